From an optimization exercise on the open Yosys and OpenROAD flow, aimed at small area, a short achievable clock period and few clock cycles; shortcuts taken in it are not production practice.
At most, simulation tests tie the RTL to the original design; equivalence was not proved.
Order is by start time. A run may have started before the one above it ended, and the first run may already hold edits.
Not every run is shown, and edits may drop behaviour that the tests do not exercise.
No functional check of the RTL was part of runs 4, 5, 7 to 18, 22 to 28, 31, 32, 34, 54, 55, 57, 62, 69, 72 and 73.
Power and IR drop assume default switching activity.

[design/flow/run.sh]
#!/bin/bash
# synth_recipe.tcl (not shown) runs the flow's synth.tcl, then flattens the netlist and writes it again
# the make line also repeats each setting of config.mk as NAME=value (left out here)
make -C /OpenROAD-flow-scripts/flow DESIGN_CONFIG=/design/flow/config.mk WORK_HOME=/design/flow/orfs CLKGATE_MAP_FILE= SYNTH_SCRIPT=/design/flow/synth_recipe.tcl finish
[design/flow/config.mk]
export PLATFORM = sky130hd
export DESIGN_NAME = rsm_cpu
export DESIGN_NICKNAME = rsm_cpu
export VERILOG_FILES = /design/flow/design.v
export SDC_FILE = /design/flow/constraint.sdc
export NUM_CORES = 4
export LEC_CHECK = 0
export CAP_MARGIN = 20
export CORE_MARGIN = 2
export CORE_UTILIZATION = 40
export SLEW_MARGIN = 20
[design/flow/constraint.sdc]
create_clock -name core_clock -period 8.0 [get_ports {clk}]
set_input_delay 1.6000 -clock core_clock [delete_from_list [all_inputs] [get_ports {clk}]]
set_output_delay 1.6000 -clock core_clock [all_outputs]
set_load 0.01 [all_outputs]
[design/flow/design.v]
module shifter(in,shift,sout);
  input [15:0] in;
  input [1:0] shift;
  output reg [15:0] sout;
  always @(*) begin
    case (shift)
      2'b00: sout = in;
      2'b01: sout = {in[14:0],1'b0};
      2'b10: sout = {1'b0,in[15:1]};
      2'b11: sout = {in[0],in[15:1]};
    endcase
  end
endmodule
module ALU(Ain,Bin,ALUop,out,stat);
  input [15:0] Ain, Bin;
  input [1:0] ALUop;
  output reg [15:0] out;
  output reg [2:0] stat;
  wire aovf, sovf;
  wire [15:0] added, subbed;
  AddSub #(16) Add(Ain,Bin,1'b0,added,aovf);
  AddSub #(16) Sub(Ain,Bin,1'b1,subbed,sovf) ;
  always @(*) begin
    case (ALUop)
      2'b00: out = added;
      2'b01: out = subbed;
      2'b10: out = Ain & Bin;
      2'b11: out = ~Bin;
      default: out = 0;
    endcase
    casex (out)
      16'b0000000000000000: stat[1:0] = 2'b01;  
      16'b1xxxxxxxxxxxxxxx: stat[1:0] = 2'b10;  
      16'b0xxxxxxxxxxxxxxx: stat[1:0] = 2'b00;  
      default: stat[1:0] = 2'b00;
    endcase
    casex ({aovf,sovf})
      2'b00: stat[2] = 1'b0;
      2'b1x: stat[2] = 1'b1;  
      2'bx1: stat[2] = 1'b1;  
      default: stat[2] = 1'b0;
    endcase
  end
endmodule
module AddSub(a,b,sub,s,ovf) ;
  parameter n = 16 ;
  input [n-1:0] a, b ;
  input sub ;            
  output [n-1:0] s ;
  output ovf ;           
  wire c1, c2 ;          
  wire ovf = c1 ^ c2 ;   
  Adder1 #(n-1) ai(a[n-2:0],b[n-2:0]^{n-1{sub}},sub,c1,s[n-2:0]) ;
  Adder1 #(1)   as(a[n-1],b[n-1]^sub,c1,c2,s[n-1]) ;
endmodule
module Adder1(a,b,cin,cout,s) ;
  parameter n = 16 ;
  input [n-1:0] a, b ;
  input cin ;
  output [n-1:0] s ;
  output cout ;
  wire [n-1:0] s;
  wire cout ;
  assign {cout, s} = a + b + cin ;
endmodule 
module regfile(data_in, writenum, write, readnum, clk, data_out);
  input [15:0] data_in;
  input [2:0] writenum, readnum;
  input write, clk;
  output [15:0] data_out;
  wire [7:0] dec_writenum, load;
  wire [15:0] R0, R1, R2, R3, R4, R5, R6, R7;  
  Dec #(3,8) dwn(writenum, dec_writenum);
  assign load = dec_writenum & {8{write}};
  vDFFE #(16) U0(clk, load[0], data_in, R0);
  vDFFE #(16) U1(clk, load[1], data_in, R1);
  vDFFE #(16) U2(clk, load[2], data_in, R2);
  vDFFE #(16) U3(clk, load[3], data_in, R3);
  vDFFE #(16) U4(clk, load[4], data_in, R4);
  vDFFE #(16) U5(clk, load[5], data_in, R5);
  vDFFE #(16) U6(clk, load[6], data_in, R6);
  vDFFE #(16) U7(clk, load[7], data_in, R7);
  Muxb8 #(16) read(R7, R6, R5, R4, R3, R2, R1, R0, readnum, data_out);
endmodule
module vDFFE(clk, load, in, out);
  parameter n = 16;  
  input clk, load ;
  input  [n-1:0] in ;
  output [n-1:0] out ;
  reg    [n-1:0] out ;
  wire   [n-1:0] next_out ;
  assign next_out = load ? in : out;
  always @(posedge clk)
    out <= next_out;  
endmodule
module Muxb8(a7, a6, a5, a4, a3, a2, a1, a0, sb, b);
  parameter k = 16 ;  
  input [k-1:0] a7, a6, a5, a4, a3, a2, a1, a0;  
  input [2:0] sb;  
  output[k-1:0] b;  
  wire  [7:0] s;  
  Dec #(3,8) d(sb,s) ;  
  Mux8 #(16)  m(a7, a6, a5, a4, a3, a2, a1, a0, s, b) ;  
endmodule
module Dec(a, b) ;
  parameter n=3 ;
  parameter m=8 ;
  input  [n-1:0] a ;
  output [m-1:0] b ;
  wire [m-1:0] b = 1 << a ;
endmodule
module Mux8(a7, a6, a5, a4, a3, a2, a1, a0, s, out) ;
  parameter k = 16;  
  input [k-1:0] a0, a1, a2, a3, a4, a5, a6, a7;  
  input [7:0] s;  
  output[k-1:0] out;
  wire [k-1:0] out = ({k{s[0]}} & a0) | ({k{s[1]}} & a1) | ({k{s[2]}} & a2) | ({k{s[3]}} & a3) |
                   ({k{s[4]}} & a4) | ({k{s[5]}} & a5) | ({k{s[6]}} & a6) | ({k{s[7]}} & a7) ;
endmodule
module datapath (clk, readnum , vsel, loada, loadb, shift, asel, bsel, ALUop, loadc, loads, 
                 writenum, write, mdata, sximm8, PC, sximm5, stat_out, C);
  input clk, loada, loadb, asel, bsel, loadc, loads, write;
  input [1:0] shift, ALUop, vsel;
  input [2:0] readnum, writenum;
  wire [15:0] data_in, data_out, Aout, Bout, sout, Ain, Bin, out;
  input [15:0] mdata, sximm8, sximm5;
  input [8:0] PC;
  output [15:0] C;
  output [2:0] stat_out;
  wire [2:0] stat;
  wire [15:0] exPC = {7'b0,PC};
  Muxb4 #(16) muxv(mdata, sximm8, exPC, C, vsel, data_in);
  regfile REGFILE(data_in, writenum, write, readnum, clk, data_out);
  vDFFE #(16) A(clk, loada, data_out, Aout);
  vDFFE #(16) B(clk, loadb, data_out, Bout);
  shifter shifter(Bout, shift, sout);
  Muxb2 #(16) muxa(16'b0000000000000000, Aout, asel, Ain);
  Muxb2 #(16) muxb(sximm5, sout, bsel, Bin);
  ALU alu(Ain,Bin,ALUop,out,stat);
  vDFFE #(3) status(clk, loads, stat, stat_out);
  vDFFE #(16) regC(clk, loadc, out, C);
endmodule
module Muxb2(a1, a0, sb, b);
  parameter k = 16;  
  input [k-1:0] a0, a1;  
  input sb;  
  output[k-1:0] b;
  wire  [1:0] s;
  Dec #(1,2) d2(sb,s);  
  Mux2 #(k) m2(a1, a0, s, b);  
endmodule
module Mux2(a1, a0, s, out) ;
  parameter k = 16;  
  input [k-1:0] a0, a1;  
  input [1:0] s;  
  output[k-1:0] out;
  wire [k-1:0] out = ({k{s[0]}} & a0) | ({k{s[1]}} & a1);
endmodule
module Muxb4(a3, a2, a1, a0, sb, b);
  parameter k = 16 ;  
  input [k-1:0] a3, a2, a1, a0;  
  input [1:0] sb;  
  output[k-1:0] b;  
  wire  [3:0] s;  
  Dec #(2,4) d(sb,s) ;  
  Mux4 #(16) m(a3, a2, a1, a0, s, b) ;  
endmodule
module Mux4(a3, a2, a1, a0, s, out) ;
  parameter k = 16;  
  input [k-1:0] a0, a1, a2, a3;  
  input [3:0] s;  
  output[k-1:0] out;
  wire [k-1:0] out = ({k{s[0]}} & a0) | ({k{s[1]}} & a1) | ({k{s[2]}} & a2) | ({k{s[3]}} & a3);
endmodule
module cpu(clk,reset,read_data,out,N,V,Z,w,mem_addr,mem_cmd, PC, state);
  input [15:0] read_data;  
  input clk, reset;
  output [15:0] out;
  output N, V, Z, w;
  output [8:0] mem_addr;  
  output [1:0] mem_cmd;  
  output [4:0] state;  
  wire [15:0] irout;
  wire [15:0] sximm5, sximm8;
  wire [2:0] opcode, readnum, writenum;
  wire [1:0] op, ALUop, shift;
  wire [2:0] Bcond;
  wire [2:0] nsel;  
  wire [1:0] vsel;  
  wire loada, loadb, asel, bsel, loadc, loads, write;
  wire load_ir;
  wire [15:0] datapath_out;
  output wire [8:0] PC;  
  wire [2:0] stat_out;  
  wire [8:0] new_pc;
  wire [2:0] pc_select;  
  wire [8:0] pc_addOne = PC + 1'b1;  
  wire [8:0] pc_addI = PC + 1'b1 + sximm8;  
  wire [8:0] pc_addImm;
  wire [8:0] BL_register;
  wire load_BL;
  Mux3 #(9) muxpc({BL_register}, pc_addImm, pc_addOne, pc_select, new_pc);  
  vDFFE #(9) BL_Rd(clk, load_BL, PC, BL_register);
  wire reset_pc, load_pc, addr_sel, load_addr;  
  wire [8:0] data_address;  
  wire [8:0] next_pc = reset_pc ? 9'b0 : new_pc;  
  assign mem_addr = addr_sel ? PC : data_address;  
  vDFFE #(16) IR(clk, load_ir, read_data, irout);  
  vDFFE #(9) PCR(clk, load_pc, next_pc, PC);  
  vDFFE #(9) DAR(clk, load_addr, datapath_out[8:0], data_address);  
  vDFFE #(9) PCI(clk, load_pc, pc_addI, pc_addImm);  
  instruction_decoder ID(irout, nsel, opcode, op, ALUop, sximm5, sximm8, shift, readnum, writenum, Bcond);
  state_machine FSM(clk, reset, opcode, op, vsel, loada, loadb, asel, bsel, loadc, loads, write, nsel, w,
                   load_ir, load_pc, load_addr, addr_sel, reset_pc, mem_cmd, state,
		   pc_select, Bcond, stat_out, load_BL);  
  datapath DP(clk, readnum , vsel, loada, loadb, shift, asel, bsel, ALUop, loadc, loads,
              writenum, write, read_data, sximm8, PC, sximm5, stat_out, datapath_out);  
  assign Z = stat_out[0];  
  assign N = stat_out[1];  
  assign V = stat_out[2];  
  assign out = datapath_out;
endmodule
module instruction_decoder (irout, nsel, opcode, op, ALUop, sximm5, sximm8, shift, readnum, writenum, Bcond);
  input [15:0] irout;
  input [2:0] nsel;
  output [15:0] sximm5, sximm8;
  output [2:0] opcode, readnum, writenum;
  output [1:0] op, ALUop;
  output reg [1:0] shift;
  output [2:0] Bcond;
  wire [7:0] imm8 = irout[7:0];
  wire [4:0] imm5 = irout [4:0];
  wire [2:0] Rn = irout[10:8];
  wire [2:0] Rd = irout[7:5];
  wire [2:0] Rm = irout[2:0];
  Mux3 #(3) muxn(Rn, Rd, Rm, nsel, writenum);
  assign Bcond = Rn;
  assign opcode = irout[15:13];
  assign op = irout[12:11];
  assign ALUop = irout[12:11];
  assign sximm5 = {{11{imm5[4]}}, imm5};
  assign sximm8 = {{8{imm8[7]}},imm8};
  always @(*) begin
    if (({opcode,op} == 5'b01100) | ({opcode,op} == 5'b10000)) shift = 2'b00;
    else shift = irout[4:3];
  end
  assign readnum = writenum;
endmodule
module state_machine(clk, reset, opcode, op, vsel, loada, loadb, asel, bsel, loadc, loads, write, nsel, w,
                     load_ir, load_pc, load_addr, addr_sel, reset_pc, mem_cmd, p,
		     pc_select, Bcond, stat_out, load_BL);  
  input [2:0] opcode;
  input [1:0] op;
  input clk, reset;
  input [2:0] Bcond;
  input [2:0] stat_out;
  output reg [2:0] nsel;  
  output reg [1:0] vsel;  
  output reg loada, loadb, asel, bsel, loadc, loads, write;
  output reg w;
  output [4:0] p;
  output reg [1:0] mem_cmd;
  output reg load_ir, load_pc, load_addr, addr_sel, reset_pc;
  output reg [2:0] pc_select;
  output reg load_BL;
  reg [4:0] p, next_state;
  always @(posedge clk) begin
    if (reset) begin
                  next_state = 5'b00000;
                  reset_pc <= 1'b1;
                  load_pc <= 1'b1;
                  vsel <= 2'b00;
                  loada <= 1'b0;
                  loadb <= 1'b0;
                  asel <= 1'b0;
                  bsel <= 1'b0;
                  loadc <= 1'b0;
                  loads <= 1'b0;
                  write <= 1'b0;
                  nsel <= 3'b000;
                  w <= 1'b1;
                  mem_cmd <= 2'b00;
                  load_ir <= 1'b0;
                  load_addr <= 1'b0;
                  addr_sel <= 1'b0;
                  pc_select <= 3'b001;
                  load_BL <= 1'b0;
                end
    else begin
      case (p)
	5'b00000: begin
		  next_state = 5'b00001;
                  vsel <= 2'b00;
                  loada <= 1'b0;
                  loadb <= 1'b0;
                  asel <= 1'b0;
                  bsel <= 1'b0;
                  loadc <= 1'b0;
                  loads <= 1'b0;
                  write <= 1'b0;
                  nsel <= 3'b000;
                  w <= 1'b1;
		  mem_cmd <= 2'b00;
		  load_ir <= 1'b0;
		  load_addr <= 1'b0;
		  addr_sel <= 1'b0;
		  pc_select <= 3'b001;
		end
        5'b00001: begin
                next_state = 5'b00010;
                reset_pc <= 1'b0;
                load_pc <= 1'b0;
                addr_sel <= 1'b1;
                mem_cmd <= 2'b10;  
                vsel <= 2'b00;
                loada <= 1'b0;
                loadb <= 1'b0;
                asel <= 1'b0;
                bsel <= 1'b0;
                loads <= 1'b0;
                write <= 1'b0;
                nsel <= 3'b000;
                w <= 1'b1;
		pc_select <= 3'b001;
              end
        5'b00010: begin
                next_state = 5'b00011;
                load_ir <= 1'b1;
              end
        5'b00011: begin
                     next_state = 5'b00100;
                     load_ir <= 1'b0;
                     addr_sel <= 1'b0;
                     mem_cmd <= 2'b00;
                     load_pc <= 1'b1;
                   end
        5'b00100: begin
                   load_pc <= 1'b0;
                   w <= 1'b0;
                   if ({opcode,op} == 5'b11010) begin  
                     next_state = 5'b00101;
		     pc_select <= 3'b001;
                   end
                   else if (({opcode,op} == 5'b11000) | ({opcode,op} == 5'b10111)) begin  
                     next_state = 5'b00111;
		     pc_select <= 3'b001;
                   end
                   else if ({opcode,op} == 5'b11100) begin
		     next_state = 5'b10011;
		     pc_select <= 3'b001;
		   end
		   else if({opcode, op, Bcond} == 8'b00100000 |					 
	   		   {opcode, op, Bcond} == 8'b00100001 & stat_out[0] == 1 |		 
	   		   {opcode, op, Bcond} == 8'b00100010 & stat_out[0] == 0 |		 
	  		   {opcode, op, Bcond} == 8'b00100011 & stat_out[1] !== stat_out[2] |	 
	  		   {opcode, op, Bcond} == 8'b00100100 & stat_out[1] !== stat_out[2] |	 
	   		   {opcode, op, Bcond} == 8'b00100100 & stat_out[0] == 1) begin		 
			     pc_select <= 3'b010;
			     next_state = 5'b10100;
		   end
		   else if({opcode, op} == 5'b00100) begin	 
			   pc_select <= 3'b001;
			   next_state = 5'b00001;
		   end
		   else if({opcode, op} == 5'b01011 | {opcode, op} == 5'b01010) begin	 
			   next_state = 5'b10010;
		   end
		   else if({opcode, op} == 5'b01000) begin	 
			   pc_select <= 3'b100;
			   nsel <= 3'b010;
			   next_state = 5'b10100;
		   end
		   else begin  
			   next_state = 5'b00110;
		   end
                 end
	5'b10100: begin
		  next_state = 5'b00001;
		  load_BL <= 1'b0;
		  load_pc <= 1'b1;
		  write <= 1'b0;
	    end
	5'b10110: begin
		write <= 1'b1;
		load_BL <= 1'b1;
		pc_select <= 3'b010;
		if({op, opcode} == 01010) next_state = 5'b10111;
		else next_state = 5'b10100;
	       end
	5'b10111: begin
		write <= 1'b0;
		load_BL <= 1'b0;
		pc_select <= 3'b100;
		nsel <= 3'b010;
		next_state = 5'b10100;
	      end
        5'b10011: next_state = 5'b10011;
        5'b00101: begin
                     nsel <= 3'b100;  
                     vsel <= 2'b10;  
                     write <= 1'b1;
                     next_state = 5'b00001;
                  end
        5'b00110: begin
                 nsel <= 3'b100;  
                 loada <= 1'b1;
                 next_state = 5'b00111;
               end
        5'b00111: begin
                 nsel <= 3'b001;  
                 loada <= 1'b0;
                 loadb <= 1'b1;
                 if ({opcode,op} == 5'b10100) begin  
                   next_state = 5'b01001;
                 end
                 else if ({opcode,op} == 5'b10101) begin  
                   next_state = 5'b01010;
                 end
                 else if ({opcode,op} == 5'b10110) begin  
                   next_state = 5'b01011;
                 end
                 else if ({opcode,op} == 5'b10111) begin  
                   next_state = 5'b01100;
                 end
                 else if ({opcode,op} == 5'b11000) begin  
                   next_state = 5'b01000;
                 end
                 else if ({opcode,op} == 5'b01100) begin
                   next_state = 5'b01001;
                 end
                 else if ({opcode,op} == 5'b10000) begin
                   next_state = 5'b01001;
                 end
               end
        5'b01001: begin
                if ({opcode,op} == 5'b01100) begin  
                  asel <= 1'b0;  
                  bsel <= 1'b1;  
                  loadb <= 1'b0;
                  loadc <= 1'b1;  
                  next_state = 5'b01101;
                end
                else if ({opcode,op} == 5'b10000) begin  
                  asel <= 1'b0;  
                  bsel <= 1'b1;  
                  loadb <= 1'b0;
                  loadc <= 1'b1;
                  next_state = 5'b01101;
                end
                else begin  
                  asel <= 1'b0;  
                  bsel <= 1'b0;  
                  loadb <= 1'b0;
                  loadc <= 1'b1;
                  next_state = 5'b10010;
                end
              end
        5'b01101: begin
                     load_addr <= 1'b1;  
                     addr_sel <= 1'b0;  
                     loadc <= 1'b0;
                     if({opcode, op} == 5'b01100) next_state = 5'b01110;
                     else if({opcode, op} == 5'b10000) next_state = 5'b01111;
                   end
        5'b01010: begin
                asel <= 1'b0;  
                bsel <= 1'b0;  
                loadb <= 1'b0;
                loadc <= 1'b1;
                loads <= 1'b1;  
                next_state = 5'b10010;
              end
        5'b01011: begin
                asel <= 1'b0;  
                bsel <= 1'b0;  
                loadb <= 1'b0;
                loadc <= 1'b1;
                next_state = 5'b10010;
              end
        5'b01100: begin
                asel <= 1'b1;  
                bsel <= 1'b0;  
                loadb <= 1'b0;
                loadc <= 1'b1;
                next_state = 5'b10010;
              end
        5'b01000: begin
                  asel <= 1'b1;  
                  bsel <= 1'b0;  
                  loadb <= 1'b0;
                  loadc <= 1'b1;
                  next_state = 5'b10010;
                end
        5'b01110: begin
                mem_cmd <= 2'b10;
                load_addr <= 1'b0;
                next_state = 5'b10010;
              end
        5'b01111: begin
                load_addr <= 1'b0;
                nsel <= 3'b010;  
                loadb <= 1'b1;
                next_state = 5'b10000;
              end
        5'b10000: begin
                 asel <= 1'b1;
                 bsel <= 1'b0;
                 loadb <= 1'b0;
                 loadc <= 1'b1;
                 next_state = 5'b10001;
               end
        5'b10001: begin
                 mem_cmd <= 2'b01;
                 next_state = 5'b00001;
               end
        5'b10010: begin
                     if ({opcode,op} == 5'b01100) begin
                       nsel <= 3'b010;  
                       vsel <= 2'b11;  
                       write <= 1'b1;
                       next_state = 5'b00001;
                     end
		     else if({opcode, op} == 5'b10101) begin
			write <= 1'b0;
			next_state = 5'b00001;
		     end
		     else if({opcode, op} == 5'b01011 | {opcode, op} == 5'b01010) begin	 
			   write <= 1'b1;
			   vsel <= 2'b01;
			   nsel <= 3'b100;
			   next_state = 5'b10110;
		     end
                     else begin
                       nsel <= 3'b010;  
                       vsel <= 2'b00;  
                       write <= 1'b1;
                       next_state = 5'b00001;
                     end
                   end
         default: begin
                  p <= 5'b00001;
                  next_state = 5'b00001;
                  end
      endcase
    end
    p <= next_state;
  end
endmodule
module Mux3(a2, a1, a0, s, out) ;
  parameter k = 16;  
  input [k-1:0] a0, a1, a2;  
  input [2:0] s;  
  output[k-1:0] out;
  wire [k-1:0] out = ({k{s[0]}} & a0) | ({k{s[1]}} & a1) | ({k{s[2]}} & a2);
endmodule
module rsm_cpu(clk, reset, mem_rdata, mem_cmd, mem_addr, mem_wdata, halted);
  input clk, reset;
  input [15:0] mem_rdata;
  output [1:0] mem_cmd;
  output [8:0] mem_addr;
  output [15:0] mem_wdata;
  output halted;
  wire N, V, Z, w;
  wire [8:0] PC;
  wire [4:0] present_state;
  cpu CPU(clk, reset, mem_rdata, mem_wdata, N, V, Z, w, mem_addr, mem_cmd, PC, present_state);
  assign halted = (present_state == 5'b10011);
endmodule
==> impl_metrics.env, run 1 <==
export IMPL_wl_per_cell_um=23.3
export IMPL_p_leak_nw=5.22
export IMPL_path_buf_inv=0
export IMPL_path_class="register to register"
export IMPL_cp_slowest_stage_delay_ps=560
export IMPL_clockBufferDepth=3
export IMPL_post_cts_buffers=0
export IMPL_totalWireLength_um=39600
export IMPL_cp_arrival_ps=6300
export IMPL_fin_crit_ps=6010
export IMPL_first_global_vias=9649
export IMPL_clk_insertion_delay_late_ps=560
export IMPL_io_pins=46
export IMPL_cap_violations=0
export IMPL_async_flop_share=0
export IMPL_core_area_sq_um=33400
export IMPL_clock_sinks=259
export IMPL_vias_per_cell=5.96
export IMPL_ys_types=75
export IMPL_ir_worst_vdd_mv=0.203
export IMPL_ys_warn_count=7
export IMPL_htreeDepth=1
export IMPL_cellPowerDensity_nw_per_um2=195
export IMPL_rsz0062_at_grt="no"
export IMPL_synth_main_ff_cell="edfxtp_1"
export IMPL_netlist_instances=1213
export IMPL_r2r_start="CPU.IR.out[13]"
export IMPL_reg2reg_depth=18
export IMPL_vias=10112
export IMPL_crit_path_frequent_cell="a21o_1"
export IMPL_first_pass_iters=5
export IMPL_syn_area_per_cell_sq_um=11.1
export IMPL_die_area_sq_um=35100
export IMPL_place_congestion=0.915
export IMPL_cp_data_required_time_ps=8290
export IMPL_hold_path_class="register to register"
export IMPL_drv_slew=0
export IMPL_max_slew_margin=0.237
export IMPL_clk_pin_slew_ps=70
export IMPL_fin_util=0.453
export IMPL_power_w=0.00295
export IMPL_crit_fanout=23
export IMPL_holdPathStages=2
export IMPL_nFillCells=3146
export IMPL_rows=67
export IMPL_io_buffer_count=45
export IMPL_status="no timing/DRC/antenna violations"
export IMPL_drive_gt1_frac=0.0707
export IMPL_grt_start_max_net_pins=72
export IMPL_hold_violations=0
export IMPL_syn_to_final_growth_pct=12.3
export IMPL_final_area_sq_um=15100
export IMPL_ys_ff_latch=259
export IMPL_worst_r2r_setup_slack_ps=1990
export IMPL_min_to="CPU.FSM.mem_cmd[1]"
export IMPL_drc=0
export IMPL_drt_iter0_markers=1218
export IMPL_netlist_area_sq_um=13500
export IMPL_tns_ps=0
export IMPL_drtAntennaViolNets=0
export IMPL_slowest_stage="edfxtp_1"
export IMPL_period_share=0.752
export IMPL_cts_tree="built"
export IMPL_grt_pass1_wl_um=59300
export IMPL_fmax_mhz=166
export IMPL_synth_enable_flop_cells=231
export IMPL_synth_seq_area_share=0.557
export IMPL_root_buffer="clkbuf_16"
export IMPL_tightest_slew_ps=1140
export IMPL_syn_nets=1276
export IMPL_start_util=0.403
export IMPL_path_delay_family="compound AO/OA/AOI/OAI gates"
export IMPL_setup_viol=0
export IMPL_die_w_um=187
export IMPL_dpl_cell_area_sq_um=14300
export IMPL_crit_path_cell_trace="or3b_4 > a21o_1 > and3_1 > a21o_1 > o31ai_1 > ha_1 > nor2_1 > a211o_1 > o211a_1 > o41ai_1 > o31ai_1 > a21o_1 > a21oi_1 > fa_1 > mux2_2 > o221ai_1 > nand4bb_1 > nor4_2"
export IMPL_r2r_end="CPU.DP.status.out[0]"
export IMPL_grt_ovfl_total=0
export IMPL_gr_usage_all_layers=0.220
export IMPL_ctsResizeCount=0
export IMPL_final_nets=1287
export IMPL_numPlacedInstances=1643
export IMPL_critPathCaptureType="register"
export IMPL_skew_ps=14.3
export IMPL_hold_buffers=0
export IMPL_antenna_found_initial=1
export IMPL_min_from="CPU.FSM.mem_cmd[1]"
export IMPL_cts_buffers=27
export IMPL_stdcell_count=1698
export IMPL_die_h_um=187
export IMPL_post_dp_hpwl_um=27100
export IMPL_startpoint_type="register"
-- through the flow --
step | hold slack [ps] | setup WS [ps]
after CTS | 497 | 2050
after global routing | 507 | 1660
after floorplan | 472 | 2870
after detailed placement | 483 | 2070
final | 496 | 1990
after global placement | 469 | 2230
-- power by group --
group | internal [W] | switching [W]
sequential | 0.00150 | 0.0000484
clock | 0.000659 | 0.000542
combinational | 0.0000870 | 0.000113
total | 0.00225 | 0.000704
-- Yosys cell counts (6+ instances only) --
master,n,area (sq um)
buf_1,12,45.0
a22oi_1,44,330
a221oi_1,8,70.1
ha_1,40,500
nand3_1,30,150
xnor2_1,19,166
clkbuf_1,58,218
edfxtp_1,231,6940
nand4_1,14,87.6
inv_1,49,184
a21oi_1,76,380
xor2_1,13,114
a21o_1,11,82.6
or3_1,6,37.5
dfxtp_1,28,561
o21ai_0,74,370
nand2b_1,19,119
nand2_1,106,398
a211oi_1,6,45.0
mux4_2,10,225
a32oi_1,6,52.6
and2_1,12,75.1
nor2_1,93,349
o31ai_1,8,60.1
mux2_2,10,113
mux2i_1,9,90.1
a222oi_1,13,130
nor2b_1,31,194
a31oi_1,22,138
o211ai_1,8,60.1
and3_1,11,68.8
o21bai_1,10,75.1
nor3_1,28,140
-- worst max path at each step --
| stage | startpoint | endpoint | slack, ps | depth (start not counted) |
|---|---|---|---|---|
| after floorplan | CPU.IR.out[12] | CPU.DP.status.out[0] | 2870 | 22 |
| after global placement | CPU.IR.out[13] | CPU.DP.status.out[0] | 2230 | 18 |
| after detailed placement | CPU.IR.out[13] | CPU.DP.status.out[0] | 2070 | 18 |
| after CTS | CPU.IR.out[13] | CPU.DP.status.out[0] | 2050 | 18 |
| after global routing | CPU.IR.out[12] | CPU.DP.status.out[0] | 1660 | 19 |
| final | CPU.IR.out[13] | CPU.DP.status.out[0] | 1990 | 18 |
-- worst min-delay path, stage by stage, from the launching register on --
cell	delay (ps)
dfxtp_1	330
a21oi_1	60
nor2_1	70
-- kinds of logic after synthesis --
family                   Yosys count  share of synthesized area
AO/OA/AOI/OAI                    341                      0.170
XOR/XNOR                          32                     0.0208
adder cells (fa/ha/maj)           45                     0.0446
buffers and inverters            126                     0.0367
flip-flops                       259                      0.557
multiplexers                      29                     0.0318
AND/OR/NAND/NOR                  381                      0.140
-- placed cells by master (no fill, tap or decap), types with 27 or more instances in the layout --
cell             count
a21oi_1             76
a22oi_1             44
clkbuf_16           27
clkdlybuf4s50_1     45
dfxtp_1             28
edfxtp_1           231
ha_1                40
inv_1               49
nand2_1            106
nand3_1             30
nor2_1              93
nor2b_1             31
o21ai_0             73
-- layer usage --
layer | global-route usage | wire length (um) | part of all wire | vias to the layer above
li1 | - | - | - | 4623
met1 | 0.307 | 17100 | 0.43 | 4953
met2 | 0.351 | 18100 | 0.46 | 445
met3 | 0.0328 | 2940 | 0.074 | 89
met4 | 0.0790 | 1470 | 0.037 | 2
met5 | 0 | 11 | 0.00028 | -
-- final cells by class --
| class | instances | area, sq um | share of cell area |
|---|---|---|---|
| flip-flops and latches | 259 | 7500 | 0.496 |
| well taps | 448 | 561 | 0.0371 |
| inverters | 49 | 184 | 0.0122 |
| diodes | 5 | 12.5 | 0.000828 |
| clock buffers | 33 | 698 | 0.0462 |
| repair buffers | 59 | 556 | 0.0367 |
| multi-input cells | 828 | 5480 | 0.362 |
| clock inverters | 17 | 131 | 0.00869 |
Testbench counts, summed over its fixed seeds: cycles 421,003.
==> inputs of run 2 (changes only) <==
==> design/flow/design.v (replaced) <==
module rsm_cpu(clk, reset, mem_rdata, mem_cmd, mem_addr, mem_wdata, halted);
  input clk, reset;
  input [15:0] mem_rdata;
  output [1:0] mem_cmd;
  output [8:0] mem_addr;
  output [15:0] mem_wdata;
  output halted;
  reg [15:0] R [0:7];       
  reg [8:0]  fpc;           
  reg        fv;            
  reg [8:0]  link;          
  reg        fN, fV, fZ;    
  reg        halt_q;
  reg        w_ld;          
  reg [2:0]  ld_rd;
  reg [2:0]  e_ra;          
  reg [2:0]  e_rb;          
  reg [2:0]  e_wd;          
  reg [1:0]  e_sh;
  reg [7:0]  e_imm8;
  reg        e_we;          
  reg        e_ldr, e_str, e_cmp;
  reg        s_imm, s_mov, s_add, s_and, s_mvn, s_link;   
  wire        e_go = !w_ld;                
  wire [15:0] A = R[e_ra];
  wire [15:0] Bq = R[e_rb];
  reg  [15:0] B;
  always @(*)
    case (e_sh)
      2'b00: B = Bq;
      2'b01: B = {Bq[14:0], 1'b0};
      2'b10: B = {1'b0, Bq[15:1]};
      default: B = {Bq[0], Bq[15:1]};
    endcase
  wire [15:0] sum  = A + B;
  wire [15:0] diff = A - B;
  wire [15:0] res  = ({16{s_imm}}  & {{8{e_imm8[7]}}, e_imm8}) |
                     ({16{s_mov}}  & B) |
                     ({16{s_add}}  & sum) |
                     ({16{s_and}}  & (A & B)) |
                     ({16{s_mvn}}  & ~B) |
                     ({16{s_link}} & {7'b0, link});
  wire nN = diff[15];
  wire nZ = (A == B);
  wire nV = (A[15] == B[15]) ? (sum[15] != A[15]) : (diff[15] != A[15]);
  wire [8:0] daddr = A[8:0] + {{4{e_imm8[4]}}, e_imm8[4:0]};
  wire e_mem = e_go & (e_ldr | e_str);
  assign mem_cmd   = halt_q ? 2'b00 : (e_go & e_str) ? 2'b01 : 2'b10;
  assign mem_addr  = e_mem ? daddr : fpc;
  assign mem_wdata = Bq;
  assign halted    = halt_q;
  wire fetch = !halt_q & !e_mem;
  wire [15:0] I = mem_rdata;
  wire [4:0]  opc = I[15:11];
  wire d_b    = (opc == 5'b00100);
  wire d_bl   = (opc == 5'b01011) | (opc == 5'b01010);
  wire d_bx   = (opc == 5'b01000);
  wire d_halt = (opc == 5'b11100);
  wire d_str  = (opc == 5'b10000);
  wire cmp_now = e_go & e_cmp;
  wire cN = cmp_now ? nN : fN;
  wire cV = cmp_now ? nV : fV;
  wire cZ = cmp_now ? nZ : fZ;
  reg cond;
  always @(*)
    case (I[10:8])
      3'b000: cond = 1'b1;
      3'b001: cond = cZ;
      3'b010: cond = ~cZ;
      3'b011: cond = cN ^ cV;
      3'b100: cond = (cN ^ cV) | cZ;
      default: cond = 1'b0;
    endcase
  wire taken = fv & ((d_b & cond) | d_bl | d_bx);
  wire [8:0] target = d_bx ? link : fpc + {I[7], I[7:0]};
  integer i;
  always @(posedge clk) begin
    if (reset) begin
      fpc <= 9'd0;
      fv <= 1'b0;
      halt_q <= 1'b0;
      w_ld <= 1'b0;
      e_we <= 1'b0; e_ldr <= 1'b0; e_str <= 1'b0; e_cmp <= 1'b0;
    end else begin
      if (taken) fpc <= target;
      else if (fetch) fpc <= fpc + 9'd1;
      fv <= fetch & ~taken;
      if (fv & d_bl) link <= fpc;
      if (fv & d_halt) halt_q <= 1'b1;
      w_ld <= e_go & e_ldr;
      if (e_go & e_ldr) ld_rd <= e_wd;
      if (fv) begin
        e_ra   <= I[10:8];
        e_rb   <= d_str ? I[7:5] : I[2:0];
        e_wd   <= ((opc == 5'b11010) | d_bl) ? I[10:8] : I[7:5];
        e_sh   <= I[4:3];
        e_imm8 <= I[7:0];
        e_we   <= (opc == 5'b11010) | (opc == 5'b11000) | (opc == 5'b10100) |
                  (opc == 5'b10110) | (opc == 5'b10111) | d_bl;
        e_ldr  <= (opc == 5'b01100);
        e_str  <= d_str;
        e_cmp  <= (opc == 5'b10101);
        s_imm  <= (opc == 5'b11010);
        s_mov  <= (opc == 5'b11000);
        s_add  <= (opc == 5'b10100);
        s_and  <= (opc == 5'b10110);
        s_mvn  <= (opc == 5'b10111);
        s_link <= d_bl;
      end else if (e_go) begin
        e_we <= 1'b0; e_ldr <= 1'b0; e_str <= 1'b0; e_cmp <= 1'b0;
      end
      if (cmp_now) begin fN <= nN; fV <= nV; fZ <= nZ; end
    end
  end
  always @(posedge clk) begin
    if (w_ld) R[ld_rd] <= mem_rdata;
    else if (e_we) R[e_wd] <= res;
  end
endmodule
==> run 2 against run 1 <==
- final area down 17%
- die area down 17%
- register-to-register slack better by 170 ps
- fmax down 4.7%
- cell count down 25%
- largest cell class unchanged
- critical path type is now register to output pin
- highest routed layer is now met4
- clock power down 29%
- worst setup slack worse by 300 ps
- hold slack worse by 49 ps
==> impl_metrics.env, run 2 <==
export IMPL_syn_to_final_growth_pct=13.3
export IMPL_biggestCellCategory="flip-flops and latches"
export IMPL_synth_xor_xnor_area_share=0.0275
export IMPL_num_nonclk_inverters=43
export IMPL_ys_ff_latch=188
export IMPL_startpoint_type="register"
export IMPL_rsz0062_at_grt="no"
export IMPL_die_w_um=170
export IMPL_cts_buffers=17
export IMPL_antenna_found_initial=0
export IMPL_vias_per_cell=5.82
export IMPL_seq_share=0.433
export IMPL_place_congestion=0.883
export IMPL_cp_data_required_time_ps=6400
export IMPL_rows=60
export IMPL_ys_warn_count=1
export IMPL_multi_input_area_share=0.425
export IMPL_drc=0
export IMPL_final_clk_cell_share=0.0480
export IMPL_layout_common_cells="166 x edfxtp_1, 72 x nor2_1, 64 x mux4_2"
export IMPL_layout_setup_ws_ps=1690
export IMPL_synth_seq_area_share=0.491
export IMPL_die_h_um=170
export IMPL_ys_top_cells_by_area="edfxtp_1 45%, mux4_2 13%, ha_1 5.5%, dfxtp_1 4.0%, mux2_2 3.9%"
export IMPL_yosysMostFrequentCell="edfxtp_1"
export IMPL_stdcell_count=1279
export IMPL_min_from="e_rb[1]"
export IMPL_ys_types=59
export IMPL_dr_wl_met2_um=14400
export IMPL_post_cts_buffers=0
export IMPL_status="no timing/DRC/antenna violations"
export IMPL_synth_top_area_share=0.451
export IMPL_fin_crit_ps=6310
export IMPL_crit_path_frequent_cell="o21ai_0"
export IMPL_gr_usage_all_layers=0.210
export IMPL_synth_area_leader_cell="edfxtp_1"
export IMPL_hold_buffers=0
export IMPL_synth_area_mux_share=0.201
export IMPL_fin_util=0.463
export IMPL_wl_per_cell_um=22.9
export IMPL_final_seq_area_sq_um=5430
export IMPL_grt_ovfl_total=0
export IMPL_cp_arrival_ps=4710
export IMPL_num_tap_cells=341
export IMPL_crit_fanout=17
export IMPL_root_buffer="clkbuf_16"
export IMPL_cellPowerDensity_nw_per_um2=202
export IMPL_drt_iter0_markers=840
export IMPL_clock_sinks=188
export IMPL_syn_nets=955
export IMPL_path_buf_inv=2
export IMPL_io_buffer_count=45
export IMPL_htreeDepth=4
export IMPL_drv_slew=0
export IMPL_grtUsageMet2=0.350
export IMPL_met3_usage=0.0330
export IMPL_yosys_area_share_adder=0.0609
export IMPL_grt_pass1_wl_um=45200
export IMPL_netlist_area_sq_um=11100
export IMPL_die_area_sq_um=29000
export IMPL_core_area_sq_um=27000
export IMPL_skew_ps=13.8
export IMPL_drive_gt1_frac=0.180
export IMPL_period_share=0.789
export IMPL_clk_insertion_delay_late_ps=440
export IMPL_slowest_stage="dfxtp_2"
export IMPL_busiest_layer="met2"
export IMPL_pre_cts_ws_ps=2100
export IMPL_vias=7439
export IMPL_path_delay_family="buffers and inverters"
export IMPL_top_layer_used="met4"
-- run 2: cell types whose count changed after synthesis, moves of 28 or more --
cell,change
a22oi_1,-36
clkbuf_1,-30
mux2_2,+28
nand2_1,-45
o21ai_0,-39
edfxtp_1,-65
mux4_2,+54
-- run 2: where the power goes --
part	switching (W)	total (W)	leakage, nW	internal [W]
clock network	0.000427	0.000847	0.288	0.000421
registers	0.0000368	0.00113	1.68	0.00110
logic	0.000300	0.000547	2.52	0.000247
-- run 2: per-stage QoR --
stage / power [W] / hold WS [ps] / instance area [sq um]
2_1_floorplan: 0.00153 / 415 / 11100
3_3_place_gp: 0.00170 / 426 / 11900
3_5_place_dp: 0.00170 / 429 / 11900
4_1_cts: 0.00254 / 448 / 12500
5_1_grt: 0.00265 / 467 / 12500
6_report: 0.00253 / 447 / 12500
-- run 2: worst paths after layout --
kind	to	slack, ps	cells past startpoint
worst min register to register	register	450	2
worst max register to register	fpc[8]	2160	17
worst min-delay path	register	450	2
worst max-delay path	mem_addr[8]	1690	13
-- run 2: kinds of logic (layout without fill, tap and decap cells) --
logic type                 count (synthesis)  count (layout)
AOI/OAI and AO/OA                        178             178
DFF                                      188             188
muxes                                    136             136
buffers and inverters                     85             138
and+or+nand+nor                          213             213
xor gates and xnor gates                  33              33
adders and majority gates                 52              52
Testbench counts for the RTL of run 2, summed over its fixed seeds: cycles 76,740.
==> inputs of run 3 (changes only) <==
--- a/design/flow/config.mk
+++ b/design/flow/config.mk
@@ -5,7 +5,9 @@
 export SDC_FILE = /design/flow/constraint.sdc
 export NUM_CORES = 4
 export LEC_CHECK = 0
+export ABC_CLOCK_PERIOD_IN_PS = 4000
 export CAP_MARGIN = 20
 export CORE_MARGIN = 2
 export CORE_UTILIZATION = 40
+export SETUP_SLACK_MARGIN = 3.5
 export SLEW_MARGIN = 20
==> run 3 against run 2 <==
- largest cell class is now multi-input gates
- sequential share of layout area fell by 4.6 points
- hold slack better by 14 ps
- synthesized cell count stayed put
- cell count grew 6.3%
- critical path type unchanged
- first-iteration DRC count is 18% lower
- combinational power rose by 42%
- wire length rose by 6.8%
- final area is 12% higher
- area after synthesis unchanged
- via count increased by 7.0%
==> impl_metrics.env, run 3 <==
export IMPL_status="no timing/DRC/antenna violations"
export IMPL_clock_sinks=188
export IMPL_grt_util_met1=0.305
export IMPL_ys_types=59
export IMPL_grt_ovfl_total=0
export IMPL_busiest_layer="met2"
export IMPL_htreeDepth=4
export IMPL_cts_tree="built"
export IMPL_top_layer_used="met4"
export IMPL_rows=60
export IMPL_antenna_cells=0
export IMPL_grt_pass1_wl_um=47300
export IMPL_drc=0
export IMPL_hold_path_class="register to register"
export IMPL_fmax_mhz=198
export IMPL_die_area_sq_um=29000
export IMPL_p_leak_nw=5.11
export IMPL_core_area_sq_um=27000
export IMPL_cp_arrival_ps=3460
export IMPL_first_global_vias=7897
export IMPL_io_pins=46
export IMPL_cp_slowest_stage_delay_ps=490
export IMPL_cts_buffers=17
export IMPL_pre_cts_ws_ps=2140
export IMPL_wl_met3_um=1700
export IMPL_cap_violations=0
export IMPL_path_buf_inv=3
export IMPL_fin_crit_ps=5060
export IMPL_async_flop_share=0
export IMPL_clk_pin_slew_ps=70
export IMPL_drive_gt1_frac=0.350
export IMPL_start_util=0.409
export IMPL_final_nets=1076
export IMPL_synth_area_leader_cell="edfxtp_1"
export IMPL_clockBufferDepth=2
export IMPL_ys_top_cells_by_area="edfxtp_1 45%, mux4_2 13%, ha_1 5.5%, dfxtp_1 4.0%, mux2_2 3.9%"
export IMPL_layout_common_cells="166 x edfxtp_1, 77 x buf_4, 71 x nor2_1"
export IMPL_period_share=0.632
export IMPL_place_congestion=0.871
export IMPL_drv_slew=0
export IMPL_syn_area_per_cell_sq_um=12.5
export IMPL_gr_usage_all_layers=0.222
export IMPL_vias_per_cell=5.85
export IMPL_ys_top_cells_by_count="166 x edfxtp_1, 80 x nor2_1, 64 x mux4_2, 61 x a21oi_1, 61 x nand2_1"
export IMPL_drtAntennaViolNets=0
export IMPL_io_buffer_count=45
export IMPL_synth_seq_area_share=0.491
export IMPL_syn_to_final_growth_pct=27.0
export IMPL_met3_usage=0.0312
-- run 3: cell counts after synthesis --
No cell type changed its count.
-- run 3: cells by family after synthesis --
family,after synthesis,synth area share
AO/OA/AOI/OAI,178,0.102
XOR/XNOR,33,0.0275
adder cells (fa/ha/maj),52,0.0609
buffers and inverters,85,0.0299
flip-flops,188,0.491
multiplexers,136,0.201
AND/OR/NAND/NOR,213,0.0884
-- run 3: power breakdown --
group / total (W) / internal [W] / switching (W)
clock: 0.000890 / 0.000453 / 0.000437
combinational: 0.000779 / 0.000386 / 0.000394
sequential: 0.00113 / 0.00110 / 0.0000292
total: 0.00280 / 0.00194 / 0.000860
-- run 3: layout make-up --
type	instances	area, sq um	area share
clock inverters	15	184	0.0131
repair buffers	143	1370	0.0977
inverters	43	161	0.0115
well taps	341	427	0.0304
multi-input cells	613	6040	0.430
flip-flops and latches	188	5440	0.387
clock buffers	17	425	0.0303
-- run 3: final timing paths --
kind | slack (ps) | endpoint | from | cells past startpoint
max | 2940 | mem_addr[8] | register | 13
min | 460 | register | e_rb[2] | 2
max reg2reg | 3120 | fpc[8] | register | 19
min reg2reg | 460 | register | e_rb[2] | 2
-- run 3: per-stage QoR --
step	utilization	total power (W)	cells	hold slack [ps]	area [sq um]
2_1_floorplan	-	0.00157	885	415	11400
4_1_cts	0.498	0.00271	1326	460	13400
3_5_place_dp	0.449	0.00174	1248	443	12100
5_1_grt	0.520	0.00290	1360	492	14000
3_3_place_gp	0.449	0.00174	1248	426	12100
6_report	0.520	0.00280	1360	461	14000
==> inputs of run 4 (changes only) <==
--- a/design/flow/design.v
+++ b/design/flow/design.v
@@ -20,8 +20,10 @@
   reg [7:0]  e_imm8;
   reg        e_we;          
   reg        e_ldr, e_str, e_cmp;
+  reg        e_fix;         
+  reg [8:0]  ea;            
   reg        s_imm, s_mov, s_add, s_and, s_mvn, s_link;   
-  wire        e_go = !w_ld;                
+  wire        e_go = !w_ld & !e_fix;       
   wire [15:0] A = R[e_ra];
   wire [15:0] Bq = R[e_rb];
   reg  [15:0] B;
@@ -43,13 +45,13 @@
   wire nN = diff[15];
   wire nZ = (A == B);
   wire nV = (A[15] == B[15]) ? (sum[15] != A[15]) : (diff[15] != A[15]);
-  wire [8:0] daddr = A[8:0] + {{4{e_imm8[4]}}, e_imm8[4:0]};
+  wire [8:0] eaddr = A[8:0] + {{4{e_imm8[4]}}, e_imm8[4:0]};
   wire e_mem = e_go & (e_ldr | e_str);
   assign mem_cmd   = halt_q ? 2'b00 : (e_go & e_str) ? 2'b01 : 2'b10;
-  assign mem_addr  = e_mem ? daddr : fpc;
+  assign mem_addr  = e_mem ? ea : fpc;
   assign mem_wdata = Bq;
   assign halted    = halt_q;
-  wire fetch = !halt_q & !e_mem;
+  wire fetch = !halt_q & !e_mem & !(e_fix & w_ld);
   wire [15:0] I = mem_rdata;
   wire [4:0]  opc = I[15:11];
   wire d_b    = (opc == 5'b00100);
@@ -57,6 +59,10 @@
   wire d_bx   = (opc == 5'b01000);
   wire d_halt = (opc == 5'b11100);
   wire d_str  = (opc == 5'b10000);
+  wire d_ldr  = (opc == 5'b01100);
+  wire [15:0] RnD = R[I[10:8]];
+  wire [8:0] daddr = RnD[8:0] + {{4{I[4]}}, I[4:0]};
+  wire haz = fv & (d_ldr | d_str) & e_go & (e_we | e_ldr) & (e_wd == I[10:8]);
   wire cmp_now = e_go & e_cmp;
   wire cN = cmp_now ? nN : fN;
   wire cV = cmp_now ? nV : fV;
@@ -81,10 +87,14 @@
       halt_q <= 1'b0;
       w_ld <= 1'b0;
       e_we <= 1'b0; e_ldr <= 1'b0; e_str <= 1'b0; e_cmp <= 1'b0;
+      e_fix <= 1'b0;
     end else begin
       if (taken) fpc <= target;
-      else if (fetch) fpc <= fpc + 9'd1;
-      fv <= fetch & ~taken;
+      else if (fetch & ~haz) fpc <= fpc + 9'd1;
+      fv <= fetch & ~taken & ~haz;
+      e_fix <= haz | (e_fix & w_ld);
+      if (e_fix & ~w_ld) ea <= eaddr;
+      else if (fv) ea <= daddr;
       if (fv & d_bl) link <= fpc;
       if (fv & d_halt) halt_q <= 1'b1;
       w_ld <= e_go & e_ldr;
@@ -97,7 +107,7 @@
         e_imm8 <= I[7:0];
         e_we   <= (opc == 5'b11010) | (opc == 5'b11000) | (opc == 5'b10100) |
                   (opc == 5'b10110) | (opc == 5'b10111) | d_bl;
-        e_ldr  <= (opc == 5'b01100);
+        e_ldr  <= d_ldr;
         e_str  <= d_str;
         e_cmp  <= (opc == 5'b10101);
         s_imm  <= (opc == 5'b11010);
@@ -114,6 +124,6 @@
   end
   always @(posedge clk) begin
     if (w_ld) R[ld_rd] <= mem_rdata;
-    else if (e_we) R[e_wd] <= res;
+    else if (e_go & e_we) R[e_wd] <= res;
   end
 endmodule
==> design/flow/config.mk (replaced) <==
export PLATFORM = sky130hd
export DESIGN_NAME = rsm_cpu
export DESIGN_NICKNAME = rsm_cpu
export VERILOG_FILES = /design/flow/design.v
export SDC_FILE = /design/flow/constraint.sdc
export NUM_CORES = 4
export LEC_CHECK = 0
export CAP_MARGIN = 20
export CORE_MARGIN = 2
export CORE_UTILIZATION = 40
export SLEW_MARGIN = 20
==> run 4 against run 3 <==
- still clean on timing, DRC and antenna
- clock power hardly changed
- utilization decreased by 6.4 points
- via count rose by 7.4%
- combinational power shrank about 20%
- clock-buffer cell count unchanged
- critical path depth grew 3
- global-route usage down 0.66 points
- final area decreased by 0.53%
- hold slack got worse by 6.2 ps
- worst setup slack worse by 710 ps
- critical path type is now register to register
- critical endpoint is now fpc[3]
==> impl_metrics.env, run 4 <==
export IMPL_crit_path_frequent_cell="o31ai_2"
export IMPL_num_nonclk_inverters=53
export IMPL_rsz0062_at_grt="no"
export IMPL_startpoint_type="register"
export IMPL_ys_types=67
export IMPL_synthSimpleGateAreaFrac=0.0822
export IMPL_cellPowerDensity_nw_per_um2=194
export IMPL_busiest_layer="met2"
export IMPL_cp_slowest_stage_delay_ps=730
export IMPL_grt_ovfl_total=0
export IMPL_tns_ps=0
export IMPL_htreeDepth=4
export IMPL_pre_cts_ws_ps=2240
export IMPL_synth_area_leader_cell="edfxtp_1"
export IMPL_tightest_slew_ps=1080
export IMPL_netlist_area_sq_um=12500
export IMPL_synth_main_ff_cell="edfxtp_1"
export IMPL_numPlacedInstances=1396
export IMPL_stdcell_count=1428
export IMPL_cts_tree="built"
export IMPL_io_pins=46
export IMPL_clk_pin_slew_ps=80
export IMPL_nClkBuffers=17
export IMPL_hold_violations=0
export IMPL_grt_pass1_wl_um=52800
export IMPL_hold_path_class="register to register"
export IMPL_drv_slew=0
export IMPL_num_tap_cells=396
export IMPL_status="no timing/DRC/antenna violations"
export IMPL_synth_area_mux_share=0.227
export IMPL_slowest_stage="dfxtp_2"
export IMPL_cts_buffers=17
export IMPL_layout_setup_ws_ps=2240
export IMPL_vias_per_cell=5.99
export IMPL_die_w_um=181
export IMPL_path_delay_family="compound AO/OA/AOI/OAI gates"
export IMPL_ys_ff_latch=198
export IMPL_path_buf_inv=2
export IMPL_clock_sinks=198
export IMPL_top_layer_used="met4"
export IMPL_crit_fanout=18
export IMPL_drive_gt1_frac=0.215
export IMPL_final_clk_cell_share=0.0436
export IMPL_ys_top_cells_by_count="175 x edfxtp_1, 84 x nor2_1, 82 x mux4_2, 60 x a21oi_1, 57 x ha_1"
export IMPL_power_w=0.00271
export IMPL_met1_length_um=14700
export IMPL_layout_common_cells="175 x edfxtp_1, 82 x mux4_2, 76 x nor2_1"
export IMPL_syn_area_per_cell_sq_um=12.6
export IMPL_setup_viol=0
==> run 4: cell types whose count changed in the layout (fill, tap and decap cells not counted), sizes merged, moves of 7 or more <==
| cell | before | now |
|---|---|---|
| edfxtp | 166 | 175 |
| mux4 | 64 | 82 |
| nand2 | 61 | 53 |
| buf | 104 | 19 |
| xnor2 | 17 | 29 |
| mux2i | 32 | 39 |
| mux2 | 40 | 53 |
| ha | 49 | 57 |
| clkdlybuf4s50 | 37 | 44 |
==> run 4: cell families (layout without fill, tap and decap cells) <==
logic type / after synthesis / count (layout)
multiplexers: 174 / 174
flip-flops: 198 / 198
buffers and inverters: 112 / 148
adder cells (fa/ha/maj): 61 / 61
XOR/XNOR: 45 / 45
AO/OA/AOI/OAI: 191 / 191
AND/OR/NAND/NOR: 215 / 215
==> run 4: path summary, 6_finish.rpt <==
| check | to | slack [ps] | cells after the start | from |
|---|---|---|---|---|
| hold / removal | register | 460 | 2 | e_rb[1] |
| setup reg to reg | fpc[3] | 2240 | 16 | register |
| hold reg to reg | register | 460 | 2 | e_rb[1] |
| setup / recovery | fpc[3] | 2240 | 16 | register |
==> run 4: report_power, final <==
| part | total [W] | internal [W] | switching [W] | leakage [nW] |
|---|---|---|---|---|
| logic | 0.000625 | 0.000281 | 0.000344 | 2.93 |
| clock network | 0.000890 | 0.000449 | 0.000442 | 0.296 |
| registers | 0.00120 | 0.00116 | 0.0000371 | 1.78 |
==> inputs of run 5 (changes only) <==
--- a/design/flow/config.mk
+++ b/design/flow/config.mk
@@ -5,7 +5,9 @@
 export SDC_FILE = /design/flow/constraint.sdc
 export NUM_CORES = 4
 export LEC_CHECK = 0
+export ABC_CLOCK_PERIOD_IN_PS = 4000
 export CAP_MARGIN = 20
 export CORE_MARGIN = 2
 export CORE_UTILIZATION = 40
+export SETUP_SLACK_MARGIN = 4
 export SLEW_MARGIN = 20
==> run 5 against run 4 <==
- register-to-register slack improved by 1400 ps
- area after synthesis unchanged
- die area is the same
- sequential share of layout area shrank 4.7 points
- clock skew up 4.1 ps
- combinational power is 42% higher
- sequential cell count did not move
- fmax increased by 32%
- clock power decreased by 5.6%
- clock-buffer cell count is 2 higher
- critical endpoint is now R[2][13]
==> impl_metrics.env, run 5 <==
export IMPL_grt_pass1_wl_um=55100
export IMPL_critPathCaptureType="register"
export IMPL_fmax_mhz=229
export IMPL_nFillCells=2587
export IMPL_ys_types=67
export IMPL_tns_ps=0
export IMPL_die_h_um=181
export IMPL_path_class="register to register"
export IMPL_post_cts_buffers=64
export IMPL_numPlacedInstances=1400
export IMPL_multi_input_comb_cells=688
export IMPL_synth_seq_area_share=0.457
export IMPL_top_layer_used="met5"
export IMPL_power_w=0.00291
export IMPL_clockBufferDepth=2
export IMPL_synth_area_leader_cell="edfxtp_1"
export IMPL_final_area_sq_um=15800
export IMPL_synth_top_area_share=0.420
export IMPL_clk_insertion_delay_late_ps=450
export IMPL_clock_sinks=198
export IMPL_ys_ff_latch=198
export IMPL_synth_enable_flop_cells=175
export IMPL_met3_usage=0.0439
export IMPL_seq_share=0.363
export IMPL_cp_arrival_ps=4630
export IMPL_ctsResizeCount=128
export IMPL_ir_worst_vdd_mv=0.102
export IMPL_nonClkBufAreaFrac=0.0963
export IMPL_hold_violations=0
export IMPL_busiest_layer="met2"
export IMPL_totalWireLength_um=36800
export IMPL_met1_length_um=15500
export IMPL_crit_fanout=8
export IMPL_cp_data_required_time_ps=8260
export IMPL_stdcell_count=1528
export IMPL_syn_nets=1075
export IMPL_htreeDepth=4
export IMPL_buffers_excl_clock=161
export IMPL_first_pass_iters=5
export IMPL_wl_met3_um=2600
export IMPL_io_buffer_count=45
export IMPL_start_util=0.408
export IMPL_synth_main_ff_cell="edfxtp_1"
export IMPL_cellPowerDensity_nw_per_um2=185
export IMPL_nFlopsAndLatches=198
export IMPL_rows=64
export IMPL_tightest_slew_ps=1100
export IMPL_core_area_sq_um=30700
export IMPL_die_w_um=181
export IMPL_yosysMostFrequentCell="edfxtp_1"
export IMPL_p_leak_nw=5.72
export IMPL_status="no timing/DRC/antenna violations"
export IMPL_drt_iter0_markers=924
export IMPL_startpoint_type="register"
export IMPL_post_dp_hpwl_um=23700
export IMPL_first_global_vias=9094
export IMPL_cts_tree="built"
export IMPL_ys_top_cells_by_area="edfxtp_1 42%, mux4_2 15%, ha_1 5.7%, mux2_2 4.8%, dfxtp_1 3.7%"
export IMPL_drtAntennaViolNets=0
export IMPL_die_area_sq_um=32700
export IMPL_period_share=0.546
export IMPL_layout_common_cells="175 x edfxtp_1, 96 x buf_4, 82 x mux4_2"
export IMPL_layout_setup_ws_ps=3630
export IMPL_grt_ovfl_total=0
export IMPL_rsz0062_at_grt="yes"
export IMPL_syn_to_final_growth_pct=26.1
export IMPL_hold_worst_slack_ps=446
export IMPL_cts_buffers=17
export IMPL_io_pins=46
export IMPL_final_seq_area_sq_um=5720
export IMPL_multi_input_area_sq_um=7270
[run 5: changes by cell type in the layout (fill, tap and decap cells not counted), sizes merged]
cell,previous run,this run
inv,59,60
bufbuf,0,1
dlygate4sd2,0,9
bufinv,1,0
or2,3,4
buf,19,117
clkinv,8,6
clkdlybuf4s15,0,3
dlymetal6s2s,0,2
clkdlybuf4s50,44,27
mux2i,39,40
clkbuf,17,21
[run 5: kinds of logic (layout without fill, tap and decap cells)]
group	count (synthesis)	after routing	share of synthesized area
compound gates	191	191	0.102
fa+ha+maj	61	61	0.0635
xor+xnor	45	45	0.0327
mux	174	175	0.227
flops	198	198	0.457
simple gates	215	216	0.0822
buf+inv	112	246	0.0356
[run 5: worst max-delay path, cell delays in order, from the launching register on]
cell and delay (ps):
dfxtp_4 420, buf_6 120, buf_12 130, mux4_2 510, mux2_4 310, mux2i_1 140
nor2_1 70, a21oi_2 220, inv_2 80, ha_4 180, or4_4 500, o21ai_4 210
buf_4 140, buf_6 90, o21ai_0 100, o21a_1 210, nor2_2 160, xnor2_1 140
nand2_1 110, a31oi_4 310
[run 5: path summary, 6_finish.rpt]
check                               from        to  slack, ps  cells after the start
worst max-delay path            register  R[2][13]       3630                     19
worst min-delay path             e_rb[2]  register        450                      2
worst max register to register  register  R[2][13]       3630                     19
worst min register to register   e_rb[2]  register        450                      2
[run 5: report_power, final]
part | internal, W | switching (W)
sequential | 0.00116 | 0.0000237
clock | 0.000418 | 0.000423
combinational | 0.000430 | 0.000457
==> inputs of run 6 (changes only) <==
==> design/flow/design.v: back to that of run 2 <==
==> design/flow/config.mk (replaced) <==
export PLATFORM = sky130hd
export DESIGN_NAME = rsm_cpu
export DESIGN_NICKNAME = rsm_cpu
export VERILOG_FILES = /design/flow/design.v
export SDC_FILE = /design/flow/constraint.sdc
export NUM_CORES = 4
export LEC_CHECK = 0
export CAP_MARGIN = 20
export CORE_MARGIN = 2
export CORE_UTILIZATION = 40
export SETUP_SLACK_MARGIN = 3.5
export SLEW_MARGIN = 20
==> run 6 against run 5 <==
- still clean
- wire length fell by 15%
- clock-buffer cell count fell by 2
- sequential share of layout area is 2.4 points higher
- synthesized cell count decreased by 11%
- die area fell by 11%
- sequential power fell by 4%
- clock power up 6.0%
- fmax fell by 14%
- area after synthesis is 12% lower
- largest cell class unchanged
- largest power group unchanged
==> impl_metrics.env, run 6 <==
export IMPL_status="no timing/DRC/antenna violations"
export IMPL_first_pass_iters=5
export IMPL_final_nets=1076
export IMPL_synth_top_area_share=0.451
export IMPL_wl_per_cell_um=23.0
export IMPL_synth_seq_area_share=0.491
export IMPL_setup_viol=0
export IMPL_gr_usage_all_layers=0.222
export IMPL_skew_ps=16.7
export IMPL_die_w_um=170
export IMPL_path_class="register to output pin"
export IMPL_wl_met3_um=1700
export IMPL_die_h_um=170
export IMPL_slowest_stage="mux4_2"
export IMPL_comb_power_w=0.000779
export IMPL_hold_worst_slack_ps=461
export IMPL_syn_to_final_growth_pct=27.0
export IMPL_vias=7962
export IMPL_place_congestion=0.871
export IMPL_cp_arrival_ps=3460
export IMPL_ir_worst_vdd_mv=0.107
export IMPL_die_area_sq_um=29000
export IMPL_power_internal_w=0.00194
export IMPL_switching_power_w=0.000860
export IMPL_rsz0062_at_grt="yes"
export IMPL_crit_path_cell_trace="buf_12 > buf_12 > mux4_2 > mux2_2 > ha_1 > a21boi_2 > o21ai_1 > nand2b_1 > a21o_1 > a21oi_2 > xor3_1 > o21ai_2 > buf_2"
export IMPL_fin_crit_ps=5060
export IMPL_ys_warn_count=1
export IMPL_yosysMostFrequentCell="edfxtp_1"
export IMPL_cap_violations=0
export IMPL_async_flop_share=0
export IMPL_fin_util=0.520
export IMPL_grt_util_met1=0.305
export IMPL_root_buffer="clkbuf_16"
export IMPL_met3_usage=0.0312
export IMPL_drc=0
export IMPL_grtUsageMet2=0.368
export IMPL_synth_area_leader_cell="edfxtp_1"
export IMPL_start_util=0.409
export IMPL_ys_ff_latch=188
export IMPL_crit_path_frequent_cell="buf_12"
export IMPL_layout_common_cells="166 x edfxtp_1, 77 x buf_4, 71 x nor2_1"
export IMPL_hold_violations=0
export IMPL_startpoint_type="register"
export IMPL_top_layer_used="met4"
export IMPL_cp_slowest_stage_delay_ps=490
export IMPL_rows=60
export IMPL_tns_ps=0
export IMPL_drtAntennaViolNets=0
## run 6: cell types whose count changed after synthesis, moves of 9 or more
cell / change
edfxtp_1: -9
mux2_2: -15
mux4_2: -18
o31ai_2: -10
xnor2_1: -12
## run 6: timing repair
| action | in CTS | in global routing |
|---|---|---|
| buffers inserted | 43 | 34 |
| pin swaps | 38 | 40 |
| resized for setup | 98 | 65 |
| setup endpoints to repair | 141 | 113 |
| cloned | 3 | 0 |
## run 6: worst paths after layout
check	startpoint	end	depth (start not counted)	slack, ps
max	register	mem_addr[8]	13	2940
min	e_rb[2]	register	2	460
max reg2reg	register	fpc[8]	19	3120
min reg2reg	e_rb[2]	register	2	460
## run 6: logic make-up (layout without fill, tap and decap cells)
kind of cell | Yosys count | count (layout)
compound gates | 178 | 178
xor+xnor | 33 | 33
fa+ha+maj | 52 | 52
buf+inv | 85 | 218
flops | 188 | 188
mux | 136 | 136
simple gates | 213 | 214
## run 6: through the flow
step	worst slack, ps	cells	area [sq um]
floorplan	3230	885	11400
global placement	2170	1248	12100
detailed placement	2140	1248	12100
CTS	2880	1326	13400
global route	2810	1360	14000
finish	2940	1360	14000
## run 6: cell type report
| type | instances | area, sq um |
|---|---|---|
| fill | 2318 | 13000 |
| inverter | 43 | 161 |
| tap | 341 | 427 |
| multi-input combinational | 613 | 6040 |
| clock buffer | 17 | 425 |
| clock inverter | 15 | 184 |
| sequential | 188 | 5440 |
| timing repair buffer | 143 | 1370 |
Testbench counts for the RTL of run 6, summed over its fixed seeds: cycles 76,740.
==> inputs of run 7 (changes only) <==
--- a/design/flow/design.v
+++ b/design/flow/design.v
@@ -13,43 +13,43 @@
   reg        halt_q;
   reg        w_ld;          
   reg [2:0]  ld_rd;
-  reg [2:0]  e_ra;          
-  reg [2:0]  e_rb;          
+  reg [15:0] A_q;           
+  reg [15:0] B_q;           
+  reg [8:0]  ea;            
   reg [2:0]  e_wd;          
   reg [1:0]  e_sh;
   reg [7:0]  e_imm8;
   reg        e_we;          
   reg        e_ldr, e_str, e_cmp;
   reg        s_imm, s_mov, s_add, s_and, s_mvn, s_link;   
+  reg        wA, wB;        
+  function [15:0] shf(input [15:0] x, input [1:0] sh);
+    case (sh)
+      2'b00: shf = x;
+      2'b01: shf = {x[14:0], 1'b0};
+      2'b10: shf = {1'b0, x[15:1]};
+      default: shf = {x[0], x[15:1]};
+    endcase
+  endfunction
   wire        e_go = !w_ld;                
-  wire [15:0] A = R[e_ra];
-  wire [15:0] Bq = R[e_rb];
-  reg  [15:0] B;
-  always @(*)
-    case (e_sh)
-      2'b00: B = Bq;
-      2'b01: B = {Bq[14:0], 1'b0};
-      2'b10: B = {1'b0, Bq[15:1]};
-      default: B = {Bq[0], Bq[15:1]};
-    endcase
-  wire [15:0] sum  = A + B;
-  wire [15:0] diff = A - B;
+  wire [15:0] sum  = A_q + B_q;
+  wire [15:0] diff = A_q - B_q;
   wire [15:0] res  = ({16{s_imm}}  & {{8{e_imm8[7]}}, e_imm8}) |
-                     ({16{s_mov}}  & B) |
+                     ({16{s_mov}}  & B_q) |
                      ({16{s_add}}  & sum) |
-                     ({16{s_and}}  & (A & B)) |
-                     ({16{s_mvn}}  & ~B) |
+                     ({16{s_and}}  & (A_q & B_q)) |
+                     ({16{s_mvn}}  & ~B_q) |
                      ({16{s_link}} & {7'b0, link});
   wire nN = diff[15];
-  wire nZ = (A == B);
-  wire nV = (A[15] == B[15]) ? (sum[15] != A[15]) : (diff[15] != A[15]);
-  wire [8:0] daddr = A[8:0] + {{4{e_imm8[4]}}, e_imm8[4:0]};
+  wire nZ = (A_q == B_q);
+  wire nV = (A_q[15] == B_q[15]) ? (sum[15] != A_q[15]) : (diff[15] != A_q[15]);
   wire e_mem = e_go & (e_ldr | e_str);
   assign mem_cmd   = halt_q ? 2'b00 : (e_go & e_str) ? 2'b01 : 2'b10;
-  assign mem_addr  = e_mem ? daddr : fpc;
-  assign mem_wdata = Bq;
+  assign mem_addr  = e_mem ? ea : fpc;
+  assign mem_wdata = B_q;
   assign halted    = halt_q;
   wire fetch = !halt_q & !e_mem;
+  wire e_wr  = e_go & e_we;                
   wire [15:0] I = mem_rdata;
   wire [4:0]  opc = I[15:11];
   wire d_b    = (opc == 5'b00100);
@@ -57,6 +57,12 @@
   wire d_bx   = (opc == 5'b01000);
   wire d_halt = (opc == 5'b11100);
   wire d_str  = (opc == 5'b10000);
+  wire d_ldr  = (opc == 5'b01100);
+  wire [2:0] rn = I[10:8];
+  wire [2:0] rb = d_str ? I[7:5] : I[2:0];
+  wire [1:0] sh = d_str ? 2'b00 : I[4:3];
+  wire [15:0] Av = (e_wr & (e_wd == rn)) ? res : R[rn];
+  wire [15:0] Bv = (e_wr & (e_wd == rb)) ? res : R[rb];
   wire cmp_now = e_go & e_cmp;
   wire cN = cmp_now ? nN : fN;
   wire cV = cmp_now ? nV : fV;
@@ -73,7 +79,6 @@
     endcase
   wire taken = fv & ((d_b & cond) | d_bl | d_bx);
   wire [8:0] target = d_bx ? link : fpc + {I[7], I[7:0]};
-  integer i;
   always @(posedge clk) begin
     if (reset) begin
       fpc <= 9'd0;
@@ -90,14 +95,12 @@
       w_ld <= e_go & e_ldr;
       if (e_go & e_ldr) ld_rd <= e_wd;
       if (fv) begin
-        e_ra   <= I[10:8];
-        e_rb   <= d_str ? I[7:5] : I[2:0];
         e_wd   <= ((opc == 5'b11010) | d_bl) ? I[10:8] : I[7:5];
-        e_sh   <= I[4:3];
+        e_sh   <= sh;
         e_imm8 <= I[7:0];
         e_we   <= (opc == 5'b11010) | (opc == 5'b11000) | (opc == 5'b10100) |
                   (opc == 5'b10110) | (opc == 5'b10111) | d_bl;
-        e_ldr  <= (opc == 5'b01100);
+        e_ldr  <= d_ldr;
         e_str  <= d_str;
         e_cmp  <= (opc == 5'b10101);
         s_imm  <= (opc == 5'b11010);
@@ -113,7 +116,22 @@
     end
   end
   always @(posedge clk) begin
+    if (fv) begin
+      A_q <= Av;
+      B_q <= shf(Bv, sh);
+      ea  <= Av[8:0] + {{4{I[4]}}, I[4:0]};
+      wA  <= e_go & e_ldr & (e_wd == rn);
+      wB  <= e_go & e_ldr & (e_wd == rb);
+    end else if (w_ld) begin
+      if (wA) begin
+        A_q <= mem_rdata;
+        ea  <= mem_rdata[8:0] + {{4{e_imm8[4]}}, e_imm8[4:0]};
+      end
+      if (wB) B_q <= shf(mem_rdata, e_sh);
+    end
+  end
+  always @(posedge clk) begin
     if (w_ld) R[ld_rd] <= mem_rdata;
-    else if (e_we) R[e_wd] <= res;
+    else if (e_wr) R[e_wd] <= res;
   end
 endmodule
--- a/design/flow/config.mk
+++ b/design/flow/config.mk
@@ -8,5 +8,5 @@
 export CAP_MARGIN = 20
 export CORE_MARGIN = 2
 export CORE_UTILIZATION = 40
-export SETUP_SLACK_MARGIN = 3.5
+export SETUP_SLACK_MARGIN = 4.5
 export SLEW_MARGIN = 20
==> run 7 against run 6 <==
- area after synthesis up 25%
- critical path type is now input pin to register
- largest cell class unchanged
- sequential cell count up 33
- die area up 24%
- sequential power up 21%
- global-route usage up 3.3 points
- worst setup slack better by 990 ps
- hold slack better by 57 ps
- final area up 29%
- combinational power about the same
- non-clock buffer count up 51
- critical path depth up 2
- largest power group is now the clock network
==> impl_metrics.env, run 7 <==
export IMPL_stdcell_count=1893
export IMPL_slowest_stage="mux4_2"
export IMPL_start_util=0.403
export IMPL_holdPathStages=2
export IMPL_status="no timing/DRC/antenna violations"
export IMPL_critPathCaptureType="register"
export IMPL_cts_buffers=27
export IMPL_worst_r2r_setup_slack_ps=4130
export IMPL_synth_seq_area_share=0.469
export IMPL_numPlacedInstances=1717
export IMPL_rsz0062_at_grt="yes"
export IMPL_first_global_vias=11128
export IMPL_syn_nets=1342
export IMPL_grt_start_max_net_pins=54
export IMPL_tns_ps=0
export IMPL_core_area_sq_um=34300
export IMPL_startpoint="mem_rdata[8]"
export IMPL_power_w=0.00358
export IMPL_clk_pin_slew_ps=60
export IMPL_htreeDepth=1
export IMPL_min_from="e_ldr"
export IMPL_pre_cts_ws_ps=2360
export IMPL_drc=0
export IMPL_drive_gt1_frac=0.293
export IMPL_cp_arrival_ps=4360
export IMPL_layout_commonest_cell="edfxtp_1"
export IMPL_syn_area_per_cell_sq_um=10.9
export IMPL_wl_per_cell_um=24.8
export IMPL_startpoint_type="input pin"
export IMPL_crit_path_cell_trace="buf_16 > buf_16 > mux4_2 > mux2i_4 > a21oi_2 > ha_2 > fa_2 > a21o_1 > a21oi_2 > o21bai_1 > a21oi_2 > o21ai_2 > xnor2_1 > xnor2_1 > mux2i_1"
export IMPL_die_h_um=190
export IMPL_cellPowerDensity_nw_per_um2=198
export IMPL_fin_crit_ps=4070
export IMPL_ys_warn_count=1
export IMPL_drt_iter0_markers=993
export IMPL_io_buffer_count=45
export IMPL_ir_worst_vdd_mv=0.178
export IMPL_min_to="e_ldr"
export IMPL_hold_buffers=0
export IMPL_vias_per_cell=6.07
export IMPL_io_pins=46
export IMPL_synth_main_ff_cell="edfxtp_1"
export IMPL_skew_ps=27.4
export IMPL_vias=11497
export IMPL_clock_sinks=221
export IMPL_cp_data_required_time_ps=8280
export IMPL_crit_end="ea[8]"
export IMPL_path_delay_family="multiplexers"
export IMPL_final_area_sq_um=18100
==> run 7: routing by layer <==
layer / part of all wire / GRT usage / up-vias / wire, um
li1: - / - / 5094 / -
met1: 0.40 / 0.345 / 5696 / 18900
met2: 0.47 / 0.411 / 585 / 21900
met3: 0.085 / 0.0365 / 122 / 4000
met4: 0.046 / 0.106 / 0 / 2170
met5: 0 / 0 / - / 0
==> run 7: cell type report <==
class	count	area, sq um
fillers	2861	16200
multi-input cells	924	7840
flip-flops and latches	221	6490
repair buffers	194	1970
clock buffers	34	712
well taps	455	569
clock inverters	16	327
inverters	49	191
==> run 7: power breakdown <==
part / leakage (nW) / internal (W) / switching [W]
sequential: 2.03 / 0.00132 / 0.0000463
clock: 0.495 / 0.000923 / 0.000509
combinational: 4.36 / 0.000345 / 0.000436
==> run 7: cell families (layout without fill, tap and decap cells) <==
| group | after synthesis | in the layout | synth area share |
|---|---|---|---|
| AND/OR/NAND/NOR | 361 | 365 | 0.119 |
| AO/OA/AOI/OAI | 291 | 292 | 0.136 |
| flip-flops | 221 | 221 | 0.469 |
| multiplexers | 162 | 162 | 0.156 |
| buffers and inverters | 124 | 293 | 0.0346 |
| adder cells (fa/ha/maj) | 60 | 60 | 0.0566 |
| XOR/XNOR | 45 | 45 | 0.0286 |
==> run 7: what timing repair did <==
item,in CTS,in global routing
setup endpoints to repair,88,58
buffers inserted,69,45
gates cloned,11,1
resized for setup,188,104
pin swaps,42,63
==> inputs of run 8 (changes only) <==
--- a/design/flow/design.v
+++ b/design/flow/design.v
@@ -1,3 +1,30 @@
+module pfx_add #(parameter N = 16) (a, b, cin, s, c);
+  input  [N-1:0] a, b;
+  input          cin;
+  output [N-1:0] s;
+  output [N:0]   c;
+  localparam L = (N <= 1) ? 1 : $clog2(N);
+  wire [N-1:0] p = a ^ b;
+  wire [(L+1)*N-1:0] G, P;
+  assign G[N-1:0] = {a[N-1:1] & b[N-1:1], (a[0] & b[0]) | (p[0] & cin)};
+  assign P[N-1:0] = p;
+  genvar k, i;
+  generate
+    for (k = 0; k < L; k = k + 1) begin : lvl
+      for (i = 0; i < N; i = i + 1) begin : bt
+        if (i >= (1 << k)) begin : op
+          assign G[(k+1)*N+i] = G[k*N+i] | (P[k*N+i] & G[k*N+i-(1<<k)]);
+          assign P[(k+1)*N+i] = P[k*N+i] & P[k*N+i-(1<<k)];
+        end else begin : pass
+          assign G[(k+1)*N+i] = G[k*N+i];
+          assign P[(k+1)*N+i] = P[k*N+i];
+        end
+      end
+    end
+  endgenerate
+  assign c = {G[L*N +: N], cin};
+  assign s = p ^ c[N-1:0];
+endmodule
 module rsm_cpu(clk, reset, mem_rdata, mem_cmd, mem_addr, mem_wdata, halted);
   input clk, reset;
   input [15:0] mem_rdata;
@@ -31,18 +58,23 @@
       default: shf = {x[0], x[15:1]};
     endcase
   endfunction
-  wire        e_go = !w_ld;                
-  wire [15:0] sum  = A_q + B_q;
-  wire [15:0] diff = A_q - B_q;
+  reg         e_fix;         
+  wire        e_go = !w_ld & !e_fix;       
+  wire [15:0] sum;
+  wire [16:0] ca;                           
+  wire [14:0] dlo;
+  wire [15:0] cs;                           
+  pfx_add #(16) u_add(A_q, B_q, 1'b0, sum, ca);
+  pfx_add #(15) u_sub(A_q[14:0], ~B_q[14:0], 1'b1, dlo, cs);
   wire [15:0] res  = ({16{s_imm}}  & {{8{e_imm8[7]}}, e_imm8}) |
                      ({16{s_mov}}  & B_q) |
                      ({16{s_add}}  & sum) |
                      ({16{s_and}}  & (A_q & B_q)) |
                      ({16{s_mvn}}  & ~B_q) |
                      ({16{s_link}} & {7'b0, link});
-  wire nN = diff[15];
+  wire nN = A_q[15] ^ ~B_q[15] ^ cs[15];
   wire nZ = (A_q == B_q);
-  wire nV = (A_q[15] == B_q[15]) ? (sum[15] != A_q[15]) : (diff[15] != A_q[15]);
+  wire nV = (A_q[15] == B_q[15]) ? (ca[15] != A_q[15]) : (cs[15] != A_q[15]);
   wire e_mem = e_go & (e_ldr | e_str);
   assign mem_cmd   = halt_q ? 2'b00 : (e_go & e_str) ? 2'b01 : 2'b10;
   assign mem_addr  = e_mem ? ea : fpc;
@@ -61,7 +93,15 @@
   wire [2:0] rn = I[10:8];
   wire [2:0] rb = d_str ? I[7:5] : I[2:0];
   wire [1:0] sh = d_str ? 2'b00 : I[4:3];
-  wire [15:0] Av = (e_wr & (e_wd == rn)) ? res : R[rn];
+  wire [15:0] Rn_v = R[rn];
+  wire        fA = e_wr & (e_wd == rn);
+  wire [15:0] Av = fA ? res : Rn_v;
+  wire [8:0]  eaD, eaF, eaW;
+  wire [9:0]  c1_unused, c2_unused, c3_unused;
+  pfx_add #(9) u_eaD(Rn_v[8:0], {{4{I[4]}}, I[4:0]}, 1'b0, eaD, c1_unused);
+  pfx_add #(9) u_eaF(A_q[8:0], {{4{e_imm8[4]}}, e_imm8[4:0]}, 1'b0, eaF, c2_unused);
+  pfx_add #(9) u_eaW(mem_rdata[8:0], {{4{e_imm8[4]}}, e_imm8[4:0]}, 1'b0, eaW, c3_unused);
+  wire haz = fv & (d_ldr | d_str) & fA;
   wire [15:0] Bv = (e_wr & (e_wd == rb)) ? res : R[rb];
   wire cmp_now = e_go & e_cmp;
   wire cN = cmp_now ? nN : fN;
@@ -78,7 +118,10 @@
       default: cond = 1'b0;
     endcase
   wire taken = fv & ((d_b & cond) | d_bl | d_bx);
-  wire [8:0] target = d_bx ? link : fpc + {I[7], I[7:0]};
+  wire [8:0] boff;
+  wire [9:0] bc_unused;
+  pfx_add #(9) u_tgt(fpc, {I[7], I[7:0]}, 1'b0, boff, bc_unused);
+  wire [8:0] target = d_bx ? link : boff;
   always @(posedge clk) begin
     if (reset) begin
       fpc <= 9'd0;
@@ -86,10 +129,12 @@
       halt_q <= 1'b0;
       w_ld <= 1'b0;
       e_we <= 1'b0; e_ldr <= 1'b0; e_str <= 1'b0; e_cmp <= 1'b0;
+      e_fix <= 1'b0;
     end else begin
       if (taken) fpc <= target;
-      else if (fetch) fpc <= fpc + 9'd1;
-      fv <= fetch & ~taken;
+      else if (fetch & ~haz) fpc <= fpc + 9'd1;
+      fv <= fetch & ~taken & ~haz;
+      e_fix <= haz;
       if (fv & d_bl) link <= fpc;
       if (fv & d_halt) halt_q <= 1'b1;
       w_ld <= e_go & e_ldr;
@@ -119,16 +164,17 @@
     if (fv) begin
       A_q <= Av;
       B_q <= shf(Bv, sh);
-      ea  <= Av[8:0] + {{4{I[4]}}, I[4:0]};
+      ea  <= eaD;
       wA  <= e_go & e_ldr & (e_wd == rn);
       wB  <= e_go & e_ldr & (e_wd == rb);
     end else if (w_ld) begin
       if (wA) begin
         A_q <= mem_rdata;
-        ea  <= mem_rdata[8:0] + {{4{e_imm8[4]}}, e_imm8[4:0]};
+        ea  <= eaW;
       end
       if (wB) B_q <= shf(mem_rdata, e_sh);
-    end
+    end else if (e_fix)
+      ea <= eaF;
   end
   always @(posedge clk) begin
     if (w_ld) R[ld_rd] <= mem_rdata;
==> run 8 against run 7 <==
- still clean on timing, DRC and antenna
- combinational power grew 9.0%
- largest power group is now registers
- sequential share of layout area shrank 2.2 points
- die area grew 5.6%
- non-clock buffer count is 33 higher
- synthesized cell count up 11%
- sequential power about the same
==> impl_metrics.env, run 8 <==
export IMPL_rsz0062_at_grt="yes"
export IMPL_rows=69
export IMPL_grt_pass1_wl_um=76600
export IMPL_syn_nets=1491
export IMPL_synth_area_leader_cell="edfxtp_1"
export IMPL_status="no timing/DRC/antenna violations"
export IMPL_worst_r2r_setup_slack_ps=4360
export IMPL_die_w_um=195
export IMPL_grtUsageMet2=0.416
export IMPL_core_area_sq_um=35700
export IMPL_first_global_vias=12026
export IMPL_grt_util_met1=0.367
export IMPL_power_internal_w=0.00240
export IMPL_netlist_area_sq_um=14600
export IMPL_cts_buffers=26
export IMPL_final_nets=1667
export IMPL_htreeDepth=1
export IMPL_slowest_stage="mux4_2"
export IMPL_hold_buffers=0
export IMPL_final_seq_area_sq_um=6500
export IMPL_io_buffer_count=45
export IMPL_ctsResizeCount=273
export IMPL_power_group_top="registers"
export IMPL_path_buf_inv=1
export IMPL_grt_start_max_net_pins=68
export IMPL_async_flop_share=0
export IMPL_seqPwrFrac=0.406
export IMPL_switching_power_w=0.00101
export IMPL_drtAntennaViolNets=0
export IMPL_path_class="input pin to register"
export IMPL_comb_power_w=0.000851
export IMPL_totalWireLength_um=53100
export IMPL_top_layer_used="met4"
export IMPL_nFillCells=3029
export IMPL_root_buffer="clkbuf_16"
export IMPL_crit_fanout=5
export IMPL_netlist_instances=1404
export IMPL_gr_usage_all_layers=0.266
export IMPL_synth_top_area_share=0.422
export IMPL_hold_violations=0
export IMPL_post_cts_buffers=103
export IMPL_synth_seq_area_share=0.445
export IMPL_fin_util=0.540
export IMPL_powerSeq_w=0.00138
export IMPL_ir_worst_vdd_mv=0.195
export IMPL_drt_iter0_markers=1410
export IMPL_wl_met3_um=4450
export IMPL_clkPwrFrac=0.345
export IMPL_drc=0
[run 8: cell types whose count changed after synthesis, sizes merged, moves of 13 or more]
cell / previous run / this run
a211oi: 9 / 54
o31ai: 3 / 16
o21ai: 64 / 88
and3: 7 / 29
mux2i: 81 / 65
a32oi: 16 / 3
nor2: 94 / 115
nand2: 152 / 133
[run 8: through the flow]
stage | instance area, sq um | setup WS [ps] | hold WS (ps)
after floorplan | 15000 | 3740 | 424
after global placement | 15700 | 2170 | 466
after detailed placement | 15700 | 2150 | 487
after CTS | 18500 | 4240 | 503
after global routing | 19300 | 4080 | 520
final | 19300 | 4190 | 501
[run 8: how the worst max path moves through the flow]
stage          endpoint  slack (ps)
3_5_place_dp     B_q[2]        2150
4_1_cts           ea[8]        4240
3_3_place_gp     B_q[1]        2170
5_1_grt           ea[8]        4080
2_1_floorplan     ea[8]        3740
6_report          ea[8]        4190
[run 8: kinds of logic (layout without fill, tap and decap cells)]
kind of cell / after synthesis / after routing / share of synthesized area
fa+ha+maj: 69 / 69 / 0.0617
compound gates: 362 / 362 / 0.161
buf+inv: 145 / 327 / 0.0394
simple gates: 418 / 429 / 0.136
xor+xnor: 50 / 50 / 0.0300
flops: 222 / 222 / 0.445
mux: 138 / 138 / 0.126
[run 8: layout make-up]
cell class                      instances  area share
Inverter                               55      0.0118
Sequential cell                       222       0.336
Timing Repair Buffer                  227       0.131
Multi-Input combinational cell       1048       0.448
Clock inverter                         13     0.00784
Tap cell                              461      0.0299
Clock buffer                           32      0.0348
==> inputs of run 9 (changes only) <==
--- a/design/flow/design.v
+++ b/design/flow/design.v
@@ -42,7 +42,6 @@
   reg [2:0]  ld_rd;
   reg [15:0] A_q;           
   reg [15:0] B_q;           
-  reg [8:0]  ea;            
   reg [2:0]  e_wd;          
   reg [1:0]  e_sh;
   reg [7:0]  e_imm8;
@@ -50,31 +49,33 @@
   reg        e_ldr, e_str, e_cmp;
   reg        s_imm, s_mov, s_add, s_and, s_mvn, s_link;   
   reg        wA, wB;        
-  function [15:0] shf(input [15:0] x, input [1:0] sh);
-    case (sh)
-      2'b00: shf = x;
-      2'b01: shf = {x[14:0], 1'b0};
-      2'b10: shf = {1'b0, x[15:1]};
-      default: shf = {x[0], x[15:1]};
+  wire        e_go = !w_ld;                
+  reg  [15:0] B;                           
+  always @(*)
+    case (e_sh)
+      2'b00: B = B_q;
+      2'b01: B = {B_q[14:0], 1'b0};
+      2'b10: B = {1'b0, B_q[15:1]};
+      default: B = {B_q[0], B_q[15:1]};
     endcase
-  endfunction
-  reg         e_fix;         
-  wire        e_go = !w_ld & !e_fix;       
   wire [15:0] sum;
   wire [16:0] ca;                           
   wire [14:0] dlo;
   wire [15:0] cs;                           
-  pfx_add #(16) u_add(A_q, B_q, 1'b0, sum, ca);
-  pfx_add #(15) u_sub(A_q[14:0], ~B_q[14:0], 1'b1, dlo, cs);
+  pfx_add #(16) u_add(A_q, B, 1'b0, sum, ca);
+  pfx_add #(15) u_sub(A_q[14:0], ~B[14:0], 1'b1, dlo, cs);
   wire [15:0] res  = ({16{s_imm}}  & {{8{e_imm8[7]}}, e_imm8}) |
-                     ({16{s_mov}}  & B_q) |
+                     ({16{s_mov}}  & B) |
                      ({16{s_add}}  & sum) |
-                     ({16{s_and}}  & (A_q & B_q)) |
-                     ({16{s_mvn}}  & ~B_q) |
+                     ({16{s_and}}  & (A_q & B)) |
+                     ({16{s_mvn}}  & ~B) |
                      ({16{s_link}} & {7'b0, link});
-  wire nN = A_q[15] ^ ~B_q[15] ^ cs[15];
-  wire nZ = (A_q == B_q);
-  wire nV = (A_q[15] == B_q[15]) ? (ca[15] != A_q[15]) : (cs[15] != A_q[15]);
+  wire nN = A_q[15] ^ ~B[15] ^ cs[15];
+  wire nZ = (A_q == B);
+  wire nV = (A_q[15] == B[15]) ? (ca[15] != A_q[15]) : (cs[15] != A_q[15]);
+  wire [8:0] ea;
+  wire [9:0] ea_c;
+  pfx_add #(9) u_ea(A_q[8:0], {{4{e_imm8[4]}}, e_imm8[4:0]}, 1'b0, ea, ea_c);
   wire e_mem = e_go & (e_ldr | e_str);
   assign mem_cmd   = halt_q ? 2'b00 : (e_go & e_str) ? 2'b01 : 2'b10;
   assign mem_addr  = e_mem ? ea : fpc;
@@ -92,16 +93,7 @@
   wire d_ldr  = (opc == 5'b01100);
   wire [2:0] rn = I[10:8];
   wire [2:0] rb = d_str ? I[7:5] : I[2:0];
-  wire [1:0] sh = d_str ? 2'b00 : I[4:3];
-  wire [15:0] Rn_v = R[rn];
-  wire        fA = e_wr & (e_wd == rn);
-  wire [15:0] Av = fA ? res : Rn_v;
-  wire [8:0]  eaD, eaF, eaW;
-  wire [9:0]  c1_unused, c2_unused, c3_unused;
-  pfx_add #(9) u_eaD(Rn_v[8:0], {{4{I[4]}}, I[4:0]}, 1'b0, eaD, c1_unused);
-  pfx_add #(9) u_eaF(A_q[8:0], {{4{e_imm8[4]}}, e_imm8[4:0]}, 1'b0, eaF, c2_unused);
-  pfx_add #(9) u_eaW(mem_rdata[8:0], {{4{e_imm8[4]}}, e_imm8[4:0]}, 1'b0, eaW, c3_unused);
-  wire haz = fv & (d_ldr | d_str) & fA;
+  wire [15:0] Av = (e_wr & (e_wd == rn)) ? res : R[rn];
   wire [15:0] Bv = (e_wr & (e_wd == rb)) ? res : R[rb];
   wire cmp_now = e_go & e_cmp;
   wire cN = cmp_now ? nN : fN;
@@ -129,19 +121,17 @@
       halt_q <= 1'b0;
       w_ld <= 1'b0;
       e_we <= 1'b0; e_ldr <= 1'b0; e_str <= 1'b0; e_cmp <= 1'b0;
-      e_fix <= 1'b0;
     end else begin
       if (taken) fpc <= target;
-      else if (fetch & ~haz) fpc <= fpc + 9'd1;
-      fv <= fetch & ~taken & ~haz;
-      e_fix <= haz;
+      else if (fetch) fpc <= fpc + 9'd1;
+      fv <= fetch & ~taken;
       if (fv & d_bl) link <= fpc;
       if (fv & d_halt) halt_q <= 1'b1;
       w_ld <= e_go & e_ldr;
       if (e_go & e_ldr) ld_rd <= e_wd;
       if (fv) begin
         e_wd   <= ((opc == 5'b11010) | d_bl) ? I[10:8] : I[7:5];
-        e_sh   <= sh;
+        e_sh   <= I[4:3];
         e_imm8 <= I[7:0];
         e_we   <= (opc == 5'b11010) | (opc == 5'b11000) | (opc == 5'b10100) |
                   (opc == 5'b10110) | (opc == 5'b10111) | d_bl;
@@ -163,18 +153,13 @@
   always @(posedge clk) begin
     if (fv) begin
       A_q <= Av;
-      B_q <= shf(Bv, sh);
-      ea  <= eaD;
+      B_q <= Bv;
       wA  <= e_go & e_ldr & (e_wd == rn);
       wB  <= e_go & e_ldr & (e_wd == rb);
     end else if (w_ld) begin
-      if (wA) begin
-        A_q <= mem_rdata;
-        ea  <= eaW;
-      end
-      if (wB) B_q <= shf(mem_rdata, e_sh);
-    end else if (e_fix)
-      ea <= eaF;
+      if (wA) A_q <= mem_rdata;
+      if (wB) B_q <= mem_rdata;
+    end
   end
   always @(posedge clk) begin
     if (w_ld) R[ld_rd] <= mem_rdata;
--- a/design/flow/config.mk
+++ b/design/flow/config.mk
@@ -8,5 +8,5 @@
 export CAP_MARGIN = 20
 export CORE_MARGIN = 2
 export CORE_UTILIZATION = 40
-export SETUP_SLACK_MARGIN = 4.5
+export SETUP_SLACK_MARGIN = 3.5
 export SLEW_MARGIN = 20
==> run 9 against run 8 <==
- global-route usage is 5.6 points lower
- still clean
- worst setup slack lost 700 ps
- largest power group unchanged
- fmax fell by 15%
- critical path depth stayed put
==> impl_metrics.env, run 9 <==
export IMPL_clock_sinks=210
export IMPL_dr_wl_met2_um=16100
export IMPL_status="no timing/DRC/antenna violations"
export IMPL_critPathCaptureType="output pin"
export IMPL_ys_types=75
export IMPL_synth_seq_area_share=0.484
export IMPL_place_congestion=0.890
export IMPL_ys_ff_latch=210
export IMPL_cap_violations=0
export IMPL_drv_slew=0
export IMPL_clk_pin_slew_ps=60
export IMPL_p_leak_nw=5.35
export IMPL_first_pass_iters=6
export IMPL_ys_warn_count=1
export IMPL_syn_to_final_growth_pct=14.3
export IMPL_rsz0062_at_grt="yes"
export IMPL_syn_area_per_cell_sq_um=12.2
export IMPL_totalWireLength_um=34400
export IMPL_cp_slowest_stage_delay_ps=420
export IMPL_setup_viol=0
export IMPL_path_class="register to output pin"
export IMPL_tns_ps=0
export IMPL_met1_length_um=15000
export IMPL_grtUsageMet2=0.345
export IMPL_pre_cts_ws_ps=2540
export IMPL_grt_start_max_net_pins=51
export IMPL_tightest_slew_ps=994
export IMPL_hold_violations=0
export IMPL_die_area_sq_um=33200
export IMPL_drive_gt1_frac=0.179
export IMPL_root_buffer="clkbuf_16"
export IMPL_hold_path_class="register to register"
export IMPL_clockBufferDepth=3
export IMPL_rows=65
export IMPL_stdcell_count=1509
export IMPL_vias_per_cell=5.92
export IMPL_grt_util_met1=0.294
export IMPL_period_share=0.564
export IMPL_final_nets=1162
export IMPL_post_dp_hpwl_um=24200
export IMPL_ys_top_cells_by_area="edfxtp_1 46%, mux4_2 11%, mux2i_1 5.4%, ha_1 5.0%, nand2_1 2.9%"
export IMPL_cts_tree="built"
export IMPL_ys_top_cells_by_count="194 x edfxtp_1, 98 x nand2_1, 74 x nor2_1, 72 x a21oi_1, 68 x mux2i_1"
export IMPL_layout_setup_ws_ps=3490
export IMPL_busiest_layer="met2"
export IMPL_core_area_sq_um=31400
export IMPL_netlist_instances=1041
export IMPL_fin_crit_ps=4510
export IMPL_async_flop_share=0
export IMPL_cts_buffers=24
export IMPL_syn_nets=1113
export IMPL_gr_usage_all_layers=0.210
export IMPL_max_slew_margin=0.331
export IMPL_antenna_cells=0
export IMPL_htreeDepth=1
export IMPL_drtAntennaViolNets=0
export IMPL_power_w=0.00287
export IMPL_netlist_area_sq_um=12700
export IMPL_drt_iter0_markers=942
export IMPL_synth_main_ff_cell="edfxtp_1"
export IMPL_antenna_found_initial=0
export IMPL_vias=8938
export IMPL_layout_common_cells="194 x edfxtp_1, 98 x nand2_1, 74 x nor2_1"
export IMPL_crit_fanout=3
export IMPL_yosysMostFrequentCell="edfxtp_1"
export IMPL_die_w_um=182
export IMPL_synth_top_area_share=0.459
export IMPL_io_pins=46
export IMPL_cp_data_required_time_ps=6400
export IMPL_skew_ps=31.8
export IMPL_met3_usage=0.0239
-- run 9: cells by family after synthesis --
family | Yosys count | share of synthesized area
and+or+nand+nor | 265 | 0.0998
muxes | 147 | 0.183
buffers and inverters | 99 | 0.0323
xor gates and xnor gates | 37 | 0.0255
adders and majority gates | 54 | 0.0550
DFF | 210 | 0.484
AOI/OAI and AO/OA | 229 | 0.120
-- run 9: final timing paths --
path	from	end	slack, ps	cells after the start
setup / recovery	A_q[0]	mem_addr[8]	3490	13
hold / removal	e_ldr	e_ldr	470	2
setup reg to reg	e_sh[0]	fpc[6]	3770	16
hold reg to reg	e_ldr	e_ldr	470	2
-- run 9: report_power, final --
group	switching (W)	internal [W]	total (W)
sequential	0.0000495	0.00125	0.00130
clock	0.000435	0.000611	0.00105
combinational	0.000303	0.000224	0.000527
-- run 9: area by class of cell --
| cell class | count | area [sq um] |
|---|---|---|
| multi-input cells | 732 | 6220 |
| well taps | 402 | 503 |
| clock inverters | 12 | 98.8 |
| flip-flops and latches | 210 | 6150 |
| inverters | 43 | 161 |
| fillers | 2806 | 16900 |
| repair buffers | 79 | 709 |
| clock buffers | 31 | 657 |
-- run 9: repair_timing --
item,in CTS,in global routing
resized for setup,8,24
hold buffers,0,0
pin swaps,3,5
buffers inserted,8,3
endpoints found under the setup margin,63,61
-- run 9: metrics by stage --
step	hold slack, ps	util	cell area [sq um]
after floorplan	445	-	12700
after global routing	489	0.462	14500
after CTS	471	0.459	14400
after detailed placement	463	0.432	13600
after global placement	457	0.432	13600
final	473	0.462	14500
==> inputs of run 10 (changes only) <==
--- a/design/flow/config.mk
+++ b/design/flow/config.mk
@@ -8,5 +8,5 @@
 export CAP_MARGIN = 20
 export CORE_MARGIN = 2
 export CORE_UTILIZATION = 40
-export SETUP_SLACK_MARGIN = 3.5
+export SETUP_SLACK_MARGIN = 4.0
 export SLEW_MARGIN = 20
==> run 10 against run 9 <==
- fmax is 6.6% higher
- via count is 0.81% higher
- hold slack hardly changed
- combinational power is 9.9% higher
- clock-buffer cell count is 5 lower
- first-iteration DRC count is 2.3% lower
- clock power hardly changed
- worst setup slack better by 280 ps
- final area is 2.9% higher
- critical endpoint is now mem_addr[7]
- largest power group unchanged
- highest routed layer unchanged
==> impl_metrics.env, run 10 <==
export IMPL_synth_top_family_by_area="multiplexers"
export IMPL_cp_data_required_time_ps=6400
export IMPL_power_w=0.00293
export IMPL_first_pass_iters=5
export IMPL_max_slew_margin=0.285
export IMPL_cts_buffers=24
export IMPL_vias=9010
export IMPL_layout_common_cells="194 x edfxtp_1, 98 x nand2_1, 73 x nor2_1"
export IMPL_ir_worst_vdd_mv=0.137
export IMPL_grt_pass1_wl_um=53300
export IMPL_synth_area_mux_share=0.183
export IMPL_status="no timing/DRC/antenna violations"
export IMPL_ctsResizeCount=67
export IMPL_synth_seq_area_share=0.484
export IMPL_yosys_area_share_adder=0.0550
export IMPL_slowest_stage="edfxtp_1"
export IMPL_holdPathStages=2
export IMPL_io_buffer_count=45
export IMPL_synthSimpleGateAreaFrac=0.0998
export IMPL_antenna_cells=0
export IMPL_root_buffer="clkbuf_16"
export IMPL_post_dp_hpwl_um=24300
export IMPL_min_to="e_ldr"
export IMPL_drive_gt1_frac=0.229
export IMPL_die_w_um=182
export IMPL_ys_top_cells_by_count="194 x edfxtp_1, 98 x nand2_1, 74 x nor2_1, 72 x a21oi_1, 68 x mux2i_1"
export IMPL_htreeDepth=1
export IMPL_ys_ff_latch=210
export IMPL_drtAntennaViolNets=0
export IMPL_numPlacedInstances=1453
export IMPL_fmax_mhz=236
export IMPL_hold_path_class="register to register"
export IMPL_final_area_sq_um=14900
export IMPL_ys_warn_count=1
export IMPL_min_from="e_ldr"
export IMPL_critPathCaptureType="output pin"
export IMPL_period_share=0.529
export IMPL_crit_path_frequent_cell="a21oi_2"
export IMPL_ys_top_cells_by_area="edfxtp_1 46%, mux4_2 11%, mux2i_1 5.4%, ha_1 5.0%, nand2_1 2.9%"
export IMPL_synth_area_leader_cell="edfxtp_1"
export IMPL_r2r_end="fpc[4]"
export IMPL_rsz0062_at_grt="yes"
export IMPL_vias_per_cell=5.89
export IMPL_netlist_instances=1041
export IMPL_cellPowerDensity_nw_per_um2=196
export IMPL_hold_buffers=0
export IMPL_stdcell_count=1529
export IMPL_syn_to_final_growth_pct=17.7
export IMPL_io_pins=46
run 10: final cells by class:
cell class | instances | share of cell area
Multi-Input combinational cell | 733 | 0.430
Sequential cell | 210 | 0.412
Timing Repair Buffer | 97 | 0.0622
Clock buffer | 26 | 0.0422
Tap cell | 402 | 0.0337
Inverter | 43 | 0.0109
Clock inverter | 18 | 0.00872
run 10: per-layer routing:
layer | vias up | routed length (um) | global-route usage | share of wire
met5 | - | 0 | 0 | 0
met4 | 0 | 1270 | 0.0758 | 0.036
met3 | 71 | 2470 | 0.0327 | 0.070
met2 | 289 | 16500 | 0.338 | 0.47
met1 | 4503 | 14800 | 0.293 | 0.42
li1 | 4147 | - | - | -
run 10: how the worst max path moves through the flow:
stage | start | cells past startpoint | end
after global routing | A_q[0] | 13 | mem_addr[8]
after CTS | e_imm8[0] | 13 | mem_addr[8]
final | A_q[1] | 11 | mem_addr[7]
after global placement | mem_rdata[15] | 11 | B_q[10]
after detailed placement | mem_rdata[15] | 11 | B_q[10]
after floorplan | mem_rdata[15] | 10 | B_q[10]
run 10: worst max-delay path, delay by kind of cell (launching register included):
kind | cells | cell delay [ps]
adders and majority gates | 1 | 200
buffers and inverters | 2 | 290
xor gates and xnor gates | 1 | 220
DFF | 1 | 430
AOI/OAI and AO/OA | 7 | 980
run 10: power breakdown:
part / internal (W) / switching (W) / total [W]
sequential: 0.00125 / 0.0000445 / 0.00129
clock: 0.000604 / 0.000453 / 0.00106
combinational: 0.000254 / 0.000325 / 0.000579
==> inputs of run 11 (changes only) <==
--- a/design/flow/config.mk
+++ b/design/flow/config.mk
@@ -8,5 +8,5 @@
 export CAP_MARGIN = 20
 export CORE_MARGIN = 2
 export CORE_UTILIZATION = 40
-export SETUP_SLACK_MARGIN = 4.0
+export SETUP_SLACK_MARGIN = 3.0
 export SLEW_MARGIN = 20
==> run 11 against run 10 <==
- largest power group unchanged
- critical path type unchanged
- via count down 0.59%
- sequential power about the same
- largest cell class unchanged
- final area fell by 3.3%
- utilization down 1.6 points
- clock power hardly changed
- still clean
- area after synthesis unchanged
- global-route usage fell by 0.21 points
- cell count shrank 1.3%
- non-clock buffer count down 19
- critical endpoint is now mem_addr[8]
==> impl_metrics.env, run 11 <==
export IMPL_critPathCaptureType="output pin"
export IMPL_r2r_end="R[4][14]"
export IMPL_setup_viol=0
export IMPL_hold_worst_slack_ps=472
export IMPL_htreeDepth=1
export IMPL_syn_nets=1113
export IMPL_cts_buffers=24
export IMPL_syn_to_final_growth_pct=13.8
export IMPL_post_dp_hpwl_um=24200
export IMPL_crit_path_cell_trace="ha_1 > inv_1 > fa_1 > nor2b_1 > o21ai_0 > a21boi_1 > o21ai_0 > nand2b_1 > a21o_1 > a21oi_1 > xnor2_1 > o21ai_0 > clkdlybuf4s50_1"
export IMPL_die_area_sq_um=33200
export IMPL_hold_violations=0
export IMPL_syn_area_per_cell_sq_um=12.2
export IMPL_grt_pass1_wl_um=53000
export IMPL_fin_util=0.460
export IMPL_io_buffer_count=45
export IMPL_skew_ps=31.6
export IMPL_r2r_start="e_sh[0]"
export IMPL_ir_worst_vdd_mv=0.149
export IMPL_crit_path_frequent_cell="o21ai_0"
export IMPL_die_h_um=182
export IMPL_start_util=0.404
export IMPL_min_to="e_ldr"
export IMPL_synth_main_ff_cell="edfxtp_1"
export IMPL_status="no timing/DRC/antenna violations"
export IMPL_drc=0
export IMPL_totalWireLength_um=34100
export IMPL_final_area_sq_um=14400
export IMPL_synth_top_area_share=0.459
export IMPL_tightest_slew_ps=1010
export IMPL_gr_usage_all_layers=0.209
export IMPL_yosysMostFrequentCell="edfxtp_1"
export IMPL_synth_compound_area_frac=0.120
export IMPL_layout_commonest_cell="edfxtp_1"
export IMPL_slowest_stage="clkdlybuf4s50_1"
export IMPL_final_nets=1161
export IMPL_root_buffer="clkbuf_16"
export IMPL_crit_fanout=3
export IMPL_max_slew_margin=0.320
export IMPL_multi_input_area_sq_um=6150
export IMPL_p_leak_nw=5.33
export IMPL_clockBufferDepth=3
export IMPL_grt_start_max_net_pins=51
export IMPL_pre_cts_ws_ps=2540
export IMPL_fin_crit_ps=4880
export IMPL_ys_top_cells_by_area="edfxtp_1 46%, mux4_2 11%, mux2i_1 5.4%, ha_1 5.0%, nand2_1 2.9%"
export IMPL_cp_data_required_time_ps=6400
export IMPL_first_pass_iters=6
export IMPL_yosys_area_share_adder=0.0550
## run 11: worst max-delay path by stage
stage	depth (start not counted)	slack (ps)	from	to
after floorplan	16	3790	e_sh[0]	R[0][14]
after global placement	8	2640	mem_rdata[14]	B_q[10]
after detailed placement	8	2540	mem_rdata[14]	B_q[10]
after CTS	12	3030	A_q[1]	mem_addr[8]
after global routing	13	2770	A_q[0]	mem_addr[8]
final	13	3120	A_q[0]	mem_addr[8]
## run 11: power breakdown
group          total (W)  leakage (nW)  internal (W)  switching [W]
registers        0.00130          1.92       0.00125      0.0000491
logic           0.000512          3.04      0.000217       0.000295
clock network    0.00105         0.373      0.000611       0.000435
## run 11: critical path, delay by kind of cell, from the launching register on
kind,cells,cell delay [ps]
AO/OA/AOI/OAI,6,1000
XOR/XNOR,1,110
adder cells (fa/ha/maj),2,450
buffers and inverters,2,620
flip-flops,1,420
AND/OR/NAND/NOR,2,160
## run 11: layer usage
layer,wire (um),global-route usage,vias up
met1,15200,0.292,4507
li1,-,-,4095
met5,0,0,-
met3,1840,0.0277,58
met2,16000,0.340,297
met4,1050,0.0671,0
## run 11: final cells by class
cell class                 count  area share
multi-input combinational    732       0.426
sequential                   210       0.426
timing repair buffer          78      0.0497
clock buffer                  31      0.0455
tap                          402      0.0348
inverter                      43      0.0112
clock inverter                12     0.00685
antenna                        1    0.000173
## run 11: what timing repair did
| item | CTS | global route |
|---|---|---|
| setup buffers | 1 | 9 |
| pin swaps | 0 | 2 |
| endpoints found under the setup margin | 1 | 56 |
| gates resized for setup | 0 | 4 |
==> inputs of run 12 (changes only) <==
--- a/design/flow/config.mk
+++ b/design/flow/config.mk
@@ -5,8 +5,9 @@
 export SDC_FILE = /design/flow/constraint.sdc
 export NUM_CORES = 4
 export LEC_CHECK = 0
+export ABC_AREA = 1
 export CAP_MARGIN = 20
 export CORE_MARGIN = 2
 export CORE_UTILIZATION = 40
-export SETUP_SLACK_MARGIN = 3.0
+export SETUP_SLACK_MARGIN = 3.5
 export SLEW_MARGIN = 20
==> run 12 against run 11 <==
- largest cell class is now flip-flops and latches
- die area fell by 0.16%
- utilization rose by 0.12 points
- clock-buffer cell count fell by 3
- critical endpoint unchanged
- largest power group unchanged
- critical path type unchanged
- first-iteration DRC count grew 15%
==> impl_metrics.env, run 12 <==
export IMPL_p_leak_nw=5.68
export IMPL_drc=0
export IMPL_period_share=0.545
export IMPL_ys_ff_latch=210
export IMPL_antenna_found_initial=0
export IMPL_stdcell_count=1913
export IMPL_ys_warn_count=1
export IMPL_power_clock_w=0.00110
export IMPL_critPathCaptureType="output pin"
export IMPL_layout_setup_ws_ps=3640
export IMPL_clkPwrFrac=0.378
export IMPL_seqPwrFrac=0.441
export IMPL_core_area_sq_um=31400
export IMPL_die_h_um=182
export IMPL_startpoint_type="register"
export IMPL_place_congestion=0.889
export IMPL_met1_length_um=16700
export IMPL_drive_gt1_frac=0.0834
export IMPL_wl_met3_um=2780
export IMPL_skew_ps=18.4
export IMPL_first_pass_iters=6
export IMPL_clk_insertion_delay_late_ps=520
export IMPL_fin_crit_ps=4360
export IMPL_ys_top_cells_by_count="276 x nand2_1, 194 x edfxtp_1, 166 x nor2_1, 148 x o21ai_0, 142 x inv_1"
export IMPL_rsz0062_at_grt="yes"
export IMPL_dpl_cell_area_sq_um=13500
export IMPL_drv_slew=0
export IMPL_async_flop_share=0
export IMPL_vias_per_cell=5.67
export IMPL_setup_viol=0
export IMPL_power_internal_w=0.00209
export IMPL_fin_util=0.461
export IMPL_start_util=0.403
export IMPL_r2r_start="e_imm8[4]"
export IMPL_comb_power_w=0.000526
export IMPL_grt_pass1_wl_um=59500
export IMPL_htreeDepth=1
export IMPL_busiest_layer="met2"
export IMPL_reg2reg_depth=22
export IMPL_synth_seq_area_share=0.485
export IMPL_synth_main_ff_cell="edfxtp_1"
export IMPL_swShare=0.282
export IMPL_cap_violations=0
export IMPL_r2r_end="A_q[12]"
export IMPL_cts_tree="built"
export IMPL_synth_enable_flop_cells=194
export IMPL_root_buffer="clkbuf_16"
export IMPL_syn_nets=1533
export IMPL_die_w_um=182
export IMPL_clock_sinks=210
export IMPL_numPlacedInstances=1854
export IMPL_final_area_sq_um=14500
export IMPL_ys_top_cells_by_area="edfxtp_1 46%, nand2_1 8.2%, o21ai_0 5.8%, ha_1 5.0%, nor2_1 4.9%"
export IMPL_wl_per_cell_um=20.3
export IMPL_power_w=0.00291
export IMPL_tns_ps=0
export IMPL_cp_data_required_time_ps=6400
export IMPL_hold_worst_slack_ps=480
export IMPL_power_group_top="registers"
export IMPL_cellPowerDensity_nw_per_um2=201
export IMPL_antenna_cells=0
export IMPL_gr_usage_all_layers=0.233
export IMPL_min_to="e_ldr"
export IMPL_final_nets=1567
export IMPL_nFillCells=2948
export IMPL_cts_buffers=24
export IMPL_grtUsageMet2=0.396
export IMPL_syn_to_final_growth_pct=14.3
export IMPL_worst_r2r_setup_slack_ps=3900
export IMPL_grt_start_max_net_pins=66
export IMPL_status="no timing/DRC/antenna violations"
==> run 12: cell types whose count changed after synthesis, moves of 23 or more <==
cell     delta
o22ai_1    +36
o21ai_0    +97
nor2_1     +92
nand2_1   +178
a21oi_1    -23
mux4_2     -64
mux2i_1    -68
nand3_1    +55
inv_1     +101
a22oi_1    +55
==> run 12: layout make-up <==
cell class	instances	area, sq um	area share
clock buffer	28	637	0.0440
clock inverter	14	150	0.0104
inverter	151	583	0.0403
multi-input combinational	1032	5750	0.397
sequential	210	6150	0.425
tap	402	503	0.0348
timing repair buffer	76	706	0.0488
==> run 12: logic make-up (layout without fill, tap and decap cells) <==
group | after synthesis | after routing | share of synthesized area
compound gates | 389 | 389 | 0.188
xor+xnor | 27 | 27 | 0.0187
fa+ha+maj | 54 | 54 | 0.0551
buf+inv | 219 | 269 | 0.0681
flops | 210 | 210 | 0.485
simple gates | 562 | 562 | 0.184
==> run 12: worst max-delay path, cell delays in order, from the launching register on <==
cell and delay, ps:
edfxtp_1 400, ha_1 210, inv_1 90, fa_2 220, nor2_1 60, a211oi_2 230
nor2_1 70, nor2_1 90, nor2_1 40, nor2_1 110, nor2_1 70, o21ai_1 110
nand2_1 70, xor2_1 150, o21ai_0 150, clkbuf_2 150
==> run 12: repair_timing <==
action / in CTS / in global routing
setup buffers: 6 / 10
pin swaps: 0 / 2
resized for setup: 11 / 22
setup endpoints to repair: 98 / 74
==> inputs of run 13 (changes only) <==
--- a/design/flow/config.mk
+++ b/design/flow/config.mk
@@ -5,9 +5,8 @@
 export SDC_FILE = /design/flow/constraint.sdc
 export NUM_CORES = 4
 export LEC_CHECK = 0
-export ABC_AREA = 1
 export CAP_MARGIN = 20
 export CORE_MARGIN = 2
-export CORE_UTILIZATION = 40
+export CORE_UTILIZATION = 60
 export SETUP_SLACK_MARGIN = 3.5
 export SLEW_MARGIN = 20
==> run 13 against run 12 <==
- non-clock buffer count is 2 lower
- total power is 3.6% lower
- sequential cell count stayed put
- die area is 33% lower
- final area is 1.7% lower
- clock power is 9% lower
- area after synthesis is 0.17% higher
- critical path type unchanged
- highest routed layer unchanged
==> impl_metrics.env, run 13 <==
export IMPL_status="no timing/DRC/antenna violations"
export IMPL_path_delay_family="compound AO/OA/AOI/OAI gates"
export IMPL_drv_slew=0
export IMPL_tightest_slew_ps=1060
export IMPL_path_class="register to output pin"
export IMPL_io_pins=46
export IMPL_power_internal_w=0.00203
export IMPL_biggestCellCategory="multi-input gates"
export IMPL_grt_ovfl_total=0
export IMPL_combPwrFrac=0.183
export IMPL_synth_enable_flop_cells=194
export IMPL_seq_share=0.432
export IMPL_syn_nets=1113
export IMPL_synth_seq_area_share=0.484
export IMPL_grt_pass1_wl_um=50700
export IMPL_antenna_cells=0
export IMPL_nonClkBufAreaFrac=0.0479
export IMPL_cp_slowest_stage_delay_ps=420
export IMPL_cts_buffers=24
export IMPL_htreeDepth=1
export IMPL_ys_top_cells_by_area="edfxtp_1 46%, mux4_2 11%, mux2i_1 5.4%, ha_1 5.0%, nand2_1 2.9%"
export IMPL_fin_crit_ps=4490
export IMPL_skew_ps=35.8
export IMPL_ys_warn_count=1
export IMPL_num_tap_cells=275
export IMPL_gr_usage_all_layers=0.305
export IMPL_cellPowerDensity_nw_per_um2=197
export IMPL_wl_per_cell_um=24.4
export IMPL_path_buf_inv=2
export IMPL_yosys_area_share_adder=0.0550
export IMPL_root_buffer="clkbuf_16"
export IMPL_start_util=0.607
export IMPL_yosysMostFrequentCell="edfxtp_1"
export IMPL_multi_input_area_sq_um=6170
export IMPL_nFlopsAndLatches=210
export IMPL_layout_common_cells="194 x edfxtp_1, 98 x nand2_1, 74 x nor2_1"
export IMPL_cp_data_required_time_ps=6400
export IMPL_ys_types=75
export IMPL_grt_start_max_net_pins=51
export IMPL_synth_top_area_share=0.459
export IMPL_clk_insertion_delay_late_ps=540
export IMPL_io_buffer_count=45
export IMPL_core_area_sq_um=20900
export IMPL_p_leak_nw=5.32
export IMPL_cts_tree="built"
export IMPL_crit_fanout=4
export IMPL_first_pass_iters=5
export IMPL_nClkBuffers=31
export IMPL_die_h_um=149
export IMPL_clk_pin_slew_ps=50
export IMPL_drtAntennaViolNets=0
export IMPL_drive_gt1_frac=0.167
export IMPL_tns_ps=0
export IMPL_startpoint_type="register"
export IMPL_synth_main_ff_cell="edfxtp_1"
export IMPL_fmax_mhz=223
export IMPL_post_dp_hpwl_um=23500
export IMPL_slowest_stage="edfxtp_1"
export IMPL_cap_violations=0
export IMPL_max_slew_margin=0.294
export IMPL_antenna_found_initial=0
export IMPL_synthSimpleGateAreaFrac=0.0998
export IMPL_setup_viol=0
export IMPL_die_area_sq_um=22300
export IMPL_ir_worst_vdd_mv=0.190
export IMPL_multi_input_comb_cells=732
export IMPL_place_congestion=0.856
export IMPL_clockBufferDepth=3
export IMPL_hold_path_class="register to register"
export IMPL_ys_ff_latch=210
export IMPL_vias_per_cell=6.44
-- run 13: layer usage --
layer,GRT usage,vias up,wire length [um]
li1,-,4086,-
met1,0.418,4384,13900
met2,0.501,334,16000
met3,0.0466,67,2210
met4,0.112,0,1420
met5,0,-,0
-- run 13: timing repair --
action	4_1_cts	5_1_grt
gates resized for setup	8	15
hold buffers	0	0
setup buffers	6	2
setup endpoints to repair	83	78
pin swaps	4	2
-- run 13: final timing paths --
path                start     endpoint  slack [ps]  cells past startpoint
setup / recovery   A_q[1]  mem_addr[7]        3510                     11
hold / removal      e_ldr        e_ldr         470                      2
setup reg to reg  e_sh[0]       fpc[4]        3730                     16
hold reg to reg     e_ldr        e_ldr         470                      2
-- run 13: through the flow --
stage               hold WS [ps]  instances   util  total power, W  setup WS [ps]
finish                       468       1378  0.681         0.00281           3510
global route                 497       1378  0.681         0.00292           3310
CTS                          471       1376  0.679         0.00281           3370
detailed placement           466       1326  0.641         0.00182           2630
global placement             460       1326  0.641         0.00181           2660
floorplan                    445       1041      -         0.00166           3790
-- run 13: power groups by stage --
stage | sequential, W | combinational, W | clock [W]
2_1_floorplan | 0.00130 | 0.000364 | 0
3_5_place_dp | 0.00132 | 0.000496 | 0
3_3_place_gp | 0.00132 | 0.000491 | 0
6_report | 0.00130 | 0.000514 | 0.000996
4_1_cts | 0.00130 | 0.000505 | 0.00101
5_1_grt | 0.00130 | 0.000563 | 0.00105
==> inputs of run 14 (changes only) <==
--- a/design/flow/config.mk
+++ b/design/flow/config.mk
@@ -7,6 +7,6 @@
 export LEC_CHECK = 0
 export CAP_MARGIN = 20
 export CORE_MARGIN = 2
-export CORE_UTILIZATION = 60
-export SETUP_SLACK_MARGIN = 3.5
+export CORE_UTILIZATION = 40
+export SETUP_SLACK_MARGIN = 4.5
 export SLEW_MARGIN = 20
==> run 14 against run 13 <==
- combinational power rose by about 40%
- clock skew shrank 22 ps
- non-clock buffer count grew 83
- still clean
- hold slack better by 6.9 ps
- die area grew 49%
- highest routed layer unchanged
- critical endpoint is now mem_addr[8]
- sequential power about the same
- final area is 13% higher
==> impl_metrics.env, run 14 <==
export IMPL_swShare=0.286
export IMPL_synth_main_ff_cell="edfxtp_1"
export IMPL_drive_gt1_frac=0.344
export IMPL_start_util=0.404
export IMPL_hold_path_class="register to register"
export IMPL_syn_area_per_cell_sq_um=12.2
export IMPL_totalWireLength_um=37700
export IMPL_drt_iter0_markers=909
export IMPL_vias_per_cell=5.94
export IMPL_fin_crit_ps=4260
export IMPL_first_pass_iters=6
export IMPL_clk_insertion_delay_late_ps=530
export IMPL_antenna_found_initial=0
export IMPL_root_buffer="clkbuf_16"
export IMPL_clock_sinks=210
export IMPL_ys_warn_count=1
export IMPL_ys_top_cells_by_area="edfxtp_1 46%, mux4_2 11%, mux2i_1 5.4%, ha_1 5.0%, nand2_1 2.9%"
export IMPL_power_internal_w=0.00226
export IMPL_ys_types=75
export IMPL_grt_start_max_net_pins=51
export IMPL_fin_util=0.512
export IMPL_power_w=0.00317
export IMPL_critPathCaptureType="output pin"
export IMPL_power_clock_w=0.00115
export IMPL_power_group_top="registers"
export IMPL_rsz0062_at_grt="yes"
export IMPL_hold_worst_slack_ps=474
export IMPL_path_buf_inv=2
export IMPL_seqPwrFrac=0.410
export IMPL_htreeDepth=1
export IMPL_synth_enable_flop_cells=194
export IMPL_hold_buffers=0
export IMPL_status="no timing/DRC/antenna violations"
export IMPL_die_h_um=182
export IMPL_first_global_vias=9223
export IMPL_switching_power_w=0.000906
export IMPL_io_buffer_count=45
export IMPL_die_area_sq_um=33200
export IMPL_powerSeq_w=0.00130
export IMPL_synth_top_area_share=0.459
export IMPL_place_congestion=0.873
export IMPL_post_dp_hpwl_um=24800
export IMPL_drtAntennaViolNets=0
export IMPL_clk_pin_slew_ps=60
export IMPL_drc=0
export IMPL_pre_cts_ws_ps=2530
export IMPL_slowest_stage="edfxtp_1"
export IMPL_nFillCells=2654
export IMPL_syn_to_final_growth_pct=26.7
-- run 14: worst paths after layout --
path                      end  cells past startpoint  slack [ps]    start
hold reg to reg         e_cmp                      2         470    e_cmp
setup / recovery  mem_addr[8]                     13        3740   A_q[0]
setup reg to reg     R[5][14]                     19        3990  e_sh[0]
hold / removal          e_cmp                      2         470    e_cmp
-- run 14: logic make-up (layout without fill, tap and decap cells) --
group | after synthesis | count (layout) | share of synthesized area
XOR/XNOR | 37 | 37 | 0.0255
multiplexers | 147 | 148 | 0.183
flip-flops | 210 | 210 | 0.484
buffers and inverters | 99 | 246 | 0.0323
adder cells (fa/ha/maj) | 54 | 54 | 0.0550
AND/OR/NAND/NOR | 265 | 267 | 0.0998
AO/OA/AOI/OAI | 229 | 229 | 0.120
-- run 14: per-layer routing --
metal,GRT usage,share of wire,vias to the layer above
li1,-,-,4275
met1,0.294,0.41,4749
met2,0.381,0.49,340
met3,0.0309,0.063,91
met4,0.0690,0.035,0
met5,0,0,-
-- run 14: area by class of cell --
type,count,area [sq um],share of cell area
clock buffers,26,629,0.0391
clock inverters,20,205,0.0128
inverters,43,169,0.0105
multi-input cells,735,7010,0.436
flip-flops and latches,210,6150,0.383
well taps,402,503,0.0313
repair buffers,157,1410,0.0879
-- run 14: through the flow --
step                      cells  instance area (sq um)
after floorplan            1041                  12900
after global placement     1455                  13700
after detailed placement   1455                  13700
after CTS                  1570                  15500
after global routing       1593                  16100
final                      1593                  16100
==> inputs of run 15 (changes only) <==
--- a/design/flow/design.v
+++ b/design/flow/design.v
@@ -1,29 +1,8 @@
-module pfx_add #(parameter N = 16) (a, b, cin, s, c);
-  input  [N-1:0] a, b;
-  input          cin;
-  output [N-1:0] s;
-  output [N:0]   c;
-  localparam L = (N <= 1) ? 1 : $clog2(N);
-  wire [N-1:0] p = a ^ b;
-  wire [(L+1)*N-1:0] G, P;
-  assign G[N-1:0] = {a[N-1:1] & b[N-1:1], (a[0] & b[0]) | (p[0] & cin)};
-  assign P[N-1:0] = p;
-  genvar k, i;
-  generate
-    for (k = 0; k < L; k = k + 1) begin : lvl
-      for (i = 0; i < N; i = i + 1) begin : bt
-        if (i >= (1 << k)) begin : op
-          assign G[(k+1)*N+i] = G[k*N+i] | (P[k*N+i] & G[k*N+i-(1<<k)]);
-          assign P[(k+1)*N+i] = P[k*N+i] & P[k*N+i-(1<<k)];
-        end else begin : pass
-          assign G[(k+1)*N+i] = G[k*N+i];
-          assign P[(k+1)*N+i] = P[k*N+i];
-        end
-      end
-    end
-  endgenerate
-  assign c = {G[L*N +: N], cin};
-  assign s = p ^ c[N-1:0];
+module ea_add(base, imm5, ea);
+  input  [8:0] base;
+  input  [4:0] imm5;
+  output [8:0] ea;
+  assign ea = base + {{4{imm5[4]}}, imm5};
 endmodule
 module rsm_cpu(clk, reset, mem_rdata, mem_cmd, mem_addr, mem_wdata, halted);
   input clk, reset;
@@ -58,24 +37,21 @@
       2'b10: B = {1'b0, B_q[15:1]};
       default: B = {B_q[0], B_q[15:1]};
     endcase
-  wire [15:0] sum;
-  wire [16:0] ca;                           
-  wire [14:0] dlo;
-  wire [15:0] cs;                           
-  pfx_add #(16) u_add(A_q, B, 1'b0, sum, ca);
-  pfx_add #(15) u_sub(A_q[14:0], ~B[14:0], 1'b1, dlo, cs);
+  wire [15:0] sum = A_q + B;
+  wire [15:0] dlo = {1'b0, A_q[14:0]} + {1'b0, ~B[14:0]} + 16'd1;
+  wire ca15 = sum[15] ^ A_q[15] ^ B[15];
+  wire cs15 = dlo[15];
   wire [15:0] res  = ({16{s_imm}}  & {{8{e_imm8[7]}}, e_imm8}) |
                      ({16{s_mov}}  & B) |
                      ({16{s_add}}  & sum) |
                      ({16{s_and}}  & (A_q & B)) |
                      ({16{s_mvn}}  & ~B) |
                      ({16{s_link}} & {7'b0, link});
-  wire nN = A_q[15] ^ ~B[15] ^ cs[15];
+  wire nN = A_q[15] ^ ~B[15] ^ cs15;
   wire nZ = (A_q == B);
-  wire nV = (A_q[15] == B[15]) ? (ca[15] != A_q[15]) : (cs[15] != A_q[15]);
+  wire nV = (A_q[15] == B[15]) ? (ca15 != A_q[15]) : (cs15 != A_q[15]);
   wire [8:0] ea;
-  wire [9:0] ea_c;
-  pfx_add #(9) u_ea(A_q[8:0], {{4{e_imm8[4]}}, e_imm8[4:0]}, 1'b0, ea, ea_c);
+  ea_add u_ea(A_q[8:0], e_imm8[4:0], ea);
   wire e_mem = e_go & (e_ldr | e_str);
   assign mem_cmd   = halt_q ? 2'b00 : (e_go & e_str) ? 2'b01 : 2'b10;
   assign mem_addr  = e_mem ? ea : fpc;
@@ -110,9 +86,7 @@
       default: cond = 1'b0;
     endcase
   wire taken = fv & ((d_b & cond) | d_bl | d_bx);
-  wire [8:0] boff;
-  wire [9:0] bc_unused;
-  pfx_add #(9) u_tgt(fpc, {I[7], I[7:0]}, 1'b0, boff, bc_unused);
+  wire [8:0] boff = fpc + {I[7], I[7:0]};
   wire [8:0] target = d_bx ? link : boff;
   always @(posedge clk) begin
     if (reset) begin
==> design/flow/flow/run.sh (new file) <==
#!/bin/bash
# The standard layout, with the input and output port buffers made from
# plain buffers (sky130_fd_sc_hd__buf_4) instead of the delay cells
# buffer_ports picks by default. Every port is still buffered.
set -euo pipefail
cd "$(dirname "$0")/.."
export BUFFER_PORTS_ARGS="-buffer_cell sky130_fd_sc_hd__buf_4"
bash standard.sh > standard_flow.log 2>&1
==> design/flow/standard.sh (new file) <==
#!/bin/bash
# synth_recipe.tcl (not shown) runs the flow's synth.tcl, then flattens the netlist and writes it again
# the make line also repeats each setting of config.mk as NAME=value (left out here)
make -C /OpenROAD-flow-scripts/flow DESIGN_CONFIG=/design/flow/config.mk WORK_HOME=/design/flow/orfs CLKGATE_MAP_FILE= SYNTH_SCRIPT=/design/flow/synth_recipe.tcl "${@:-finish}"
--- a/design/flow/config.mk
+++ b/design/flow/config.mk
@@ -8,5 +8,5 @@
 export CAP_MARGIN = 20
 export CORE_MARGIN = 2
 export CORE_UTILIZATION = 40
-export SETUP_SLACK_MARGIN = 4.5
+export SETUP_SLACK_MARGIN = 4
 export SLEW_MARGIN = 20
removed: design/flow/run.sh
==> run 15 against run 14 <==
- first-iteration DRC count is 5.4% lower
- wire length decreased by 3.6%
- via count fell by 3.6%
- sequential share of layout area rose by 2.7 points
- largest power group unchanged
- critical path type unchanged
- global-route usage down 0.65 points
- non-clock buffer count shrank 45
- combinational power down 21%
- still clean
==> impl_metrics.env, run 15 <==
export IMPL_status="no timing/DRC/antenna violations"
export IMPL_worst_r2r_setup_slack_ps=4190
export IMPL_met1_length_um=15600
export IMPL_vias=9118
export IMPL_r2r_end="fpc[2]"
export IMPL_min_from="e_cmp"
export IMPL_ys_top_cells_by_count="194 x edfxtp_1, 111 x nand2_1, 71 x a21oi_1, 71 x nor2_1, 64 x mux4_2"
export IMPL_clockBufferDepth=3
export IMPL_die_h_um=181
export IMPL_syn_nets=1128
export IMPL_fin_crit_ps=4510
export IMPL_post_dp_hpwl_um=24400
export IMPL_vias_per_cell=5.90
export IMPL_power_w=0.00297
export IMPL_first_pass_iters=6
export IMPL_dpl_cell_area_sq_um=13300
export IMPL_drc=0
export IMPL_crit_end="mem_addr[4]"
export IMPL_drt_iter0_markers=860
export IMPL_place_congestion=0.912
export IMPL_synth_enable_flop_cells=194
export IMPL_hold_path_class="register to register"
export IMPL_ys_top_cells_by_area="edfxtp_1 46%, mux4_2 11%, ha_1 5.0%, mux2i_1 4.9%, nand2_1 3.3%"
export IMPL_htreeDepth=1
export IMPL_startpoint="A_q[0]"
export IMPL_ys_types=70
export IMPL_tns_ps=0
export IMPL_stdcell_count=1546
export IMPL_wl_met3_um=2110
export IMPL_synth_main_ff_cell="edfxtp_1"
export IMPL_cts_tree="built"
export IMPL_min_to="e_cmp"
export IMPL_drtAntennaViolNets=0
export IMPL_ir_worst_vdd_mv=0.156
export IMPL_critPathCaptureType="output pin"
export IMPL_startpoint_type="register"
export IMPL_grt_start_max_net_pins=48
export IMPL_numPlacedInstances=1456
export IMPL_layout_setup_ws_ps=3490
export IMPL_netlist_instances=1057
export IMPL_clk_insertion_delay_late_ps=540
export IMPL_ys_ff_latch=210
export IMPL_die_area_sq_um=32900
export IMPL_netlist_area_sq_um=12600
export IMPL_gr_usage_all_layers=0.216
export IMPL_drive_gt1_frac=0.277
export IMPL_slowest_stage="edfxtp_1"
export IMPL_cp_slowest_stage_delay_ps=410
export IMPL_syn_area_per_cell_sq_um=11.9
[run 15: changes by cell type after synthesis, moves of 7 or more]
cell / change
a211oi_1: +7
nand2_1: +13
nor3_1: +8
inv_1: +10
clkbuf_1: +7
[run 15: critical path, delay by kind of cell, from the launching register on]
| family | cells | cell delay (ps) |
|---|---|---|
| flops | 1 | 410 |
| compound gates | 2 | 270 |
| fa+ha+maj | 2 | 530 |
| buf+inv | 9 | 950 |
| simple gates | 3 | 210 |
[run 15: cell families (layout without fill, tap and decap cells)]
family / Yosys count / in the layout / synth area share
AND/OR/NAND/NOR: 278 / 278 / 0.102
flip-flops: 210 / 210 / 0.488
multiplexers: 139 / 139 / 0.177
adder cells (fa/ha/maj): 53 / 53 / 0.0544
AO/OA/AOI/OAI: 227 / 227 / 0.116
XOR/XNOR: 37 / 37 / 0.0257
buffers and inverters: 113 / 206 / 0.0365
[run 15: report_power, final]
group,switching [W],internal [W],leakage (nW),total (W)
Clock,0.000448,0.000681,0.399,0.00113
Combinational,0.000318,0.000250,3.27,0.000568
Sequential,0.0000392,0.00124,1.92,0.00128
[run 15: layout make-up]
type | instances | area (sq um) | area share
Timing Repair Buffer | 112 | 997 | 0.0664
Clock inverter | 14 | 191 | 0.0128
Tap cell | 396 | 495 | 0.0330
Clock buffer | 28 | 614 | 0.0409
Multi-Input combinational cell | 734 | 6370 | 0.424
Sequential cell | 210 | 6150 | 0.409
Inverter | 52 | 195 | 0.0130
==> inputs of run 16 (changes only) <==
==> design/flow/run.sh (new file) <==
#!/bin/bash
# synth_recipe.tcl (not shown) runs the flow's synth.tcl, then flattens the netlist and writes it again
# the make line also repeats each setting of config.mk as NAME=value (left out here)
make -C /OpenROAD-flow-scripts/flow DESIGN_CONFIG=/design/flow/config.mk WORK_HOME=/design/flow/orfs CLKGATE_MAP_FILE= SYNTH_SCRIPT=/design/flow/synth_recipe.tcl finish
removed: design/flow/flow/run.sh
removed: design/flow/standard.sh
==> run 16 against run 15 <==
- sequential share of layout area rose by 0.38 points
- critical endpoint is now mem_addr[8]
- clock skew fell by 5.8 ps
- clock-buffer cell count rose by 1
- still clean
- worst setup slack improved by 29 ps
- sequential cell count did not move
- critical path depth fell by 4
- non-clock buffer count fell by 11
- first-iteration DRC count rose by 0.12%
- via count barely moved
- die area did not move
- cell count fell by 0.65%
==> impl_metrics.env, run 16 <==
export IMPL_die_area_sq_um=32900
export IMPL_drive_gt1_frac=0.223
export IMPL_clockBufferDepth=3
export IMPL_synth_main_ff_cell="edfxtp_1"
export IMPL_vias=9113
export IMPL_busiest_layer="met2"
export IMPL_layout_setup_ws_ps=3520
export IMPL_cellPowerDensity_nw_per_um2=197
export IMPL_cts_tree="built"
export IMPL_top_layer_used="met4"
export IMPL_numPlacedInstances=1460
export IMPL_yosysMostFrequentCell="edfxtp_1"
export IMPL_ys_types=70
export IMPL_layout_commonest_cell="edfxtp_1"
export IMPL_max_slew_margin=0.179
export IMPL_rsz0062_at_grt="yes"
export IMPL_die_w_um=181
export IMPL_skew_ps=17.0
export IMPL_cp_arrival_ps=2880
export IMPL_cap_violations=0
export IMPL_tightest_slew_ps=1220
export IMPL_antenna_cells=0
export IMPL_fin_util=0.483
export IMPL_reg2reg_depth=14
export IMPL_r2r_end="R[5][14]"
export IMPL_startpoint_type="register"
export IMPL_dr_wl_met2_um=16900
export IMPL_hold_violations=0
export IMPL_synth_seq_area_share=0.488
export IMPL_rows=64
export IMPL_first_pass_iters=5
export IMPL_netlist_instances=1057
export IMPL_netlist_area_sq_um=12600
export IMPL_vias_per_cell=5.93
export IMPL_power_w=0.00293
export IMPL_pre_cts_ws_ps=2050
export IMPL_wl_met3_um=2250
export IMPL_cp_data_required_time_ps=6400
export IMPL_syn_nets=1128
export IMPL_synth_enable_flop_cells=194
export IMPL_io_pins=46
export IMPL_die_h_um=181
export IMPL_synth_area_leader_cell="edfxtp_1"
export IMPL_core_area_sq_um=30800
export IMPL_status="no timing/DRC/antenna violations"
export IMPL_drc=0
export IMPL_grt_start_max_net_pins=48
export IMPL_final_area_sq_um=14900
export IMPL_antenna_found_initial=0
export IMPL_r2r_start="e_imm8[4]"
export IMPL_final_nets=1194
export IMPL_io_buffer_count=45
export IMPL_syn_area_per_cell_sq_um=11.9
export IMPL_htreeDepth=1
export IMPL_grt_pass1_wl_um=53600
export IMPL_period_share=0.560
export IMPL_clk_insertion_delay_late_ps=540
export IMPL_layout_common_cells="194 x edfxtp_1, 111 x nand2_1, 71 x nor2_1"
export IMPL_crit_fanout=2
export IMPL_met1_length_um=15300
export IMPL_tns_ps=0
export IMPL_fmax_mhz=223
export IMPL_post_dp_hpwl_um=24500
export IMPL_met3_usage=0.0311
export IMPL_path_class="register to output pin"
export IMPL_crit_end="mem_addr[8]"
export IMPL_synth_top_area_share=0.462
export IMPL_hold_buffers=0
export IMPL_ys_ff_latch=210
export IMPL_first_global_vias=8829
export IMPL_p_leak_nw=5.54
run 16: layout make-up:
cell class                 count  area [sq um]
sequential                   210          6150
fill                        2746         16000
clock buffer                  29           619
tap                          396           495
timing repair buffer         101           967
clock inverter                14           170
multi-input combinational    734          6280
inverter                      52           195
run 16: critical path: stages (launching register included):
cell      delay, ps
edfxtp_1        400
ha_2            220
inv_2            40
fa_2            350
nor2b_2         130
o21ai_2          70
a21boi_2        160
o21ai_2          90
a21oi_2         170
o21a_1          160
nor4b_1          50
or3b_4          380
buf_6           130
run 16: report_power, final:
group | leakage (nW) | switching, W | internal, W | total (W)
registers | 1.92 | 0.0000447 | 0.00124 | 0.00128
logic | 3.25 | 0.000300 | 0.000240 | 0.000540
clock network | 0.369 | 0.000457 | 0.000651 | 0.00111
total | 5.54 | 0.000802 | 0.00213 | 0.00293
run 16: cells by family (layout without fill, tap and decap cells):
logic type,Yosys count,count (layout),synth area share
simple gates,278,278,0.102
compound gates,227,227,0.116
flops,210,210,0.488
mux,139,139,0.177
buf+inv,113,196,0.0365
fa+ha+maj,53,53,0.0544
xor+xnor,37,37,0.0257
run 16: worst min path at each step:
stage	from	slack, ps	to
after floorplan	e_cmp	460	e_cmp
after global placement	e_cmp	480	e_cmp
after detailed placement	e_cmp	480	e_cmp
after CTS	e_cmp	500	e_cmp
after global routing	e_we	560	e_we
final	e_cmp	510	e_cmp
run 16: timing repair:
action                     CTS  global route
pin swaps                   15             6
gates resized for setup     74            60
cloned                       2             0
buffers inserted            23             8
setup endpoints to repair  111           113
==> inputs of run 17 (changes only) <==
--- a/design/flow/config.mk
+++ b/design/flow/config.mk
@@ -10,3 +10,4 @@
 export CORE_UTILIZATION = 40
 export SETUP_SLACK_MARGIN = 4
 export SLEW_MARGIN = 20
+export SYNTH_HIERARCHICAL = 1
==> run 17 against run 16 <==
- area after synthesis up 0.85%
- clock skew up 11 ps
- final area up 3.6%
- combinational power up about 10%
- die area up 0.83%
- hold slack worse by 16 ps
- fmax up 5.6%
- wire length up 5.3%
- sequential power about the same
- worst setup slack better by 240 ps
- total power down 0.42%
- critical path type unchanged
- largest cell class unchanged
==> impl_metrics.env, run 17 <==
export IMPL_ys_types=69
export IMPL_die_area_sq_um=33200
export IMPL_crit_path_cell_trace="buf_6 > fa_2 > a21o_4 > a21oi_4 > o21ai_1 > xor2_1 > mux2_2 > clkdlybuf4s15_2"
export IMPL_io_pins=46
export IMPL_drv_slew=0
export IMPL_synth_area_leader_cell="edfxtp_1"
export IMPL_dr_wl_met2_um=17500
export IMPL_clk_insertion_delay_late_ps=550
export IMPL_hold_violations=0
export IMPL_pre_cts_ws_ps=2170
export IMPL_power_internal_w=0.00210
export IMPL_netlist_instances=1042
export IMPL_wl_per_cell_um=24.1
export IMPL_htreeDepth=1
export IMPL_core_area_sq_um=31400
export IMPL_post_dp_hpwl_um=24800
export IMPL_hold_buffers=0
export IMPL_status="no timing/DRC/antenna violations"
export IMPL_totalWireLength_um=37300
export IMPL_clockBufferDepth=3
export IMPL_r2r_start="e_sh[0]"
export IMPL_drtAntennaViolNets=0
export IMPL_yosysMostFrequentCell="edfxtp_1"
export IMPL_synth_top_area_share=0.458
export IMPL_die_h_um=182
export IMPL_power_w=0.00292
export IMPL_power_clock_w=0.00104
export IMPL_min_from="e_we"
export IMPL_cts_buffers=24
export IMPL_cp_slowest_stage_delay_ps=440
export IMPL_reg2reg_depth=15
export IMPL_period_share=0.530
export IMPL_skew_ps=27.6
export IMPL_stdcell_count=1550
export IMPL_io_buffer_count=45
export IMPL_ys_top_cells_by_area="edfxtp_1 46%, mux4_2 11%, ha_1 4.9%, mux2i_1 4.7%, mux2_2 3.2%"
export IMPL_final_nets=1201
export IMPL_comb_power_w=0.000595
export IMPL_layout_setup_ws_ps=3760
export IMPL_clock_sinks=210
export IMPL_synth_main_ff_cell="edfxtp_1"
export IMPL_swShare=0.282
export IMPL_worst_r2r_setup_slack_ps=3800
export IMPL_cp_data_required_time_ps=6400
export IMPL_path_delay_family="compound AO/OA/AOI/OAI gates"
export IMPL_holdPathStages=2
export IMPL_max_slew_margin=0.339
export IMPL_r2r_end="fpc[8]"
export IMPL_top_layer_used="met4"
## run 17: logic make-up (layout without fill, tap and decap cells)
| logic type | after synthesis | count (layout) | synth area share |
|---|---|---|---|
| muxes | 161 | 161 | 0.194 |
| AOI/OAI and AO/OA | 212 | 212 | 0.110 |
| and+or+nand+nor | 274 | 275 | 0.104 |
| DFF | 210 | 210 | 0.484 |
| buffers and inverters | 96 | 201 | 0.0297 |
| xor gates and xnor gates | 36 | 36 | 0.0248 |
| adders and majority gates | 53 | 53 | 0.0540 |
## run 17: worst max-delay path by stage
stage | from | to | slack (ps) | cells after the start
4_1_cts | e_sh[0] | fpc[6] | 3750 | 17
6_report | e_imm8[1] | mem_addr[6] | 3760 | 8
2_1_floorplan | mem_rdata[11] | B_q[10] | 3820 | 10
3_3_place_gp | mem_rdata[15] | B_q[10] | 2220 | 9
3_5_place_dp | mem_rdata[15] | B_q[10] | 2170 | 9
5_1_grt | e_sh[0] | fpc[7] | 3650 | 17
## run 17: cell type report
cell class / instances / area (sq um) / area share
Inverter: 40 / 150 / 0.00974
Clock inverter: 18 / 141 / 0.00917
Sequential cell: 210 / 6150 / 0.399
Multi-Input combinational cell: 737 / 6720 / 0.436
Tap cell: 402 / 503 / 0.0326
Timing Repair Buffer: 117 / 1140 / 0.0743
Clock buffer: 26 / 608 / 0.0395
## run 17: timing repair
item                                    in CTS  in global routing
gates resized for setup                    101                 42
gates cloned                                 4                  1
pin swaps                                   21                  6
endpoints found under the setup margin     104                112
endpoints found under the hold margin        0                  0
setup buffers                               36                  9
==> inputs of run 18 (changes only) <==
--- a/design/flow/config.mk
+++ b/design/flow/config.mk
@@ -5,9 +5,9 @@
 export SDC_FILE = /design/flow/constraint.sdc
 export NUM_CORES = 4
 export LEC_CHECK = 0
+export ABC_AREA = 1
 export CAP_MARGIN = 20
 export CORE_MARGIN = 2
 export CORE_UTILIZATION = 40
 export SETUP_SLACK_MARGIN = 4
 export SLEW_MARGIN = 20
-export SYNTH_HIERARCHICAL = 1
==> run 18 against run 17 <==
- sequential share of layout area down 0.22 points
- fmax down 1.8%
- non-clock buffer count up 3
- utilization up 0.40 points
- highest routed layer unchanged
- sequential power about the same
- combinational power up 7.1%
- die area down 0.59%
- largest cell class unchanged
- clock skew down 10 ps
- total power up 4.5%
- first-iteration DRC count up 28%
- global-route usage up 1.5 points
==> impl_metrics.env, run 18 <==
export IMPL_rsz0062_at_grt="yes"
export IMPL_synth_main_ff_cell="edfxtp_1"
export IMPL_cts_tree="built"
export IMPL_rows=65
export IMPL_grt_pass1_wl_um=59900
export IMPL_io_buffer_count=45
export IMPL_path_delay_family="simple AND/OR/NAND/NOR gates"
export IMPL_pre_cts_ws_ps=2500
export IMPL_synth_enable_flop_cells=194
export IMPL_synth_top_area_share=0.461
export IMPL_clockBufferDepth=3
export IMPL_root_buffer="clkbuf_16"
export IMPL_totalWireLength_um=41900
export IMPL_gr_usage_all_layers=0.237
export IMPL_status="no timing/DRC/antenna violations"
export IMPL_post_dp_hpwl_um=26600
export IMPL_synth_seq_area_share=0.487
export IMPL_start_util=0.403
export IMPL_first_global_vias=10348
export IMPL_cp_slowest_stage_delay_ps=360
export IMPL_yosysMostFrequentCell="nand2_1"
export IMPL_fin_crit_ps=4320
export IMPL_wl_per_cell_um=21.5
export IMPL_slowest_stage="edfxtp_1"
export IMPL_synth_xor_xnor_area_share=0.0166
export IMPL_drc=0
export IMPL_stdcell_count=1946
export IMPL_cp_arrival_ps=2720
export IMPL_synthSimpleGateAreaFrac=0.182
export IMPL_ir_worst_vdd_mv=0.158
export IMPL_cap_violations=0
export IMPL_htreeDepth=1
export IMPL_final_nets=1597
export IMPL_crit_path_cell_trace="ha_2 > inv_2 > fa_2 > nor2_2 > a211oi_2 > nor2_1 > nor2_1 > nor2_1 > nor2_1 > nor2_1 > nor2_1 > nor2_1 > nor3_1 > nand3b_1 > o21ai_1 > buf_2"
export IMPL_clk_insertion_delay_late_ps=520
export IMPL_synth_area_mux_share=0.00347
export IMPL_first_pass_iters=5
export IMPL_drive_gt1_frac=0.169
export IMPL_fmax_mhz=232
export IMPL_vias=11305
export IMPL_cp_data_required_time_ps=6400
export IMPL_synth_compound_area_frac=0.190
export IMPL_netlist_area_sq_um=12600
export IMPL_tightest_slew_ps=1030
export IMPL_tns_ps=0
export IMPL_clock_sinks=210
export IMPL_place_congestion=0.911
export IMPL_drtAntennaViolNets=0
export IMPL_drt_iter0_markers=1277
[run 18: power breakdown]
part           leakage, nW  internal [W]  switching [W]  total (W)
clock                0.392      0.000696       0.000437    0.00113
combinational         3.64      0.000240       0.000396   0.000637
sequential            1.92       0.00124      0.0000391    0.00128
total                 5.95       0.00218       0.000872    0.00305
[run 18: path summary, 6_finish.rpt]
check             startpoint     endpoint  slack [ps]  cells past startpoint
hold / removal        fpc[8]      link[8]         480                      0
setup / recovery      A_q[0]  mem_addr[8]        3680                     16
setup reg to reg     e_sh[0]       fpc[3]        3930                     28
hold reg to reg       fpc[8]      link[8]         480                      0
[run 18: area by class of cell]
| cell class | instances | area [sq um] |
|---|---|---|
| multi-input combinational | 1020 | 6260 |
| sequential | 210 | 6150 |
| timing repair buffer | 120 | 1170 |
| timing repair inverter | 2 | 15.0 |
| inverter | 148 | 579 |
| tap | 402 | 503 |
| clock inverter | 9 | 123 |
| clock buffer | 35 | 693 |
| fill | 2862 | 15800 |
[run 18: timing repair]
action,CTS,global route
setup endpoints to repair,137,124
setup buffers,22,31
cloned,3,6
gates resized for setup,76,119
pin swaps,13,65
[run 18: metal layers]
metal,part of all wire,vias up,GRT usage,wire [um]
met4,0.038,0,0.0888,1590
li1,-,5269,-,-
met3,0.081,110,0.0319,3410
met5,0,-,0,0
met2,0.48,568,0.402,20000
met1,0.40,5358,0.311,16800
==> inputs of run 19 (changes only) <==
--- a/design/flow/design.v
+++ b/design/flow/design.v
@@ -1,8 +1,28 @@
-module ea_add(base, imm5, ea);
-  input  [8:0] base;
-  input  [4:0] imm5;
-  output [8:0] ea;
-  assign ea = base + {{4{imm5[4]}}, imm5};
+module pfx_add #(parameter N = 16, parameter L = 4) (a, b, cin, s, c);
+  input  [N-1:0] a, b;
+  input          cin;
+  output [N-1:0] s;
+  output [N:0]   c;
+  wire [N-1:0] p = a ^ b;
+  wire [(L+1)*N-1:0] G, P;
+  assign G[N-1:0] = {a[N-1:1] & b[N-1:1], (a[0] & b[0]) | (p[0] & cin)};
+  assign P[N-1:0] = p;
+  genvar k, i;
+  generate
+    for (k = 0; k < L; k = k + 1) begin : lvl
+      for (i = 0; i < N; i = i + 1) begin : bt
+        if (i >= (1 << k)) begin : op
+          assign G[(k+1)*N+i] = G[k*N+i] | (P[k*N+i] & G[k*N+i-(1<<k)]);
+          assign P[(k+1)*N+i] = P[k*N+i] & P[k*N+i-(1<<k)];
+        end else begin : pass
+          assign G[(k+1)*N+i] = G[k*N+i];
+          assign P[(k+1)*N+i] = P[k*N+i];
+        end
+      end
+    end
+  endgenerate
+  assign c = {G[L*N +: N], cin};
+  assign s = p ^ c[N-1:0];
 endmodule
 module rsm_cpu(clk, reset, mem_rdata, mem_cmd, mem_addr, mem_wdata, halted);
   input clk, reset;
@@ -37,21 +57,24 @@
       2'b10: B = {1'b0, B_q[15:1]};
       default: B = {B_q[0], B_q[15:1]};
     endcase
-  wire [15:0] sum = A_q + B;
-  wire [15:0] dlo = {1'b0, A_q[14:0]} + {1'b0, ~B[14:0]} + 16'd1;
-  wire ca15 = sum[15] ^ A_q[15] ^ B[15];
-  wire cs15 = dlo[15];
+  wire [15:0] sum;
+  wire [16:0] ca;                           
+  wire [14:0] dlo;
+  wire [15:0] cs;                           
+  pfx_add #(16, 4) u_add(A_q, B, 1'b0, sum, ca);
+  pfx_add #(15, 4) u_sub(A_q[14:0], ~B[14:0], 1'b1, dlo, cs);
   wire [15:0] res  = ({16{s_imm}}  & {{8{e_imm8[7]}}, e_imm8}) |
                      ({16{s_mov}}  & B) |
                      ({16{s_add}}  & sum) |
                      ({16{s_and}}  & (A_q & B)) |
                      ({16{s_mvn}}  & ~B) |
                      ({16{s_link}} & {7'b0, link});
-  wire nN = A_q[15] ^ ~B[15] ^ cs15;
+  wire nN = A_q[15] ^ ~B[15] ^ cs[15];
   wire nZ = (A_q == B);
-  wire nV = (A_q[15] == B[15]) ? (ca15 != A_q[15]) : (cs15 != A_q[15]);
+  wire nV = (A_q[15] == B[15]) ? (ca[15] != A_q[15]) : (cs[15] != A_q[15]);
   wire [8:0] ea;
-  ea_add u_ea(A_q[8:0], e_imm8[4:0], ea);
+  wire [9:0] ea_c;
+  pfx_add #(9, 4) u_ea(A_q[8:0], {{4{e_imm8[4]}}, e_imm8[4:0]}, 1'b0, ea, ea_c);
   wire e_mem = e_go & (e_ldr | e_str);
   assign mem_cmd   = halt_q ? 2'b00 : (e_go & e_str) ? 2'b01 : 2'b10;
   assign mem_addr  = e_mem ? ea : fpc;
@@ -86,7 +109,9 @@
       default: cond = 1'b0;
     endcase
   wire taken = fv & ((d_b & cond) | d_bl | d_bx);
-  wire [8:0] boff = fpc + {I[7], I[7:0]};
+  wire [8:0] boff;
+  wire [9:0] bc_unused;
+  pfx_add #(9, 4) u_tgt(fpc, {I[7], I[7:0]}, 1'b0, boff, bc_unused);
   wire [8:0] target = d_bx ? link : boff;
   always @(posedge clk) begin
     if (reset) begin
--- a/design/flow/config.mk
+++ b/design/flow/config.mk
@@ -5,7 +5,6 @@
 export SDC_FILE = /design/flow/constraint.sdc
 export NUM_CORES = 4
 export LEC_CHECK = 0
-export ABC_AREA = 1
 export CAP_MARGIN = 20
 export CORE_MARGIN = 2
 export CORE_UTILIZATION = 40
==> run 19 against run 18 <==
- sequential cell count unchanged
- global-route usage decreased by 2.6 points
- via count decreased by 20%
- clock power decreased by 6%
- hold slack got worse by 11 ps
- register-to-register slack improved by 240 ps
- synthesized cell count decreased by 28%
- total power decreased by 3.9%
- critical endpoint is now mem_addr[7]
==> impl_metrics.env, run 19 <==
export IMPL_status="no timing/DRC/antenna violations"
export IMPL_startpoint="A_q[1]"
export IMPL_yosysMostFrequentCell="edfxtp_1"
export IMPL_layout_setup_ws_ps=3770
export IMPL_final_seq_area_sq_um=6150
export IMPL_ys_top_cells_by_area="edfxtp_1 46%, mux4_2 11%, mux2i_1 5.4%, ha_1 5.0%, nand2_1 2.9%"
export IMPL_period_share=0.529
export IMPL_p_leak_nw=5.57
export IMPL_netlist_instances=1041
export IMPL_r2r_end="fpc[4]"
export IMPL_drc=0
export IMPL_cts_tree="built"
export IMPL_ys_top_cells_by_count="194 x edfxtp_1, 98 x nand2_1, 74 x nor2_1, 72 x a21oi_1, 68 x mux2i_1"
export IMPL_worst_r2r_setup_slack_ps=4170
export IMPL_min_from="e_ldr"
export IMPL_rsz0062_at_grt="yes"
export IMPL_place_congestion=0.878
export IMPL_path_class="register to output pin"
export IMPL_antenna_cells=0
export IMPL_totalWireLength_um=35100
export IMPL_path_delay_family="compound AO/OA/AOI/OAI gates"
export IMPL_first_pass_iters=5
export IMPL_final_nets=1181
export IMPL_rows=65
export IMPL_die_area_sq_um=33200
export IMPL_syn_area_per_cell_sq_um=12.2
export IMPL_synth_area_leader_cell="edfxtp_1"
export IMPL_synth_enable_flop_cells=194
export IMPL_syn_nets=1113
export IMPL_holdPathStages=2
export IMPL_post_dp_hpwl_um=24300
export IMPL_drtAntennaViolNets=0
export IMPL_power_w=0.00293
export IMPL_syn_to_final_growth_pct=17.7
export IMPL_hold_buffers=0
export IMPL_final_area_sq_um=14900
export IMPL_start_util=0.404
export IMPL_multi_input_area_sq_um=6420
export IMPL_setup_viol=0
export IMPL_synth_main_ff_cell="edfxtp_1"
export IMPL_path_buf_inv=2
export IMPL_drv_slew=0
export IMPL_fmax_mhz=236
export IMPL_async_flop_share=0
export IMPL_root_buffer="clkbuf_16"
export IMPL_cap_violations=0
export IMPL_drt_iter0_markers=920
export IMPL_vias_per_cell=5.89
export IMPL_r2r_start="e_sh[0]"
-- run 19: changes by cell type in the layout (fill, tap and decap cells not counted), moves of 15 or more --
cell     change
nor2_1      -74
a22oi_1     -50
inv_1       -89
mux2i_1     +66
mux4_2      +64
o21ai_1     -19
o22ai_1     -28
xnor2_1     +15
nand2_2     -17
o21ai_0    -104
buf_4       -15
nor2b_1     +16
nand2_1    -138
nand3_1     -43
-- run 19: kinds of logic after synthesis --
kind of cell	count (synthesis)	share of synthesized area
simple gates	265	0.0998
buf+inv	99	0.0323
xor+xnor	37	0.0255
fa+ha+maj	54	0.0550
compound gates	229	0.120
mux	147	0.183
flops	210	0.484
-- run 19: what timing repair did --
item                                   CTS  global route
cloned                                   1             1
resized for setup                       67            44
setup endpoints to repair              134           110
setup buffers                           18            12
endpoints found under the hold margin    0             0
pin swaps                               20            16
-- run 19: layer usage --
metal	global-route usage	share of wire
met5	0	0
met4	0.0758	0.036
met3	0.0327	0.070
met2	0.338	0.47
met1	0.293	0.42
-- run 19: power by group --
part	switching [W]	internal, W	leakage [nW]
sequential	0.0000445	0.00125	1.92
clock	0.000453	0.000604	0.367
combinational	0.000325	0.000254	3.29
-- run 19: final cells by class --
type	instances	area share
Sequential cell	210	0.412
Clock inverter	18	0.00872
Clock buffer	26	0.0422
Timing Repair Buffer	97	0.0622
Multi-Input combinational cell	733	0.430
Inverter	43	0.0109
Tap cell	402	0.0337
-- run 19: tightest hold or removal path: stages (launching register included) --
cell and delay [ps]:
dfxtp_1 320, nand2_1 60, a21oi_1 50
Testbench counts for the RTL of run 19, summed over its fixed seeds: cycles 76,740.
==> inputs of run 20 (changes only) <==
--- a/design/flow/config.mk
+++ b/design/flow/config.mk
@@ -8,5 +8,6 @@
 export CAP_MARGIN = 20
 export CORE_MARGIN = 2
 export CORE_UTILIZATION = 40
+export CTS_BUF_LIST = sky130_fd_sc_hd__clkbuf_8
 export SETUP_SLACK_MARGIN = 4
 export SLEW_MARGIN = 20
==> run 20 against run 19 <==
- total power is 5.9% lower
- utilization is 0.41 points lower
- fmax is 0.60% lower
- cell count is 1.1% higher
- synthesized cell count stayed put
- global-route usage is 0.13 points higher
- non-clock buffer count is 1 lower
- clock skew is 29 ps higher
- worst setup slack worse by 25 ps
- combinational power hardly changed
- critical endpoint unchanged
- largest power group unchanged
==> impl_metrics.env, run 20 <==
export IMPL_power_internal_w=0.00195
export IMPL_cp_arrival_ps=2660
export IMPL_grt_ovfl_total=0
export IMPL_clk_insertion_delay_late_ps=550
export IMPL_vias_per_cell=5.88
export IMPL_clock_sinks=210
export IMPL_ir_worst_vdd_mv=0.121
export IMPL_swShare=0.294
export IMPL_tightest_slew_ps=1030
export IMPL_gr_usage_all_layers=0.212
export IMPL_skew_ps=38.3
export IMPL_totalWireLength_um=35400
export IMPL_seqPwrFrac=0.470
export IMPL_cp_data_required_time_ps=6400
export IMPL_core_area_sq_um=31400
export IMPL_yosysMostFrequentCell="edfxtp_1"
export IMPL_max_slew_margin=0.310
export IMPL_start_util=0.404
export IMPL_fin_crit_ps=4260
export IMPL_power_w=0.00276
export IMPL_clk_pin_slew_ps=60
export IMPL_hold_path_class="register to register"
export IMPL_drive_gt1_frac=0.235
export IMPL_cellPowerDensity_nw_per_um2=186
export IMPL_crit_path_frequent_cell="a21oi_2"
export IMPL_async_flop_share=0
export IMPL_p_leak_nw=5.58
export IMPL_place_congestion=0.878
export IMPL_switching_power_w=0.000811
export IMPL_combPwrFrac=0.211
export IMPL_root_buffer="clkbuf_8"
export IMPL_clkPwrFrac=0.319
export IMPL_drtAntennaViolNets=0
export IMPL_status="no timing/DRC/antenna violations"
export IMPL_first_pass_iters=6
export IMPL_dpl_cell_area_sq_um=13600
export IMPL_netlist_area_sq_um=12700
export IMPL_synthSimpleGateAreaFrac=0.0998
export IMPL_synth_compound_area_frac=0.120
export IMPL_path_delay_family="compound AO/OA/AOI/OAI gates"
export IMPL_cts_tree="built"
export IMPL_synth_main_ff_cell="edfxtp_1"
export IMPL_die_h_um=182
export IMPL_hold_violations=0
export IMPL_path_class="register to output pin"
export IMPL_layout_commonest_cell="edfxtp_1"
export IMPL_vias=9085
export IMPL_cp_slowest_stage_delay_ps=430
export IMPL_yosys_area_share_adder=0.0550
## run 20: cell counts after synthesis
Identical to the previous run, type by type.
## run 20: final cells by class
cell class              count  area, sq um  share of cell area
repair buffers             96          918              0.0621
multi-input cells         732         6430               0.434
clock buffers              38          523              0.0353
well taps                 402          503              0.0340
inverters                  43          163              0.0110
clock inverters            25          115             0.00778
flip-flops and latches    210         6150               0.416
## run 20: kinds of logic after synthesis
logic type      count (synthesis)
compound gates                229
fa+ha+maj                      54
flops                         210
xor+xnor                       37
mux                           147
simple gates                  265
buf+inv                        99
## run 20: timing repair
| action | in CTS | in global routing |
|---|---|---|
| pin swaps | 20 | 15 |
| endpoints found under the setup margin | 134 | 104 |
| setup buffers | 19 | 10 |
| gates cloned | 1 | 0 |
| gates resized for setup | 64 | 56 |
## run 20: worst paths after layout
path                start           to  slack (ps)  cells after the start
hold reg to reg     e_cmp        e_cmp         470                      2
setup / recovery   A_q[1]  mem_addr[7]        3740                     11
hold / removal      e_cmp        e_cmp         470                      2
setup reg to reg  e_sh[0]       fpc[4]        4010                     17
## run 20: metal layers
layer | track usage | share of wire
met1 | 0.294 | 0.43
met5 | 0 | 0
met3 | 0.0303 | 0.059
met4 | 0.0874 | 0.039
met2 | 0.338 | 0.47
## run 20: power groups by stage
stage	registers [W]	logic [W]	clock network [W]
final	0.00129	0.000581	0.000881
after global routing	0.00130	0.000631	0.000943
after CTS	0.00129	0.000546	0.000894
after detailed placement	0.00132	0.000507	0
after global placement	0.00132	0.000503	0
after floorplan	0.00130	0.000365	0
==> inputs of run 21 (changes only) <==
--- a/design/flow/config.mk
+++ b/design/flow/config.mk
@@ -5,9 +5,9 @@
 export SDC_FILE = /design/flow/constraint.sdc
 export NUM_CORES = 4
 export LEC_CHECK = 0
+export ABC_AREA = 1
 export CAP_MARGIN = 20
 export CORE_MARGIN = 2
 export CORE_UTILIZATION = 40
-export CTS_BUF_LIST = sky130_fd_sc_hd__clkbuf_8
 export SETUP_SLACK_MARGIN = 4
 export SLEW_MARGIN = 20
==> run 21 against run 20 <==
- still clean
- register-to-register slack hardly changed
- clock-buffer cell count is 10 lower
- clock skew is 20 ps lower
- utilization is 1.4 points higher
- synthesized cell count is 40% higher
- sequential share of layout area is 1.2 points lower
- total power is 8.7% higher
- sequential cell count stayed put
- area after synthesis is 0.17% lower
- via count is 24% higher
- clock power is 25% higher
- highest routed layer unchanged
==> impl_metrics.env, run 21 <==
export IMPL_path_class="register to output pin"
export IMPL_buffers_excl_clock=104
export IMPL_multi_input_area_share=0.409
export IMPL_syn_area_per_cell_sq_um=8.67
export IMPL_synth_area_leader_cell="edfxtp_1"
export IMPL_layout_commonest_cell="nand2_1"
export IMPL_io_buffer_count=45
export IMPL_tns_ps=0
export IMPL_clock_sinks=210
export IMPL_hold_violations=0
export IMPL_seqPwrFrac=0.431
export IMPL_post_dp_hpwl_um=26400
export IMPL_top_layer_used="met4"
export IMPL_ys_ff_latch=210
export IMPL_clk_insertion_delay_late_ps=520
export IMPL_start_util=0.403
export IMPL_combPwrFrac=0.202
export IMPL_synth_enable_flop_cells=194
export IMPL_clockBufferDepth=3
export IMPL_hold_path_class="register to register"
export IMPL_numPlacedInstances=1854
export IMPL_reg2reg_depth=24
export IMPL_die_w_um=182
export IMPL_power_internal_w=0.00213
export IMPL_syn_nets=1533
export IMPL_vias=11238
export IMPL_num_nonclk_inverters=152
export IMPL_critPathCaptureType="output pin"
export IMPL_totalWireLength_um=41800
export IMPL_min_from="e_ldr"
export IMPL_drive_gt1_frac=0.153
export IMPL_antenna_found_initial=0
export IMPL_grt_ovfl_total=0
export IMPL_status="no timing/DRC/antenna violations"
export IMPL_stdcell_count=1948
export IMPL_comb_power_w=0.000604
export IMPL_synth_seq_area_share=0.485
export IMPL_nFlopsAndLatches=210
export IMPL_drtAntennaViolNets=0
export IMPL_power_clock_w=0.00110
export IMPL_wl_per_cell_um=21.5
export IMPL_r2r_end="A_q[12]"
export IMPL_fmax_mhz=233
export IMPL_startpoint="A_q[0]"
export IMPL_period_share=0.537
export IMPL_antenna_cells=1
export IMPL_seq_share=0.404
export IMPL_crit_end="mem_addr[8]"
export IMPL_num_tap_cells=402
export IMPL_met1_length_um=17500
export IMPL_rows=65
export IMPL_layout_common_cells="268 x nand2_1, 194 x edfxtp_1, 148 x nor2_1"
export IMPL_grt_pass1_wl_um=60700
export IMPL_place_congestion=0.889
export IMPL_powerSeq_w=0.00129
export IMPL_htreeDepth=1
export IMPL_power_group_top="registers"
export IMPL_final_nets=1601
export IMPL_nFillCells=2882
export IMPL_drc=0
export IMPL_first_global_vias=10414
export IMPL_die_h_um=182
export IMPL_die_area_sq_um=33100
export IMPL_met3_usage=0.0341
export IMPL_async_flop_share=0
export IMPL_nClkBuffers=28
export IMPL_final_clk_cell_share=0.0517
export IMPL_setup_viol=0
export IMPL_synth_main_ff_cell="edfxtp_1"
export IMPL_switching_power_w=0.000867
export IMPL_grt_util_met1=0.317
## run 21: cell count changes in the layout (fill, tap and decap cells not counted), sizes merged, moves of 55 or more
cell   before  now
inv        57  148
nand2     100  284
mux2i      71    0
nand3      16   74
o21ai      55  174
nor2       75  171
a22oi       3   58
mux4       64    0
## run 21: per-stage QoR
stage                     instance area, sq um   util  power [W]
final                                    15200  0.485    0.00300
after global routing                     15200  0.485    0.00312
after CTS                                14600  0.465    0.00293
after detailed placement                 13500  0.429    0.00181
after global placement                   13500  0.429    0.00180
after floorplan                          12700      -    0.00164
## run 21: repair_timing
action,CTS,global route
resized for setup,58,107
pin swaps,9,17
endpoints found under the hold margin,0,0
setup buffers,26,17
cloned,2,6
endpoints found under the setup margin,159,114
## run 21: critical path, stage by stage, from the launching register on
cell	delay [ps]
edfxtp_1	410
ha_2	190
inv_2	70
fa_2	240
nor2_2	50
a211oi_2	220
nor2_1	80
nor2_1	90
nor2_1	40
nor2_1	120
nor2_1	80
o21ai_1	110
nand2_1	70
xor2_1	150
o21ai_1	120
buf_2	140
## run 21: logic make-up (layout without fill, tap and decap cells)
kind of cell,count (synthesis),after routing,synth area share
adder cells (fa/ha/maj),54,54,0.0551
buffers and inverters,219,298,0.0681
AND/OR/NAND/NOR,562,566,0.184
other,0,1,0
flip-flops,210,210,0.485
AO/OA/AOI/OAI,389,390,0.188
XOR/XNOR,27,27,0.0187
==> inputs of run 22 (changes only) <==
==> design/flow/design.v (replaced) <==
module ea_add(base, imm5, ea);
  input  [8:0] base;
  input  [4:0] imm5;
  output [8:0] ea;
  assign ea = base + {{4{imm5[4]}}, imm5};
endmodule
module rsm_cpu(clk, reset, mem_rdata, mem_cmd, mem_addr, mem_wdata, halted);
  input clk, reset;
  input [15:0] mem_rdata;
  output [1:0] mem_cmd;
  output [8:0] mem_addr;
  output [15:0] mem_wdata;
  output halted;
  reg [15:0] R [0:7];       
  reg [8:0]  fpc;           
  reg        fv;            
  reg [8:0]  link;          
  reg        fN, fV, fZ;    
  reg        halt_q;
  reg        w_ld;          
  reg [2:0]  ld_rd;
  reg [15:0] A_q;           
  reg [15:0] B_q;           
  reg [2:0]  e_wd;          
  reg [1:0]  e_sh;
  reg [7:0]  e_imm8;
  reg        e_we;          
  reg        e_ldr, e_str, e_cmp;
  reg        s_imm, s_mov, s_add, s_and, s_mvn, s_link;   
  reg        wA, wB;        
  wire        e_go = !w_ld;                
  reg  [15:0] B;                           
  always @(*)
    case (e_sh)
      2'b00: B = B_q;
      2'b01: B = {B_q[14:0], 1'b0};
      2'b10: B = {1'b0, B_q[15:1]};
      default: B = {B_q[0], B_q[15:1]};
    endcase
  wire [15:0] sum = A_q + B;
  wire [15:0] dlo = {1'b0, A_q[14:0]} + {1'b0, ~B[14:0]} + 16'd1;
  wire ca15 = sum[15] ^ A_q[15] ^ B[15];
  wire cs15 = dlo[15];
  wire [15:0] res  = ({16{s_imm}}  & {{8{e_imm8[7]}}, e_imm8}) |
                     ({16{s_mov}}  & B) |
                     ({16{s_add}}  & sum) |
                     ({16{s_and}}  & (A_q & B)) |
                     ({16{s_mvn}}  & ~B) |
                     ({16{s_link}} & {7'b0, link});
  wire nN = A_q[15] ^ ~B[15] ^ cs15;
  wire nZ = (A_q == B);
  wire nV = (A_q[15] == B[15]) ? (ca15 != A_q[15]) : (cs15 != A_q[15]);
  wire [8:0] ea;
  ea_add u_ea(A_q[8:0], e_imm8[4:0], ea);
  wire e_mem = e_go & (e_ldr | e_str);
  assign mem_cmd   = halt_q ? 2'b00 : (e_go & e_str) ? 2'b01 : 2'b10;
  assign mem_addr  = e_mem ? ea : fpc;
  assign mem_wdata = B_q;
  assign halted    = halt_q;
  wire fetch = !halt_q & !e_mem;
  wire e_wr  = e_go & e_we;                
  wire [15:0] I = mem_rdata;
  wire [2:0]  opc = I[15:13];
  wire d_b    = (opc == 3'b001);
  wire d_bl   = (opc == 3'b010) &  I[12];    
  wire d_bx   = (opc == 3'b010) & ~I[12];
  wire d_halt = (opc == 3'b111);
  wire d_str  = (opc == 3'b100);
  wire d_ldr  = (opc == 3'b011);
  wire d_movi = (opc == 3'b110) &  I[12];
  wire d_movr = (opc == 3'b110) & ~I[12];
  wire d_alu  = (opc == 3'b101);            
  wire [2:0] rn = I[10:8];
  wire [2:0] rb = d_str ? I[7:5] : I[2:0];
  function [15:0] rd8(input [2:0] n, input [127:0] r);
    integer k;
    begin
      rd8 = 16'd0;
      for (k = 0; k < 8; k = k + 1)
        rd8 = rd8 | (r[16*k +: 16] & {16{n == k}});
    end
  endfunction
  wire [127:0] Rall = {R[7], R[6], R[5], R[4], R[3], R[2], R[1], R[0]};
  wire [15:0] Av = (e_wr & (e_wd == rn)) ? res : rd8(rn, Rall);
  wire [15:0] Bv = (e_wr & (e_wd == rb)) ? res : rd8(rb, Rall);
  wire cmp_now = e_go & e_cmp;
  wire cN = cmp_now ? nN : fN;
  wire cV = cmp_now ? nV : fV;
  wire cZ = cmp_now ? nZ : fZ;
  reg cond;
  always @(*)
    case (I[10:8])
      3'b000: cond = 1'b1;
      3'b001: cond = cZ;
      3'b010: cond = ~cZ;
      3'b011: cond = cN ^ cV;
      3'b100: cond = (cN ^ cV) | cZ;
      default: cond = 1'b0;
    endcase
  wire taken = fv & ((d_b & cond) | d_bl | d_bx);
  wire [8:0] boff = fpc + {I[7], I[7:0]};
  wire [8:0] target = d_bx ? link : boff;
  always @(posedge clk) begin
    if (reset) begin
      fpc <= 9'd0;
      fv <= 1'b0;
      halt_q <= 1'b0;
      w_ld <= 1'b0;
      e_we <= 1'b0; e_ldr <= 1'b0; e_str <= 1'b0; e_cmp <= 1'b0;
    end else begin
      if (taken) fpc <= target;
      else if (fetch) fpc <= fpc + 9'd1;
      fv <= fetch & ~taken;
      if (fv & d_bl) link <= fpc;
      if (fv & d_halt) halt_q <= 1'b1;
      w_ld <= e_go & e_ldr;
      if (e_go & e_ldr) ld_rd <= e_wd;
      if (fv) begin
        e_wd   <= (d_movi | d_bl) ? I[10:8] : I[7:5];
        e_sh   <= I[4:3];
        e_imm8 <= I[7:0];
        e_we   <= d_movi | d_movr | (d_alu & (I[12:11] != 2'b01)) | d_bl;
        e_ldr  <= d_ldr;
        e_str  <= d_str;
        e_cmp  <= d_alu & (I[12:11] == 2'b01);
        s_imm  <= d_movi;
        s_mov  <= d_movr;
        s_add  <= d_alu & (I[12:11] == 2'b00);
        s_and  <= d_alu & (I[12:11] == 2'b10);
        s_mvn  <= d_alu & (I[12:11] == 2'b11);
        s_link <= d_bl;
      end else if (e_go) begin
        e_we <= 1'b0; e_ldr <= 1'b0; e_str <= 1'b0; e_cmp <= 1'b0;
      end
      if (cmp_now) begin fN <= nN; fV <= nV; fZ <= nZ; end
    end
  end
  always @(posedge clk) begin
    if (fv) begin
      A_q <= Av;
      B_q <= Bv;
      wA  <= e_go & e_ldr & (e_wd == rn);
      wB  <= e_go & e_ldr & (e_wd == rb);
    end else if (w_ld) begin
      if (wA) A_q <= mem_rdata;
      if (wB) B_q <= mem_rdata;
    end
  end
  always @(posedge clk) begin
    if (w_ld) R[ld_rd] <= mem_rdata;
    else if (e_wr) R[e_wd] <= res;
  end
endmodule
--- a/design/flow/config.mk
+++ b/design/flow/config.mk
@@ -5,7 +5,6 @@
 export SDC_FILE = /design/flow/constraint.sdc
 export NUM_CORES = 4
 export LEC_CHECK = 0
-export ABC_AREA = 1
 export CAP_MARGIN = 20
 export CORE_MARGIN = 2
 export CORE_UTILIZATION = 40
==> run 22 against run 21 <==
- register-to-register slack lost 40 ps
- combinational power grew 7.9%
- via count shrank 9.1%
- critical endpoint unchanged
- sequential share of layout area grew 0.70 points
- clock-buffer cell count grew 5
- still clean on timing, DRC and antenna
==> impl_metrics.env, run 22 <==
export IMPL_synth_xor_xnor_area_share=0.0301
export IMPL_layout_setup_ws_ps=3740
export IMPL_crit_fanout=2
export IMPL_grt_pass1_wl_um=58400
export IMPL_syn_to_final_growth_pct=16.8
export IMPL_period_share=0.532
export IMPL_totalWireLength_um=38900
export IMPL_synthSimpleGateAreaFrac=0.161
export IMPL_clockBufferDepth=3
export IMPL_io_buffer_count=45
export IMPL_tns_ps=0
export IMPL_async_flop_share=0
export IMPL_rsz0062_at_grt="yes"
export IMPL_dpl_cell_area_sq_um=13700
export IMPL_final_seq_area_sq_um=6150
export IMPL_die_area_sq_um=33500
export IMPL_pre_cts_ws_ps=2490
export IMPL_antenna_found_initial=0
export IMPL_yosysMostFrequentCell="nand2_1"
export IMPL_reg2reg_depth=16
export IMPL_synth_seq_area_share=0.480
export IMPL_vias_per_cell=5.91
export IMPL_status="no timing/DRC/antenna violations"
export IMPL_path_class="register to output pin"
export IMPL_cts_tree="built"
export IMPL_antenna_cells=0
export IMPL_ir_worst_vdd_mv=0.119
export IMPL_fmax_mhz=235
export IMPL_skew_ps=16.5
export IMPL_power_w=0.00306
export IMPL_cp_slowest_stage_delay_ps=390
export IMPL_cts_buffers=25
export IMPL_drv_slew=0
export IMPL_first_pass_iters=5
export IMPL_path_delay_family="compound AO/OA/AOI/OAI gates"
export IMPL_root_buffer="clkbuf_16"
export IMPL_setup_viol=0
export IMPL_layout_commonest_cell="nand2_1"
export IMPL_drtAntennaViolNets=0
export IMPL_first_global_vias=9612
export IMPL_path_buf_inv=2
export IMPL_cp_data_required_time_ps=6400
export IMPL_hold_violations=0
export IMPL_p_leak_nw=5.67
export IMPL_synth_area_leader_cell="edfxtp_1"
export IMPL_rows=65
export IMPL_synth_enable_flop_cells=194
export IMPL_grt_ovfl_total=0
export IMPL_drc=0
## run 22: what timing repair did
item,CTS,global route
cloned,2,0
buffers inserted,17,12
pin swaps,17,12
endpoints found under the setup margin,88,85
gates resized for setup,61,43
## run 22: final timing paths
path,from,end,slack [ps]
max reg2reg,e_sh[0],R[5][12],3980
min reg2reg,e_ldr,e_ldr,540
max,A_q[0],mem_addr[8],3740
min,e_ldr,e_ldr,540
## run 22: routing by layer
layer | vias up | wire length [um] | GRT usage | part of all wire
met5 | - | 0 | 0 | 0
met4 | 0 | 1090 | 0.0749 | 0.028
met3 | 67 | 2520 | 0.0238 | 0.065
met2 | 402 | 18300 | 0.370 | 0.47
met1 | 5001 | 17000 | 0.316 | 0.44
li1 | 4744 | - | - | -
## run 22: area by class of cell
cell class                      instances  area share
Clock buffer                           33      0.0458
Clock inverter                         12     0.00794
Inverter                               39      0.0100
Multi-Input combinational cell        934       0.435
Sequential cell                       210       0.411
Tap cell                              402      0.0336
Timing Repair Buffer                   98      0.0569
## run 22: power breakdown
part | leakage, nW | switching [W] | internal [W] | total [W]
combinational | 3.35 | 0.000379 | 0.000273 | 0.000652
sequential | 1.92 | 0.0000472 | 0.00125 | 0.00129
clock | 0.399 | 0.000447 | 0.000666 | 0.00111
total | 5.67 | 0.000873 | 0.00219 | 0.00306
## run 22: worst min-delay path, delay by kind of cell, from the launching register on
| kind | cells | cell delay (ps) |
|---|---|---|
| compound gates | 1 | 60 |
| simple gates | 1 | 90 |
| flops | 1 | 340 |
==> inputs of run 23 (changes only) <==
--- a/design/flow/design.v
+++ b/design/flow/design.v
@@ -1,8 +1,28 @@
-module ea_add(base, imm5, ea);
-  input  [8:0] base;
-  input  [4:0] imm5;
-  output [8:0] ea;
-  assign ea = base + {{4{imm5[4]}}, imm5};
+module pfx_add #(parameter N = 16, parameter L = 4) (a, b, cin, s, c);
+  input  [N-1:0] a, b;
+  input          cin;
+  output [N-1:0] s;
+  output [N:0]   c;
+  wire [N-1:0] p = a ^ b;
+  wire [(L+1)*N-1:0] G, P;
+  assign G[N-1:0] = {a[N-1:1] & b[N-1:1], (a[0] & b[0]) | (p[0] & cin)};
+  assign P[N-1:0] = p;
+  genvar k, i;
+  generate
+    for (k = 0; k < L; k = k + 1) begin : lvl
+      for (i = 0; i < N; i = i + 1) begin : bt
+        if (i >= (1 << k)) begin : op
+          assign G[(k+1)*N+i] = G[k*N+i] | (P[k*N+i] & G[k*N+i-(1<<k)]);
+          assign P[(k+1)*N+i] = P[k*N+i] & P[k*N+i-(1<<k)];
+        end else begin : pass
+          assign G[(k+1)*N+i] = G[k*N+i];
+          assign P[(k+1)*N+i] = P[k*N+i];
+        end
+      end
+    end
+  endgenerate
+  assign c = {G[L*N +: N], cin};
+  assign s = p ^ c[N-1:0];
 endmodule
 module rsm_cpu(clk, reset, mem_rdata, mem_cmd, mem_addr, mem_wdata, halted);
   input clk, reset;
@@ -37,21 +57,24 @@
       2'b10: B = {1'b0, B_q[15:1]};
       default: B = {B_q[0], B_q[15:1]};
     endcase
-  wire [15:0] sum = A_q + B;
-  wire [15:0] dlo = {1'b0, A_q[14:0]} + {1'b0, ~B[14:0]} + 16'd1;
-  wire ca15 = sum[15] ^ A_q[15] ^ B[15];
-  wire cs15 = dlo[15];
+  wire [15:0] sum;
+  wire [16:0] ca;                           
+  wire [14:0] dlo;
+  wire [15:0] cs;                           
+  pfx_add #(16, 4) u_add(A_q, B, 1'b0, sum, ca);
+  pfx_add #(15, 4) u_sub(A_q[14:0], ~B[14:0], 1'b1, dlo, cs);
   wire [15:0] res  = ({16{s_imm}}  & {{8{e_imm8[7]}}, e_imm8}) |
                      ({16{s_mov}}  & B) |
                      ({16{s_add}}  & sum) |
                      ({16{s_and}}  & (A_q & B)) |
                      ({16{s_mvn}}  & ~B) |
                      ({16{s_link}} & {7'b0, link});
-  wire nN = A_q[15] ^ ~B[15] ^ cs15;
+  wire nN = A_q[15] ^ ~B[15] ^ cs[15];
   wire nZ = (A_q == B);
-  wire nV = (A_q[15] == B[15]) ? (ca15 != A_q[15]) : (cs15 != A_q[15]);
+  wire nV = (A_q[15] == B[15]) ? (ca[15] != A_q[15]) : (cs[15] != A_q[15]);
   wire [8:0] ea;
-  ea_add u_ea(A_q[8:0], e_imm8[4:0], ea);
+  wire [9:0] ea_c;
+  pfx_add #(9, 4) u_ea(A_q[8:0], {{4{e_imm8[4]}}, e_imm8[4:0]}, 1'b0, ea, ea_c);
   wire e_mem = e_go & (e_ldr | e_str);
   assign mem_cmd   = halt_q ? 2'b00 : (e_go & e_str) ? 2'b01 : 2'b10;
   assign mem_addr  = e_mem ? ea : fpc;
@@ -72,17 +95,12 @@
   wire d_alu  = (opc == 3'b101);            
   wire [2:0] rn = I[10:8];
   wire [2:0] rb = d_str ? I[7:5] : I[2:0];
-  function [15:0] rd8(input [2:0] n, input [127:0] r);
-    integer k;
-    begin
-      rd8 = 16'd0;
-      for (k = 0; k < 8; k = k + 1)
-        rd8 = rd8 | (r[16*k +: 16] & {16{n == k}});
-    end
-  endfunction
-  wire [127:0] Rall = {R[7], R[6], R[5], R[4], R[3], R[2], R[1], R[0]};
-  wire [15:0] Av = (e_wr & (e_wd == rn)) ? res : rd8(rn, Rall);
-  wire [15:0] Bv = (e_wr & (e_wd == rb)) ? res : rd8(rb, Rall);
+  wire fA = e_wr & (e_wd == rn);
+  wire fB = e_wr & (e_wd == rb);
+  wire [15:0] Ain = ({16{w_ld}} & mem_rdata) | ({16{~w_ld & fA}} & res) |
+                    ({16{~w_ld & ~fA}} & R[rn]);
+  wire [15:0] Bin = ({16{w_ld}} & mem_rdata) | ({16{~w_ld & fB}} & res) |
+                    ({16{~w_ld & ~fB}} & R[rb]);
   wire cmp_now = e_go & e_cmp;
   wire cN = cmp_now ? nN : fN;
   wire cV = cmp_now ? nV : fV;
@@ -98,7 +116,9 @@
       default: cond = 1'b0;
     endcase
   wire taken = fv & ((d_b & cond) | d_bl | d_bx);
-  wire [8:0] boff = fpc + {I[7], I[7:0]};
+  wire [8:0] boff;
+  wire [9:0] bc_unused;
+  pfx_add #(9, 4) u_tgt(fpc, {I[7], I[7:0]}, 1'b0, boff, bc_unused);
   wire [8:0] target = d_bx ? link : boff;
   always @(posedge clk) begin
     if (reset) begin
@@ -136,14 +156,11 @@
     end
   end
   always @(posedge clk) begin
+    if (fv | (w_ld & wA)) A_q <= Ain;
+    if (fv | (w_ld & wB)) B_q <= Bin;
     if (fv) begin
-      A_q <= Av;
-      B_q <= Bv;
       wA  <= e_go & e_ldr & (e_wd == rn);
       wB  <= e_go & e_ldr & (e_wd == rb);
-    end else if (w_ld) begin
-      if (wA) A_q <= mem_rdata;
-      if (wB) B_q <= mem_rdata;
     end
   end
   always @(posedge clk) begin
==> run 23 against run 22 <==
- still clean
- utilization is 0.51 points higher
- clock-buffer cell count is 8 lower
- total power shrank 2.7%
- hold slack got worse by 33 ps
- clock power fell by 9%
- clock skew shrank 5.2 ps
- area after synthesis decreased by 0.32%
==> impl_metrics.env, run 23 <==
export IMPL_seqPwrFrac=0.436
export IMPL_antenna_cells=0
export IMPL_post_cts_buffers=19
export IMPL_ys_top_cells_by_count="225 x nand2_1, 194 x edfxtp_1, 62 x nor2_1, 59 x a21oi_1"
export IMPL_post_dp_hpwl_um=25000
export IMPL_dr_wl_met2_um=18000
export IMPL_met3_usage=0.0307
export IMPL_layout_common_cells="222 x nand2_1, 194 x edfxtp_1, 61 x nor2_1"
export IMPL_stdcell_count=1672
export IMPL_root_buffer="clkbuf_16"
export IMPL_dpl_cell_area_sq_um=13600
export IMPL_htreeDepth=1
export IMPL_grt_pass1_wl_um=56900
export IMPL_netlist_area_sq_um=12800
export IMPL_numPlacedInstances=1588
export IMPL_synth_enable_flop_cells=194
export IMPL_power_internal_w=0.00211
export IMPL_io_pins=46
export IMPL_critPathCaptureType="output pin"
export IMPL_grt_ovfl_total=0
export IMPL_cp_arrival_ps=2670
export IMPL_layout_commonest_cell="nand2_1"
export IMPL_pre_cts_ws_ps=2180
export IMPL_combPwrFrac=0.226
export IMPL_ys_types=81
export IMPL_synth_top_area_share=0.456
export IMPL_hold_buffers=0
export IMPL_crit_fanout=2
export IMPL_tightest_slew_ps=972
export IMPL_first_pass_iters=5
export IMPL_reg2reg_depth=15
export IMPL_switching_power_w=0.000863
export IMPL_vias=9928
export IMPL_cts_buffers=23
export IMPL_ys_ff_latch=210
export IMPL_fin_util=0.480
export IMPL_cts_tree="built"
export IMPL_worst_r2r_setup_slack_ps=4120
export IMPL_ys_warn_count=1
export IMPL_synth_main_ff_cell="edfxtp_1"
export IMPL_async_flop_share=0
export IMPL_synth_area_leader_cell="edfxtp_1"
export IMPL_drv_slew=0
export IMPL_final_area_sq_um=15100
export IMPL_core_area_sq_um=31500
export IMPL_grt_util_met1=0.302
export IMPL_io_buffer_count=45
export IMPL_clkPwrFrac=0.338
export IMPL_clockBufferDepth=3
export IMPL_hold_worst_slack_ps=511
export IMPL_drc=0
export IMPL_clk_insertion_delay_late_ps=510
export IMPL_status="no timing/DRC/antenna violations"
export IMPL_ctsResizeCount=84
export IMPL_crit_end="mem_addr[8]"
export IMPL_startpoint="A_q[0]"
export IMPL_die_h_um=183
export IMPL_antenna_found_initial=0
export IMPL_drtAntennaViolNets=0
export IMPL_netlist_instances=1190
export IMPL_rows=65
export IMPL_r2r_end="R[2][14]"
export IMPL_period_share=0.533
export IMPL_wl_met3_um=2410
export IMPL_wl_per_cell_um=22.6
export IMPL_busiest_layer="met2"
export IMPL_layout_setup_ws_ps=3730
export IMPL_gr_usage_all_layers=0.222
export IMPL_final_nets=1329
export IMPL_syn_area_per_cell_sq_um=10.7
export IMPL_max_slew_margin=0.345
run 23: changes by cell type in the layout (fill, tap and decap cells not counted), sizes merged, moves of 12 or more:
cell	delta
a21oi	-28
a31oi	+14
nand3	-29
mux4	+12
o221ai	+23
nor2	-33
mux2	-24
a311oi	+13
run 23: layout make-up:
cell class	count	area [sq um]	share of cell area
Clock buffer	25	583	0.0386
Clock inverter	13	111	0.00738
Inverter	44	165	0.0109
Multi-Input combinational cell	868	6590	0.436
Sequential cell	210	6150	0.407
Tap cell	402	503	0.0333
Timing Repair Buffer	110	996	0.0660
run 23: critical path: stages, from the launching register on:
cell	delay [ps]
edfxtp_1	380
ha_2	210
inv_2	40
fa_2	350
nor2b_1	140
o21ai_2	80
a21boi_2	150
o21ai_1	90
nand2b_1	100
a21o_1	150
a21oi_2	60
xnor2_1	180
o21ai_1	90
buf_2	140
run 23: power by group through the flow:
stage	clock (W)	combinational [W]	sequential (W)
after floorplan	0	0.000411	0.00130
after global placement	0	0.000562	0.00132
after detailed placement	0	0.000570	0.00132
after CTS	0.00102	0.000611	0.00130
after global routing	0.00107	0.000733	0.00130
final	0.00101	0.000672	0.00130
run 23: logic make-up after synthesis:
family,count (synthesis),synth area share
AO/OA/AOI/OAI,256,0.144
XOR/XNOR,38,0.0275
adder cells (fa/ha/maj),54,0.0546
buffers and inverters,113,0.0354
flip-flops,210,0.481
multiplexers,89,0.103
AND/OR/NAND/NOR,430,0.155
==> inputs of run 24 (changes only) <==
==> design/flow/flow/run.sh (new file) <==
#!/bin/bash
# The standard layout, with the input and output port buffers made from
# plain buffers (sky130_fd_sc_hd__buf_4) instead of the delay cells
# buffer_ports picks by default. Every port is still buffered.
set -euo pipefail
cd "$(dirname "$0")/.."
export BUFFER_PORTS_ARGS="-buffer_cell sky130_fd_sc_hd__buf_4"
bash standard.sh > standard_flow.log 2>&1
==> design/flow/standard.sh (new file) <==
#!/bin/bash
# synth_recipe.tcl (not shown) runs the flow's synth.tcl, then flattens the netlist and writes it again
# the make line also repeats each setting of config.mk as NAME=value (left out here)
make -C /OpenROAD-flow-scripts/flow DESIGN_CONFIG=/design/flow/config.mk WORK_HOME=/design/flow/orfs CLKGATE_MAP_FILE= SYNTH_SCRIPT=/design/flow/synth_recipe.tcl "${@:-finish}"
removed: design/flow/run.sh
==> run 24 against run 23 <==
- sequential power about the same
- final area down 0.33%
- non-clock buffer count down 6
- synthesized cell count unchanged
- clock skew up 12 ps
- via count down 0.26%
- fmax down 0.17%
- sequential share of layout area up 0.11 points
- sequential cell count unchanged
- register-to-register slack worse by 70 ps
- wire length down 2.2%
- critical path type unchanged
- largest power group unchanged
==> impl_metrics.env, run 24 <==
export IMPL_status="no timing/DRC/antenna violations"
export IMPL_post_cts_buffers=16
export IMPL_netlist_instances=1190
export IMPL_drive_gt1_frac=0.213
export IMPL_wl_met3_um=2270
export IMPL_dr_wl_met2_um=17600
export IMPL_seq_share=0.408
export IMPL_synth_top_area_share=0.456
export IMPL_numPlacedInstances=1585
export IMPL_cellPowerDensity_nw_per_um2=208
export IMPL_layout_common_cells="222 x nand2_1, 194 x edfxtp_1, 94 x buf_4"
export IMPL_antenna_found_initial=0
export IMPL_slowest_stage="edfxtp_1"
export IMPL_first_global_vias=9435
export IMPL_io_buffer_count=45
export IMPL_clock_sinks=210
export IMPL_vias_per_cell=5.92
export IMPL_wl_per_cell_um=22.1
export IMPL_crit_path_frequent_cell="o21ai_1"
export IMPL_busiest_layer="met2"
export IMPL_max_slew_margin=0.302
export IMPL_syn_nets=1262
export IMPL_cp_arrival_ps=2670
export IMPL_die_w_um=183
export IMPL_final_nets=1325
export IMPL_nFlopsAndLatches=210
export IMPL_drtAntennaViolNets=0
export IMPL_nonClkBufAreaFrac=0.0558
export IMPL_grt_ovfl_total=0
export IMPL_path_class="register to output pin"
export IMPL_die_area_sq_um=33400
export IMPL_met1_length_um=15900
export IMPL_grtUsageMet2=0.359
export IMPL_htreeDepth=1
export IMPL_crit_path_cell_trace="ha_4 > inv_2 > fa_2 > nor2b_1 > o21ai_1 > a21boi_1 > o21ai_1 > nand2b_1 > a21o_1 > a21oi_2 > xnor2_1 > o21ai_1 > buf_4"
export IMPL_hold_path_class="register to register"
export IMPL_core_area_sq_um=31500
export IMPL_holdPathStages=2
export IMPL_multi_input_area_share=0.435
export IMPL_hold_worst_slack_ps=509
export IMPL_hold_buffers=0
export IMPL_ir_worst_vdd_mv=0.133
export IMPL_synth_area_leader_cell="edfxtp_1"
export IMPL_vias=9902
export IMPL_buffers_excl_clock=104
export IMPL_fin_crit_ps=4270
export IMPL_syn_to_final_growth_pct=17.8
export IMPL_top_layer_used="met4"
export IMPL_ys_types=81
==> run 24: cell counts after synthesis <==
Identical to the previous run, type by type.
==> run 24: worst paths after layout <==
check	startpoint	to	slack, ps
hold / removal	e_ldr	e_ldr	510
setup / recovery	A_q[0]	mem_addr[8]	3730
hold reg to reg	e_ldr	e_ldr	510
setup reg to reg	e_sh[0]	fpc[0]	4050
==> run 24: cells by family after synthesis <==
kind of cell | Yosys count | synth area share
adder cells (fa/ha/maj) | 54 | 0.0546
AO/OA/AOI/OAI | 256 | 0.144
buffers and inverters | 113 | 0.0354
XOR/XNOR | 38 | 0.0275
flip-flops | 210 | 0.481
AND/OR/NAND/NOR | 430 | 0.155
multiplexers | 89 | 0.103
==> run 24: power breakdown <==
part           internal (W)  leakage, nW  switching, W  total, W
registers           0.00125         1.91     0.0000508   0.00130
clock network      0.000715        0.416      0.000454   0.00117
logic              0.000272         3.26      0.000384  0.000656
total               0.00224         5.59      0.000888   0.00312
==> run 24: metrics by stage <==
| step | total power, W | utilization | cell area (sq um) |
|---|---|---|---|
| 5_1_grt | 0.00325 | 0.478 | 15000 |
| 4_1_cts | 0.00308 | 0.464 | 14600 |
| 6_report | 0.00312 | 0.478 | 15000 |
| 3_5_place_dp | 0.00188 | 0.428 | 13500 |
| 2_1_floorplan | 0.00171 | - | 12800 |
| 3_3_place_gp | 0.00188 | 0.428 | 13500 |
==> inputs of run 25 (changes only) <==
==> design/flow/run.sh (new file) <==
#!/bin/bash
# synth_recipe.tcl (not shown) runs the flow's synth.tcl, then flattens the netlist and writes it again
# the make line also repeats each setting of config.mk as NAME=value (left out here)
make -C /OpenROAD-flow-scripts/flow DESIGN_CONFIG=/design/flow/config.mk WORK_HOME=/design/flow/orfs CLKGATE_MAP_FILE= SYNTH_SCRIPT=/design/flow/synth_recipe.tcl finish
--- a/design/flow/config.mk
+++ b/design/flow/config.mk
@@ -8,5 +8,6 @@
 export CAP_MARGIN = 20
 export CORE_MARGIN = 2
 export CORE_UTILIZATION = 40
+export CTS_BUF_LIST = sky130_fd_sc_hd__clkbuf_8
 export SETUP_SLACK_MARGIN = 4
 export SLEW_MARGIN = 20
removed: design/flow/flow/run.sh
removed: design/flow/standard.sh
==> run 25 against run 24 <==
- die area unchanged
- cell count grew 1.4%
- first-iteration DRC count increased by 12%
- worst setup slack lost 16 ps
- non-clock buffer count increased by 2
- sequential cell count is the same
- area after synthesis unchanged
- global-route usage is 0.65 points higher
- utilization barely moved
- sequential share of layout area about the same
- total power is 5.9% lower
- critical path type unchanged
- largest cell class unchanged
- highest routed layer unchanged
==> impl_metrics.env, run 25 <==
export IMPL_die_h_um=183
export IMPL_crit_path_frequent_cell="o21ai_1"
export IMPL_syn_to_final_growth_pct=17.8
export IMPL_post_dp_hpwl_um=25000
export IMPL_syn_area_per_cell_sq_um=10.7
export IMPL_ctsResizeCount=92
export IMPL_cts_tree="built"
export IMPL_antenna_cells=0
export IMPL_synth_top_family_by_area="simple AND/OR/NAND/NOR gates"
export IMPL_top_layer_used="met4"
export IMPL_cap_violations=0
export IMPL_drtAntennaViolNets=0
export IMPL_vias=9987
export IMPL_startpoint_type="register"
export IMPL_synth_seq_area_share=0.481
export IMPL_netlist_area_sq_um=12800
export IMPL_ys_top_cells_by_count="225 x nand2_1, 194 x edfxtp_1, 62 x nor2_1, 59 x a21oi_1"
export IMPL_drc=0
export IMPL_max_slew_margin=0.327
export IMPL_place_congestion=0.864
export IMPL_fin_crit_ps=4290
export IMPL_rsz0062_at_grt="yes"
export IMPL_synth_enable_flop_cells=194
export IMPL_reg2reg_depth=17
export IMPL_numPlacedInstances=1588
export IMPL_netlist_instances=1190
export IMPL_crit_fanout=2
export IMPL_wl_met3_um=2490
export IMPL_rows=65
export IMPL_layout_common_cells="222 x nand2_1, 194 x edfxtp_1, 61 x nor2_1"
export IMPL_clk_insertion_delay_late_ps=550
export IMPL_cellPowerDensity_nw_per_um2=195
export IMPL_skew_ps=34.3
export IMPL_switching_power_w=0.000897
export IMPL_cp_slowest_stage_delay_ps=380
export IMPL_grt_pass1_wl_um=57700
export IMPL_hold_violations=0
export IMPL_ys_top_cells_by_area="edfxtp_1 46%, nand2_1 6.6%, mux4_2 5.6%, ha_1 5.0%, mux2i_1 4.0%"
export IMPL_core_area_sq_um=31500
export IMPL_yosysMostFrequentCell="nand2_1"
export IMPL_clk_pin_slew_ps=60
export IMPL_hold_worst_slack_ps=512
export IMPL_die_w_um=183
export IMPL_stdcell_count=1698
export IMPL_status="no timing/DRC/antenna violations"
export IMPL_wl_per_cell_um=22.3
export IMPL_io_pins=46
export IMPL_cp_data_required_time_ps=6400
export IMPL_drv_slew=0
run 25: cell counts after synthesis:
No cell type changed its count.
run 25: cell type report:
type	count	area [sq um]	area share
well taps	402	503	0.0334
repair buffers	106	956	0.0635
clock buffers	39	537	0.0357
flip-flops and latches	210	6150	0.409
multi-input cells	868	6560	0.436
clock inverters	29	181	0.0121
inverters	44	165	0.0110
run 25: power groups by stage:
stage          combinational, W  sequential (W)  clock, W
2_1_floorplan          0.000411         0.00130         0
3_3_place_gp           0.000562         0.00132         0
3_5_place_dp           0.000570         0.00132         0
4_1_cts                0.000616         0.00130   0.00100
5_1_grt                0.000720         0.00130   0.00105
6_report               0.000660         0.00130  0.000980
run 25: layer usage:
layer,track usage,up-vias
met5,0,-
met4,0.0858,0
met3,0.0367,82
met2,0.367,375
met1,0.305,4894
li1,-,4636
run 25: worst paths after layout:
kind	slack (ps)	start	endpoint
setup / recovery	3710	A_q[0]	mem_addr[8]
hold / removal	510	e_ldr	e_ldr
setup reg to reg	4090	e_sh[0]	fpc[6]
hold reg to reg	510	e_ldr	e_ldr
run 25: worst reg2reg max path: stages (launching register included):
cell	delay, ps
edfxtp_1	460
buf_6	190
buf_4	140
mux2i_1	130
nor2_1	50
a21oi_1	260
inv_1	80
ha_1	390
nor4_4	240
nand2_2	150
a311oi_4	370
nor3_2	100
nor3b_2	290
o211ai_4	180
buf_12	180
or3_1	360
a21oi_1	160
a2111oi_2	70
==> inputs of run 26 (changes only) <==
--- a/design/flow/config.mk
+++ b/design/flow/config.mk
@@ -8,6 +8,6 @@
 export CAP_MARGIN = 20
 export CORE_MARGIN = 2
 export CORE_UTILIZATION = 40
-export CTS_BUF_LIST = sky130_fd_sc_hd__clkbuf_8
 export SETUP_SLACK_MARGIN = 4
 export SLEW_MARGIN = 20
+export TNS_END_PERCENT = 5
==> run 26 against run 25 <==
- worst setup slack better by 32 ps
- clock-buffer cell count shrank 14
- via count is 2.5% lower
- utilization shrank 1.3 points
- first-iteration DRC count decreased by 15%
- wire length decreased by 2.9%
- non-clock buffer count is 21 lower
- sequential cell count unchanged
- die area is the same
- fmax up 0.75%
- clock power hardly changed
- critical path type unchanged
- largest power group unchanged
==> impl_metrics.env, run 26 <==
export IMPL_drc=0
export IMPL_path_class="register to output pin"
export IMPL_fmax_mhz=235
export IMPL_grt_start_max_net_pins=66
export IMPL_p_leak_nw=5.37
export IMPL_async_flop_share=0
export IMPL_ys_top_cells_by_area="edfxtp_1 46%, nand2_1 6.6%, mux4_2 5.6%, ha_1 5.0%, mux2i_1 4.0%"
export IMPL_wl_per_cell_um=22.4
export IMPL_root_buffer="clkbuf_16"
export IMPL_drive_gt1_frac=0.137
export IMPL_synth_area_mux_share=0.103
export IMPL_clk_pin_slew_ps=60
export IMPL_power_group_top="registers"
export IMPL_setup_viol=0
export IMPL_cp_data_required_time_ps=6400
export IMPL_synth_main_ff_cell="edfxtp_1"
export IMPL_status="no timing/DRC/antenna violations"
export IMPL_power_internal_w=0.00208
export IMPL_synth_top_family_by_area="simple AND/OR/NAND/NOR gates"
export IMPL_cp_arrival_ps=2660
export IMPL_synth_seq_area_share=0.481
export IMPL_yosys_area_share_adder=0.0546
export IMPL_nClkBuffers=25
export IMPL_syn_area_per_cell_sq_um=10.7
export IMPL_ys_warn_count=1
export IMPL_totalWireLength_um=36800
export IMPL_clock_sinks=210
export IMPL_nFillCells=2853
export IMPL_gr_usage_all_layers=0.221
export IMPL_final_nets=1304
export IMPL_switching_power_w=0.000840
export IMPL_die_h_um=183
export IMPL_netlist_instances=1190
export IMPL_clk_insertion_delay_late_ps=510
export IMPL_antenna_cells=0
export IMPL_fin_crit_ps=4260
export IMPL_core_area_sq_um=31500
export IMPL_cts_tree="built"
export IMPL_ctsResizeCount=36
export IMPL_rows=65
export IMPL_crit_fanout=2
export IMPL_ir_worst_vdd_mv=0.108
export IMPL_crit_path_frequent_cell="o21ai_1"
export IMPL_cts_buffers=23
export IMPL_grt_pass1_wl_um=56600
export IMPL_rsz0062_at_grt="yes"
export IMPL_num_nonclk_inverters=44
export IMPL_cp_slowest_stage_delay_ps=380
export IMPL_start_util=0.406
export IMPL_first_pass_iters=5
export IMPL_ys_top_cells_by_count="225 x nand2_1, 194 x edfxtp_1, 62 x nor2_1, 59 x a21oi_1"
export IMPL_stdcell_count=1647
export IMPL_post_dp_hpwl_um=25000
export IMPL_ys_ff_latch=210
export IMPL_synth_enable_flop_cells=194
export IMPL_tightest_slew_ps=977
export IMPL_multi_input_area_sq_um=6360
export IMPL_hold_violations=0
export IMPL_final_seq_area_sq_um=6150
export IMPL_num_tap_cells=402
export IMPL_synth_compound_area_frac=0.144
export IMPL_seqPwrFrac=0.444
export IMPL_nFlopsAndLatches=210
export IMPL_slowest_stage="edfxtp_1"
export IMPL_layout_commonest_cell="nand2_1"
export IMPL_synthSimpleGateAreaFrac=0.155
export IMPL_synth_top_area_share=0.456
export IMPL_vias_per_cell=5.91
export IMPL_cellPowerDensity_nw_per_um2=200
export IMPL_hold_buffers=0
export IMPL_io_pins=46
## run 26: cell count changes in the layout (fill, tap and decap cells not counted), moves of 10 or more
cell and change:
clkbuf_8 -39, buf_4 -16, a21oi_1 +10, a21oi_2 -10
clkbuf_16 +22
## run 26: path summary, 6_finish.rpt
check / startpoint / endpoint / slack, ps / depth (start not counted)
setup / recovery: A_q[0] / mem_addr[8] / 3740 / 13
hold / removal: e_ldr / e_ldr / 510 / 2
setup reg to reg: e_sh[0] / R[2][14] / 3770 / 15
hold reg to reg: e_ldr / e_ldr / 510 / 2
## run 26: routing by layer
layer / GRT usage / part of all wire / routed length [um] / up-vias
met1: 0.298 / 0.44 / 16000 / 4813
met3: 0.0339 / 0.059 / 2190 / 66
met4: 0.0813 / 0.036 / 1330 / 0
met5: 0 / 0 / 0 / -
li1: - / - / - / 4555
met2: 0.362 / 0.47 / 17300 / 301
## run 26: metrics by stage
stage / setup slack, ps / hold slack [ps] / util / total power (W) / cell area, sq um
after CTS: 3700 / 518 / 0.460 / 0.00291 / 14500
final: 3740 / 511 / 0.465 / 0.00292 / 14600
after global placement: 2180 / 498 / 0.432 / 0.00188 / 13600
after floorplan: 4000 / 477 / - / 0.00171 / 12800
after detailed placement: 2180 / 506 / 0.432 / 0.00189 / 13600
after global routing: 3570 / 548 / 0.465 / 0.00305 / 14600
==> inputs of run 27 (changes only) <==
--- a/design/flow/config.mk
+++ b/design/flow/config.mk
@@ -8,6 +8,6 @@
 export CAP_MARGIN = 20
 export CORE_MARGIN = 2
 export CORE_UTILIZATION = 40
-export SETUP_SLACK_MARGIN = 4
+export SETUP_SLACK_MARGIN = 4.5
 export SLEW_MARGIN = 20
 export TNS_END_PERCENT = 5
==> run 27 against run 26 <==
- still clean
- sequential power about the same
- total power increased by 2.1%
- first-iteration DRC count increased by 2.4%
- critical endpoint unchanged
==> impl_metrics.env, run 27 <==
export IMPL_status="no timing/DRC/antenna violations"
export IMPL_worst_r2r_setup_slack_ps=3910
export IMPL_hold_buffers=0
export IMPL_critical_path_cell_count=13
export IMPL_multi_input_comb_cells=868
export IMPL_totalWireLength_um=38000
export IMPL_io_buffer_count=45
export IMPL_dr_wl_met2_um=18200
export IMPL_drtAntennaViolNets=0
export IMPL_layout_setup_ws_ps=3780
export IMPL_ys_warn_count=1
export IMPL_synth_top_area_share=0.456
export IMPL_ys_top_cells_by_count="225 x nand2_1, 194 x edfxtp_1, 62 x nor2_1, 59 x a21oi_1"
export IMPL_vias_per_cell=5.97
export IMPL_wl_per_cell_um=22.7
export IMPL_nClkBuffers=31
export IMPL_multi_input_area_sq_um=6540
export IMPL_dpl_cell_area_sq_um=13700
export IMPL_power_internal_w=0.00210
export IMPL_met1_length_um=16400
export IMPL_critPathCaptureType="output pin"
export IMPL_grt_ovfl_total=0
export IMPL_yosysMostFrequentCell="nand2_1"
export IMPL_seq_share=0.406
export IMPL_slowest_stage="edfxtp_1"
export IMPL_ys_types=81
export IMPL_core_area_sq_um=31500
export IMPL_power_group_top="registers"
export IMPL_final_nets=1327
export IMPL_layout_commonest_cell="nand2_1"
export IMPL_antenna_cells=0
export IMPL_htreeDepth=1
export IMPL_nFlopsAndLatches=210
export IMPL_busiest_layer="met2"
export IMPL_syn_nets=1262
export IMPL_layout_common_cells="224 x nand2_1, 194 x edfxtp_1, 60 x nor2_1"
export IMPL_drc=0
export IMPL_num_nonclk_inverters=44
export IMPL_r2r_end="R[5][14]"
export IMPL_num_tap_cells=402
export IMPL_synth_main_ff_cell="edfxtp_1"
export IMPL_die_w_um=183
export IMPL_power_clock_w=0.00102
export IMPL_die_area_sq_um=33400
export IMPL_first_pass_iters=8
export IMPL_cp_data_required_time_ps=6400
export IMPL_gr_usage_all_layers=0.226
export IMPL_comb_power_w=0.000669
export IMPL_cp_slowest_stage_delay_ps=380
export IMPL_biggestCellCategory="multi-input gates"
export IMPL_crit_path_frequent_cell="o21ai_1"
export IMPL_cellPowerDensity_nw_per_um2=197
export IMPL_grt_util_met1=0.312
export IMPL_setup_viol=0
export IMPL_crit_fanout=2
export IMPL_wl_met3_um=2310
export IMPL_cts_tree="built"
export IMPL_max_slew_margin=0.268
export IMPL_drive_gt1_frac=0.178
export IMPL_start_util=0.406
export IMPL_grtUsageMet2=0.373
export IMPL_first_global_vias=9468
export IMPL_nonClkBufAreaFrac=0.0691
export IMPL_final_seq_area_sq_um=6150
export IMPL_clk_pin_slew_ps=60
export IMPL_syn_area_per_cell_sq_um=10.7
export IMPL_clkPwrFrac=0.340
export IMPL_startpoint="A_q[0]"
export IMPL_path_buf_inv=2
export IMPL_crit_path_cell_trace="ha_2 > inv_2 > fa_2 > nor2b_2 > o21ai_2 > a21boi_2 > o21ai_1 > nand2b_1 > a21o_1 > a21oi_2 > xnor2_1 > o21ai_1 > buf_2"
export IMPL_min_from="e_ldr"
-- run 27: cell types whose count changed in the layout (fill, tap and decap cells not counted), moves of 4 or more --
cell,previous run,this run
ha_4,0,4
clkinv_1,7,3
ha_2,1,8
buf_12,1,5
a21oi_2,10,16
clkdlybuf4s50_1,36,31
buf_6,1,5
ha_1,50,39
a21oi_1,50,43
clkinv_2,2,7
buf_4,35,47
-- run 27: per-stage QoR --
stage / std cells / utilization / hold slack, ps / total power, W
5_1_grt: 1675 / 0.481 / 560 / 0.00310
2_1_floorplan: 1190 / - / 477 / 0.00172
3_3_place_gp: 1588 / 0.434 / 498 / 0.00189
3_5_place_dp: 1588 / 0.434 / 498 / 0.00190
6_report: 1675 / 0.481 / 509 / 0.00298
4_1_cts: 1652 / 0.467 / 509 / 0.00294
-- run 27: worst min path at each step --
stage / slack, ps / to / cells after the start
after CTS: 510 / e_ldr / 2
after global placement: 500 / e_ldr / 2
after global routing: 560 / e_ldr / 2
after detailed placement: 500 / e_ldr / 2
final: 510 / e_ldr / 2
after floorplan: 480 / e_ldr / 2
-- run 27: cell families after synthesis --
group / synth area share
flops: 0.481
xor+xnor: 0.0275
fa+ha+maj: 0.0546
compound gates: 0.144
simple gates: 0.155
mux: 0.103
buf+inv: 0.0354
-- run 27: timing repair --
item / CTS / global route
gates cloned: 4 / 0
gates resized for setup: 48 / 52
pin swaps: 9 / 24
endpoints found under the setup margin: 176 / 150
setup buffers: 16 / 22
==> inputs of run 28 (changes only) <==
--- a/design/flow/config.mk
+++ b/design/flow/config.mk
@@ -8,6 +8,6 @@
 export CAP_MARGIN = 20
 export CORE_MARGIN = 2
 export CORE_UTILIZATION = 40
-export SETUP_SLACK_MARGIN = 4.5
+export SETUP_SLACK_MARGIN = 5
 export SLEW_MARGIN = 20
 export TNS_END_PERCENT = 5
==> run 28 against run 27 <==
- still clean
- hold slack gained 4.0 ps
- cell count grew 1.6%
- fmax shrank 0.38%
- sequential share of layout area shrank 2.0 points
- area after synthesis is the same
- utilization grew 2.4 points
- non-clock buffer count grew 28
- synthesized cell count is the same
- first-iteration DRC count shrank 3.2%
==> impl_metrics.env, run 28 <==
export IMPL_rsz0062_at_grt="yes"
export IMPL_clockBufferDepth=3
export IMPL_ctsResizeCount=129
export IMPL_slowest_stage="clkdlybuf4s50_1"
export IMPL_synth_top_area_share=0.456
export IMPL_multi_input_area_share=0.426
export IMPL_drive_gt1_frac=0.233
export IMPL_cap_violations=0
export IMPL_num_tap_cells=402
export IMPL_nClkBuffers=29
export IMPL_critPathCaptureType="output pin"
export IMPL_drtAntennaViolNets=0
export IMPL_vias=10277
export IMPL_root_buffer="clkbuf_16"
export IMPL_seqPwrFrac=0.408
export IMPL_syn_nets=1262
export IMPL_async_flop_share=0
export IMPL_fin_crit_ps=4240
export IMPL_startpoint_type="register"
export IMPL_hold_violations=0
export IMPL_switching_power_w=0.000913
export IMPL_post_dp_hpwl_um=24700
export IMPL_status="no timing/DRC/antenna violations"
export IMPL_num_nonclk_inverters=44
export IMPL_grt_start_max_net_pins=42
export IMPL_clk_pin_slew_ps=60
export IMPL_htreeDepth=1
export IMPL_synth_seq_area_share=0.481
export IMPL_ir_worst_vdd_mv=0.150
export IMPL_ys_top_cells_by_area="edfxtp_1 46%, nand2_1 6.6%, mux4_2 5.6%, ha_1 5.0%, mux2i_1 4.0%"
export IMPL_netlist_area_sq_um=12800
export IMPL_post_cts_buffers=36
export IMPL_drv_slew=0
export IMPL_fmax_mhz=236
export IMPL_start_util=0.406
export IMPL_multi_input_comb_cells=868
export IMPL_clock_sinks=210
export IMPL_rows=65
export IMPL_die_w_um=183
export IMPL_synth_enable_flop_cells=194
export IMPL_place_congestion=0.863
export IMPL_synth_main_ff_cell="edfxtp_1"
export IMPL_p_leak_nw=5.90
export IMPL_antenna_found_initial=0
export IMPL_final_nets=1355
export IMPL_clkPwrFrac=0.361
export IMPL_drc=0
export IMPL_die_area_sq_um=33400
export IMPL_period_share=0.530
export IMPL_first_pass_iters=6
export IMPL_power_internal_w=0.00227
export IMPL_clk_insertion_delay_late_ps=540
export IMPL_max_slew_margin=0.255
export IMPL_final_clk_cell_share=0.0523
export IMPL_yosysMostFrequentCell="nand2_1"
export IMPL_layout_common_cells="221 x nand2_1, 194 x edfxtp_1, 64 x buf_4"
export IMPL_buffers_excl_clock=135
export IMPL_totalWireLength_um=39600
export IMPL_ys_types=81
export IMPL_drt_iter0_markers=1018
export IMPL_gr_usage_all_layers=0.234
export IMPL_tightest_slew_ps=1110
export IMPL_swShare=0.287
export IMPL_die_h_um=183
export IMPL_ys_warn_count=1
export IMPL_vias_per_cell=6.04
export IMPL_grt_pass1_wl_um=59600
export IMPL_syn_to_final_growth_pct=24.4
export IMPL_cp_slowest_stage_delay_ps=490
export IMPL_setup_viol=0
export IMPL_final_seq_area_sq_um=6150
## run 28: cell counts after synthesis
Identical to the previous run, type by type.
## run 28: stage by stage
stage,util,worst slack (ps),total power (W),instance area (sq um),std cells
finish,0.505,3760,0.00319,15900,1702
global route,0.505,3560,0.00330,15900,1702
CTS,0.491,3720,0.00313,15500,1676
detailed placement,0.436,2270,0.00191,13700,1588
global placement,0.436,2350,0.00190,13700,1588
floorplan,-,4240,0.00173,12900,1190
## run 28: path summary, 6_finish.rpt
| kind | from | end | slack, ps | cells past startpoint |
|---|---|---|---|---|
| worst max-delay path | w_ld | mem_addr[0] | 3760 | 6 |
| worst min-delay path | e_ldr | e_ldr | 510 | 2 |
| worst max register to register | e_sh[0] | R[1][15] | 3990 | 15 |
| worst min register to register | e_ldr | e_ldr | 510 | 2 |
## run 28: power groups by stage
stage	clock network (W)	logic (W)	registers, W
after floorplan	0	0.000427	0.00130
after global routing	0.00121	0.000793	0.00130
after global placement	0	0.000576	0.00132
final	0.00115	0.000735	0.00130
after CTS	0.00116	0.000674	0.00130
after detailed placement	0	0.000584	0.00132
## run 28: cells by family after synthesis
logic type,share of synthesized area
and+or+nand+nor,0.155
AOI/OAI and AO/OA,0.144
DFF,0.481
buffers and inverters,0.0354
muxes,0.103
adders and majority gates,0.0546
xor gates and xnor gates,0.0275
## run 28: routing by layer
metal	wire length, um	global-route usage
met4	1540	0.0842
met5	0	0
met2	18800	0.387
met3	2290	0.0227
met1	16900	0.321
==> inputs of run 29 (changes only) <==
--- a/design/flow/design.v
+++ b/design/flow/design.v
@@ -1,28 +1,14 @@
-module pfx_add #(parameter N = 16, parameter L = 4) (a, b, cin, s, c);
-  input  [N-1:0] a, b;
-  input          cin;
-  output [N-1:0] s;
-  output [N:0]   c;
-  wire [N-1:0] p = a ^ b;
-  wire [(L+1)*N-1:0] G, P;
-  assign G[N-1:0] = {a[N-1:1] & b[N-1:1], (a[0] & b[0]) | (p[0] & cin)};
-  assign P[N-1:0] = p;
-  genvar k, i;
-  generate
-    for (k = 0; k < L; k = k + 1) begin : lvl
-      for (i = 0; i < N; i = i + 1) begin : bt
-        if (i >= (1 << k)) begin : op
-          assign G[(k+1)*N+i] = G[k*N+i] | (P[k*N+i] & G[k*N+i-(1<<k)]);
-          assign P[(k+1)*N+i] = P[k*N+i] & P[k*N+i-(1<<k)];
-        end else begin : pass
-          assign G[(k+1)*N+i] = G[k*N+i];
-          assign P[(k+1)*N+i] = P[k*N+i];
-        end
-      end
-    end
-  endgenerate
-  assign c = {G[L*N +: N], cin};
-  assign s = p ^ c[N-1:0];
+module ea_add(base, imm5, ea);
+  input  [8:0] base;
+  input  [4:0] imm5;
+  output [8:0] ea;
+  wire [5:0] lo = {1'b0, base[4:0]} + {1'b0, imm5};
+  wire [3:0] hi = base[8:5];
+  wire [3:0] hi_inc = hi + 4'd1;
+  wire [3:0] hi_dec = hi - 4'd1;
+  wire up = lo[5] & ~imm5[4];
+  wire dn = ~lo[5] & imm5[4];
+  assign ea = {up ? hi_inc : dn ? hi_dec : hi, lo[4:0]};
 endmodule
 module rsm_cpu(clk, reset, mem_rdata, mem_cmd, mem_addr, mem_wdata, halted);
   input clk, reset;
@@ -57,24 +43,21 @@
       2'b10: B = {1'b0, B_q[15:1]};
       default: B = {B_q[0], B_q[15:1]};
     endcase
-  wire [15:0] sum;
-  wire [16:0] ca;                           
-  wire [14:0] dlo;
-  wire [15:0] cs;                           
-  pfx_add #(16, 4) u_add(A_q, B, 1'b0, sum, ca);
-  pfx_add #(15, 4) u_sub(A_q[14:0], ~B[14:0], 1'b1, dlo, cs);
+  wire [15:0] sum = A_q + B;
+  wire [15:0] dlo = {1'b0, A_q[14:0]} + {1'b0, ~B[14:0]} + 16'd1;
+  wire ca15 = sum[15] ^ A_q[15] ^ B[15];
+  wire cs15 = dlo[15];
   wire [15:0] res  = ({16{s_imm}}  & {{8{e_imm8[7]}}, e_imm8}) |
                      ({16{s_mov}}  & B) |
                      ({16{s_add}}  & sum) |
                      ({16{s_and}}  & (A_q & B)) |
                      ({16{s_mvn}}  & ~B) |
                      ({16{s_link}} & {7'b0, link});
-  wire nN = A_q[15] ^ ~B[15] ^ cs[15];
+  wire nN = A_q[15] ^ ~B[15] ^ cs15;
   wire nZ = (A_q == B);
-  wire nV = (A_q[15] == B[15]) ? (ca[15] != A_q[15]) : (cs[15] != A_q[15]);
+  wire nV = (A_q[15] == B[15]) ? (ca15 != A_q[15]) : (cs15 != A_q[15]);
   wire [8:0] ea;
-  wire [9:0] ea_c;
-  pfx_add #(9, 4) u_ea(A_q[8:0], {{4{e_imm8[4]}}, e_imm8[4:0]}, 1'b0, ea, ea_c);
+  ea_add u_ea(A_q[8:0], e_imm8[4:0], ea);
   wire e_mem = e_go & (e_ldr | e_str);
   assign mem_cmd   = halt_q ? 2'b00 : (e_go & e_str) ? 2'b01 : 2'b10;
   assign mem_addr  = e_mem ? ea : fpc;
@@ -116,9 +99,7 @@
       default: cond = 1'b0;
     endcase
   wire taken = fv & ((d_b & cond) | d_bl | d_bx);
-  wire [8:0] boff;
-  wire [9:0] bc_unused;
-  pfx_add #(9, 4) u_tgt(fpc, {I[7], I[7:0]}, 1'b0, boff, bc_unused);
+  wire [8:0] boff = fpc + {I[7], I[7:0]};
   wire [8:0] target = d_bx ? link : boff;
   always @(posedge clk) begin
     if (reset) begin
--- a/design/flow/config.mk
+++ b/design/flow/config.mk
@@ -8,6 +8,6 @@
 export CAP_MARGIN = 20
 export CORE_MARGIN = 2
 export CORE_UTILIZATION = 40
-export SETUP_SLACK_MARGIN = 5
+export SETUP_SLACK_MARGIN = 4
 export SLEW_MARGIN = 20
-export TNS_END_PERCENT = 5
+export SYNTH_HIERARCHICAL = 1
==> run 29 against run 28 <==
- largest cell class unchanged
- total power decreased by 3.4%
- clock power about the same
- die area unchanged
- synthesized cell count decreased by 2.3%
- fmax decreased by 2.2%
- first-iteration DRC count decreased by 18%
- critical path type unchanged
- highest routed layer unchanged
==> impl_metrics.env, run 29 <==
export IMPL_ctsResizeCount=84
export IMPL_tightest_slew_ps=1080
export IMPL_path_delay_family="adder cells"
export IMPL_drc=0
export IMPL_cp_slowest_stage_delay_ps=460
export IMPL_syn_to_final_growth_pct=17.5
export IMPL_io_pins=46
export IMPL_final_area_sq_um=15000
export IMPL_switching_power_w=0.000862
export IMPL_synth_area_leader_cell="edfxtp_1"
export IMPL_cap_violations=0
export IMPL_hold_worst_slack_ps=506
export IMPL_max_slew_margin=0.282
export IMPL_grt_pass1_wl_um=55800
export IMPL_synth_main_ff_cell="edfxtp_1"
export IMPL_rows=65
export IMPL_period_share=0.542
export IMPL_synth_seq_area_share=0.481
export IMPL_post_cts_buffers=21
export IMPL_hold_buffers=0
export IMPL_seqPwrFrac=0.423
export IMPL_core_area_sq_um=31500
export IMPL_slowest_stage="edfxtp_1"
export IMPL_crit_fanout=4
export IMPL_setup_viol=0
export IMPL_vias_per_cell=5.93
export IMPL_p_leak_nw=5.66
export IMPL_clockBufferDepth=3
export IMPL_power_clock_w=0.00114
export IMPL_fmax_mhz=231
export IMPL_stdcell_count=1641
export IMPL_rsz0062_at_grt="yes"
export IMPL_drt_iter0_markers=832
export IMPL_totalWireLength_um=36500
export IMPL_comb_power_w=0.000635
export IMPL_ys_warn_count=7
export IMPL_dpl_cell_area_sq_um=13600
export IMPL_cp_data_required_time_ps=6400
export IMPL_fin_util=0.477
export IMPL_post_dp_hpwl_um=24500
export IMPL_combPwrFrac=0.206
export IMPL_cts_tree="built"
export IMPL_antenna_cells=0
export IMPL_power_internal_w=0.00222
export IMPL_ys_ff_latch=210
export IMPL_drv_slew=0
export IMPL_netlist_instances=1163
export IMPL_path_buf_inv=2
export IMPL_root_buffer="clkbuf_16"
export IMPL_status="no timing/DRC/antenna violations"
export IMPL_vias=9725
export IMPL_netlist_area_sq_um=12800
export IMPL_drive_gt1_frac=0.179
export IMPL_hold_violations=0
export IMPL_cp_arrival_ps=2730
export IMPL_ys_types=85
export IMPL_skew_ps=10.7
export IMPL_grt_ovfl_total=0
export IMPL_gr_usage_all_layers=0.218
export IMPL_synth_enable_flop_cells=194
export IMPL_power_w=0.00308
export IMPL_antenna_found_initial=0
export IMPL_clk_insertion_delay_late_ps=520
export IMPL_tns_ps=0
export IMPL_path_class="register to output pin"
export IMPL_nFillCells=2816
export IMPL_drtAntennaViolNets=0
export IMPL_clk_pin_slew_ps=60
export IMPL_layout_commonest_cell="nand2_1"
export IMPL_cts_buffers=24
export IMPL_powerSeq_w=0.00130
## run 29: cell types whose count changed in the layout (fill, tap and decap cells not counted), moves of 8 or more
cell,before,now
nand2_1,221,208
inv_1,32,45
inv_2,11,1
a21oi_1,33,41
mux2_4,1,12
a21oi_2,26,8
buf_4,64,42
o21ai_1,14,6
nor3_1,17,8
o21ai_0,33,20
## run 29: routing by layer
layer  GRT usage  routed length, um  vias to the layer above
met2       0.367              17500                      358
met4      0.0923               1420                        0
met3      0.0255               2180                       72
met1       0.287              15400                     4778
li1            -                  -                     4517
met5           0                  0                        -
## run 29: cell type report
type | count | area, sq um | area share
inverters | 46 | 173 | 0.0115
clock inverters | 17 | 193 | 0.0128
clock buffers | 26 | 629 | 0.0419
flip-flops and latches | 210 | 6150 | 0.410
multi-input cells | 841 | 6450 | 0.430
repair buffers | 99 | 912 | 0.0608
well taps | 402 | 503 | 0.0335
## run 29: kinds of logic after synthesis
logic type	synth area share
and+or+nand+nor	0.146
adders and majority gates	0.0536
buffers and inverters	0.0373
DFF	0.481
xor gates and xnor gates	0.0261
AOI/OAI and AO/OA	0.136
muxes	0.119
## run 29: per-module statistics from Yosys, one instance, submodules excluded
module   copies in the design  cells  area (sq um)  flip-flops and latches
rsm_cpu                     1   1119         12400                     210
ea_add                      1     44           354                       0
## run 29: final timing paths
path,end,slack (ps),cells after the start,from
worst max-delay path,mem_addr[6],3670,9,A_q[1]
worst min-delay path,e_cmp,510,2,e_cmp
worst max register to register,fpc[0],3970,16,e_sh[0]
worst min register to register,e_cmp,510,2,e_cmp
Testbench counts for the RTL of run 29, summed over its fixed seeds: cycles 76,740.
==> inputs of run 30 (changes only) <==
--- a/design/flow/config.mk
+++ b/design/flow/config.mk
@@ -10,4 +10,3 @@
 export CORE_UTILIZATION = 40
 export SETUP_SLACK_MARGIN = 4
 export SLEW_MARGIN = 20
-export SYNTH_HIERARCHICAL = 1
==> run 30 against run 29 <==
- hold slack better by 35 ps
- fmax is 1.7% higher
- total power is 0.14% lower
- utilization is 0.71 points lower
- non-clock buffer count is 14 lower
==> impl_metrics.env, run 30 <==
export IMPL_setup_viol=0
export IMPL_path_class="register to output pin"
export IMPL_syn_nets=1253
export IMPL_top_layer_used="met4"
export IMPL_yosys_area_share_adder=0.0532
export IMPL_io_pins=46
export IMPL_tightest_slew_ps=1140
export IMPL_gr_usage_all_layers=0.220
export IMPL_drt_iter0_markers=906
export IMPL_clockBufferDepth=3
export IMPL_pre_cts_ws_ps=2070
export IMPL_rsz0062_at_grt="yes"
export IMPL_cellPowerDensity_nw_per_um2=209
export IMPL_fmax_mhz=235
export IMPL_multi_input_area_sq_um=6280
export IMPL_crit_path_frequent_cell="a21oi_2"
export IMPL_dpl_cell_area_sq_um=13500
export IMPL_io_buffer_count=45
export IMPL_vias=9778
export IMPL_combPwrFrac=0.195
export IMPL_cts_tree="built"
export IMPL_r2r_end="fpc[6]"
export IMPL_p_leak_nw=5.45
export IMPL_async_flop_share=0
export IMPL_vias_per_cell=5.94
export IMPL_antenna_cells=0
export IMPL_period_share=0.533
export IMPL_first_pass_iters=9
export IMPL_layout_commonest_cell="nand2_1"
export IMPL_synth_top_family_by_area="simple AND/OR/NAND/NOR gates"
export IMPL_yosysMostFrequentCell="nand2_1"
export IMPL_synthSimpleGateAreaFrac=0.151
export IMPL_cp_slowest_stage_delay_ps=420
export IMPL_holdPathStages=0
export IMPL_synth_area_leader_cell="edfxtp_1"
export IMPL_power_internal_w=0.00222
export IMPL_hold_violations=0
export IMPL_syn_to_final_growth_pct=16.3
export IMPL_path_buf_inv=2
export IMPL_status="no timing/DRC/antenna violations"
export IMPL_hold_path_class="register to register"
export IMPL_netlist_instances=1183
export IMPL_clkPwrFrac=0.383
export IMPL_ys_types=76
export IMPL_crit_path_cell_trace="ha_1 > a21o_1 > a21oi_2 > o21bai_2 > a21oi_2 > buf_6 > nor4_2 > a21oi_1 > xor2_1 > o21ai_1 > buf_2"
export IMPL_grt_start_max_net_pins=66
export IMPL_ir_worst_vdd_mv=0.134
export IMPL_fin_util=0.470
export IMPL_met1_length_um=15300
-- run 30: cell types whose count changed after synthesis, moves of 5 or more --
cell      delta
o221ai_2    -10
clkbuf_1     +8
nand2_1     +12
o221ai_1    +10
mux2_2       -9
mux2_4       -7
a21oi_1     +20
buf_2        -7
a211oi_1     -5
o21ai_0      +9
-- run 30: power by group through the flow --
| stage | Combinational, W | Sequential, W | Clock, W |
|---|---|---|---|
| floorplan | 0.000399 | 0.00130 | 0 |
| detailed placement | 0.000551 | 0.00132 | 0 |
| global route | 0.000661 | 0.00130 | 0.00123 |
| global placement | 0.000545 | 0.00132 | 0 |
| finish | 0.000600 | 0.00130 | 0.00118 |
| CTS | 0.000582 | 0.00129 | 0.00119 |
-- run 30: worst max path at each step --
stage | endpoint | slack, ps | cells after the start
global route | mem_addr[8] | 3630 | 11
floorplan | R[0][14] | 4070 | 16
global placement | B_q[14] | 2130 | 9
CTS | mem_addr[8] | 3710 | 11
detailed placement | B_q[14] | 2070 | 9
finish | mem_addr[8] | 3740 | 11
-- run 30: area by class of cell --
type	count	area share
Inverter	47	0.0121
Timing Repair Buffer	85	0.0513
Clock inverter	18	0.0148
Clock buffer	26	0.0428
Multi-Input combinational cell	857	0.427
Sequential cell	210	0.418
Tap cell	402	0.0342
-- run 30: what timing repair did --
action,4_1_cts,5_1_grt
setup buffers,14,4
pin swaps,11,12
hold buffers,0,0
resized for setup,68,37
cloned,1,1
endpoints found under the setup margin,130,115
==> inputs of run 31 (changes only) <==
--- a/design/flow/design.v
+++ b/design/flow/design.v
@@ -2,13 +2,7 @@
   input  [8:0] base;
   input  [4:0] imm5;
   output [8:0] ea;
-  wire [5:0] lo = {1'b0, base[4:0]} + {1'b0, imm5};
-  wire [3:0] hi = base[8:5];
-  wire [3:0] hi_inc = hi + 4'd1;
-  wire [3:0] hi_dec = hi - 4'd1;
-  wire up = lo[5] & ~imm5[4];
-  wire dn = ~lo[5] & imm5[4];
-  assign ea = {up ? hi_inc : dn ? hi_dec : hi, lo[4:0]};
+  assign ea = base + {{4{imm5[4]}}, imm5};
 endmodule
 module rsm_cpu(clk, reset, mem_rdata, mem_cmd, mem_addr, mem_wdata, halted);
   input clk, reset;
@@ -78,12 +72,8 @@
   wire d_alu  = (opc == 3'b101);            
   wire [2:0] rn = I[10:8];
   wire [2:0] rb = d_str ? I[7:5] : I[2:0];
-  wire fA = e_wr & (e_wd == rn);
-  wire fB = e_wr & (e_wd == rb);
-  wire [15:0] Ain = ({16{w_ld}} & mem_rdata) | ({16{~w_ld & fA}} & res) |
-                    ({16{~w_ld & ~fA}} & R[rn]);
-  wire [15:0] Bin = ({16{w_ld}} & mem_rdata) | ({16{~w_ld & fB}} & res) |
-                    ({16{~w_ld & ~fB}} & R[rb]);
+  wire [15:0] Av = (e_wr & (e_wd == rn)) ? res : R[rn];
+  wire [15:0] Bv = (e_wr & (e_wd == rb)) ? res : R[rb];
   wire cmp_now = e_go & e_cmp;
   wire cN = cmp_now ? nN : fN;
   wire cV = cmp_now ? nV : fV;
@@ -137,11 +127,14 @@
     end
   end
   always @(posedge clk) begin
-    if (fv | (w_ld & wA)) A_q <= Ain;
-    if (fv | (w_ld & wB)) B_q <= Bin;
     if (fv) begin
+      A_q <= Av;
+      B_q <= Bv;
       wA  <= e_go & e_ldr & (e_wd == rn);
       wB  <= e_go & e_ldr & (e_wd == rb);
+    end else if (w_ld) begin
+      if (wA) A_q <= mem_rdata;
+      if (wB) B_q <= mem_rdata;
     end
   end
   always @(posedge clk) begin
==> run 31 against run 30 <==
- still clean
- combinational power up 16%
- first-iteration DRC count up 20%
- wire length increased by 5.0%
- sequential power about the same
- largest cell class unchanged
==> impl_metrics.env, run 31 <==
export IMPL_status="no timing/DRC/antenna violations"
export IMPL_skew_ps=15.1
export IMPL_stdcell_count=1721
export IMPL_io_pins=46
export IMPL_totalWireLength_um=38300
export IMPL_switching_power_w=0.000890
export IMPL_dpl_cell_area_sq_um=13700
export IMPL_wl_per_cell_um=22.2
export IMPL_hold_worst_slack_ps=492
export IMPL_antenna_found_initial=0
export IMPL_seqPwrFrac=0.418
export IMPL_post_dp_hpwl_um=25300
export IMPL_clkPwrFrac=0.358
export IMPL_crit_path_cell_trace="ha_2 > inv_2 > fa_2 > nor2b_1 > o21ai_1 > nand2b_1 > a21oi_2 > o21bai_2 > a21o_1 > a21oi_2 > xnor2_2 > o21ai_1 > buf_2"
export IMPL_cp_slowest_stage_delay_ps=410
export IMPL_path_class="register to output pin"
export IMPL_fin_util=0.484
export IMPL_post_cts_buffers=17
export IMPL_die_h_um=183
export IMPL_syn_to_final_growth_pct=19.0
export IMPL_startpoint="A_q[0]"
export IMPL_final_nets=1374
export IMPL_core_area_sq_um=31600
export IMPL_cp_arrival_ps=2640
export IMPL_tns_ps=0
export IMPL_gr_usage_all_layers=0.222
export IMPL_final_area_sq_um=15300
export IMPL_startpoint_type="register"
export IMPL_cts_buffers=24
export IMPL_grt_pass1_wl_um=57400
export IMPL_r2r_start="e_sh[0]"
export IMPL_hold_buffers=0
export IMPL_fin_crit_ps=4240
export IMPL_path_delay_family="compound AO/OA/AOI/OAI gates"
export IMPL_ys_ff_latch=210
export IMPL_ys_top_cells_by_count="244 x nand2_1, 194 x edfxtp_1, 74 x nor2_1, 63 x o21ai_0, 58 x a21oi_1"
export IMPL_synth_top_area_share=0.453
export IMPL_synth_area_mux_share=0.105
export IMPL_ir_worst_vdd_mv=0.164
export IMPL_holdPathStages=2
export IMPL_netlist_instances=1234
export IMPL_root_buffer="clkbuf_16"
export IMPL_synthSimpleGateAreaFrac=0.161
export IMPL_drc=0
export IMPL_hold_violations=0
export IMPL_synth_top_family_by_area="simple AND/OR/NAND/NOR gates"
export IMPL_synth_seq_area_share=0.478
export IMPL_cellPowerDensity_nw_per_um2=202
export IMPL_clockBufferDepth=3
[run 31: power groups by stage]
stage	sequential, W	clock [W]	combinational, W
floorplan	0.00130	0	0.000421
global placement	0.00132	0	0.000575
detailed placement	0.00132	0	0.000584
CTS	0.00129	0.00112	0.000617
global route	0.00130	0.00117	0.000756
finish	0.00130	0.00111	0.000694
[run 31: kinds of logic (layout without fill, tap and decap cells)]
| family | after synthesis | after routing |
|---|---|---|
| AO/OA/AOI/OAI | 260 | 260 |
| XOR/XNOR | 40 | 40 |
| adder cells (fa/ha/maj) | 53 | 53 |
| buffers and inverters | 116 | 199 |
| flip-flops | 210 | 210 |
| multiplexers | 92 | 92 |
| AND/OR/NAND/NOR | 463 | 465 |
[run 31: area by class of cell]
| class | count | area [sq um] | area share |
|---|---|---|---|
| clock inverter | 15 | 153 | 0.00997 |
| timing repair buffer | 113 | 1010 | 0.0661 |
| tap | 402 | 503 | 0.0329 |
| inverter | 44 | 168 | 0.0110 |
| sequential | 210 | 6150 | 0.402 |
| multi-input combinational | 910 | 6690 | 0.437 |
| clock buffer | 27 | 633 | 0.0414 |
[run 31: routing by layer]
metal	GRT usage	part of all wire	vias up
li1	-	-	4708
met1	0.301	0.43	5030
met2	0.373	0.48	356
met3	0.0306	0.061	63
met4	0.0576	0.027	0
met5	0	0	-
[run 31: through the flow]
stage / total power (W) / setup slack (ps)
floorplan: 0.00172 / 4000
global placement: 0.00189 / 2550
detailed placement: 0.00190 / 2460
CTS: 0.00303 / 3660
global route: 0.00322 / 3600
finish: 0.00310 / 3760
==> inputs of run 32 (changes only) <==
--- a/design/flow/design.v
+++ b/design/flow/design.v
@@ -72,8 +72,17 @@
   wire d_alu  = (opc == 3'b101);            
   wire [2:0] rn = I[10:8];
   wire [2:0] rb = d_str ? I[7:5] : I[2:0];
-  wire [15:0] Av = (e_wr & (e_wd == rn)) ? res : R[rn];
-  wire [15:0] Bv = (e_wr & (e_wd == rb)) ? res : R[rb];
+  function [15:0] rd8(input [2:0] n, input [127:0] r);
+    integer k;
+    begin
+      rd8 = 16'd0;
+      for (k = 0; k < 8; k = k + 1)
+        rd8 = rd8 | (r[16*k +: 16] & {16{n == k}});
+    end
+  endfunction
+  wire [127:0] Rall = {R[7], R[6], R[5], R[4], R[3], R[2], R[1], R[0]};
+  wire [15:0] Av = (e_wr & (e_wd == rn)) ? res : rd8(rn, Rall);
+  wire [15:0] Bv = (e_wr & (e_wd == rb)) ? res : rd8(rb, Rall);
   wire cmp_now = e_go & e_cmp;
   wire cN = cmp_now ? nN : fN;
   wire cV = cmp_now ? nV : fV;
--- a/design/flow/config.mk
+++ b/design/flow/config.mk
@@ -10,3 +10,4 @@
 export CORE_UTILIZATION = 40
 export SETUP_SLACK_MARGIN = 4
 export SLEW_MARGIN = 20
+export SYNTH_HIERARCHICAL = 1
==> run 32 against run 31 <==
- still clean on timing, DRC and antenna
- wire length rose by 6.3%
- cell count barely moved
- fmax rose by 1.8%
- critical endpoint is now mem_addr[6]
- largest cell class unchanged
- largest power group unchanged
==> impl_metrics.env, run 32 <==
export IMPL_layout_commonest_cell="edfxtp_1"
export IMPL_period_share=0.520
export IMPL_post_cts_buffers=15
export IMPL_netlist_area_sq_um=13000
export IMPL_grt_ovfl_total=0
export IMPL_drv_slew=0
export IMPL_synth_area_mux_share=0.104
export IMPL_grt_pass1_wl_um=60900
export IMPL_fmax_mhz=240
export IMPL_ys_top_cells_by_area="edfxtp_1 45%, ha_1 4.8%, nand2_1 4.0%, mux2i_1 3.9%, mux2_2 3.6%"
export IMPL_yosys_area_share_adder=0.0527
export IMPL_ys_types=90
export IMPL_synth_compound_area_frac=0.177
export IMPL_crit_fanout=3
export IMPL_ys_ff_latch=210
export IMPL_skew_ps=33.2
export IMPL_cp_arrival_ps=2560
export IMPL_root_buffer="clkbuf_16"
export IMPL_top_layer_used="met4"
export IMPL_numPlacedInstances=1652
export IMPL_async_flop_share=0
export IMPL_cts_buffers=24
export IMPL_synth_xor_xnor_area_share=0.0263
export IMPL_final_nets=1334
export IMPL_cellPowerDensity_nw_per_um2=201
export IMPL_path_delay_family="adder cells"
export IMPL_stdcell_count=1722
export IMPL_min_from="e_cmp"
export IMPL_core_area_sq_um=32300
export IMPL_cp_slowest_stage_delay_ps=420
export IMPL_start_util=0.403
export IMPL_syn_area_per_cell_sq_um=10.7
export IMPL_drc=0
export IMPL_startpoint_type="register"
export IMPL_hold_violations=0
export IMPL_grt_util_met1=0.332
export IMPL_totalWireLength_um=40700
export IMPL_gr_usage_all_layers=0.237
export IMPL_antenna_found_initial=0
export IMPL_status="no timing/DRC/antenna violations"
export IMPL_ys_warn_count=7
export IMPL_path_buf_inv=1
export IMPL_synth_top_area_share=0.448
export IMPL_die_w_um=184
export IMPL_clockBufferDepth=3
export IMPL_power_w=0.00307
export IMPL_netlist_instances=1218
export IMPL_rows=66
export IMPL_synth_enable_flop_cells=194
export IMPL_fin_crit_ps=4160
export IMPL_grt_start_max_net_pins=65
export IMPL_hold_path_class="register to register"
export IMPL_met1_length_um=17800
export IMPL_drt_iter0_markers=1279
export IMPL_wl_per_cell_um=23.6
export IMPL_path_class="register to output pin"
export IMPL_busiest_layer="met2"
export IMPL_met3_usage=0.0265
export IMPL_io_buffer_count=45
export IMPL_slowest_stage="edfxtp_1"
export IMPL_vias_per_cell=6.06
export IMPL_ir_worst_vdd_mv=0.146
export IMPL_cts_tree="built"
export IMPL_syn_nets=1289
export IMPL_drtAntennaViolNets=0
export IMPL_crit_path_cell_trace="ha_2 > fa_2 > a21o_4 > a21oi_4 > o21ai_2 > xor2_1 > mux2_2 > buf_6"
export IMPL_dr_wl_met2_um=18800
export IMPL_startpoint="e_imm8[0]"
export IMPL_hold_worst_slack_ps=497
export IMPL_htreeDepth=1
export IMPL_die_area_sq_um=34000
## run 32: cell types whose count changed after synthesis, moves of 18 or more
| cell | delta |
|---|---|
| nand2_1 | -105 |
| a21oi_1 | +35 |
| mux2_2 | +34 |
| nand3_1 | -31 |
| a221oi_1 | +21 |
| and3_1 | -18 |
| o21ai_0 | -18 |
## run 32: path summary, 6_finish.rpt
| path | endpoint | slack, ps | cells past startpoint |
|---|---|---|---|
| setup reg to reg | fpc[5] | 4150 | 15 |
| hold / removal | e_cmp | 500 | 2 |
| setup / recovery | mem_addr[6] | 3840 | 8 |
| hold reg to reg | e_cmp | 500 | 2 |
## run 32: power breakdown
part	total [W]	switching, W	internal, W
combinational	0.000686	0.000403	0.000283
clock	0.00109	0.000450	0.000638
sequential	0.00130	0.0000508	0.00125
## run 32: per-stage QoR
stage	setup slack (ps)	area (sq um)
floorplan	4050	13000
global placement	2820	13900
detailed placement	2730	13900
CTS	3820	15000
global route	3770	15300
finish	3840	15300
## run 32: per-module statistics from Yosys (local to each module, per instance)
module / copies in the design / cells / flip-flops and latches
ea_add: 1 / 41 / 0
rsm_cpu: 1 / 1177 / 210
## run 32: cell type report
| cell class | instances | area [sq um] |
|---|---|---|
| clock buffer | 30 | 643 |
| clock inverter | 13 | 140 |
| fill | 2959 | 17000 |
| inverter | 41 | 158 |
| multi-input combinational | 894 | 6730 |
| sequential | 210 | 6150 |
| tap | 442 | 553 |
| timing repair buffer | 92 | 883 |
==> inputs of run 33 (changes only) <==
--- a/design/flow/design.v
+++ b/design/flow/design.v
@@ -2,7 +2,13 @@
   input  [8:0] base;
   input  [4:0] imm5;
   output [8:0] ea;
-  assign ea = base + {{4{imm5[4]}}, imm5};
+  wire [5:0] lo = {1'b0, base[4:0]} + {1'b0, imm5};
+  wire [3:0] hi = base[8:5];
+  wire [3:0] hi_inc = hi + 4'd1;
+  wire [3:0] hi_dec = hi - 4'd1;
+  wire up = lo[5] & ~imm5[4];
+  wire dn = ~lo[5] & imm5[4];
+  assign ea = {up ? hi_inc : dn ? hi_dec : hi, lo[4:0]};
 endmodule
 module rsm_cpu(clk, reset, mem_rdata, mem_cmd, mem_addr, mem_wdata, halted);
   input clk, reset;
@@ -72,17 +78,12 @@
   wire d_alu  = (opc == 3'b101);            
   wire [2:0] rn = I[10:8];
   wire [2:0] rb = d_str ? I[7:5] : I[2:0];
-  function [15:0] rd8(input [2:0] n, input [127:0] r);
-    integer k;
-    begin
-      rd8 = 16'd0;
-      for (k = 0; k < 8; k = k + 1)
-        rd8 = rd8 | (r[16*k +: 16] & {16{n == k}});
-    end
-  endfunction
-  wire [127:0] Rall = {R[7], R[6], R[5], R[4], R[3], R[2], R[1], R[0]};
-  wire [15:0] Av = (e_wr & (e_wd == rn)) ? res : rd8(rn, Rall);
-  wire [15:0] Bv = (e_wr & (e_wd == rb)) ? res : rd8(rb, Rall);
+  wire fA = e_wr & (e_wd == rn);
+  wire fB = e_wr & (e_wd == rb);
+  wire [15:0] Ain = ({16{w_ld}} & mem_rdata) | ({16{~w_ld & fA}} & res) |
+                    ({16{~w_ld & ~fA}} & R[rn]);
+  wire [15:0] Bin = ({16{w_ld}} & mem_rdata) | ({16{~w_ld & fB}} & res) |
+                    ({16{~w_ld & ~fB}} & R[rb]);
   wire cmp_now = e_go & e_cmp;
   wire cN = cmp_now ? nN : fN;
   wire cV = cmp_now ? nV : fV;
@@ -136,14 +137,11 @@
     end
   end
   always @(posedge clk) begin
+    if (fv | (w_ld & wA)) A_q <= Ain;
+    if (fv | (w_ld & wB)) B_q <= Bin;
     if (fv) begin
-      A_q <= Av;
-      B_q <= Bv;
       wA  <= e_go & e_ldr & (e_wd == rn);
       wB  <= e_go & e_ldr & (e_wd == rb);
-    end else if (w_ld) begin
-      if (wA) A_q <= mem_rdata;
-      if (wB) B_q <= mem_rdata;
     end
   end
   always @(posedge clk) begin
--- a/design/flow/config.mk
+++ b/design/flow/config.mk
@@ -10,4 +10,4 @@
 export CORE_UTILIZATION = 40
 export SETUP_SLACK_MARGIN = 4
 export SLEW_MARGIN = 20
-export SYNTH_HIERARCHICAL = 1
+export TNS_END_PERCENT = 5
==> run 33 against run 32 <==
- fmax decreased by 2.5%
- non-clock buffer count shrank 9
- synthesized cell count shrank 2.9%
- total power down 0.52%
- first-iteration DRC count down 29%
- cell count decreased by 4.6%
- via count decreased by 7.0%
- sequential cell count unchanged
- sequential power about the same
- global-route usage down 1.9 points
- critical endpoint is now mem_addr[7]
- largest power group unchanged
==> impl_metrics.env, run 33 <==
export IMPL_drtAntennaViolNets=0
export IMPL_clk_pin_slew_ps=60
export IMPL_power_w=0.00306
export IMPL_place_congestion=0.893
export IMPL_die_area_sq_um=33100
export IMPL_final_nets=1292
export IMPL_wl_met3_um=2530
export IMPL_path_buf_inv=2
export IMPL_reg2reg_depth=15
export IMPL_met3_usage=0.0253
export IMPL_vias=9709
export IMPL_start_util=0.404
export IMPL_synth_top_area_share=0.461
export IMPL_critical_path_cell_count=11
export IMPL_antenna_found_initial=0
export IMPL_setup_viol=0
export IMPL_fin_crit_ps=4270
export IMPL_crit_path_cell_trace="ha_1 > a21o_1 > a21oi_2 > o21bai_2 > a21oi_2 > buf_6 > nor3b_1 > a31oi_1 > xor2_1 > o21ai_1 > buf_2"
export IMPL_numPlacedInstances=1581
export IMPL_layout_setup_ws_ps=3730
export IMPL_tns_ps=0
export IMPL_cellPowerDensity_nw_per_um2=209
export IMPL_grt_pass1_wl_um=55700
export IMPL_netlist_area_sq_um=12600
export IMPL_grt_util_met1=0.291
export IMPL_fin_util=0.466
export IMPL_yosysMostFrequentCell="nand2_1"
export IMPL_dr_wl_met2_um=17500
export IMPL_io_pins=46
export IMPL_status="no timing/DRC/antenna violations"
export IMPL_grt_start_max_net_pins=66
export IMPL_path_delay_family="compound AO/OA/AOI/OAI gates"
export IMPL_cp_data_required_time_ps=6400
export IMPL_ir_worst_vdd_mv=0.133
export IMPL_ctsResizeCount=41
export IMPL_met1_length_um=15100
export IMPL_netlist_instances=1183
export IMPL_cts_buffers=24
export IMPL_busiest_layer="met2"
export IMPL_grt_ovfl_total=0
export IMPL_drc=0
export IMPL_clockBufferDepth=3
export IMPL_async_flop_share=0
export IMPL_max_slew_margin=0.251
export IMPL_syn_area_per_cell_sq_um=10.7
export IMPL_first_global_vias=9387
export IMPL_post_dp_hpwl_um=24100
export IMPL_core_area_sq_um=31300
export IMPL_rsz0062_at_grt="yes"
export IMPL_holdPathStages=0
export IMPL_vias_per_cell=5.91
export IMPL_tightest_slew_ps=1100
export IMPL_layout_commonest_cell="nand2_1"
export IMPL_ys_warn_count=1
export IMPL_clk_insertion_delay_late_ps=530
export IMPL_ys_types=76
export IMPL_gr_usage_all_layers=0.219
export IMPL_cts_tree="built"
export IMPL_drive_gt1_frac=0.131
export IMPL_cp_arrival_ps=2670
export IMPL_drt_iter0_markers=911
export IMPL_startpoint_type="register"
export IMPL_synth_main_ff_cell="edfxtp_1"
export IMPL_critPathCaptureType="output pin"
export IMPL_crit_path_frequent_cell="a21oi_2"
export IMPL_top_layer_used="met4"
export IMPL_layout_common_cells="220 x nand2_1, 194 x edfxtp_1, 65 x nor2_1"
export IMPL_nFillCells=2810
export IMPL_path_class="register to output pin"
export IMPL_post_cts_buffers=10
export IMPL_syn_nets=1253
run 33: cell count changes after synthesis, moves of 18 or more:
cell | before | now
o221ai_1 | 2 | 28
nor2_1 | 88 | 65
a221oi_1 | 24 | 1
mux2_2 | 42 | 4
nand2_1 | 139 | 220
a21oi_1 | 93 | 68
nand3_1 | 23 | 41
run 33: cell families (layout without fill, tap and decap cells):
family,after synthesis,after routing,synth area share
buffers and inverters,118,174,0.0372
adder cells (fa/ha/maj),52,52,0.0532
XOR/XNOR,41,41,0.0284
AND/OR/NAND/NOR,420,420,0.151
flip-flops,210,210,0.486
AO/OA/AOI/OAI,254,254,0.143
multiplexers,88,89,0.102
run 33: path summary, 6_finish.rpt:
path            endpoint    start  slack (ps)
max reg2reg     R[5][14]  e_sh[0]        3850
max          mem_addr[7]   A_q[1]        3730
min reg2reg      link[8]   fpc[8]         540
min              link[8]   fpc[8]         540
run 33: report_power, final:
part / total [W] / switching, W / internal [W]
combinational: 0.000589 / 0.000351 / 0.000238
clock: 0.00117 / 0.000445 / 0.000728
sequential: 0.00129 / 0.0000472 / 0.00125
total: 0.00306 / 0.000843 / 0.00221
run 33: area by class of cell:
class                           instances  area, sq um  area share
Clock buffer                           26          629      0.0431
Clock inverter                         18          218      0.0149
Inverter                               47          176      0.0121
Multi-Input combinational cell        856         6180       0.424
Sequential cell                       210         6150       0.421
Tap cell                              402          503      0.0345
Timing Repair Buffer                   83          734      0.0503
Testbench counts for the RTL of run 33, summed over its fixed seeds: cycles 76,740.
==> inputs of run 34 (changes only) <==
--- a/design/flow/design.v
+++ b/design/flow/design.v
@@ -60,7 +60,7 @@
   ea_add u_ea(A_q[8:0], e_imm8[4:0], ea);
   wire e_mem = e_go & (e_ldr | e_str);
   assign mem_cmd   = halt_q ? 2'b00 : (e_go & e_str) ? 2'b01 : 2'b10;
-  assign mem_addr  = e_mem ? ea : fpc;
+  assign mem_addr  = e_mem ? ea : fbase;
   assign mem_wdata = B_q;
   assign halted    = halt_q;
   wire fetch = !halt_q & !e_mem;
@@ -79,26 +79,28 @@
   wire [2:0] rn = I[10:8];
   wire [2:0] rb = d_str ? I[7:5] : I[2:0];
   wire fA = e_wr & (e_wd == rn);
-  wire fB = e_wr & (e_wd == rb);
+  wire fB = e_wr & (d_str ? (e_wd == I[7:5]) : (e_wd == I[2:0]));
   wire [15:0] Ain = ({16{w_ld}} & mem_rdata) | ({16{~w_ld & fA}} & res) |
                     ({16{~w_ld & ~fA}} & R[rn]);
   wire [15:0] Bin = ({16{w_ld}} & mem_rdata) | ({16{~w_ld & fB}} & res) |
                     ({16{~w_ld & ~fB}} & R[rb]);
   wire cmp_now = e_go & e_cmp;
-  wire cN = cmp_now ? nN : fN;
-  wire cV = cmp_now ? nV : fV;
-  wire cZ = cmp_now ? nZ : fZ;
-  reg cond;
-  always @(*)
-    case (I[10:8])
-      3'b000: cond = 1'b1;
-      3'b001: cond = cZ;
-      3'b010: cond = ~cZ;
-      3'b011: cond = cN ^ cV;
-      3'b100: cond = (cN ^ cV) | cZ;
-      default: cond = 1'b0;
+  function cnd(input [2:0] c, input n, input v, input z);
+    case (c)
+      3'b000: cnd = 1'b1;
+      3'b001: cnd = z;
+      3'b010: cnd = ~z;
+      3'b011: cnd = n ^ v;
+      3'b100: cnd = (n ^ v) | z;
+      default: cnd = 1'b0;
     endcase
-  wire taken = fv & ((d_b & cond) | d_bl | d_bx);
+  endfunction
+  wire cond_old = cnd(I[10:8], fN, fV, fZ);
+  wire cond_new = cnd(I[10:8], nN, nV, nZ);
+  wire bx_now = fv & d_bx & ~e_mem;
+  wire [8:0] fbase = bx_now ? link : fpc;   
+  wire taken = (fv & (d_bl | d_bx)) |
+               (fv & d_b & (cmp_now ? cond_new : cond_old));
   wire [8:0] boff = fpc + {I[7], I[7:0]};
   wire [8:0] target = d_bx ? link : boff;
   always @(posedge clk) begin
@@ -109,9 +111,9 @@
       w_ld <= 1'b0;
       e_we <= 1'b0; e_ldr <= 1'b0; e_str <= 1'b0; e_cmp <= 1'b0;
     end else begin
-      if (taken) fpc <= target;
-      else if (fetch) fpc <= fpc + 9'd1;
-      fv <= fetch & ~taken;
+      if (taken & ~bx_now) fpc <= target;
+      else if (fetch) fpc <= fbase + 9'd1;
+      fv <= fetch & (~taken | bx_now);
       if (fv & d_bl) link <= fpc;
       if (fv & d_halt) halt_q <= 1'b1;
       w_ld <= e_go & e_ldr;
==> run 34 against run 33 <==
- die area up 2.7%
- non-clock buffer count up 8
- cell count up 6.2%
- first-iteration DRC count up 24%
- largest cell class unchanged
==> impl_metrics.env, run 34 <==
export IMPL_cp_data_required_time_ps=6400
export IMPL_cp_slowest_stage_delay_ps=560
export IMPL_clk_insertion_delay_late_ps=530
export IMPL_dpl_cell_area_sq_um=13900
export IMPL_drive_gt1_frac=0.138
export IMPL_nonClkBufAreaFrac=0.0509
export IMPL_period_share=0.601
export IMPL_layout_common_cells="218 x nand2_1, 194 x edfxtp_1, 78 x nor2_1"
export IMPL_tightest_slew_ps=1060
export IMPL_multi_input_area_share=0.435
export IMPL_drtAntennaViolNets=0
export IMPL_status="no timing/DRC/antenna violations"
export IMPL_io_buffer_count=45
export IMPL_seq_share=0.409
export IMPL_final_area_sq_um=15000
export IMPL_cts_buffers=24
export IMPL_ys_warn_count=1
export IMPL_path_buf_inv=4
export IMPL_crit_path_frequent_cell="buf_6"
export IMPL_min_from="e_cmp"
export IMPL_p_leak_nw=5.63
export IMPL_layout_setup_ws_ps=3190
export IMPL_grtUsageMet2=0.374
export IMPL_first_pass_iters=6
export IMPL_root_buffer="clkbuf_16"
export IMPL_ys_top_cells_by_area="edfxtp_1 45%, nand2_1 6.3%, mux4_2 5.5%, mux2i_1 4.7%, ha_1 4.6%"
export IMPL_worst_r2r_setup_slack_ps=3330
export IMPL_crit_path_cell_trace="buf_12 > or4b_4 > nor3_4 > buf_6 > buf_6 > and2_4 > a211oi_2 > a21oi_1 > buf_2"
export IMPL_synth_top_area_share=0.448
export IMPL_syn_area_per_cell_sq_um=10.5
export IMPL_path_class="input pin to output pin"
export IMPL_synth_xor_xnor_area_share=0.0216
export IMPL_r2r_end="fpc[4]"
export IMPL_final_nets=1352
export IMPL_syn_to_final_growth_pct=15.4
export IMPL_antenna_cells=0
export IMPL_clk_pin_slew_ps=60
export IMPL_multi_input_comb_cells=912
export IMPL_pre_cts_ws_ps=1970
export IMPL_wl_met3_um=2760
export IMPL_hold_buffers=0
export IMPL_cp_arrival_ps=3210
export IMPL_antenna_found_initial=0
export IMPL_ys_types=77
export IMPL_cts_tree="built"
export IMPL_start_util=0.403
export IMPL_buffers_excl_clock=91
export IMPL_cap_violations=0
export IMPL_synth_enable_flop_cells=194
[run 34: cell types whose count changed in the layout (fill, tap and decap cells not counted), moves of 8 or more]
cell,delta
nor2_1,+13
nand3_1,+8
xnor2_1,-8
mux2_1,+11
nor2b_1,-9
buf_4,+8
a211oi_1,+11
[run 34: metrics by stage]
| stage | hold slack (ps) | instances |
|---|---|---|
| 6_report | 478 | 1743 |
| 3_3_place_gp | 459 | 1675 |
| 5_1_grt | 499 | 1743 |
| 4_1_cts | 477 | 1741 |
| 3_5_place_dp | 468 | 1675 |
| 2_1_floorplan | 448 | 1244 |
[run 34: report_power, final]
group,internal [W],switching [W]
Sequential,0.00125,0.0000487
Combinational,0.000233,0.000347
Clock,0.000732,0.000448
[run 34: worst max path at each step]
stage,startpoint,endpoint,slack [ps],depth (start not counted)
6_report,mem_rdata[12],mem_addr[6],3190,9
5_1_grt,mem_rdata[13],mem_addr[6],3120,9
4_1_cts,mem_rdata[12],mem_addr[6],3170,9
3_5_place_dp,mem_rdata[15],mem_addr[6],1970,6
3_3_place_gp,mem_rdata[13],mem_addr[6],2020,6
2_1_floorplan,mem_rdata[13],mem_addr[1],3300,10
[run 34: kinds of logic after synthesis]
kind of cell	count (synthesis)
simple gates	442
compound gates	273
flops	210
mux	114
xor+xnor	32
fa+ha+maj	51
buf+inv	122
[run 34: worst min-delay path: cells and delay by family (launching register included)]
| kind | cells | cell delay [ps] |
|---|---|---|
| AOI/OAI and AO/OA | 1 | 60 |
| DFF | 1 | 320 |
| and+or+nand+nor | 1 | 60 |
==> inputs of run 35 (changes only) <==
--- a/design/flow/design.v
+++ b/design/flow/design.v
@@ -60,7 +60,7 @@
   ea_add u_ea(A_q[8:0], e_imm8[4:0], ea);
   wire e_mem = e_go & (e_ldr | e_str);
   assign mem_cmd   = halt_q ? 2'b00 : (e_go & e_str) ? 2'b01 : 2'b10;
-  assign mem_addr  = e_mem ? ea : fbase;
+  assign mem_addr  = e_mem ? ea : fpc;
   assign mem_wdata = B_q;
   assign halted    = halt_q;
   wire fetch = !halt_q & !e_mem;
@@ -97,8 +97,6 @@
   endfunction
   wire cond_old = cnd(I[10:8], fN, fV, fZ);
   wire cond_new = cnd(I[10:8], nN, nV, nZ);
-  wire bx_now = fv & d_bx & ~e_mem;
-  wire [8:0] fbase = bx_now ? link : fpc;   
   wire taken = (fv & (d_bl | d_bx)) |
                (fv & d_b & (cmp_now ? cond_new : cond_old));
   wire [8:0] boff = fpc + {I[7], I[7:0]};
@@ -111,9 +109,9 @@
       w_ld <= 1'b0;
       e_we <= 1'b0; e_ldr <= 1'b0; e_str <= 1'b0; e_cmp <= 1'b0;
     end else begin
-      if (taken & ~bx_now) fpc <= target;
-      else if (fetch) fpc <= fbase + 9'd1;
-      fv <= fetch & (~taken | bx_now);
+      if (taken) fpc <= target;
+      else if (fetch) fpc <= fpc + 9'd1;
+      fv <= fetch & ~taken;
       if (fv & d_bl) link <= fpc;
       if (fv & d_halt) halt_q <= 1'b1;
       w_ld <= e_go & e_ldr;
==> run 35 against run 34 <==
- critical path depth increased by 2
- total power decreased by 6.1%
- hold slack improved by 42 ps
- critical endpoint is now mem_addr[7]
- largest cell class is now flip-flops and latches
- largest power group unchanged
==> impl_metrics.env, run 35 <==
export IMPL_dpl_cell_area_sq_um=13400
export IMPL_gr_usage_all_layers=0.218
export IMPL_hold_buffers=0
export IMPL_die_w_um=181
export IMPL_antenna_found_initial=0
export IMPL_tns_ps=0
export IMPL_combPwrFrac=0.198
export IMPL_powerSeq_w=0.00129
export IMPL_hold_path_class="register to register"
export IMPL_seqPwrFrac=0.450
export IMPL_synth_main_ff_cell="edfxtp_1"
export IMPL_path_buf_inv=2
export IMPL_pre_cts_ws_ps=2530
export IMPL_cp_slowest_stage_delay_ps=450
export IMPL_die_h_um=181
export IMPL_rows=64
export IMPL_min_from="e_ldr"
export IMPL_totalWireLength_um=36100
export IMPL_htreeDepth=1
export IMPL_crit_path_frequent_cell="a21o_1"
export IMPL_post_dp_hpwl_um=24500
export IMPL_switching_power_w=0.000811
export IMPL_fin_crit_ps=4440
export IMPL_setup_viol=0
export IMPL_drc=0
export IMPL_synth_enable_flop_cells=194
export IMPL_comb_power_w=0.000568
export IMPL_synth_area_leader_cell="edfxtp_1"
export IMPL_vias_per_cell=5.90
export IMPL_r2r_start="e_sh[0]"
export IMPL_syn_area_per_cell_sq_um=10.7
export IMPL_layout_setup_ws_ps=3560
export IMPL_first_global_vias=9143
export IMPL_synth_top_area_share=0.463
export IMPL_status="no timing/DRC/antenna violations"
export IMPL_swShare=0.282
export IMPL_rsz0062_at_grt="yes"
export IMPL_critPathCaptureType="output pin"
export IMPL_clkPwrFrac=0.352
export IMPL_grt_ovfl_total=0
export IMPL_drt_iter0_markers=1001
export IMPL_yosysMostFrequentCell="nand2_1"
export IMPL_path_delay_family="compound AO/OA/AOI/OAI gates"
export IMPL_antenna_cells=0
export IMPL_grt_start_max_net_pins=65
export IMPL_power_internal_w=0.00206
export IMPL_grt_pass1_wl_um=55200
export IMPL_path_class="register to output pin"
export IMPL_layout_commonest_cell="nand2_1"
export IMPL_post_cts_buffers=9
export IMPL_multi_input_area_sq_um=6070
export IMPL_async_flop_share=0
export IMPL_crit_path_cell_trace="ha_1 > a21o_1 > a21o_1 > a21o_1 > a21oi_4 > buf_6 > nor3b_2 > a31oi_1 > xor2_1 > o21ai_1 > buf_2"
export IMPL_nFillCells=2849
export IMPL_ys_ff_latch=210
export IMPL_io_buffer_count=45
export IMPL_drtAntennaViolNets=0
export IMPL_drv_slew=0
export IMPL_cap_violations=0
export IMPL_final_seq_area_sq_um=6150
export IMPL_clockBufferDepth=3
export IMPL_start_util=0.409
export IMPL_wl_per_cell_um=22.3
export IMPL_core_area_sq_um=30700
export IMPL_clk_pin_slew_ps=60
export IMPL_max_slew_margin=0.298
export IMPL_final_nets=1273
export IMPL_vias=9547
export IMPL_drive_gt1_frac=0.113
export IMPL_power_w=0.00287
export IMPL_die_area_sq_um=32900
-- run 35: changes by cell type after synthesis, moves of 9 or more --
cell / delta
a21o_1: +11
nand3_1: -10
mux2i_1: -11
clkbuf_1: -10
nor2_1: -14
xnor2_1: +9
mux2_1: -11
-- run 35: final cells by class --
type | instances | area share
repair buffers | 78 | 0.0505
multi-input cells | 849 | 0.424
clock buffers | 28 | 0.0430
flip-flops and latches | 210 | 0.429
well taps | 396 | 0.0346
clock inverters | 16 | 0.00769
inverters | 41 | 0.0108
-- run 35: stage by stage --
step | hold slack [ps] | cells
finish | 520 | 1618
global route | 544 | 1618
CTS | 510 | 1617
detailed placement | 503 | 1563
global placement | 490 | 1563
floorplan | 478 | 1174
-- run 35: kinds of logic (layout without fill, tap and decap cells) --
family                   after synthesis  after routing  share of synthesized area
multiplexers                          92             92                      0.106
XOR/XNOR                              43             43                     0.0299
AND/OR/NAND/NOR                      404            404                      0.145
adder cells (fa/ha/maj)               51             51                     0.0525
flip-flops                           210            210                      0.488
AO/OA/AOI/OAI                        259            259                      0.141
buffers and inverters                115            163                     0.0369
-- run 35: worst paths after layout --
check | slack, ps | cells after the start | endpoint
hold / removal | 520 | 2 | e_ldr
setup reg to reg | 3850 | 12 | R[2][9]
hold reg to reg | 520 | 2 | e_ldr
setup / recovery | 3560 | 11 | mem_addr[7]
-- run 35: layer usage --
metal  wire, um  GRT usage  vias to the layer above
li1           -          -                     4473
met1      15800      0.303                     4683
met2      17200      0.362                      333
met3       2100     0.0241                       58
met4       1060     0.0637                        0
met5          0          0                        -
Testbench counts for the RTL of run 35, summed over its fixed seeds: cycles 76,740.
==> inputs of run 36 (changes only) <==
--- a/design/flow/design.v
+++ b/design/flow/design.v
@@ -79,26 +79,26 @@
   wire [2:0] rn = I[10:8];
   wire [2:0] rb = d_str ? I[7:5] : I[2:0];
   wire fA = e_wr & (e_wd == rn);
-  wire fB = e_wr & (d_str ? (e_wd == I[7:5]) : (e_wd == I[2:0]));
+  wire fB = e_wr & (e_wd == rb);
   wire [15:0] Ain = ({16{w_ld}} & mem_rdata) | ({16{~w_ld & fA}} & res) |
                     ({16{~w_ld & ~fA}} & R[rn]);
   wire [15:0] Bin = ({16{w_ld}} & mem_rdata) | ({16{~w_ld & fB}} & res) |
                     ({16{~w_ld & ~fB}} & R[rb]);
   wire cmp_now = e_go & e_cmp;
-  function cnd(input [2:0] c, input n, input v, input z);
-    case (c)
-      3'b000: cnd = 1'b1;
-      3'b001: cnd = z;
-      3'b010: cnd = ~z;
-      3'b011: cnd = n ^ v;
-      3'b100: cnd = (n ^ v) | z;
-      default: cnd = 1'b0;
+  wire cN = cmp_now ? nN : fN;
+  wire cV = cmp_now ? nV : fV;
+  wire cZ = cmp_now ? nZ : fZ;
+  reg cond;
+  always @(*)
+    case (I[10:8])
+      3'b000: cond = 1'b1;
+      3'b001: cond = cZ;
+      3'b010: cond = ~cZ;
+      3'b011: cond = cN ^ cV;
+      3'b100: cond = (cN ^ cV) | cZ;
+      default: cond = 1'b0;
     endcase
-  endfunction
-  wire cond_old = cnd(I[10:8], fN, fV, fZ);
-  wire cond_new = cnd(I[10:8], nN, nV, nZ);
-  wire taken = (fv & (d_bl | d_bx)) |
-               (fv & d_b & (cmp_now ? cond_new : cond_old));
+  wire taken = fv & ((d_b & cond) | d_bl | d_bx);
   wire [8:0] boff = fpc + {I[7], I[7:0]};
   wire [8:0] target = d_bx ? link : boff;
   always @(posedge clk) begin
--- a/design/flow/config.mk
+++ b/design/flow/config.mk
@@ -8,6 +8,7 @@
 export CAP_MARGIN = 20
 export CORE_MARGIN = 2
 export CORE_UTILIZATION = 40
+export CTS_BUF_LIST = sky130_fd_sc_hd__clkbuf_8
 export SETUP_SLACK_MARGIN = 4
 export SLEW_MARGIN = 20
 export TNS_END_PERCENT = 5
==> run 36 against run 35 <==
- still clean
- die area rose by 0.48%
- final area is 0.85% higher
- clock-buffer cell count is 10 higher
- critical path depth unchanged
- via count up 2.6%
- clock power about the same
- sequential share of layout area decreased by 0.36 points
- combinational power increased by 3%
==> impl_metrics.env, run 36 <==
export IMPL_cts_buffers=37
export IMPL_drtAntennaViolNets=0
export IMPL_totalWireLength_um=36300
export IMPL_layout_commonest_cell="nand2_1"
export IMPL_first_global_vias=9507
export IMPL_rows=65
export IMPL_num_nonclk_inverters=47
export IMPL_place_congestion=0.893
export IMPL_cts_tree="built"
export IMPL_pre_cts_ws_ps=2070
export IMPL_hold_worst_slack_ps=535
export IMPL_cellPowerDensity_nw_per_um2=198
export IMPL_critPathCaptureType="output pin"
export IMPL_grt_pass1_wl_um=55800
export IMPL_switching_power_w=0.000840
export IMPL_async_flop_share=0
export IMPL_netlist_area_sq_um=12600
export IMPL_numPlacedInstances=1581
export IMPL_fin_util=0.461
export IMPL_power_internal_w=0.00202
export IMPL_clk_insertion_delay_late_ps=540
export IMPL_htreeDepth=2
export IMPL_skew_ps=17.1
export IMPL_nFlopsAndLatches=210
export IMPL_biggestCellCategory="multi-input gates"
export IMPL_final_seq_area_sq_um=6150
export IMPL_rsz0062_at_grt="yes"
export IMPL_buffers_excl_clock=80
export IMPL_dpl_cell_area_sq_um=13500
export IMPL_vias=9799
export IMPL_combPwrFrac=0.205
export IMPL_first_pass_iters=6
export IMPL_num_tap_cells=402
export IMPL_vias_per_cell=5.92
export IMPL_io_buffer_count=45
export IMPL_drt_iter0_markers=875
export IMPL_layout_setup_ws_ps=3690
export IMPL_clockBufferDepth=3
export IMPL_start_util=0.404
export IMPL_post_dp_hpwl_um=24100
export IMPL_path_class="register to output pin"
export IMPL_fmax_mhz=232
export IMPL_nFillCells=2867
export IMPL_clk_pin_slew_ps=60
export IMPL_power_group_top="registers"
export IMPL_synth_enable_flop_cells=194
export IMPL_root_buffer="clkbuf_8"
export IMPL_grt_start_max_net_pins=66
export IMPL_grt_ovfl_total=0
export IMPL_ys_top_cells_by_count="220 x nand2_1, 194 x edfxtp_1, 68 x a21oi_1, 65 x nor2_1, 52 x mux2i_1"
export IMPL_multi_input_area_sq_um=6180
export IMPL_setup_viol=0
export IMPL_yosysMostFrequentCell="nand2_1"
export IMPL_worst_r2r_setup_slack_ps=3900
export IMPL_status="no timing/DRC/antenna violations"
export IMPL_p_leak_nw=5.31
export IMPL_gr_usage_all_layers=0.220
export IMPL_hold_violations=0
export IMPL_antenna_cells=0
export IMPL_antenna_found_initial=0
export IMPL_syn_nets=1253
export IMPL_comb_power_w=0.000587
export IMPL_final_area_sq_um=14400
export IMPL_netlist_instances=1183
export IMPL_stdcell_count=1656
export IMPL_synth_area_leader_cell="edfxtp_1"
export IMPL_syn_to_final_growth_pct=14.1
export IMPL_tightest_slew_ps=1090
export IMPL_max_slew_margin=0.258
export IMPL_drv_slew=0
export IMPL_tns_ps=0
## run 36: cell types whose count changed after synthesis, sizes merged, moves of 4 or more
cell and change:
a21o -8, o221ai +5, mux2 -6, clkbuf +5, a221o -5, nand2b +4
inv +5, buf -8, a211oi -4
## run 36: cell families (layout without fill, tap and decap cells)
logic type / count (synthesis) / in the layout / synth area share
buffers and inverters: 118 / 188 / 0.0372
AND/OR/NAND/NOR: 420 / 420 / 0.151
adder cells (fa/ha/maj): 52 / 52 / 0.0532
AO/OA/AOI/OAI: 254 / 254 / 0.143
XOR/XNOR: 41 / 41 / 0.0284
multiplexers: 88 / 89 / 0.102
flip-flops: 210 / 210 / 0.486
## run 36: worst max-delay path: stages, from the launching register on
cell and delay, ps:
edfxtp_1 440, ha_1 310, a21o_1 170, a21oi_2 180
o21bai_2 110, a21oi_2 140, buf_6 120, nor3b_1 40
a31oi_1 190, xor2_1 260, o21ai_1 80, buf_2 140
## run 36: path summary, 6_finish.rpt
check,from,to,depth (start not counted)
worst max-delay path,A_q[1],mem_addr[7],11
worst min-delay path,fpc[8],link[8],0
worst max register to register,e_sh[0],fpc[6],15
worst min register to register,fpc[8],link[8],0
## run 36: per-layer routing
metal | vias to the layer above | share of wire | GRT usage
met2 | 367 | 0.48 | 0.369
met4 | 0 | 0.031 | 0.0803
li1 | 4535 | - | -
met3 | 73 | 0.062 | 0.0321
met5 | - | 0 | 0
met1 | 4824 | 0.42 | 0.290
Testbench counts for the RTL of run 36, summed over its fixed seeds: cycles 76,740.
==> inputs of run 37 (changes only) <==
--- a/design/flow/config.mk
+++ b/design/flow/config.mk
@@ -8,7 +8,6 @@
 export CAP_MARGIN = 20
 export CORE_MARGIN = 2
 export CORE_UTILIZATION = 40
-export CTS_BUF_LIST = sky130_fd_sc_hd__clkbuf_8
-export SETUP_SLACK_MARGIN = 4
+export SETUP_SLACK_MARGIN = 4.2
 export SLEW_MARGIN = 20
 export TNS_END_PERCENT = 5
==> run 37 against run 36 <==
- total power is 3.8% higher
- wire length shrank 0.98%
- utilization grew 0.14 points
- highest routed layer unchanged
- combinational power shrank 0.9%
- still clean
- synthesized cell count unchanged
- critical endpoint unchanged
==> impl_metrics.env, run 37 <==
export IMPL_synth_main_ff_cell="edfxtp_1"
export IMPL_totalWireLength_um=35900
export IMPL_core_area_sq_um=31300
export IMPL_io_buffer_count=45
export IMPL_io_pins=46
export IMPL_cts_tree="built"
export IMPL_drc=0
export IMPL_first_global_vias=9555
export IMPL_final_area_sq_um=14500
export IMPL_synth_seq_area_share=0.486
export IMPL_fin_crit_ps=4320
export IMPL_ir_worst_vdd_mv=0.119
export IMPL_ys_ff_latch=210
export IMPL_powerSeq_w=0.00129
export IMPL_min_from="fpc[8]"
export IMPL_critPathCaptureType="output pin"
export IMPL_slowest_stage="edfxtp_1"
export IMPL_grtUsageMet2=0.369
export IMPL_status="no timing/DRC/antenna violations"
export IMPL_r2r_start="e_imm8[4]"
export IMPL_async_flop_share=0
export IMPL_crit_end="mem_addr[7]"
export IMPL_holdPathStages=0
export IMPL_period_share=0.541
export IMPL_ys_top_cells_by_count="220 x nand2_1, 194 x edfxtp_1, 68 x a21oi_1, 65 x nor2_1, 52 x mux2i_1"
export IMPL_rows=65
export IMPL_vias_per_cell=5.88
export IMPL_hold_buffers=0
export IMPL_clkPwrFrac=0.369
export IMPL_cp_data_required_time_ps=6400
export IMPL_antenna_found_initial=0
export IMPL_cp_arrival_ps=2720
export IMPL_htreeDepth=1
export IMPL_wl_per_cell_um=21.9
export IMPL_yosysMostFrequentCell="nand2_1"
export IMPL_busiest_layer="met2"
export IMPL_drtAntennaViolNets=0
export IMPL_fmax_mhz=231
export IMPL_crit_fanout=3
export IMPL_ys_types=76
export IMPL_clk_insertion_delay_late_ps=520
export IMPL_worst_r2r_setup_slack_ps=3850
export IMPL_drv_slew=0
export IMPL_clock_sinks=210
export IMPL_cap_violations=0
export IMPL_hold_violations=0
export IMPL_min_to="link[8]"
export IMPL_first_pass_iters=6
export IMPL_seqPwrFrac=0.435
==> run 37: kinds of logic (layout without fill, tap and decap cells) <==
| group | count (synthesis) | count (layout) | share of synthesized area |
|---|---|---|---|
| xor+xnor | 41 | 41 | 0.0284 |
| compound gates | 254 | 254 | 0.143 |
| fa+ha+maj | 52 | 52 | 0.0532 |
| simple gates | 420 | 420 | 0.151 |
| flops | 210 | 210 | 0.486 |
| buf+inv | 118 | 170 | 0.0372 |
| mux | 88 | 88 | 0.102 |
==> run 37: stage by stage <==
| step | cells | total power (W) | hold slack (ps) | setup slack, ps | utilization |
|---|---|---|---|---|---|
| detailed placement | 1581 | 0.00187 | 534 | 2130 | 0.431 |
| finish | 1637 | 0.00297 | 543 | 3680 | 0.462 |
| CTS | 1634 | 0.00298 | 542 | 3620 | 0.460 |
| floorplan | 1183 | 0.00170 | 489 | 4160 | - |
| global placement | 1581 | 0.00186 | 533 | 2200 | 0.431 |
| global route | 1637 | 0.00309 | 561 | 3500 | 0.462 |
==> run 37: area by class of cell <==
cell class	count	area (sq um)
Inverter	47	176
Tap cell	402	503
Timing Repair Buffer	79	733
Multi-Input combinational cell	855	6120
Sequential cell	210	6150
Clock inverter	16	154
Fill cell	2873	16800
Clock buffer	28	637
==> run 37: timing repair <==
| action | CTS | global route |
|---|---|---|
| buffers inserted | 8 | 2 |
| setup endpoints to repair | 118 | 137 |
| cloned | 1 | 0 |
| pin swaps | 8 | 2 |
| gates resized for setup | 40 | 12 |
==> inputs of run 38 (changes only) <==
--- a/design/flow/config.mk
+++ b/design/flow/config.mk
@@ -5,9 +5,10 @@
 export SDC_FILE = /design/flow/constraint.sdc
 export NUM_CORES = 4
 export LEC_CHECK = 0
+export ABC_AREA = 1
 export CAP_MARGIN = 20
 export CORE_MARGIN = 2
 export CORE_UTILIZATION = 40
-export SETUP_SLACK_MARGIN = 4.2
+export SETUP_SLACK_MARGIN = 4
 export SLEW_MARGIN = 20
 export TNS_END_PERCENT = 5
==> run 38 against run 37 <==
- synthesized cell count increased by 24%
- fmax increased by 1.5%
- area after synthesis down 0.39%
- final area grew 1.6%
- largest cell class unchanged
- critical endpoint is now B_q[10]
- hold slack worse by 55 ps
- critical path type is now input pin to register
- total power is 1.6% higher
- via count rose by 18%
- cell count is 18% higher
- register-to-register slack better by 40 ps
==> impl_metrics.env, run 38 <==
export IMPL_status="no timing/DRC/antenna violations"
export IMPL_biggestCellCategory="flip-flops and latches"
export IMPL_syn_area_per_cell_sq_um=8.61
export IMPL_hold_worst_slack_ps=488
export IMPL_clockBufferDepth=3
export IMPL_worst_r2r_setup_slack_ps=3890
export IMPL_period_share=0.533
export IMPL_synth_seq_area_share=0.488
export IMPL_r2r_start="e_imm8[4]"
export IMPL_nClkBuffers=26
export IMPL_syn_nets=1534
export IMPL_post_dp_hpwl_um=28500
export IMPL_skew_ps=11.1
export IMPL_netlist_instances=1464
export IMPL_gr_usage_all_layers=0.253
export IMPL_totalWireLength_um=42900
export IMPL_cts_tree="built"
export IMPL_clk_insertion_delay_late_ps=520
export IMPL_nFillCells=2935
export IMPL_antenna_cells=0
export IMPL_num_nonclk_inverters=147
export IMPL_power_clock_w=0.00109
export IMPL_tightest_slew_ps=1060
export IMPL_ys_types=56
export IMPL_netlist_area_sq_um=12600
export IMPL_first_pass_iters=6
export IMPL_switching_power_w=0.000888
export IMPL_cp_slowest_stage_delay_ps=560
export IMPL_nFlopsAndLatches=210
export IMPL_critPathCaptureType="register"
export IMPL_drv_slew=0
export IMPL_fin_crit_ps=4260
export IMPL_seq_share=0.418
export IMPL_synth_area_leader_cell="edfxtp_1"
export IMPL_io_pins=46
export IMPL_dpl_cell_area_sq_um=13400
export IMPL_crit_end="B_q[10]"
export IMPL_synth_top_area_share=0.462
export IMPL_grt_start_max_net_pins=67
export IMPL_wl_per_cell_um=22.1
export IMPL_hold_violations=0
export IMPL_cellPowerDensity_nw_per_um2=205
export IMPL_num_tap_cells=396
export IMPL_final_seq_area_sq_um=6150
export IMPL_layout_common_cells="360 x nand2_1, 194 x edfxtp_1, 136 x inv_1"
export IMPL_synth_main_ff_cell="edfxtp_1"
export IMPL_combPwrFrac=0.209
export IMPL_slowest_stage="clkdlybuf4s50_1"
export IMPL_power_internal_w=0.00213
export IMPL_p_leak_nw=5.83
export IMPL_drc=0
export IMPL_r2r_end="fpc[2]"
export IMPL_comb_power_w=0.000631
export IMPL_setup_viol=0
export IMPL_vias_per_cell=5.87
export IMPL_multi_input_comb_cells=1046
export IMPL_antenna_found_initial=0
export IMPL_critical_path_cell_count=12
export IMPL_first_global_vias=10650
export IMPL_htreeDepth=1
export IMPL_ctsResizeCount=47
export IMPL_path_class="input pin to register"
export IMPL_die_h_um=181
export IMPL_rsz0062_at_grt="yes"
export IMPL_final_clk_cell_share=0.0516
export IMPL_seqPwrFrac=0.431
export IMPL_drive_gt1_frac=0.118
export IMPL_place_congestion=0.919
export IMPL_root_buffer="clkbuf_16"
export IMPL_cp_data_required_time_ps=8240
export IMPL_path_buf_inv=3
[run 38: cell types whose count changed after synthesis, moves of 20 or more]
| cell | before | now |
|---|---|---|
| mux2i_1 | 52 | 0 |
| mux4_2 | 32 | 0 |
| o21ai_0 | 40 | 88 |
| o221ai_1 | 28 | 5 |
| o22ai_1 | 1 | 72 |
| nand2_1 | 220 | 366 |
| inv_1 | 43 | 143 |
| nor2_1 | 65 | 94 |
| nand3_1 | 41 | 133 |
| a31oi_1 | 26 | 1 |
| and3_1 | 20 | 0 |
[run 38: cells by family after synthesis]
family,share of synthesized area
compound gates,0.146
xor+xnor,0.0188
fa+ha+maj,0.0534
buf+inv,0.0657
flops,0.488
mux,0.00179
simple gates,0.226
[run 38: per-layer routing]
metal,routed length [um],share of wire,vias to the layer above,track usage
met4,2000,0.047,0,0.101
met2,19900,0.46,661,0.419
met3,3720,0.087,129,0.0317
met5,0,0,-,0
met1,17300,0.40,5361,0.337
li1,-,-,5223,-
[run 38: worst min path at each step]
| stage | end | slack, ps | cells past startpoint |
|---|---|---|---|
| after CTS | e_ldr | 490 | 2 |
| after global placement | e_ldr | 470 | 2 |
| final | e_ldr | 490 | 2 |
| after detailed placement | e_ldr | 480 | 2 |
| after floorplan | e_ldr | 450 | 2 |
| after global routing | e_ldr | 510 | 2 |
[run 38: stage by stage]
stage	util	cells	setup WS, ps
after floorplan	-	1464	4340
after global placement	0.436	1862	2560
after detailed placement	0.436	1862	2770
after CTS	0.468	1922	3770
after global routing	0.477	1937	3560
final	0.477	1937	3740
==> inputs of run 39 (changes only) <==
--- a/design/flow/config.mk
+++ b/design/flow/config.mk
@@ -5,10 +5,9 @@
 export SDC_FILE = /design/flow/constraint.sdc
 export NUM_CORES = 4
 export LEC_CHECK = 0
-export ABC_AREA = 1
 export CAP_MARGIN = 20
 export CORE_MARGIN = 2
-export CORE_UTILIZATION = 40
+export CORE_UTILIZATION = 55
 export SETUP_SLACK_MARGIN = 4
 export SLEW_MARGIN = 20
 export TNS_END_PERCENT = 5
==> run 39 against run 38 <==
- wire length decreased by 18%
- critical path depth decreased by 1
- register-to-register slack improved by 30 ps
- fmax decreased by 1.9%
- worst setup slack got worse by 84 ps
- clock skew increased by 17 ps
- first-iteration DRC count decreased by 21%
- sequential share of layout area increased by 1.1 points
- hold slack improved by 50 ps
- die area decreased by 26%
- combinational power decreased by 6.3%
- synthesized cell count decreased by 19%
- critical path type is now register to output pin
- largest power group unchanged
==> impl_metrics.env, run 39 <==
export IMPL_comb_power_w=0.000591
export IMPL_post_dp_hpwl_um=23900
export IMPL_clockBufferDepth=3
export IMPL_final_area_sq_um=14300
export IMPL_pre_cts_ws_ps=2670
export IMPL_cp_data_required_time_ps=6400
export IMPL_die_w_um=156
export IMPL_combPwrFrac=0.207
export IMPL_power_internal_w=0.00204
export IMPL_ys_types=76
export IMPL_io_pins=46
export IMPL_grt_ovfl_total=0
export IMPL_drv_slew=0
export IMPL_path_delay_family="compound AO/OA/AOI/OAI gates"
export IMPL_totalWireLength_um=35200
export IMPL_multi_input_area_share=0.430
export IMPL_critPathCaptureType="output pin"
export IMPL_syn_to_final_growth_pct=13.2
export IMPL_grt_util_met1=0.405
export IMPL_start_util=0.559
export IMPL_path_class="register to output pin"
export IMPL_numPlacedInstances=1467
export IMPL_synth_main_ff_cell="edfxtp_1"
export IMPL_met3_usage=0.0569
export IMPL_syn_nets=1253
export IMPL_cts_buffers=24
export IMPL_seq_share=0.429
export IMPL_p_leak_nw=5.33
export IMPL_clk_insertion_delay_late_ps=530
export IMPL_fmax_mhz=230
export IMPL_async_flop_share=0
export IMPL_die_area_sq_um=24200
export IMPL_tightest_slew_ps=1060
export IMPL_skew_ps=28.3
export IMPL_ys_top_cells_by_count="220 x nand2_1, 194 x edfxtp_1, 68 x a21oi_1, 65 x nor2_1, 52 x mux2i_1"
export IMPL_antenna_cells=0
export IMPL_synth_enable_flop_cells=194
export IMPL_max_slew_margin=0.287
export IMPL_grt_pass1_wl_um=54300
export IMPL_layout_common_cells="220 x nand2_1, 194 x edfxtp_1, 65 x nor2_1"
export IMPL_synth_top_area_share=0.461
export IMPL_gr_usage_all_layers=0.296
export IMPL_first_global_vias=9173
export IMPL_synth_area_leader_cell="edfxtp_1"
export IMPL_syn_area_per_cell_sq_um=10.7
export IMPL_rsz0062_at_grt="yes"
export IMPL_die_h_um=156
export IMPL_power_clock_w=0.000973
export IMPL_status="no timing/DRC/antenna violations"
[run 39: changes by cell type in the layout (fill, tap and decap cells not counted), moves of 23 or more]
cell | previous run | this run
o22ai_1 | 71 | 1
o21ai_0 | 79 | 33
inv_1 | 136 | 43
mux4_2 | 0 | 32
nand3_1 | 132 | 41
a31oi_1 | 0 | 26
mux2i_1 | 0 | 50
o221ai_1 | 5 | 28
nand2_1 | 360 | 220
[run 39: per-layer routing]
metal	wire length (um)	part of all wire	up-vias
li1	-	-	4524
met1	15100	0.43	4672
met2	16700	0.47	315
met3	2520	0.071	66
met4	969	0.028	0
met5	0	0	-
[run 39: logic make-up after synthesis]
logic type / after synthesis / share of synthesized area
DFF: 210 / 0.486
adders and majority gates: 52 / 0.0532
AOI/OAI and AO/OA: 254 / 0.143
muxes: 88 / 0.102
and+or+nand+nor: 420 / 0.151
buffers and inverters: 118 / 0.0372
xor gates and xnor gates: 41 / 0.0284
[run 39: worst paths after layout]
| path | startpoint | to | slack [ps] | cells past startpoint |
|---|---|---|---|---|
| min reg2reg | fpc[8] | link[8] | 540 | 0 |
| max reg2reg | e_sh[0] | fpc[7] | 3920 | 15 |
| min | fpc[8] | link[8] | 540 | 0 |
| max | A_q[0] | mem_addr[7] | 3650 | 11 |
[run 39: timing repair]
item                                   CTS  global route
pin swaps                               13             2
setup endpoints to repair              138           119
buffers inserted                        15             4
resized for setup                       43             9
endpoints found under the hold margin    0             0
==> inputs of run 40 (changes only) <==
--- a/design/flow/config.mk
+++ b/design/flow/config.mk
@@ -7,7 +7,9 @@
 export LEC_CHECK = 0
 export CAP_MARGIN = 20
 export CORE_MARGIN = 2
-export CORE_UTILIZATION = 55
+export CORE_UTILIZATION = 40
+export CTS_CLUSTER_DIAMETER = 100
+export CTS_CLUSTER_SIZE = 30
 export SETUP_SLACK_MARGIN = 4
 export SLEW_MARGIN = 20
 export TNS_END_PERCENT = 5
==> run 40 against run 39 <==
- register-to-register slack got worse by 60 ps
- largest cell class unchanged
- sequential share of layout area increased by 0.70 points
- total power decreased by 10%
- critical path type unchanged
- first-iteration DRC count increased by 3.8%
==> impl_metrics.env, run 40 <==
export IMPL_ys_warn_count=1
export IMPL_tightest_slew_ps=1120
export IMPL_ys_top_cells_by_count="220 x nand2_1, 194 x edfxtp_1, 68 x a21oi_1, 65 x nor2_1, 52 x mux2i_1"
export IMPL_max_slew_margin=0.236
export IMPL_vias=9629
export IMPL_met3_usage=0.0257
export IMPL_ctsResizeCount=37
export IMPL_clk_pin_slew_ps=120
export IMPL_r2r_start="e_sh[0]"
export IMPL_die_h_um=182
export IMPL_synth_enable_flop_cells=194
export IMPL_yosysMostFrequentCell="nand2_1"
export IMPL_root_buffer="clkbuf_16"
export IMPL_vias_per_cell=5.97
export IMPL_core_area_sq_um=31300
export IMPL_wl_met3_um=2140
export IMPL_place_congestion=0.893
export IMPL_period_share=0.535
export IMPL_crit_fanout=6
export IMPL_syn_to_final_growth_pct=11.4
export IMPL_hold_path_class="register to register"
export IMPL_drt_iter0_markers=1003
export IMPL_setup_viol=0
export IMPL_multi_input_area_sq_um=6160
export IMPL_hold_violations=0
export IMPL_post_dp_hpwl_um=24100
export IMPL_cp_data_required_time_ps=6400
export IMPL_dr_wl_met2_um=17400
export IMPL_status="no timing/DRC/antenna violations"
export IMPL_min_from="fpc[8]"
export IMPL_hold_buffers=0
export IMPL_grt_pass1_wl_um=54700
export IMPL_drtAntennaViolNets=0
export IMPL_p_leak_nw=5.12
export IMPL_path_class="register to output pin"
export IMPL_die_area_sq_um=33100
export IMPL_grt_ovfl_total=0
export IMPL_async_flop_share=0
export IMPL_tns_ps=0
export IMPL_syn_area_per_cell_sq_um=10.7
export IMPL_cts_buffers=12
export IMPL_synth_top_family_by_area="simple AND/OR/NAND/NOR gates"
export IMPL_clk_insertion_delay_late_ps=490
export IMPL_grt_util_met1=0.287
export IMPL_fin_crit_ps=4280
export IMPL_synth_area_mux_share=0.102
export IMPL_clock_sinks=210
export IMPL_synth_top_area_share=0.461
export IMPL_synth_xor_xnor_area_share=0.0284
export IMPL_synth_main_ff_cell="edfxtp_1"
export IMPL_first_global_vias=9263
export IMPL_synth_area_leader_cell="edfxtp_1"
export IMPL_rsz0062_at_grt="yes"
export IMPL_synthSimpleGateAreaFrac=0.151
export IMPL_layout_common_cells="220 x nand2_1, 194 x edfxtp_1, 65 x nor2_1"
export IMPL_ir_worst_vdd_mv=0.104
export IMPL_synth_compound_area_frac=0.143
export IMPL_io_pins=46
export IMPL_post_cts_buffers=7
export IMPL_startpoint="A_q[1]"
export IMPL_first_pass_iters=6
export IMPL_io_buffer_count=45
export IMPL_drive_gt1_frac=0.114
export IMPL_busiest_layer="met2"
export IMPL_wl_per_cell_um=22.1
export IMPL_drc=0
export IMPL_grtUsageMet2=0.366
export IMPL_syn_nets=1253
export IMPL_layout_commonest_cell="nand2_1"
export IMPL_final_nets=1276
export IMPL_netlist_area_sq_um=12600
run 40: cell counts after synthesis:
No cell type changed its count.
run 40: critical path, stage by stage (launching register included):
cell,delay [ps]
edfxtp_1,450
ha_1,300
a21o_1,170
a21oi_2,180
o21bai_2,110
a21oi_2,140
buf_6,130
nor3b_1,40
a31oi_1,200
xor2_1,250
o21ai_1,80
buf_2,140
run 40: path summary, 6_finish.rpt:
check                      to  slack [ps]  depth (start not counted)
hold / removal        link[8]         570                          0
setup reg to reg     R[2][14]        3860                         15
setup / recovery  mem_addr[7]        3720                         11
hold reg to reg       link[8]         570                          0
run 40: cell type report:
cell class,count,area share
Clock buffer,13,0.0231
Timing Repair Buffer,79,0.0498
Clock inverter,5,0.00489
Antenna cell,1,0.000178
Tap cell,402,0.0357
Multi-Input combinational cell,856,0.437
Sequential cell,210,0.436
Inverter,47,0.0125
run 40: report_power, final:
group / switching [W] / leakage [nW] / internal [W]
Clock: 0.000381 / 0.188 / 0.000312
Sequential: 0.0000473 / 1.91 / 0.00125
Combinational: 0.000347 / 3.02 / 0.000236
run 40: stage by stage:
step / cell area (sq um) / power, W / hold WS (ps) / util / setup WS [ps]
finish: 14100 / 0.00257 / 571 / 0.450 / 3720
global route: 14100 / 0.00268 / 589 / 0.450 / 3620
CTS: 14000 / 0.00256 / 565 / 0.446 / 3730
detailed placement: 13500 / 0.00187 / 532 / 0.431 / 2070
global placement: 13500 / 0.00186 / 535 / 0.430 / 2130
floorplan: 12600 / 0.00170 / 489 / - / 4070
==> inputs of run 41 (changes only) <==
--- a/design/flow/config.mk
+++ b/design/flow/config.mk
@@ -8,7 +8,7 @@
 export CAP_MARGIN = 20
 export CORE_MARGIN = 2
 export CORE_UTILIZATION = 40
-export CTS_CLUSTER_DIAMETER = 100
+export CTS_CLUSTER_DIAMETER = 60
 export CTS_CLUSTER_SIZE = 30
 export SETUP_SLACK_MARGIN = 4
 export SLEW_MARGIN = 20
==> run 41 against run 40 <==
- area after synthesis unchanged
- synthesized cell count stayed put
- largest power group unchanged
- fmax barely moved
- combinational power hardly changed
- non-clock buffer count is 2 higher
- first-iteration DRC count down 2.9%
- clock power rose by 72%
- clock-buffer cell count grew 10
==> impl_metrics.env, run 41 <==
export IMPL_grt_ovfl_total=0
export IMPL_final_nets=1288
export IMPL_drt_iter0_markers=974
export IMPL_fin_crit_ps=4280
export IMPL_synth_seq_area_share=0.486
export IMPL_synth_xor_xnor_area_share=0.0284
export IMPL_post_dp_hpwl_um=24100
export IMPL_io_buffer_count=45
export IMPL_crit_fanout=6
export IMPL_place_congestion=0.893
export IMPL_start_util=0.404
export IMPL_fin_util=0.465
export IMPL_layout_setup_ws_ps=3720
export IMPL_cts_tree="built"
export IMPL_totalWireLength_um=36100
export IMPL_path_class="register to output pin"
export IMPL_vias=9713
export IMPL_ir_worst_vdd_mv=0.136
export IMPL_synthSimpleGateAreaFrac=0.151
export IMPL_drive_gt1_frac=0.133
export IMPL_path_buf_inv=2
export IMPL_core_area_sq_um=31300
export IMPL_antenna_cells=0
export IMPL_stdcell_count=1636
export IMPL_max_slew_margin=0.279
export IMPL_layout_common_cells="220 x nand2_1, 194 x edfxtp_1, 65 x nor2_1"
export IMPL_cts_buffers=22
export IMPL_die_area_sq_um=33100
export IMPL_drtAntennaViolNets=0
export IMPL_critPathCaptureType="output pin"
export IMPL_fmax_mhz=234
export IMPL_status="no timing/DRC/antenna violations"
export IMPL_wl_per_cell_um=22.1
export IMPL_ys_ff_latch=210
export IMPL_cp_arrival_ps=2680
export IMPL_drc=0
export IMPL_clk_pin_slew_ps=70
export IMPL_antenna_found_initial=0
export IMPL_rows=65
export IMPL_first_global_vias=9426
export IMPL_root_buffer="clkbuf_16"
export IMPL_hold_worst_slack_ps=544
export IMPL_clockBufferDepth=3
export IMPL_netlist_area_sq_um=12600
export IMPL_grtUsageMet2=0.369
export IMPL_cp_slowest_stage_delay_ps=430
export IMPL_hold_path_class="register to register"
export IMPL_cap_violations=0
export IMPL_io_pins=46
run 41: cell counts after synthesis:
No cell type changed its count.
run 41: logic make-up (layout without fill, tap and decap cells):
logic type      after synthesis  in the layout
compound gates              254            254
xor+xnor                     41             41
fa+ha+maj                    52             52
buf+inv                     118            168
flops                       210            210
mux                          88             89
simple gates                420            420
run 41: area by class of cell:
cell class | count | area (sq um)
fill | 2806 | 16800
sequential | 210 | 6150
inverter | 47 | 176
tap | 402 | 503
clock buffer | 23 | 576
multi-input combinational | 856 | 6160
clock inverter | 17 | 275
timing repair buffer | 81 | 722
run 41: final timing paths:
check,startpoint,to,slack (ps),cells past startpoint
worst max-delay path,A_q[1],mem_addr[7],3720,11
worst min register to register,fpc[8],link[8],540,0
worst max register to register,e_sh[0],R[4][14],3820,15
worst min-delay path,fpc[8],link[8],540,0
run 41: report_power, final:
part,internal [W],leakage [nW],switching (W)
combinational,0.000237,3.03,0.000348
sequential,0.00125,1.91,0.0000472
clock,0.000664,0.409,0.000524
run 41: timing repair:
item                       CTS  global route
resized for setup           39            18
hold endpoints to repair     0             0
pin swaps                    7             1
setup endpoints to repair  129           112
setup buffers                9             3
cloned                       1             0
run 41: metal layers:
metal / up-vias / wire [um]
li1: 4514 / -
met2: 361 / 17500
met3: 84 / 2350
met4: 0 / 1260
met5: - / 0
met1: 4754 / 15000
==> inputs of run 42 (changes only) <==
--- a/design/flow/design.v
+++ b/design/flow/design.v
@@ -79,26 +79,26 @@
   wire [2:0] rn = I[10:8];
   wire [2:0] rb = d_str ? I[7:5] : I[2:0];
   wire fA = e_wr & (e_wd == rn);
-  wire fB = e_wr & (e_wd == rb);
+  wire fB = e_wr & (d_str ? (e_wd == I[7:5]) : (e_wd == I[2:0]));
   wire [15:0] Ain = ({16{w_ld}} & mem_rdata) | ({16{~w_ld & fA}} & res) |
                     ({16{~w_ld & ~fA}} & R[rn]);
   wire [15:0] Bin = ({16{w_ld}} & mem_rdata) | ({16{~w_ld & fB}} & res) |
                     ({16{~w_ld & ~fB}} & R[rb]);
   wire cmp_now = e_go & e_cmp;
-  wire cN = cmp_now ? nN : fN;
-  wire cV = cmp_now ? nV : fV;
-  wire cZ = cmp_now ? nZ : fZ;
-  reg cond;
-  always @(*)
-    case (I[10:8])
-      3'b000: cond = 1'b1;
-      3'b001: cond = cZ;
-      3'b010: cond = ~cZ;
-      3'b011: cond = cN ^ cV;
-      3'b100: cond = (cN ^ cV) | cZ;
-      default: cond = 1'b0;
+  function cnd(input [2:0] c, input n, input v, input z);
+    case (c)
+      3'b000: cnd = 1'b1;
+      3'b001: cnd = z;
+      3'b010: cnd = ~z;
+      3'b011: cnd = n ^ v;
+      3'b100: cnd = (n ^ v) | z;
+      default: cnd = 1'b0;
     endcase
-  wire taken = fv & ((d_b & cond) | d_bl | d_bx);
+  endfunction
+  wire cond_old = cnd(I[10:8], fN, fV, fZ);
+  wire cond_new = cnd(I[10:8], nN, nV, nZ);
+  wire taken = (fv & (d_bl | d_bx)) |
+               (fv & d_b & (cmp_now ? cond_new : cond_old));
   wire [8:0] boff = fpc + {I[7], I[7:0]};
   wire [8:0] target = d_bx ? link : boff;
   always @(posedge clk) begin
--- a/design/flow/config.mk
+++ b/design/flow/config.mk
@@ -8,7 +8,7 @@
 export CAP_MARGIN = 20
 export CORE_MARGIN = 2
 export CORE_UTILIZATION = 40
-export CTS_CLUSTER_DIAMETER = 60
+export CTS_CLUSTER_DIAMETER = 100
 export CTS_CLUSTER_SIZE = 30
 export SETUP_SLACK_MARGIN = 4
 export SLEW_MARGIN = 20
==> run 42 against run 41 <==
- still clean
- clock-buffer cell count shrank 10
- hold slack lost 14 ps
- total power shrank 19%
- first-iteration DRC count grew 1.7%
- sequential power is essentially flat
- area after synthesis shrank 0.48%
- clock skew is essentially flat
- wire length shrank 0.29%
- cell count shrank 2.8%
- clock power shrank 47%
- largest cell class is now flip-flops and latches
- highest routed layer unchanged
==> impl_metrics.env, run 42 <==
export IMPL_seqPwrFrac=0.517
export IMPL_swShare=0.299
export IMPL_crit_path_cell_trace="ha_1 > a21o_1 > a21o_1 > a21o_1 > a21oi_4 > buf_6 > nor3b_2 > a31oi_1 > xor2_1 > o21ai_1 > buf_2"
export IMPL_critical_path_cell_count=11
export IMPL_comb_power_w=0.000570
export IMPL_clk_insertion_delay_late_ps=490
export IMPL_synth_top_area_share=0.463
export IMPL_tns_ps=0
export IMPL_htreeDepth=1
export IMPL_die_h_um=181
export IMPL_p_leak_nw=5.12
export IMPL_max_slew_margin=0.301
export IMPL_ys_top_cells_by_area="edfxtp_1 46%, nand2_1 6.5%, mux4_2 5.7%, ha_1 4.8%, mux2i_1 4.0%"
export IMPL_hold_buffers=0
export IMPL_cts_buffers=11
export IMPL_r2r_start="e_sh[0]"
export IMPL_setup_viol=0
export IMPL_layout_common_cells="218 x nand2_1, 194 x edfxtp_1, 66 x a21oi_1"
export IMPL_ys_types=74
export IMPL_met1_length_um=16000
export IMPL_ys_ff_latch=210
export IMPL_totalWireLength_um=36000
export IMPL_tightest_slew_ps=1040
export IMPL_crit_end="mem_addr[7]"
export IMPL_period_share=0.557
export IMPL_worst_r2r_setup_slack_ps=3810
export IMPL_synth_area_leader_cell="edfxtp_1"
export IMPL_slowest_stage="edfxtp_1"
export IMPL_drc=0
export IMPL_combPwrFrac=0.228
export IMPL_crit_path_frequent_cell="a21o_1"
export IMPL_powerSeq_w=0.00129
export IMPL_power_internal_w=0.00175
export IMPL_r2r_end="R[7][9]"
export IMPL_wl_per_cell_um=22.6
export IMPL_min_to="e_ldr"
export IMPL_final_area_sq_um=13900
export IMPL_clock_sinks=210
export IMPL_start_util=0.409
export IMPL_syn_area_per_cell_sq_um=10.7
export IMPL_status="no timing/DRC/antenna violations"
export IMPL_drt_iter0_markers=991
export IMPL_cp_arrival_ps=2850
export IMPL_gr_usage_all_layers=0.218
export IMPL_fin_crit_ps=4450
export IMPL_first_global_vias=9029
export IMPL_antenna_cells=0
export IMPL_holdPathStages=2
export IMPL_startpoint_type="register"
-- run 42: cell count changes after synthesis, moves of 4 or more --
cell,change
a21o_1,+8
a211oi_1,+7
o21ai_0,+4
clkbuf_1,-5
a221o_1,+5
mux2_2,+5
buf_2,+10
o21ai_1,-5
nand2b_1,-4
o221ai_1,-5
-- run 42: metrics by stage --
| stage | hold WS, ps | power, W |
|---|---|---|
| global route | 554 | 0.00260 |
| detailed placement | 503 | 0.00186 |
| finish | 530 | 0.00250 |
| floorplan | 478 | 0.00168 |
| CTS | 520 | 0.00250 |
| global placement | 490 | 0.00185 |
-- run 42: area by class of cell --
class                   instances  area (sq um)
repair buffers                 79           729
inverters                      41           154
fillers                      2874         16800
clock buffers                  13           293
flip-flops and latches        210          6150
well taps                     396           495
clock inverters                 3          33.8
multi-input cells             849          6070
-- run 42: logic make-up (layout without fill, tap and decap cells) --
kind of cell,Yosys count,in the layout,share of synthesized area
AO/OA/AOI/OAI,259,259,0.141
XOR/XNOR,43,43,0.0299
adder cells (fa/ha/maj),51,51,0.0525
buffers and inverters,115,136,0.0369
flip-flops,210,210,0.488
multiplexers,92,92,0.106
AND/OR/NAND/NOR,404,404,0.145
-- run 42: repair_timing --
action | 4_1_cts | 5_1_grt
resized for setup | 37 | 7
setup endpoints to repair | 109 | 123
gates cloned | 1 | 0
pin swaps | 8 | 2
setup buffers | 10 | 0
Testbench counts for the RTL of run 42, summed over its fixed seeds: cycles 76,740.
==> inputs of run 43 (changes only) <==
--- a/design/flow/design.v
+++ b/design/flow/design.v
@@ -79,26 +79,26 @@
   wire [2:0] rn = I[10:8];
   wire [2:0] rb = d_str ? I[7:5] : I[2:0];
   wire fA = e_wr & (e_wd == rn);
-  wire fB = e_wr & (d_str ? (e_wd == I[7:5]) : (e_wd == I[2:0]));
+  wire fB = e_wr & (e_wd == rb);
   wire [15:0] Ain = ({16{w_ld}} & mem_rdata) | ({16{~w_ld & fA}} & res) |
                     ({16{~w_ld & ~fA}} & R[rn]);
   wire [15:0] Bin = ({16{w_ld}} & mem_rdata) | ({16{~w_ld & fB}} & res) |
                     ({16{~w_ld & ~fB}} & R[rb]);
   wire cmp_now = e_go & e_cmp;
-  function cnd(input [2:0] c, input n, input v, input z);
-    case (c)
-      3'b000: cnd = 1'b1;
-      3'b001: cnd = z;
-      3'b010: cnd = ~z;
-      3'b011: cnd = n ^ v;
-      3'b100: cnd = (n ^ v) | z;
-      default: cnd = 1'b0;
+  wire cN = cmp_now ? nN : fN;
+  wire cV = cmp_now ? nV : fV;
+  wire cZ = cmp_now ? nZ : fZ;
+  reg cond;
+  always @(*)
+    case (I[10:8])
+      3'b000: cond = 1'b1;
+      3'b001: cond = cZ;
+      3'b010: cond = ~cZ;
+      3'b011: cond = cN ^ cV;
+      3'b100: cond = (cN ^ cV) | cZ;
+      default: cond = 1'b0;
     endcase
-  endfunction
-  wire cond_old = cnd(I[10:8], fN, fV, fZ);
-  wire cond_new = cnd(I[10:8], nN, nV, nZ);
-  wire taken = (fv & (d_bl | d_bx)) |
-               (fv & d_b & (cmp_now ? cond_new : cond_old));
+  wire taken = fv & ((d_b & cond) | d_bl | d_bx);
   wire [8:0] boff = fpc + {I[7], I[7:0]};
   wire [8:0] target = d_bx ? link : boff;
   always @(posedge clk) begin
==> design/flow/flow/run.sh (new file) <==
#!/bin/bash
# The standard layout, with the input and output port buffers made from
# plain buffers (sky130_fd_sc_hd__buf_1) instead of the delay cells
# buffer_ports picks by default. Every port is still buffered.
set -euo pipefail
cd "$(dirname "$0")/.."
export BUFFER_PORTS_ARGS="-buffer_cell sky130_fd_sc_hd__buf_1"
bash standard.sh > standard_flow.log 2>&1
==> design/flow/standard.sh (new file) <==
#!/bin/bash
# synth_recipe.tcl (not shown) runs the flow's synth.tcl, then flattens the netlist and writes it again
# the make line also repeats each setting of config.mk as NAME=value (left out here)
make -C /OpenROAD-flow-scripts/flow DESIGN_CONFIG=/design/flow/config.mk WORK_HOME=/design/flow/orfs CLKGATE_MAP_FILE= SYNTH_SCRIPT=/design/flow/synth_recipe.tcl "${@:-finish}"
--- a/design/flow/config.mk
+++ b/design/flow/config.mk
@@ -8,8 +8,6 @@
 export CAP_MARGIN = 20
 export CORE_MARGIN = 2
 export CORE_UTILIZATION = 40
-export CTS_CLUSTER_DIAMETER = 100
-export CTS_CLUSTER_SIZE = 30
 export SETUP_SLACK_MARGIN = 4
 export SLEW_MARGIN = 20
 export TNS_END_PERCENT = 5
removed: design/flow/run.sh
==> run 43 against run 42 <==
- worst setup slack improved by 150 ps
- wire length shrank 0.66%
- critical path depth is 1 lower
- clock skew shrank 21 ps
- via count increased by 2.2%
- sequential cell count is the same
- largest power group unchanged
==> impl_metrics.env, run 43 <==
export IMPL_fin_crit_ps=4300
export IMPL_synth_main_ff_cell="edfxtp_1"
export IMPL_synth_area_mux_share=0.102
export IMPL_root_buffer="clkbuf_16"
export IMPL_ys_warn_count=1
export IMPL_wl_per_cell_um=21.7
export IMPL_tightest_slew_ps=1060
export IMPL_yosysMostFrequentCell="nand2_1"
export IMPL_ys_top_cells_by_count="220 x nand2_1, 194 x edfxtp_1, 68 x a21oi_1, 65 x nor2_1, 52 x mux2i_1"
export IMPL_crit_fanout=5
export IMPL_hold_path_class="register to register"
export IMPL_layout_commonest_cell="nand2_1"
export IMPL_min_from="fpc[8]"
export IMPL_path_buf_inv=1
export IMPL_die_w_um=182
export IMPL_cp_arrival_ps=2700
export IMPL_vias_per_cell=5.86
export IMPL_max_slew_margin=0.284
export IMPL_final_nets=1298
export IMPL_startpoint="A_q[1]"
export IMPL_hold_violations=0
export IMPL_tns_ps=0
export IMPL_gr_usage_all_layers=0.217
export IMPL_clockBufferDepth=3
export IMPL_first_global_vias=9268
export IMPL_reg2reg_depth=14
export IMPL_die_area_sq_um=33100
export IMPL_cap_violations=0
export IMPL_p_leak_nw=5.26
export IMPL_hold_worst_slack_ps=549
export IMPL_status="no timing/DRC/antenna violations"
export IMPL_synth_top_family_by_area="simple AND/OR/NAND/NOR gates"
export IMPL_place_congestion=0.912
export IMPL_cts_buffers=25
export IMPL_pre_cts_ws_ps=2670
export IMPL_drc=0
export IMPL_path_class="register to output pin"
export IMPL_fmax_mhz=233
export IMPL_cp_data_required_time_ps=6400
export IMPL_async_flop_share=0
export IMPL_clk_insertion_delay_late_ps=530
export IMPL_grt_ovfl_total=0
export IMPL_critical_path_cell_count=10
export IMPL_cellPowerDensity_nw_per_um2=209
export IMPL_yosys_area_share_adder=0.0532
export IMPL_synth_enable_flop_cells=194
export IMPL_drtAntennaViolNets=0
export IMPL_grt_pass1_wl_um=55300
export IMPL_numPlacedInstances=1588
## run 43: logic make-up after synthesis
| group | count (synthesis) |
|---|---|
| buffers and inverters | 118 |
| AO/OA/AOI/OAI | 254 |
| XOR/XNOR | 41 |
| flip-flops | 210 |
| AND/OR/NAND/NOR | 420 |
| multiplexers | 88 |
| adder cells (fa/ha/maj) | 52 |
## run 43: power breakdown
part / switching, W / internal, W / total [W] / leakage, nW
Sequential: 0.0000466 / 0.00125 / 0.00129 / 1.91
Clock: 0.000447 / 0.000684 / 0.00113 / 0.393
Combinational: 0.000347 / 0.000217 / 0.000564 / 2.95
## run 43: repair_timing
action                     4_1_cts  5_1_grt
hold endpoints to repair         0        0
hold buffers                     0        0
setup endpoints to repair      126      113
resized for setup               22        7
pin swaps                        8        5
buffers inserted                10        4
cloned                           0        0
## run 43: final timing paths
check | slack (ps) | endpoint
hold reg to reg | 550 | link[8]
hold / removal | 550 | link[8]
setup reg to reg | 3890 | fpc[2]
setup / recovery | 3700 | mem_addr[7]
## run 43: routing by layer
layer / share of wire / up-vias / GRT usage
li1: - / 4522 / -
met1: 0.43 / 4748 / 0.293
met2: 0.47 / 335 / 0.362
met3: 0.067 / 59 / 0.0315
met4: 0.029 / 0 / 0.0667
met5: 0 / - / 0
## run 43: layout make-up
cell class / count / area, sq um
clock inverter: 12 / 145
timing repair buffer: 89 / 533
inverter: 47 / 176
tap: 402 / 503
fill: 2887 / 17000
sequential: 210 / 6150
multi-input combinational: 855 / 6110
clock buffer: 34 / 669
Testbench counts for the RTL of run 43, summed over its fixed seeds: cycles 76,740.
==> inputs of run 44 (changes only) <==
==> design/flow/run.sh (new file) <==
#!/bin/bash
# synth_recipe.tcl (not shown) runs the flow's synth.tcl, then flattens the netlist and writes it again
# the make line also repeats each setting of config.mk as NAME=value (left out here)
make -C /OpenROAD-flow-scripts/flow DESIGN_CONFIG=/design/flow/config.mk WORK_HOME=/design/flow/orfs CLKGATE_MAP_FILE= SYNTH_SCRIPT=/design/flow/synth_recipe.tcl finish
--- a/design/flow/config.mk
+++ b/design/flow/config.mk
@@ -8,6 +8,8 @@
 export CAP_MARGIN = 20
 export CORE_MARGIN = 2
 export CORE_UTILIZATION = 40
+export CTS_BUF_LIST = sky130_fd_sc_hd__clkbuf_8
+export GPL_TIMING_DRIVEN = 1
 export SETUP_SLACK_MARGIN = 4
 export SLEW_MARGIN = 20
 export TNS_END_PERCENT = 5
removed: design/flow/flow/run.sh
removed: design/flow/standard.sh
==> run 44 against run 43 <==
- still clean on timing, DRC and antenna
- clock skew rose by 2.4 ps
- clock-buffer cell count rose by 4
- global-route usage rose by 0.32 points
- wire length rose by 1.3%
- combinational power rose by 4.1%
- non-clock buffer count fell by 9
- critical path depth rose by 1
- register-to-register slack barely moved
- sequential share of layout area fell by 0.44 points
- utilization rose by 0.47 points
- sequential power barely moved
- critical endpoint unchanged
==> impl_metrics.env, run 44 <==
export IMPL_tns_ps=0
export IMPL_holdPathStages=0
export IMPL_final_nets=1302
export IMPL_reg2reg_depth=15
export IMPL_clk_pin_slew_ps=60
export IMPL_synthSimpleGateAreaFrac=0.151
export IMPL_die_area_sq_um=33100
export IMPL_first_global_vias=9507
export IMPL_netlist_instances=1183
export IMPL_synth_top_family_by_area="simple AND/OR/NAND/NOR gates"
export IMPL_synth_xor_xnor_area_share=0.0284
export IMPL_layout_common_cells="220 x nand2_1, 194 x edfxtp_1, 65 x nor2_1"
export IMPL_antenna_found_initial=0
export IMPL_rows=65
export IMPL_place_congestion=0.893
export IMPL_status="no timing/DRC/antenna violations"
export IMPL_io_pins=46
export IMPL_clockBufferDepth=3
export IMPL_first_pass_iters=6
export IMPL_nFillCells=2867
export IMPL_dr_wl_met2_um=17500
export IMPL_post_dp_hpwl_um=24100
export IMPL_top_layer_used="met4"
export IMPL_dpl_cell_area_sq_um=13500
export IMPL_ys_warn_count=1
export IMPL_drt_iter0_markers=875
export IMPL_slowest_stage="edfxtp_1"
export IMPL_cellPowerDensity_nw_per_um2=198
export IMPL_htreeDepth=2
export IMPL_setup_viol=0
export IMPL_path_class="register to output pin"
export IMPL_syn_area_per_cell_sq_um=10.7
export IMPL_ys_top_cells_by_count="220 x nand2_1, 194 x edfxtp_1, 68 x a21oi_1, 65 x nor2_1, 52 x mux2i_1"
export IMPL_critical_path_cell_count=11
export IMPL_die_h_um=182
export IMPL_drv_slew=0
export IMPL_rsz0062_at_grt="yes"
export IMPL_drtAntennaViolNets=0
export IMPL_path_buf_inv=2
export IMPL_hold_violations=0
export IMPL_met1_length_um=15400
export IMPL_cp_slowest_stage_delay_ps=440
export IMPL_drive_gt1_frac=0.136
export IMPL_grt_util_met1=0.290
export IMPL_fmax_mhz=232
export IMPL_yosys_area_share_adder=0.0532
export IMPL_die_w_um=182
export IMPL_root_buffer="clkbuf_8"
export IMPL_tightest_slew_ps=1090
export IMPL_wl_per_cell_um=21.9
export IMPL_ys_types=76
export IMPL_grtUsageMet2=0.369
export IMPL_synth_compound_area_frac=0.143
export IMPL_grt_start_max_net_pins=66
export IMPL_skew_ps=17.1
export IMPL_fin_util=0.461
export IMPL_synth_area_mux_share=0.102
export IMPL_fin_crit_ps=4310
export IMPL_ys_ff_latch=210
export IMPL_gr_usage_all_layers=0.220
export IMPL_syn_nets=1253
export IMPL_crit_fanout=4
export IMPL_synth_seq_area_share=0.486
export IMPL_io_buffer_count=45
export IMPL_vias=9799
export IMPL_critPathCaptureType="output pin"
export IMPL_vias_per_cell=5.92
export IMPL_cp_arrival_ps=2710
export IMPL_grt_pass1_wl_um=55800
export IMPL_cap_violations=0
export IMPL_met3_usage=0.0321
## run 44: cell counts after synthesis
Identical to the previous run, type by type.
## run 44: report_power, final
group          switching, W  internal, W  total, W
logic              0.000349     0.000238  0.000587
clock network      0.000444     0.000538  0.000982
registers         0.0000474      0.00125   0.00130
## run 44: worst reg2reg max path: cells and delay by family, from the launching register on
kind,cells,cell delay (ps)
compound gates,10,2640
buf+inv,2,330
simple gates,1,50
fa+ha+maj,1,350
flops,1,400
mux,1,210
## run 44: cell type report
class,instances,area (sq um),area share
multi-input combinational,856,6180,0.428
sequential,210,6150,0.426
timing repair buffer,80,716,0.0496
clock buffer,38,523,0.0362
tap,402,503,0.0349
clock inverter,23,185,0.0128
inverter,47,176,0.0122
## run 44: what timing repair did
action,CTS,global route
hold endpoints to repair,0,0
cloned,1,0
resized for setup,41,19
buffers inserted,8,4
pin swaps,9,2
endpoints found under the setup margin,129,116
## run 44: final timing paths
path / from / endpoint
worst max-delay path: A_q[1] / mem_addr[7]
worst min-delay path: fpc[8] / link[8]
worst max register to register: e_sh[0] / fpc[6]
worst min register to register: fpc[8] / link[8]
## run 44: through the flow
| step | setup WS, ps | hold slack (ps) | cells |
|---|---|---|---|
| floorplan | 4070 | 489 | 1183 |
| CTS | 3690 | 540 | 1651 |
| global route | 3610 | 561 | 1656 |
| detailed placement | 2070 | 532 | 1581 |
| global placement | 2130 | 535 | 1580 |
| finish | 3690 | 535 | 1656 |
==> inputs of run 45 (changes only) <==
==> design/flow/flow/run.sh (new file) <==
#!/bin/bash
# The standard layout, with the input and output port buffers made from
# plain buffers (sky130_fd_sc_hd__buf_1) instead of the delay cells
# buffer_ports picks by default. Every port is still buffered.
set -euo pipefail
cd "$(dirname "$0")/.."
export BUFFER_PORTS_ARGS="-buffer_cell sky130_fd_sc_hd__buf_1"
bash standard.sh > standard_flow.log 2>&1
==> design/flow/standard.sh (new file) <==
#!/bin/bash
# synth_recipe.tcl (not shown) runs the flow's synth.tcl, then flattens the netlist and writes it again
# the make line also repeats each setting of config.mk as NAME=value (left out here)
make -C /OpenROAD-flow-scripts/flow DESIGN_CONFIG=/design/flow/config.mk WORK_HOME=/design/flow/orfs CLKGATE_MAP_FILE= SYNTH_SCRIPT=/design/flow/synth_recipe.tcl "${@:-finish}"
--- a/design/flow/config.mk
+++ b/design/flow/config.mk
@@ -8,8 +8,8 @@
 export CAP_MARGIN = 20
 export CORE_MARGIN = 2
 export CORE_UTILIZATION = 40
-export CTS_BUF_LIST = sky130_fd_sc_hd__clkbuf_8
-export GPL_TIMING_DRIVEN = 1
+export CTS_CLUSTER_DIAMETER = 100
+export CTS_CLUSTER_SIZE = 30
 export SETUP_SLACK_MARGIN = 4
 export SLEW_MARGIN = 20
 export TNS_END_PERCENT = 5
removed: design/flow/run.sh
==> run 45 against run 44 <==
- clock-buffer cell count fell by 25
- largest power group unchanged
- via count down 2.1%
- clock power down 29%
- synthesized cell count stayed put
- critical endpoint unchanged
- combinational power down 3.7%
- wire length is 2.5% lower
==> impl_metrics.env, run 45 <==
export IMPL_hold_buffers=0
export IMPL_hold_path_class="register to register"
export IMPL_power_internal_w=0.00177
export IMPL_drtAntennaViolNets=0
export IMPL_ys_types=76
export IMPL_power_clock_w=0.000701
export IMPL_final_nets=1286
export IMPL_async_flop_share=0
export IMPL_syn_nets=1253
export IMPL_layout_common_cells="220 x nand2_1, 194 x edfxtp_1, 65 x nor2_1"
export IMPL_grt_pass1_wl_um=54500
export IMPL_power_group_top="registers"
export IMPL_r2r_start="e_imm8[4]"
export IMPL_swShare=0.306
export IMPL_die_w_um=182
export IMPL_cts_buffers=12
export IMPL_synth_main_ff_cell="edfxtp_1"
export IMPL_clock_sinks=210
export IMPL_grt_start_max_net_pins=66
export IMPL_clockBufferDepth=3
export IMPL_cp_arrival_ps=2690
export IMPL_rows=65
export IMPL_syn_to_final_growth_pct=9.88
export IMPL_wl_per_cell_um=21.8
export IMPL_min_to="link[8]"
export IMPL_first_pass_iters=5
export IMPL_post_cts_buffers=10
export IMPL_drt_iter0_markers=1009
export IMPL_cellPowerDensity_nw_per_um2=184
export IMPL_ys_warn_count=1
export IMPL_die_area_sq_um=33100
export IMPL_p_leak_nw=5.06
export IMPL_skew_ps=27.5
export IMPL_start_util=0.404
export IMPL_totalWireLength_um=35300
export IMPL_ys_top_cells_by_count="220 x nand2_1, 194 x edfxtp_1, 68 x a21oi_1, 65 x nor2_1, 52 x mux2i_1"
export IMPL_ys_ff_latch=210
export IMPL_worst_r2r_setup_slack_ps=3880
export IMPL_status="no timing/DRC/antenna violations"
export IMPL_path_class="register to output pin"
export IMPL_busiest_layer="met2"
export IMPL_synth_enable_flop_cells=194
export IMPL_rsz0062_at_grt="yes"
export IMPL_layout_commonest_cell="nand2_1"
export IMPL_startpoint_type="register"
export IMPL_yosysMostFrequentCell="nand2_1"
export IMPL_crit_path_frequent_cell="a21oi_2"
export IMPL_slowest_stage="edfxtp_1"
export IMPL_die_h_um=182
[run 45: per-stage QoR]
step | hold WS (ps) | total power (W) | setup WS [ps] | cell area (sq um) | util
5_1_grt | 587 | 0.00267 | 3570 | 13900 | 0.444
3_5_place_dp | 544 | 0.00185 | 2670 | 13300 | 0.424
6_report | 576 | 0.00256 | 3710 | 13900 | 0.444
3_3_place_gp | 538 | 0.00185 | 2740 | 13300 | 0.424
2_1_floorplan | 489 | 0.00170 | 4070 | 12600 | -
4_1_cts | 573 | 0.00256 | 3710 | 13800 | 0.441
[run 45: final cells by class]
class / instances / area (sq um)
timing repair buffer: 90 / 537
clock buffer: 13 / 325
multi-input combinational: 855 / 6130
tap: 402 / 503
clock inverter: 6 / 78.8
fill: 2908 / 17400
inverter: 47 / 176
sequential: 210 / 6150
[run 45: how the worst max path moves through the flow]
stage / slack [ps] / cells past startpoint / startpoint / endpoint
floorplan: 4070 / 16 / e_sh[0] / R[0][14]
global route: 3570 / 10 / A_q[1] / mem_addr[8]
finish: 3710 / 10 / A_q[1] / mem_addr[7]
global placement: 2740 / 10 / mem_rdata[15] / B_q[14]
detailed placement: 2670 / 10 / mem_rdata[15] / B_q[14]
CTS: 3710 / 10 / e_imm8[1] / mem_addr[7]
[run 45: kinds of logic after synthesis]
family,synth area share
compound gates,0.143
xor+xnor,0.0284
fa+ha+maj,0.0532
buf+inv,0.0372
flops,0.486
mux,0.102
simple gates,0.151
==> inputs of run 46 (changes only) <==
==> design/flow/run.sh (new file) <==
#!/bin/bash
# synth_recipe.tcl (not shown) runs the flow's synth.tcl, then flattens the netlist and writes it again
# the make line also repeats each setting of config.mk as NAME=value (left out here)
make -C /OpenROAD-flow-scripts/flow DESIGN_CONFIG=/design/flow/config.mk WORK_HOME=/design/flow/orfs CLKGATE_MAP_FILE= SYNTH_SCRIPT=/design/flow/synth_recipe.tcl finish
--- a/design/flow/config.mk
+++ b/design/flow/config.mk
@@ -12,4 +12,4 @@
 export CTS_CLUSTER_SIZE = 30
 export SETUP_SLACK_MARGIN = 4
 export SLEW_MARGIN = 20
-export TNS_END_PERCENT = 5
+export TNS_END_PERCENT = 1
removed: design/flow/flow/run.sh
removed: design/flow/standard.sh
==> run 46 against run 45 <==
- combinational power grew 3%
- via count grew 0.57%
- register-to-register slack lost 30 ps
- largest cell class is now multi-input gates
- sequential power is essentially flat
- area after synthesis is the same
- still clean
- clock skew grew 0.87 ps
- fmax grew 0.63%
- final area grew 1.2%
- utilization grew 0.52 points
- clock power shrank 1%
==> impl_metrics.env, run 46 <==
export IMPL_final_nets=1275
export IMPL_critPathCaptureType="output pin"
export IMPL_path_class="register to output pin"
export IMPL_grt_start_max_net_pins=66
export IMPL_r2r_start="e_sh[0]"
export IMPL_p_leak_nw=5.11
export IMPL_swShare=0.301
export IMPL_setup_viol=0
export IMPL_powerSeq_w=0.00129
export IMPL_cp_arrival_ps=2660
export IMPL_place_congestion=0.893
export IMPL_final_area_sq_um=14100
export IMPL_rows=65
export IMPL_die_h_um=182
export IMPL_tns_ps=0
export IMPL_numPlacedInstances=1581
export IMPL_combPwrFrac=0.226
export IMPL_synth_area_leader_cell="edfxtp_1"
export IMPL_ys_ff_latch=210
export IMPL_r2r_end="R[1][14]"
export IMPL_clkPwrFrac=0.270
export IMPL_netlist_instances=1183
export IMPL_drtAntennaViolNets=0
export IMPL_cp_data_required_time_ps=6400
export IMPL_fin_crit_ps=4260
export IMPL_clock_sinks=210
export IMPL_synth_enable_flop_cells=194
export IMPL_hold_buffers=0
export IMPL_async_flop_share=0
export IMPL_syn_nets=1253
export IMPL_seqPwrFrac=0.504
export IMPL_post_dp_hpwl_um=24100
export IMPL_synth_top_area_share=0.461
export IMPL_status="no timing/DRC/antenna violations"
export IMPL_cts_buffers=12
export IMPL_tightest_slew_ps=1130
export IMPL_drv_slew=0
export IMPL_syn_area_per_cell_sq_um=10.7
export IMPL_root_buffer="clkbuf_16"
export IMPL_totalWireLength_um=35600
export IMPL_ys_top_cells_by_count="220 x nand2_1, 194 x edfxtp_1, 68 x a21oi_1, 65 x nor2_1, 52 x mux2i_1"
export IMPL_antenna_found_initial=0
export IMPL_io_pins=46
export IMPL_crit_end="mem_addr[7]"
export IMPL_layout_common_cells="220 x nand2_1, 194 x edfxtp_1, 65 x nor2_1"
export IMPL_synth_main_ff_cell="edfxtp_1"
export IMPL_yosysMostFrequentCell="nand2_1"
export IMPL_vias_per_cell=5.99
export IMPL_start_util=0.404
==> run 46: cell count changes in the layout (fill, tap and decap cells not counted), sizes merged, moves of 2 or more <==
| cell | delta |
|---|---|
| buf | -51 |
| clkdlybuf4s15 | +2 |
| clkdlybuf4s50 | +35 |
| clkinv | -2 |
| dlygate4sd2 | +3 |
| inv | +2 |
==> run 46: logic make-up (layout without fill, tap and decap cells) <==
logic type      count (synthesis)  after routing  share of synthesized area
buf+inv                       118            143                     0.0372
mux                            88             89                      0.102
simple gates                  420            420                      0.151
flops                         210            210                      0.486
xor+xnor                       41             41                     0.0284
fa+ha+maj                      52             52                     0.0532
other cells                     0              1                          0
compound gates                254            254                      0.143
==> run 46: layout make-up <==
cell class | instances | area (sq um)
inverters | 47 | 176
well taps | 402 | 503
flip-flops and latches | 210 | 6150
multi-input cells | 856 | 6150
diodes | 1 | 2.50
repair buffers | 78 | 686
clock inverters | 5 | 68.8
fillers | 2863 | 17300
clock buffers | 13 | 325
==> run 46: critical path: stages (launching register included) <==
cell	delay, ps
edfxtp_1	450
ha_1	310
a21o_1	170
a21oi_2	180
o21bai_2	110
a21oi_2	140
buf_6	130
nor3b_1	40
a31oi_1	190
xor2_1	240
o21ai_1	70
buf_2	140
==> run 46: per-layer routing <==
metal | routed length [um] | global-route usage | vias up
li1 | - | - | 4463
met1 | 15200 | 0.287 | 4796
met4 | 914 | 0.0660 | 0
met2 | 17400 | 0.366 | 343
met5 | 0 | 0 | -
met3 | 2070 | 0.0257 | 51
==> inputs of run 47 (changes only) <==
--- a/design/flow/config.mk
+++ b/design/flow/config.mk
@@ -10,6 +10,7 @@
 export CORE_UTILIZATION = 40
 export CTS_CLUSTER_DIAMETER = 100
 export CTS_CLUSTER_SIZE = 30
+export PLACE_DENSITY = 0.7
 export SETUP_SLACK_MARGIN = 4
 export SLEW_MARGIN = 20
-export TNS_END_PERCENT = 1
+export TNS_END_PERCENT = 5
==> run 47 against run 46 <==
- global-route usage fell by 0.65 points
- first-iteration DRC count rose by 16%
- area after synthesis did not move
- combinational power about the same
- register-to-register slack lost 30 ps
- fmax is 1.5% lower
- critical path depth decreased by 2
- total power shrank 2.5%
- sequential power about the same
- critical path type unchanged
- largest power group unchanged
==> impl_metrics.env, run 47 <==
export IMPL_status="no timing/DRC/antenna violations"
export IMPL_final_seq_area_sq_um=6150
export IMPL_syn_to_final_growth_pct=10.4
export IMPL_vias=9646
export IMPL_swShare=0.294
export IMPL_p_leak_nw=5.07
export IMPL_vias_per_cell=6.01
export IMPL_hold_violations=0
export IMPL_rsz0062_at_grt="yes"
export IMPL_final_nets=1272
export IMPL_synth_seq_area_share=0.486
export IMPL_cp_data_required_time_ps=6400
export IMPL_clockBufferDepth=3
export IMPL_place_congestion=0.882
export IMPL_powerSeq_w=0.00129
export IMPL_hold_worst_slack_ps=554
export IMPL_cts_tree="built"
export IMPL_synth_main_ff_cell="edfxtp_1"
export IMPL_nClkBuffers=12
export IMPL_netlist_instances=1183
export IMPL_final_clk_cell_share=0.0230
export IMPL_drive_gt1_frac=0.105
export IMPL_startpoint_type="register"
export IMPL_ys_ff_latch=210
export IMPL_ys_warn_count=1
export IMPL_multi_input_area_sq_um=6140
export IMPL_clk_pin_slew_ps=110
export IMPL_root_buffer="clkbuf_16"
export IMPL_drc=0
export IMPL_skew_ps=18.4
export IMPL_ys_top_cells_by_count="220 x nand2_1, 194 x edfxtp_1, 68 x a21oi_1, 65 x nor2_1, 52 x mux2i_1"
export IMPL_post_cts_buffers=9
export IMPL_post_dp_hpwl_um=23600
export IMPL_grt_start_max_net_pins=66
export IMPL_first_pass_iters=5
export IMPL_hold_buffers=0
export IMPL_die_h_um=182
export IMPL_syn_nets=1253
export IMPL_power_w=0.00250
export IMPL_hold_path_class="register to register"
export IMPL_clkPwrFrac=0.251
export IMPL_power_clock_w=0.000629
export IMPL_fin_util=0.446
export IMPL_numPlacedInstances=1580
export IMPL_async_flop_share=0
export IMPL_clock_sinks=210
export IMPL_tns_ps=0
export IMPL_seqPwrFrac=0.517
export IMPL_htreeDepth=1
export IMPL_crit_fanout=3
export IMPL_nFlopsAndLatches=210
export IMPL_layout_setup_ws_ps=3670
export IMPL_ys_top_cells_by_area="edfxtp_1 46%, nand2_1 6.5%, mux4_2 5.7%, ha_1 4.8%, mux2i_1 4.1%"
export IMPL_power_internal_w=0.00177
export IMPL_drtAntennaViolNets=0
export IMPL_start_util=0.404
export IMPL_critPathCaptureType="output pin"
export IMPL_io_buffer_count=45
export IMPL_num_nonclk_inverters=47
export IMPL_wl_per_cell_um=21.6
export IMPL_die_w_um=182
export IMPL_multi_input_comb_cells=856
export IMPL_netlist_area_sq_um=12600
export IMPL_final_area_sq_um=14000
export IMPL_die_area_sq_um=33100
export IMPL_rows=65
export IMPL_fin_crit_ps=4330
export IMPL_yosysMostFrequentCell="nand2_1"
export IMPL_syn_area_per_cell_sq_um=10.7
export IMPL_synth_area_leader_cell="edfxtp_1"
export IMPL_antenna_found_initial=0
[run 47: changes by cell type in the layout (fill, tap and decap cells not counted), sizes merged]
cell / previous run / this run
clkdlybuf4s50: 35 / 36
diode: 1 / 0
dlygate4sd2: 3 / 2
clkinvlp: 1 / 0
clkbuf: 15 / 12
bufinv: 0 / 1
inv: 49 / 47
[run 47: worst max-delay path, stage by stage, from the launching register on]
cell and delay, ps:
edfxtp_1 430, buf_4 160, inv_1 90, fa_1 470, inv_1 80, a21o_1 110, a21oi_1 80, xor2_1 140
o21ai_0 140, clkdlybuf4s50_1 560
[run 47: path summary, 6_finish.rpt]
kind,end,slack (ps),startpoint,cells past startpoint
min,link[8],550,fpc[8],0
max reg2reg,A_q[14],3820,e_sh[0],15
min reg2reg,link[8],550,fpc[8],0
max,mem_addr[4],3670,A_q[1],9
[run 47: routing by layer]
metal  vias to the layer above  routed length, um  global-route usage
met5                         -                  0                   0
met4                         0               1180              0.0722
met3                        75               2500              0.0293
met2                       376              16400               0.343
met1                      4744              14600               0.282
li1                       4451                  -                   -
[run 47: kinds of logic (layout without fill, tap and decap cells)]
family,count (synthesis),count (layout),synth area share
and+or+nand+nor,420,420,0.151
AOI/OAI and AO/OA,254,254,0.143
DFF,210,210,0.486
buffers and inverters,118,138,0.0372
muxes,88,89,0.102
adders and majority gates,52,52,0.0532
xor gates and xnor gates,41,41,0.0284
==> inputs of run 48 (changes only) <==
--- a/design/flow/config.mk
+++ b/design/flow/config.mk
@@ -10,7 +10,6 @@
 export CORE_UTILIZATION = 40
 export CTS_CLUSTER_DIAMETER = 100
 export CTS_CLUSTER_SIZE = 30
-export PLACE_DENSITY = 0.7
-export SETUP_SLACK_MARGIN = 4
+export SETUP_SLACK_MARGIN = 3.8
 export SLEW_MARGIN = 20
 export TNS_END_PERCENT = 5
==> run 48 against run 47 <==
- sequential share of layout area is 0.095 points lower
- first-iteration DRC count is 9.1% lower
- via count is 1.0% lower
- critical path type unchanged
- largest cell class unchanged
- largest power group unchanged
==> impl_metrics.env, run 48 <==
export IMPL_yosysMostFrequentCell="nand2_1"
export IMPL_grtUsageMet2=0.365
export IMPL_nFillCells=2879
export IMPL_die_w_um=182
export IMPL_synth_top_area_share=0.461
export IMPL_drv_slew=0
export IMPL_die_h_um=182
export IMPL_crit_path_frequent_cell="a21oi_2"
export IMPL_syn_to_final_growth_pct=10.7
export IMPL_hold_path_class="register to register"
export IMPL_synth_seq_area_share=0.486
export IMPL_core_area_sq_um=31300
export IMPL_critical_path_cell_count=9
export IMPL_antenna_cells=0
export IMPL_stdcell_count=1607
export IMPL_reg2reg_depth=13
export IMPL_ys_warn_count=1
export IMPL_vias_per_cell=5.94
export IMPL_power_w=0.00256
export IMPL_status="no timing/DRC/antenna violations"
export IMPL_ys_types=76
export IMPL_busiest_layer="met2"
export IMPL_drt_iter0_markers=996
export IMPL_io_pins=46
export IMPL_ys_ff_latch=210
export IMPL_fin_util=0.447
export IMPL_rsz0062_at_grt="yes"
export IMPL_startpoint_type="register"
export IMPL_seqPwrFrac=0.505
export IMPL_start_util=0.404
export IMPL_critPathCaptureType="output pin"
export IMPL_p_leak_nw=5.09
export IMPL_path_buf_inv=2
export IMPL_clk_insertion_delay_late_ps=490
export IMPL_met3_usage=0.0257
export IMPL_hold_worst_slack_ps=561
export IMPL_cp_arrival_ps=2770
export IMPL_drtAntennaViolNets=0
export IMPL_powerSeq_w=0.00129
export IMPL_clkPwrFrac=0.271
export IMPL_post_cts_buffers=5
export IMPL_first_pass_iters=7
export IMPL_comb_power_w=0.000572
export IMPL_hold_buffers=0
export IMPL_wl_per_cell_um=22.1
export IMPL_tightest_slew_ps=1100
export IMPL_antenna_found_initial=0
export IMPL_path_delay_family="buffers and inverters"
export IMPL_grt_ovfl_total=0
export IMPL_layout_common_cells="220 x nand2_1, 194 x edfxtp_1, 65 x nor2_1, 65 x a21oi_1, 50 x mux2i_1"
export IMPL_async_flop_share=0
export IMPL_dr_wl_met2_um=17200
export IMPL_totalWireLength_um=35500
export IMPL_rows=65
export IMPL_power_internal_w=0.00179
export IMPL_final_nets=1271
export IMPL_netlist_instances=1183
export IMPL_pre_cts_ws_ps=2070
export IMPL_wl_met3_um=2320
export IMPL_drc=0
export IMPL_dpl_cell_area_sq_um=13500
export IMPL_layout_commonest_cell="nand2_1"
export IMPL_tns_ps=0
export IMPL_path_class="register to output pin"
export IMPL_grt_start_max_net_pins=66
export IMPL_cts_buffers=12
export IMPL_final_area_sq_um=14000
export IMPL_ys_top_cells_by_count="220 x nand2_1, 194 x edfxtp_1, 68 x a21oi_1, 65 x nor2_1, 52 x mux2i_1"
export IMPL_clockBufferDepth=3
export IMPL_setup_viol=0
export IMPL_fin_crit_ps=4370
==> run 48: cell count changes in the layout (fill, tap and decap cells not counted), sizes merged <==
cell | previous run | this run
clkdlybuf4s50 | 36 | 37
clkbuf | 12 | 14
clkinvlp | 0 | 1
buf | 36 | 32
dlymetal6s2s | 0 | 1
clkdlybuf4s15 | 2 | 1
bufinv | 1 | 0
inv | 47 | 49
==> run 48: worst register-to-register path, stage by stage (launching register included) <==
cell and delay [ps]:
edfxtp_1 400, buf_6 270, mux2i_1 210, nor2_1 60, a21oi_1 360, inv_1 90
ha_1 350, a211oi_2 300, o211ai_1 170, a31o_2 330, a21o_1 200, xor2_1 130
a21oi_1 150, o21ai_0 870
==> run 48: logic make-up (layout without fill, tap and decap cells) <==
family          after synthesis  in the layout  share of synthesized area
compound gates              254            254                      0.143
xor+xnor                     41             41                     0.0284
fa+ha+maj                    52             52                     0.0532
buf+inv                     118            139                     0.0372
flops                       210            210                      0.486
mux                          88             89                      0.102
simple gates                420            420                      0.151
==> run 48: area by class of cell <==
cell class	instances	area, sq um	share of cell area
Tap cell	402	503	0.0359
Clock buffer	13	325	0.0232
Timing Repair Buffer	74	664	0.0475
Multi-Input combinational cell	856	6110	0.437
Inverter	47	176	0.0126
Sequential cell	210	6150	0.439
Clock inverter	5	68.8	0.00492
==> run 48: worst paths after layout <==
check        slack [ps]    start           to
max                3630   A_q[2]  mem_addr[6]
min reg2reg         560   fpc[8]      link[8]
min                 560   fpc[8]      link[8]
max reg2reg        3780  e_sh[0]     R[7][15]
==> inputs of run 49 (changes only) <==
==> design/flow/config.mk (replaced) <==
export PLATFORM = sky130hd
export DESIGN_NAME = rsm_cpu
export DESIGN_NICKNAME = rsm_cpu
export VERILOG_FILES = /design/flow/design.v
export SDC_FILE = /design/flow/constraint.sdc
export NUM_CORES = 4
export LEC_CHECK = 0
export CAP_MARGIN = 5
export CORE_MARGIN = 2
export CORE_UTILIZATION = 40
export CTS_CLUSTER_DIAMETER = 100
export CTS_CLUSTER_SIZE = 30
export SETUP_SLACK_MARGIN = 4
export SLEW_MARGIN = 5
export TNS_END_PERCENT = 5
==> run 49 against run 48 <==
- clock power up 0.6%
- critical path type unchanged
- clock-buffer cell count is the same
- largest power group unchanged
- combinational power up 1%
==> impl_metrics.env, run 49 <==
export IMPL_tns_ps=0
export IMPL_hold_worst_slack_ps=577
export IMPL_async_flop_share=0
export IMPL_clock_sinks=210
export IMPL_synth_main_ff_cell="edfxtp_1"
export IMPL_wl_per_cell_um=22.0
export IMPL_drc=0
export IMPL_clk_pin_slew_ps=120
export IMPL_netlist_instances=1183
export IMPL_cts_buffers=12
export IMPL_grt_ovfl_total=0
export IMPL_status="no timing/DRC/antenna violations"
export IMPL_met1_length_um=15100
export IMPL_ir_worst_vdd_mv=0.113
export IMPL_antenna_found_initial=0
export IMPL_antenna_cells=0
export IMPL_numPlacedInstances=1580
export IMPL_max_slew_margin=0.203
export IMPL_cp_data_required_time_ps=6400
export IMPL_wl_met3_um=2080
export IMPL_cp_slowest_stage_delay_ps=450
export IMPL_cts_tree="built"
export IMPL_dpl_cell_area_sq_um=13500
export IMPL_clk_insertion_delay_late_ps=490
export IMPL_drv_slew=0
export IMPL_drt_iter0_markers=850
export IMPL_ys_top_cells_by_count="220 x nand2_1, 194 x edfxtp_1, 68 x a21oi_1, 65 x nor2_1, 52 x mux2i_1"
export IMPL_htreeDepth=1
export IMPL_fmax_mhz=232
export IMPL_synth_seq_area_share=0.486
export IMPL_crit_path_frequent_cell="a21oi_2"
export IMPL_layout_common_cells="220 x nand2_1, 194 x edfxtp_1, 65 x nor2_1, 65 x a21oi_1, 50 x mux2i_1"
export IMPL_post_dp_hpwl_um=24200
export IMPL_power_w=0.00257
export IMPL_crit_path_cell_trace="ha_1 > a21o_1 > a21oi_2 > o21bai_2 > a21oi_2 > buf_6 > nor4_2 > a21oi_1 > xor2_1 > o21ai_1 > buf_2"
export IMPL_vias=9552
export IMPL_drive_gt1_frac=0.109
export IMPL_p_leak_nw=5.13
export IMPL_rows=65
export IMPL_critPathCaptureType="output pin"
export IMPL_die_area_sq_um=33100
export IMPL_busiest_layer="met2"
export IMPL_final_nets=1275
export IMPL_root_buffer="clkbuf_16"
export IMPL_fin_util=0.449
export IMPL_fin_crit_ps=4320
export IMPL_path_buf_inv=2
export IMPL_layout_setup_ws_ps=3680
export IMPL_layout_commonest_cell="nand2_1"
## run 49: cell count changes in the layout (fill, tap and decap cells not counted), sizes merged
cell | previous run | this run
clkdlybuf4s50 | 37 | 33
clkdlybuf4s15 | 1 | 2
buf | 32 | 38
clkbuf | 14 | 13
dlygate4sd2 | 2 | 4
## run 49: cell families after synthesis
kind of cell,synth area share
buf+inv,0.0372
flops,0.486
compound gates,0.143
mux,0.102
fa+ha+maj,0.0532
simple gates,0.151
xor+xnor,0.0284
## run 49: layout make-up
cell class,instances,area [sq um]
fill,2896,17300
timing repair buffer,78,696
tap,402,503
multi-input combinational,856,6140
sequential,210,6150
clock buffer,13,325
inverter,47,176
clock inverter,5,71.3
## run 49: repair_timing
action | 4_1_cts | 5_1_grt
gates resized for setup | 41 | 11
pin swaps | 8 | 2
hold endpoints to repair | 0 | 0
setup endpoints to repair | 129 | 126
cloned | 1 | 0
buffers inserted | 7 | 5
## run 49: power by group
group / leakage [nW] / switching, W / internal, W / total (W)
combinational: 3.03 / 0.000345 / 0.000234 / 0.000580
sequential: 1.91 / 0.0000468 / 0.00125 / 0.00129
clock: 0.190 / 0.000384 / 0.000313 / 0.000697
total: 5.13 / 0.000775 / 0.00179 / 0.00257
## run 49: path summary, 6_finish.rpt
check	startpoint	end	slack, ps	depth (start not counted)
setup / recovery	A_q[1]	mem_addr[8]	3680	11
hold reg to reg	fpc[8]	link[8]	580	0
setup reg to reg	e_sh[0]	fpc[6]	3850	15
hold / removal	fpc[8]	link[8]	580	0
==> inputs of run 50 (changes only) <==
==> design/flow/flow/run.sh (new file) <==
#!/bin/bash
# The standard layout, with the input and output port buffers made from
# plain buffers (sky130_fd_sc_hd__buf_1) instead of the delay cells
# buffer_ports picks by default. Every port is still buffered.
set -euo pipefail
cd "$(dirname "$0")/.."
export BUFFER_PORTS_ARGS="-buffer_cell sky130_fd_sc_hd__buf_1"
bash standard.sh > standard_flow.log 2>&1
==> design/flow/standard.sh (new file) <==
#!/bin/bash
# synth_recipe.tcl (not shown) runs the flow's synth.tcl, then flattens the netlist and writes it again
# the make line also repeats each setting of config.mk as NAME=value (left out here)
make -C /OpenROAD-flow-scripts/flow DESIGN_CONFIG=/design/flow/config.mk WORK_HOME=/design/flow/orfs CLKGATE_MAP_FILE= SYNTH_SCRIPT=/design/flow/synth_recipe.tcl "${@:-finish}"
==> design/flow/config.mk (replaced) <==
export PLATFORM = sky130hd
export DESIGN_NAME = rsm_cpu
export DESIGN_NICKNAME = rsm_cpu
export VERILOG_FILES = /design/flow/design.v
export SDC_FILE = /design/flow/constraint.sdc
export NUM_CORES = 4
export LEC_CHECK = 0
export CAP_MARGIN = 20
export CORE_MARGIN = 2
export CORE_UTILIZATION = 40
export CTS_CLUSTER_DIAMETER = 100
export CTS_CLUSTER_SIZE = 30
export SETUP_SLACK_MARGIN = 4
export SLEW_MARGIN = 20
export TNS_END_PERCENT = 1
removed: design/flow/run.sh
==> run 50 against run 49 <==
- critical path type unchanged
- via count barely moved
- largest power group unchanged
- sequential cell count unchanged
- wire length shrank 0.34%
- combinational power decreased by 3%
- final area decreased by 1.3%
- sequential share of layout area up 0.56 points
- non-clock buffer count is 12 higher
- sequential power is essentially flat
==> impl_metrics.env, run 50 <==
export IMPL_wl_per_cell_um=21.8
export IMPL_final_nets=1286
export IMPL_fin_crit_ps=4290
export IMPL_hold_violations=0
export IMPL_syn_area_per_cell_sq_um=10.7
export IMPL_synth_main_ff_cell="edfxtp_1"
export IMPL_hold_path_class="register to register"
export IMPL_layout_commonest_cell="nand2_1"
export IMPL_slowest_stage="edfxtp_1"
export IMPL_ys_ff_latch=210
export IMPL_p_leak_nw=5.04
export IMPL_ys_top_cells_by_count="220 x nand2_1, 194 x edfxtp_1, 68 x a21oi_1, 65 x nor2_1, 52 x mux2i_1"
export IMPL_status="no timing/DRC/antenna violations"
export IMPL_cts_buffers=12
export IMPL_grt_pass1_wl_um=54500
export IMPL_drc=0
export IMPL_ir_worst_vdd_mv=0.0959
export IMPL_buffers_excl_clock=90
export IMPL_drt_iter0_markers=1004
export IMPL_num_tap_cells=402
export IMPL_final_clk_cell_share=0.0291
export IMPL_yosysMostFrequentCell="nand2_1"
export IMPL_gr_usage_all_layers=0.214
export IMPL_setup_viol=0
export IMPL_seq_share=0.443
export IMPL_rows=65
export IMPL_synth_area_leader_cell="edfxtp_1"
export IMPL_multi_input_comb_cells=855
export IMPL_crit_fanout=5
export IMPL_io_pins=46
export IMPL_power_internal_w=0.00177
export IMPL_ys_types=76
export IMPL_syn_nets=1253
export IMPL_die_area_sq_um=33100
export IMPL_startpoint_type="register"
export IMPL_start_util=0.404
export IMPL_htreeDepth=1
export IMPL_seqPwrFrac=0.506
export IMPL_cp_data_required_time_ps=6400
export IMPL_layout_setup_ws_ps=3710
export IMPL_drtAntennaViolNets=0
export IMPL_root_buffer="clkbuf_16"
export IMPL_stdcell_count=1623
export IMPL_combPwrFrac=0.220
export IMPL_ys_top_cells_by_area="edfxtp_1 46%, nand2_1 6.5%, mux4_2 5.7%, ha_1 4.8%, mux2i_1 4.1%"
export IMPL_period_share=0.536
export IMPL_crit_path_cell_trace="ha_1 > a21o_1 > a21oi_2 > o21bai_1 > a21oi_2 > nor3b_2 > a31oi_1 > xor2_1 > o21ai_1 > buf_2"
export IMPL_layout_common_cells="220 x nand2_1, 194 x edfxtp_1, 66 x a21oi_1"
export IMPL_drv_slew=0
[run 50: cell counts after synthesis]
No cell type changed its count.
[run 50: path summary, 6_finish.rpt]
check             slack (ps)          end  depth (start not counted)       from
hold / removal           580      link[8]                          0     fpc[8]
setup / recovery        3710  mem_addr[7]                         10     A_q[1]
setup reg to reg        3840     R[5][14]                         15  e_imm8[4]
hold reg to reg          580      link[8]                          0     fpc[8]
[run 50: power by group through the flow]
stage                     registers (W)  clock network (W)  logic (W)
after global routing            0.00130           0.000752   0.000620
final                           0.00129           0.000699   0.000561
after detailed placement        0.00132                  0   0.000535
after global placement          0.00132                  0   0.000527
after CTS                       0.00129           0.000714   0.000548
after floorplan                 0.00130                  0   0.000399
[run 50: kinds of logic (layout without fill, tap and decap cells)]
| group | after synthesis | in the layout | share of synthesized area |
|---|---|---|---|
| AO/OA/AOI/OAI | 254 | 254 | 0.143 |
| XOR/XNOR | 41 | 41 | 0.0284 |
| adder cells (fa/ha/maj) | 52 | 52 | 0.0532 |
| buffers and inverters | 118 | 156 | 0.0372 |
| flip-flops | 210 | 210 | 0.486 |
| multiplexers | 88 | 88 | 0.102 |
| AND/OR/NAND/NOR | 420 | 420 | 0.151 |
[run 50: timing repair]
action,4_1_cts,5_1_grt
resized for setup,11,10
setup endpoints to repair,126,131
setup buffers,10,5
gates cloned,0,0
pin swaps,6,6
[run 50: layer usage]
metal	vias up	share of wire	track usage
met4	0	0.030	0.0670
met3	57	0.060	0.0253
met2	321	0.47	0.354
met1	4689	0.44	0.295
li1	4478	-	-
met5	-	0	0
==> inputs of run 51 (changes only) <==
--- a/design/flow/config.mk
+++ b/design/flow/config.mk
@@ -8,7 +8,7 @@
 export CAP_MARGIN = 20
 export CORE_MARGIN = 2
 export CORE_UTILIZATION = 40
-export CTS_CLUSTER_DIAMETER = 100
+export CTS_CLUSTER_DIAMETER = 150
 export CTS_CLUSTER_SIZE = 30
 export SETUP_SLACK_MARGIN = 4
 export SLEW_MARGIN = 20
==> run 51 against run 50 <==
- register-to-register slack got worse by 40 ps
- non-clock buffer count did not move
- clock power fell by 16%
- largest cell class unchanged
- critical endpoint unchanged
==> impl_metrics.env, run 51 <==
export IMPL_status="no timing/DRC/antenna violations"
export IMPL_holdPathStages=0
export IMPL_drc=0
export IMPL_buffers_excl_clock=90
export IMPL_ir_worst_vdd_mv=0.113
export IMPL_cp_data_required_time_ps=6400
export IMPL_crit_path_cell_trace="ha_1 > a21o_1 > a21oi_2 > o21bai_1 > a21oi_2 > nor3b_2 > a31oi_1 > xor2_1 > o21ai_1 > buf_2"
export IMPL_htreeDepth=1
export IMPL_io_buffer_count=45
export IMPL_final_seq_area_sq_um=6150
export IMPL_fmax_mhz=234
export IMPL_ys_top_cells_by_area="edfxtp_1 46%, nand2_1 6.5%, mux4_2 5.7%, ha_1 4.8%, mux2i_1 4.1%"
export IMPL_nFlopsAndLatches=210
export IMPL_busiest_layer="met2"
export IMPL_max_slew_margin=0.318
export IMPL_biggestCellCategory="flip-flops and latches"
export IMPL_r2r_end="R[0][14]"
export IMPL_root_buffer="clkbuf_16"
export IMPL_yosysMostFrequentCell="nand2_1"
export IMPL_layout_commonest_cell="nand2_1"
export IMPL_ys_types=76
export IMPL_antenna_found_initial=0
export IMPL_totalWireLength_um=35300
export IMPL_critPathCaptureType="output pin"
export IMPL_grt_ovfl_total=0
export IMPL_grt_util_met1=0.292
export IMPL_multi_input_area_share=0.445
export IMPL_first_pass_iters=7
export IMPL_ys_ff_latch=210
export IMPL_ys_warn_count=1
export IMPL_vias_per_cell=5.91
export IMPL_nonClkBufAreaFrac=0.0385
export IMPL_grt_pass1_wl_um=54500
export IMPL_skew_ps=22.0
export IMPL_slowest_stage="edfxtp_1"
export IMPL_core_area_sq_um=31300
export IMPL_clk_pin_slew_ps=120
export IMPL_async_flop_share=0
export IMPL_path_delay_family="compound AO/OA/AOI/OAI gates"
export IMPL_synth_seq_area_share=0.486
export IMPL_switching_power_w=0.000724
export IMPL_seqPwrFrac=0.530
export IMPL_drt_iter0_markers=999
export IMPL_netlist_area_sq_um=12600
export IMPL_nClkBuffers=13
export IMPL_ys_top_cells_by_count="220 x nand2_1, 194 x edfxtp_1, 68 x a21oi_1, 65 x nor2_1, 52 x mux2i_1"
export IMPL_crit_path_frequent_cell="a21oi_2"
export IMPL_hold_violations=0
export IMPL_swShare=0.297
## run 51: kinds of logic (layout without fill, tap and decap cells)
kind of cell               Yosys count  count (layout)  share of synthesized area
xor gates and xnor gates            41              41                     0.0284
buffers and inverters              118             150                     0.0372
DFF                                210             210                      0.486
and+or+nand+nor                    420             420                      0.151
AOI/OAI and AO/OA                  254             254                      0.143
adders and majority gates           52              52                     0.0532
muxes                               88              88                      0.102
## run 51: power by group through the flow
stage	clock network, W	logic [W]	registers (W)
final	0.000584	0.000562	0.00129
after global routing	0.000634	0.000621	0.00130
after CTS	0.000598	0.000548	0.00129
after detailed placement	0	0.000535	0.00132
after global placement	0	0.000527	0.00132
after floorplan	0	0.000399	0.00130
## run 51: worst max path at each step
stage,cells past startpoint,start,endpoint
2_1_floorplan,16,e_sh[0],R[0][14]
6_report,10,e_imm8[1],mem_addr[7]
3_5_place_dp,10,mem_rdata[15],B_q[14]
5_1_grt,17,e_sh[0],fpc[7]
3_3_place_gp,10,mem_rdata[15],B_q[14]
4_1_cts,10,e_imm8[1],mem_addr[7]
## run 51: metrics by stage
stage	cell area [sq um]	util	worst slack, ps	std cells
finish	13800	0.439	3720	1617
global route	13800	0.439	3560	1617
CTS	13700	0.436	3700	1611
detailed placement	13300	0.424	2670	1588
global placement	13300	0.424	2740	1587
floorplan	12600	-	4070	1183
## run 51: what timing repair did
| action | in CTS | in global routing |
|---|---|---|
| setup endpoints to repair | 126 | 131 |
| pin swaps | 6 | 6 |
| resized for setup | 11 | 11 |
| setup buffers | 10 | 5 |
==> inputs of run 52 (changes only) <==
--- a/design/flow/config.mk
+++ b/design/flow/config.mk
@@ -8,8 +8,8 @@
 export CAP_MARGIN = 20
 export CORE_MARGIN = 2
 export CORE_UTILIZATION = 40
-export CTS_CLUSTER_DIAMETER = 150
-export CTS_CLUSTER_SIZE = 30
+export CTS_CLUSTER_DIAMETER = 100
+export CTS_CLUSTER_SIZE = 25
 export SETUP_SLACK_MARGIN = 4
 export SLEW_MARGIN = 20
 export TNS_END_PERCENT = 1
==> run 52 against run 51 <==
- still clean
- register-to-register slack about the same
- fmax about the same
- global-route usage increased by 0.072 points
- final area increased by 0.67%
- die area unchanged
- via count increased by 0.51%
- synthesized cell count unchanged
- sequential power about the same
- area after synthesis unchanged
- largest power group unchanged
==> impl_metrics.env, run 52 <==
export IMPL_status="no timing/DRC/antenna violations"
export IMPL_fmax_mhz=234
export IMPL_async_flop_share=0
export IMPL_drc=0
export IMPL_powerSeq_w=0.00129
export IMPL_io_pins=46
export IMPL_synth_area_leader_cell="edfxtp_1"
export IMPL_synth_enable_flop_cells=194
export IMPL_max_slew_margin=0.283
export IMPL_die_area_sq_um=33100
export IMPL_top_layer_used="met4"
export IMPL_syn_area_per_cell_sq_um=10.7
export IMPL_grt_util_met1=0.294
export IMPL_drive_gt1_frac=0.109
export IMPL_clockBufferDepth=3
export IMPL_setup_viol=0
export IMPL_critPathCaptureType="output pin"
export IMPL_vias_per_cell=5.93
export IMPL_drt_iter0_markers=993
export IMPL_drv_slew=0
export IMPL_root_buffer="clkbuf_16"
export IMPL_pre_cts_ws_ps=2670
export IMPL_syn_nets=1253
export IMPL_worst_r2r_setup_slack_ps=3800
export IMPL_rows=65
export IMPL_cts_buffers=13
export IMPL_power_w=0.00255
export IMPL_skew_ps=24.2
export IMPL_layout_common_cells="220 x nand2_1, 194 x edfxtp_1, 66 x a21oi_1"
export IMPL_layout_commonest_cell="nand2_1"
export IMPL_netlist_area_sq_um=12600
export IMPL_die_h_um=182
export IMPL_met3_usage=0.0265
export IMPL_htreeDepth=1
export IMPL_final_area_sq_um=13800
export IMPL_first_pass_iters=6
export IMPL_hold_violations=0
export IMPL_p_leak_nw=5.03
export IMPL_wl_met3_um=2140
export IMPL_dr_wl_met2_um=16700
export IMPL_clkPwrFrac=0.272
export IMPL_post_dp_hpwl_um=24300
export IMPL_synth_main_ff_cell="edfxtp_1"
export IMPL_dpl_cell_area_sq_um=13300
export IMPL_netlist_instances=1183
export IMPL_layout_setup_ws_ps=3720
export IMPL_grt_ovfl_total=0
export IMPL_comb_power_w=0.000562
export IMPL_ys_top_cells_by_count="220 x nand2_1, 194 x edfxtp_1, 68 x a21oi_1, 65 x nor2_1, 52 x mux2i_1"
-- run 52: metrics by stage --
| step | hold WS (ps) | util | std cells |
|---|---|---|---|
| after floorplan | 489 | - | 1183 |
| after global placement | 538 | 0.424 | 1587 |
| after detailed placement | 544 | 0.424 | 1588 |
| after CTS | 559 | 0.439 | 1614 |
| after global routing | 566 | 0.442 | 1620 |
| final | 561 | 0.442 | 1620 |
-- run 52: area by class of cell --
cell class                      instances  area (sq um)
Multi-Input combinational cell        855          6110
Timing Repair Buffer                   88           523
Clock buffer                           15           333
Clock inverter                          3          55.1
Tap cell                              402           503
Fill cell                            2903         17500
Inverter                               47           176
Sequential cell                       210          6150
-- run 52: final timing paths --
path	startpoint	to	cells past startpoint
worst max-delay path	A_q[1]	mem_addr[7]	10
worst min-delay path	fpc[8]	link[8]	0
worst max register to register	e_sh[0]	R[5][14]	15
worst min register to register	fpc[8]	link[8]	0
-- run 52: timing repair --
action / CTS / global route
pin swaps: 6 / 5
setup buffers: 8 / 5
resized for setup: 11 / 13
setup endpoints to repair: 126 / 131
hold buffers: 0 / 0
-- run 52: kinds of logic after synthesis --
family          share of synthesized area
xor+xnor                           0.0284
flops                               0.486
compound gates                      0.143
mux                                 0.102
buf+inv                            0.0372
fa+ha+maj                          0.0532
simple gates                        0.151
-- run 52: critical path, cell delays in order, from the launching register on --
cell and delay [ps]:
edfxtp_1 430, ha_1 290, a21o_1 180, a21oi_2 170, o21bai_1 110, a21oi_2 290
nor3b_2 70, a31oi_1 190, xor2_1 250, o21ai_1 80, buf_2 140
==> inputs of run 53 (changes only) <==
==> design/flow/config.mk (replaced) <==
export PLATFORM = sky130hd
export DESIGN_NAME = rsm_cpu
export DESIGN_NICKNAME = rsm_cpu
export VERILOG_FILES = /design/flow/design.v
export SDC_FILE = /design/flow/constraint.sdc
export NUM_CORES = 4
export LEC_CHECK = 0
export CAP_MARGIN = 5
export CORE_MARGIN = 2
export CORE_UTILIZATION = 40
export CTS_CLUSTER_DIAMETER = 100
export CTS_CLUSTER_SIZE = 30
export SETUP_SLACK_MARGIN = 4
export SLEW_MARGIN = 5
export TNS_END_PERCENT = 1
==> run 53 against run 52 <==
- still clean
- first-iteration DRC count grew 17%
- via count about the same
- utilization shrank 0.056 points
- area after synthesis stayed put
- combinational power is 0.7% lower
- sequential cell count is the same
- sequential power is essentially flat
- cell count down 0.12%
- hold slack better by 5.5 ps
- critical endpoint unchanged
- largest power group unchanged
- highest routed layer unchanged
==> impl_metrics.env, run 53 <==
export IMPL_skew_ps=40.4
export IMPL_slowest_stage="edfxtp_1"
export IMPL_cp_arrival_ps=2730
export IMPL_fmax_mhz=231
export IMPL_switching_power_w=0.000769
export IMPL_synth_xor_xnor_area_share=0.0284
export IMPL_root_buffer="clkbuf_16"
export IMPL_setup_viol=0
export IMPL_tns_ps=0
export IMPL_drt_iter0_markers=1158
export IMPL_startpoint="A_q[1]"
export IMPL_min_from="fpc[8]"
export IMPL_fin_crit_ps=4330
export IMPL_status="no timing/DRC/antenna violations"
export IMPL_drc=0
export IMPL_path_buf_inv=1
export IMPL_cellPowerDensity_nw_per_um2=186
export IMPL_max_slew_margin=0.202
export IMPL_clock_sinks=210
export IMPL_core_area_sq_um=31300
export IMPL_cts_buffers=12
export IMPL_vias=9615
export IMPL_cp_data_required_time_ps=6400
export IMPL_layout_common_cells="220 x nand2_1, 194 x edfxtp_1, 66 x a21oi_1"
export IMPL_first_pass_iters=7
export IMPL_r2r_start="e_sh[0]"
export IMPL_tightest_slew_ps=1190
export IMPL_pre_cts_ws_ps=2680
export IMPL_hold_buffers=0
export IMPL_path_delay_family="compound AO/OA/AOI/OAI gates"
export IMPL_layout_setup_ws_ps=3670
export IMPL_drive_gt1_frac=0.108
export IMPL_hold_path_class="register to register"
export IMPL_syn_nets=1253
export IMPL_clkPwrFrac=0.280
export IMPL_final_seq_area_sq_um=6150
export IMPL_clk_pin_slew_ps=110
export IMPL_synth_seq_area_share=0.486
export IMPL_vias_per_cell=5.94
export IMPL_crit_path_cell_trace="ha_1 > a21o_1 > a21oi_2 > o21bai_1 > a21oi_2 > nor3b_2 > a31oi_1 > xor2_1 > o21ai_1 > buf_2"
export IMPL_clockBufferDepth=3
export IMPL_path_class="register to output pin"
export IMPL_synth_enable_flop_cells=194
export IMPL_ys_types=76
export IMPL_post_dp_hpwl_um=24300
export IMPL_netlist_instances=1183
export IMPL_place_congestion=0.912
export IMPL_first_global_vias=9288
export IMPL_critPathCaptureType="output pin"
run 53: final timing paths:
check | end | slack (ps) | cells after the start
setup / recovery | mem_addr[7] | 3670 | 10
hold / removal | link[8] | 570 | 0
setup reg to reg | fpc[2] | 3810 | 16
hold reg to reg | link[8] | 570 | 0
run 53: metrics by stage:
stage           util  hold slack [ps]  cell area (sq um)  total power (W)
3_3_place_gp   0.424              538              13300          0.00185
2_1_floorplan      -              489              12600          0.00170
4_1_cts        0.440              563              13800          0.00257
6_report       0.442              567              13800          0.00257
5_1_grt        0.442              590              13800          0.00268
3_5_place_dp   0.424              536              13300          0.00186
run 53: cell type report:
| type | instances | share of cell area |
|---|---|---|
| clock inverter | 4 | 0.00579 |
| timing repair buffer | 86 | 0.0363 |
| sequential | 210 | 0.444 |
| multi-input combinational | 855 | 0.440 |
| tap | 402 | 0.0364 |
| clock buffer | 14 | 0.0239 |
| inverter | 47 | 0.0128 |
run 53: layer usage:
layer | track usage | wire [um]
met1 | 0.295 | 15400
met3 | 0.0237 | 2230
met5 | 0 | 0
met4 | 0.0715 | 1200
met2 | 0.360 | 16900
run 53: timing repair:
action                                  4_1_cts  5_1_grt
buffers inserted                             10        3
endpoints found under the setup margin      128      135
gates resized for setup                      12        5
pin swaps                                     7        4
run 53: power groups by stage:
stage	logic [W]	clock network (W)	registers [W]
after floorplan	0.000399	0	0.00130
after global placement	0.000527	0	0.00132
after detailed placement	0.000536	0	0.00132
after CTS	0.000549	0.000730	0.00129
after global routing	0.000616	0.000770	0.00130
final	0.000558	0.000719	0.00129
==> inputs of run 54 (changes only) <==
==> design/flow/design.v: back to that of run 23 <==
--- a/design/flow/config.mk
+++ b/design/flow/config.mk
@@ -5,11 +5,11 @@
 export SDC_FILE = /design/flow/constraint.sdc
 export NUM_CORES = 4
 export LEC_CHECK = 0
-export CAP_MARGIN = 5
+export CAP_MARGIN = 20
 export CORE_MARGIN = 2
 export CORE_UTILIZATION = 40
 export CTS_CLUSTER_DIAMETER = 100
 export CTS_CLUSTER_SIZE = 30
 export SETUP_SLACK_MARGIN = 4
-export SLEW_MARGIN = 5
+export SLEW_MARGIN = 20
 export TNS_END_PERCENT = 1
==> run 54 against run 53 <==
- clock power down 14%
- wire length up 1.4%
- hold slack worse by 48 ps
- largest power group unchanged
==> impl_metrics.env, run 54 <==
export IMPL_final_clk_cell_share=0.0225
export IMPL_yosysMostFrequentCell="nand2_1"
export IMPL_nFillCells=2947
export IMPL_first_pass_iters=5
export IMPL_synth_top_area_share=0.456
export IMPL_ys_top_cells_by_area="edfxtp_1 46%, nand2_1 6.6%, mux4_2 5.6%, ha_1 5.0%, mux2i_1 4.0%"
export IMPL_buffers_excl_clock=90
export IMPL_layout_commonest_cell="nand2_1"
export IMPL_syn_to_final_growth_pct=9.05
export IMPL_multi_input_area_sq_um=6290
export IMPL_wl_per_cell_um=22.2
export IMPL_comb_power_w=0.000587
export IMPL_layout_setup_ws_ps=3700
export IMPL_ir_worst_vdd_mv=0.103
export IMPL_synth_enable_flop_cells=194
export IMPL_cts_tree="built"
export IMPL_crit_fanout=4
export IMPL_clockBufferDepth=3
export IMPL_swShare=0.306
export IMPL_htreeDepth=1
export IMPL_fin_crit_ps=4300
export IMPL_nonClkBufAreaFrac=0.0372
export IMPL_synth_area_leader_cell="edfxtp_1"
export IMPL_final_seq_area_sq_um=6150
export IMPL_grt_ovfl_total=0
export IMPL_netlist_instances=1190
export IMPL_synth_seq_area_share=0.481
export IMPL_die_h_um=183
export IMPL_status="no timing/DRC/antenna violations"
export IMPL_cts_buffers=11
export IMPL_switching_power_w=0.000765
export IMPL_dpl_cell_area_sq_um=13400
export IMPL_cp_arrival_ps=2700
export IMPL_stdcell_count=1629
export IMPL_place_congestion=0.878
export IMPL_async_flop_share=0
export IMPL_max_slew_margin=0.216
export IMPL_ys_warn_count=1
export IMPL_drtAntennaViolNets=0
export IMPL_tns_ps=0
export IMPL_critPathCaptureType="output pin"
export IMPL_p_leak_nw=5.08
export IMPL_multi_input_comb_cells=868
export IMPL_drc=0
export IMPL_clk_insertion_delay_late_ps=480
export IMPL_io_pins=46
export IMPL_power_w=0.00250
export IMPL_syn_nets=1262
export IMPL_root_buffer="clkbuf_16"
export IMPL_antenna_cells=0
export IMPL_grt_start_max_net_pins=66
export IMPL_biggestCellCategory="multi-input gates"
export IMPL_path_class="register to output pin"
export IMPL_final_area_sq_um=13900
export IMPL_period_share=0.538
export IMPL_combPwrFrac=0.235
export IMPL_hold_buffers=0
export IMPL_die_w_um=183
export IMPL_nClkBuffers=11
export IMPL_powerSeq_w=0.00130
export IMPL_num_tap_cells=402
export IMPL_num_nonclk_inverters=44
export IMPL_clock_sinks=210
export IMPL_synth_main_ff_cell="edfxtp_1"
export IMPL_startpoint_type="register"
export IMPL_first_global_vias=9157
export IMPL_die_area_sq_um=33400
export IMPL_pre_cts_ws_ps=2500
export IMPL_setup_viol=0
export IMPL_syn_area_per_cell_sq_um=10.7
export IMPL_clkPwrFrac=0.246
run 54: cell count changes in the layout (fill, tap and decap cells not counted), moves of 5 or more:
cell      change
nor3_1       +11
buf_4         +5
nand2_1       +5
a221oi_2      +7
nand4_1       -5
o21a_1        +7
inv_1         -6
a21oi_1      -10
run 54: logic make-up (layout without fill, tap and decap cells):
group	count (synthesis)	after routing	synth area share
muxes	89	90	0.103
buffers and inverters	113	149	0.0354
DFF	210	210	0.481
AOI/OAI and AO/OA	256	256	0.144
adders and majority gates	54	54	0.0546
and+or+nand+nor	430	430	0.155
xor gates and xnor gates	38	38	0.0275
run 54: critical path, stage by stage, from the launching register on:
cell and delay, ps:
edfxtp_1 430, buf_4 180, ha_1 280, a21o_1 200
a21oi_2 140, o21ai_1 90, a21oi_2 190, o21bai_1 120
a21oi_1 160, xor2_1 180, o21ai_0 110, clkbuf_2 130
run 54: metal layers:
layer	wire length (um)	global-route usage	vias up
met4	818	0.0494	0
met3	1940	0.0168	46
met2	17500	0.364	304
li1	-	-	4530
met1	16000	0.302	4795
met5	0	0	-
run 54: worst paths after layout:
kind / start / cells after the start / to / slack (ps)
max: A_q[1] / 11 / mem_addr[7] / 3700
min: e_ldr / 2 / e_ldr / 520
max reg2reg: e_sh[0] / 14 / R[1][14] / 3850
min reg2reg: e_ldr / 2 / e_ldr / 520
==> inputs of run 55 (changes only) <==
--- a/design/flow/design.v
+++ b/design/flow/design.v
@@ -1,28 +1,14 @@
-module pfx_add #(parameter N = 16, parameter L = 4) (a, b, cin, s, c);
-  input  [N-1:0] a, b;
-  input          cin;
-  output [N-1:0] s;
-  output [N:0]   c;
-  wire [N-1:0] p = a ^ b;
-  wire [(L+1)*N-1:0] G, P;
-  assign G[N-1:0] = {a[N-1:1] & b[N-1:1], (a[0] & b[0]) | (p[0] & cin)};
-  assign P[N-1:0] = p;
-  genvar k, i;
-  generate
-    for (k = 0; k < L; k = k + 1) begin : lvl
-      for (i = 0; i < N; i = i + 1) begin : bt
-        if (i >= (1 << k)) begin : op
-          assign G[(k+1)*N+i] = G[k*N+i] | (P[k*N+i] & G[k*N+i-(1<<k)]);
-          assign P[(k+1)*N+i] = P[k*N+i] & P[k*N+i-(1<<k)];
-        end else begin : pass
-          assign G[(k+1)*N+i] = G[k*N+i];
-          assign P[(k+1)*N+i] = P[k*N+i];
-        end
-      end
-    end
-  endgenerate
-  assign c = {G[L*N +: N], cin};
-  assign s = p ^ c[N-1:0];
+module ea_add(base, imm5, ea);
+  input  [8:0] base;
+  input  [4:0] imm5;
+  output [8:0] ea;
+  wire [5:0] lo = {1'b0, base[4:0]} + {1'b0, imm5};
+  wire [3:0] hi = base[8:5];
+  wire [3:0] hi_inc = hi + 4'd1;
+  wire [3:0] hi_dec = hi - 4'd1;
+  wire up = lo[5] & ~imm5[4];
+  wire dn = ~lo[5] & imm5[4];
+  assign ea = {up ? hi_inc : dn ? hi_dec : hi, lo[4:0]};
 endmodule
 module rsm_cpu(clk, reset, mem_rdata, mem_cmd, mem_addr, mem_wdata, halted);
   input clk, reset;
@@ -35,7 +21,7 @@
   reg [8:0]  fpc;           
   reg        fv;            
   reg [8:0]  link;          
-  reg        fN, fV, fZ;    
+  reg        fZ, fL;        
   reg        halt_q;
   reg        w_ld;          
   reg [2:0]  ld_rd;
@@ -57,24 +43,22 @@
       2'b10: B = {1'b0, B_q[15:1]};
       default: B = {B_q[0], B_q[15:1]};
     endcase
-  wire [15:0] sum;
-  wire [16:0] ca;                           
-  wire [14:0] dlo;
-  wire [15:0] cs;                           
-  pfx_add #(16, 4) u_add(A_q, B, 1'b0, sum, ca);
-  pfx_add #(15, 4) u_sub(A_q[14:0], ~B[14:0], 1'b1, dlo, cs);
+  wire [15:0] sum = A_q + B;
+  wire [15:0] dlo = {1'b0, A_q[14:0]} + {1'b0, ~B[14:0]} + 16'd1;
+  wire ca15 = sum[15] ^ A_q[15] ^ B[15];
+  wire cs15 = dlo[15];
   wire [15:0] res  = ({16{s_imm}}  & {{8{e_imm8[7]}}, e_imm8}) |
                      ({16{s_mov}}  & B) |
                      ({16{s_add}}  & sum) |
                      ({16{s_and}}  & (A_q & B)) |
                      ({16{s_mvn}}  & ~B) |
                      ({16{s_link}} & {7'b0, link});
-  wire nN = A_q[15] ^ ~B[15] ^ cs[15];
+  wire nN = A_q[15] ^ ~B[15] ^ cs15;
   wire nZ = (A_q == B);
-  wire nV = (A_q[15] == B[15]) ? (ca[15] != A_q[15]) : (cs[15] != A_q[15]);
+  wire nV = (A_q[15] == B[15]) ? (ca15 != A_q[15]) : (cs15 != A_q[15]);
+  wire nL = nN ^ nV;
   wire [8:0] ea;
-  wire [9:0] ea_c;
-  pfx_add #(9, 4) u_ea(A_q[8:0], {{4{e_imm8[4]}}, e_imm8[4:0]}, 1'b0, ea, ea_c);
+  ea_add u_ea(A_q[8:0], e_imm8[4:0], ea);
   wire e_mem = e_go & (e_ldr | e_str);
   assign mem_cmd   = halt_q ? 2'b00 : (e_go & e_str) ? 2'b01 : 2'b10;
   assign mem_addr  = e_mem ? ea : fpc;
@@ -102,8 +86,7 @@
   wire [15:0] Bin = ({16{w_ld}} & mem_rdata) | ({16{~w_ld & fB}} & res) |
                     ({16{~w_ld & ~fB}} & R[rb]);
   wire cmp_now = e_go & e_cmp;
-  wire cN = cmp_now ? nN : fN;
-  wire cV = cmp_now ? nV : fV;
+  wire cL = cmp_now ? nL : fL;
   wire cZ = cmp_now ? nZ : fZ;
   reg cond;
   always @(*)
@@ -111,14 +94,12 @@
       3'b000: cond = 1'b1;
       3'b001: cond = cZ;
       3'b010: cond = ~cZ;
-      3'b011: cond = cN ^ cV;
-      3'b100: cond = (cN ^ cV) | cZ;
+      3'b011: cond = cL;
+      3'b100: cond = cL | cZ;
       default: cond = 1'b0;
     endcase
   wire taken = fv & ((d_b & cond) | d_bl | d_bx);
-  wire [8:0] boff;
-  wire [9:0] bc_unused;
-  pfx_add #(9, 4) u_tgt(fpc, {I[7], I[7:0]}, 1'b0, boff, bc_unused);
+  wire [8:0] boff = fpc + {I[7], I[7:0]};
   wire [8:0] target = d_bx ? link : boff;
   always @(posedge clk) begin
     if (reset) begin
@@ -152,7 +133,7 @@
       end else if (e_go) begin
         e_we <= 1'b0; e_ldr <= 1'b0; e_str <= 1'b0; e_cmp <= 1'b0;
       end
-      if (cmp_now) begin fN <= nN; fV <= nV; fZ <= nZ; end
+      if (cmp_now) begin fL <= nL; fZ <= nZ; end
     end
   end
   always @(posedge clk) begin
==> run 55 against run 54 <==
- still clean
- clock skew up 12 ps
- first-iteration DRC count down 22%
- hold slack better by 40 ps
==> impl_metrics.env, run 55 <==
export IMPL_synth_area_leader_cell="edfxtp_1"
export IMPL_drive_gt1_frac=0.102
export IMPL_clkPwrFrac=0.288
export IMPL_clock_sinks=209
export IMPL_combPwrFrac=0.207
export IMPL_ys_types=67
export IMPL_ir_worst_vdd_mv=0.170
export IMPL_period_share=0.535
export IMPL_crit_end="mem_addr[7]"
export IMPL_r2r_end="fpc[6]"
export IMPL_cts_tree="built"
export IMPL_vias=9376
export IMPL_totalWireLength_um=35300
export IMPL_grt_start_max_net_pins=66
export IMPL_root_buffer="clkbuf_16"
export IMPL_power_clock_w=0.000735
export IMPL_synth_main_ff_cell="edfxtp_1"
export IMPL_io_pins=46
export IMPL_synth_enable_flop_cells=193
export IMPL_ys_warn_count=1
export IMPL_drt_iter0_markers=922
export IMPL_drtAntennaViolNets=0
export IMPL_crit_fanout=5
export IMPL_rsz0062_at_grt="yes"
export IMPL_power_group_top="registers"
export IMPL_path_delay_family="compound AO/OA/AOI/OAI gates"
export IMPL_fin_crit_ps=4280
export IMPL_fmax_mhz=234
export IMPL_rows=64
export IMPL_syn_area_per_cell_sq_um=10.8
export IMPL_first_global_vias=8872
export IMPL_top_layer_used="met4"
export IMPL_start_util=0.408
export IMPL_switching_power_w=0.000783
export IMPL_synth_top_family_by_area="simple AND/OR/NAND/NOR gates"
export IMPL_hold_violations=0
export IMPL_drc=0
export IMPL_critical_path_cell_count=10
export IMPL_multi_input_area_sq_um=6000
export IMPL_setup_viol=0
export IMPL_path_class="register to output pin"
export IMPL_status="no timing/DRC/antenna violations"
export IMPL_p_leak_nw=5.04
export IMPL_netlist_instances=1160
export IMPL_synthSimpleGateAreaFrac=0.149
export IMPL_power_internal_w=0.00177
export IMPL_tns_ps=0
export IMPL_yosys_area_share_adder=0.0538
export IMPL_dr_wl_met2_um=16700
==> run 55: changes by cell type after synthesis, moves of 7 or more <==
cell      previous run  this run
o21ai_0             42        26
o221ai_2             0         7
o221ai_1            27        15
o21ai_1             10        22
nand2_1            225       210
nor2_1              62        73
a21oi_1             59        51
==> run 55: per-layer routing <==
layer,vias up,global-route usage
li1,4400,-
met1,4635,0.295
met2,288,0.349
met3,53,0.0236
met4,0,0.0652
met5,-,0
==> run 55: layout make-up <==
| cell class | instances | area share |
|---|---|---|
| clock buffer | 13 | 0.0239 |
| inverter | 39 | 0.0107 |
| clock inverter | 6 | 0.00762 |
| multi-input combinational | 843 | 0.440 |
| tap | 396 | 0.0363 |
| sequential | 209 | 0.449 |
| timing repair buffer | 81 | 0.0329 |
==> run 55: what timing repair did <==
action / 4_1_cts / 5_1_grt
endpoints found under the hold margin: 0 / 0
pin swaps: 4 / 0
setup buffers: 11 / 0
gates cloned: 0 / 0
setup endpoints to repair: 134 / 122
resized for setup: 11 / 1
==> run 55: through the flow <==
stage | power (W) | area [sq um] | worst slack, ps | utilization | cells
2_1_floorplan | 0.00167 | 12500 | 4110 | - | 1160
3_3_place_gp | 0.00182 | 13100 | 2670 | 0.427 | 1557
3_5_place_dp | 0.00182 | 13100 | 2630 | 0.427 | 1557
4_1_cts | 0.00256 | 13600 | 3700 | 0.444 | 1587
5_1_grt | 0.00266 | 13600 | 3510 | 0.445 | 1587
6_report | 0.00255 | 13600 | 3720 | 0.445 | 1587
==> inputs of run 56 (changes only) <==
--- a/design/flow/design.v
+++ b/design/flow/design.v
@@ -21,7 +21,7 @@
   reg [8:0]  fpc;           
   reg        fv;            
   reg [8:0]  link;          
-  reg        fZ, fL;        
+  reg        fN, fV, fZ;    
   reg        halt_q;
   reg        w_ld;          
   reg [2:0]  ld_rd;
@@ -56,7 +56,6 @@
   wire nN = A_q[15] ^ ~B[15] ^ cs15;
   wire nZ = (A_q == B);
   wire nV = (A_q[15] == B[15]) ? (ca15 != A_q[15]) : (cs15 != A_q[15]);
-  wire nL = nN ^ nV;
   wire [8:0] ea;
   ea_add u_ea(A_q[8:0], e_imm8[4:0], ea);
   wire e_mem = e_go & (e_ldr | e_str);
@@ -80,25 +79,26 @@
   wire [2:0] rn = I[10:8];
   wire [2:0] rb = d_str ? I[7:5] : I[2:0];
   wire fA = e_wr & (e_wd == rn);
-  wire fB = e_wr & (e_wd == rb);
+  wire fB = e_wr & (d_str ? (e_wd == I[7:5]) : (e_wd == I[2:0]));
   wire [15:0] Ain = ({16{w_ld}} & mem_rdata) | ({16{~w_ld & fA}} & res) |
                     ({16{~w_ld & ~fA}} & R[rn]);
   wire [15:0] Bin = ({16{w_ld}} & mem_rdata) | ({16{~w_ld & fB}} & res) |
                     ({16{~w_ld & ~fB}} & R[rb]);
   wire cmp_now = e_go & e_cmp;
-  wire cL = cmp_now ? nL : fL;
-  wire cZ = cmp_now ? nZ : fZ;
-  reg cond;
-  always @(*)
-    case (I[10:8])
-      3'b000: cond = 1'b1;
-      3'b001: cond = cZ;
-      3'b010: cond = ~cZ;
-      3'b011: cond = cL;
-      3'b100: cond = cL | cZ;
-      default: cond = 1'b0;
+  function cnd(input [2:0] c, input n, input v, input z);
+    case (c)
+      3'b000: cnd = 1'b1;
+      3'b001: cnd = z;
+      3'b010: cnd = ~z;
+      3'b011: cnd = n ^ v;
+      3'b100: cnd = (n ^ v) | z;
+      default: cnd = 1'b0;
     endcase
-  wire taken = fv & ((d_b & cond) | d_bl | d_bx);
+  endfunction
+  wire cond_old = cnd(I[10:8], fN, fV, fZ);
+  wire cond_new = cnd(I[10:8], nN, nV, nZ);
+  wire taken = (fv & (d_bl | d_bx)) |
+               (fv & d_b & (cmp_now ? cond_new : cond_old));
   wire [8:0] boff = fpc + {I[7], I[7:0]};
   wire [8:0] target = d_bx ? link : boff;
   always @(posedge clk) begin
@@ -133,7 +133,7 @@
       end else if (e_go) begin
         e_we <= 1'b0; e_ldr <= 1'b0; e_str <= 1'b0; e_cmp <= 1'b0;
       end
-      if (cmp_now) begin fL <= nL; fZ <= nZ; end
+      if (cmp_now) begin fN <= nN; fV <= nV; fZ <= nZ; end
     end
   end
   always @(posedge clk) begin
==> run 56 against run 55 <==
- largest cell class unchanged
- highest routed layer unchanged
- global-route usage grew 0.34 points
- still clean
- clock power shrank 13%
- final area shrank 0.45%
- wire length grew 0.98%
==> impl_metrics.env, run 56 <==
export IMPL_drtAntennaViolNets=0
export IMPL_power_w=0.00247
export IMPL_crit_fanout=4
export IMPL_ys_top_cells_by_count="218 x nand2_1, 194 x edfxtp_1, 68 x a21oi_1, 64 x nor2_1, 50 x mux2i_1"
export IMPL_fmax_mhz=233
export IMPL_layout_setup_ws_ps=3700
export IMPL_busiest_layer="met2"
export IMPL_synth_area_leader_cell="edfxtp_1"
export IMPL_syn_to_final_growth_pct=7.83
export IMPL_synth_top_area_share=0.463
export IMPL_synth_compound_area_frac=0.141
export IMPL_clkPwrFrac=0.259
export IMPL_syn_area_per_cell_sq_um=10.7
export IMPL_combPwrFrac=0.217
export IMPL_grt_start_max_net_pins=66
export IMPL_status="no timing/DRC/antenna violations"
export IMPL_vias_per_cell=5.99
export IMPL_hold_buffers=0
export IMPL_p_leak_nw=4.96
export IMPL_cellPowerDensity_nw_per_um2=182
export IMPL_synth_xor_xnor_area_share=0.0299
export IMPL_layout_commonest_cell="nand2_1"
export IMPL_cp_data_required_time_ps=6400
export IMPL_power_internal_w=0.00174
export IMPL_clock_sinks=210
export IMPL_synthSimpleGateAreaFrac=0.145
export IMPL_grt_util_met1=0.302
export IMPL_synth_main_ff_cell="edfxtp_1"
export IMPL_final_area_sq_um=13600
export IMPL_numPlacedInstances=1562
export IMPL_gr_usage_all_layers=0.215
export IMPL_max_slew_margin=0.283
export IMPL_die_h_um=181
export IMPL_dr_wl_met2_um=17000
export IMPL_grt_pass1_wl_um=54800
export IMPL_comb_power_w=0.000536
export IMPL_fin_util=0.441
export IMPL_reg2reg_depth=15
export IMPL_dpl_cell_area_sq_um=13100
export IMPL_hold_violations=0
export IMPL_die_area_sq_um=32900
export IMPL_syn_nets=1243
export IMPL_final_nets=1256
export IMPL_first_global_vias=9105
export IMPL_period_share=0.537
export IMPL_antenna_found_initial=0
export IMPL_netlist_instances=1174
export IMPL_die_w_um=181
export IMPL_ys_ff_latch=210
export IMPL_synth_enable_flop_cells=194
export IMPL_synth_top_family_by_area="simple AND/OR/NAND/NOR gates"
export IMPL_top_layer_used="met4"
export IMPL_clk_insertion_delay_late_ps=480
export IMPL_critPathCaptureType="output pin"
export IMPL_path_class="register to output pin"
export IMPL_power_clock_w=0.000640
export IMPL_hold_worst_slack_ps=532
export IMPL_rsz0062_at_grt="yes"
export IMPL_drive_gt1_frac=0.0967
export IMPL_met1_length_um=15700
export IMPL_yosys_area_share_adder=0.0525
export IMPL_pre_cts_ws_ps=2820
export IMPL_powerSeq_w=0.00129
export IMPL_synth_area_mux_share=0.106
export IMPL_io_pins=46
export IMPL_async_flop_share=0
export IMPL_met3_usage=0.0197
export IMPL_drt_iter0_markers=1009
export IMPL_totalWireLength_um=35700
export IMPL_drv_slew=0
export IMPL_stdcell_count=1585
[run 56: cell count changes in the layout (fill, tap and decap cells not counted), moves of 7 or more]
cell | previous run | this run
a21o_1 | 8 | 17
a21oi_1 | 50 | 67
buf_4 | 35 | 28
nand2_1 | 210 | 218
nor2_1 | 73 | 64
nor3_1 | 12 | 5
o21ai_0 | 21 | 38
o21ai_1 | 25 | 5
o221ai_1 | 15 | 23
o221ai_2 | 7 | 0
[run 56: critical path, cell delays in order, from the launching register on]
cell      delay, ps
edfxtp_1        430
ha_1            320
a21o_1          170
a21o_1          180
a21o_1          190
a21oi_4         180
nor3b_2          70
a31oi_1         220
xor2_1          240
o21ai_1          80
buf_2           160
[run 56: final timing paths]
| path | start | end | slack [ps] |
|---|---|---|---|
| worst max-delay path | e_imm8[1] | mem_addr[7] | 3700 |
| worst min-delay path | e_ldr | e_ldr | 530 |
| worst min register to register | e_ldr | e_ldr | 530 |
| worst max register to register | e_sh[0] | fpc[8] | 3830 |
[run 56: final cells by class]
class | count | area, sq um | share of cell area
inverter | 41 | 154 | 0.0113
multi-input combinational | 849 | 6040 | 0.445
tap | 396 | 495 | 0.0365
clock inverter | 1 | 11.3 | 0.000830
sequential | 210 | 6150 | 0.453
timing repair buffer | 74 | 399 | 0.0294
clock buffer | 14 | 328 | 0.0242
[run 56: what timing repair did]
item                       4_1_cts  5_1_grt
setup endpoints to repair      132      116
buffers inserted                 8        0
pin swaps                        7        0
gates resized for setup         10        6
Testbench counts for the RTL of run 56, summed over its fixed seeds: cycles 76,740.
==> inputs of run 57 (changes only) <==
--- a/design/flow/design.v
+++ b/design/flow/design.v
@@ -21,7 +21,7 @@
   reg [8:0]  fpc;           
   reg        fv;            
   reg [8:0]  link;          
-  reg        fN, fV, fZ;    
+  reg        fZ, fL;        
   reg        halt_q;
   reg        w_ld;          
   reg [2:0]  ld_rd;
@@ -56,6 +56,7 @@
   wire nN = A_q[15] ^ ~B[15] ^ cs15;
   wire nZ = (A_q == B);
   wire nV = (A_q[15] == B[15]) ? (ca15 != A_q[15]) : (cs15 != A_q[15]);
+  wire nL = nN ^ nV;
   wire [8:0] ea;
   ea_add u_ea(A_q[8:0], e_imm8[4:0], ea);
   wire e_mem = e_go & (e_ldr | e_str);
@@ -85,18 +86,18 @@
   wire [15:0] Bin = ({16{w_ld}} & mem_rdata) | ({16{~w_ld & fB}} & res) |
                     ({16{~w_ld & ~fB}} & R[rb]);
   wire cmp_now = e_go & e_cmp;
-  function cnd(input [2:0] c, input n, input v, input z);
+  function cnd(input [2:0] c, input l, input z);
     case (c)
       3'b000: cnd = 1'b1;
       3'b001: cnd = z;
       3'b010: cnd = ~z;
-      3'b011: cnd = n ^ v;
-      3'b100: cnd = (n ^ v) | z;
+      3'b011: cnd = l;
+      3'b100: cnd = l | z;
       default: cnd = 1'b0;
     endcase
   endfunction
-  wire cond_old = cnd(I[10:8], fN, fV, fZ);
-  wire cond_new = cnd(I[10:8], nN, nV, nZ);
+  wire cond_old = cnd(I[10:8], fL, fZ);
+  wire cond_new = cnd(I[10:8], nL, nZ);
   wire taken = (fv & (d_bl | d_bx)) |
                (fv & d_b & (cmp_now ? cond_new : cond_old));
   wire [8:0] boff = fpc + {I[7], I[7:0]};
@@ -133,7 +134,7 @@
       end else if (e_go) begin
         e_we <= 1'b0; e_ldr <= 1'b0; e_str <= 1'b0; e_cmp <= 1'b0;
       end
-      if (cmp_now) begin fN <= nN; fV <= nV; fZ <= nZ; end
+      if (cmp_now) begin fL <= nL; fZ <= nZ; end
     end
   end
   always @(posedge clk) begin
==> run 57 against run 56 <==
- total power rose by 0.61%
- sequential power barely moved
- clock skew up 3.5 ps
- global-route usage fell by 0.55 points
- highest routed layer unchanged
- cell count grew 0.25%
- still clean on timing, DRC and antenna
- wire length shrank 2.4%
- sequential cell count fell by 1
- register-to-register slack about the same
==> impl_metrics.env, run 57 <==
export IMPL_layout_commonest_cell="nand2_1"
export IMPL_synth_area_leader_cell="edfxtp_1"
export IMPL_drtAntennaViolNets=0
export IMPL_drc=0
export IMPL_syn_area_per_cell_sq_um=10.8
export IMPL_skew_ps=20.8
export IMPL_period_share=0.539
export IMPL_swShare=0.302
export IMPL_p_leak_nw=4.99
export IMPL_cellPowerDensity_nw_per_um2=182
export IMPL_path_class="register to output pin"
export IMPL_syn_nets=1235
export IMPL_rsz0062_at_grt="yes"
export IMPL_ys_ff_latch=209
export IMPL_startpoint_type="register"
export IMPL_root_buffer="clkbuf_16"
export IMPL_path_buf_inv=1
export IMPL_ys_warn_count=1
export IMPL_power_internal_w=0.00173
export IMPL_numPlacedInstances=1562
export IMPL_netlist_area_sq_um=12600
export IMPL_cp_data_required_time_ps=6400
export IMPL_status="no timing/DRC/antenna violations"
export IMPL_ys_top_cells_by_count="214 x nand2_1, 193 x edfxtp_1, 64 x nor2_1, 57 x a21oi_1, 53 x mux2i_1"
export IMPL_path_delay_family="compound AO/OA/AOI/OAI gates"
export IMPL_synth_seq_area_share=0.484
export IMPL_ctsResizeCount=6
export IMPL_crit_fanout=6
export IMPL_antenna_cells=0
export IMPL_synth_top_area_share=0.458
export IMPL_dpl_cell_area_sq_um=13200
export IMPL_grt_ovfl_total=0
export IMPL_cp_arrival_ps=2710
export IMPL_clock_sinks=209
export IMPL_hold_path_class="register to register"
export IMPL_die_w_um=182
export IMPL_hold_violations=0
export IMPL_drv_slew=0
export IMPL_post_cts_buffers=9
export IMPL_ys_top_cells_by_area="edfxtp_1 46%, nand2_1 6.4%, mux4_2 5.7%, ha_1 4.7%, mux2i_1 4.2%"
export IMPL_switching_power_w=0.000749
export IMPL_die_area_sq_um=33100
export IMPL_place_congestion=0.869
export IMPL_cap_violations=0
export IMPL_critPathCaptureType="output pin"
export IMPL_cp_slowest_stage_delay_ps=430
export IMPL_combPwrFrac=0.232
export IMPL_clk_insertion_delay_late_ps=480
export IMPL_ir_worst_vdd_mv=0.113
export IMPL_yosysMostFrequentCell="nand2_1"
export IMPL_max_slew_margin=0.251
export IMPL_drive_gt1_frac=0.109
export IMPL_pre_cts_ws_ps=2510
export IMPL_cts_buffers=11
export IMPL_grt_start_max_net_pins=66
export IMPL_synth_main_ff_cell="edfxtp_1"
export IMPL_rows=65
export IMPL_final_nets=1254
export IMPL_fmax_mhz=232
export IMPL_layout_setup_ws_ps=3690
export IMPL_drt_iter0_markers=1027
export IMPL_netlist_instances=1166
export IMPL_fin_util=0.435
export IMPL_power_w=0.00248
export IMPL_die_h_um=182
export IMPL_clockBufferDepth=3
export IMPL_tns_ps=0
export IMPL_clk_pin_slew_ps=120
export IMPL_gr_usage_all_layers=0.210
export IMPL_fin_crit_ps=4310
export IMPL_nFillCells=2922
## run 57: metal layers
metal,vias to the layer above,track usage,wire length [um]
met5,-,0,0
met4,0,0.0491,774
met3,42,0.0241,2100
met2,300,0.358,16800
met1,4695,0.288,15100
li1,4388,-,-
## run 57: worst paths after layout
| kind | start | end | slack (ps) | cells past startpoint |
|---|---|---|---|---|
| max | A_q[1] | mem_addr[8] | 3690 | 10 |
| min | e_ldr | e_ldr | 520 | 2 |
| max reg2reg | e_imm8[3] | R[7][13] | 3840 | 14 |
| min reg2reg | e_ldr | e_ldr | 520 | 2 |
## run 57: cells by family after synthesis
| logic type | synth area share |
|---|---|
| AND/OR/NAND/NOR | 0.148 |
| AO/OA/AOI/OAI | 0.136 |
| flip-flops | 0.484 |
| buffers and inverters | 0.0386 |
| multiplexers | 0.114 |
| adder cells (fa/ha/maj) | 0.0522 |
| XOR/XNOR | 0.0270 |
## run 57: power groups by stage
stage	clock network, W	registers [W]	logic, W
6_report	0.000611	0.00130	0.000575
4_1_cts	0.000628	0.00130	0.000569
3_5_place_dp	0	0.00132	0.000555
2_1_floorplan	0	0.00130	0.000418
5_1_grt	0.000661	0.00130	0.000635
3_3_place_gp	0	0.00132	0.000549
## run 57: area by class of cell
type                       count  area [sq um]  share of cell area
sequential                   209          6120               0.449
timing repair buffer          80           440              0.0323
clock buffer                  11           275              0.0202
clock inverter                 4          40.0             0.00294
inverter                      40           150              0.0110
multi-input combinational    843          6100               0.448
tap                          402           503              0.0369
==> inputs of run 58 (changes only) <==
--- a/design/flow/design.v
+++ b/design/flow/design.v
@@ -21,7 +21,7 @@
   reg [8:0]  fpc;           
   reg        fv;            
   reg [8:0]  link;          
-  reg        fZ, fL;        
+  reg        fN, fV, fZ;    
   reg        halt_q;
   reg        w_ld;          
   reg [2:0]  ld_rd;
@@ -56,7 +56,6 @@
   wire nN = A_q[15] ^ ~B[15] ^ cs15;
   wire nZ = (A_q == B);
   wire nV = (A_q[15] == B[15]) ? (ca15 != A_q[15]) : (cs15 != A_q[15]);
-  wire nL = nN ^ nV;
   wire [8:0] ea;
   ea_add u_ea(A_q[8:0], e_imm8[4:0], ea);
   wire e_mem = e_go & (e_ldr | e_str);
@@ -86,18 +85,18 @@
   wire [15:0] Bin = ({16{w_ld}} & mem_rdata) | ({16{~w_ld & fB}} & res) |
                     ({16{~w_ld & ~fB}} & R[rb]);
   wire cmp_now = e_go & e_cmp;
-  function cnd(input [2:0] c, input l, input z);
+  function cnd(input [2:0] c, input n, input v, input z);
     case (c)
       3'b000: cnd = 1'b1;
       3'b001: cnd = z;
       3'b010: cnd = ~z;
-      3'b011: cnd = l;
-      3'b100: cnd = l | z;
+      3'b011: cnd = n ^ v;
+      3'b100: cnd = (n ^ v) | z;
       default: cnd = 1'b0;
     endcase
   endfunction
-  wire cond_old = cnd(I[10:8], fL, fZ);
-  wire cond_new = cnd(I[10:8], nL, nZ);
+  wire cond_old = cnd(I[10:8], fN, fV, fZ);
+  wire cond_new = cnd(I[10:8], nN, nV, nZ);
   wire taken = (fv & (d_bl | d_bx)) |
                (fv & d_b & (cmp_now ? cond_new : cond_old));
   wire [8:0] boff = fpc + {I[7], I[7:0]};
@@ -134,7 +133,7 @@
       end else if (e_go) begin
         e_we <= 1'b0; e_ldr <= 1'b0; e_str <= 1'b0; e_cmp <= 1'b0;
       end
-      if (cmp_now) begin fL <= nL; fZ <= nZ; end
+      if (cmp_now) begin fN <= nN; fV <= nV; fZ <= nZ; end
     end
   end
   always @(posedge clk) begin
--- a/design/flow/config.mk
+++ b/design/flow/config.mk
@@ -9,7 +9,7 @@
 export CORE_MARGIN = 2
 export CORE_UTILIZATION = 40
 export CTS_CLUSTER_DIAMETER = 100
-export CTS_CLUSTER_SIZE = 30
+export CTS_CLUSTER_SIZE = 25
 export SETUP_SLACK_MARGIN = 4
 export SLEW_MARGIN = 20
 export TNS_END_PERCENT = 1
==> run 58 against run 57 <==
- still clean
- critical path depth unchanged
- die area decreased by 0.47%
- area after synthesis decreased by 0.47%
- fmax decreased by 0.42%
- global-route usage increased by 0.62 points
- largest power group unchanged
==> impl_metrics.env, run 58 <==
export IMPL_status="no timing/DRC/antenna violations"
export IMPL_cp_slowest_stage_delay_ps=430
export IMPL_numPlacedInstances=1562
export IMPL_seqPwrFrac=0.520
export IMPL_drv_slew=0
export IMPL_ys_top_cells_by_area="edfxtp_1 46%, nand2_1 6.5%, mux4_2 5.7%, ha_1 4.8%, mux2i_1 4.0%"
export IMPL_grt_ovfl_total=0
export IMPL_hold_worst_slack_ps=532
export IMPL_cts_buffers=12
export IMPL_root_buffer="clkbuf_16"
export IMPL_top_layer_used="met4"
export IMPL_clock_sinks=210
export IMPL_syn_to_final_growth_pct=8.04
export IMPL_layout_commonest_cell="nand2_1"
export IMPL_crit_fanout=4
export IMPL_drive_gt1_frac=0.0972
export IMPL_synth_seq_area_share=0.488
export IMPL_synth_enable_flop_cells=194
export IMPL_switching_power_w=0.000732
export IMPL_cellPowerDensity_nw_per_um2=183
export IMPL_nFillCells=2906
export IMPL_holdPathStages=2
export IMPL_clkPwrFrac=0.264
export IMPL_critPathCaptureType="output pin"
export IMPL_ys_top_cells_by_count="218 x nand2_1, 194 x edfxtp_1, 68 x a21oi_1, 64 x nor2_1, 50 x mux2i_1"
export IMPL_grt_pass1_wl_um=54800
export IMPL_grt_util_met1=0.304
export IMPL_multi_input_area_sq_um=6040
export IMPL_final_nets=1258
export IMPL_p_leak_nw=4.98
export IMPL_clk_pin_slew_ps=100
export IMPL_busiest_layer="met2"
export IMPL_startpoint_type="register"
export IMPL_fin_util=0.442
export IMPL_comb_power_w=0.000537
export IMPL_pre_cts_ws_ps=2820
export IMPL_totalWireLength_um=35800
export IMPL_io_buffer_count=45
export IMPL_place_congestion=0.864
export IMPL_setup_viol=0
export IMPL_wl_met3_um=2110
export IMPL_gr_usage_all_layers=0.216
export IMPL_netlist_area_sq_um=12600
export IMPL_cp_data_required_time_ps=6400
export IMPL_layout_common_cells="218 x nand2_1, 194 x edfxtp_1, 67 x a21oi_1"
export IMPL_cap_violations=0
export IMPL_reg2reg_depth=15
export IMPL_hold_buffers=0
export IMPL_htreeDepth=1
export IMPL_grtUsageMet2=0.360
export IMPL_hold_path_class="register to register"
export IMPL_clk_insertion_delay_late_ps=480
export IMPL_crit_path_cell_trace="ha_1 > a21o_1 > a21o_1 > a21o_1 > a21oi_4 > nor3b_2 > a31oi_1 > xor2_1 > o21ai_1 > buf_2"
export IMPL_final_area_sq_um=13600
export IMPL_met3_usage=0.0201
export IMPL_ys_types=74
export IMPL_first_global_vias=9057
export IMPL_drc=0
export IMPL_rows=64
export IMPL_clockBufferDepth=3
export IMPL_combPwrFrac=0.216
export IMPL_die_w_um=181
export IMPL_path_class="register to output pin"
export IMPL_power_internal_w=0.00175
export IMPL_async_flop_share=0
export IMPL_rsz0062_at_grt="yes"
export IMPL_final_seq_area_sq_um=6150
export IMPL_dr_wl_met2_um=17000
export IMPL_fin_crit_ps=4330
export IMPL_crit_path_frequent_cell="a21o_1"
export IMPL_fmax_mhz=231
-- run 58: changes by cell type after synthesis, moves of 7 or more --
cell | previous run | this run
a21o_1 | 10 | 17
a21oi_1 | 57 | 68
nor3_1 | 12 | 5
o21ai_0 | 25 | 44
o21ai_1 | 24 | 1
o221ai_1 | 13 | 23
o221ai_2 | 7 | 0
-- run 58: final cells by class --
class | instances | share of cell area
inverters | 41 | 0.0113
multi-input cells | 849 | 0.444
well taps | 396 | 0.0364
clock inverters | 2 | 0.00129
repair buffers | 75 | 0.0299
clock buffers | 17 | 0.0250
flip-flops and latches | 210 | 0.452
-- run 58: critical path, delay by kind of cell (launching register included) --
family                     cells  cell delay [ps]
AOI/OAI and AO/OA              6             1010
DFF                            1              430
adders and majority gates      1              320
xor gates and xnor gates       1              260
buffers and inverters          1              160
and+or+nand+nor                1               70
-- run 58: path summary, 6_finish.rpt --
kind | start | to | slack, ps
setup / recovery | e_imm8[1] | mem_addr[7] | 3670
hold / removal | e_ldr | e_ldr | 530
setup reg to reg | e_sh[0] | fpc[8] | 3810
hold reg to reg | e_ldr | e_ldr | 530
-- run 58: cells by family after synthesis --
kind of cell / synth area share
adders and majority gates: 0.0525
buffers and inverters: 0.0369
and+or+nand+nor: 0.145
muxes: 0.106
DFF: 0.488
AOI/OAI and AO/OA: 0.141
xor gates and xnor gates: 0.0299
Testbench counts for the RTL of run 58, summed over its fixed seeds: cycles 76,740.
==> inputs of run 59 (changes only) <==
--- a/design/flow/config.mk
+++ b/design/flow/config.mk
@@ -9,7 +9,7 @@
 export CORE_MARGIN = 2
 export CORE_UTILIZATION = 40
 export CTS_CLUSTER_DIAMETER = 100
-export CTS_CLUSTER_SIZE = 25
-export SETUP_SLACK_MARGIN = 4
+export CTS_CLUSTER_SIZE = 30
+export SETUP_SLACK_MARGIN = 4.2
 export SLEW_MARGIN = 20
 export TNS_END_PERCENT = 1
==> run 59 against run 58 <==
- largest cell class unchanged
- largest power group unchanged
- utilization decreased by 0.13 points
- first-iteration DRC count rose by 18%
- cell count did not move
- non-clock buffer count grew 4
- critical path depth unchanged
- wire length down 0.76%
- sequential power is essentially flat
- combinational power about the same
- area after synthesis unchanged
- still clean on timing, DRC and antenna
- fmax is 0.12% lower
- final area decreased by 0.28%
==> impl_metrics.env, run 59 <==
export IMPL_crit_fanout=5
export IMPL_fin_util=0.441
export IMPL_numPlacedInstances=1566
export IMPL_p_leak_nw=4.97
export IMPL_swShare=0.297
export IMPL_power_clock_w=0.000600
export IMPL_powerSeq_w=0.00129
export IMPL_htreeDepth=1
export IMPL_power_w=0.00243
export IMPL_hold_violations=0
export IMPL_root_buffer="clkbuf_16"
export IMPL_clk_insertion_delay_late_ps=470
export IMPL_rsz0062_at_grt="yes"
export IMPL_start_util=0.409
export IMPL_layout_setup_ws_ps=3660
export IMPL_syn_nets=1243
export IMPL_path_buf_inv=1
export IMPL_io_buffer_count=45
export IMPL_stdcell_count=1590
export IMPL_die_w_um=181
export IMPL_power_group_top="registers"
export IMPL_startpoint_type="register"
export IMPL_cp_slowest_stage_delay_ps=440
export IMPL_status="no timing/DRC/antenna violations"
export IMPL_synth_top_area_share=0.463
export IMPL_die_h_um=181
export IMPL_tns_ps=0
export IMPL_rows=64
export IMPL_drt_iter0_markers=1108
export IMPL_final_nets=1261
export IMPL_grt_start_max_net_pins=66
export IMPL_combPwrFrac=0.222
export IMPL_ys_types=74
export IMPL_first_pass_iters=6
export IMPL_reg2reg_depth=13
export IMPL_tightest_slew_ps=955
export IMPL_ir_worst_vdd_mv=0.102
export IMPL_path_delay_family="compound AO/OA/AOI/OAI gates"
export IMPL_min_from="e_ldr"
export IMPL_ys_top_cells_by_count="218 x nand2_1, 194 x edfxtp_1, 68 x a21oi_1, 64 x nor2_1, 50 x mux2i_1"
export IMPL_ys_top_cells_by_area="edfxtp_1 46%, nand2_1 6.5%, mux4_2 5.7%, ha_1 4.8%, mux2i_1 4.0%"
export IMPL_cp_arrival_ps=2740
export IMPL_clk_pin_slew_ps=120
export IMPL_first_global_vias=9148
export IMPL_place_congestion=0.885
export IMPL_fmax_mhz=231
export IMPL_async_flop_share=0
export IMPL_yosysMostFrequentCell="nand2_1"
export IMPL_comb_power_w=0.000539
export IMPL_clockBufferDepth=3
export IMPL_drive_gt1_frac=0.0972
export IMPL_io_pins=46
export IMPL_cts_buffers=11
export IMPL_ys_ff_latch=210
export IMPL_synth_enable_flop_cells=194
export IMPL_clkPwrFrac=0.247
export IMPL_core_area_sq_um=30700
export IMPL_synth_area_leader_cell="edfxtp_1"
export IMPL_drtAntennaViolNets=0
export IMPL_min_to="e_ldr"
export IMPL_hold_buffers=0
export IMPL_holdPathStages=2
export IMPL_dpl_cell_area_sq_um=13200
export IMPL_grt_pass1_wl_um=54900
export IMPL_final_area_sq_um=13600
export IMPL_r2r_start="e_sh[0]"
export IMPL_fin_crit_ps=4340
export IMPL_netlist_area_sq_um=12600
export IMPL_skew_ps=22.3
export IMPL_period_share=0.542
export IMPL_setup_viol=0
[run 59: routing by layer]
metal | vias up | track usage | part of all wire
met1 | 4590 | 0.301 | 0.43
met4 | 2 | 0.0527 | 0.025
met2 | 322 | 0.356 | 0.47
met5 | - | 0.0133 | 0.0017
li1 | 4423 | - | -
met3 | 58 | 0.0285 | 0.070
[run 59: final cells by class]
cell class,count,area [sq um]
Multi-Input combinational cell,849,6030
Tap cell,396,495
Clock buffer,12,279
Clock inverter,3,21.3
Sequential cell,210,6150
Inverter,41,154
Timing Repair Buffer,79,437
Fill cell,2940,17200
[run 59: repair_timing]
item,in CTS,in global routing
gates resized for setup,6,11
pin swaps,6,1
setup endpoints to repair,120,156
buffers inserted,7,2
[run 59: how the worst max path moves through the flow]
stage / slack (ps) / depth (start not counted) / endpoint
2_1_floorplan: 4100 / 15 / fpc[8]
3_3_place_gp: 2920 / 9 / B_q[10]
3_5_place_dp: 2810 / 9 / B_q[10]
4_1_cts: 3660 / 10 / mem_addr[7]
5_1_grt: 3550 / 10 / mem_addr[7]
6_report: 3660 / 10 / mem_addr[7]
[run 59: kinds of logic after synthesis]
logic type                 after synthesis  synth area share
xor gates and xnor gates                43            0.0299
AOI/OAI and AO/OA                      259             0.141
and+or+nand+nor                        404             0.145
buffers and inverters                  115            0.0369
muxes                                   92             0.106
adders and majority gates               51            0.0525
DFF                                    210             0.488
==> inputs of run 60 (changes only) <==
--- a/design/flow/config.mk
+++ b/design/flow/config.mk
@@ -10,6 +10,6 @@
 export CORE_UTILIZATION = 40
 export CTS_CLUSTER_DIAMETER = 100
 export CTS_CLUSTER_SIZE = 30
-export SETUP_SLACK_MARGIN = 4.2
+export SETUP_SLACK_MARGIN = 3.9
 export SLEW_MARGIN = 20
 export TNS_END_PERCENT = 1
==> run 60 against run 59 <==
- global-route usage about the same
- total power up 1.5%
- final area about the same
- die area unchanged
- sequential cell count unchanged
- first-iteration DRC count down 8.9%
- critical path type unchanged
- largest cell class unchanged
- highest routed layer is now met4
==> impl_metrics.env, run 60 <==
export IMPL_crit_end="mem_addr[7]"
export IMPL_final_area_sq_um=13600
export IMPL_wl_per_cell_um=22.5
export IMPL_synth_seq_area_share=0.488
export IMPL_io_pins=46
export IMPL_hold_worst_slack_ps=532
export IMPL_slowest_stage="edfxtp_1"
export IMPL_min_from="e_ldr"
export IMPL_die_area_sq_um=32900
export IMPL_numPlacedInstances=1562
export IMPL_crit_fanout=4
export IMPL_grt_pass1_wl_um=54800
export IMPL_clk_pin_slew_ps=110
export IMPL_antenna_cells=0
export IMPL_clk_insertion_delay_late_ps=480
export IMPL_vias=9500
export IMPL_hold_path_class="register to register"
export IMPL_core_area_sq_um=30700
export IMPL_path_buf_inv=1
export IMPL_dpl_cell_area_sq_um=13100
export IMPL_max_slew_margin=0.283
export IMPL_fin_util=0.441
export IMPL_stdcell_count=1585
export IMPL_clockBufferDepth=3
export IMPL_cp_arrival_ps=2700
export IMPL_ys_top_cells_by_count="218 x nand2_1, 194 x edfxtp_1, 68 x a21oi_1, 64 x nor2_1, 50 x mux2i_1"
export IMPL_netlist_instances=1174
export IMPL_cellPowerDensity_nw_per_um2=182
export IMPL_die_h_um=181
export IMPL_place_congestion=0.864
export IMPL_status="no timing/DRC/antenna violations"
export IMPL_path_delay_family="compound AO/OA/AOI/OAI gates"
export IMPL_synth_top_area_share=0.463
export IMPL_async_flop_share=0
export IMPL_cts_tree="built"
export IMPL_holdPathStages=2
export IMPL_min_to="e_ldr"
export IMPL_gr_usage_all_layers=0.215
export IMPL_hold_violations=0
export IMPL_layout_common_cells="218 x nand2_1, 194 x edfxtp_1, 67 x a21oi_1"
export IMPL_rsz0062_at_grt="yes"
export IMPL_drtAntennaViolNets=0
export IMPL_ys_ff_latch=210
export IMPL_first_global_vias=9105
export IMPL_yosysMostFrequentCell="nand2_1"
export IMPL_skew_ps=17.3
export IMPL_layout_setup_ws_ps=3700
export IMPL_clock_sinks=210
export IMPL_vias_per_cell=5.99
-- run 60: cell counts after synthesis --
No cell type changed its count.
-- run 60: worst min-delay path, delay by kind of cell (launching register included) --
| kind | cells | cell delay (ps) |
|---|---|---|
| AO/OA/AOI/OAI | 1 | 60 |
| flip-flops | 1 | 350 |
| AND/OR/NAND/NOR | 1 | 90 |
-- run 60: cell families after synthesis --
logic type | after synthesis | share of synthesized area
and+or+nand+nor | 404 | 0.145
AOI/OAI and AO/OA | 259 | 0.141
DFF | 210 | 0.488
buffers and inverters | 115 | 0.0369
muxes | 92 | 0.106
adders and majority gates | 51 | 0.0525
xor gates and xnor gates | 43 | 0.0299
-- run 60: power by group --
group          internal (W)  switching (W)
clock              0.000294       0.000346
sequential          0.00124      0.0000473
combinational      0.000204       0.000332
total               0.00174       0.000725
-- run 60: final cells by class --
class                           instances  area (sq um)  share of cell area
Tap cell                              396           495              0.0365
Sequential cell                       210          6150               0.453
Clock buffer                           14           328              0.0242
Timing Repair Buffer                   74           399              0.0294
Multi-Input combinational cell        849          6040               0.445
Clock inverter                          1          11.3            0.000830
Inverter                               41           154              0.0113
-- run 60: layer usage --
layer  global-route usage  part of all wire  vias to the layer above
met2                0.360              0.48                      309
met1                0.302              0.44                     4716
met3               0.0197             0.058                       56
met4               0.0582             0.026                        0
met5                    0                 0                        -
li1                     -                 -                     4419
-- run 60: what timing repair did --
action                                  CTS  global route
buffers inserted                          8             0
endpoints found under the setup margin  119           112
pin swaps                                 7             0
resized for setup                        10             6
==> inputs of run 61 (changes only) <==
--- a/design/flow/config.mk
+++ b/design/flow/config.mk
@@ -7,9 +7,9 @@
 export LEC_CHECK = 0
 export CAP_MARGIN = 20
 export CORE_MARGIN = 2
-export CORE_UTILIZATION = 40
+export CORE_UTILIZATION = 50
 export CTS_CLUSTER_DIAMETER = 100
 export CTS_CLUSTER_SIZE = 30
-export SETUP_SLACK_MARGIN = 3.9
+export SETUP_SLACK_MARGIN = 4
 export SLEW_MARGIN = 20
 export TNS_END_PERCENT = 1
==> run 61 against run 60 <==
- non-clock buffer count rose by 2
- register-to-register slack got worse by 60 ps
- clock power barely moved
- worst setup slack got worse by 17 ps
- global-route usage rose by 5.4 points
- clock-buffer cell count fell by 3
==> impl_metrics.env, run 61 <==
export IMPL_min_to="e_ldr"
export IMPL_holdPathStages=2
export IMPL_hold_violations=0
export IMPL_fmax_mhz=232
export IMPL_busiest_layer="met2"
export IMPL_crit_path_cell_trace="ha_1 > a21o_1 > a21o_1 > a21o_1 > a21oi_4 > nor4_1 > a41o_1 > xnor2_2 > o21ai_1 > buf_2"
export IMPL_yosysMostFrequentCell="nand2_1"
export IMPL_startpoint="A_q[1]"
export IMPL_synth_seq_area_share=0.488
export IMPL_vias_per_cell=6.20
export IMPL_rows=58
export IMPL_drv_slew=0
export IMPL_grt_ovfl_total=0
export IMPL_p_leak_nw=4.97
export IMPL_cp_slowest_stage_delay_ps=440
export IMPL_synth_enable_flop_cells=194
export IMPL_core_area_sq_um=25000
export IMPL_tightest_slew_ps=1030
export IMPL_status="no timing/DRC/antenna violations"
export IMPL_drtAntennaViolNets=0
export IMPL_ys_top_cells_by_count="218 x nand2_1, 194 x edfxtp_1, 68 x a21oi_1, 64 x nor2_1, 50 x mux2i_1"
export IMPL_fin_crit_ps=4320
export IMPL_syn_to_final_growth_pct=7.24
export IMPL_synth_top_area_share=0.463
export IMPL_slowest_stage="edfxtp_1"
export IMPL_path_delay_family="compound AO/OA/AOI/OAI gates"
export IMPL_power_group_top="registers"
export IMPL_grt_pass1_wl_um=53500
export IMPL_switching_power_w=0.000729
export IMPL_grt_util_met1=0.373
export IMPL_final_nets=1258
export IMPL_first_global_vias=8877
export IMPL_drt_iter0_markers=842
export IMPL_final_area_sq_um=13500
export IMPL_clockBufferDepth=3
export IMPL_async_flop_share=0
export IMPL_setup_viol=0
export IMPL_antenna_found_initial=0
export IMPL_path_class="register to output pin"
export IMPL_drc=0
export IMPL_gr_usage_all_layers=0.269
export IMPL_cts_tree="built"
export IMPL_worst_r2r_setup_slack_ps=3770
export IMPL_min_from="e_ldr"
export IMPL_io_pins=46
export IMPL_drive_gt1_frac=0.0965
export IMPL_crit_fanout=4
export IMPL_first_pass_iters=6
export IMPL_dr_wl_met2_um=16900
[run 61: cell types whose count changed in the layout (fill, tap and decap cells not counted), sizes merged]
cell    previous run  this run
buf               70        73
inv               42        43
bufinv             0         1
clkinv             0         2
clkbuf            18        14
[run 61: cell families (layout without fill, tap and decap cells)]
kind of cell | after synthesis | in the layout | share of synthesized area
fa+ha+maj | 51 | 51 | 0.0525
mux | 92 | 92 | 0.106
compound gates | 259 | 259 | 0.141
flops | 210 | 210 | 0.488
simple gates | 404 | 404 | 0.145
xor+xnor | 43 | 43 | 0.0299
buf+inv | 115 | 133 | 0.0369
[run 61: final cells by class]
| class | instances | area [sq um] |
|---|---|---|
| clock buffers | 11 | 275 |
| clock inverters | 5 | 57.6 |
| fillers | 2220 | 11500 |
| inverters | 41 | 154 |
| multi-input cells | 849 | 6040 |
| flip-flops and latches | 210 | 6150 |
| well taps | 330 | 413 |
| repair buffers | 76 | 415 |
[run 61: timing repair]
| action | CTS | global route |
|---|---|---|
| buffers inserted | 7 | 0 |
| setup endpoints to repair | 128 | 136 |
| endpoints found under the hold margin | 0 | 0 |
| pin swaps | 4 | 0 |
| gates cloned | 0 | 0 |
| gates resized for setup | 10 | 10 |
[run 61: stage by stage]
step	setup WS (ps)	util	std cells
floorplan	4100	-	1174
finish	3680	0.541	1522
global placement	2920	0.523	1499
detailed placement	2860	0.523	1499
CTS	3670	0.540	1522
global route	3560	0.541	1522
[run 61: worst min-delay path: cells and delay by family, from the launching register on]
family	cells	cell delay (ps)
simple gates	1	80
flops	1	340
compound gates	1	60
==> inputs of run 62 (changes only) <==
--- a/design/flow/design.v
+++ b/design/flow/design.v
@@ -35,14 +35,15 @@
   reg        s_imm, s_mov, s_add, s_and, s_mvn, s_link;   
   reg        wA, wB;        
   wire        e_go = !w_ld;                
-  reg  [15:0] B;                           
-  always @(*)
-    case (e_sh)
-      2'b00: B = B_q;
-      2'b01: B = {B_q[14:0], 1'b0};
-      2'b10: B = {1'b0, B_q[15:1]};
-      default: B = {B_q[0], B_q[15:1]};
+  wire [15:0] B = B_q;
+  function [15:0] shf(input [15:0] x, input [1:0] sh);
+    case (sh)
+      2'b00: shf = x;
+      2'b01: shf = {x[14:0], 1'b0};
+      2'b10: shf = {1'b0, x[15:1]};
+      default: shf = {x[0], x[15:1]};
     endcase
+  endfunction
   wire [15:0] sum = A_q + B;
   wire [15:0] dlo = {1'b0, A_q[14:0]} + {1'b0, ~B[14:0]} + 16'd1;
   wire ca15 = sum[15] ^ A_q[15] ^ B[15];
@@ -82,8 +83,10 @@
   wire fB = e_wr & (d_str ? (e_wd == I[7:5]) : (e_wd == I[2:0]));
   wire [15:0] Ain = ({16{w_ld}} & mem_rdata) | ({16{~w_ld & fA}} & res) |
                     ({16{~w_ld & ~fA}} & R[rn]);
-  wire [15:0] Bin = ({16{w_ld}} & mem_rdata) | ({16{~w_ld & fB}} & res) |
-                    ({16{~w_ld & ~fB}} & R[rb]);
+  wire [1:0] sh = (d_str | d_ldr) ? 2'b00 : I[4:3];
+  wire [15:0] Bsrc = ({16{w_ld}} & mem_rdata) | ({16{~w_ld & fB}} & res) |
+                     ({16{~w_ld & ~fB}} & R[rb]);
+  wire [15:0] Bin = shf(Bsrc, w_ld ? e_sh : sh);
   wire cmp_now = e_go & e_cmp;
   function cnd(input [2:0] c, input n, input v, input z);
     case (c)
@@ -118,7 +121,7 @@
       if (e_go & e_ldr) ld_rd <= e_wd;
       if (fv) begin
         e_wd   <= (d_movi | d_bl) ? I[10:8] : I[7:5];
-        e_sh   <= I[4:3];
+        e_sh   <= sh;
         e_imm8 <= I[7:0];
         e_we   <= d_movi | d_movr | (d_alu & (I[12:11] != 2'b01)) | d_bl;
         e_ldr  <= d_ldr;
--- a/design/flow/config.mk
+++ b/design/flow/config.mk
@@ -7,7 +7,7 @@
 export LEC_CHECK = 0
 export CAP_MARGIN = 20
 export CORE_MARGIN = 2
-export CORE_UTILIZATION = 50
+export CORE_UTILIZATION = 40
 export CTS_CLUSTER_DIAMETER = 100
 export CTS_CLUSTER_SIZE = 30
 export SETUP_SLACK_MARGIN = 4
==> run 62 against run 61 <==
- still clean
- cell count is essentially flat
- non-clock buffer count grew 2
- clock skew grew 4.5 ps
- sequential share of layout area increased by 0.39 points
- register-to-register slack better by 140 ps
- largest cell class unchanged
==> impl_metrics.env, run 62 <==
export IMPL_synth_seq_area_share=0.499
export IMPL_path_delay_family="simple AND/OR/NAND/NOR gates"
export IMPL_die_area_sq_um=32500
export IMPL_ys_top_cells_by_area="edfxtp_1 47%, mux4_2 7.8%, nand2_1 5.0%, ha_1 4.7%, mux2i_1 3.9%"
export IMPL_grt_pass1_wl_um=54800
export IMPL_syn_area_per_cell_sq_um=11.3
export IMPL_post_dp_hpwl_um=25400
export IMPL_antenna_found_initial=0
export IMPL_cap_violations=0
export IMPL_final_nets=1193
export IMPL_yosysMostFrequentCell="edfxtp_1"
export IMPL_ctsResizeCount=9
export IMPL_synth_top_area_share=0.474
export IMPL_grt_start_max_net_pins=47
export IMPL_clk_pin_slew_ps=120
export IMPL_synth_enable_flop_cells=196
export IMPL_min_from="fpc[8]"
export IMPL_drive_gt1_frac=0.113
export IMPL_rows=64
export IMPL_place_congestion=0.904
export IMPL_cts_buffers=11
export IMPL_netlist_area_sq_um=12400
export IMPL_crit_path_cell_trace="buf_2 > or3b_4 > mux2i_4 > buf_4 > nor2_1 > nand3_1 > nand4_1 > o221ai_2 > mux2_4 > nor2_1 > a21oi_1"
export IMPL_drt_iter0_markers=858
export IMPL_fin_crit_ps=4210
export IMPL_fmax_mhz=237
export IMPL_vias=9142
export IMPL_startpoint_type="input pin"
export IMPL_crit_fanout=11
export IMPL_cellPowerDensity_nw_per_um2=187
export IMPL_status="no timing/DRC/antenna violations"
export IMPL_tns_ps=0
export IMPL_final_area_sq_um=13500
export IMPL_ys_warn_count=1
export IMPL_die_w_um=180
export IMPL_vias_per_cell=6.00
export IMPL_post_cts_buffers=11
export IMPL_htreeDepth=1
export IMPL_io_pins=46
export IMPL_startpoint="mem_rdata[15]"
export IMPL_path_buf_inv=2
export IMPL_synth_main_ff_cell="edfxtp_1"
export IMPL_synth_area_leader_cell="edfxtp_1"
export IMPL_gr_usage_all_layers=0.218
export IMPL_r2r_start="A_q[1]"
export IMPL_tightest_slew_ps=1060
export IMPL_async_flop_share=0
export IMPL_drc=0
export IMPL_drv_slew=0
export IMPL_cts_tree="built"
export IMPL_antenna_cells=0
export IMPL_hold_worst_slack_ps=550
export IMPL_hold_buffers=0
export IMPL_io_buffer_count=45
export IMPL_hold_path_class="register to register"
export IMPL_syn_to_final_growth_pct=8.74
export IMPL_p_leak_nw=4.85
export IMPL_layout_commonest_cell="edfxtp_1"
export IMPL_core_area_sq_um=30600
export IMPL_grt_ovfl_total=0
export IMPL_period_share=0.527
export IMPL_clock_sinks=212
export IMPL_cp_data_required_time_ps=8220
export IMPL_ys_types=75
export IMPL_multi_input_area_sq_um=5910
export IMPL_syn_nets=1163
export IMPL_dpl_cell_area_sq_um=13100
export IMPL_max_slew_margin=0.284
export IMPL_setup_viol=0
export IMPL_ys_ff_latch=212
export IMPL_first_global_vias=8857
run 62: final cells by class:
cell class | instances | share of cell area
clock buffers | 12 | 0.0206
clock inverters | 3 | 0.00250
inverters | 43 | 0.0120
multi-input cells | 779 | 0.438
flip-flops and latches | 212 | 0.459
well taps | 396 | 0.0367
repair buffers | 78 | 0.0313
run 62: kinds of logic (layout without fill, tap and decap cells):
logic type,count (synthesis),count (layout),share of synthesized area
buf+inv,104,136,0.0336
fa+ha+maj,50,50,0.0521
xor+xnor,41,41,0.0289
compound gates,225,225,0.123
simple gates,361,361,0.134
mux,102,102,0.129
flops,212,212,0.499
run 62: where the power goes:
group	internal, W	switching, W
Combinational	0.000223	0.000347
Sequential	0.00127	0.0000564
Clock	0.000263	0.000360
Total	0.00176	0.000764
run 62: worst paths after layout:
check	cells past startpoint	slack (ps)	to
worst min register to register	0	550	link[8]
worst max-delay path	11	3790	B_q[4]
worst min-delay path	0	550	link[8]
worst max register to register	12	3910	fpc[2]
run 62: stage by stage:
stage	total power (W)	cells	setup slack, ps
after floorplan	0.00173	1095	3910
after global placement	0.00190	1497	2560
after detailed placement	0.00191	1497	2490
after CTS	0.00253	1523	3780
after global routing	0.00263	1523	3580
final	0.00252	1523	3790
run 62: per-layer routing:
layer | vias to the layer above | wire length (um) | global-route usage
met2 | 327 | 17300 | 0.364
met3 | 36 | 1930 | 0.0307
met4 | 0 | 701 | 0.0429
met5 | - | 0 | 0
li1 | 4221 | - | -
met1 | 4558 | 15700 | 0.304
==> inputs of run 63 (changes only) <==
--- a/design/flow/design.v
+++ b/design/flow/design.v
@@ -2,13 +2,21 @@
   input  [8:0] base;
   input  [4:0] imm5;
   output [8:0] ea;
-  wire [5:0] lo = {1'b0, base[4:0]} + {1'b0, imm5};
+  wire [4:0] g = base[4:0] & imm5;
+  wire [4:0] p = base[4:0] ^ imm5;
+  wire c1 = g[0];
+  wire c2 = g[1] | (p[1] & g[0]);
+  wire g32 = g[3] | (p[3] & g[2]);
+  wire p32 = p[3] & p[2];
+  wire c3 = g[2] | (p[2] & c2);
+  wire c4 = g32 | (p32 & c2);
+  wire c5 = g[4] | (p[4] & g32) | (p[4] & p32 & c2);
+  wire [4:0] lo = p ^ {c4, c3, c2, c1, 1'b0};
   wire [3:0] hi = base[8:5];
-  wire [3:0] hi_inc = hi + 4'd1;
-  wire [3:0] hi_dec = hi - 4'd1;
-  wire up = lo[5] & ~imm5[4];
-  wire dn = ~lo[5] & imm5[4];
-  assign ea = {up ? hi_inc : dn ? hi_dec : hi, lo[4:0]};
+  wire s = imm5[4];
+  wire [3:0] hi_c1 = s ? hi : hi + 4'd1;        
+  wire [3:0] hi_c0 = s ? hi - 4'd1 : hi;        
+  assign ea = {c5 ? hi_c1 : hi_c0, lo};
 endmodule
 module rsm_cpu(clk, reset, mem_rdata, mem_cmd, mem_addr, mem_wdata, halted);
   input clk, reset;
@@ -35,15 +43,14 @@
   reg        s_imm, s_mov, s_add, s_and, s_mvn, s_link;   
   reg        wA, wB;        
   wire        e_go = !w_ld;                
-  wire [15:0] B = B_q;
-  function [15:0] shf(input [15:0] x, input [1:0] sh);
-    case (sh)
-      2'b00: shf = x;
-      2'b01: shf = {x[14:0], 1'b0};
-      2'b10: shf = {1'b0, x[15:1]};
-      default: shf = {x[0], x[15:1]};
+  reg  [15:0] B;                           
+  always @(*)
+    case (e_sh)
+      2'b00: B = B_q;
+      2'b01: B = {B_q[14:0], 1'b0};
+      2'b10: B = {1'b0, B_q[15:1]};
+      default: B = {B_q[0], B_q[15:1]};
     endcase
-  endfunction
   wire [15:0] sum = A_q + B;
   wire [15:0] dlo = {1'b0, A_q[14:0]} + {1'b0, ~B[14:0]} + 16'd1;
   wire ca15 = sum[15] ^ A_q[15] ^ B[15];
@@ -83,10 +90,8 @@
   wire fB = e_wr & (d_str ? (e_wd == I[7:5]) : (e_wd == I[2:0]));
   wire [15:0] Ain = ({16{w_ld}} & mem_rdata) | ({16{~w_ld & fA}} & res) |
                     ({16{~w_ld & ~fA}} & R[rn]);
-  wire [1:0] sh = (d_str | d_ldr) ? 2'b00 : I[4:3];
-  wire [15:0] Bsrc = ({16{w_ld}} & mem_rdata) | ({16{~w_ld & fB}} & res) |
-                     ({16{~w_ld & ~fB}} & R[rb]);
-  wire [15:0] Bin = shf(Bsrc, w_ld ? e_sh : sh);
+  wire [15:0] Bin = ({16{w_ld}} & mem_rdata) | ({16{~w_ld & fB}} & res) |
+                    ({16{~w_ld & ~fB}} & R[rb]);
   wire cmp_now = e_go & e_cmp;
   function cnd(input [2:0] c, input n, input v, input z);
     case (c)
@@ -121,7 +126,7 @@
       if (e_go & e_ldr) ld_rd <= e_wd;
       if (fv) begin
         e_wd   <= (d_movi | d_bl) ? I[10:8] : I[7:5];
-        e_sh   <= sh;
+        e_sh   <= I[4:3];
         e_imm8 <= I[7:0];
         e_we   <= d_movi | d_movr | (d_alu & (I[12:11] != 2'b01)) | d_bl;
         e_ldr  <= d_ldr;
==> run 63 against run 62 <==
- worst setup slack worse by 43 ps
- still clean on timing, DRC and antenna
- sequential cell count decreased by 2
- critical path type is now register to output pin
- critical endpoint is now mem_addr[8]
- critical path depth increased by 1
- non-clock buffer count shrank 5
- fmax down 1.0%
- via count increased by 2.1%
- die area about the same
- clock power is 0.6% lower
==> impl_metrics.env, run 63 <==
export IMPL_multi_input_area_sq_um=6000
export IMPL_critPathCaptureType="output pin"
export IMPL_drtAntennaViolNets=0
export IMPL_power_w=0.00243
export IMPL_slowest_stage="edfxtp_1"
export IMPL_cts_buffers=11
export IMPL_seq_share=0.455
export IMPL_first_pass_iters=8
export IMPL_worst_r2r_setup_slack_ps=3880
export IMPL_syn_area_per_cell_sq_um=10.8
export IMPL_pre_cts_ws_ps=2470
export IMPL_start_util=0.407
export IMPL_synth_top_area_share=0.468
export IMPL_netlist_area_sq_um=12400
export IMPL_die_h_um=180
export IMPL_grt_pass1_wl_um=53900
export IMPL_ctsResizeCount=15
export IMPL_gr_usage_all_layers=0.211
export IMPL_period_share=0.532
export IMPL_biggestCellCategory="flip-flops and latches"
export IMPL_hold_buffers=0
export IMPL_cp_slowest_stage_delay_ps=430
export IMPL_path_class="register to output pin"
export IMPL_buffers_excl_clock=73
export IMPL_nClkBuffers=12
export IMPL_grt_util_met1=0.281
export IMPL_multi_input_area_share=0.444
export IMPL_final_clk_cell_share=0.0231
export IMPL_met3_usage=0.0273
export IMPL_fin_util=0.442
export IMPL_nFlopsAndLatches=210
export IMPL_grt_ovfl_total=0
export IMPL_wl_per_cell_um=22.0
export IMPL_rows=64
export IMPL_status="no timing/DRC/antenna violations"
export IMPL_htreeDepth=1
export IMPL_final_nets=1238
export IMPL_crit_fanout=5
export IMPL_cap_violations=0
export IMPL_ys_ff_latch=210
export IMPL_antenna_cells=0
export IMPL_num_nonclk_inverters=42
export IMPL_wl_met3_um=1930
export IMPL_layout_commonest_cell="nand2_1"
export IMPL_ys_types=69
export IMPL_fin_crit_ps=4260
export IMPL_path_buf_inv=3
export IMPL_ir_worst_vdd_mv=0.100
export IMPL_ys_warn_count=1
-- run 63: changes by cell type in the layout (fill, tap and decap cells not counted), sizes merged, moves of 16 or more --
cell    previous run  this run
nand2            167       216
a21oi             41        63
a311oi             1        19
a31oi              9        26
and3               6        22
nand4             18         2
-- run 63: worst max path at each step --
stage	to	start	depth (start not counted)	slack, ps
floorplan	B_q[14]	mem_rdata[14]	9	3970
global route	mem_addr[8]	A_q[0]	12	3630
CTS	mem_addr[7]	A_q[0]	12	3730
finish	mem_addr[8]	A_q[0]	12	3740
detailed placement	B_q[6]	mem_rdata[15]	7	2470
global placement	B_q[14]	mem_rdata[15]	7	2550
-- run 63: worst min-delay path, delay by kind of cell, from the launching register on --
family             cells  cell delay, ps
AOI/OAI and AO/OA      1              50
DFF                    1             330
and+or+nand+nor        1              60
-- run 63: power breakdown --
part | internal, W | leakage [nW] | switching, W
clock | 0.000262 | 0.154 | 0.000355
sequential | 0.00125 | 1.91 | 0.0000454
combinational | 0.000203 | 2.87 | 0.000322
-- run 63: cell families (layout without fill, tap and decap cells) --
| kind of cell | Yosys count | in the layout | share of synthesized area |
|---|---|---|---|
| muxes | 103 | 104 | 0.117 |
| buffers and inverters | 113 | 130 | 0.0358 |
| DFF | 210 | 210 | 0.494 |
| AOI/OAI and AO/OA | 230 | 230 | 0.127 |
| xor gates and xnor gates | 38 | 38 | 0.0268 |
| and+or+nand+nor | 408 | 408 | 0.146 |
| adders and majority gates | 51 | 51 | 0.0537 |
Testbench counts for the RTL of run 63, summed over its fixed seeds: cycles 76,740.
==> inputs of run 64 (changes only) <==
--- a/design/flow/config.mk
+++ b/design/flow/config.mk
@@ -12,4 +12,5 @@
 export CTS_CLUSTER_SIZE = 30
 export SETUP_SLACK_MARGIN = 4
 export SLEW_MARGIN = 20
+export SYNTH_HIERARCHICAL = 1
 export TNS_END_PERCENT = 1
==> run 64 against run 63 <==
- register-to-register slack is essentially flat
- clock skew shrank 1.1 ps
- global-route usage grew 0.45 points
- worst setup slack lost 49 ps
- utilization shrank 0.43 points
- clock power grew 4.9%
- cell count grew 2.0%
- fmax shrank 1.1%
- largest power group unchanged
- largest cell class unchanged
==> impl_metrics.env, run 64 <==
export IMPL_antenna_cells=0
export IMPL_combPwrFrac=0.220
export IMPL_tns_ps=0
export IMPL_ys_ff_latch=210
export IMPL_clk_pin_slew_ps=120
export IMPL_min_from="e_ldr"
export IMPL_nFillCells=2957
export IMPL_die_h_um=182
export IMPL_seqPwrFrac=0.519
export IMPL_reg2reg_depth=13
export IMPL_min_to="e_ldr"
export IMPL_syn_to_final_growth_pct=8.50
export IMPL_ys_warn_count=7
export IMPL_drv_slew=0
export IMPL_layout_setup_ws_ps=3700
export IMPL_netlist_area_sq_um=12700
export IMPL_crit_path_cell_trace="ha_2 > fa_2 > a211oi_2 > o21bai_2 > buf_6 > mux2_4 > mux2i_2 > mux2_4 > buf_6"
export IMPL_grtUsageMet2=0.357
export IMPL_totalWireLength_um=35700
export IMPL_dr_wl_met2_um=17000
export IMPL_period_share=0.538
export IMPL_busiest_layer="met2"
export IMPL_place_congestion=0.888
export IMPL_synth_top_area_share=0.460
export IMPL_vias_per_cell=5.98
export IMPL_status="no timing/DRC/antenna violations"
export IMPL_synth_area_leader_cell="edfxtp_1"
export IMPL_cellPowerDensity_nw_per_um2=181
export IMPL_pre_cts_ws_ps=2720
export IMPL_syn_area_per_cell_sq_um=10.8
export IMPL_grt_util_met1=0.310
export IMPL_path_class="register to output pin"
export IMPL_fin_crit_ps=4300
export IMPL_startpoint="e_imm8[0]"
export IMPL_r2r_start="e_sh[0]"
export IMPL_layout_common_cells="210 x nand2_1, 194 x edfxtp_1, 61 x a21oi_1"
export IMPL_start_util=0.403
export IMPL_top_layer_used="met4"
export IMPL_synth_xor_xnor_area_share=0.0242
export IMPL_gr_usage_all_layers=0.215
export IMPL_ir_worst_vdd_mv=0.108
export IMPL_clockBufferDepth=3
export IMPL_grt_pass1_wl_um=54900
export IMPL_clk_insertion_delay_late_ps=490
export IMPL_synth_seq_area_share=0.486
export IMPL_crit_fanout=5
export IMPL_drtAntennaViolNets=0
export IMPL_hold_path_class="register to register"
export IMPL_clock_sinks=210
## run 64: cell types whose count changed in the layout (fill, tap and decap cells not counted), moves of 8 or more
cell and change:
o21ai_0 +21, nand2b_1 +12, a211oi_1 +8, o221ai_1 -13
nand3_1 -14, and3_1 +8, o211ai_1 +8
## run 64: final cells by class
class / instances / area, sq um / area share
Sequential cell: 210 / 6150 / 0.447
Tap cell: 402 / 503 / 0.0366
Clock inverter: 4 / 62.6 / 0.00455
Clock buffer: 11 / 275 / 0.0200
Multi-Input combinational cell: 850 / 6140 / 0.447
Inverter: 41 / 154 / 0.0112
Timing Repair Buffer: 80 / 454 / 0.0331
## run 64: power groups by stage
stage	Sequential, W	Clock (W)	Combinational (W)
after floorplan	0.00130	0	0.000386
final	0.00129	0.000648	0.000549
after global placement	0.00132	0	0.000520
after CTS	0.00129	0.000662	0.000541
after detailed placement	0.00132	0	0.000530
after global routing	0.00130	0.000695	0.000605
## run 64: timing repair
action                                  CTS  global route
endpoints found under the setup margin  114           127
pin swaps                                 4             4
gates resized for setup                  14             9
buffers inserted                          7             2
## run 64: logic make-up after synthesis
| family | Yosys count |
|---|---|
| adder cells (fa/ha/maj) | 51 |
| flip-flops | 210 |
| multiplexers | 106 |
| XOR/XNOR | 35 |
| AO/OA/AOI/OAI | 258 |
| buffers and inverters | 110 |
| AND/OR/NAND/NOR | 400 |
## run 64: stage by stage
stage | util | hold slack, ps
floorplan | - | 462
global placement | 0.422 | 476
detailed placement | 0.422 | 491
CTS | 0.436 | 508
global route | 0.438 | 528
finish | 0.438 | 504
==> inputs of run 65 (changes only) <==
--- a/design/flow/config.mk
+++ b/design/flow/config.mk
@@ -9,8 +9,7 @@
 export CORE_MARGIN = 2
 export CORE_UTILIZATION = 40
 export CTS_CLUSTER_DIAMETER = 100
-export CTS_CLUSTER_SIZE = 30
+export CTS_CLUSTER_SIZE = 25
 export SETUP_SLACK_MARGIN = 4
 export SLEW_MARGIN = 20
-export SYNTH_HIERARCHICAL = 1
 export TNS_END_PERCENT = 1
==> run 65 against run 64 <==
- fmax is 0.21% higher
- cell count fell by 1.6%
- sequential power about the same
- critical path type unchanged
- still clean
- critical path depth rose by 3
- global-route usage down 0.25 points
- die area fell by 1.7%
- worst setup slack better by 8.9 ps
- utilization increased by 0.77 points
- total power up 1.1%
- combinational power is 3% lower
- register-to-register slack is essentially flat
- hold slack got worse by 29 ps
==> impl_metrics.env, run 65 <==
export IMPL_tns_ps=0
export IMPL_min_from="e_cmp"
export IMPL_tightest_slew_ps=1130
export IMPL_hold_violations=0
export IMPL_fmax_mhz=233
export IMPL_core_area_sq_um=30600
export IMPL_met3_usage=0.0331
export IMPL_rsz0062_at_grt="yes"
export IMPL_syn_to_final_growth_pct=9.49
export IMPL_drive_gt1_frac=0.119
export IMPL_cts_buffers=13
export IMPL_worst_r2r_setup_slack_ps=3870
export IMPL_drc=0
export IMPL_drv_slew=0
export IMPL_crit_path_cell_trace="ha_2 > inv_2 > fa_2 > inv_2 > a21o_1 > a21o_1 > a21oi_4 > nor3b_2 > a31oi_4 > xor2_1 > o21ai_1 > buf_2"
export IMPL_totalWireLength_um=34900
export IMPL_hold_path_class="register to register"
export IMPL_dr_wl_met2_um=16700
export IMPL_die_area_sq_um=32500
export IMPL_max_slew_margin=0.248
export IMPL_numPlacedInstances=1538
export IMPL_stdcell_count=1573
export IMPL_setup_viol=0
export IMPL_ys_warn_count=1
export IMPL_synth_compound_area_frac=0.127
export IMPL_clockBufferDepth=3
export IMPL_path_delay_family="compound AO/OA/AOI/OAI gates"
export IMPL_vias_per_cell=5.94
export IMPL_synthSimpleGateAreaFrac=0.146
export IMPL_min_to="e_cmp"
export IMPL_cp_data_required_time_ps=6400
export IMPL_busiest_layer="met2"
export IMPL_synth_top_family_by_area="simple AND/OR/NAND/NOR gates"
export IMPL_post_dp_hpwl_um=23600
export IMPL_async_flop_share=0
export IMPL_ir_worst_vdd_mv=0.0996
export IMPL_reg2reg_depth=15
export IMPL_layout_commonest_cell="nand2_1"
export IMPL_synth_area_leader_cell="edfxtp_1"
export IMPL_io_pins=46
export IMPL_status="no timing/DRC/antenna violations"
export IMPL_holdPathStages=2
export IMPL_die_w_um=180
export IMPL_r2r_start="e_sh[0]"
export IMPL_cap_violations=0
export IMPL_hold_buffers=0
export IMPL_ys_ff_latch=210
export IMPL_fin_crit_ps=4300
export IMPL_io_buffer_count=45
## run 65: cell count changes in the layout (fill, tap and decap cells not counted), moves of 6 or more
cell      change
nand2b_1     -12
o211ai_1      -8
and3_1        -8
o221ai_1     +13
a211oi_1      -8
nand3_1      +14
o21ai_0      -21
buf_4         -6
o21ai_1       +6
## run 65: report_power, final
part / switching [W] / leakage [nW] / internal, W
Sequential: 0.0000458 / 1.91 / 0.00125
Clock: 0.000383 / 0.184 / 0.000311
Combinational: 0.000325 / 2.88 / 0.000205
Total: 0.000754 / 4.97 / 0.00176
## run 65: final cells by class
class                   instances  area [sq um]
repair buffers                 74           417
clock inverters                 6          65.1
well taps                     396           495
multi-input cells             831          6010
fillers                      2807         17000
flip-flops and latches        210          6150
clock buffers                  14           329
inverters                      42           158
## run 65: worst max path at each step
stage | start | end | depth (start not counted)
final | A_q[0] | mem_addr[7] | 12
after CTS | A_q[0] | mem_addr[7] | 12
after global routing | A_q[0] | mem_addr[7] | 12
after floorplan | mem_rdata[14] | B_q[14] | 9
after global placement | mem_rdata[15] | B_q[14] | 7
after detailed placement | mem_rdata[15] | B_q[6] | 7
## run 65: kinds of logic after synthesis
logic type	after synthesis
xor+xnor	38
mux	103
flops	210
compound gates	230
buf+inv	113
simple gates	408
fa+ha+maj	51
## run 65: timing repair
item,in CTS,in global routing
setup buffers,11,2
gates cloned,1,0
gates resized for setup,21,7
pin swaps,9,4
endpoints found under the setup margin,136,111
==> inputs of run 66 (changes only) <==
--- a/design/flow/config.mk
+++ b/design/flow/config.mk
@@ -7,9 +7,9 @@
 export LEC_CHECK = 0
 export CAP_MARGIN = 20
 export CORE_MARGIN = 2
-export CORE_UTILIZATION = 40
+export CORE_UTILIZATION = 50
 export CTS_CLUSTER_DIAMETER = 100
-export CTS_CLUSTER_SIZE = 25
+export CTS_CLUSTER_SIZE = 30
 export SETUP_SLACK_MARGIN = 4
 export SLEW_MARGIN = 20
 export TNS_END_PERCENT = 1
==> run 66 against run 65 <==
- worst setup slack worse by 5.9 ps
- critical endpoint unchanged
- sequential cell count unchanged
- highest routed layer unchanged
- die area decreased by 20%
- final area is 0.88% lower
- global-route usage grew 5.0 points
==> impl_metrics.env, run 66 <==
export IMPL_rsz0062_at_grt="yes"
export IMPL_r2r_end="fpc[5]"
export IMPL_rows=57
export IMPL_hold_violations=0
export IMPL_setup_viol=0
export IMPL_synth_compound_area_frac=0.127
export IMPL_clock_sinks=210
export IMPL_layout_commonest_cell="nand2_1"
export IMPL_first_global_vias=8842
export IMPL_numPlacedInstances=1473
export IMPL_vias_per_cell=6.17
export IMPL_path_delay_family="compound AO/OA/AOI/OAI gates"
export IMPL_die_area_sq_um=26200
export IMPL_path_class="register to output pin"
export IMPL_grt_start_max_net_pins=65
export IMPL_comb_power_w=0.000537
export IMPL_die_h_um=162
export IMPL_cap_violations=0
export IMPL_ys_warn_count=1
export IMPL_p_leak_nw=4.97
export IMPL_syn_to_final_growth_pct=8.52
export IMPL_vias=9270
export IMPL_skew_ps=34.6
export IMPL_place_congestion=0.847
export IMPL_drive_gt1_frac=0.121
export IMPL_totalWireLength_um=34500
export IMPL_drc=0
export IMPL_first_pass_iters=5
export IMPL_switching_power_w=0.000726
export IMPL_path_buf_inv=3
export IMPL_startpoint="A_q[0]"
export IMPL_netlist_instances=1153
export IMPL_hold_path_class="register to register"
export IMPL_cts_tree="built"
export IMPL_ys_types=69
export IMPL_final_nets=1244
export IMPL_yosysMostFrequentCell="nand2_1"
export IMPL_max_slew_margin=0.299
export IMPL_ys_top_cells_by_area="edfxtp_1 47%, nand2_1 6.5%, mux4_2 5.8%, ha_1 4.7%, mux2i_1 4.3%"
export IMPL_drt_iter0_markers=854
export IMPL_busiest_layer="met2"
export IMPL_ys_ff_latch=210
export IMPL_dr_wl_met2_um=17000
export IMPL_power_internal_w=0.00171
export IMPL_clockBufferDepth=3
export IMPL_cts_buffers=11
export IMPL_antenna_cells=0
export IMPL_synth_top_area_share=0.468
export IMPL_synth_xor_xnor_area_share=0.0268
export IMPL_syn_area_per_cell_sq_um=10.8
export IMPL_cp_data_required_time_ps=6400
export IMPL_worst_r2r_setup_slack_ps=3760
export IMPL_slowest_stage="edfxtp_1"
export IMPL_gr_usage_all_layers=0.263
export IMPL_swShare=0.298
export IMPL_fin_crit_ps=4300
export IMPL_synthSimpleGateAreaFrac=0.146
export IMPL_fin_util=0.553
export IMPL_crit_fanout=5
export IMPL_status="no timing/DRC/antenna violations"
export IMPL_power_w=0.00244
export IMPL_drv_slew=0
export IMPL_powerSeq_w=0.00129
export IMPL_synth_area_leader_cell="edfxtp_1"
export IMPL_synth_main_ff_cell="edfxtp_1"
export IMPL_critical_path_cell_count=12
export IMPL_io_buffer_count=45
export IMPL_start_util=0.510
export IMPL_syn_nets=1222
export IMPL_multi_input_area_sq_um=6030
export IMPL_root_buffer="clkbuf_16"
[run 66: worst min path at each step]
| stage | startpoint | end | slack [ps] |
|---|---|---|---|
| 3_3_place_gp | e_ldr | e_ldr | 480 |
| 6_report | e_cmp | e_cmp | 500 |
| 4_1_cts | e_ldr | e_ldr | 500 |
| 3_5_place_dp | e_cmp | e_cmp | 490 |
| 5_1_grt | e_cmp | e_cmp | 510 |
| 2_1_floorplan | e_cmp | e_cmp | 440 |
[run 66: stage by stage]
step | instance area (sq um) | setup WS, ps
detailed placement | 13000 | 2390
CTS | 13400 | 3650
floorplan | 12400 | 3970
finish | 13500 | 3700
global route | 13500 | 3520
global placement | 12900 | 2510
[run 66: cell type report]
type	count	share of cell area
Inverter	42	0.0117
Clock buffer	12	0.0207
Clock inverter	4	0.00269
Multi-Input combinational cell	832	0.447
Tap cell	324	0.0300
Timing Repair Buffer	78	0.0328
Sequential cell	210	0.455
[run 66: cell families after synthesis]
family / count (synthesis)
adders and majority gates: 51
buffers and inverters: 113
AOI/OAI and AO/OA: 230
DFF: 210
muxes: 103
and+or+nand+nor: 408
xor gates and xnor gates: 38
[run 66: what timing repair did]
action | in CTS | in global routing
endpoints found under the setup margin | 146 | 115
hold buffers | 0 | 0
pin swaps | 7 | 2
resized for setup | 14 | 16
setup buffers | 9 | 2
cloned | 1 | 1
==> inputs of run 67 (changes only) <==
--- a/design/flow/config.mk
+++ b/design/flow/config.mk
@@ -5,9 +5,10 @@
 export SDC_FILE = /design/flow/constraint.sdc
 export NUM_CORES = 4
 export LEC_CHECK = 0
+export ABC_AREA = 1
 export CAP_MARGIN = 20
 export CORE_MARGIN = 2
-export CORE_UTILIZATION = 50
+export CORE_UTILIZATION = 40
 export CTS_CLUSTER_DIAMETER = 100
 export CTS_CLUSTER_SIZE = 30
 export SETUP_SLACK_MARGIN = 4
==> run 67 against run 66 <==
- fmax up 0.91%
- critical path depth grew 3
- global-route usage down 2.3 points
- register-to-register slack gained 80 ps
- wire length grew 15%
- synthesized cell count increased by 27%
- hold slack worse by 3.8 ps
- largest cell class unchanged
- largest power group unchanged
- highest routed layer unchanged
==> impl_metrics.env, run 67 <==
export IMPL_slowest_stage="edfxtp_1"
export IMPL_die_area_sq_um=32900
export IMPL_powerSeq_w=0.00129
export IMPL_start_util=0.409
export IMPL_post_cts_buffers=11
export IMPL_pre_cts_ws_ps=3090
export IMPL_netlist_instances=1459
export IMPL_layout_setup_ws_ps=3740
export IMPL_post_dp_hpwl_um=27500
export IMPL_combPwrFrac=0.231
export IMPL_ir_worst_vdd_mv=0.112
export IMPL_grt_pass1_wl_um=60700
export IMPL_crit_path_cell_trace="ha_2 > inv_2 > fa_2 > nor2_2 > a211oi_2 > nor2_1 > nor2_1 > inv_2 > nor2_4 > nand3_2 > o21ai_2 > xor2_1 > nand2_1 > nand2_1 > buf_2"
export IMPL_netlist_area_sq_um=12600
export IMPL_cts_tree="built"
export IMPL_ys_types=60
export IMPL_cellPowerDensity_nw_per_um2=182
export IMPL_yosysMostFrequentCell="nand2_1"
export IMPL_grt_start_max_net_pins=65
export IMPL_startpoint_type="register"
export IMPL_switching_power_w=0.000781
export IMPL_path_buf_inv=3
export IMPL_status="no timing/DRC/antenna violations"
export IMPL_io_buffer_count=45
export IMPL_die_w_um=181
export IMPL_syn_area_per_cell_sq_um=8.62
export IMPL_drtAntennaViolNets=0
export IMPL_drc=0
export IMPL_max_slew_margin=0.263
export IMPL_power_clock_w=0.000612
export IMPL_cap_violations=0
export IMPL_crit_fanout=4
export IMPL_io_pins=46
export IMPL_cp_slowest_stage_delay_ps=420
export IMPL_fmax_mhz=235
export IMPL_first_global_vias=10146
export IMPL_grt_util_met1=0.331
export IMPL_core_area_sq_um=30700
export IMPL_place_congestion=0.896
export IMPL_hold_path_class="register to register"
export IMPL_cts_buffers=11
export IMPL_root_buffer="clkbuf_16"
export IMPL_fin_crit_ps=4260
export IMPL_ys_top_cells_by_area="edfxtp_1 46%, nand2_1 10%, nand3_1 5.1%, ha_1 4.7%, inv_1 4.1%"
export IMPL_cp_arrival_ps=2660
export IMPL_hold_violations=0
export IMPL_final_nets=1556
export IMPL_cp_data_required_time_ps=6400
export IMPL_synth_enable_flop_cells=194
export IMPL_period_share=0.533
export IMPL_swShare=0.315
export IMPL_grt_ovfl_total=0
export IMPL_comb_power_w=0.000574
export IMPL_gr_usage_all_layers=0.240
export IMPL_htreeDepth=1
export IMPL_antenna_found_initial=0
export IMPL_drv_slew=0
export IMPL_vias=10929
export IMPL_p_leak_nw=5.34
export IMPL_critPathCaptureType="output pin"
export IMPL_synth_seq_area_share=0.488
export IMPL_tightest_slew_ps=1090
export IMPL_synth_top_area_share=0.463
export IMPL_top_layer_used="met4"
export IMPL_syn_to_final_growth_pct=8.39
export IMPL_ys_ff_latch=210
export IMPL_clkPwrFrac=0.247
export IMPL_wl_per_cell_um=21.1
export IMPL_rsz0062_at_grt="yes"
export IMPL_met3_usage=0.0236
export IMPL_ys_warn_count=1
## run 67: cell count changes after synthesis, moves of 21 or more
cell	delta
nand2_1	+134
inv_1	+96
nand3_1	+86
o22ai_1	+65
o21ai_0	+57
mux2i_1	-54
mux4_2	-32
o221ai_1	-30
nor2_1	+26
and3_1	-21
## run 67: cell type report
class	count	area, sq um	share of cell area
clock buffers	13	283	0.0207
clock inverters	3	35.0	0.00257
inverters	146	553	0.0406
multi-input cells	1036	5660	0.415
flip-flops and latches	210	6150	0.451
well taps	396	495	0.0363
repair buffers	82	464	0.0340
## run 67: metrics by stage
step	power (W)	cell area [sq um]	util	std cells
final	0.00248	13600	0.444	1886
after global routing	0.00260	13600	0.444	1886
after CTS	0.00248	13600	0.441	1882
after detailed placement	0.00186	13100	0.427	1855
after global placement	0.00186	13100	0.427	1855
after floorplan	0.00169	12600	-	1459
## run 67: kinds of logic (layout without fill, tap and decap cells)
logic type,after synthesis,after routing,synth area share
and+or+nand+nor,656,656,0.228
AOI/OAI and AO/OA,305,305,0.147
buffers and inverters,213,244,0.0665
DFF,210,210,0.488
adders and majority gates,51,51,0.0531
xor gates and xnor gates,23,23,0.0160
muxes,1,1,0.000895
## run 67: final timing paths
kind	from	end	slack (ps)	cells after the start
min	e_ldr	e_ldr	500	2
min reg2reg	e_ldr	e_ldr	500	2
max	e_imm8[0]	mem_addr[8]	3740	15
max reg2reg	e_sh[0]	R[2][10]	3840	18
==> inputs of run 68 (changes only) <==
==> design/flow/config.mk (replaced) <==
export PLATFORM = sky130hd
export DESIGN_NAME = rsm_cpu
export DESIGN_NICKNAME = rsm_cpu
export VERILOG_FILES = /design/flow/design.v
export SDC_FILE = /design/flow/constraint.sdc
export NUM_CORES = 4
export LEC_CHECK = 0
export CAP_MARGIN = 20
export CORE_MARGIN = 2
export CORE_UTILIZATION = 40
export CTS_CLUSTER_DIAMETER = 100
export CTS_CLUSTER_SIZE = 30
export SETUP_SLACK_MARGIN = 4.1
export SLEW_MARGIN = 20
export TNS_END_PERCENT = 1
==> run 68 against run 67 <==
- still clean
- wire length down 13%
- critical path depth down 3
- clock power up 1%
- worst setup slack better by 6.8 ps
- total power down 1.8%
- sequential power about the same
- fmax up 0.16%
- clock skew up 8.9 ps
- clock-buffer cell count down 1
- synthesized cell count down 21%
- via count down 15%
- area after synthesis down 1.1%
- largest cell class unchanged
==> impl_metrics.env, run 68 <==
export IMPL_ys_types=69
export IMPL_root_buffer="clkbuf_16"
export IMPL_final_nets=1238
export IMPL_drt_iter0_markers=975
export IMPL_synth_top_area_share=0.468
export IMPL_io_pins=46
export IMPL_io_buffer_count=45
export IMPL_met1_length_um=14700
export IMPL_place_congestion=0.893
export IMPL_dr_wl_met2_um=16600
export IMPL_fin_util=0.442
export IMPL_worst_r2r_setup_slack_ps=3880
export IMPL_hold_buffers=0
export IMPL_grt_ovfl_total=0
export IMPL_first_pass_iters=8
export IMPL_htreeDepth=1
export IMPL_synth_area_leader_cell="edfxtp_1"
export IMPL_first_global_vias=9251
export IMPL_reg2reg_depth=15
export IMPL_r2r_end="fpc[8]"
export IMPL_cp_arrival_ps=2660
export IMPL_cp_data_required_time_ps=6400
export IMPL_drv_slew=0
export IMPL_antenna_cells=0
export IMPL_vias_per_cell=5.96
export IMPL_fmax_mhz=235
export IMPL_crit_end="mem_addr[8]"
export IMPL_crit_fanout=5
export IMPL_clk_insertion_delay_late_ps=490
export IMPL_wl_met3_um=1930
export IMPL_pre_cts_ws_ps=2470
export IMPL_path_buf_inv=3
export IMPL_cp_slowest_stage_delay_ps=430
export IMPL_power_w=0.00243
export IMPL_vias=9333
export IMPL_path_delay_family="compound AO/OA/AOI/OAI gates"
export IMPL_hold_path_class="register to register"
export IMPL_synth_enable_flop_cells=194
export IMPL_yosysMostFrequentCell="nand2_1"
export IMPL_path_class="register to output pin"
export IMPL_drc=0
export IMPL_min_to="e_cmp"
export IMPL_hold_violations=0
export IMPL_critical_path_cell_count=12
export IMPL_core_area_sq_um=30600
export IMPL_clock_sinks=210
export IMPL_synth_seq_area_share=0.494
export IMPL_skew_ps=24.9
export IMPL_grt_start_max_net_pins=66
export IMPL_setup_viol=0
export IMPL_r2r_start="e_sh[0]"
export IMPL_clockBufferDepth=3
export IMPL_fin_crit_ps=4260
export IMPL_drive_gt1_frac=0.115
export IMPL_ctsResizeCount=15
export IMPL_period_share=0.532
export IMPL_tns_ps=0
export IMPL_rows=64
export IMPL_ys_top_cells_by_count="215 x nand2_1, 194 x edfxtp_1, 66 x nor2_1, 62 x a21oi_1, 54 x mux2i_1"
export IMPL_syn_nets=1222
export IMPL_netlist_area_sq_um=12400
export IMPL_layout_setup_ws_ps=3740
export IMPL_async_flop_share=0
export IMPL_grt_util_met1=0.281
export IMPL_die_h_um=180
export IMPL_start_util=0.407
export IMPL_netlist_instances=1153
export IMPL_post_dp_hpwl_um=23600
export IMPL_cts_buffers=11
export IMPL_status="no timing/DRC/antenna violations"
export IMPL_holdPathStages=2
run 68: cell types whose count changed after synthesis, moves of 30 or more:
| cell | delta |
|---|---|
| o221ai_1 | +30 |
| mux2i_1 | +54 |
| mux4_2 | +32 |
| o21ai_0 | -57 |
| inv_1 | -96 |
| nand2_1 | -134 |
| o22ai_1 | -65 |
| nand3_1 | -86 |
run 68: final cells by class:
cell class                      count  area [sq um]  area share
Clock buffer                       12           279      0.0206
Clock inverter                      3          32.5     0.00241
Inverter                           42           158      0.0117
Multi-Input combinational cell    831          6000       0.444
Sequential cell                   210          6150       0.455
Tap cell                          396           495      0.0367
Timing Repair Buffer               73           405      0.0300
run 68: kinds of logic (layout without fill, tap and decap cells):
logic type | Yosys count | in the layout | share of synthesized area
adder cells (fa/ha/maj) | 51 | 51 | 0.0537
multiplexers | 103 | 104 | 0.117
XOR/XNOR | 38 | 38 | 0.0268
AO/OA/AOI/OAI | 230 | 230 | 0.127
buffers and inverters | 113 | 130 | 0.0358
AND/OR/NAND/NOR | 408 | 408 | 0.146
flip-flops | 210 | 210 | 0.494
run 68: through the flow:
stage / cell area (sq um) / hold slack, ps / std cells
5_1_grt: 13500 / 513 / 1567
6_report: 13500 / 478 / 1567
2_1_floorplan: 12400 / 444 / 1153
3_3_place_gp: 13000 / 452 / 1538
3_5_place_dp: 13000 / 459 / 1538
4_1_cts: 13400 / 476 / 1563
run 68: report_power, final:
group,switching [W],internal (W),leakage (nW)
clock network,0.000355,0.000262,0.154
logic,0.000322,0.000203,2.87
registers,0.0000454,0.00125,1.91
==> inputs of run 69 (changes only) <==
--- a/design/flow/design.v
+++ b/design/flow/design.v
@@ -40,7 +40,7 @@
   reg [7:0]  e_imm8;
   reg        e_we;          
   reg        e_ldr, e_str, e_cmp;
-  reg        s_imm, s_mov, s_add, s_and, s_mvn, s_link;   
+  reg  [2:0] e_op;          
   reg        wA, wB;        
   wire        e_go = !w_ld;                
   reg  [15:0] B;                           
@@ -55,6 +55,14 @@
   wire [15:0] dlo = {1'b0, A_q[14:0]} + {1'b0, ~B[14:0]} + 16'd1;
   wire ca15 = sum[15] ^ A_q[15] ^ B[15];
   wire cs15 = dlo[15];
+  localparam OP_IMM = 3'd1, OP_MOV = 3'd2, OP_ADD = 3'd3, OP_AND = 3'd4,
+             OP_MVN = 3'd5, OP_LINK = 3'd6;
+  wire s_imm  = (e_op == OP_IMM);
+  wire s_mov  = (e_op == OP_MOV);
+  wire s_add  = (e_op == OP_ADD);
+  wire s_and  = (e_op == OP_AND);
+  wire s_mvn  = (e_op == OP_MVN);
+  wire s_link = (e_op == OP_LINK);
   wire [15:0] res  = ({16{s_imm}}  & {{8{e_imm8[7]}}, e_imm8}) |
                      ({16{s_mov}}  & B) |
                      ({16{s_add}}  & sum) |
@@ -132,12 +140,10 @@
         e_ldr  <= d_ldr;
         e_str  <= d_str;
         e_cmp  <= d_alu & (I[12:11] == 2'b01);
-        s_imm  <= d_movi;
-        s_mov  <= d_movr;
-        s_add  <= d_alu & (I[12:11] == 2'b00);
-        s_and  <= d_alu & (I[12:11] == 2'b10);
-        s_mvn  <= d_alu & (I[12:11] == 2'b11);
-        s_link <= d_bl;
+        e_op   <= d_movi ? OP_IMM : d_movr ? OP_MOV : d_bl ? OP_LINK :
+                  (d_alu & (I[12:11] == 2'b00)) ? OP_ADD :
+                  (d_alu & (I[12:11] == 2'b10)) ? OP_AND :
+                  (d_alu & (I[12:11] == 2'b11)) ? OP_MVN : 3'd0;
       end else if (e_go) begin
         e_we <= 1'b0; e_ldr <= 1'b0; e_str <= 1'b0; e_cmp <= 1'b0;
       end
--- a/design/flow/config.mk
+++ b/design/flow/config.mk
@@ -10,6 +10,6 @@
 export CORE_UTILIZATION = 40
 export CTS_CLUSTER_DIAMETER = 100
 export CTS_CLUSTER_SIZE = 30
-export SETUP_SLACK_MARGIN = 4.1
+export SETUP_SLACK_MARGIN = 4
 export SLEW_MARGIN = 20
 export TNS_END_PERCENT = 1
==> run 69 against run 68 <==
- via count increased by 3.1%
- fmax decreased by 0.15%
- hold slack improved by 49 ps
- worst setup slack got worse by 6.5 ps
- highest routed layer unchanged
- cell count increased by 2.2%
- sequential power about the same
- first-iteration DRC count increased by 17%
- clock skew increased by 0.52 ps
- sequential share of layout area decreased by 1.1 points
- largest cell class is now multi-input gates
- largest power group unchanged
- clock power decreased by 0.8%
- total power decreased by 0.28%
- die area increased by 1.3%
==> impl_metrics.env, run 69 <==
export IMPL_syn_nets=1255
export IMPL_ys_top_cells_by_count="229 x nand2_1, 191 x edfxtp_1, 59 x a21oi_1, 54 x o21ai_0, 52 x nor2_1"
export IMPL_max_slew_margin=0.268
export IMPL_p_leak_nw=4.92
export IMPL_die_h_um=181
export IMPL_synth_top_family_by_area="compound AO/OA/AOI/OAI gates"
export IMPL_die_area_sq_um=32900
export IMPL_synth_top_area_share=0.455
export IMPL_io_buffer_count=45
export IMPL_clock_sinks=207
export IMPL_gr_usage_all_layers=0.215
export IMPL_multi_input_area_sq_um=6170
export IMPL_first_global_vias=9067
export IMPL_synthSimpleGateAreaFrac=0.143
export IMPL_synth_seq_area_share=0.481
export IMPL_clk_pin_slew_ps=110
export IMPL_fin_crit_ps=4260
export IMPL_tightest_slew_ps=1080
export IMPL_cp_arrival_ps=2660
export IMPL_start_util=0.409
export IMPL_root_buffer="clkbuf_16"
export IMPL_drive_gt1_frac=0.115
export IMPL_ys_types=79
export IMPL_core_area_sq_um=30800
export IMPL_final_nets=1272
export IMPL_ir_worst_vdd_mv=0.142
export IMPL_ys_top_cells_by_area="edfxtp_1 46%, nand2_1 6.8%, mux4_2 5.7%, ha_1 4.7%, mux2i_1 2.9%"
export IMPL_antenna_found_initial=0
export IMPL_die_w_um=181
export IMPL_netlist_instances=1186
export IMPL_power_w=0.00243
export IMPL_crit_path_cell_trace="ha_2 > inv_2 > fa_2 > inv_2 > a21o_1 > a21o_1 > a21oi_4 > nor3b_2 > a31oi_1 > xor2_1 > o21ai_1 > buf_2"
export IMPL_fmax_mhz=235
export IMPL_clockBufferDepth=3
export IMPL_cts_buffers=11
export IMPL_grt_pass1_wl_um=55200
export IMPL_layout_common_cells="229 x nand2_1, 191 x edfxtp_1, 58 x a21oi_1"
export IMPL_place_congestion=0.889
export IMPL_startpoint_type="register"
export IMPL_tns_ps=0
export IMPL_antenna_cells=0
export IMPL_yosysMostFrequentCell="nand2_1"
export IMPL_status="no timing/DRC/antenna violations"
export IMPL_numPlacedInstances=1574
export IMPL_rsz0062_at_grt="yes"
export IMPL_stdcell_count=1601
export IMPL_drv_slew=0
export IMPL_totalWireLength_um=35600
export IMPL_synth_main_ff_cell="edfxtp_1"
[run 69: cell type report]
class,count,share of cell area
sequential,207,0.443
multi-input combinational,858,0.452
inverter,46,0.0126
clock buffer,11,0.0202
tap,396,0.0363
clock inverter,4,0.00293
timing repair buffer,79,0.0330
[run 69: report_power, final]
group          internal, W  switching [W]
Clock             0.000262       0.000351
Sequential         0.00122      0.0000420
Combinational     0.000210       0.000339
Total              0.00170       0.000732
[run 69: final timing paths]
kind | from | to | depth (start not counted)
hold reg to reg | e_ldr | e_ldr | 2
setup reg to reg | B_q[0] | R[2][10] | 14
hold / removal | e_ldr | e_ldr | 2
setup / recovery | e_imm8[0] | mem_addr[7] | 12
[run 69: cell families (layout without fill, tap and decap cells)]
logic type                 count (synthesis)  count (layout)
and+or+nand+nor                          400             400
AOI/OAI and AO/OA                        281             281
DFF                                      207             207
buffers and inverters                    122             140
muxes                                     79              80
adders and majority gates                 51              51
xor gates and xnor gates                  46              46
[run 69: timing repair]
| action | CTS | global route |
|---|---|---|
| hold buffers | 0 | 0 |
| gates resized for setup | 16 | 11 |
| buffers inserted | 10 | 1 |
| setup endpoints to repair | 137 | 120 |
| gates cloned | 1 | 0 |
| pin swaps | 7 | 0 |
| hold endpoints to repair | 0 | 0 |
[run 69: routing by layer]
layer	vias to the layer above	global-route usage	wire length (um)
li1	4459	-	-
met1	4818	0.307	16000
met2	309	0.357	16900
met3	40	0.0178	1880
met4	0	0.0475	772
met5	-	0	0
==> inputs of run 70 (changes only) <==
--- a/design/flow/design.v
+++ b/design/flow/design.v
@@ -40,7 +40,7 @@
   reg [7:0]  e_imm8;
   reg        e_we;          
   reg        e_ldr, e_str, e_cmp;
-  reg  [2:0] e_op;          
+  reg        s_imm, s_mov, s_add, s_and, s_mvn, s_link;   
   reg        wA, wB;        
   wire        e_go = !w_ld;                
   reg  [15:0] B;                           
@@ -55,14 +55,6 @@
   wire [15:0] dlo = {1'b0, A_q[14:0]} + {1'b0, ~B[14:0]} + 16'd1;
   wire ca15 = sum[15] ^ A_q[15] ^ B[15];
   wire cs15 = dlo[15];
-  localparam OP_IMM = 3'd1, OP_MOV = 3'd2, OP_ADD = 3'd3, OP_AND = 3'd4,
-             OP_MVN = 3'd5, OP_LINK = 3'd6;
-  wire s_imm  = (e_op == OP_IMM);
-  wire s_mov  = (e_op == OP_MOV);
-  wire s_add  = (e_op == OP_ADD);
-  wire s_and  = (e_op == OP_AND);
-  wire s_mvn  = (e_op == OP_MVN);
-  wire s_link = (e_op == OP_LINK);
   wire [15:0] res  = ({16{s_imm}}  & {{8{e_imm8[7]}}, e_imm8}) |
                      ({16{s_mov}}  & B) |
                      ({16{s_add}}  & sum) |
@@ -96,10 +88,19 @@
   wire [2:0] rb = d_str ? I[7:5] : I[2:0];
   wire fA = e_wr & (e_wd == rn);
   wire fB = e_wr & (d_str ? (e_wd == I[7:5]) : (e_wd == I[2:0]));
+  function [15:0] rd8(input [2:0] n, input [127:0] r);
+    integer k;
+    begin
+      rd8 = 16'd0;
+      for (k = 0; k < 8; k = k + 1)
+        rd8 = rd8 | (r[16*k +: 16] & {16{n == k}});
+    end
+  endfunction
+  wire [127:0] Rall = {R[7], R[6], R[5], R[4], R[3], R[2], R[1], R[0]};
   wire [15:0] Ain = ({16{w_ld}} & mem_rdata) | ({16{~w_ld & fA}} & res) |
-                    ({16{~w_ld & ~fA}} & R[rn]);
+                    ({16{~w_ld & ~fA}} & rd8(rn, Rall));
   wire [15:0] Bin = ({16{w_ld}} & mem_rdata) | ({16{~w_ld & fB}} & res) |
-                    ({16{~w_ld & ~fB}} & R[rb]);
+                    ({16{~w_ld & ~fB}} & rd8(rb, Rall));
   wire cmp_now = e_go & e_cmp;
   function cnd(input [2:0] c, input n, input v, input z);
     case (c)
@@ -140,10 +141,12 @@
         e_ldr  <= d_ldr;
         e_str  <= d_str;
         e_cmp  <= d_alu & (I[12:11] == 2'b01);
-        e_op   <= d_movi ? OP_IMM : d_movr ? OP_MOV : d_bl ? OP_LINK :
-                  (d_alu & (I[12:11] == 2'b00)) ? OP_ADD :
-                  (d_alu & (I[12:11] == 2'b10)) ? OP_AND :
-                  (d_alu & (I[12:11] == 2'b11)) ? OP_MVN : 3'd0;
+        s_imm  <= d_movi;
+        s_mov  <= d_movr;
+        s_add  <= d_alu & (I[12:11] == 2'b00);
+        s_and  <= d_alu & (I[12:11] == 2'b10);
+        s_mvn  <= d_alu & (I[12:11] == 2'b11);
+        s_link <= d_bl;
       end else if (e_go) begin
         e_we <= 1'b0; e_ldr <= 1'b0; e_str <= 1'b0; e_cmp <= 1'b0;
       end
--- a/design/flow/config.mk
+++ b/design/flow/config.mk
@@ -12,4 +12,5 @@
 export CTS_CLUSTER_SIZE = 30
 export SETUP_SLACK_MARGIN = 4
 export SLEW_MARGIN = 20
+export SYNTH_HIERARCHICAL = 1
 export TNS_END_PERCENT = 1
==> run 70 against run 69 <==
- highest routed layer unchanged
- hold slack better by 5.7 ps
- sequential power about the same
- still clean on timing, DRC and antenna
- non-clock buffer count down 3
- fmax down 0.29%
==> impl_metrics.env, run 70 <==
export IMPL_status="no timing/DRC/antenna violations"
export IMPL_hold_worst_slack_ps=533
export IMPL_syn_area_per_cell_sq_um=11.0
export IMPL_synth_compound_area_frac=0.175
export IMPL_first_global_vias=9111
export IMPL_totalWireLength_um=38300
export IMPL_layout_commonest_cell="edfxtp_1"
export IMPL_tns_ps=0
export IMPL_root_buffer="clkbuf_16"
export IMPL_path_class="register to output pin"
export IMPL_place_congestion=0.933
export IMPL_synth_area_leader_cell="edfxtp_1"
export IMPL_first_pass_iters=6
export IMPL_io_pins=46
export IMPL_synth_top_family_by_area="compound AO/OA/AOI/OAI gates"
export IMPL_vias=9658
export IMPL_wl_per_cell_um=24.6
export IMPL_crit_fanout=5
export IMPL_p_leak_nw=4.89
export IMPL_die_w_um=181
export IMPL_tightest_slew_ps=973
export IMPL_synth_seq_area_share=0.493
export IMPL_netlist_area_sq_um=12500
export IMPL_fmax_mhz=234
export IMPL_htreeDepth=1
export IMPL_ys_types=75
export IMPL_drc=0
export IMPL_cp_data_required_time_ps=6400
export IMPL_fin_crit_ps=4280
export IMPL_layout_setup_ws_ps=3720
export IMPL_dr_wl_met2_um=18100
export IMPL_final_nets=1226
export IMPL_ctsResizeCount=26
export IMPL_period_share=0.534
export IMPL_ys_warn_count=7
export IMPL_clk_pin_slew_ps=110
export IMPL_syn_nets=1202
export IMPL_skew_ps=37.7
export IMPL_die_h_um=181
export IMPL_pre_cts_ws_ps=2400
export IMPL_yosysMostFrequentCell="edfxtp_1"
export IMPL_drv_slew=0
export IMPL_hold_violations=0
export IMPL_synth_area_mux_share=0.105
export IMPL_path_buf_inv=1
export IMPL_path_delay_family="multiplexers"
export IMPL_yosys_area_share_adder=0.0536
export IMPL_ys_top_cells_by_area="edfxtp_1 47%, mux2i_1 4.9%, ha_1 4.7%, a21oi_1 3.7%, nand2_1 3.3%"
export IMPL_crit_path_frequent_cell="mux2_4"
export IMPL_cellPowerDensity_nw_per_um2=191
export IMPL_rsz0062_at_grt="yes"
export IMPL_antenna_found_initial=0
export IMPL_clk_insertion_delay_late_ps=510
export IMPL_top_layer_used="met4"
export IMPL_cp_arrival_ps=2680
export IMPL_startpoint_type="register"
export IMPL_ys_top_cells_by_count="194 x edfxtp_1, 109 x nand2_1, 91 x a21oi_1, 87 x nor2_1, 61 x mux2i_1"
export IMPL_slowest_stage="edfxtp_1"
export IMPL_critPathCaptureType="output pin"
export IMPL_start_util=0.407
export IMPL_grt_pass1_wl_um=57400
export IMPL_synth_xor_xnor_area_share=0.0281
export IMPL_async_flop_share=0
export IMPL_max_slew_margin=0.344
export IMPL_cp_slowest_stage_delay_ps=420
export IMPL_cts_buffers=12
export IMPL_stdcell_count=1558
export IMPL_final_area_sq_um=13700
export IMPL_clock_sinks=210
export IMPL_die_area_sq_um=32600
export IMPL_antenna_cells=0
-- run 70: worst paths after layout --
| path | start | to | slack, ps | depth (start not counted) |
|---|---|---|---|---|
| setup reg to reg | e_imm8[4] | R[7][14] | 3860 | 14 |
| hold / removal | e_ldr | e_ldr | 530 | 2 |
| hold reg to reg | e_ldr | e_ldr | 530 | 2 |
| setup / recovery | e_imm8[0] | mem_addr[6] | 3720 | 8 |
-- run 70: modules after synthesis, one instance, submodules excluded --
module	cell area, sq um	flip-flops and latches
ea_add	315	0
rsm_cpu	12200	210
-- run 70: power by group --
group          switching, W  internal, W  total (W)  leakage (nW)
registers         0.0000513      0.00125    0.00130          1.91
logic              0.000345     0.000219   0.000564          2.77
clock network      0.000399     0.000346   0.000745         0.204
total              0.000795      0.00181    0.00261          4.89
-- run 70: routing by layer --
metal,global-route usage,vias to the layer above
met5,0,-
met4,0.0590,0
met3,0.0307,55
met2,0.377,405
met1,0.319,4811
li1,-,4387
-- run 70: kinds of logic after synthesis --
family | after synthesis
AO/OA/AOI/OAI | 318
AND/OR/NAND/NOR | 297
flip-flops | 210
multiplexers | 109
buffers and inverters | 108
adder cells (fa/ha/maj) | 51
XOR/XNOR | 40
-- run 70: final cells by class --
type | count | area (sq um) | share of cell area
clock inverter | 6 | 97.6 | 0.00714
inverter | 42 | 158 | 0.0115
timing repair buffer | 76 | 427 | 0.0312
multi-input combinational | 815 | 6030 | 0.441
sequential | 210 | 6150 | 0.449
tap | 396 | 495 | 0.0362
clock buffer | 13 | 325 | 0.0238
Testbench counts for the RTL of run 70, summed over its fixed seeds: cycles 76,740.
==> inputs of run 71 (changes only) <==
--- a/design/flow/config.mk
+++ b/design/flow/config.mk
@@ -12,5 +12,5 @@
 export CTS_CLUSTER_SIZE = 30
 export SETUP_SLACK_MARGIN = 4
 export SLEW_MARGIN = 20
-export SYNTH_HIERARCHICAL = 1
+export SYNTH_HIERARCHICAL = 0
 export TNS_END_PERCENT = 1
==> run 71 against run 70 <==
- wire length is 2.5% lower
- sequential power hardly changed
- worst setup slack better by 40 ps
- area after synthesis is 0.69% lower
- critical endpoint is now mem_addr[8]
- largest cell class unchanged
- highest routed layer unchanged
==> impl_metrics.env, run 71 <==
export IMPL_power_internal_w=0.00172
export IMPL_pre_cts_ws_ps=2930
export IMPL_power_group_top="registers"
export IMPL_ys_warn_count=1
export IMPL_stdcell_count=1531
export IMPL_layout_common_cells="194 x edfxtp_1, 95 x nor2_1, 82 x nand2_1"
export IMPL_die_h_um=180
export IMPL_clkPwrFrac=0.255
export IMPL_syn_area_per_cell_sq_um=11.3
export IMPL_tns_ps=0
export IMPL_synth_enable_flop_cells=194
export IMPL_numPlacedInstances=1508
export IMPL_swShare=0.301
export IMPL_max_slew_margin=0.367
export IMPL_clockBufferDepth=3
export IMPL_layout_setup_ws_ps=3770
export IMPL_wl_per_cell_um=24.4
export IMPL_path_delay_family="compound AO/OA/AOI/OAI gates"
export IMPL_nFillCells=2794
export IMPL_grt_pass1_wl_um=56200
export IMPL_vias_per_cell=6.19
export IMPL_post_dp_hpwl_um=25500
export IMPL_drtAntennaViolNets=0
export IMPL_clk_insertion_delay_late_ps=490
export IMPL_grt_ovfl_total=0
export IMPL_first_global_vias=8973
export IMPL_switching_power_w=0.000741
export IMPL_antenna_found_initial=1
export IMPL_grt_start_max_net_pins=51
export IMPL_hold_worst_slack_ps=509
export IMPL_fin_crit_ps=4230
export IMPL_critPathCaptureType="output pin"
export IMPL_yosysMostFrequentCell="edfxtp_1"
export IMPL_netlist_area_sq_um=12400
export IMPL_comb_power_w=0.000538
export IMPL_synth_top_area_share=0.470
export IMPL_io_buffer_count=45
export IMPL_ys_ff_latch=210
export IMPL_syn_nets=1168
export IMPL_synth_seq_area_share=0.496
export IMPL_ys_types=80
export IMPL_cap_violations=0
export IMPL_syn_to_final_growth_pct=8.43
export IMPL_netlist_instances=1099
export IMPL_cp_slowest_stage_delay_ps=430
export IMPL_totalWireLength_um=37400
export IMPL_drive_gt1_frac=0.125
export IMPL_clk_pin_slew_ps=120
export IMPL_path_buf_inv=3
export IMPL_io_pins=46
export IMPL_final_nets=1202
export IMPL_gr_usage_all_layers=0.225
export IMPL_antenna_cells=0
export IMPL_place_congestion=0.887
export IMPL_skew_ps=17.6
export IMPL_crit_fanout=5
export IMPL_cp_arrival_ps=2630
export IMPL_die_w_um=180
export IMPL_combPwrFrac=0.218
export IMPL_htreeDepth=1
export IMPL_seqPwrFrac=0.527
export IMPL_status="no timing/DRC/antenna violations"
export IMPL_power_clock_w=0.000628
export IMPL_tightest_slew_ps=946
export IMPL_fin_util=0.440
export IMPL_drv_slew=0
export IMPL_fmax_mhz=236
export IMPL_rsz0062_at_grt="yes"
export IMPL_async_flop_share=0
export IMPL_final_area_sq_um=13400
export IMPL_die_area_sq_um=32400
run 71: cell families after synthesis:
logic type	after synthesis	share of synthesized area
AOI/OAI and AO/OA	306	0.174
and+or+nand+nor	292	0.115
DFF	210	0.496
buffers and inverters	101	0.0344
muxes	97	0.0965
adders and majority gates	51	0.0539
xor gates and xnor gates	42	0.0303
run 71: worst paths after layout:
| kind | start | endpoint | slack [ps] | cells past startpoint |
|---|---|---|---|---|
| setup / recovery | A_q[0] | mem_addr[8] | 3770 | 12 |
| hold / removal | e_ldr | e_ldr | 510 | 2 |
| setup reg to reg | e_imm8[4] | fpc[8] | 3910 | 13 |
| hold reg to reg | e_ldr | e_ldr | 510 | 2 |
run 71: worst min-delay path, stage by stage, from the launching register on:
cell     delay [ps]
dfxtp_1         350
nand3_1          70
a21oi_1          60
run 71: cell type report:
type | instances | area (sq um) | share of cell area
Sequential cell | 210 | 6150 | 0.457
Multi-Input combinational cell | 788 | 5860 | 0.436
Tap cell | 396 | 495 | 0.0369
Timing Repair Buffer | 84 | 472 | 0.0351
Clock buffer | 12 | 279 | 0.0208
Inverter | 38 | 143 | 0.0106
Clock inverter | 3 | 36.3 | 0.00270
run 71: per-layer routing:
layer	vias to the layer above	global-route usage	share of wire
met1	4707	0.314	0.42
li1	4298	-	-
met3	50	0.0276	0.078
met2	416	0.372	0.48
met5	-	0	0
met4	0	0.0559	0.021
run 71: repair_timing:
item	CTS	global route
gates resized for setup	19	8
endpoints found under the setup margin	98	129
gates cloned	0	0
hold buffers	0	0
buffers inserted	6	2
pin swaps	7	5
==> inputs of run 72 (changes only) <==
--- a/design/flow/design.v
+++ b/design/flow/design.v
@@ -29,7 +29,7 @@
   reg [8:0]  fpc;           
   reg        fv;            
   reg [8:0]  link;          
-  reg        fN, fV, fZ;    
+  reg        fZ, fL;        
   reg        halt_q;
   reg        w_ld;          
   reg [2:0]  ld_rd;
@@ -64,6 +64,7 @@
   wire nN = A_q[15] ^ ~B[15] ^ cs15;
   wire nZ = (A_q == B);
   wire nV = (A_q[15] == B[15]) ? (ca15 != A_q[15]) : (cs15 != A_q[15]);
+  wire nL = nN ^ nV;
   wire [8:0] ea;
   ea_add u_ea(A_q[8:0], e_imm8[4:0], ea);
   wire e_mem = e_go & (e_ldr | e_str);
@@ -102,18 +103,18 @@
   wire [15:0] Bin = ({16{w_ld}} & mem_rdata) | ({16{~w_ld & fB}} & res) |
                     ({16{~w_ld & ~fB}} & rd8(rb, Rall));
   wire cmp_now = e_go & e_cmp;
-  function cnd(input [2:0] c, input n, input v, input z);
+  function cnd(input [2:0] c, input l, input z);
     case (c)
       3'b000: cnd = 1'b1;
       3'b001: cnd = z;
       3'b010: cnd = ~z;
-      3'b011: cnd = n ^ v;
-      3'b100: cnd = (n ^ v) | z;
+      3'b011: cnd = l;
+      3'b100: cnd = l | z;
       default: cnd = 1'b0;
     endcase
   endfunction
-  wire cond_old = cnd(I[10:8], fN, fV, fZ);
-  wire cond_new = cnd(I[10:8], nN, nV, nZ);
+  wire cond_old = cnd(I[10:8], fL, fZ);
+  wire cond_new = cnd(I[10:8], nL, nZ);
   wire taken = (fv & (d_bl | d_bx)) |
                (fv & d_b & (cmp_now ? cond_new : cond_old));
   wire [8:0] boff = fpc + {I[7], I[7:0]};
@@ -150,7 +151,7 @@
       end else if (e_go) begin
         e_we <= 1'b0; e_ldr <= 1'b0; e_str <= 1'b0; e_cmp <= 1'b0;
       end
-      if (cmp_now) begin fN <= nN; fV <= nV; fZ <= nZ; end
+      if (cmp_now) begin fL <= nL; fZ <= nZ; end
     end
   end
   always @(posedge clk) begin
--- a/design/flow/config.mk
+++ b/design/flow/config.mk
@@ -12,5 +12,4 @@
 export CTS_CLUSTER_SIZE = 30
 export SETUP_SLACK_MARGIN = 4
 export SLEW_MARGIN = 20
-export SYNTH_HIERARCHICAL = 0
 export TNS_END_PERCENT = 1
==> run 72 against run 71 <==
- combinational power increased by 11%
- clock-buffer cell count unchanged
- total power up 2.3%
- worst setup slack got worse by 33 ps
- critical endpoint is now mem_addr[6]
- largest power group unchanged
- highest routed layer unchanged
==> impl_metrics.env, run 72 <==
export IMPL_synth_top_area_share=0.467
export IMPL_ys_top_cells_by_area="edfxtp_1 47%, nand2_1 4.9%, ha_1 4.7%, a21oi_1 4.1%, mux2i_1 3.6%"
export IMPL_nFlopsAndLatches=209
export IMPL_final_nets=1266
export IMPL_fin_util=0.441
export IMPL_final_clk_cell_share=0.0234
export IMPL_antenna_found_initial=0
export IMPL_ys_ff_latch=209
export IMPL_syn_area_per_cell_sq_um=10.6
export IMPL_clkPwrFrac=0.246
export IMPL_switching_power_w=0.000782
export IMPL_die_w_um=180
export IMPL_hold_violations=0
export IMPL_power_group_top="registers"
export IMPL_clk_pin_slew_ps=110
export IMPL_core_area_sq_um=30600
export IMPL_nFillCells=2877
export IMPL_synthSimpleGateAreaFrac=0.124
export IMPL_cap_violations=0
export IMPL_skew_ps=14.2
export IMPL_first_pass_iters=7
export IMPL_combPwrFrac=0.238
export IMPL_die_area_sq_um=32400
export IMPL_powerSeq_w=0.00130
export IMPL_post_dp_hpwl_um=26800
export IMPL_nonClkBufAreaFrac=0.0329
export IMPL_start_util=0.405
export IMPL_synth_seq_area_share=0.493
export IMPL_place_congestion=0.911
export IMPL_multi_input_comb_cells=852
export IMPL_fmax_mhz=234
export IMPL_netlist_instances=1171
export IMPL_power_clock_w=0.000619
export IMPL_ir_worst_vdd_mv=0.129
export IMPL_drv_slew=0
export IMPL_status="no timing/DRC/antenna violations"
export IMPL_numPlacedInstances=1568
export IMPL_path_delay_family="compound AO/OA/AOI/OAI gates"
export IMPL_startpoint_type="register"
export IMPL_syn_nets=1240
export IMPL_ys_top_cells_by_count="193 x edfxtp_1, 163 x nand2_1, 101 x a21oi_1, 93 x nor2_1, 49 x o21ai_0"
export IMPL_period_share=0.533
export IMPL_first_global_vias=9618
export IMPL_max_slew_margin=0.262
export IMPL_swShare=0.310
export IMPL_multi_input_area_sq_um=5950
export IMPL_nClkBuffers=12
export IMPL_totalWireLength_um=38300
export IMPL_vias=9879
export IMPL_async_flop_share=0
export IMPL_synth_enable_flop_cells=193
export IMPL_setup_viol=0
export IMPL_fin_crit_ps=4270
export IMPL_yosys_area_share_adder=0.0539
export IMPL_syn_to_final_growth_pct=8.71
export IMPL_clock_sinks=209
export IMPL_multi_input_area_share=0.441
export IMPL_stdcell_count=1595
export IMPL_htreeDepth=1
export IMPL_synth_area_mux_share=0.0825
export IMPL_grt_ovfl_total=0
export IMPL_cp_arrival_ps=2670
export IMPL_wl_per_cell_um=24.0
export IMPL_comb_power_w=0.000598
export IMPL_p_leak_nw=4.87
export IMPL_critPathCaptureType="output pin"
export IMPL_gr_usage_all_layers=0.230
export IMPL_path_class="register to output pin"
export IMPL_synth_xor_xnor_area_share=0.0247
export IMPL_rsz0062_at_grt="yes"
export IMPL_drive_gt1_frac=0.108
==> run 72: cell types whose count changed after synthesis, moves of 7 or more <==
cell      delta
nand2_1     +81
a22oi_1     -28
a21oi_1     +26
a22o_1      -14
clkbuf_1    +10
mux2_2       -9
a211oi_1     +8
o22ai_1      +8
xor2_1       -8
mux2_4       -7
o21ai_0      +7
==> run 72: repair_timing <==
item / in CTS / in global routing
pin swaps: 8 / 2
hold buffers: 0 / 0
gates resized for setup: 25 / 10
setup buffers: 11 / 1
setup endpoints to repair: 126 / 127
hold endpoints to repair: 0 / 0
==> run 72: final timing paths <==
path,start,to,slack [ps],cells past startpoint
max,e_imm8[0],mem_addr[6],3730,13
min,e_cmp,e_cmp,480,2
max reg2reg,e_sh[0],fpc[5],3840,15
min reg2reg,e_cmp,e_cmp,480,2
==> run 72: metal layers <==
metal / global-route usage / wire length [um]
met1: 0.307 / 15800
met2: 0.394 / 18500
met3: 0.0331 / 3090
met4: 0.0584 / 883
met5: 0 / 0
==> run 72: per-stage QoR <==
step | instance area (sq um) | hold WS [ps] | total power (W) | setup slack, ps
after floorplan | 12400 | 448 | 0.00172 | 4050
after global placement | 13000 | 458 | 0.00189 | 3030
after detailed placement | 13000 | 469 | 0.00190 | 2870
after CTS | 13400 | 485 | 0.00252 | 3740
after global routing | 13500 | 516 | 0.00263 | 3620
final | 13500 | 482 | 0.00252 | 3730
==> inputs of run 73 (changes only) <==
--- a/design/flow/design.v
+++ b/design/flow/design.v
@@ -29,7 +29,7 @@
   reg [8:0]  fpc;           
   reg        fv;            
   reg [8:0]  link;          
-  reg        fZ, fL;        
+  reg        fN, fV, fZ;    
   reg        halt_q;
   reg        w_ld;          
   reg [2:0]  ld_rd;
@@ -43,14 +43,15 @@
   reg        s_imm, s_mov, s_add, s_and, s_mvn, s_link;   
   reg        wA, wB;        
   wire        e_go = !w_ld;                
-  reg  [15:0] B;                           
-  always @(*)
-    case (e_sh)
-      2'b00: B = B_q;
-      2'b01: B = {B_q[14:0], 1'b0};
-      2'b10: B = {1'b0, B_q[15:1]};
-      default: B = {B_q[0], B_q[15:1]};
+  wire [15:0] B = B_q;
+  function [15:0] shf(input [15:0] x, input [1:0] sh);
+    case (sh)
+      2'b00: shf = x;
+      2'b01: shf = {x[14:0], 1'b0};
+      2'b10: shf = {1'b0, x[15:1]};
+      default: shf = {x[0], x[15:1]};
     endcase
+  endfunction
   wire [15:0] sum = A_q + B;
   wire [15:0] dlo = {1'b0, A_q[14:0]} + {1'b0, ~B[14:0]} + 16'd1;
   wire ca15 = sum[15] ^ A_q[15] ^ B[15];
@@ -64,7 +65,6 @@
   wire nN = A_q[15] ^ ~B[15] ^ cs15;
   wire nZ = (A_q == B);
   wire nV = (A_q[15] == B[15]) ? (ca15 != A_q[15]) : (cs15 != A_q[15]);
-  wire nL = nN ^ nV;
   wire [8:0] ea;
   ea_add u_ea(A_q[8:0], e_imm8[4:0], ea);
   wire e_mem = e_go & (e_ldr | e_str);
@@ -100,21 +100,23 @@
   wire [127:0] Rall = {R[7], R[6], R[5], R[4], R[3], R[2], R[1], R[0]};
   wire [15:0] Ain = ({16{w_ld}} & mem_rdata) | ({16{~w_ld & fA}} & res) |
                     ({16{~w_ld & ~fA}} & rd8(rn, Rall));
-  wire [15:0] Bin = ({16{w_ld}} & mem_rdata) | ({16{~w_ld & fB}} & res) |
-                    ({16{~w_ld & ~fB}} & rd8(rb, Rall));
+  wire [1:0] sh = (d_str | d_ldr) ? 2'b00 : I[4:3];
+  wire [15:0] Bsrc = ({16{w_ld}} & mem_rdata) | ({16{~w_ld & fB}} & res) |
+                     ({16{~w_ld & ~fB}} & rd8(rb, Rall));
+  wire [15:0] Bin = shf(Bsrc, w_ld ? e_sh : sh);
   wire cmp_now = e_go & e_cmp;
-  function cnd(input [2:0] c, input l, input z);
+  function cnd(input [2:0] c, input n, input v, input z);
     case (c)
       3'b000: cnd = 1'b1;
       3'b001: cnd = z;
       3'b010: cnd = ~z;
-      3'b011: cnd = l;
-      3'b100: cnd = l | z;
+      3'b011: cnd = n ^ v;
+      3'b100: cnd = (n ^ v) | z;
       default: cnd = 1'b0;
     endcase
   endfunction
-  wire cond_old = cnd(I[10:8], fL, fZ);
-  wire cond_new = cnd(I[10:8], nL, nZ);
+  wire cond_old = cnd(I[10:8], fN, fV, fZ);
+  wire cond_new = cnd(I[10:8], nN, nV, nZ);
   wire taken = (fv & (d_bl | d_bx)) |
                (fv & d_b & (cmp_now ? cond_new : cond_old));
   wire [8:0] boff = fpc + {I[7], I[7:0]};
@@ -136,7 +138,7 @@
       if (e_go & e_ldr) ld_rd <= e_wd;
       if (fv) begin
         e_wd   <= (d_movi | d_bl) ? I[10:8] : I[7:5];
-        e_sh   <= I[4:3];
+        e_sh   <= sh;
         e_imm8 <= I[7:0];
         e_we   <= d_movi | d_movr | (d_alu & (I[12:11] != 2'b01)) | d_bl;
         e_ldr  <= d_ldr;
@@ -151,7 +153,7 @@
       end else if (e_go) begin
         e_we <= 1'b0; e_ldr <= 1'b0; e_str <= 1'b0; e_cmp <= 1'b0;
       end
-      if (cmp_now) begin fL <= nL; fZ <= nZ; end
+      if (cmp_now) begin fN <= nN; fV <= nV; fZ <= nZ; end
     end
   end
   always @(posedge clk) begin
==> run 73 against run 72 <==
- clock power increased by 4.5%
- sequential share of layout area decreased by 0.79 points
- combinational power increased by 7.0%
- register-to-register slack improved by 150 ps
- final area increased by 3.3%
- total power increased by 3.7%
- hold slack improved by 69 ps
- utilization decreased by 0.067 points
- critical path type unchanged
==> impl_metrics.env, run 73 <==
export IMPL_status="no timing/DRC/antenna violations"
export IMPL_fmax_mhz=234
export IMPL_busiest_layer="met2"
export IMPL_stdcell_count=1663
export IMPL_synth_area_mux_share=0.0717
export IMPL_die_w_um=183
export IMPL_synth_main_ff_cell="edfxtp_1"
export IMPL_cts_tree="built"
export IMPL_yosysMostFrequentCell="edfxtp_1"
export IMPL_synthSimpleGateAreaFrac=0.139
export IMPL_cap_violations=0
export IMPL_grt_ovfl_total=0
export IMPL_first_global_vias=9850
export IMPL_syn_to_final_growth_pct=8.13
export IMPL_tightest_slew_ps=1050
export IMPL_htreeDepth=1
export IMPL_grt_start_max_net_pins=50
export IMPL_die_area_sq_um=33600
export IMPL_synth_seq_area_share=0.482
export IMPL_crit_fanout=4
export IMPL_core_area_sq_um=31600
export IMPL_skew_ps=18.2
export IMPL_drive_gt1_frac=0.0888
export IMPL_ys_warn_count=1
export IMPL_ys_top_cells_by_count="196 x edfxtp_1, 154 x nand2_1, 113 x nor2_1, 69 x a21oi_1, 67 x o21ai_0"
export IMPL_async_flop_share=0
export IMPL_r2r_start="A_q[0]"
export IMPL_final_nets=1326
export IMPL_vias=10368
export IMPL_drc=0
export IMPL_ys_ff_latch=212
export IMPL_clk_pin_slew_ps=120
export IMPL_netlist_area_sq_um=12900
export IMPL_top_layer_used="met5"
export IMPL_holdPathStages=2
export IMPL_min_from="e_we"
export IMPL_pre_cts_ws_ps=2850
export IMPL_yosys_area_share_adder=0.0509
export IMPL_antenna_found_initial=1
export IMPL_power_w=0.00261
export IMPL_fin_util=0.440
export IMPL_drv_slew=0
export IMPL_cts_buffers=11
export IMPL_hold_path_class="register to register"
export IMPL_met1_length_um=17300
export IMPL_clock_sinks=212
export IMPL_rsz0062_at_grt="yes"
export IMPL_drtAntennaViolNets=0
export IMPL_tns_ps=0
export IMPL_ys_top_cells_by_area="edfxtp_1 46%, nand2_1 4.5%, ha_1 4.5%, mux2i_1 4.2%, nor2_1 3.3%"
export IMPL_synth_compound_area_frac=0.191
export IMPL_hold_violations=0
export IMPL_netlist_instances=1241
export IMPL_path_class="register to output pin"
export IMPL_grt_pass1_wl_um=61200
export IMPL_cellPowerDensity_nw_per_um2=188
export IMPL_reg2reg_depth=11
export IMPL_ys_types=82
export IMPL_io_pins=46
export IMPL_numPlacedInstances=1641
export IMPL_synth_enable_flop_cells=196
export IMPL_antenna_cells=0
export IMPL_syn_area_per_cell_sq_um=10.4
export IMPL_synth_xor_xnor_area_share=0.0278
export IMPL_gr_usage_all_layers=0.239
export IMPL_synth_top_family_by_area="compound AO/OA/AOI/OAI gates"
export IMPL_post_dp_hpwl_um=28800
export IMPL_synth_top_area_share=0.457
export IMPL_grtUsageMet2=0.398
export IMPL_wl_per_cell_um=24.5
export IMPL_io_buffer_count=45
## run 73: changes by cell type after synthesis, sizes merged, moves of 10 or more
cell,delta
a21oi,-33
nor2,+20
clkbuf,+12
o21ai,+19
mux2,-13
nand3,+10
nor2b,+11
## run 73: where the power goes
group | switching, W | internal (W)
Combinational | 0.000408 | 0.000232
Sequential | 0.0000538 | 0.00127
Clock | 0.000355 | 0.000292
## run 73: cell type report
class / instances / area (sq um)
tap: 402 / 503
clock inverter: 5 / 61.3
inverter: 46 / 173
sequential: 212 / 6210
multi-input combinational: 908 / 6270
timing repair buffer: 79 / 437
fill: 3000 / 17700
clock buffer: 11 / 275
## run 73: final timing paths
path | endpoint | slack [ps]
worst min register to register | e_we | 550
worst max register to register | R[0][14] | 3990
worst max-delay path | mem_addr[8] | 3730
worst min-delay path | e_we | 550
## run 73: what timing repair did
action | in CTS | in global routing
setup buffers | 4 | 1
hold buffers | 0 | 0
gates resized for setup | 20 | 1
pin swaps | 8 | 2
gates cloned | 0 | 1
endpoints found under the setup margin | 32 | 38
## run 73: critical path, cell delays in order (launching register included)
cell	delay [ps]
edfxtp_1	430
ha_2	200
inv_2	50
fa_2	190
inv_2	40
a21o_1	150
a21o_1	200
a21oi_4	200
nor4_2	60
a41o_1	230
xnor2_1	180
o21ai_1	90
buf_2	170

static timing again, ports no longer ideal:
The flow's constraints put no driver on any port. The routed layouts listed below were extracted and timed again, unchanged, in two steps.
Step 1 sets driving cells, clkbuf_16 on the clock port and buf_2 on the other inputs (assumed; they add their load-dependent delay and slew).
Step 2 also shifts input and output timing later by t, the mid clock arrival at the registers, as if the neighbouring blocks saw the same clock.
a / b / c = ideal / step 1 / step 2; a / b = the first two.
run	t (ns)	slack for setup (ns)	worst setup path after step 2	worst slew at a driven data input, ns
run 1	0.600	1.986 / 1.986 / 1.986	register to register	0.04
run 2	0.480	1.687 / 1.638 / 2.118	register to output	0.03
run 3	0.489	2.941 / 2.890 / 3.119	register to register	0.04
run 4	0.496	2.235 / 2.235 / 2.235	register to register	0.04
run 5	0.495	3.634 / 3.634 / 3.526	input to register	0.05
run 6	0.489	2.941 / 2.890 / 3.119	register to register	0.04
run 7	0.602	3.927 / 3.845 / 3.243	input to register	0.13
run 8	0.603	4.189 / 3.993 / 3.390	input to register	0.24
run 9	0.567	3.490 / 3.438 / 3.166	input to register	0.05
run 10	0.567	3.770 / 3.720 / 3.582	input to register	0.07
run 11	0.565	3.118 / 3.066 / 2.821	input to register	0.05
run 12	0.561	3.641 / 3.589 / 3.212	input to register	0.03
run 13	0.574	3.508 / 3.459 / 3.155	input to register	0.03
run 14	0.579	3.742 / 3.690 / 3.729	input to register	0.03
run 15	0.580	3.493 / 3.444 / 3.506	input to register	0.05
run 16	0.579	3.522 / 3.474 / 3.546	input to register	0.03
run 17	0.585	3.761 / 3.708 / 3.478	input to register	0.04
run 18	0.562	3.682 / 3.634 / 3.328	input to register	0.03
run 19	0.567	3.770 / 3.720 / 3.582	input to register	0.07
run 20	0.581	3.744 / 3.698 / 3.553	input to register	0.08
run 21	0.563	3.702 / 3.649 / 3.330	input to register	0.03
run 22	0.570	3.745 / 3.691 / 3.513	input to register	0.04
run 23	0.556	3.735 / 3.686 / 3.638	input to register	0.04
run 24	0.565	3.728 / 3.679 / 3.609	input to register	0.03
run 25	0.577	3.711 / 3.667 / 3.597	input to register	0.04
run 26	0.555	3.743 / 3.694 / 3.222	input to register	0.04
run 27	0.567	3.778 / 3.728 / 3.273	input to register	0.04
run 28	0.582	3.762 / 3.710 / 3.645	input to register	0.07
run 29	0.564	3.666 / 3.617 / 3.561	input to register	0.04
run 30	0.571	3.740 / 3.690 / 3.524	input to register	0.03
run 31	0.570	3.764 / 3.711 / 3.526	input to register	0.03
run 32	0.572	3.837 / 3.787 / 3.536	input to register	0.04
run 33	0.570	3.732 / 3.683 / 3.432	input to register	0.04
run 34	0.568	3.193 / 3.145 / 2.888	input to register	0.06
run 35	0.555	3.558 / 3.513 / 3.412	input to register	0.06
run 36	0.576	3.686 / 3.638 / 3.416	input to register	0.04
run 37	0.563	3.676 / 3.625 / 3.478	input to register	0.03
run 38	0.565	3.738 / 3.690 / 3.192	input to register	0.04
run 39	0.561	3.654 / 3.608 / 3.306	input to register	0.03
run 40	0.525	3.721 / 3.671 / 3.451	input to register	0.04
run 41	0.577	3.719 / 3.667 / 3.427	input to register	0.04
run 42	0.526	3.546 / 3.496 / 3.458	input to register	0.06
run 43	0.571	3.700 / 3.649 / 3.427	input to register	0.04
run 44	0.576	3.686 / 3.638 / 3.416	input to register	0.04
run 45	0.526	3.711 / 3.661 / 3.519	input to register	0.04
run 46	0.522	3.738 / 3.689 / 3.302	input to register	0.04
run 47	0.512	3.672 / 3.626 / 3.382	input to register	0.04
run 48	0.524	3.628 / 3.579 / 3.243	input to register	0.04
run 49	0.526	3.683 / 3.635 / 3.441	input to register	0.03
run 50	0.524	3.710 / 3.660 / 3.365	input to register	0.04
run 51	0.520	3.725 / 3.673 / 3.312	input to register	0.04
run 52	0.522	3.722 / 3.673 / 3.364	input to register	0.04
run 53	0.520	3.666 / 3.616 / 3.281	input to register	0.04
run 54	0.515	3.696 / 3.650 / 3.322	input to register	0.04
run 55	0.526	3.724 / 3.674 / 3.259	input to register	0.03
run 56	0.518	3.701 / 3.654 / 3.355	input to register	0.07
run 57	0.518	3.687 / 3.636 / 3.397	input to register	0.03
run 58	0.524	3.669 / 3.618 / 3.391	input to register	0.07
run 59	0.511	3.663 / 3.615 / 3.334	input to register	0.07
run 60	0.518	3.701 / 3.654 / 3.355	input to register	0.07
run 61	0.520	3.685 / 3.636 / 3.407	input to register	0.03
run 62	0.521	3.787 / 3.756 / 3.294	input to register	0.03
run 63	0.528	3.744 / 3.694 / 3.290	input to register	0.04
run 64	0.527	3.695 / 3.647 / 3.319	input to register	0.03
run 65	0.540	3.704 / 3.652 / 3.244	input to register	0.04
run 66	0.518	3.698 / 3.650 / 3.305	input to register	0.04
run 67	0.518	3.737 / 3.686 / 3.455	input to register	0.03
run 68	0.528	3.744 / 3.694 / 3.290	input to register	0.04
run 69	0.516	3.737 / 3.687 / 3.468	input to register	0.03
run 70	0.539	3.725 / 3.675 / 3.309	input to register	0.04
run 71	0.531	3.765 / 3.713 / 3.325	input to register	0.04
run 72	0.516	3.733 / 3.689 / 3.366	input to register	0.03
run 73	0.528	3.731 / 3.681 / 3.302	input to register	0.03
After both steps setup and hold are still met in every run listed. For run 8, which loses most, drivers alone change the setup slack by -0.196 ns; drivers and shift together by -0.799 ns.
